This is an optimization exercise on Yosys and OpenROAD, whose aim is a short achievable clock period and few clock cycles per item, not a production implementation.
Where RTL was checked, it was by simulation tests only, not by an equivalence proof against the original.
Runs are listed by start time; runs that overlapped did not see each other's results, and the first one shown may already differ from the original design.
Some runs may be left out. An edit can pass the tests and still lose a function that they never use.
The RTL of runs 2 to 10, 12, 14, 15, 17, 18, 22 to 24, 26 and 28 was laid out without a check of its function.

[design.v]
module cpu (
   prog_addr, mem_control, equal, mem_addr, mem_data_in, request_rom,
   request_ram,
   clk, rst, opcode, ab_select, op_addr, mem_data_out
   );
input clk, rst;
input [3:0] opcode;
input ab_select;
input [7:0] op_addr;
input [7:0] mem_data_out;
output reg [11:0] prog_addr;
output reg mem_control;
output reg equal;
output reg [11:0] mem_addr;
output reg [7:0] mem_data_in;
output reg request_rom, request_ram;
localparam Env_pos_ROM    = 3'b000;
localparam Espera_ROM     = 3'b001;
localparam Leer_datos     = 3'b010;
localparam Load_o_Store   = 3'b011;
localparam Espera_RAM     = 3'b100;
localparam Registro       = 3'b101;  
localparam Operaciones    = 3'b110;  
localparam fin            = 3'b111;
localparam store = 4'b0100;
localparam load  = 4'b0011;
localparam add   = 4'b1001;
localparam sub   = 4'b1010;
localparam and_  = 4'b0010;
localparam or_   = 4'b0001;
localparam equal_op = 4'b0101;
reg [7:0] a, b, next_a, next_b;
reg [3:0] state, next_state;
reg [3:0] opcode_reg, next_opcode_reg;
reg ab_select_reg, next_ab_select_reg;
reg [7:0] op_addr_reg, next_op_addr_reg;
reg next_mem_control, next_request_rom, next_request_ram;
reg [11:0] next_mem_addr;
reg [7:0] next_mem_data_in;
reg next_equal;
always @(posedge clk) begin
    if (!rst) begin  
        state <= Env_pos_ROM;
        prog_addr <= 12'b0;
        mem_control <= 0;
        mem_addr <= 12'b0;
        mem_data_in <= 8'b0;
        equal <= 0;
        a <= 8'b0;
        b <= 8'b0;
        request_rom <= 0;
        request_ram <= 0;
        opcode_reg <= 4'b0;
        ab_select_reg <= 0;
        op_addr_reg <= 8'b0;
    end else begin  
        state <= next_state;
        a <= next_a;
        b <= next_b;
        mem_control <= next_mem_control;
        mem_addr <= next_mem_addr;
        mem_data_in <= next_mem_data_in;
        request_rom <= next_request_rom;
        request_ram <= next_request_ram;
        opcode_reg <= next_opcode_reg;
        ab_select_reg <= next_ab_select_reg;
        op_addr_reg <= next_op_addr_reg;
        equal <= next_equal;
        if (next_state == Env_pos_ROM) begin
            prog_addr <= prog_addr + 1;
        end
    end
end
always @(*) begin
    next_state = state;
    next_a = a;
    next_b = b;
    next_mem_control = 0;
    next_mem_addr = 12'b0;
    next_mem_data_in = 8'b0;
    next_request_rom = 0;  
    next_request_ram = 0; 
    next_opcode_reg = opcode_reg;
    next_ab_select_reg = ab_select_reg;
    next_op_addr_reg = op_addr_reg;
    next_equal = equal;
    case (state)
        Env_pos_ROM: begin
            next_request_rom = 1;   
            next_state = Espera_ROM;
            next_equal = 0;
        end
        Espera_ROM: begin
            next_state = Leer_datos;
        end
        Leer_datos: begin
            next_opcode_reg = opcode;  
            next_ab_select_reg = ab_select;  
            next_op_addr_reg = op_addr;  
            case (opcode)
                store: begin
                    next_state = Load_o_Store;  
                end
                load: begin
                    next_state = Load_o_Store;  
                end
                default: begin
                    next_state = Operaciones;  
                end
            endcase
        end
        Load_o_Store: begin
            next_request_ram = 1;   
            next_mem_addr = op_addr_reg;  
            case (opcode_reg)
                load: begin 
                    next_mem_control = 1;  
                    next_state = Espera_RAM;
                end
                store: begin
                    next_mem_control = 0;   
                    if (ab_select_reg) begin
                        next_mem_data_in = b;  
                    end else begin
                        next_mem_data_in = a;  
                    end
                    next_state = Espera_RAM;
                end
            endcase
        end
        Espera_RAM: begin
            next_mem_control = mem_control;   
            next_mem_addr = mem_addr;         
            next_mem_data_in = mem_data_in;   
            case (opcode_reg)
                load: begin  
                    next_state = Registro;
                end
                store: begin
                    next_state = Env_pos_ROM;
                end
            endcase
        end
        Registro: begin
            if (ab_select_reg) begin  
                next_b = mem_data_out;  
            end else begin
                next_a = mem_data_out;  
            end
            next_state = Env_pos_ROM;
        end
        Operaciones: begin
            case (opcode_reg)
                add: begin  
                    if (ab_select_reg) begin
                        next_b = a + b;  
                    end else begin
                        next_a = a + b;  
                    end
                    next_state = Env_pos_ROM;
                end
                sub: begin  
                    if (ab_select_reg) begin
                        next_b = a - b;  
                    end else begin
                        next_a = a - b;  
                    end
                    next_state = Env_pos_ROM;
                end
                and_: begin  
                    if (ab_select_reg) begin
                        next_b = a & b;
                    end else begin
                        next_a = a & b;
                    end
                    next_state = Env_pos_ROM;
                end
                or_: begin  
                    if (ab_select_reg) begin
                        next_b = a | b;
                    end else begin
                        next_a = a | b;
                    end
                    next_state = Env_pos_ROM;
                end
                equal_op: begin  
                    next_a = b;
                    next_equal = 1;
                    next_state = fin;
                end
                default: begin
                    next_state = Env_pos_ROM;
                end
            endcase
        end
        fin: begin 
            next_equal = 1;  
        end
        default: begin
            next_state = Env_pos_ROM;
        end
    endcase
end
endmodule
[config.mk]
export PLATFORM = sky130hd
export DESIGN_NAME = cpu
export DESIGN_NICKNAME = cpu
export VERILOG_FILES = /design/flow/design.v
export SDC_FILE = /design/flow/constraint.sdc
export NUM_CORES = 4
export LEC_CHECK = 0
export CAP_MARGIN = 20
export CORE_MARGIN = 2
export CORE_UTILIZATION = 40
export PLACE_DENSITY = 0.6
export SLEW_MARGIN = 20
[constraint.sdc]
create_clock -name core_clock -period 4.0 [get_ports {clk}]
set_input_delay 0.8000 -clock core_clock [delete_from_list [all_inputs] [get_ports {clk}]]
set_output_delay 0.8000 -clock core_clock [all_outputs]
set_load 0.01 [all_outputs]
[run.sh]
#!/bin/bash
# synth_recipe.tcl (not shown) runs the flow's synth.tcl, then flattens the netlist and writes it again
# the make line also repeats each setting of config.mk as NAME=value (left out here)
make -C /OpenROAD-flow-scripts/flow DESIGN_CONFIG=/design/flow/config.mk WORK_HOME=/design/flow/orfs CLKGATE_MAP_FILE= SYNTH_SCRIPT=/design/flow/synth_recipe.tcl finish
==> impl_metrics.prom, run 1 <==
# TYPE chip_impl_metric gauge
chip_impl_info{name="status",value="finished clean"} 1
chip_impl_metric{name="seq_area",unit="sq um"} 1300
chip_impl_metric{name="grt_pass1_vias",unit=""} 3482
chip_impl_metric{name="antenna_cells_inserted",unit=""} 0
chip_impl_metric{name="netlist-cell-type-count",unit=""} 64
chip_impl_metric{name="die_area",unit="sq um"} 10800
chip_impl_metric{name="first_pass_grt_wire_length",unit="mm"} 17.2
chip_impl_info{name="cts.root.buffer_cell",value="sky130_fd_sc_hd__clkbuf_8"} 1
chip_impl_metric{name="detail_route.iter0.violations",unit=""} 163
chip_impl_metric{name="firstDrtPassIters",unit=""} 5
chip_impl_metric{name="layout.nets",unit=""} 575
chip_impl_info{name="cp_cell_sequence",value="and4bb_1 -> o21ai_4 -> nor2_1 -> a32oi_1 -> nor3b_2 -> xor2_1 -> and2_1"} 1
chip_impl_metric{name="critical_path_peak_fanout",unit=""} 17
chip_impl_metric{name="synth-edff-count",unit=""} 0
chip_impl_info{name="dr.max_layer_used",value="met4"} 1
chip_impl_metric{name="share_of_the_clock_period_used_by_the_worst_path_after_layout",unit=""} 0.749
chip_impl_metric{name="met2WireLength",unit="mm"} 4.49
chip_impl_metric{name="worst_slew_margin_rel",unit=""} 0.363
chip_impl_metric{name="globalRouteTotalUtil",unit=""} 0.195
chip_impl_metric{name="gp_congestion",unit=""} 0.904
chip_impl_metric{name="synth_warnings",unit=""} 1
chip_impl_metric{name="maxClockFrequency",unit="GHz"} 0.334
chip_impl_metric{name="synth_sequential_area_ratio",unit=""} 0.326
chip_impl_metric{name="met3_length",unit="um"} 458
chip_impl_metric{name="drt-met1-wl",unit="mm"} 5.00
chip_impl_metric{name="pin_count",unit=""} 59
chip_impl_metric{name="hold_buffers",unit=""} 0
chip_impl_metric{name="maximum_number_of_pins_on_one_net_before_global_route_repair",unit=""} 53
chip_impl_info{name="path_delay_family",value="simple AND/OR/NAND/NOR gates"} 1
chip_impl_metric{name="core_area",unit="sq um"} 9730
chip_impl_info{name="registers.top_by_ff_count",value="prog_addr"} 1
chip_impl_metric{name="dr_total_vias",unit=""} 3561
chip_impl_metric{name="multi_input_area",unit="sq um"} 2470
chip_impl_metric{name="worst_slew_pin_slew",unit="ns"} 0.956
chip_impl_metric{name="netlist_area",unit="sq um"} 3990
chip_impl_metric{name="antenna_found_initial",unit=""} 0
chip_impl_metric{name="count_of_antenna_violating_nets_left_after_detailed_routing",unit=""} 0
chip_impl_metric{name="timing.clock.skew",unit="ns"} 0.0137
chip_impl_metric{name="worst-r2r-setup-slack",unit="ns"} 1.00
chip_impl_metric{name="setup_slack",unit="ns"} 1.00
chip_impl_metric{name="fill_cells",unit=""} 991
chip_impl_metric{name="cts_made_buffers",unit=""} 9
chip_impl_metric{name="dp_slack",unit="ns"} 0.868
chip_impl_metric{name="clock-sinks",unit=""} 65
chip_impl_metric{name="slowest_delay",unit="ns"} 0.77
chip_impl_info{name="predominant_post_synthesis_flop_cell",value="sky130_fd_sc_hd__dfxtp_1"} 1
chip_impl_metric{name="largest_register_ffs",unit=""} 12
chip_impl_metric{name="synth_cells",unit=""} 480
chip_impl_info{name="hp-class",value="flop to flop"} 1
chip_impl_metric{name="latest_clock_arrival_within_the_worst_skew_pair",unit="ns"} 0.35
chip_impl_metric{name="place.port_buffers",unit=""} 54
chip_impl_metric{name="post-cts-setup-buffer-count",unit=""} 0
chip_impl_metric{name="route.detailed.wl_per_inst",unit="um"} 15.3
chip_impl_metric{name="setup_viol_count_final",unit=""} 0
chip_impl_metric{name="std_cell_rows",unit=""} 36
chip_impl_metric{name="die-height",unit="um"} 104
chip_impl_metric{name="clock_tree.buffer_depth",unit=""} 2
chip_impl_metric{name="flop_and_latch_count_out_of_synthesis",unit=""} 65
chip_impl_metric{name="max_cap_violations",unit=""} 0
chip_impl_metric{name="htreeDepth",unit=""} 3
chip_impl_metric{name="route.detailed.vias_per_inst",unit=""} 5.36
chip_impl_metric{name="cell_area_reported_after_detailed_placement",unit="sq um"} 4600
chip_impl_metric{name="worstPathArrival",unit="ns"} 3.25
chip_impl_metric{name="hold_viol_final",unit=""} 0
chip_impl_metric{name="path_buf_inv",unit=""} 0
chip_impl_metric{name="fin_area",unit="sq um"} 4790
chip_impl_metric{name="start_util",unit=""} 0.410
chip_impl_info{name="critical_path.slowest_cell",value="sky130_fd_sc_hd__dfxtp_1"} 1
chip_impl_metric{name="synth.avg_cell_area",unit="sq um"} 8.31
chip_impl_info{name="cp_launch_type",value="flop"} 1
chip_impl_metric{name="area.growth.synth_to_final",unit="%"} 20.1
chip_impl_metric{name="worst_setup_hold_path_clk_slew",unit="ns"} 0.08
chip_impl_metric{name="drive_gt1_frac",unit=""} 0.0640
chip_impl_metric{name="drc_errors",unit=""} 0
chip_impl_info{name="rsz0062_at_grt",value="false"} 1
chip_impl_metric{name="cts.repair.resized",unit=""} 0
chip_impl_metric{name="cp_data_required_time",unit="ns"} 4.25
chip_impl_metric{name="min_period",unit="ns"} 3.00
chip_impl_info{name="clock_tree_from_tritoncts",value="yes"} 1
chip_impl_metric{name="setup_total_negative_slack",unit="ns"} 0
chip_impl_metric{name="final-max-slew-violation-count",unit=""} 0
chip_impl_metric{name="die_x",unit="um"} 104
chip_impl_metric{name="wl",unit="mm"} 10.2
chip_impl_metric{name="globalRouteOverflowTotal",unit=""} 0
chip_impl_info{name="cp-end-kind",value="flop"} 1
chip_impl_metric{name="postSynth.asyncResetShare",unit=""} 0
chip_impl_info{name="critPathKind",value="flop to flop"} 1
chip_impl_metric{name="place.detailed.hpwl",unit="mm"} 7.22
==> cells in the mapped netlist (4+ instances only) <==
library cell	count	area share
sky130_fd_sc_hd__dfxtp_1	65	0.33
sky130_fd_sc_hd__o221ai_1	4	0.0088
sky130_fd_sc_hd__a21oi_1	18	0.023
sky130_fd_sc_hd__xnor2_1	17	0.037
sky130_fd_sc_hd__nand2b_1	7	0.011
sky130_fd_sc_hd__buf_4	6	0.011
sky130_fd_sc_hd__a22o_1	8	0.018
sky130_fd_sc_hd__ha_1	24	0.075
sky130_fd_sc_hd__clkbuf_1	15	0.014
sky130_fd_sc_hd__nor3_1	6	0.0075
sky130_fd_sc_hd__nand3_1	17	0.021
sky130_fd_sc_hd__a31oi_1	6	0.0094
sky130_fd_sc_hd__nor2b_1	7	0.011
sky130_fd_sc_hd__and3_1	4	0.0063
sky130_fd_sc_hd__nand3b_1	5	0.0094
sky130_fd_sc_hd__a221oi_1	4	0.0088
sky130_fd_sc_hd__a21boi_0	14	0.026
sky130_fd_sc_hd__nand4_1	4	0.0063
sky130_fd_sc_hd__a21o_1	5	0.0094
sky130_fd_sc_hd__nand2_1	67	0.063
sky130_fd_sc_hd__and2_1	16	0.025
sky130_fd_sc_hd__o22ai_1	5	0.0078
sky130_fd_sc_hd__nor2_1	29	0.027
sky130_fd_sc_hd__o31ai_1	8	0.015
sky130_fd_sc_hd__mux2i_1	10	0.025
sky130_fd_sc_hd__o21ai_0	32	0.040
sky130_fd_sc_hd__inv_1	22	0.021
==> cell families (layout without fill, tap and decap cells) <==
| kind of cell | Yosys count | after routing | share of synthesized area |
|---|---|---|---|
| XOR/XNOR | 20 | 20 | 0.0439 |
| flip-flops | 65 | 65 | 0.326 |
| AO/OA/AOI/OAI | 128 | 128 | 0.228 |
| multiplexers | 10 | 10 | 0.0251 |
| other | 1 | 5 | 0.000940 |
| buffers and inverters | 50 | 97 | 0.0577 |
| adder cells (fa/ha/maj) | 26 | 26 | 0.0853 |
| AND/OR/NAND/NOR | 180 | 180 | 0.233 |
==> worst register-to-register path: stages (launching register included) <==
cell and delay (ns):
sky130_fd_sc_hd__dfxtp_1 0.77, sky130_fd_sc_hd__and4bb_1 0.43, sky130_fd_sc_hd__o21ai_4 0.24, sky130_fd_sc_hd__nor2_1 0.08
sky130_fd_sc_hd__a32oi_1 0.72, sky130_fd_sc_hd__nor3b_2 0.42, sky130_fd_sc_hd__xor2_1 0.09, sky130_fd_sc_hd__and2_1 0.16
==> placed cells by master (no fill, tap or decap), types with 10 or more instances in the layout <==
cell                              synthesis  routed
sky130_fd_sc_hd__nand3_1                 17      17
sky130_fd_sc_hd__mux2i_1                 10      10
sky130_fd_sc_hd__ha_1                    24      24
sky130_fd_sc_hd__a21oi_1                 18      18
sky130_fd_sc_hd__a21boi_0                14      14
sky130_fd_sc_hd__o21ai_0                 32      32
sky130_fd_sc_hd__xnor2_1                 17      17
sky130_fd_sc_hd__inv_1                   22      22
sky130_fd_sc_hd__nor2_1                  29      29
sky130_fd_sc_hd__nand2_1                 67      67
sky130_fd_sc_hd__and2_1                  16      16
sky130_fd_sc_hd__dfxtp_1                 65      65
sky130_fd_sc_hd__clkdlybuf4s50_1          0      54
==> per-layer routing <==
layer / track usage / up-vias
li1: - / 1774
met1: 0.275 / 1670
met2: 0.297 / 92
met3: 0.0332 / 25
met4: 0.0714 / 0
met5: 0 / -
==> final timing paths <==
check,start,endpoint,cells after the start
setup / recovery,opcode_reg[3],prog_addr[0],7
hold / removal,mem_data_in[6],mem_data_in[6],2
setup reg to reg,opcode_reg[3],prog_addr[0],7
hold reg to reg,mem_data_in[6],mem_data_in[6],2
==> layout make-up <==
cell class / instances / area share
multi-input cells: 369 / 0.516
flip-flops and latches: 65 / 0.272
repair buffers: 58 / 0.119
well taps: 133 / 0.0347
clock buffers: 10 / 0.0266
inverters: 23 / 0.0180
clock inverters: 6 / 0.0138
==> per-stage QoR <==
step / utilization / cells / hold WS (ns)
after global routing: 0.492 / 664 / 0.478
after detailed placement: 0.472 / 648 / 0.441
after global placement: 0.472 / 648 / 0.432
after floorplan: - / 484 / 0.442
final: 0.492 / 664 / 0.453
after CTS: 0.492 / 664 / 0.457
Testbench counts, summed over its fixed seeds: cycles 290,972, instructions 58,115.
Power of run 1 is not shown: the default activity estimate is doubtful for this run.
==> run 2, diff against run 1 <==
==> design.v (replaced) <==
module cpu (
   prog_addr, mem_control, equal, mem_addr, mem_data_in, request_rom,
   request_ram,
   clk, rst, opcode, ab_select, op_addr, mem_data_out
   );
input clk, rst;
input [3:0] opcode;
input ab_select;
input [7:0] op_addr;
input [7:0] mem_data_out;
output reg [11:0] prog_addr;
output reg mem_control;
output reg equal;
output reg [11:0] mem_addr;
output reg [7:0] mem_data_in;
output reg request_rom, request_ram;
localparam store = 4'b0100;
localparam load  = 4'b0011;
localparam add   = 4'b1001;
localparam sub   = 4'b1010;
localparam and_  = 4'b0010;
localparam or_   = 4'b0001;
localparam equal_op = 4'b0101;
reg [7:0] a, b;
reg ir_alu, ir_sel, ir_arith, ir_f1;
reg ld1, ld1_sel, ld2, ld2_sel;
reg st_pend, st_sel;
wire dv     = !equal && !st_pend;
wire is_ld  = (opcode == load);
wire is_st  = (opcode == store);
wire is_alu = (opcode == add) || (opcode == sub) || (opcode == and_) || (opcode == or_);
wire is_eq  = (opcode == equal_op);
wire hazard = dv && is_st && ld1 && (ld1_sel == ab_select);
wire [7:0] a_eff = (ld2 && !ld2_sel) ? mem_data_out : a;
wire [7:0] b_eff = (ld2 &&  ld2_sel) ? mem_data_out : b;
reg [7:0] res;
always @(*) begin
    case ({ir_arith, ir_f1})
        2'b10: res = a_eff + b_eff;
        2'b11: res = a_eff - b_eff;
        2'b01: res = a_eff & b_eff;
        default: res = a_eff | b_eff;
    endcase
end
wire [7:0] a_next = (ir_alu && !ir_sel) ? res : a_eff;
wire [7:0] b_next = (ir_alu &&  ir_sel) ? res : b_eff;
wire st_r = st_pend ? st_sel : ab_select;
always @(posedge clk) begin
    mem_addr    <= st_pend ? mem_addr : {4'b0, op_addr};
    mem_data_in <= st_r ? b_next : a_next;
    mem_control <= !st_pend && is_ld;
    ld1_sel <= ab_select;
    ld2_sel <= ld1_sel;
    ir_sel  <= ab_select;
    ir_arith <= opcode[3];
    ir_f1    <= opcode[1];
    st_sel   <= ab_select;
    if (!rst) begin
        prog_addr   <= 12'b0;
        request_rom <= 1'b1;
        request_ram <= 1'b0;
        equal <= 1'b0;
        a <= 8'b0;
        b <= 8'b0;
        ir_alu <= 1'b0;
        ld1 <= 1'b0;
        ld2 <= 1'b0;
        st_pend <= 1'b0;
    end else begin
        prog_addr   <= hazard ? prog_addr : prog_addr + 12'd1;
        request_rom <= 1'b1;
        request_ram <= (dv && (is_ld || (is_st && !hazard))) || st_pend;
        equal <= equal || (dv && is_eq);
        a <= a_next;
        b <= b_next;
        ir_alu <= dv && is_alu;
        ld1 <= dv && is_ld;
        ld2 <= ld1;
        st_pend <= hazard;
    end
end
endmodule
--- a/config.mk
+++ b/config.mk
@@ -5,8 +5,11 @@
 export SDC_FILE = /design/flow/constraint.sdc
 export NUM_CORES = 4
 export LEC_CHECK = 0
+export ABC_CLOCK_PERIOD_IN_PS = 1500
 export CAP_MARGIN = 20
 export CORE_MARGIN = 2
 export CORE_UTILIZATION = 40
 export PLACE_DENSITY = 0.6
+export SETUP_SLACK_MARGIN = 2.4
 export SLEW_MARGIN = 20
+export TNS_END_PERCENT = 100
==> impl_metrics.prom, run 2 <==
# TYPE chip_impl_metric gauge
chip_impl_info{name="status",value="finished clean"} 1
chip_impl_info{name="critPathLaunch",value="mem_data_out[3]"} 1
chip_impl_metric{name="synth_warnings",unit=""} 1
chip_impl_metric{name="flop_and_latch_count_out_of_synthesis",unit=""} 55
chip_impl_metric{name="seq_area",unit="sq um"} 1220
chip_impl_metric{name="netlist_area",unit="sq um"} 3270
chip_impl_info{name="layout.cells.most_common_list",value="43 x sky130_fd_sc_hd__nor2_1, 43 x sky130_fd_sc_hd__buf_4, 32 x sky130_fd_sc_hd__nand2_1"} 1
chip_impl_info{name="most_common_cell_in_the_synthesized_netlist",value="sky130_fd_sc_hd__dfxtp_1"} 1
chip_impl_metric{name="pin_count",unit=""} 59
chip_impl_metric{name="route.detailed.wl_per_inst",unit="um"} 16.7
chip_impl_info{name="worstReg2RegStart",value="ld2"} 1
chip_impl_metric{name="worstPathArrival",unit="ns"} 3.19
chip_impl_info{name="cp-end-kind",value="flop"} 1
chip_impl_info{name="registers.top_by_ff_count",value="prog_addr"} 1
chip_impl_info{name="synth_top_cells_by_count",value="47 x sky130_fd_sc_hd__dfxtp_1, 46 x sky130_fd_sc_hd__nor2_1, 37 x sky130_fd_sc_hd__nand2_1"} 1
chip_impl_metric{name="multi_input_area",unit="sq um"} 2250
chip_impl_metric{name="worst-r2r-setup-slack",unit="ns"} 1.05
chip_impl_info{name="yosys-top-cells-area",value="sky130_fd_sc_hd__dfxtp_1 29%, sky130_fd_sc_hd__edfxtp_1 7.3%, sky130_fd_sc_hd__nor2_1 5.3%"} 1
chip_impl_metric{name="netlist-cell-type-count",unit=""} 58
chip_impl_metric{name="latest_clock_arrival_within_the_worst_skew_pair",unit="ns"} 0.32
chip_impl_metric{name="max_cap_violations",unit=""} 0
chip_impl_metric{name="synth-edff-count",unit=""} 8
chip_impl_metric{name="maxClockFrequency",unit="GHz"} 0.339
chip_impl_info{name="clock_tree_from_tritoncts",value="yes"} 1
chip_impl_metric{name="share_of_the_clock_period_used_by_the_worst_path_after_layout",unit=""} 0.737
chip_impl_metric{name="std_cell_rows",unit=""} 32
chip_impl_info{name="cpMostUsedCell",value="sky130_fd_sc_hd__xnor2_1"} 1
chip_impl_metric{name="final.hold.worst_slack",unit="ns"} 0.486
chip_impl_info{name="critical_path.slowest_cell",value="sky130_fd_sc_hd__or4_4"} 1
chip_impl_metric{name="synth.avg_cell_area",unit="sq um"} 8.55
chip_impl_metric{name="clock_tree.buffer_depth",unit=""} 2
chip_impl_info{name="predominant_post_synthesis_flop_cell",value="sky130_fd_sc_hd__dfxtp_1"} 1
chip_impl_metric{name="wl",unit="mm"} 9.68
chip_impl_metric{name="post-place-cells",unit=""} 527
chip_impl_metric{name="slowest_delay",unit="ns"} 0.50
chip_impl_metric{name="critical_path_peak_fanout",unit=""} 5
chip_impl_metric{name="dr_total_vias",unit=""} 3234
chip_impl_metric{name="cp_data_required_time",unit="ns"} 4.24
chip_impl_info{name="cts.root.buffer_cell",value="sky130_fd_sc_hd__clkbuf_8"} 1
chip_impl_metric{name="hold_viol_final",unit=""} 0
chip_impl_metric{name="reg2reg_depth",unit=""} 13
chip_impl_metric{name="hold_buffers",unit=""} 0
chip_impl_metric{name="worst_setup_hold_path_clk_slew",unit="ns"} 0.11
chip_impl_metric{name="timing.critical_path.depth",unit=""} 11
chip_impl_metric{name="start_util",unit=""} 0.417
chip_impl_metric{name="detail_route.iter0.violations",unit=""} 207
chip_impl_metric{name="setup_slack",unit="ns"} 1.05
chip_impl_metric{name="worstHoldPathCells",unit=""} 1
chip_impl_metric{name="area.growth.synth_to_final",unit="%"} 42.2
chip_impl_metric{name="layout.nets",unit=""} 509
chip_impl_metric{name="setup_total_negative_slack",unit="ns"} 0
chip_impl_metric{name="globalRouteOverflowTotal",unit=""} 0
chip_impl_metric{name="synth_cells",unit=""} 383
chip_impl_metric{name="maximum_number_of_pins_on_one_net_before_global_route_repair",unit=""} 28
chip_impl_metric{name="synthDominantCellAreaShare",unit=""} 0.287
chip_impl_metric{name="largest_register_ffs",unit=""} 12
chip_impl_metric{name="htreeDepth",unit=""} 2
chip_impl_metric{name="first_pass_grt_wire_length",unit="mm"} 15.1
chip_impl_metric{name="die_x",unit="um"} 94.5
chip_impl_metric{name="grt_pass1_vias",unit=""} 2993
chip_impl_metric{name="antenna_found_initial",unit=""} 0
chip_impl_metric{name="count_of_antenna_violating_nets_left_after_detailed_routing",unit=""} 0
chip_impl_metric{name="timing.clock.skew",unit="ns"} 0.00891
chip_impl_metric{name="worst_slew_margin_rel",unit=""} 0.594
chip_impl_info{name="timing.rr.end",value="a[7]"} 1
chip_impl_info{name="worst_setup_path_endpoint",value="a[7]"} 1
chip_impl_info{name="rsz0062_at_grt",value="true"} 1
chip_impl_info{name="critPathKind",value="input pin to flop"} 1
chip_impl_metric{name="die-height",unit="um"} 94.5
chip_impl_metric{name="route.detailed.vias_per_inst",unit=""} 5.60
chip_impl_metric{name="firstDrtPassIters",unit=""} 6
chip_impl_metric{name="postSynth.asyncResetShare",unit=""} 0
chip_impl_metric{name="die_area",unit="sq um"} 8920
chip_impl_metric{name="globalRouteTotalUtil",unit=""} 0.217
chip_impl_metric{name="fill_cells",unit=""} 719
chip_impl_metric{name="dp_slack",unit="ns"} 0.339
chip_impl_metric{name="path_buf_inv",unit=""} 1
chip_impl_metric{name="min_period",unit="ns"} 2.95
chip_impl_metric{name="place.port_buffers",unit=""} 53
chip_impl_info{name="cp_launch_type",value="input pin"} 1
chip_impl_metric{name="synth_sequential_area_ratio",unit=""} 0.361
chip_impl_metric{name="setup_viol_count_final",unit=""} 0
chip_impl_metric{name="drive_gt1_frac",unit=""} 0.397
chip_impl_info{name="cp_cell_sequence",value="clkdlybuf4s15_1 -> o31ai_4 -> nand3_1 -> nand2_1 -> xnor2_1 -> ha_2 -> or4_4 -> o22ai_4 -> xor2_2 -> xnor2_1 -> a311oi_1"} 1
chip_impl_metric{name="worst_slew_pin_slew",unit="ns"} 0.608
chip_impl_info{name="hp-class",value="flop to flop"} 1
chip_impl_metric{name="layoutNonFillerInstCount",unit=""} 578
chip_impl_metric{name="final-max-slew-violation-count",unit=""} 0
chip_impl_metric{name="place.detailed.hpwl",unit="mm"} 6.33
chip_impl_metric{name="drc_errors",unit=""} 0
chip_impl_info{name="post_synth_top_area_cell",value="sky130_fd_sc_hd__dfxtp_1"} 1
chip_impl_metric{name="cts_made_buffers",unit=""} 5
chip_impl_info{name="path_delay_family",value="simple AND/OR/NAND/NOR gates"} 1
chip_impl_metric{name="clock-sinks",unit=""} 55
chip_impl_metric{name="antenna_cells_inserted",unit=""} 0
chip_impl_metric{name="gp_congestion",unit=""} 0.901
chip_impl_metric{name="core_area",unit="sq um"} 7850
==> run 2: per-layer routing <==
layer  up-vias  global-route usage  wire, um
met4         0              0.0628       175
met5         -                   0         0
met2       146               0.350      4540
li1       1548                   -         -
met3        18              0.0423       738
met1      1522               0.296      4230
==> run 2: worst min path at each step <==
stage	from	endpoint	slack (ns)
finish	ld1	ld2	0.49
global route	ld1	ld2	0.53
CTS	ld1	ld2	0.50
detailed placement	prog_addr[11]	prog_addr[11]	0.49
global placement	prog_addr[11]	prog_addr[11]	0.47
floorplan	ld1_sel	ld2_sel	0.33
==> run 2: worst register-to-register path: cells and delay by family, from the launching register on <==
kind,cells,cell delay [ns]
simple gates,3,0.70
xor+xnor,3,0.47
flops,1,0.39
buf+inv,2,0.29
fa+ha+maj,1,0.22
compound gates,4,0.82
==> run 2: cell type report <==
| type | instances | area share |
|---|---|---|
| inverters | 16 | 0.0167 |
| multi-input cells | 292 | 0.483 |
| clock buffers | 5 | 0.0148 |
| repair buffers | 105 | 0.191 |
| clock inverters | 3 | 0.00591 |
| flip-flops and latches | 55 | 0.261 |
| well taps | 102 | 0.0274 |
==> run 2: per-stage QoR <==
stage	utilization	area [sq um]
after floorplan	-	3440
after global placement	0.514	4030
after detailed placement	0.514	4030
after CTS	0.555	4360
after global routing	0.593	4650
final	0.593	4650
==> run 2: cell families (layout without fill, tap and decap cells) <==
group / Yosys count / in the layout / share of synthesized area
buf+inv: 39 / 129 / 0.0577
xor+xnor: 22 / 22 / 0.0589
fa+ha+maj: 18 / 18 / 0.0661
other cells: 2 / 5 / 0.00229
compound gates: 90 / 90 / 0.183
mux: 26 / 26 / 0.0852
flops: 55 / 55 / 0.361
simple gates: 131 / 131 / 0.186
==> run 2: timing repair <==
item,4_1_cts,5_1_grt
endpoints found under the setup margin,72,60
gates resized for setup,223,42
pin swaps,29,27
buffers inserted,31,12
Power of run 2 is not shown: the default activity estimate is doubtful for this run.
==> run 3, diff against run 2 <==
==> design.v (replaced) <==
module cpu (
   prog_addr, mem_control, equal, mem_addr, mem_data_in, request_rom,
   request_ram,
   clk, rst, opcode, ab_select, op_addr, mem_data_out
   );
input clk, rst;
input [3:0] opcode;
input ab_select;
input [7:0] op_addr;
input [7:0] mem_data_out;
output reg [11:0] prog_addr;
output reg mem_control;
output reg equal;
output reg [11:0] mem_addr;
output reg [7:0] mem_data_in;
output reg request_rom, request_ram;
localparam store = 4'b0100;
localparam load  = 4'b0011;
localparam add   = 4'b1001;
localparam sub   = 4'b1010;
localparam and_  = 4'b0010;
localparam or_   = 4'b0001;
localparam equal_op = 4'b0101;
reg [3:0] a_lo, a_hi, b_lo, b_hi;
reg s1_alu, s1_ld, s1_sel, s1_arith, s1_f1;
reg s2_alu, s2_ld, s2_sel, s2_arith, s2_f1, s2_c;
reg st_pend, st_sel;
wire dv     = !equal && !st_pend;
wire is_ld  = (opcode == load);
wire is_st  = (opcode == store);
wire is_alu = (opcode == add) || (opcode == sub) || (opcode == and_) || (opcode == or_);
wire is_eq  = (opcode == equal_op);
wire hazard = dv && is_st && (s1_ld || s1_alu) && (s1_sel == ab_select);
wire [3:0] a_lo_eff = (s2_ld && !s2_sel) ? mem_data_out[3:0] : a_lo;
wire [3:0] b_lo_eff = (s2_ld &&  s2_sel) ? mem_data_out[3:0] : b_lo;
wire [4:0] sum_lo = {1'b0, a_lo_eff} + {1'b0, b_lo_eff};
wire [4:0] dif_lo = {1'b0, a_lo_eff} + {1'b0, ~b_lo_eff} + 5'd1;
reg  [3:0] r_lo;
always @(*) begin
    case ({s1_arith, s1_f1})
        2'b10: r_lo = sum_lo[3:0];
        2'b11: r_lo = dif_lo[3:0];
        2'b01: r_lo = a_lo_eff & b_lo_eff;
        default: r_lo = a_lo_eff | b_lo_eff;
    endcase
end
wire c_lo = s1_f1 ? dif_lo[4] : sum_lo[4];
wire [3:0] a_lo_next = (s1_alu && !s1_sel) ? r_lo : a_lo_eff;
wire [3:0] b_lo_next = (s1_alu &&  s1_sel) ? r_lo : b_lo_eff;
wire [3:0] sum_hi = a_hi + b_hi + {3'b0, s2_c};
wire [3:0] dif_hi = a_hi + ~b_hi + {3'b0, s2_c};
reg  [3:0] r_hi;
always @(*) begin
    case ({s2_arith, s2_f1})
        2'b10: r_hi = sum_hi;
        2'b11: r_hi = dif_hi;
        2'b01: r_hi = a_hi & b_hi;
        default: r_hi = a_hi | b_hi;
    endcase
    if (s2_ld) r_hi = mem_data_out[7:4];
end
wire s2_w = s2_alu || s2_ld;
wire [3:0] a_hi_next = (s2_w && !s2_sel) ? r_hi : a_hi;
wire [3:0] b_hi_next = (s2_w &&  s2_sel) ? r_hi : b_hi;
wire st_r = st_pend ? st_sel : ab_select;
always @(posedge clk) begin
    mem_addr    <= st_pend ? mem_addr : {4'b0, op_addr};
    mem_data_in <= st_r ? {b_hi_next, b_lo_next} : {a_hi_next, a_lo_next};
    mem_control <= !st_pend && is_ld;
    s1_sel   <= ab_select;
    s1_arith <= opcode[3];
    s1_f1    <= opcode[1];
    s2_sel   <= s1_sel;
    s2_arith <= s1_arith;
    s2_f1    <= s1_f1;
    s2_c     <= c_lo;
    st_sel   <= ab_select;
    if (!rst) begin
        prog_addr   <= 12'b0;
        request_rom <= 1'b1;
        request_ram <= 1'b0;
        equal <= 1'b0;
        a_lo <= 4'b0;
        a_hi <= 4'b0;
        b_lo <= 4'b0;
        b_hi <= 4'b0;
        s1_alu <= 1'b0;
        s1_ld  <= 1'b0;
        s2_alu <= 1'b0;
        s2_ld  <= 1'b0;
        st_pend <= 1'b0;
    end else begin
        prog_addr   <= hazard ? prog_addr : prog_addr + 12'd1;
        request_rom <= 1'b1;
        request_ram <= (dv && (is_ld || (is_st && !hazard))) || st_pend;
        equal <= equal || (dv && is_eq);
        a_lo <= a_lo_next;
        a_hi <= a_hi_next;
        b_lo <= b_lo_next;
        b_hi <= b_hi_next;
        s1_alu <= dv && is_alu;
        s1_ld  <= dv && is_ld;
        s2_alu <= s1_alu;
        s2_ld  <= s1_ld;
        st_pend <= hazard;
    end
end
endmodule
==> impl_metrics.prom, run 3 <==
# TYPE chip_impl_metric gauge
chip_impl_info{name="status",value="finished clean"} 1
chip_impl_metric{name="postSynth.asyncResetShare",unit=""} 0
chip_impl_metric{name="drive_gt1_frac",unit=""} 0.420
chip_impl_metric{name="clock-sinks",unit=""} 59
chip_impl_metric{name="start_util",unit=""} 0.415
chip_impl_metric{name="synth_cells",unit=""} 383
chip_impl_metric{name="die_area",unit="sq um"} 9370
chip_impl_metric{name="std_cell_rows",unit=""} 33
chip_impl_info{name="rsz0062_at_grt",value="true"} 1
chip_impl_metric{name="wl",unit="mm"} 8.68
chip_impl_metric{name="drc_errors",unit=""} 0
chip_impl_metric{name="final-max-slew-violation-count",unit=""} 0
chip_impl_metric{name="clock_tree.buffer_depth",unit=""} 2
chip_impl_info{name="hp-class",value="flop to flop"} 1
chip_impl_metric{name="die-height",unit="um"} 96.8
chip_impl_metric{name="die_x",unit="um"} 96.8
chip_impl_metric{name="synth_warnings",unit=""} 1
chip_impl_metric{name="fill_cells",unit=""} 716
chip_impl_info{name="clock_tree_from_tritoncts",value="yes"} 1
chip_impl_metric{name="detail_route.iter0.violations",unit=""} 91
chip_impl_metric{name="cp_data_required_time",unit="ns"} 4.26
chip_impl_info{name="most_common_cell_in_the_synthesized_netlist",value="sky130_fd_sc_hd__dfxtp_1"} 1
chip_impl_metric{name="area.growth.synth_to_final",unit="%"} 45.6
chip_impl_metric{name="slowest_delay",unit="ns"} 0.54
chip_impl_metric{name="cts_made_buffers",unit=""} 9
chip_impl_info{name="registers.top_by_ff_count",value="prog_addr"} 1
chip_impl_metric{name="globalRouteOverflowTotal",unit=""} 0
chip_impl_metric{name="synth_sequential_area_ratio",unit=""} 0.366
chip_impl_metric{name="count_of_antenna_violating_nets_left_after_detailed_routing",unit=""} 0
chip_impl_metric{name="netlist-cell-type-count",unit=""} 64
chip_impl_info{name="critical_path.slowest_cell",value="sky130_fd_sc_hd__mux4_2"} 1
chip_impl_metric{name="hold_viol_final",unit=""} 0
chip_impl_info{name="cp_launch_type",value="flop"} 1
chip_impl_metric{name="maximum_number_of_pins_on_one_net_before_global_route_repair",unit=""} 29
chip_impl_metric{name="core_area",unit="sq um"} 8300
chip_impl_metric{name="worstPathArrival",unit="ns"} 2.88
chip_impl_metric{name="flop_and_latch_count_out_of_synthesis",unit=""} 59
chip_impl_metric{name="firstDrtPassIters",unit=""} 4
chip_impl_metric{name="route.detailed.vias_per_inst",unit=""} 5.12
chip_impl_info{name="critPathKind",value="flop to flop"} 1
chip_impl_metric{name="place.port_buffers",unit=""} 53
chip_impl_info{name="predominant_post_synthesis_flop_cell",value="sky130_fd_sc_hd__dfxtp_1"} 1
chip_impl_info{name="yosys-top-cells-area",value="sky130_fd_sc_hd__dfxtp_1 30%, sky130_fd_sc_hd__ha_1 8.4%, sky130_fd_sc_hd__edfxtp_1 7.0%"} 1
chip_impl_info{name="reg.largest.list",value="prog_addr x12, mem_addr x8, mem_data_in x8"} 1
chip_impl_metric{name="latest_clock_arrival_within_the_worst_skew_pair",unit="ns"} 0.33
chip_impl_info{name="post_synth_top_area_cell",value="sky130_fd_sc_hd__dfxtp_1"} 1
chip_impl_metric{name="dr_total_vias",unit=""} 3028
chip_impl_info{name="cts.root.buffer_cell",value="sky130_fd_sc_hd__clkbuf_8"} 1
chip_impl_metric{name="netlist_area",unit="sq um"} 3440
chip_impl_metric{name="gp_congestion",unit=""} 0.778
chip_impl_metric{name="place.detailed.hpwl",unit="mm"} 5.73
chip_impl_metric{name="path_buf_inv",unit=""} 2
chip_impl_info{name="layout.cells.most_common_list",value="41 x sky130_fd_sc_hd__buf_4, 39 x sky130_fd_sc_hd__nor2_1, 27 x sky130_fd_sc_hd__buf_6"} 1
chip_impl_metric{name="worst_setup_hold_path_clk_slew",unit="ns"} 0.06
chip_impl_metric{name="synth.avg_cell_area",unit="sq um"} 8.99
chip_impl_metric{name="route.detailed.wl_per_inst",unit="um"} 14.7
chip_impl_metric{name="setup_viol_count_final",unit=""} 0
chip_impl_metric{name="timing.clock.skew",unit="ns"} 0.00782
chip_impl_metric{name="worst_slew_pin_slew",unit="ns"} 0.805
chip_impl_metric{name="largest_register_ffs",unit=""} 12
chip_impl_metric{name="globalRouteTotalUtil",unit=""} 0.188
chip_impl_metric{name="synthDominantCellAreaShare",unit=""} 0.296
chip_impl_metric{name="antenna_cells_inserted",unit=""} 0
chip_impl_metric{name="pin_count",unit=""} 59
chip_impl_metric{name="first_pass_grt_wire_length",unit="mm"} 14.3
chip_impl_metric{name="max_cap_violations",unit=""} 0
chip_impl_metric{name="grt_pass1_vias",unit=""} 2945
chip_impl_info{name="synth_top_cells_by_count",value="51 x sky130_fd_sc_hd__dfxtp_1, 40 x sky130_fd_sc_hd__nor2_1, 32 x sky130_fd_sc_hd__inv_1"} 1
chip_impl_info{name="mostFrequentLayoutCell",value="sky130_fd_sc_hd__buf_4"} 1
chip_impl_metric{name="setup_total_negative_slack",unit="ns"} 0
chip_impl_info{name="cp_cell_sequence",value="nor2b_1 -> buf_4 -> mux2_4 -> ha_4 -> inv_2 -> fa_2 -> mux4_2 -> a22oi_2 -> o22ai_1 -> a21oi_1"} 1
chip_impl_metric{name="antenna_found_initial",unit=""} 0
chip_impl_metric{name="htreeDepth",unit=""} 3
chip_impl_metric{name="maxClockFrequency",unit="GHz"} 0.382
chip_impl_info{name="cp-end-kind",value="flop"} 1
chip_impl_info{name="path_delay_family",value="multiplexers"} 1
chip_impl_metric{name="layout.nets",unit=""} 533
chip_impl_metric{name="share_of_the_clock_period_used_by_the_worst_path_after_layout",unit=""} 0.655
chip_impl_metric{name="min_period",unit="ns"} 2.62
chip_impl_metric{name="synth-edff-count",unit=""} 8
chip_impl_metric{name="worst_slew_margin_rel",unit=""} 0.462
chip_impl_metric{name="critical_path_peak_fanout",unit=""} 4
==> run 3: cell families (layout without fill, tap and decap cells) <==
family          after synthesis  count (layout)  share of synthesized area
simple gates                129             129                      0.199
buf+inv                      54             154                     0.0690
xor+xnor                     11              11                     0.0280
fa+ha+maj                    29              29                      0.118
other cells                   2               5                    0.00218
compound gates               81              81                      0.155
mux                          18              18                     0.0621
flops                        59              59                      0.366
==> run 3: layout make-up <==
class                           instances  area, sq um  share of cell area
Inverter                               34          154              0.0307
Multi-Input combinational cell        273         2300               0.458
Clock inverter                          7         82.6              0.0165
Timing Repair Buffer                  104          907               0.181
Sequential cell                        59         1320               0.263
Clock buffer                            9          124              0.0247
Tap cell                              105          131              0.0262
==> run 3: per-layer routing <==
layer  part of all wire  up-vias  track usage
li1                   -     1511            -
met1               0.45     1455        0.236
met5                  0        -            0
met2               0.50       53        0.321
met3              0.033        9       0.0383
met4              0.015        0       0.0618
==> run 3: metrics by stage <==
stage                     area [sq um]  setup WS, ns   util  hold slack, ns  std cells
after global routing              5010          1.31  0.604           0.494        591
after floorplan                   3630          1.40      -           0.329        386
after detailed placement          4180         0.659  0.504           0.470        525
after CTS                         4760          1.40  0.573           0.486        578
after global placement            4180         0.737  0.504           0.464        525
final                             5010          1.38  0.604           0.485        591
==> run 3: final timing paths <==
check                           slack, ns        endpoint  depth (start not counted)  start
worst min register to register       0.48           s2_ld                          1  s1_ld
worst max-delay path                 1.38  mem_data_in[1]                         10  s2_ld
worst max register to register       1.38  mem_data_in[1]                         10  s2_ld
worst min-delay path                 0.48           s2_ld                          1  s1_ld
==> run 3: repair_timing <==
action,4_1_cts,5_1_grt
gates resized for setup,220,44
pin swaps,25,29
buffers inserted,37,13
setup endpoints to repair,73,63
hold buffers,0,0
Power of run 3 is not shown: the default activity estimate is doubtful for this run.
==> run 4, diff against run 3 <==
==> design.v (replaced) <==
module cpu (
   prog_addr, mem_control, equal, mem_addr, mem_data_in, request_rom,
   request_ram,
   clk, rst, opcode, ab_select, op_addr, mem_data_out
   );
input clk, rst;
input [3:0] opcode;
input ab_select;
input [7:0] op_addr;
input [7:0] mem_data_out;
output reg [11:0] prog_addr;
output reg mem_control;
output reg equal;
output reg [11:0] mem_addr;
output reg [7:0] mem_data_in;
output reg request_rom, request_ram;
localparam store = 4'b0100;
localparam load  = 4'b0011;
localparam add   = 4'b1001;
localparam sub   = 4'b1010;
localparam and_  = 4'b0010;
localparam or_   = 4'b0001;
localparam equal_op = 4'b0101;
localparam L = 3;        
localparam H = 8 - L;    
reg [L-1:0] a_lo, b_lo;
reg [H-1:0] a_hi, b_hi;
reg s1_w, s1_sel;                
reg s1_wa, s1_wb;                
reg s1_arith, s1_sub, s1_and, s1_or;
reg s2_wa, s2_wb;                
reg s2_la, s2_lb;                
reg s2_arith, s2_sub, s2_and, s2_or, s2_c;
reg st_pend, st_sel;
wire dv     = !equal && !st_pend;
wire is_ld  = (opcode == load);
wire is_st  = (opcode == store);
wire is_alu = (opcode == add) || (opcode == sub) || (opcode == and_) || (opcode == or_);
wire is_eq  = (opcode == equal_op);
wire hazard = dv && is_st && s1_w && (s1_sel == ab_select);
wire [L-1:0] a_lo_eff = s2_la ? mem_data_out[L-1:0] : a_lo;
wire [L-1:0] b_lo_eff = s2_lb ? mem_data_out[L-1:0] : b_lo;
wire [L-1:0] y_lo = b_lo_eff ^ {L{s1_sub}};
wire [L:0] sum_lo = {1'b0, a_lo_eff} + {1'b0, y_lo} + {{L{1'b0}}, s1_sub};
wire [L-1:0] r_lo = s1_arith ? sum_lo[L-1:0] :
                    s1_and   ? (a_lo_eff & b_lo_eff) : (a_lo_eff | b_lo_eff);
wire [L-1:0] a_lo_next = s1_wa ? r_lo : a_lo_eff;
wire [L-1:0] b_lo_next = s1_wb ? r_lo : b_lo_eff;
wire [H-1:0] y_hi = b_hi ^ {H{s2_sub}};
wire [H-1:0] sum_hi = a_hi + y_hi + {{(H-1){1'b0}}, s2_c};
wire [H-1:0] r_hi = s2_arith ? sum_hi :
                    s2_and   ? (a_hi & b_hi) : (a_hi | b_hi);
wire [H-1:0] a_hi_next = s2_la ? mem_data_out[7:L] : s2_wa ? r_hi : a_hi;
wire [H-1:0] b_hi_next = s2_lb ? mem_data_out[7:L] : s2_wb ? r_hi : b_hi;
wire st_r = st_pend ? st_sel : ab_select;
always @(posedge clk) begin
    mem_addr    <= st_pend ? mem_addr : {4'b0, op_addr};
    mem_data_in <= st_r ? {b_hi_next, b_lo_eff} : {a_hi_next, a_lo_eff};
    mem_control <= !st_pend && is_ld;
    s1_sel   <= ab_select;
    s1_arith <= opcode[3];
    s1_sub   <= opcode[3] && opcode[1];
    s1_and   <= opcode[1];
    s1_or    <= !opcode[3] && !opcode[1];
    s2_arith <= s1_arith;
    s2_sub   <= s1_sub;
    s2_and   <= s1_and;
    s2_or    <= s1_or;
    s2_c     <= sum_lo[L];
    st_sel   <= ab_select;
    if (!rst) begin
        prog_addr   <= 12'b0;
        request_rom <= 1'b1;
        request_ram <= 1'b0;
        equal <= 1'b0;
        a_lo <= 0;
        a_hi <= 0;
        b_lo <= 0;
        b_hi <= 0;
        s1_w  <= 1'b0;
        s1_wa <= 1'b0;
        s1_wb <= 1'b0;
        s2_wa <= 1'b0;
        s2_wb <= 1'b0;
        s2_la <= 1'b0;
        s2_lb <= 1'b0;
        st_pend <= 1'b0;
    end else begin
        prog_addr   <= hazard ? prog_addr : prog_addr + 12'd1;
        request_rom <= 1'b1;
        request_ram <= (dv && (is_ld || (is_st && !hazard))) || st_pend;
        equal <= equal || (dv && is_eq);
        a_lo <= a_lo_next;
        a_hi <= a_hi_next;
        b_lo <= b_lo_next;
        b_hi <= b_hi_next;
        s1_w  <= dv && (is_alu || is_ld);
        s1_wa <= dv && is_alu && !ab_select;
        s1_wb <= dv && is_alu &&  ab_select;
        s2_wa <= s1_wa;
        s2_wb <= s1_wb;
        s2_la <= s1_w && !s1_wa && !s1_wb && !s1_sel;
        s2_lb <= s1_w && !s1_wa && !s1_wb &&  s1_sel;
        st_pend <= hazard;
    end
end
endmodule
==> impl_metrics.prom, run 4 <==
# TYPE chip_impl_metric gauge
chip_impl_metric{name="area.growth.synth_to_final",unit="%"} 45.4
chip_impl_info{name="rsz0062_at_grt",value="true"} 1
chip_impl_metric{name="cts_made_buffers",unit=""} 9
chip_impl_metric{name="htreeDepth",unit=""} 3
chip_impl_info{name="post_synth_top_area_cell",value="sky130_fd_sc_hd__dfxtp_1"} 1
chip_impl_info{name="hp-class",value="flop to flop"} 1
chip_impl_metric{name="first_pass_grt_wire_length",unit="mm"} 11.9
chip_impl_metric{name="netlist_area",unit="sq um"} 3000
chip_impl_metric{name="latest_clock_arrival_within_the_worst_skew_pair",unit="ns"} 0.34
chip_impl_metric{name="share_of_the_clock_period_used_by_the_worst_path_after_layout",unit=""} 0.532
chip_impl_info{name="cp_launch_type",value="flop"} 1
chip_impl_metric{name="worst_slew_margin_rel",unit=""} 0.481
chip_impl_info{name="registers.top_by_ff_count",value="prog_addr"} 1
chip_impl_metric{name="firstDrtPassIters",unit=""} 4
chip_impl_info{name="synth_top_cells_by_count",value="55 x sky130_fd_sc_hd__dfxtp_1, 40 x sky130_fd_sc_hd__nor2_1, 19 x sky130_fd_sc_hd__a21oi_1"} 1
chip_impl_info{name="status",value="finished clean"} 1
chip_impl_metric{name="core_area",unit="sq um"} 7250
chip_impl_metric{name="cp_data_required_time",unit="ns"} 4.21
chip_impl_metric{name="synth-edff-count",unit=""} 8
chip_impl_metric{name="maxClockFrequency",unit="GHz"} 0.470
chip_impl_metric{name="critical_path_peak_fanout",unit=""} 3
chip_impl_metric{name="wl",unit="mm"} 7.17
chip_impl_metric{name="synth_cells",unit=""} 310
chip_impl_metric{name="drc_errors",unit=""} 0
chip_impl_metric{name="globalRouteOverflowTotal",unit=""} 0
chip_impl_metric{name="place.detailed.hpwl",unit="mm"} 4.43
chip_impl_metric{name="setup_viol_count_final",unit=""} 0
chip_impl_metric{name="max_cap_violations",unit=""} 0
chip_impl_metric{name="flop_and_latch_count_out_of_synthesis",unit=""} 63
chip_impl_metric{name="place.port_buffers",unit=""} 53
chip_impl_info{name="clock_tree_from_tritoncts",value="yes"} 1
chip_impl_metric{name="route.detailed.vias_per_inst",unit=""} 5.04
chip_impl_metric{name="globalRouteTotalUtil",unit=""} 0.180
chip_impl_metric{name="timing.clock.skew",unit="ns"} 0.00867
chip_impl_metric{name="synth.avg_cell_area",unit="sq um"} 9.69
chip_impl_metric{name="fill_cells",unit=""} 629
chip_impl_metric{name="grt_pass1_vias",unit=""} 2513
chip_impl_info{name="cts.root.buffer_cell",value="sky130_fd_sc_hd__clkbuf_8"} 1
chip_impl_info{name="cpMostUsedCell",value="sky130_fd_sc_hd__fa_2"} 1
chip_impl_metric{name="synthDominantCellAreaShare",unit=""} 0.367
chip_impl_info{name="reg.largest.list",value="prog_addr x12, mem_addr x8, mem_data_in x8"} 1
chip_impl_info{name="critPathKind",value="flop to flop"} 1
chip_impl_metric{name="slowest_delay",unit="ns"} 0.37
chip_impl_info{name="critical_path.slowest_cell",value="sky130_fd_sc_hd__fa_2"} 1
chip_impl_metric{name="setup_slack",unit="ns"} 1.87
chip_impl_info{name="yosys-top-cells-area",value="sky130_fd_sc_hd__dfxtp_1 37%, sky130_fd_sc_hd__edfxtp_1 8.0%, sky130_fd_sc_hd__nor2_1 5.0%"} 1
chip_impl_info{name="cp-end-kind",value="flop"} 1
chip_impl_metric{name="worstPathArrival",unit="ns"} 2.34
chip_impl_metric{name="netlist-cell-type-count",unit=""} 56
chip_impl_metric{name="std_cell_rows",unit=""} 31
chip_impl_metric{name="antenna_found_initial",unit=""} 0
chip_impl_metric{name="dp_slack",unit="ns"} 1.26
chip_impl_metric{name="start_util",unit=""} 0.414
chip_impl_metric{name="pin_count",unit=""} 59
chip_impl_metric{name="maximum_number_of_pins_on_one_net_before_global_route_repair",unit=""} 19
chip_impl_metric{name="gp_congestion",unit=""} 0.779
chip_impl_metric{name="postSynth.asyncResetShare",unit=""} 0
chip_impl_metric{name="antenna_cells_inserted",unit=""} 0
chip_impl_metric{name="min_period",unit="ns"} 2.13
chip_impl_metric{name="detail_route.iter0.violations",unit=""} 124
chip_impl_metric{name="die-height",unit="um"} 90.7
chip_impl_metric{name="synth_warnings",unit=""} 1
chip_impl_metric{name="worst_setup_hold_path_clk_slew",unit="ns"} 0.07
chip_impl_metric{name="largest_register_ffs",unit=""} 12
chip_impl_metric{name="die_area",unit="sq um"} 8220
chip_impl_metric{name="route.detailed.wl_per_inst",unit="um"} 14.4
chip_impl_info{name="predominant_post_synthesis_flop_cell",value="sky130_fd_sc_hd__dfxtp_1"} 1
chip_impl_metric{name="drive_gt1_frac",unit=""} 0.413
chip_impl_metric{name="hold_viol_final",unit=""} 0
chip_impl_info{name="most_common_cell_in_the_synthesized_netlist",value="sky130_fd_sc_hd__dfxtp_1"} 1
chip_impl_metric{name="layout.nets",unit=""} 427
chip_impl_metric{name="synth_sequential_area_ratio",unit=""} 0.446
chip_impl_info{name="cp_cell_sequence",value="xor2_1 -> fa_2 -> fa_2 -> a21o_1 -> a21oi_2 -> xnor2_2 -> o211ai_1 -> o221ai_1"} 1
chip_impl_metric{name="count_of_antenna_violating_nets_left_after_detailed_routing",unit=""} 0
chip_impl_metric{name="setup_total_negative_slack",unit="ns"} 0
chip_impl_metric{name="final-max-slew-violation-count",unit=""} 0
chip_impl_metric{name="clock-sinks",unit=""} 63
chip_impl_metric{name="dr_total_vias",unit=""} 2517
chip_impl_info{name="mostFrequentLayoutCell",value="sky130_fd_sc_hd__nor2_1"} 1
chip_impl_metric{name="worst_slew_pin_slew",unit="ns"} 0.756
chip_impl_metric{name="die_x",unit="um"} 90.7
chip_impl_metric{name="clock_tree.buffer_depth",unit=""} 2
chip_impl_info{name="layout.cells.most_common_list",value="40 x sky130_fd_sc_hd__nor2_1, 37 x sky130_fd_sc_hd__buf_4, 36 x sky130_fd_sc_hd__dfxtp_1"} 1
run 4: changes by cell type in the layout (fill, tap and decap cells not counted), sizes merged, moves of 4 or more:
cell	previous run	this run
inv	33	13
xnor2	9	14
nor2b	12	2
ha	23	6
and2	9	4
a21oi	28	19
a311oi	0	7
dfxtp	51	55
o21ai	12	8
buf	86	78
nand2	30	19
xor2	2	11
or3	4	0
run 4: cells by family after synthesis:
logic type / count (synthesis) / share of synthesized area
simple gates: 93 / 0.156
other cells: 2 / 0.00250
compound gates: 63 / 0.143
fa+ha+maj: 11 / 0.0525
xor+xnor: 25 / 0.0754
buf+inv: 35 / 0.0616
flops: 63 / 0.446
mux: 18 / 0.0625
run 4: per-stage QoR:
stage	area [sq um]	hold WS [ns]	cells	utilization
after floorplan	3080	0.374	313	-
after global placement	3600	0.416	445	0.496
after detailed placement	3600	0.420	445	0.496
after CTS	4210	0.425	490	0.580
after global routing	4370	0.445	499	0.602
final	4370	0.430	499	0.602
run 4: per-layer routing:
metal,vias to the layer above,share of wire,global-route usage
met3,6,0.037,0.0476
met2,58,0.50,0.305
met1,1206,0.46,0.224
li1,1247,-,-
met4,0,0.0047,0.0500
met5,-,0,0
run 4: area by class of cell:
type | count | area [sq um] | share of cell area
Clock inverter | 5 | 81.3 | 0.0186
Timing Repair Buffer | 92 | 797 | 0.182
Inverter | 14 | 56.3 | 0.0129
Clock buffer | 11 | 141 | 0.0324
Tap cell | 99 | 124 | 0.0284
Multi-Input combinational cell | 215 | 1780 | 0.408
Sequential cell | 63 | 1390 | 0.317
run 4: path summary, 6_finish.rpt:
kind | startpoint | depth (start not counted) | to | slack [ns]
worst max-delay path | s2_sub | 8 | mem_data_in[7] | 1.87
worst min register to register | s1_and | 0 | s2_and | 0.43
worst max register to register | s2_sub | 8 | mem_data_in[7] | 1.87
worst min-delay path | s1_and | 0 | s2_and | 0.43
run 4: what timing repair did:
item                       CTS  global route
gates resized for setup    232            24
setup buffers               29             9
pin swaps                   19            15
setup endpoints to repair   76            60
hold buffers                 0             0
run 4: worst max-delay path, delay by kind of cell, from the launching register on:
| kind | cells | cell delay (ns) |
|---|---|---|
| xor+xnor | 2 | 0.26 |
| flops | 1 | 0.34 |
| fa+ha+maj | 2 | 0.73 |
| compound gates | 4 | 0.67 |
Power of run 4 is not shown: the default activity estimate is doubtful for this run.
==> run 5, diff against run 4 <==
--- a/design.v
+++ b/design.v
@@ -21,7 +21,7 @@
 localparam and_  = 4'b0010;
 localparam or_   = 4'b0001;
 localparam equal_op = 4'b0101;
-localparam L = 3;        
+localparam L = 4;        
 localparam H = 8 - L;    
 reg [L-1:0] a_lo, b_lo;
 reg [H-1:0] a_hi, b_hi;
==> impl_metrics.prom, run 5 <==
# TYPE chip_impl_metric gauge
chip_impl_metric{name="hold_viol_final",unit=""} 0
chip_impl_info{name="yosys-top-cells-area",value="sky130_fd_sc_hd__dfxtp_1 37%, sky130_fd_sc_hd__edfxtp_1 8.0%, sky130_fd_sc_hd__nor2_1 5.3%"} 1
chip_impl_metric{name="fill_cells",unit=""} 586
chip_impl_metric{name="maximum_number_of_pins_on_one_net_before_global_route_repair",unit=""} 30
chip_impl_metric{name="setup_viol_count_final",unit=""} 0
chip_impl_info{name="predominant_post_synthesis_flop_cell",value="sky130_fd_sc_hd__dfxtp_1"} 1
chip_impl_metric{name="worst_slew_margin_rel",unit=""} 0.612
chip_impl_metric{name="setup_total_negative_slack",unit="ns"} 0
chip_impl_metric{name="multi_input_area",unit="sq um"} 1870
chip_impl_info{name="cp_cell_sequence",value="xnor2_2 -> fa_2 -> inv_2 -> fa_2 -> nand2_1 -> o31a_1 -> a211oi_2 -> a21oi_2 -> mux2i_1"} 1
chip_impl_metric{name="reg2reg_depth",unit=""} 9
chip_impl_metric{name="critical_path_peak_fanout",unit=""} 2
chip_impl_info{name="cp-end-kind",value="flop"} 1
chip_impl_metric{name="synth_sequential_area_ratio",unit=""} 0.449
chip_impl_info{name="capture_endpoint_of_the_worst_hold_path",value="s2_la"} 1
chip_impl_metric{name="postSynth.asyncResetShare",unit=""} 0
chip_impl_metric{name="final-max-slew-violation-count",unit=""} 0
chip_impl_metric{name="largest_register_ffs",unit=""} 12
chip_impl_metric{name="timing.clock.skew",unit="ns"} 0.00604
chip_impl_metric{name="count_of_antenna_violating_nets_left_after_detailed_routing",unit=""} 0
chip_impl_metric{name="flop_and_latch_count_out_of_synthesis",unit=""} 63
chip_impl_metric{name="detail_route.iter0.violations",unit=""} 144
chip_impl_metric{name="latest_clock_arrival_within_the_worst_skew_pair",unit="ns"} 0.33
chip_impl_metric{name="worst_setup_hold_path_clk_slew",unit="ns"} 0.07
chip_impl_metric{name="worst_slew_pin_slew",unit="ns"} 0.570
chip_impl_metric{name="cts_made_buffers",unit=""} 9
chip_impl_info{name="critPathKind",value="flop to flop"} 1
chip_impl_metric{name="route.detailed.vias_per_inst",unit=""} 5.04
chip_impl_info{name="hp-class",value="flop to flop"} 1
chip_impl_metric{name="start_util",unit=""} 0.412
chip_impl_metric{name="post-place-cells",unit=""} 445
chip_impl_metric{name="firstDrtPassIters",unit=""} 6
chip_impl_metric{name="gp_congestion",unit=""} 0.802
chip_impl_info{name="reg.largest.list",value="prog_addr x12, mem_addr x8, mem_data_in x8"} 1
chip_impl_info{name="path_delay_family",value="adder cells"} 1
chip_impl_info{name="status",value="finished clean"} 1
chip_impl_metric{name="worstPathArrival",unit="ns"} 2.29
chip_impl_metric{name="seq_area",unit="sq um"} 1390
chip_impl_info{name="registers.top_by_ff_count",value="prog_addr"} 1
chip_impl_metric{name="slowest_delay",unit="ns"} 0.55
chip_impl_metric{name="drive_gt1_frac",unit=""} 0.460
chip_impl_info{name="rsz0062_at_grt",value="true"} 1
chip_impl_metric{name="place.port_buffers",unit=""} 53
chip_impl_metric{name="synth_warnings",unit=""} 1
chip_impl_metric{name="route.detailed.wl_per_inst",unit="um"} 14.6
chip_impl_metric{name="cp_data_required_time",unit="ns"} 4.26
chip_impl_info{name="worstReg2RegStart",value="b_hi[0]"} 1
chip_impl_metric{name="place.detailed.hpwl",unit="mm"} 4.54
chip_impl_info{name="layout.cells.most_common_list",value="45 x sky130_fd_sc_hd__buf_4, 42 x sky130_fd_sc_hd__nor2_1, 35 x sky130_fd_sc_hd__dfxtp_1"} 1
chip_impl_metric{name="globalRouteTotalUtil",unit=""} 0.188
chip_impl_metric{name="synth_cells",unit=""} 311
chip_impl_metric{name="layoutNonFillerInstCount",unit=""} 510
chip_impl_metric{name="globalRouteOverflowTotal",unit=""} 0
chip_impl_metric{name="maxClockFrequency",unit="GHz"} 0.492
chip_impl_metric{name="antenna_cells_inserted",unit=""} 0
chip_impl_metric{name="share_of_the_clock_period_used_by_the_worst_path_after_layout",unit=""} 0.508
chip_impl_metric{name="dr_total_vias",unit=""} 2570
chip_impl_metric{name="antenna_found_initial",unit=""} 0
chip_impl_metric{name="std_cell_rows",unit=""} 31
chip_impl_metric{name="final.hold.worst_slack",unit="ns"} 0.458
chip_impl_info{name="clock_tree_from_tritoncts",value="yes"} 1
chip_impl_info{name="cts.root.buffer_cell",value="sky130_fd_sc_hd__clkbuf_8"} 1
chip_impl_metric{name="synth-edff-count",unit=""} 8
chip_impl_info{name="cp_launch_type",value="flop"} 1
chip_impl_info{name="timing.rr.end",value="mem_data_in[5]"} 1
chip_impl_info{name="synth_top_cells_by_count",value="55 x sky130_fd_sc_hd__dfxtp_1, 42 x sky130_fd_sc_hd__nor2_1, 24 x sky130_fd_sc_hd__a21oi_1"} 1
chip_impl_metric{name="min_period",unit="ns"} 2.03
chip_impl_metric{name="die_x",unit="um"} 90.4
chip_impl_metric{name="netlist_area",unit="sq um"} 2990
chip_impl_metric{name="wl",unit="mm"} 7.44
chip_impl_metric{name="synthDominantCellAreaShare",unit=""} 0.369
chip_impl_metric{name="netlist-cell-type-count",unit=""} 54
chip_impl_metric{name="path_buf_inv",unit=""} 1
chip_impl_metric{name="pin_count",unit=""} 59
chip_impl_metric{name="area.growth.synth_to_final",unit="%"} 50.5
chip_impl_metric{name="worstHoldPathCells",unit=""} 2
chip_impl_metric{name="drc_errors",unit=""} 0
chip_impl_metric{name="htreeDepth",unit=""} 3
chip_impl_metric{name="core_area",unit="sq um"} 7250
chip_impl_info{name="critical_path.slowest_cell",value="sky130_fd_sc_hd__fa_2"} 1
chip_impl_info{name="most_common_cell_in_the_synthesized_netlist",value="sky130_fd_sc_hd__dfxtp_1"} 1
chip_impl_metric{name="max_cap_violations",unit=""} 0
chip_impl_info{name="hold_path_startpoint",value="s1_w"} 1
chip_impl_metric{name="die_area",unit="sq um"} 8170
chip_impl_metric{name="clock_tree.buffer_depth",unit=""} 2
chip_impl_metric{name="die-height",unit="um"} 90.4
chip_impl_metric{name="clock-sinks",unit=""} 63
chip_impl_metric{name="layout.nets",unit=""} 438
chip_impl_metric{name="worst-r2r-setup-slack",unit="ns"} 1.97
chip_impl_metric{name="grt_pass1_vias",unit=""} 2533
chip_impl_metric{name="first_pass_grt_wire_length",unit="mm"} 12.3
chip_impl_info{name="cpMostUsedCell",value="sky130_fd_sc_hd__fa_2"} 1
chip_impl_info{name="post_synth_top_area_cell",value="sky130_fd_sc_hd__dfxtp_1"} 1
chip_impl_metric{name="synth.avg_cell_area",unit="sq um"} 9.60
chip_impl_info{name="mostFrequentLayoutCell",value="sky130_fd_sc_hd__buf_4"} 1
[run 5: changes by cell type in the layout (fill, tap and decap cells not counted), moves of 4 or more]
cell,change
sky130_fd_sc_hd__a211oi_1,-4
sky130_fd_sc_hd__a21oi_2,+9
sky130_fd_sc_hd__mux2i_4,+4
sky130_fd_sc_hd__o21ai_1,-4
sky130_fd_sc_hd__nand2_1,-8
sky130_fd_sc_hd__buf_4,+8
sky130_fd_sc_hd__a211oi_2,+4
[run 5: worst max-delay path by stage]
stage / from / endpoint / slack (ns) / cells after the start
after floorplan: mem_data_out[2] / a_lo[3] / 1.86 / 7
after global placement: mem_data_out[0] / a_lo[2] / 1.22 / 8
after detailed placement: mem_data_out[0] / a_lo[2] / 1.16 / 8
after CTS: s2_lb / a_lo[3] / 1.97 / 7
after global routing: b_hi[0] / mem_data_in[5] / 1.87 / 9
final: b_hi[0] / mem_data_in[5] / 1.97 / 9
[run 5: final cells by class]
cell class	count	share of cell area
flip-flops and latches	63	0.309
well taps	99	0.0276
multi-input cells	217	0.416
clock inverters	6	0.0136
repair buffers	102	0.193
clock buffers	10	0.0284
inverters	13	0.0120
[run 5: metal layers]
metal / GRT usage / share of wire
met4: 0.0821 / 0.014
met1: 0.247 / 0.47
met2: 0.304 / 0.48
met5: 0 / 0
met3: 0.0317 / 0.033
[run 5: worst reg2reg max path, stage by stage (launching register included)]
cell and delay (ns):
sky130_fd_sc_hd__dfxtp_4 0.35, sky130_fd_sc_hd__xnor2_2 0.16, sky130_fd_sc_hd__fa_2 0.24, sky130_fd_sc_hd__inv_2 0.04, sky130_fd_sc_hd__fa_2 0.55, sky130_fd_sc_hd__nand2_1 0.05
sky130_fd_sc_hd__o31a_1 0.14, sky130_fd_sc_hd__a211oi_2 0.24, sky130_fd_sc_hd__a21oi_2 0.06, sky130_fd_sc_hd__mux2i_1 0.12
[run 5: what timing repair did]
action	CTS	global route
hold buffers	0	0
pin swaps	30	30
setup buffers	43	6
setup endpoints to repair	77	58
resized for setup	239	29
[run 5: cells by family after synthesis]
kind of cell    share of synthesized area
other cells                       0.00252
fa+ha+maj                          0.0520
buf+inv                            0.0507
compound gates                      0.154
flops                               0.449
simple gates                        0.157
xor+xnor                           0.0721
mux                                0.0624
[run 5: metrics by stage]
| stage | setup WS (ns) | cell area (sq um) | utilization |
|---|---|---|---|
| 3_3_place_gp | 1.22 | 3720 | 0.513 |
| 5_1_grt | 1.87 | 4490 | 0.619 |
| 6_report | 1.97 | 4490 | 0.619 |
| 3_5_place_dp | 1.16 | 3720 | 0.513 |
| 2_1_floorplan | 1.86 | 3210 | - |
| 4_1_cts | 1.97 | 4300 | 0.593 |
Power of run 5 is not shown: the default activity estimate is doubtful for this run.
==> run 6, diff against run 5 <==
--- a/design.v
+++ b/design.v
@@ -23,14 +23,44 @@
 localparam equal_op = 4'b0101;
 localparam L = 4;        
 localparam H = 8 - L;    
+function [8:0] slice;    
+    input [7:0] x, y;
+    input cin, arith, sb, an;
+    input integer w;
+    reg [7:0] yy, p, g, t;
+    reg [8:0] c;
+    reg prod;
+    integer i, j, k;
+    begin
+        yy = y ^ {8{sb}};
+        p = x ^ yy;
+        g = x & yy & {8{arith}};
+        t = arith ? p : (an ? (x & y) : (x | y));
+        c = 9'b0;
+        c[0] = cin;
+        for (i = 1; i <= 8; i = i + 1) begin
+            prod = cin;
+            for (j = 0; j < 8; j = j + 1)
+                if (j < i) prod = prod & p[j];
+            c[i] = prod;
+            for (k = 0; k < 8; k = k + 1) begin
+                if (k < i) begin
+                    prod = g[k];
+                    for (j = 0; j < 8; j = j + 1)
+                        if (j > k && j < i) prod = prod & p[j];
+                    c[i] = c[i] | prod;
+                end
+            end
+        end
+        slice = 9'b0;
+        slice[7:0] = t ^ c[7:0];
+        slice[8] = c[w];
+    end
+endfunction
 reg [L-1:0] a_lo, b_lo;
 reg [H-1:0] a_hi, b_hi;
-reg s1_w, s1_sel;                
-reg s1_wa, s1_wb;                
-reg s1_arith, s1_sub, s1_and, s1_or;
-reg s2_wa, s2_wb;                
-reg s2_la, s2_lb;                
-reg s2_arith, s2_sub, s2_and, s2_or, s2_c;
+reg s1_w, s1_sel, s1_wa, s1_wb, s1_arith, s1_sub, s1_and;
+reg s2_wa, s2_wb, s2_la, s2_lb, s2_arith, s2_sub, s2_and, s2_c;
 reg st_pend, st_sel;
 wire dv     = !equal && !st_pend;
 wire is_ld  = (opcode == load);
@@ -40,33 +70,30 @@
 wire hazard = dv && is_st && s1_w && (s1_sel == ab_select);
 wire [L-1:0] a_lo_eff = s2_la ? mem_data_out[L-1:0] : a_lo;
 wire [L-1:0] b_lo_eff = s2_lb ? mem_data_out[L-1:0] : b_lo;
-wire [L-1:0] y_lo = b_lo_eff ^ {L{s1_sub}};
-wire [L:0] sum_lo = {1'b0, a_lo_eff} + {1'b0, y_lo} + {{L{1'b0}}, s1_sub};
-wire [L-1:0] r_lo = s1_arith ? sum_lo[L-1:0] :
-                    s1_and   ? (a_lo_eff & b_lo_eff) : (a_lo_eff | b_lo_eff);
+wire [8:0] lo = slice({{H{1'b0}}, a_lo_eff}, {{H{1'b0}}, b_lo_eff}, s1_sub, s1_arith, s1_sub, s1_and, L);
+wire [L-1:0] r_lo = lo[L-1:0];
 wire [L-1:0] a_lo_next = s1_wa ? r_lo : a_lo_eff;
 wire [L-1:0] b_lo_next = s1_wb ? r_lo : b_lo_eff;
-wire [H-1:0] y_hi = b_hi ^ {H{s2_sub}};
-wire [H-1:0] sum_hi = a_hi + y_hi + {{(H-1){1'b0}}, s2_c};
-wire [H-1:0] r_hi = s2_arith ? sum_hi :
-                    s2_and   ? (a_hi & b_hi) : (a_hi | b_hi);
+wire [8:0] hi = slice({{L{1'b0}}, a_hi}, {{L{1'b0}}, b_hi}, s2_c, s2_arith, s2_sub, s2_and, H);
+wire [H-1:0] r_hi = hi[H-1:0];
 wire [H-1:0] a_hi_next = s2_la ? mem_data_out[7:L] : s2_wa ? r_hi : a_hi;
 wire [H-1:0] b_hi_next = s2_lb ? mem_data_out[7:L] : s2_wb ? r_hi : b_hi;
 wire st_r = st_pend ? st_sel : ab_select;
+wire st_w  = st_r ? s2_wb : s2_wa;
+wire st_l  = st_r ? s2_lb : s2_la;
+wire [H-1:0] st_hi_old = st_l ? mem_data_out[7:L] : (st_r ? b_hi : a_hi);
 always @(posedge clk) begin
     mem_addr    <= st_pend ? mem_addr : {4'b0, op_addr};
-    mem_data_in <= st_r ? {b_hi_next, b_lo_eff} : {a_hi_next, a_lo_eff};
+    mem_data_in <= {st_w ? r_hi : st_hi_old, st_r ? b_lo_eff : a_lo_eff};
     mem_control <= !st_pend && is_ld;
     s1_sel   <= ab_select;
     s1_arith <= opcode[3];
     s1_sub   <= opcode[3] && opcode[1];
     s1_and   <= opcode[1];
-    s1_or    <= !opcode[3] && !opcode[1];
     s2_arith <= s1_arith;
     s2_sub   <= s1_sub;
     s2_and   <= s1_and;
-    s2_or    <= s1_or;
-    s2_c     <= sum_lo[L];
+    s2_c     <= lo[8];
     st_sel   <= ab_select;
     if (!rst) begin
         prog_addr   <= 12'b0;
==> impl_metrics.prom, run 6 <==
# TYPE chip_impl_metric gauge
chip_impl_info{name="status",value="finished clean"} 1
chip_impl_metric{name="netlist_area",unit="sq um"} 3020
chip_impl_metric{name="area.growth.synth_to_final",unit="%"} 50.5
chip_impl_info{name="reg.largest.list",value="prog_addr x12, mem_addr x8, mem_data_in x8"} 1
chip_impl_metric{name="fin_area",unit="sq um"} 4550
chip_impl_info{name="synth_top_cells_by_count",value="55 x sky130_fd_sc_hd__dfxtp_1, 22 x sky130_fd_sc_hd__o21ai_0, 20 x sky130_fd_sc_hd__a21oi_1"} 1
chip_impl_info{name="most_common_cell_in_the_synthesized_netlist",value="sky130_fd_sc_hd__dfxtp_1"} 1
chip_impl_metric{name="fill_cells",unit=""} 624
chip_impl_metric{name="critical_path_peak_fanout",unit=""} 3
chip_impl_metric{name="hold_viol_final",unit=""} 0
chip_impl_metric{name="antenna_found_initial",unit=""} 0
chip_impl_info{name="clock_tree_from_tritoncts",value="yes"} 1
chip_impl_info{name="predominant_post_synthesis_flop_cell",value="sky130_fd_sc_hd__dfxtp_1"} 1
chip_impl_metric{name="min_period",unit="ns"} 1.97
chip_impl_info{name="layout.cells.most_common_list",value="46 x sky130_fd_sc_hd__buf_4, 33 x sky130_fd_sc_hd__dfxtp_1, 22 x sky130_fd_sc_hd__buf_6"} 1
chip_impl_metric{name="setup_total_negative_slack",unit="ns"} 0
chip_impl_metric{name="pin_count",unit=""} 59
chip_impl_metric{name="start_util",unit=""} 0.414
chip_impl_metric{name="maximum_number_of_pins_on_one_net_before_global_route_repair",unit=""} 13
chip_impl_metric{name="core_area",unit="sq um"} 7290
chip_impl_info{name="mostFrequentLayoutCell",value="sky130_fd_sc_hd__buf_4"} 1
chip_impl_metric{name="clock_tree.buffer_depth",unit=""} 2
chip_impl_metric{name="worst_slew_pin_slew",unit="ns"} 0.511
chip_impl_metric{name="gp_congestion",unit=""} 0.836
chip_impl_info{name="critPathKind",value="input pin to flop"} 1
chip_impl_info{name="cp_launch_type",value="input pin"} 1
chip_impl_info{name="registers.top_by_ff_count",value="prog_addr"} 1
chip_impl_metric{name="netlist-cell-type-count",unit=""} 49
chip_impl_info{name="yosys-top-cells-area",value="sky130_fd_sc_hd__dfxtp_1 36%, sky130_fd_sc_hd__edfxtp_1 8.0%, sky130_fd_sc_hd__xor2_1 4.9%"} 1
chip_impl_metric{name="count_of_antenna_violating_nets_left_after_detailed_routing",unit=""} 0
chip_impl_metric{name="place.detailed.hpwl",unit="mm"} 4.62
chip_impl_metric{name="synth.avg_cell_area",unit="sq um"} 9.78
chip_impl_metric{name="die-height",unit="um"} 90.9
chip_impl_metric{name="cts_made_buffers",unit=""} 9
chip_impl_metric{name="synth-edff-count",unit=""} 8
chip_impl_metric{name="route.detailed.vias_per_inst",unit=""} 5.05
chip_impl_info{name="hp-class",value="flop to flop"} 1
chip_impl_metric{name="layout.nets",unit=""} 441
chip_impl_metric{name="grt_pass1_vias",unit=""} 2672
chip_impl_metric{name="synth_sequential_area_ratio",unit=""} 0.444
chip_impl_info{name="rsz0062_at_grt",value="true"} 1
chip_impl_metric{name="synth_warnings",unit=""} 1
chip_impl_metric{name="route.detailed.wl_per_inst",unit="um"} 15.4
chip_impl_metric{name="globalRouteTotalUtil",unit=""} 0.198
chip_impl_metric{name="max_cap_violations",unit=""} 0
chip_impl_metric{name="globalRouteOverflowTotal",unit=""} 0
chip_impl_metric{name="worst_slew_margin_rel",unit=""} 0.659
chip_impl_metric{name="setup_viol_count_final",unit=""} 0
chip_impl_info{name="cts.root.buffer_cell",value="sky130_fd_sc_hd__clkbuf_8"} 1
chip_impl_metric{name="std_cell_rows",unit=""} 31
chip_impl_metric{name="synth_cells",unit=""} 309
chip_impl_metric{name="cell_area_reported_after_detailed_placement",unit="sq um"} 3650
chip_impl_metric{name="final-max-slew-violation-count",unit=""} 0
chip_impl_metric{name="maxClockFrequency",unit="GHz"} 0.508
chip_impl_metric{name="antenna_cells_inserted",unit=""} 0
chip_impl_metric{name="clock-sinks",unit=""} 63
chip_impl_metric{name="die_x",unit="um"} 90.9
chip_impl_metric{name="cp_data_required_time",unit="ns"} 4.20
chip_impl_metric{name="die_area",unit="sq um"} 8270
chip_impl_metric{name="drc_errors",unit=""} 0
chip_impl_metric{name="synthDominantCellAreaShare",unit=""} 0.364
chip_impl_metric{name="drive_gt1_frac",unit=""} 0.422
chip_impl_metric{name="detail_route.iter0.violations",unit=""} 124
chip_impl_metric{name="multi_input_area",unit="sq um"} 1810
chip_impl_metric{name="dr_total_vias",unit=""} 2598
chip_impl_metric{name="seq_area",unit="sq um"} 1390
chip_impl_info{name="post_synth_top_area_cell",value="sky130_fd_sc_hd__dfxtp_1"} 1
chip_impl_metric{name="share_of_the_clock_period_used_by_the_worst_path_after_layout",unit=""} 0.492
chip_impl_metric{name="postSynth.asyncResetShare",unit=""} 0
chip_impl_metric{name="wl",unit="mm"} 7.91
chip_impl_metric{name="final.hold.worst_slack",unit="ns"} 0.460
chip_impl_metric{name="flop_and_latch_count_out_of_synthesis",unit=""} 63
chip_impl_info{name="cp-end-kind",value="flop"} 1
chip_impl_metric{name="worstPathArrival",unit="ns"} 2.17
chip_impl_metric{name="timing.clock.skew",unit="ns"} 0.00728
chip_impl_metric{name="first_pass_grt_wire_length",unit="mm"} 13.0
chip_impl_metric{name="worst_setup_hold_path_clk_slew",unit="ns"} 0.07
chip_impl_metric{name="latest_clock_arrival_within_the_worst_skew_pair",unit="ns"} 0.34
chip_impl_metric{name="firstDrtPassIters",unit=""} 4
chip_impl_metric{name="largest_register_ffs",unit=""} 12
chip_impl_metric{name="htreeDepth",unit=""} 3
chip_impl_metric{name="place.port_buffers",unit=""} 53
run 6: cell count changes in the layout (fill, tap and decap cells not counted), moves of 6 or more:
cell / change
sky130_fd_sc_hd__o21ai_1: +10
sky130_fd_sc_hd__nor3b_1: +6
sky130_fd_sc_hd__o211ai_1: +7
sky130_fd_sc_hd__a211oi_2: -6
sky130_fd_sc_hd__o21ai_0: +7
sky130_fd_sc_hd__a21o_1: -6
sky130_fd_sc_hd__nor2_1: -23
sky130_fd_sc_hd__a21oi_2: -10
run 6: final timing paths:
| check | from | to | slack, ns | cells after the start |
|---|---|---|---|---|
| setup reg to reg | s2_lb | b_lo[3] | 2.07 | 8 |
| hold reg to reg | s1_w | s2_la | 0.46 | 2 |
| setup / recovery | mem_data_out[3] | b_lo[3] | 2.03 | 7 |
| hold / removal | s1_w | s2_la | 0.46 | 2 |
run 6: repair_timing:
action	4_1_cts	5_1_grt
setup endpoints to repair	74	59
pin swaps	26	28
hold buffers	0	0
resized for setup	237	40
setup buffers	39	11
cloned	1	0
run 6: area by class of cell:
| class | count | share of cell area |
|---|---|---|
| multi-input cells | 215 | 0.398 |
| flip-flops and latches | 63 | 0.306 |
| repair buffers | 105 | 0.208 |
| clock buffers | 9 | 0.0272 |
| well taps | 99 | 0.0272 |
| clock inverters | 7 | 0.0193 |
| inverters | 16 | 0.0140 |
run 6: critical path, stage by stage:
cell	delay, ns
sky130_fd_sc_hd__clkdlybuf4s15_1	0.25
sky130_fd_sc_hd__mux2i_4	0.24
sky130_fd_sc_hd__xnor2_2	0.16
sky130_fd_sc_hd__ha_4	0.23
sky130_fd_sc_hd__a22oi_2	0.19
sky130_fd_sc_hd__xor2_1	0.21
sky130_fd_sc_hd__a21oi_1	0.09
run 6: stage by stage:
stage               cells  utilization  worst slack, ns
floorplan             312            -             1.86
global placement      447        0.501             1.22
detailed placement    447        0.501             1.16
CTS                   503        0.594             2.04
global route          514        0.624             1.98
finish                514        0.624             2.03
run 6: logic make-up after synthesis:
family | count (synthesis) | synth area share
AO/OA/AOI/OAI | 79 | 0.166
adder cells (fa/ha/maj) | 12 | 0.0472
buffers and inverters | 34 | 0.0563
XOR/XNOR | 31 | 0.0899
multiplexers | 13 | 0.0509
other | 2 | 0.00249
AND/OR/NAND/NOR | 75 | 0.143
flip-flops | 63 | 0.444
run 6: layer usage:
metal	track usage	part of all wire	vias to the layer above
li1	-	-	1297
met1	0.242	0.44	1234
met2	0.333	0.51	56
met3	0.0442	0.034	11
met4	0.0896	0.017	0
met5	0	0	-
Power of run 6 is not shown: the default activity estimate is doubtful for this run.
==> run 7, diff against run 6 <==
--- a/design.v
+++ b/design.v
@@ -21,7 +21,7 @@
 localparam and_  = 4'b0010;
 localparam or_   = 4'b0001;
 localparam equal_op = 4'b0101;
-localparam L = 4;        
+localparam L = 5;        
 localparam H = 8 - L;    
 function [8:0] slice;    
     input [7:0] x, y;
==> impl_metrics.prom, run 7 <==
# TYPE chip_impl_metric gauge
chip_impl_metric{name="die_x",unit="um"} 91.7
chip_impl_metric{name="route.detailed.wl_per_inst",unit="um"} 15.5
chip_impl_metric{name="globalRouteOverflowTotal",unit=""} 0
chip_impl_metric{name="pin_count",unit=""} 59
chip_impl_info{name="hold_path_startpoint",value="s1_w"} 1
chip_impl_metric{name="clock-sinks",unit=""} 63
chip_impl_metric{name="final-max-slew-violation-count",unit=""} 0
chip_impl_metric{name="die-height",unit="um"} 91.7
chip_impl_metric{name="globalRouteTotalUtil",unit=""} 0.199
chip_impl_info{name="predominant_post_synthesis_flop_cell",value="sky130_fd_sc_hd__dfxtp_1"} 1
chip_impl_metric{name="antenna_found_initial",unit=""} 0
chip_impl_metric{name="timing.clock.skew",unit="ns"} 0.00639
chip_impl_metric{name="slowest_delay",unit="ns"} 0.34
chip_impl_info{name="critPathLaunch",value="mem_data_out[3]"} 1
chip_impl_info{name="reg.largest.list",value="prog_addr x12, mem_addr x8, mem_data_in x8"} 1
chip_impl_info{name="cp_cell_sequence",value="dlygate4sd2_1 -> mux2i_2 -> inv_1 -> ha_1 -> o22a_1 -> a221o_1"} 1
chip_impl_info{name="status",value="finished clean"} 1
chip_impl_metric{name="die_area",unit="sq um"} 8400
chip_impl_metric{name="postSynth.asyncResetShare",unit=""} 0
chip_impl_metric{name="synth-edff-count",unit=""} 8
chip_impl_metric{name="cp_data_required_time",unit="ns"} 4.22
chip_impl_info{name="layout.cells.most_common_list",value="41 x sky130_fd_sc_hd__buf_4, 35 x sky130_fd_sc_hd__dfxtp_1, 24 x sky130_fd_sc_hd__buf_6"} 1
chip_impl_info{name="most_common_cell_in_the_synthesized_netlist",value="sky130_fd_sc_hd__dfxtp_1"} 1
chip_impl_info{name="capture_endpoint_of_the_worst_hold_path",value="s2_la"} 1
chip_impl_info{name="post_synth_top_area_cell",value="sky130_fd_sc_hd__dfxtp_1"} 1
chip_impl_metric{name="dr_total_vias",unit=""} 2789
chip_impl_metric{name="std_cell_rows",unit=""} 31
chip_impl_info{name="critical_path.slowest_cell",value="sky130_fd_sc_hd__a221o_1"} 1
chip_impl_metric{name="synth.avg_cell_area",unit="sq um"} 9.40
chip_impl_metric{name="area.growth.synth_to_final",unit="%"} 52.6
chip_impl_metric{name="worst_slew_pin_slew",unit="ns"} 0.606
chip_impl_metric{name="drive_gt1_frac",unit=""} 0.444
chip_impl_info{name="timing.rr.end",value="a_lo[3]"} 1
chip_impl_metric{name="detail_route.iter0.violations",unit=""} 91
chip_impl_metric{name="maxClockFrequency",unit="GHz"} 0.477
chip_impl_metric{name="setup_total_negative_slack",unit="ns"} 0
chip_impl_metric{name="start_util",unit=""} 0.419
chip_impl_metric{name="worst_setup_hold_path_clk_slew",unit="ns"} 0.07
chip_impl_metric{name="synthDominantCellAreaShare",unit=""} 0.358
chip_impl_metric{name="flop_and_latch_count_out_of_synthesis",unit=""} 63
chip_impl_metric{name="largest_register_ffs",unit=""} 12
chip_impl_metric{name="worst-r2r-setup-slack",unit="ns"} 1.92
chip_impl_info{name="yosys-top-cells-area",value="sky130_fd_sc_hd__dfxtp_1 36%, sky130_fd_sc_hd__edfxtp_1 7.8%, sky130_fd_sc_hd__mux2i_1 6.2%"} 1
chip_impl_metric{name="synth_warnings",unit=""} 1
chip_impl_metric{name="first_pass_grt_wire_length",unit="mm"} 13.2
chip_impl_metric{name="share_of_the_clock_period_used_by_the_worst_path_after_layout",unit=""} 0.524
chip_impl_metric{name="cts_made_buffers",unit=""} 9
chip_impl_info{name="clock_tree_from_tritoncts",value="yes"} 1
chip_impl_metric{name="synth_cells",unit=""} 327
chip_impl_metric{name="synth_sequential_area_ratio",unit=""} 0.436
chip_impl_info{name="critPathKind",value="input pin to flop"} 1
chip_impl_metric{name="count_of_antenna_violating_nets_left_after_detailed_routing",unit=""} 0
chip_impl_metric{name="route.detailed.vias_per_inst",unit=""} 5.22
chip_impl_metric{name="latest_clock_arrival_within_the_worst_skew_pair",unit="ns"} 0.33
chip_impl_info{name="mostFrequentLayoutCell",value="sky130_fd_sc_hd__buf_4"} 1
chip_impl_metric{name="critical_path_peak_fanout",unit=""} 4
chip_impl_info{name="cp-end-kind",value="flop"} 1
chip_impl_metric{name="clock_tree.buffer_depth",unit=""} 2
chip_impl_metric{name="worstHoldPathCells",unit=""} 2
chip_impl_metric{name="fill_cells",unit=""} 557
chip_impl_metric{name="place.port_buffers",unit=""} 53
chip_impl_metric{name="layout.nets",unit=""} 461
chip_impl_metric{name="worst_slew_margin_rel",unit=""} 0.596
chip_impl_metric{name="maximum_number_of_pins_on_one_net_before_global_route_repair",unit=""} 16
chip_impl_metric{name="min_period",unit="ns"} 2.10
chip_impl_metric{name="max_cap_violations",unit=""} 0
chip_impl_metric{name="core_area",unit="sq um"} 7330
chip_impl_info{name="rsz0062_at_grt",value="true"} 1
chip_impl_metric{name="reg2reg_depth",unit=""} 8
chip_impl_metric{name="wl",unit="mm"} 8.28
chip_impl_info{name="cts.root.buffer_cell",value="sky130_fd_sc_hd__clkbuf_8"} 1
chip_impl_metric{name="worstPathArrival",unit="ns"} 2.31
chip_impl_info{name="synth_top_cells_by_count",value="55 x sky130_fd_sc_hd__dfxtp_1, 25 x sky130_fd_sc_hd__nor2_1, 20 x sky130_fd_sc_hd__nand2_1"} 1
chip_impl_metric{name="htreeDepth",unit=""} 3
chip_impl_metric{name="hold_viol_final",unit=""} 0
chip_impl_info{name="cp_launch_type",value="input pin"} 1
chip_impl_info{name="worstReg2RegStart",value="s2_lb"} 1
chip_impl_metric{name="netlist_area",unit="sq um"} 3070
chip_impl_metric{name="setup_viol_count_final",unit=""} 0
chip_impl_metric{name="netlist-cell-type-count",unit=""} 57
chip_impl_info{name="registers.top_by_ff_count",value="prog_addr"} 1
chip_impl_metric{name="drc_errors",unit=""} 0
chip_impl_metric{name="gp_congestion",unit=""} 0.839
chip_impl_metric{name="firstDrtPassIters",unit=""} 4
chip_impl_metric{name="grt_pass1_vias",unit=""} 2696
chip_impl_info{name="hp-class",value="flop to flop"} 1
chip_impl_metric{name="place.detailed.hpwl",unit="mm"} 5.09
chip_impl_metric{name="antenna_cells_inserted",unit=""} 0
## run 7: cell families after synthesis
family	Yosys count	share of synthesized area
adders and majority gates	14	0.0521
AOI/OAI and AO/OA	68	0.149
and+or+nand+nor	102	0.176
xor gates and xnor gates	23	0.0655
buffers and inverters	35	0.0529
other	2	0.00244
DFF	63	0.436
muxes	20	0.0655
## run 7: critical path: cells and delay by family
kind,cells,cell delay (ns)
AOI/OAI and AO/OA,2,0.62
buffers and inverters,2,0.37
adders and majority gates,1,0.32
muxes,1,0.21
## run 7: per-stage QoR
step / cells / utilization / instance area (sq um) / worst slack [ns] / hold slack [ns]
after floorplan: 330 / - / 3210 / 1.70 / 0.330
after global placement: 465 / 0.515 / 3780 / 1.07 / 0.453
after detailed placement: 465 / 0.515 / 3780 / 1.00 / 0.463
after CTS: 522 / 0.599 / 4390 / 1.90 / 0.464
after global routing: 534 / 0.640 / 4690 / 1.83 / 0.500
final: 534 / 0.640 / 4690 / 1.90 / 0.465
## run 7: repair_timing
action                                  in CTS  in global routing
gates cloned                                 2                  0
pin swaps                                   34                 42
gates resized for setup                    244                 46
hold buffers                                 0                  0
buffers inserted                            39                 12
endpoints found under the setup margin      74                 55
## run 7: cell type report
type                    instances  area [sq um]  area share
well taps                      99           124      0.0264
flip-flops and latches         63          1390       0.297
inverters                      15          60.1      0.0128
clock buffers                  11           131      0.0280
repair buffers                108           973       0.208
multi-input cells             232          1950       0.417
clock inverters                 5          48.8      0.0104
repair inverters                1          5.00     0.00107
## run 7: worst max-delay path by stage
stage,endpoint,slack [ns],depth (start not counted)
after floorplan,a_lo[4],1.70,8
final,a_lo[3],1.90,6
after global routing,a_lo[3],1.83,6
after global placement,a_lo[4],1.07,9
after CTS,b_lo[4],1.90,8
after detailed placement,b_lo[4],1.00,9
## run 7: layer usage
metal	track usage	wire [um]	vias to the layer above
met2	0.321	4000	71
met5	0	0	-
li1	-	-	1384
met3	0.0468	398	12
met4	0.0707	128	0
met1	0.260	3750	1322
Power of run 7 is not shown: the default activity estimate is doubtful for this run.
==> run 8, diff against run 7 <==
--- a/design.v
+++ b/design.v
@@ -21,7 +21,7 @@
 localparam and_  = 4'b0010;
 localparam or_   = 4'b0001;
 localparam equal_op = 4'b0101;
-localparam L = 5;        
+localparam L = 3;        
 localparam H = 8 - L;    
 function [8:0] slice;    
     input [7:0] x, y;
==> impl_metrics.prom, run 8 <==
# TYPE chip_impl_metric gauge
chip_impl_metric{name="dp_slack",unit="ns"} 1.03
chip_impl_info{name="mostFrequentLayoutCell",value="sky130_fd_sc_hd__buf_4"} 1
chip_impl_metric{name="place.detailed.hpwl",unit="mm"} 5.03
chip_impl_info{name="registers.top_by_ff_count",value="prog_addr"} 1
chip_impl_metric{name="grtUsageMet3",unit=""} 0.0329
chip_impl_metric{name="hold_buffers",unit=""} 0
chip_impl_metric{name="start_util",unit=""} 0.419
chip_impl_metric{name="detail_route.iter0.violations",unit=""} 90
chip_impl_metric{name="grt_pass1_vias",unit=""} 2563
chip_impl_metric{name="globalRouteOverflowTotal",unit=""} 0
chip_impl_metric{name="groute.layer.met2.usage",unit=""} 0.317
chip_impl_metric{name="final-max-slew-violation-count",unit=""} 0
chip_impl_metric{name="dr_total_vias",unit=""} 2699
chip_impl_info{name="status",value="finished clean"} 1
chip_impl_metric{name="antenna_cells_inserted",unit=""} 0
chip_impl_info{name="synth_top_cells_by_count",value="55 x sky130_fd_sc_hd__dfxtp_1, 26 x sky130_fd_sc_hd__nor2_1, 19 x sky130_fd_sc_hd__mux2i_1"} 1
chip_impl_metric{name="latest_clock_arrival_within_the_worst_skew_pair",unit="ns"} 0.33
chip_impl_metric{name="place.port_buffers",unit=""} 53
chip_impl_metric{name="route.detailed.wl_per_inst",unit="um"} 15.7
chip_impl_metric{name="largest_register_ffs",unit=""} 12
chip_impl_metric{name="setup_total_negative_slack",unit="ns"} 0
chip_impl_metric{name="setup_slack",unit="ns"} 1.86
chip_impl_metric{name="antenna_found_initial",unit=""} 0
chip_impl_metric{name="clock_tree.buffer_depth",unit=""} 2
chip_impl_metric{name="netlist-cell-type-count",unit=""} 50
chip_impl_metric{name="fill_cells",unit=""} 587
chip_impl_info{name="clock_tree_from_tritoncts",value="yes"} 1
chip_impl_metric{name="synthDominantCellAreaShare",unit=""} 0.358
chip_impl_metric{name="std_cell_rows",unit=""} 31
chip_impl_info{name="hp-class",value="flop to flop"} 1
chip_impl_metric{name="die-height",unit="um"} 91.6
chip_impl_metric{name="finalCoreUtilization",unit=""} 0.621
chip_impl_metric{name="critical_path_peak_fanout",unit=""} 6
chip_impl_metric{name="synth_cells",unit=""} 317
chip_impl_metric{name="maximum_number_of_pins_on_one_net_before_global_route_repair",unit=""} 16
chip_impl_metric{name="synth_sequential_area_ratio",unit=""} 0.437
chip_impl_metric{name="first_pass_grt_wire_length",unit="mm"} 12.9
chip_impl_metric{name="postSynth.asyncResetShare",unit=""} 0
chip_impl_info{name="layout.cells.most_common_list",value="35 x sky130_fd_sc_hd__buf_4, 34 x sky130_fd_sc_hd__dfxtp_1, 25 x sky130_fd_sc_hd__buf_6"} 1
chip_impl_metric{name="firstDrtPassIters",unit=""} 4
chip_impl_metric{name="maxClockFrequency",unit="GHz"} 0.468
chip_impl_metric{name="max_cap_violations",unit=""} 0
chip_impl_metric{name="netlist_area",unit="sq um"} 3070
chip_impl_metric{name="worstPathArrival",unit="ns"} 2.34
chip_impl_info{name="globalRoute.busiestLayer",value="met2"} 1
chip_impl_metric{name="timing.clock.skew",unit="ns"} 0.00857
chip_impl_metric{name="drive_gt1_frac",unit=""} 0.411
chip_impl_metric{name="count_of_antenna_violating_nets_left_after_detailed_routing",unit=""} 0
chip_impl_metric{name="share_of_the_clock_period_used_by_the_worst_path_after_layout",unit=""} 0.534
chip_impl_metric{name="synth_warnings",unit=""} 1
chip_impl_metric{name="drc_errors",unit=""} 0
chip_impl_info{name="post_synth_top_area_cell",value="sky130_fd_sc_hd__dfxtp_1"} 1
chip_impl_info{name="yosys-top-cells-area",value="sky130_fd_sc_hd__dfxtp_1 36%, sky130_fd_sc_hd__edfxtp_1 7.8%, sky130_fd_sc_hd__mux2i_1 6.2%"} 1
chip_impl_info{name="most_common_cell_in_the_synthesized_netlist",value="sky130_fd_sc_hd__dfxtp_1"} 1
chip_impl_metric{name="area.growth.synth_to_final",unit="%"} 48.1
chip_impl_metric{name="synth-edff-count",unit=""} 8
chip_impl_metric{name="core_area",unit="sq um"} 7330
chip_impl_metric{name="die_x",unit="um"} 91.6
chip_impl_info{name="cp_launch_type",value="input pin"} 1
chip_impl_metric{name="pin_count",unit=""} 59
chip_impl_info{name="cp-end-kind",value="flop"} 1
chip_impl_metric{name="clock-sinks",unit=""} 63
chip_impl_metric{name="wl",unit="mm"} 8.10
chip_impl_metric{name="grtUsageMet1",unit=""} 0.255
chip_impl_info{name="predominant_post_synthesis_flop_cell",value="sky130_fd_sc_hd__dfxtp_1"} 1
chip_impl_metric{name="globalRouteTotalUtil",unit=""} 0.194
chip_impl_metric{name="route.detailed.vias_per_inst",unit=""} 5.24
chip_impl_metric{name="gp_congestion",unit=""} 0.851
chip_impl_metric{name="setup_viol_count_final",unit=""} 0
chip_impl_info{name="reg.largest.list",value="prog_addr x12, mem_addr x8, mem_data_in x8"} 1
chip_impl_info{name="rsz0062_at_grt",value="true"} 1
chip_impl_info{name="cts.root.buffer_cell",value="sky130_fd_sc_hd__clkbuf_8"} 1
chip_impl_metric{name="synth.avg_cell_area",unit="sq um"} 9.69
chip_impl_metric{name="layout.nets",unit=""} 442
chip_impl_metric{name="die_area",unit="sq um"} 8400
chip_impl_metric{name="hold_viol_final",unit=""} 0
chip_impl_metric{name="flop_and_latch_count_out_of_synthesis",unit=""} 63
chip_impl_info{name="critPathKind",value="input pin to flop"} 1
chip_impl_metric{name="min_period",unit="ns"} 2.14
chip_impl_metric{name="htreeDepth",unit=""} 3
chip_impl_metric{name="worst_setup_hold_path_clk_slew",unit="ns"} 0.07
chip_impl_metric{name="final.hold.worst_slack",unit="ns"} 0.462
chip_impl_metric{name="cp_data_required_time",unit="ns"} 4.20
chip_impl_metric{name="cts_made_buffers",unit=""} 9
## run 8: cell types whose count changed after synthesis, sizes merged, moves of 3 or more
cell	delta
a311o	-3
nand2	-14
a22o	+4
nor3b	+6
clkbuf	+4
a31oi	+4
nand2b	+6
nand4	+4
nand3	-8
inv	-3
o21ai	-5
xnor2	+3
buf	-5
## run 8: layout make-up
class / count / area (sq um) / share of cell area
clock buffers: 12 / 145 / 0.0319
flip-flops and latches: 63 / 1380 / 0.304
clock inverters: 4 / 45.0 / 0.00990
multi-input cells: 226 / 1900 / 0.417
repair buffers: 99 / 907 / 0.199
inverters: 12 / 48.8 / 0.0107
well taps: 99 / 124 / 0.0272
## run 8: repair_timing
action,4_1_cts,5_1_grt
pin swaps,21,31
cloned,2,0
setup endpoints to repair,76,58
resized for setup,232,31
endpoints found under the hold margin,0,0
buffers inserted,37,5
## run 8: stage by stage
step,instance area (sq um),cells
floorplan,3210,320
global placement,3760,455
detailed placement,3760,455
CTS,4370,510
global route,4550,515
finish,4550,515
## run 8: logic make-up after synthesis
family                   Yosys count  share of synthesized area
AND/OR/NAND/NOR                   95                      0.174
AO/OA/AOI/OAI                     63                      0.138
flip-flops                        63                      0.437
buffers and inverters             31                     0.0456
XOR/XNOR                          28                     0.0798
multiplexers                      21                     0.0713
adder cells (fa/ha/maj)           14                     0.0521
other                              2                    0.00244
## run 8: path summary, 6_finish.rpt
kind | to | from | depth (start not counted) | slack [ns]
worst max register to register | b_lo[2] | s2_lb | 8 | 1.95
worst max-delay path | b_lo[2] | mem_data_out[0] | 9 | 1.86
worst min register to register | s2_and | s1_and | 0 | 0.46
worst min-delay path | s2_and | s1_and | 0 | 0.46
## run 8: per-layer routing
metal | part of all wire | up-vias | wire length, um
met5 | 0 | - | 0
met4 | 0.020 | 0 | 165
met3 | 0.033 | 16 | 266
met2 | 0.50 | 54 | 4030
met1 | 0.45 | 1313 | 3630
li1 | - | 1316 | -
## run 8: worst max-delay path: stages
cell and delay, ns:
sky130_fd_sc_hd__buf_8 0.10, sky130_fd_sc_hd__mux2i_4 0.18, sky130_fd_sc_hd__xnor2_2 0.09, sky130_fd_sc_hd__ha_1 0.32, sky130_fd_sc_hd__a22o_1 0.22, sky130_fd_sc_hd__a22o_4 0.25
sky130_fd_sc_hd__and3_4 0.15, sky130_fd_sc_hd__mux2i_1 0.12, sky130_fd_sc_hd__o311ai_1 0.10
Power of run 8 is not shown: the default activity estimate is doubtful for this run.
==> run 9, diff against run 8 <==
--- a/design.v
+++ b/design.v
@@ -21,40 +21,41 @@
 localparam and_  = 4'b0010;
 localparam or_   = 4'b0001;
 localparam equal_op = 4'b0101;
-localparam L = 3;        
+localparam L = 2;        
 localparam H = 8 - L;    
-function [8:0] slice;    
+function [8:0] carries;
     input [7:0] x, y;
-    input cin, arith, sb, an;
-    input integer w;
-    reg [7:0] yy, p, g, t;
-    reg [8:0] c;
+    input sb, cin;
+    reg [7:0] yy, g, t;
     reg prod;
     integer i, j, k;
     begin
         yy = y ^ {8{sb}};
-        p = x ^ yy;
-        g = x & yy & {8{arith}};
-        t = arith ? p : (an ? (x & y) : (x | y));
-        c = 9'b0;
-        c[0] = cin;
+        g = x & yy;
+        t = x | yy;
+        carries = 9'b0;
+        carries[0] = cin;
         for (i = 1; i <= 8; i = i + 1) begin
             prod = cin;
             for (j = 0; j < 8; j = j + 1)
-                if (j < i) prod = prod & p[j];
-            c[i] = prod;
+                if (j < i) prod = prod & t[j];
+            carries[i] = prod;
             for (k = 0; k < 8; k = k + 1) begin
                 if (k < i) begin
                     prod = g[k];
                     for (j = 0; j < 8; j = j + 1)
-                        if (j > k && j < i) prod = prod & p[j];
-                    c[i] = c[i] | prod;
+                        if (j > k && j < i) prod = prod & t[j];
+                    carries[i] = carries[i] | prod;
                 end
             end
         end
-        slice = 9'b0;
-        slice[7:0] = t ^ c[7:0];
-        slice[8] = c[w];
+    end
+endfunction
+function [7:0] half;
+    input [7:0] x, y;
+    input sb, arith, an;
+    begin
+        half = arith ? ((x ^ {8{sb}}) ^ y) : (an ? (x & y) : (x | y));
     end
 endfunction
 reg [L-1:0] a_lo, b_lo;
@@ -70,21 +71,28 @@
 wire hazard = dv && is_st && s1_w && (s1_sel == ab_select);
 wire [L-1:0] a_lo_eff = s2_la ? mem_data_out[L-1:0] : a_lo;
 wire [L-1:0] b_lo_eff = s2_lb ? mem_data_out[L-1:0] : b_lo;
-wire [8:0] lo = slice({{H{1'b0}}, a_lo_eff}, {{H{1'b0}}, b_lo_eff}, s1_sub, s1_arith, s1_sub, s1_and, L);
-wire [L-1:0] r_lo = lo[L-1:0];
+wire [8:0] c_lo = carries({{H{1'b0}}, a_lo_eff}, {{H{1'b0}}, b_lo_eff}, s1_sub, s1_sub);
+wire [7:0] u_lo = half({{H{1'b0}}, a_lo_eff}, {{H{1'b0}}, b_lo_eff}, s1_sub, s1_arith, s1_and);
+wire [L-1:0] r_lo = u_lo[L-1:0] ^ (c_lo[L-1:0] & {L{s1_arith}});
 wire [L-1:0] a_lo_next = s1_wa ? r_lo : a_lo_eff;
 wire [L-1:0] b_lo_next = s1_wb ? r_lo : b_lo_eff;
-wire [8:0] hi = slice({{L{1'b0}}, a_hi}, {{L{1'b0}}, b_hi}, s2_c, s2_arith, s2_sub, s2_and, H);
-wire [H-1:0] r_hi = hi[H-1:0];
-wire [H-1:0] a_hi_next = s2_la ? mem_data_out[7:L] : s2_wa ? r_hi : a_hi;
-wire [H-1:0] b_hi_next = s2_lb ? mem_data_out[7:L] : s2_wb ? r_hi : b_hi;
+wire [8:0] c_hi = carries({{L{1'b0}}, a_hi}, {{L{1'b0}}, b_hi}, s2_sub, s2_c);
+wire [7:0] u_hi8 = half({{L{1'b0}}, a_hi}, {{L{1'b0}}, b_hi}, s2_sub, s2_arith, s2_and);
+wire [H-1:0] u0 = u_hi8[H-1:0];
+wire [H-1:0] u1 = u0 ^ {H{s2_arith}};
+wire [H-1:0] ci = c_hi[H-1:0];
+wire [H-1:0] a_hi0 = s2_la ? mem_data_out[7:L] : s2_wa ? u0 : a_hi;
+wire [H-1:0] a_hi1 = s2_la ? mem_data_out[7:L] : s2_wa ? u1 : a_hi;
+wire [H-1:0] b_hi0 = s2_lb ? mem_data_out[7:L] : s2_wb ? u0 : b_hi;
+wire [H-1:0] b_hi1 = s2_lb ? mem_data_out[7:L] : s2_wb ? u1 : b_hi;
+wire [H-1:0] a_hi_next = (ci & a_hi1) | (~ci & a_hi0);
+wire [H-1:0] b_hi_next = (ci & b_hi1) | (~ci & b_hi0);
 wire st_r = st_pend ? st_sel : ab_select;
-wire st_w  = st_r ? s2_wb : s2_wa;
-wire st_l  = st_r ? s2_lb : s2_la;
-wire [H-1:0] st_hi_old = st_l ? mem_data_out[7:L] : (st_r ? b_hi : a_hi);
+wire [H-1:0] st_hi0 = st_r ? b_hi0 : a_hi0;
+wire [H-1:0] st_hi1 = st_r ? b_hi1 : a_hi1;
 always @(posedge clk) begin
     mem_addr    <= st_pend ? mem_addr : {4'b0, op_addr};
-    mem_data_in <= {st_w ? r_hi : st_hi_old, st_r ? b_lo_eff : a_lo_eff};
+    mem_data_in <= {(ci & st_hi1) | (~ci & st_hi0), st_r ? b_lo_eff : a_lo_eff};
     mem_control <= !st_pend && is_ld;
     s1_sel   <= ab_select;
     s1_arith <= opcode[3];
@@ -93,7 +101,7 @@
     s2_arith <= s1_arith;
     s2_sub   <= s1_sub;
     s2_and   <= s1_and;
-    s2_c     <= lo[8];
+    s2_c     <= c_lo[L];
     st_sel   <= ab_select;
     if (!rst) begin
         prog_addr   <= 12'b0;
==> impl_metrics.prom, run 9 <==
# TYPE chip_impl_metric gauge
chip_impl_info{name="status",value="finished clean"} 1
chip_impl_metric{name="share_of_the_clock_period_used_by_the_worst_path_after_layout",unit=""} 0.491
chip_impl_metric{name="synth_sequential_area_ratio",unit=""} 0.389
chip_impl_metric{name="grt_pass1_vias",unit=""} 3141
chip_impl_info{name="yosys-top-cells-area",value="sky130_fd_sc_hd__dfxtp_1 32%, sky130_fd_sc_hd__edfxtp_1 7.0%, sky130_fd_sc_hd__a21oi_1 5.1%"} 1
chip_impl_metric{name="antenna_found_initial",unit=""} 0
chip_impl_metric{name="std_cell_rows",unit=""} 33
chip_impl_info{name="capture_endpoint_of_the_worst_hold_path",value="s2_sub"} 1
chip_impl_metric{name="worst-r2r-setup-slack",unit="ns"} 2.08
chip_impl_metric{name="critical_path_peak_fanout",unit=""} 4
chip_impl_metric{name="reg2reg_depth",unit=""} 7
chip_impl_info{name="clock_tree_from_tritoncts",value="yes"} 1
chip_impl_metric{name="place.port_buffers",unit=""} 53
chip_impl_metric{name="wl",unit="mm"} 9.06
chip_impl_metric{name="worstPathArrival",unit="ns"} 2.20
chip_impl_metric{name="cp_data_required_time",unit="ns"} 4.23
chip_impl_metric{name="place.detailed.hpwl",unit="mm"} 5.25
chip_impl_info{name="hp-class",value="flop to flop"} 1
chip_impl_metric{name="post-place-cells",unit=""} 534
chip_impl_metric{name="final-max-slew-violation-count",unit=""} 0
chip_impl_metric{name="timing.clock.skew",unit="ns"} 0.0134
chip_impl_metric{name="synthDominantCellAreaShare",unit=""} 0.320
chip_impl_info{name="synth_top_cells_by_count",value="55 x sky130_fd_sc_hd__dfxtp_1, 44 x sky130_fd_sc_hd__nor2_1, 35 x sky130_fd_sc_hd__a21oi_1"} 1
chip_impl_metric{name="globalRouteTotalUtil",unit=""} 0.191
chip_impl_metric{name="clock_tree.buffer_depth",unit=""} 2
chip_impl_metric{name="start_util",unit=""} 0.415
chip_impl_info{name="predominant_post_synthesis_flop_cell",value="sky130_fd_sc_hd__dfxtp_1"} 1
chip_impl_metric{name="pin_count",unit=""} 59
chip_impl_info{name="cp_launch_type",value="input pin"} 1
chip_impl_info{name="reg.largest.list",value="prog_addr x12, mem_addr x8, mem_data_in x8"} 1
chip_impl_metric{name="worst_setup_hold_path_clk_slew",unit="ns"} 0.07
chip_impl_metric{name="worstHoldPathCells",unit=""} 0
chip_impl_info{name="critPathKind",value="input pin to flop"} 1
chip_impl_metric{name="area.growth.synth_to_final",unit="%"} 42.6
chip_impl_info{name="timing.rr.end",value="mem_data_in[5]"} 1
chip_impl_metric{name="die_x",unit="um"} 96.8
chip_impl_metric{name="groute.layer.met2.usage",unit=""} 0.318
chip_impl_metric{name="latest_clock_arrival_within_the_worst_skew_pair",unit="ns"} 0.35
chip_impl_metric{name="min_period",unit="ns"} 1.96
chip_impl_metric{name="core_area",unit="sq um"} 8300
chip_impl_metric{name="synth_warnings",unit=""} 1
chip_impl_metric{name="detail_route.iter0.violations",unit=""} 108
chip_impl_info{name="layout.cells.most_common_list",value="41 x sky130_fd_sc_hd__nor2_1, 36 x sky130_fd_sc_hd__buf_4, 31 x sky130_fd_sc_hd__a21oi_1"} 1
chip_impl_metric{name="cts_made_buffers",unit=""} 9
chip_impl_metric{name="netlist_area",unit="sq um"} 3440
chip_impl_metric{name="die-height",unit="um"} 96.8
chip_impl_metric{name="dr_total_vias",unit=""} 3228
chip_impl_metric{name="setup_viol_count_final",unit=""} 0
chip_impl_metric{name="drive_gt1_frac",unit=""} 0.398
chip_impl_info{name="registers.top_by_ff_count",value="prog_addr"} 1
chip_impl_metric{name="firstDrtPassIters",unit=""} 4
chip_impl_metric{name="route.detailed.vias_per_inst",unit=""} 5.43
chip_impl_info{name="mostFrequentLayoutCell",value="sky130_fd_sc_hd__nor2_1"} 1
chip_impl_metric{name="hold_viol_final",unit=""} 0
chip_impl_info{name="hold_path_startpoint",value="s1_sub"} 1
chip_impl_metric{name="htreeDepth",unit=""} 3
chip_impl_metric{name="drc_errors",unit=""} 0
chip_impl_metric{name="postSynth.asyncResetShare",unit=""} 0
chip_impl_metric{name="grtUsageMet1",unit=""} 0.238
chip_impl_metric{name="antenna_cells_inserted",unit=""} 0
chip_impl_metric{name="grtUsageMet3",unit=""} 0.0448
chip_impl_metric{name="first_pass_grt_wire_length",unit="mm"} 14.8
chip_impl_metric{name="flop_and_latch_count_out_of_synthesis",unit=""} 63
chip_impl_metric{name="count_of_antenna_violating_nets_left_after_detailed_routing",unit=""} 0
chip_impl_metric{name="maxClockFrequency",unit="GHz"} 0.509
chip_impl_metric{name="route.detailed.wl_per_inst",unit="um"} 15.2
chip_impl_metric{name="netlist-cell-type-count",unit=""} 61
chip_impl_metric{name="largest_register_ffs",unit=""} 12
chip_impl_metric{name="maximum_number_of_pins_on_one_net_before_global_route_repair",unit=""} 28
chip_impl_info{name="cts.root.buffer_cell",value="sky130_fd_sc_hd__clkbuf_8"} 1
chip_impl_metric{name="synth.avg_cell_area",unit="sq um"} 8.48
chip_impl_info{name="cp-end-kind",value="flop"} 1
chip_impl_metric{name="gp_congestion",unit=""} 0.786
chip_impl_metric{name="synth-edff-count",unit=""} 8
chip_impl_info{name="globalRoute.busiestLayer",value="met2"} 1
chip_impl_metric{name="setup_total_negative_slack",unit="ns"} 0
chip_impl_info{name="post_synth_top_area_cell",value="sky130_fd_sc_hd__dfxtp_1"} 1
chip_impl_metric{name="fill_cells",unit=""} 714
chip_impl_metric{name="clock-sinks",unit=""} 63
chip_impl_metric{name="synth_cells",unit=""} 406
chip_impl_metric{name="die_area",unit="sq um"} 9370
chip_impl_info{name="rsz0062_at_grt",value="true"} 1
chip_impl_metric{name="layout.nets",unit=""} 509
chip_impl_metric{name="layoutNonFillerInstCount",unit=""} 595
chip_impl_metric{name="globalRouteOverflowTotal",unit=""} 0
chip_impl_info{name="worstReg2RegStart",value="b_hi[1]"} 1
chip_impl_info{name="most_common_cell_in_the_synthesized_netlist",value="sky130_fd_sc_hd__dfxtp_1"} 1
chip_impl_metric{name="max_cap_violations",unit=""} 0
## run 9: cell types whose count changed after synthesis, moves of 9 or more
cell,before,now
sky130_fd_sc_hd__a21oi_1,14,35
sky130_fd_sc_hd__clkbuf_1,10,19
sky130_fd_sc_hd__nand2_1,7,26
sky130_fd_sc_hd__nor2_1,26,44
sky130_fd_sc_hd__o21ai_0,13,29
## run 9: final cells by class
| type | count | area (sq um) | area share |
|---|---|---|---|
| well taps | 105 | 131 | 0.0268 |
| flip-flops and latches | 63 | 1420 | 0.289 |
| clock buffers | 10 | 128 | 0.0260 |
| inverters | 10 | 42.5 | 0.00866 |
| clock inverters | 6 | 62.6 | 0.0127 |
| multi-input cells | 303 | 2260 | 0.460 |
| repair buffers | 98 | 870 | 0.177 |
## run 9: worst max path at each step
stage                    from             to  slack, ns  depth (start not counted)
floorplan           ab_select  prog_addr[10]       1.81                          8
global placement    ab_select  prog_addr[10]       1.06                          8
detailed placement  ab_select  prog_addr[10]       1.01                          8
CTS                 ab_select  prog_addr[10]       2.07                          8
global route        ab_select  prog_addr[10]       1.96                          8
finish              ab_select  prog_addr[10]       2.04                          8
## run 9: layer usage
metal  vias to the layer above  wire [um]  part of all wire
li1                       1611          -                 -
met1                      1526       4070              0.45
met2                        75       4430              0.49
met3                        16        409             0.045
met4                         0        154             0.017
met5                         -          0                 0
## run 9: timing repair
action,CTS,global route
endpoints found under the setup margin,76,64
pin swaps,30,42
hold buffers,0,0
setup buffers,33,11
resized for setup,224,54
gates cloned,1,0
## run 9: stage by stage
step / util / area, sq um / setup slack (ns) / hold slack (ns)
global placement: 0.487 / 4040 / 1.06 / 0.397
detailed placement: 0.487 / 4040 / 1.01 / 0.406
finish: 0.592 / 4910 / 2.04 / 0.411
floorplan: - / 3570 / 1.81 / 0.352
global route: 0.592 / 4910 / 1.96 / 0.421
CTS: 0.554 / 4590 / 2.07 / 0.407
## run 9: cell families (layout without fill, tap and decap cells)
logic type      after synthesis  count (layout)  synth area share
xor+xnor                     20              20            0.0509
compound gates              110             110             0.203
fa+ha+maj                     6               6            0.0189
mux                          25              25            0.0781
buf+inv                      44             124            0.0599
other cells                   2               5           0.00218
flops                        63              63             0.389
simple gates                136             137             0.198
## run 9: critical path, cell delays in order
cell	delay, ns
sky130_fd_sc_hd__buf_8	0.10
sky130_fd_sc_hd__xnor2_2	0.13
sky130_fd_sc_hd__nand3_2	0.10
sky130_fd_sc_hd__or4_4	0.58
sky130_fd_sc_hd__and3_4	0.20
sky130_fd_sc_hd__nand4_1	0.10
sky130_fd_sc_hd__xor2_1	0.14
sky130_fd_sc_hd__nor2_1	0.05
Power of run 9 is not shown: the default activity estimate is doubtful for this run.
==> run 10, diff against run 9 <==
--- a/design.v
+++ b/design.v
@@ -21,7 +21,7 @@
 localparam and_  = 4'b0010;
 localparam or_   = 4'b0001;
 localparam equal_op = 4'b0101;
-localparam L = 2;        
+localparam L = 3;        
 localparam H = 8 - L;    
 function [8:0] carries;
     input [7:0] x, y;
==> impl_metrics.prom, run 10 <==
# TYPE chip_impl_metric gauge
chip_impl_info{name="reg.largest.list",value="prog_addr x12, mem_addr x8, mem_data_in x8"} 1
chip_impl_metric{name="area.growth.synth_to_final",unit="%"} 43.1
chip_impl_info{name="hp-class",value="flop to flop"} 1
chip_impl_metric{name="die-height",unit="um"} 97.8
chip_impl_info{name="cts.root.buffer_cell",value="sky130_fd_sc_hd__clkbuf_8"} 1
chip_impl_metric{name="htreeDepth",unit=""} 3
chip_impl_metric{name="start_util",unit=""} 0.408
chip_impl_metric{name="layout.nets",unit=""} 532
chip_impl_metric{name="die_area",unit="sq um"} 9570
chip_impl_metric{name="largest_register_ffs",unit=""} 12
chip_impl_metric{name="synth_warnings",unit=""} 1
chip_impl_metric{name="dr_total_vias",unit=""} 3419
chip_impl_metric{name="hold_buffers",unit=""} 0
chip_impl_metric{name="setup_viol_count_final",unit=""} 0
chip_impl_metric{name="fill_cells",unit=""} 763
chip_impl_metric{name="netlist-cell-type-count",unit=""} 65
chip_impl_metric{name="cp_data_required_time",unit="ns"} 4.23
chip_impl_metric{name="count_of_antenna_violating_nets_left_after_detailed_routing",unit=""} 0
chip_impl_metric{name="drc_errors",unit=""} 0
chip_impl_metric{name="worstPathArrival",unit="ns"} 2.17
chip_impl_metric{name="setup_slack",unit="ns"} 2.07
chip_impl_metric{name="synth_cells",unit=""} 422
chip_impl_metric{name="clock_tree.buffer_depth",unit=""} 2
chip_impl_metric{name="wl",unit="mm"} 9.76
chip_impl_metric{name="pin_count",unit=""} 59
chip_impl_metric{name="latest_clock_arrival_within_the_worst_skew_pair",unit="ns"} 0.34
chip_impl_metric{name="critical_path_peak_fanout",unit=""} 14
chip_impl_info{name="cp-end-kind",value="flop"} 1
chip_impl_metric{name="globalRouteTotalUtil",unit=""} 0.205
chip_impl_info{name="cp_cell_sequence",value="inv_1 -> a211oi_4 -> nor4_4 -> a311oi_1 -> a21oi_1 -> mux2_4"} 1
chip_impl_info{name="registers.top_by_ff_count",value="prog_addr"} 1
chip_impl_metric{name="grt_pass1_vias",unit=""} 3337
chip_impl_metric{name="dp_slack",unit="ns"} 1.08
chip_impl_info{name="status",value="finished clean"} 1
chip_impl_info{name="clock_tree_from_tritoncts",value="yes"} 1
chip_impl_metric{name="netlist_area",unit="sq um"} 3520
chip_impl_metric{name="seq_area",unit="sq um"} 1410
chip_impl_metric{name="fin_area",unit="sq um"} 5040
chip_impl_metric{name="route.detailed.wl_per_inst",unit="um"} 15.7
chip_impl_metric{name="hold_viol_final",unit=""} 0
chip_impl_metric{name="synth-edff-count",unit=""} 8
chip_impl_metric{name="path_buf_inv",unit=""} 1
chip_impl_metric{name="synth_sequential_area_ratio",unit=""} 0.381
chip_impl_metric{name="firstDrtPassIters",unit=""} 5
chip_impl_metric{name="core_area",unit="sq um"} 8640
chip_impl_metric{name="timing.clock.skew",unit="ns"} 0.0106
chip_impl_metric{name="route.detailed.vias_per_inst",unit=""} 5.51
chip_impl_info{name="cp_launch_type",value="flop"} 1
chip_impl_metric{name="cell_area_reported_after_detailed_placement",unit="sq um"} 4190
chip_impl_metric{name="min_period",unit="ns"} 1.93
chip_impl_metric{name="detail_route.iter0.violations",unit=""} 124
chip_impl_metric{name="clock-sinks",unit=""} 63
chip_impl_info{name="rsz0062_at_grt",value="true"} 1
chip_impl_metric{name="share_of_the_clock_period_used_by_the_worst_path_after_layout",unit=""} 0.484
chip_impl_metric{name="maxClockFrequency",unit="GHz"} 0.517
chip_impl_metric{name="antenna_found_initial",unit=""} 0
chip_impl_metric{name="flop_and_latch_count_out_of_synthesis",unit=""} 63
chip_impl_metric{name="maximum_number_of_pins_on_one_net_before_global_route_repair",unit=""} 16
chip_impl_metric{name="cts_made_buffers",unit=""} 9
chip_impl_info{name="post_synth_top_area_cell",value="sky130_fd_sc_hd__dfxtp_1"} 1
chip_impl_info{name="critPathKind",value="flop to flop"} 1
chip_impl_metric{name="synthDominantCellAreaShare",unit=""} 0.313
chip_impl_metric{name="multi_input_area",unit="sq um"} 2310
chip_impl_metric{name="gp_congestion",unit=""} 0.797
chip_impl_metric{name="final-max-slew-violation-count",unit=""} 0
chip_impl_info{name="most_common_cell_in_the_synthesized_netlist",value="sky130_fd_sc_hd__dfxtp_1"} 1
chip_impl_metric{name="antenna_cells_inserted",unit=""} 0
chip_impl_info{name="synth_top_cells_by_count",value="55 x sky130_fd_sc_hd__dfxtp_1, 44 x sky130_fd_sc_hd__nor2_1, 39 x sky130_fd_sc_hd__a21oi_1"} 1
chip_impl_metric{name="setup_total_negative_slack",unit="ns"} 0
chip_impl_info{name="predominant_post_synthesis_flop_cell",value="sky130_fd_sc_hd__dfxtp_1"} 1
chip_impl_info{name="critical_path.slowest_cell",value="sky130_fd_sc_hd__dfxtp_2"} 1
chip_impl_metric{name="slowest_delay",unit="ns"} 0.54
chip_impl_metric{name="place.detailed.hpwl",unit="mm"} 6.19
chip_impl_metric{name="place.port_buffers",unit=""} 53
chip_impl_metric{name="max_cap_violations",unit=""} 0
chip_impl_info{name="layout.cells.most_common_list",value="41 x sky130_fd_sc_hd__nor2_1, 41 x sky130_fd_sc_hd__buf_4, 30 x sky130_fd_sc_hd__a21oi_1"} 1
chip_impl_info{name="path_delay_family",value="compound AO/OA/AOI/OAI gates"} 1
chip_impl_info{name="yosys-top-cells-area",value="sky130_fd_sc_hd__dfxtp_1 31%, sky130_fd_sc_hd__edfxtp_1 6.8%, sky130_fd_sc_hd__a21oi_1 5.5%"} 1
chip_impl_metric{name="worst_setup_hold_path_clk_slew",unit="ns"} 0.08
chip_impl_metric{name="postSynth.asyncResetShare",unit=""} 0
chip_impl_metric{name="drive_gt1_frac",unit=""} 0.405
chip_impl_metric{name="die_x",unit="um"} 97.8
chip_impl_metric{name="finalCoreUtilization",unit=""} 0.583
chip_impl_metric{name="globalRouteOverflowTotal",unit=""} 0
chip_impl_metric{name="synth.avg_cell_area",unit="sq um"} 8.34
chip_impl_metric{name="first_pass_grt_wire_length",unit="mm"} 16.2
chip_impl_metric{name="std_cell_rows",unit=""} 34
-- run 10: cell count changes after synthesis, moves of 6 or more --
cell,delta
sky130_fd_sc_hd__inv_1,+7
sky130_fd_sc_hd__clkbuf_1,-6
sky130_fd_sc_hd__and3_1,+6
sky130_fd_sc_hd__nand2_1,+6
sky130_fd_sc_hd__o21a_1,-8
-- run 10: stage by stage --
step,std cells,hold slack [ns]
after global placement,558,0.444
after detailed placement,558,0.432
after floorplan,425,0.329
after CTS,612,0.430
after global routing,621,0.446
final,621,0.426
-- run 10: routing by layer --
metal | GRT usage | vias up | wire length [um] | share of wire
li1 | - | 1686 | - | -
met1 | 0.278 | 1630 | 4380 | 0.45
met2 | 0.334 | 95 | 4870 | 0.50
met3 | 0.0336 | 8 | 408 | 0.042
met4 | 0.0673 | 0 | 99 | 0.010
met5 | 0 | - | 0 | 0
-- run 10: final cells by class --
type / count / area share
multi-input combinational: 318 / 0.459
sequential: 63 / 0.279
timing repair buffer: 99 / 0.172
tap: 108 / 0.0268
clock inverter: 7 / 0.0248
clock buffer: 9 / 0.0246
inverter: 16 / 0.0127
timing repair inverter: 1 / 0.000994
-- run 10: kinds of logic (layout without fill, tap and decap cells) --
| family | after synthesis | after routing | synth area share |
|---|---|---|---|
| AO/OA/AOI/OAI | 124 | 124 | 0.225 |
| XOR/XNOR | 21 | 21 | 0.0522 |
| adder cells (fa/ha/maj) | 7 | 7 | 0.0210 |
| buffers and inverters | 44 | 132 | 0.0590 |
| flip-flops | 63 | 63 | 0.381 |
| multiplexers | 18 | 18 | 0.0569 |
| other | 2 | 5 | 0.00213 |
| AND/OR/NAND/NOR | 143 | 143 | 0.203 |
-- run 10: what timing repair did --
action	CTS	global route
gates resized for setup	241	37
hold endpoints to repair	0	0
endpoints found under the setup margin	76	66
pin swaps	35	24
buffers inserted	37	9
gates cloned	1	0
-- run 10: path summary, 6_finish.rpt --
path | depth (start not counted) | slack, ns | from | to
max | 6 | 2.07 | s2_arith | mem_data_in[4]
min | 0 | 0.43 | s1_and | s2_and
max reg2reg | 6 | 2.07 | s2_arith | mem_data_in[4]
min reg2reg | 0 | 0.43 | s1_and | s2_and
Power of run 10 is not shown: the default activity estimate is doubtful for this run.
==> run 11, diff against run 10 <==
--- a/design.v
+++ b/design.v
@@ -21,41 +21,40 @@
 localparam and_  = 4'b0010;
 localparam or_   = 4'b0001;
 localparam equal_op = 4'b0101;
-localparam L = 3;        
+localparam L = 2;        
 localparam H = 8 - L;    
-function [8:0] carries;
+function [8:0] slice;    
     input [7:0] x, y;
-    input sb, cin;
-    reg [7:0] yy, g, t;
+    input cin, arith, sb, an;
+    input integer w;
+    reg [7:0] yy, p, g, t;
+    reg [8:0] c;
     reg prod;
     integer i, j, k;
     begin
         yy = y ^ {8{sb}};
-        g = x & yy;
-        t = x | yy;
-        carries = 9'b0;
-        carries[0] = cin;
+        p = x ^ yy;
+        g = x & yy & {8{arith}};
+        t = arith ? p : (an ? (x & y) : (x | y));
+        c = 9'b0;
+        c[0] = cin;
         for (i = 1; i <= 8; i = i + 1) begin
             prod = cin;
             for (j = 0; j < 8; j = j + 1)
-                if (j < i) prod = prod & t[j];
-            carries[i] = prod;
+                if (j < i) prod = prod & p[j];
+            c[i] = prod;
             for (k = 0; k < 8; k = k + 1) begin
                 if (k < i) begin
                     prod = g[k];
                     for (j = 0; j < 8; j = j + 1)
-                        if (j > k && j < i) prod = prod & t[j];
-                    carries[i] = carries[i] | prod;
+                        if (j > k && j < i) prod = prod & p[j];
+                    c[i] = c[i] | prod;
                 end
             end
         end
-    end
-endfunction
-function [7:0] half;
-    input [7:0] x, y;
-    input sb, arith, an;
-    begin
-        half = arith ? ((x ^ {8{sb}}) ^ y) : (an ? (x & y) : (x | y));
+        slice = 9'b0;
+        slice[7:0] = t ^ c[7:0];
+        slice[8] = c[w];
     end
 endfunction
 reg [L-1:0] a_lo, b_lo;
@@ -71,28 +70,21 @@
 wire hazard = dv && is_st && s1_w && (s1_sel == ab_select);
 wire [L-1:0] a_lo_eff = s2_la ? mem_data_out[L-1:0] : a_lo;
 wire [L-1:0] b_lo_eff = s2_lb ? mem_data_out[L-1:0] : b_lo;
-wire [8:0] c_lo = carries({{H{1'b0}}, a_lo_eff}, {{H{1'b0}}, b_lo_eff}, s1_sub, s1_sub);
-wire [7:0] u_lo = half({{H{1'b0}}, a_lo_eff}, {{H{1'b0}}, b_lo_eff}, s1_sub, s1_arith, s1_and);
-wire [L-1:0] r_lo = u_lo[L-1:0] ^ (c_lo[L-1:0] & {L{s1_arith}});
+wire [8:0] lo = slice({{H{1'b0}}, a_lo_eff}, {{H{1'b0}}, b_lo_eff}, s1_sub, s1_arith, s1_sub, s1_and, L);
+wire [L-1:0] r_lo = lo[L-1:0];
 wire [L-1:0] a_lo_next = s1_wa ? r_lo : a_lo_eff;
 wire [L-1:0] b_lo_next = s1_wb ? r_lo : b_lo_eff;
-wire [8:0] c_hi = carries({{L{1'b0}}, a_hi}, {{L{1'b0}}, b_hi}, s2_sub, s2_c);
-wire [7:0] u_hi8 = half({{L{1'b0}}, a_hi}, {{L{1'b0}}, b_hi}, s2_sub, s2_arith, s2_and);
-wire [H-1:0] u0 = u_hi8[H-1:0];
-wire [H-1:0] u1 = u0 ^ {H{s2_arith}};
-wire [H-1:0] ci = c_hi[H-1:0];
-wire [H-1:0] a_hi0 = s2_la ? mem_data_out[7:L] : s2_wa ? u0 : a_hi;
-wire [H-1:0] a_hi1 = s2_la ? mem_data_out[7:L] : s2_wa ? u1 : a_hi;
-wire [H-1:0] b_hi0 = s2_lb ? mem_data_out[7:L] : s2_wb ? u0 : b_hi;
-wire [H-1:0] b_hi1 = s2_lb ? mem_data_out[7:L] : s2_wb ? u1 : b_hi;
-wire [H-1:0] a_hi_next = (ci & a_hi1) | (~ci & a_hi0);
-wire [H-1:0] b_hi_next = (ci & b_hi1) | (~ci & b_hi0);
+wire [8:0] hi = slice({{L{1'b0}}, a_hi}, {{L{1'b0}}, b_hi}, s2_c, s2_arith, s2_sub, s2_and, H);
+wire [H-1:0] r_hi = hi[H-1:0];
+wire [H-1:0] a_hi_next = s2_la ? mem_data_out[7:L] : s2_wa ? r_hi : a_hi;
+wire [H-1:0] b_hi_next = s2_lb ? mem_data_out[7:L] : s2_wb ? r_hi : b_hi;
 wire st_r = st_pend ? st_sel : ab_select;
-wire [H-1:0] st_hi0 = st_r ? b_hi0 : a_hi0;
-wire [H-1:0] st_hi1 = st_r ? b_hi1 : a_hi1;
+wire st_w  = st_r ? s2_wb : s2_wa;
+wire st_l  = st_r ? s2_lb : s2_la;
+wire [H-1:0] st_hi_old = st_l ? mem_data_out[7:L] : (st_r ? b_hi : a_hi);
 always @(posedge clk) begin
     mem_addr    <= st_pend ? mem_addr : {4'b0, op_addr};
-    mem_data_in <= {(ci & st_hi1) | (~ci & st_hi0), st_r ? b_lo_eff : a_lo_eff};
+    mem_data_in <= {st_w ? r_hi : st_hi_old, st_r ? b_lo_eff : a_lo_eff};
     mem_control <= !st_pend && is_ld;
     s1_sel   <= ab_select;
     s1_arith <= opcode[3];
@@ -101,7 +93,7 @@
     s2_arith <= s1_arith;
     s2_sub   <= s1_sub;
     s2_and   <= s1_and;
-    s2_c     <= c_lo[L];
+    s2_c     <= lo[8];
     st_sel   <= ab_select;
     if (!rst) begin
         prog_addr   <= 12'b0;
==> impl_metrics.prom, run 11 <==
# TYPE chip_impl_metric gauge
chip_impl_metric{name="pin_count",unit=""} 59
chip_impl_info{name="clock_tree_from_tritoncts",value="yes"} 1
chip_impl_info{name="yosys-top-cells-area",value="sky130_fd_sc_hd__dfxtp_1 36%, sky130_fd_sc_hd__edfxtp_1 7.8%, sky130_fd_sc_hd__xnor2_1 4.3%"} 1
chip_impl_metric{name="first_pass_grt_wire_length",unit="mm"} 12.6
chip_impl_metric{name="synth.avg_cell_area",unit="sq um"} 9.52
chip_impl_metric{name="std_cell_rows",unit=""} 31
chip_impl_metric{name="flop_and_latch_count_out_of_synthesis",unit=""} 63
chip_impl_metric{name="synth_sequential_area_ratio",unit=""} 0.438
chip_impl_info{name="registers.top_by_ff_count",value="prog_addr"} 1
chip_impl_metric{name="synth-edff-count",unit=""} 8
chip_impl_metric{name="route.detailed.wl_per_inst",unit="um"} 14.8
chip_impl_metric{name="worst-r2r-setup-slack",unit="ns"} 2.15
chip_impl_metric{name="die_area",unit="sq um"} 8380
chip_impl_metric{name="synthDominantCellAreaShare",unit=""} 0.359
chip_impl_metric{name="worst_setup_hold_path_clk_slew",unit="ns"} 0.07
chip_impl_metric{name="antenna_cells_inserted",unit=""} 0
chip_impl_metric{name="die-height",unit="um"} 91.5
chip_impl_metric{name="maxClockFrequency",unit="GHz"} 0.542
chip_impl_metric{name="gp_congestion",unit=""} 0.796
chip_impl_metric{name="globalRouteTotalUtil",unit=""} 0.191
chip_impl_info{name="post_synth_top_area_cell",value="sky130_fd_sc_hd__dfxtp_1"} 1
chip_impl_metric{name="start_util",unit=""} 0.418
chip_impl_metric{name="final-max-slew-violation-count",unit=""} 0
chip_impl_metric{name="multi_input_area",unit="sq um"} 1890
chip_impl_metric{name="maximum_number_of_pins_on_one_net_before_global_route_repair",unit=""} 20
chip_impl_metric{name="timing.clock.skew",unit="ns"} 0.00526
chip_impl_info{name="status",value="finished clean"} 1
chip_impl_metric{name="synth_warnings",unit=""} 1
chip_impl_metric{name="slowest_delay",unit="ns"} 0.38
chip_impl_metric{name="latest_clock_arrival_within_the_worst_skew_pair",unit="ns"} 0.33
chip_impl_info{name="critPathKind",value="flop to flop"} 1
chip_impl_metric{name="min_period",unit="ns"} 1.85
chip_impl_metric{name="netlist_area",unit="sq um"} 3060
chip_impl_metric{name="clock_tree.buffer_depth",unit=""} 2
chip_impl_info{name="synth_top_cells_by_count",value="55 x sky130_fd_sc_hd__dfxtp_1, 25 x sky130_fd_sc_hd__o21ai_0, 21 x sky130_fd_sc_hd__a21oi_1"} 1
chip_impl_info{name="critical_path.slowest_cell",value="sky130_fd_sc_hd__dfxtp_4"} 1
chip_impl_metric{name="fill_cells",unit=""} 634
chip_impl_info{name="reg.largest.list",value="prog_addr x12, mem_addr x8, mem_data_in x8"} 1
chip_impl_info{name="hold_path_startpoint",value="s1_and"} 1
chip_impl_metric{name="cp_data_required_time",unit="ns"} 4.21
chip_impl_info{name="cp-end-kind",value="flop"} 1
chip_impl_metric{name="share_of_the_clock_period_used_by_the_worst_path_after_layout",unit=""} 0.461
chip_impl_metric{name="place.port_buffers",unit=""} 53
chip_impl_metric{name="core_area",unit="sq um"} 7330
chip_impl_metric{name="hold_viol_final",unit=""} 0
chip_impl_metric{name="globalRouteOverflowTotal",unit=""} 0
chip_impl_info{name="cp_launch_type",value="flop"} 1
chip_impl_info{name="worstReg2RegStart",value="s2_sub"} 1
chip_impl_info{name="hp-class",value="flop to flop"} 1
chip_impl_metric{name="count_of_antenna_violating_nets_left_after_detailed_routing",unit=""} 0
chip_impl_metric{name="critical_path_peak_fanout",unit=""} 6
chip_impl_metric{name="netlist-cell-type-count",unit=""} 52
chip_impl_info{name="rsz0062_at_grt",value="true"} 1
chip_impl_metric{name="worstPathArrival",unit="ns"} 2.06
chip_impl_metric{name="grt_pass1_vias",unit=""} 2561
chip_impl_metric{name="max_cap_violations",unit=""} 0
chip_impl_info{name="predominant_post_synthesis_flop_cell",value="sky130_fd_sc_hd__dfxtp_1"} 1
chip_impl_info{name="layout.cells.most_common_list",value="37 x sky130_fd_sc_hd__buf_4, 36 x sky130_fd_sc_hd__dfxtp_1, 19 x sky130_fd_sc_hd__buf_6"} 1
chip_impl_metric{name="antenna_found_initial",unit=""} 0
chip_impl_metric{name="drive_gt1_frac",unit=""} 0.392
chip_impl_info{name="cp_cell_sequence",value="xor2_1 -> ha_1 -> a22o_4 -> o2bb2ai_4 -> a21oi_2 -> xnor2_2 -> mux2i_1"} 1
chip_impl_metric{name="setup_viol_count_final",unit=""} 0
chip_impl_metric{name="cts_made_buffers",unit=""} 9
chip_impl_metric{name="clock-sinks",unit=""} 63
chip_impl_info{name="cts.root.buffer_cell",value="sky130_fd_sc_hd__clkbuf_8"} 1
chip_impl_metric{name="hold_buffers",unit=""} 0
chip_impl_metric{name="htreeDepth",unit=""} 3
chip_impl_metric{name="dr_total_vias",unit=""} 2673
chip_impl_metric{name="layout.nets",unit=""} 439
chip_impl_metric{name="firstDrtPassIters",unit=""} 5
chip_impl_metric{name="synth_cells",unit=""} 322
chip_impl_metric{name="largest_register_ffs",unit=""} 12
chip_impl_metric{name="drc_errors",unit=""} 0
chip_impl_info{name="critPathLaunch",value="s2_sub"} 1
chip_impl_metric{name="die_x",unit="um"} 91.5
chip_impl_metric{name="area.growth.synth_to_final",unit="%"} 45.4
chip_impl_metric{name="postSynth.asyncResetShare",unit=""} 0
chip_impl_metric{name="wl",unit="mm"} 7.55
chip_impl_info{name="mostFrequentLayoutCell",value="sky130_fd_sc_hd__buf_4"} 1
chip_impl_metric{name="seq_area",unit="sq um"} 1380
chip_impl_info{name="most_common_cell_in_the_synthesized_netlist",value="sky130_fd_sc_hd__dfxtp_1"} 1
chip_impl_metric{name="detail_route.iter0.violations",unit=""} 41
chip_impl_metric{name="setup_total_negative_slack",unit="ns"} 0
chip_impl_metric{name="route.detailed.vias_per_inst",unit=""} 5.22
chip_impl_metric{name="place.detailed.hpwl",unit="mm"} 5.20
run 11: cell count changes in the layout (fill, tap and decap cells not counted), sizes merged, moves of 6 or more:
| cell | previous run | this run |
|---|---|---|
| nor3b | 1 | 12 |
| a21oi | 39 | 21 |
| nor2 | 46 | 19 |
| buf | 85 | 78 |
| and3 | 10 | 1 |
| nand2 | 32 | 10 |
| o21ai | 33 | 27 |
| a22oi | 6 | 0 |
| ha | 1 | 8 |
| inv | 18 | 8 |
run 11: what timing repair did:
item | CTS | global route
gates cloned | 0 | 0
setup buffers | 30 | 8
endpoints found under the setup margin | 78 | 57
pin swaps | 16 | 19
resized for setup | 231 | 30
run 11: path summary, 6_finish.rpt:
kind / end / depth (start not counted)
worst max-delay path: mem_data_in[6] / 7
worst min-delay path: s2_and / 0
worst max register to register: mem_data_in[6] / 7
worst min register to register: s2_and / 0
run 11: kinds of logic after synthesis:
logic type / synth area share
buf+inv: 0.0449
compound gates: 0.169
fa+ha+maj: 0.0523
mux: 0.0547
xor+xnor: 0.0715
flops: 0.438
other cells: 0.00245
simple gates: 0.167
run 11: per-stage QoR:
stage / instances / hold WS [ns] / area, sq um / util / setup WS, ns
2_1_floorplan: 325 / 0.329 / 3240 / - / 2.07
3_3_place_gp: 458 / 0.377 / 3780 / 0.515 / 1.23
3_5_place_dp: 458 / 0.376 / 3780 / 0.515 / 1.22
4_1_cts: 504 / 0.382 / 4270 / 0.583 / 2.15
5_1_grt: 512 / 0.389 / 4460 / 0.608 / 2.07
6_report: 512 / 0.385 / 4460 / 0.608 / 2.15
run 11: layout make-up:
type	instances	area share
clock buffer	14	0.0435
timing repair buffer	92	0.180
clock inverter	2	0.00225
inverter	10	0.0115
sequential	63	0.310
tap	99	0.0278
multi-input combinational	232	0.425
run 11: critical path: cells and delay by family, from the launching register on:
family                   cells  cell delay, ns
AO/OA/AOI/OAI                3            0.56
flip-flops                   1            0.38
XOR/XNOR                     2            0.34
adder cells (fa/ha/maj)      1            0.32
multiplexers                 1            0.11
run 11: metal layers:
| metal | routed length, um | vias to the layer above | global-route usage | share of wire |
|---|---|---|---|---|
| met3 | 284 | 8 | 0.0440 | 0.038 |
| li1 | - | 1339 | - | - |
| met2 | 3750 | 49 | 0.312 | 0.50 |
| met1 | 3440 | 1277 | 0.241 | 0.46 |
| met4 | 77 | 0 | 0.0795 | 0.010 |
| met5 | 0 | - | 0 | 0 |
Testbench counts for the RTL of run 11, summed over its fixed seeds: cycles 66,392, instructions 58,115.
Power of run 11 is not shown: the default activity estimate is doubtful for this run.
==> run 12, diff against run 11 <==
--- a/design.v
+++ b/design.v
@@ -62,12 +62,20 @@
 reg s1_w, s1_sel, s1_wa, s1_wb, s1_arith, s1_sub, s1_and;
 reg s2_wa, s2_wb, s2_la, s2_lb, s2_arith, s2_sub, s2_and, s2_c;
 reg st_pend, st_sel;
+reg use_sk, sk_ld, sk_st, sk_alu, sk_eq, sk_sel, sk_arith, sk_sub, sk_and;
+reg [7:0] sk_addr;
+wire in_ld  = (opcode == load);
+wire in_st  = (opcode == store);
+wire in_alu = (opcode == add) || (opcode == sub) || (opcode == and_) || (opcode == or_);
+wire in_eq  = (opcode == equal_op);
 wire dv     = !equal && !st_pend;
-wire is_ld  = (opcode == load);
-wire is_st  = (opcode == store);
-wire is_alu = (opcode == add) || (opcode == sub) || (opcode == and_) || (opcode == or_);
-wire is_eq  = (opcode == equal_op);
-wire hazard = dv && is_st && s1_w && (s1_sel == ab_select);
+wire is_ld  = use_sk ? sk_ld  : in_ld;
+wire is_st  = use_sk ? sk_st  : in_st;
+wire is_alu = use_sk ? sk_alu : in_alu;
+wire is_eq  = use_sk ? sk_eq  : in_eq;
+wire sel    = use_sk ? sk_sel : ab_select;
+wire [7:0] addr = use_sk ? sk_addr : op_addr;
+wire hazard = dv && !use_sk && in_st && s1_w && (s1_sel == ab_select);
 wire [L-1:0] a_lo_eff = s2_la ? mem_data_out[L-1:0] : a_lo;
 wire [L-1:0] b_lo_eff = s2_lb ? mem_data_out[L-1:0] : b_lo;
 wire [8:0] lo = slice({{H{1'b0}}, a_lo_eff}, {{H{1'b0}}, b_lo_eff}, s1_sub, s1_arith, s1_sub, s1_and, L);
@@ -78,18 +86,27 @@
 wire [H-1:0] r_hi = hi[H-1:0];
 wire [H-1:0] a_hi_next = s2_la ? mem_data_out[7:L] : s2_wa ? r_hi : a_hi;
 wire [H-1:0] b_hi_next = s2_lb ? mem_data_out[7:L] : s2_wb ? r_hi : b_hi;
-wire st_r = st_pend ? st_sel : ab_select;
+wire st_r = st_pend ? st_sel : sel;
 wire st_w  = st_r ? s2_wb : s2_wa;
 wire st_l  = st_r ? s2_lb : s2_la;
 wire [H-1:0] st_hi_old = st_l ? mem_data_out[7:L] : (st_r ? b_hi : a_hi);
 always @(posedge clk) begin
-    mem_addr    <= st_pend ? mem_addr : {4'b0, op_addr};
+    mem_addr    <= st_pend ? mem_addr : {4'b0, addr};
     mem_data_in <= {st_w ? r_hi : st_hi_old, st_r ? b_lo_eff : a_lo_eff};
     mem_control <= !st_pend && is_ld;
-    s1_sel   <= ab_select;
-    s1_arith <= opcode[3];
-    s1_sub   <= opcode[3] && opcode[1];
-    s1_and   <= opcode[1];
+    s1_sel   <= sel;
+    s1_arith <= use_sk ? sk_arith : opcode[3];
+    s1_sub   <= use_sk ? sk_sub : (opcode[3] && opcode[1]);
+    s1_and   <= use_sk ? sk_and : opcode[1];
+    sk_ld    <= in_ld;
+    sk_st    <= in_st;
+    sk_alu   <= in_alu;
+    sk_eq    <= in_eq;
+    sk_sel   <= ab_select;
+    sk_arith <= opcode[3];
+    sk_sub   <= opcode[3] && opcode[1];
+    sk_and   <= opcode[1];
+    sk_addr  <= op_addr;
     s2_arith <= s1_arith;
     s2_sub   <= s1_sub;
     s2_and   <= s1_and;
@@ -112,8 +129,9 @@
         s2_la <= 1'b0;
         s2_lb <= 1'b0;
         st_pend <= 1'b0;
+        use_sk  <= 1'b0;
     end else begin
-        prog_addr   <= hazard ? prog_addr : prog_addr + 12'd1;
+        prog_addr   <= st_pend ? prog_addr : prog_addr + 12'd1;
         request_rom <= 1'b1;
         request_ram <= (dv && (is_ld || (is_st && !hazard))) || st_pend;
         equal <= equal || (dv && is_eq);
@@ -122,13 +140,14 @@
         b_lo <= b_lo_next;
         b_hi <= b_hi_next;
         s1_w  <= dv && (is_alu || is_ld);
-        s1_wa <= dv && is_alu && !ab_select;
-        s1_wb <= dv && is_alu &&  ab_select;
+        s1_wa <= dv && is_alu && !sel;
+        s1_wb <= dv && is_alu &&  sel;
         s2_wa <= s1_wa;
         s2_wb <= s1_wb;
         s2_la <= s1_w && !s1_wa && !s1_wb && !s1_sel;
         s2_lb <= s1_w && !s1_wa && !s1_wb &&  s1_sel;
         st_pend <= hazard;
+        use_sk  <= st_pend;
     end
 end
 endmodule
==> impl_metrics.prom, run 12 <==
# TYPE chip_impl_metric gauge
chip_impl_metric{name="post_synth_and_or_nand_nor_area_fraction",unit=""} 0.147
chip_impl_info{name="cp_launch_type",value="flop"} 1
chip_impl_metric{name="die_area",unit="sq um"} 9720
chip_impl_metric{name="critical_path_peak_fanout",unit=""} 7
chip_impl_metric{name="synth_sequential_area_ratio",unit=""} 0.470
chip_impl_info{name="main_combinational_cell_family_by_area_after_synthesis",value="simple AND/OR/NAND/NOR gates"} 1
chip_impl_metric{name="synthDominantCellAreaShare",unit=""} 0.403
chip_impl_metric{name="flop_and_latch_count_out_of_synthesis",unit=""} 80
chip_impl_metric{name="globalRouteTotalUtil",unit=""} 0.183
chip_impl_info{name="synth_top_cells_by_count",value="72 x sky130_fd_sc_hd__dfxtp_1, 25 x sky130_fd_sc_hd__nor2_1, 22 x sky130_fd_sc_hd__a21oi_1"} 1
chip_impl_metric{name="post-place-cells",unit=""} 503
chip_impl_metric{name="netlist_area",unit="sq um"} 3580
chip_impl_info{name="status",value="finished clean"} 1
chip_impl_metric{name="first_pass_grt_wire_length",unit="mm"} 14.1
chip_impl_metric{name="gp_congestion",unit=""} 0.818
chip_impl_metric{name="htreeDepth",unit=""} 3
chip_impl_metric{name="layout.nets",unit=""} 477
chip_impl_metric{name="drc_errors",unit=""} 0
chip_impl_metric{name="pin_count",unit=""} 59
chip_impl_metric{name="setup_total_negative_slack",unit="ns"} 0
chip_impl_metric{name="setup_slack",unit="ns"} 2.17
chip_impl_metric{name="share_of_the_clock_period_used_by_the_worst_path_after_layout",unit=""} 0.458
chip_impl_info{name="yosys-top-cells-area",value="sky130_fd_sc_hd__dfxtp_1 40%, sky130_fd_sc_hd__edfxtp_1 6.7%, sky130_fd_sc_hd__mux2_2 4.1%"} 1
chip_impl_metric{name="drive_gt1_frac",unit=""} 0.392
chip_impl_metric{name="post_synth_fa_ha_maj_area_fraction",unit=""} 0.0448
chip_impl_metric{name="globalRouteOverflowTotal",unit=""} 0
chip_impl_metric{name="max_cap_violations",unit=""} 0
chip_impl_metric{name="yosys-mux-area-fraction",unit=""} 0.0881
chip_impl_metric{name="maxClockFrequency",unit="GHz"} 0.546
chip_impl_metric{name="firstDrtPassIters",unit=""} 4
chip_impl_metric{name="antenna_found_initial",unit=""} 0
chip_impl_info{name="hp-class",value="flop to flop"} 1
chip_impl_metric{name="hold_buffers",unit=""} 0
chip_impl_metric{name="multi_input_area",unit="sq um"} 2080
chip_impl_metric{name="min_period",unit="ns"} 1.83
chip_impl_metric{name="place.port_buffers",unit=""} 53
chip_impl_metric{name="fill_cells",unit=""} 761
chip_impl_metric{name="std_cell_rows",unit=""} 34
chip_impl_info{name="rsz0062_at_grt",value="true"} 1
chip_impl_metric{name="dp_slack",unit="ns"} 1.33
chip_impl_metric{name="worst_setup_hold_path_clk_slew",unit="ns"} 0.10
chip_impl_metric{name="final-max-slew-violation-count",unit=""} 0
chip_impl_info{name="post_synth_top_area_cell",value="sky130_fd_sc_hd__dfxtp_1"} 1
chip_impl_metric{name="dr_total_vias",unit=""} 2943
chip_impl_info{name="registers.top_by_ff_count",value="prog_addr"} 1
chip_impl_metric{name="route.detailed.wl_per_inst",unit="um"} 15.6
chip_impl_metric{name="clock-sinks",unit=""} 80
chip_impl_metric{name="latest_clock_arrival_within_the_worst_skew_pair",unit="ns"} 0.36
chip_impl_metric{name="clock_tree.buffer_depth",unit=""} 2
chip_impl_metric{name="hold_viol_final",unit=""} 0
chip_impl_metric{name="netlist-cell-type-count",unit=""} 56
chip_impl_metric{name="cp_data_required_time",unit="ns"} 4.24
chip_impl_metric{name="worstPathArrival",unit="ns"} 2.07
chip_impl_metric{name="synth.avg_cell_area",unit="sq um"} 10.0
chip_impl_metric{name="die-height",unit="um"} 98.6
chip_impl_metric{name="seq_area",unit="sq um"} 1730
chip_impl_info{name="most_common_cell_in_the_synthesized_netlist",value="sky130_fd_sc_hd__dfxtp_1"} 1
chip_impl_metric{name="synth-edff-count",unit=""} 8
chip_impl_metric{name="share_of_the_synthesized_area_in_compound_gates_ao_oa_aoi_oai",unit=""} 0.138
chip_impl_metric{name="finalCoreUtilization",unit=""} 0.581
chip_impl_info{name="critPathKind",value="flop to flop"} 1
chip_impl_metric{name="start_util",unit=""} 0.412
chip_impl_metric{name="synth_cells",unit=""} 356
chip_impl_info{name="predominant_post_synthesis_flop_cell",value="sky130_fd_sc_hd__dfxtp_1"} 1
chip_impl_info{name="cts.root.buffer_cell",value="sky130_fd_sc_hd__clkbuf_8"} 1
chip_impl_metric{name="place.detailed.hpwl",unit="mm"} 5.58
chip_impl_metric{name="antenna_cells_inserted",unit=""} 0
chip_impl_info{name="mostFrequentLayoutCell",value="sky130_fd_sc_hd__dfxtp_1"} 1
chip_impl_metric{name="area.growth.synth_to_final",unit="%"} 41.1
chip_impl_metric{name="maximum_number_of_pins_on_one_net_before_global_route_repair",unit=""} 20
chip_impl_info{name="layout.cells.most_common_list",value="49 x sky130_fd_sc_hd__dfxtp_1, 38 x sky130_fd_sc_hd__buf_4, 25 x sky130_fd_sc_hd__nor2_1"} 1
chip_impl_metric{name="setup_viol_count_final",unit=""} 0
chip_impl_metric{name="die_x",unit="um"} 98.6
chip_impl_metric{name="count_of_antenna_violating_nets_left_after_detailed_routing",unit=""} 0
chip_impl_metric{name="largest_register_ffs",unit=""} 12
chip_impl_metric{name="cts_made_buffers",unit=""} 9
chip_impl_metric{name="postSynth.asyncResetShare",unit=""} 0
chip_impl_metric{name="route.detailed.vias_per_inst",unit=""} 5.26
chip_impl_metric{name="wl",unit="mm"} 8.74
chip_impl_metric{name="grt_pass1_vias",unit=""} 2923
chip_impl_metric{name="synth-xor-area-share",unit=""} 0.0710
chip_impl_info{name="cp-end-kind",value="flop"} 1
chip_impl_metric{name="core_area",unit="sq um"} 8680
chip_impl_metric{name="synth_warnings",unit=""} 1
chip_impl_metric{name="timing.clock.skew",unit="ns"} 0.0158
chip_impl_metric{name="detail_route.iter0.violations",unit=""} 124
chip_impl_metric{name="layoutNonFillerInstCount",unit=""} 559
chip_impl_info{name="clock_tree_from_tritoncts",value="yes"} 1
## run 12: cell types whose count changed in the layout (fill, tap and decap cells not counted), moves of 5 or more
cell and change:
sky130_fd_sc_hd__a21oi_2 -6, sky130_fd_sc_hd__dfxtp_1 +13, sky130_fd_sc_hd__nand2_1 +7, sky130_fd_sc_hd__buf_2 -5
sky130_fd_sc_hd__mux2_2 +13, sky130_fd_sc_hd__nor2_1 +8, sky130_fd_sc_hd__o21ai_0 -5
## run 12: cell type report
cell class | count | share of cell area
multi-input combinational | 250 | 0.413
inverter | 10 | 0.00868
sequential | 80 | 0.342
tap | 108 | 0.0268
timing repair buffer | 95 | 0.170
clock buffer | 9 | 0.0245
clock inverter | 7 | 0.0144
## run 12: repair_timing
item | CTS | global route
gates cloned | 1 | 0
setup endpoints to repair | 80 | 61
buffers inserted | 34 | 5
gates resized for setup | 230 | 28
pin swaps | 26 | 22
## run 12: final timing paths
check	end	cells after the start	startpoint	slack (ns)
setup reg to reg	mem_data_in[7]	7	s2_sub	2.17
hold / removal	s2_and	0	s1_and	0.39
hold reg to reg	s2_and	0	s1_and	0.39
setup / recovery	mem_data_in[7]	7	s2_sub	2.17
## run 12: layer usage
metal	track usage	part of all wire	vias to the layer above
li1	-	-	1448
met1	0.221	0.43	1408
met2	0.322	0.51	71
met3	0.0312	0.041	16
met4	0.0780	0.023	0
met5	0	0	-
## run 12: critical path, stage by stage, from the launching register on
cell and delay [ns]:
sky130_fd_sc_hd__dfxtp_4 0.41, sky130_fd_sc_hd__xor2_1 0.15, sky130_fd_sc_hd__ha_1 0.32, sky130_fd_sc_hd__a22o_4 0.27, sky130_fd_sc_hd__o2bb2ai_4 0.15, sky130_fd_sc_hd__a21oi_4 0.16
sky130_fd_sc_hd__xnor2_2 0.16, sky130_fd_sc_hd__mux2i_1 0.10
## run 12: kinds of logic (layout without fill, tap and decap cells)
family,count (synthesis),count (layout)
and+or+nand+nor,96,96
muxes,29,29
AOI/OAI and AO/OA,77,77
adders and majority gates,14,14
xor gates and xnor gates,29,29
other,2,5
DFF,80,80
buffers and inverters,29,121
## run 12: stage by stage
| step | hold slack (ns) | area, sq um |
|---|---|---|
| final | 0.391 | 5050 |
| after global routing | 0.411 | 5050 |
| after CTS | 0.397 | 4890 |
| after detailed placement | 0.379 | 4220 |
| after global placement | 0.379 | 4220 |
| after floorplan | 0.329 | 3650 |
Power of run 12 is not shown: the default activity estimate is doubtful for this run.
==> run 13, diff against run 12 <==
==> design.v: back to that of run 11 <==
--- a/config.mk
+++ b/config.mk
@@ -10,6 +10,6 @@
 export CORE_MARGIN = 2
 export CORE_UTILIZATION = 40
 export PLACE_DENSITY = 0.6
-export SETUP_SLACK_MARGIN = 2.4
+export SETUP_SLACK_MARGIN = 2.2
 export SLEW_MARGIN = 20
 export TNS_END_PERCENT = 100
==> impl_metrics.prom, run 13 <==
# TYPE chip_impl_metric gauge
chip_impl_info{name="critPathKind",value="flop to flop"} 1
chip_impl_metric{name="post_synth_and_or_nand_nor_area_fraction",unit=""} 0.167
chip_impl_metric{name="synth.avg_cell_area",unit="sq um"} 9.52
chip_impl_metric{name="antenna_cells_inserted",unit=""} 0
chip_impl_metric{name="setup_total_negative_slack",unit="ns"} 0
chip_impl_metric{name="synth-edff-count",unit=""} 8
chip_impl_metric{name="core_area",unit="sq um"} 7330
chip_impl_metric{name="clock-sinks",unit=""} 63
chip_impl_metric{name="worst-r2r-setup-slack",unit="ns"} 2.15
chip_impl_metric{name="die_area",unit="sq um"} 8380
chip_impl_info{name="critical_path.slowest_cell",value="sky130_fd_sc_hd__dfxtp_4"} 1
chip_impl_metric{name="place.detailed.hpwl",unit="mm"} 5.02
chip_impl_info{name="predominant_post_synthesis_flop_cell",value="sky130_fd_sc_hd__dfxtp_1"} 1
chip_impl_metric{name="dr_total_vias",unit=""} 2660
chip_impl_info{name="synth_top_cells_by_count",value="55 x sky130_fd_sc_hd__dfxtp_1, 25 x sky130_fd_sc_hd__o21ai_0, 21 x sky130_fd_sc_hd__a21oi_1"} 1
chip_impl_info{name="reg.largest.list",value="prog_addr x12, mem_addr x8, mem_data_in x8"} 1
chip_impl_metric{name="min_period",unit="ns"} 1.85
chip_impl_metric{name="max_cap_violations",unit=""} 0
chip_impl_metric{name="postSynth.asyncResetShare",unit=""} 0
chip_impl_metric{name="maximum_number_of_pins_on_one_net_before_global_route_repair",unit=""} 20
chip_impl_metric{name="route.detailed.wl_per_inst",unit="um"} 14.8
chip_impl_metric{name="latest_clock_arrival_within_the_worst_skew_pair",unit="ns"} 0.34
chip_impl_info{name="path_delay_family",value="compound AO/OA/AOI/OAI gates"} 1
chip_impl_metric{name="count_of_antenna_violating_nets_left_after_detailed_routing",unit=""} 0
chip_impl_metric{name="area.growth.synth_to_final",unit="%"} 39.3
chip_impl_metric{name="reg2reg_depth",unit=""} 7
chip_impl_info{name="main_combinational_cell_family_by_area_after_synthesis",value="compound AO/OA/AOI/OAI gates"} 1
chip_impl_metric{name="worst_slew_pin_slew",unit="ns"} 0.576
chip_impl_metric{name="netlist-cell-type-count",unit=""} 52
chip_impl_metric{name="firstDrtPassIters",unit=""} 5
chip_impl_info{name="layout.cells.most_common_list",value="39 x sky130_fd_sc_hd__dfxtp_1, 23 x sky130_fd_sc_hd__buf_4, 17 x sky130_fd_sc_hd__nor2_1"} 1
chip_impl_metric{name="drc_errors",unit=""} 0
chip_impl_metric{name="die_x",unit="um"} 91.5
chip_impl_info{name="mostFrequentLayoutCell",value="sky130_fd_sc_hd__dfxtp_1"} 1
chip_impl_metric{name="antenna_found_initial",unit=""} 0
chip_impl_metric{name="detail_route.iter0.violations",unit=""} 119
chip_impl_metric{name="cts_made_buffers",unit=""} 9
chip_impl_metric{name="htreeDepth",unit=""} 3
chip_impl_metric{name="seq_area",unit="sq um"} 1370
chip_impl_metric{name="worstPathArrival",unit="ns"} 2.07
chip_impl_metric{name="worstHoldPathCells",unit=""} 0
chip_impl_metric{name="grt_pass1_vias",unit=""} 2506
chip_impl_metric{name="fill_cells",unit=""} 640
chip_impl_metric{name="maxClockFrequency",unit="GHz"} 0.540
chip_impl_info{name="hold_path_startpoint",value="s1_and"} 1
chip_impl_metric{name="critical_path_peak_fanout",unit=""} 5
chip_impl_info{name="registers.top_by_ff_count",value="prog_addr"} 1
chip_impl_metric{name="path_buf_inv",unit=""} 0
chip_impl_info{name="cp-end-kind",value="flop"} 1
chip_impl_metric{name="globalRouteOverflowTotal",unit=""} 0
chip_impl_metric{name="flop_and_latch_count_out_of_synthesis",unit=""} 63
chip_impl_metric{name="die-height",unit="um"} 91.5
chip_impl_info{name="timing.rr.end",value="b_hi[5]"} 1
chip_impl_info{name="yosys-top-cells-area",value="sky130_fd_sc_hd__dfxtp_1 36%, sky130_fd_sc_hd__edfxtp_1 7.8%, sky130_fd_sc_hd__xnor2_1 4.3%"} 1
chip_impl_metric{name="place.port_buffers",unit=""} 53
chip_impl_metric{name="start_util",unit=""} 0.418
chip_impl_metric{name="largest_register_ffs",unit=""} 12
chip_impl_metric{name="share_of_the_clock_period_used_by_the_worst_path_after_layout",unit=""} 0.463
chip_impl_metric{name="clock_tree.buffer_depth",unit=""} 2
chip_impl_metric{name="netlist_area",unit="sq um"} 3060
chip_impl_metric{name="layout.nets",unit=""} 427
chip_impl_metric{name="pin_count",unit=""} 59
chip_impl_metric{name="synth_sequential_area_ratio",unit=""} 0.438
chip_impl_metric{name="worst_setup_hold_path_clk_slew",unit="ns"} 0.07
chip_impl_metric{name="timing.clock.skew",unit="ns"} 0.00943
chip_impl_metric{name="post_synth_fa_ha_maj_area_fraction",unit=""} 0.0523
chip_impl_info{name="cp_cell_sequence",value="xor2_1 -> ha_1 -> a22o_4 -> o2bb2ai_4 -> a21oi_2 -> xnor2_2 -> o21ai_1"} 1
chip_impl_metric{name="multi_input_area",unit="sq um"} 1830
chip_impl_metric{name="drive_gt1_frac",unit=""} 0.281
chip_impl_metric{name="synth_cells",unit=""} 322
chip_impl_metric{name="setup_viol_count_final",unit=""} 0
chip_impl_info{name="post_synth_top_area_cell",value="sky130_fd_sc_hd__dfxtp_1"} 1
chip_impl_info{name="worstReg2RegStart",value="s2_sub"} 1
chip_impl_info{name="cts.root.buffer_cell",value="sky130_fd_sc_hd__clkbuf_8"} 1
chip_impl_metric{name="synth-xor-area-share",unit=""} 0.0715
chip_impl_metric{name="globalRouteTotalUtil",unit=""} 0.184
chip_impl_metric{name="slowest_delay",unit="ns"} 0.37
chip_impl_metric{name="synthDominantCellAreaShare",unit=""} 0.359
chip_impl_metric{name="hold_viol_final",unit=""} 0
chip_impl_metric{name="yosys-mux-area-fraction",unit=""} 0.0547
chip_impl_info{name="status",value="finished clean"} 1
chip_impl_metric{name="share_of_the_synthesized_area_in_compound_gates_ao_oa_aoi_oai",unit=""} 0.169
chip_impl_metric{name="wl",unit="mm"} 7.39
chip_impl_info{name="capture_endpoint_of_the_worst_hold_path",value="s2_and"} 1
chip_impl_metric{name="synth_warnings",unit=""} 1
chip_impl_info{name="rsz0062_at_grt",value="true"} 1
chip_impl_metric{name="std_cell_rows",unit=""} 31
chip_impl_info{name="cp_launch_type",value="flop"} 1
chip_impl_info{name="hp-class",value="flop to flop"} 1
chip_impl_info{name="clock_tree_from_tritoncts",value="yes"} 1
chip_impl_metric{name="worst_slew_margin_rel",unit=""} 0.615
chip_impl_info{name="most_common_cell_in_the_synthesized_netlist",value="sky130_fd_sc_hd__dfxtp_1"} 1
chip_impl_metric{name="first_pass_grt_wire_length",unit="mm"} 12.1
chip_impl_metric{name="gp_congestion",unit=""} 0.811
chip_impl_metric{name="cp_data_required_time",unit="ns"} 4.22
chip_impl_metric{name="route.detailed.vias_per_inst",unit=""} 5.34
chip_impl_metric{name="final-max-slew-violation-count",unit=""} 0
run 13: kinds of logic after synthesis:
| group | after synthesis |
|---|---|
| flops | 63 |
| compound gates | 84 |
| simple gates | 89 |
| fa+ha+maj | 14 |
| mux | 15 |
| xor+xnor | 25 |
| buf+inv | 30 |
| other cells | 2 |
run 13: repair_timing:
action,CTS,global route
hold buffers,0,0
cloned,1,0
buffers inserted,13,12
endpoints found under the setup margin,71,45
resized for setup,120,50
pin swaps,32,27
run 13: worst max path at each step:
stage / from / endpoint / slack [ns] / cells past startpoint
after CTS: s2_sub / mem_data_in[5] / 2.13 / 7
after detailed placement: ab_select / mem_data_in[3] / 1.30 / 6
after global routing: s2_sub / b_hi[5] / 2.09 / 7
after floorplan: mem_data_out[0] / a_lo[1] / 2.07 / 6
final: s2_sub / b_hi[5] / 2.15 / 7
after global placement: ab_select / mem_data_in[3] / 1.32 / 6
run 13: cell type report:
type	instances	share of cell area
inverters	10	0.0117
repair buffers	80	0.168
clock buffers	13	0.0396
multi-input cells	232	0.429
flip-flops and latches	63	0.321
well taps	99	0.0290
clock inverters	1	0.00117
run 13: metrics by stage:
step | instance area (sq um) | worst slack (ns) | hold slack, ns | util | std cells
final | 4270 | 2.15 | 0.395 | 0.582 | 498
after global routing | 4270 | 2.09 | 0.403 | 0.582 | 498
after detailed placement | 3710 | 1.30 | 0.388 | 0.506 | 458
after global placement | 3710 | 1.32 | 0.395 | 0.506 | 458
after floorplan | 3150 | 2.07 | 0.329 | - | 325
after CTS | 4080 | 2.13 | 0.391 | 0.556 | 486
run 13: worst reg2reg max path: cells and delay by family (launching register included):
family / cells / cell delay, ns
adder cells (fa/ha/maj): 1 / 0.32
AO/OA/AOI/OAI: 4 / 0.70
XOR/XNOR: 2 / 0.33
flip-flops: 1 / 0.37
run 13: per-layer routing:
metal / share of wire / vias to the layer above / global-route usage
met4: 0.027 / 0 / 0.0922
li1: - / 1318 / -
met3: 0.054 / 17 / 0.0440
met1: 0.47 / 1230 / 0.246
met2: 0.45 / 95 / 0.278
met5: 0 / - / 0
Testbench counts for the RTL of run 13, summed over its fixed seeds: cycles 66,392, instructions 58,115.
Power of run 13 is not shown: the default activity estimate is doubtful for this run.
==> run 14, diff against run 13 <==
==> design.v (replaced) <==
module cpu (
   prog_addr, mem_control, equal, mem_addr, mem_data_in, request_rom,
   request_ram,
   clk, rst, opcode, ab_select, op_addr, mem_data_out
   );
input clk, rst;
input [3:0] opcode;
input ab_select;
input [7:0] op_addr;
input [7:0] mem_data_out;
output reg [11:0] prog_addr;
output reg mem_control;
output reg equal;
output reg [11:0] mem_addr;
output reg [7:0] mem_data_in;
output reg request_rom, request_ram;
localparam store = 4'b0100;
localparam load  = 4'b0011;
localparam add   = 4'b1001;
localparam sub   = 4'b1010;
localparam and_  = 4'b0010;
localparam or_   = 4'b0001;
localparam equal_op = 4'b0101;
localparam L = 2;        
localparam H = 8 - L;    
function [8:0] slice;    
    input [7:0] x, y;
    input cin, arith, sb, an;
    input integer w;
    reg [7:0] yy, p, g, t;
    reg [8:0] c;
    reg prod;
    integer i, j, k;
    begin
        yy = y ^ {8{sb}};
        p = x ^ yy;
        g = x & yy & {8{arith}};
        t = arith ? p : (an ? (x & y) : (x | y));
        c = 9'b0;
        c[0] = cin;
        for (i = 1; i <= 8; i = i + 1) begin
            prod = cin;
            for (j = 0; j < 8; j = j + 1)
                if (j < i) prod = prod & p[j];
            c[i] = prod;
            for (k = 0; k < 8; k = k + 1) begin
                if (k < i) begin
                    prod = g[k];
                    for (j = 0; j < 8; j = j + 1)
                        if (j > k && j < i) prod = prod & p[j];
                    c[i] = c[i] | prod;
                end
            end
        end
        slice = 9'b0;
        slice[7:0] = t ^ c[7:0];
        slice[8] = c[w];
    end
endfunction
reg [L-1:0] a_lo, b_lo;
reg [H-1:0] a_hi, b_hi;
reg s1_wa, s1_wb, s1_la, s1_lb, s1_arith, s1_sub, s1_and, s1_fwd;
reg s2_wa, s2_wb, s2_arith, s2_sub, s2_and, s2_c;
reg s2_la_bus, s2_lb_bus;    
reg s2_la_fwd, s2_lb_fwd;    
reg [7:0] fwd_data;
reg sb_v, sb_new, sb_sel;
reg [7:0] sb_addr, sb_data;
wire dv     = !equal;
wire is_ld  = dv && (opcode == load);
wire is_st  = dv && (opcode == store);
wire is_alu = dv && ((opcode == add) || (opcode == sub) || (opcode == and_) || (opcode == or_));
wire is_eq  = dv && (opcode == equal_op);
wire [L-1:0] a_lo_old = s2_la_fwd ? fwd_data[L-1:0] : a_lo;
wire [L-1:0] b_lo_old = s2_lb_fwd ? fwd_data[L-1:0] : b_lo;
wire [L-1:0] a_lo_eff = s2_la_bus ? mem_data_out[L-1:0] : a_lo_old;
wire [L-1:0] b_lo_eff = s2_lb_bus ? mem_data_out[L-1:0] : b_lo_old;
wire [8:0] lo = slice({{H{1'b0}}, a_lo_eff}, {{H{1'b0}}, b_lo_eff}, s1_sub, s1_arith, s1_sub, s1_and, L);
wire [L-1:0] r_lo = lo[L-1:0];
wire [L-1:0] a_lo_next = s1_wa ? r_lo : a_lo_eff;
wire [L-1:0] b_lo_next = s1_wb ? r_lo : b_lo_eff;
wire [8:0] hi = slice({{L{1'b0}}, a_hi}, {{L{1'b0}}, b_hi}, s2_c, s2_arith, s2_sub, s2_and, H);
wire [H-1:0] r_hi = hi[H-1:0];
wire [H-1:0] a_hi_old = s2_la_fwd ? fwd_data[7:L] : s2_wa ? r_hi : a_hi;
wire [H-1:0] b_hi_old = s2_lb_fwd ? fwd_data[7:L] : s2_wb ? r_hi : b_hi;
wire [H-1:0] a_hi_next = s2_la_bus ? mem_data_out[7:L] : a_hi_old;
wire [H-1:0] b_hi_next = s2_lb_bus ? mem_data_out[7:L] : b_hi_old;
wire [7:0] st_live = sb_sel ? {b_hi_next, b_lo_eff} : {a_hi_next, a_lo_eff};
wire [7:0] sb_cur  = sb_new ? st_live : sb_data;
wire sb_issue = sb_v && !is_ld;
always @(posedge clk) begin
    mem_addr    <= {4'b0, is_ld ? op_addr : sb_addr};
    mem_control <= is_ld;
    mem_data_in <= sb_cur;
    if (sb_new) sb_data <= st_live;
    if (is_st) begin
        sb_addr <= op_addr;
        sb_sel  <= ab_select;
    end
    s1_arith <= opcode[3];
    s1_sub   <= opcode[3] && opcode[1];
    s1_and   <= opcode[1];
    s2_arith <= s1_arith;
    s2_sub   <= s1_sub;
    s2_and   <= s1_and;
    s2_c     <= lo[8];
    fwd_data <= sb_data;
    if (!rst) begin
        prog_addr   <= 12'b0;
        request_rom <= 1'b1;
        request_ram <= 1'b0;
        equal <= 1'b0;
        a_lo <= 0;
        a_hi <= 0;
        b_lo <= 0;
        b_hi <= 0;
        s1_wa <= 1'b0;
        s1_wb <= 1'b0;
        s1_la <= 1'b0;
        s1_lb <= 1'b0;
        s1_fwd <= 1'b0;
        s2_wa <= 1'b0;
        s2_wb <= 1'b0;
        s2_la_bus <= 1'b0;
        s2_lb_bus <= 1'b0;
        s2_la_fwd <= 1'b0;
        s2_lb_fwd <= 1'b0;
        sb_v   <= 1'b0;
        sb_new <= 1'b0;
    end else begin
        prog_addr   <= prog_addr + 12'd1;
        request_rom <= 1'b1;
        request_ram <= is_ld || sb_v;
        equal <= equal || is_eq;
        a_lo <= a_lo_next;
        a_hi <= a_hi_next;
        b_lo <= b_lo_next;
        b_hi <= b_hi_next;
        s1_wa <= is_alu && !ab_select;
        s1_wb <= is_alu &&  ab_select;
        s1_la <= is_ld && !ab_select;
        s1_lb <= is_ld &&  ab_select;
        s1_fwd <= is_ld && sb_v && (op_addr == sb_addr);
        s2_wa <= s1_wa;
        s2_wb <= s1_wb;
        s2_la_bus <= s1_la && !s1_fwd;
        s2_lb_bus <= s1_lb && !s1_fwd;
        s2_la_fwd <= s1_la &&  s1_fwd;
        s2_lb_fwd <= s1_lb &&  s1_fwd;
        sb_v   <= is_st || (sb_v && is_ld);
        sb_new <= is_st;
    end
end
endmodule
--- a/config.mk
+++ b/config.mk
@@ -10,6 +10,6 @@
 export CORE_MARGIN = 2
 export CORE_UTILIZATION = 40
 export PLACE_DENSITY = 0.6
-export SETUP_SLACK_MARGIN = 2.2
+export SETUP_SLACK_MARGIN = 2.4
 export SLEW_MARGIN = 20
 export TNS_END_PERCENT = 100
==> impl_metrics.prom, run 14 <==
# TYPE chip_impl_metric gauge
chip_impl_metric{name="core_area",unit="sq um"} 9330
chip_impl_metric{name="die_x",unit="um"} 102
chip_impl_info{name="layout.cells.most_common_list",value="47 x sky130_fd_sc_hd__nand2_1, 42 x sky130_fd_sc_hd__dfxtp_1, 35 x sky130_fd_sc_hd__nor2_1"} 1
chip_impl_metric{name="htreeDepth",unit=""} 3
chip_impl_metric{name="post-place-cells",unit=""} 570
chip_impl_metric{name="firstDrtPassIters",unit=""} 4
chip_impl_info{name="critPathLaunch",value="s2_sub"} 1
chip_impl_metric{name="maxClockFrequency",unit="GHz"} 0.450
chip_impl_metric{name="count_of_antenna_violating_nets_left_after_detailed_routing",unit=""} 0
chip_impl_metric{name="layoutNonFillerInstCount",unit=""} 628
chip_impl_metric{name="critical_path_peak_fanout",unit=""} 5
chip_impl_metric{name="cts_made_buffers",unit=""} 9
chip_impl_metric{name="fin_area",unit="sq um"} 5290
chip_impl_info{name="hold_path_startpoint",value="mem_data_in[0]"} 1
chip_impl_info{name="post_synth_top_area_cell",value="sky130_fd_sc_hd__dfxtp_1"} 1
chip_impl_metric{name="grt_pass1_vias",unit=""} 3306
chip_impl_metric{name="netlist_area",unit="sq um"} 3870
chip_impl_metric{name="globalRouteTotalUtil",unit=""} 0.203
chip_impl_metric{name="first_pass_grt_wire_length",unit="mm"} 16.1
chip_impl_metric{name="dr_total_vias",unit=""} 3206
chip_impl_info{name="yosys-top-cells-area",value="sky130_fd_sc_hd__dfxtp_1 35%, sky130_fd_sc_hd__edfxtp_1 13%, sky130_fd_sc_hd__nand2_1 4.8%"} 1
chip_impl_metric{name="antenna_cells_inserted",unit=""} 0
chip_impl_metric{name="start_util",unit=""} 0.415
chip_impl_metric{name="maximum_number_of_pins_on_one_net_before_global_route_repair",unit=""} 17
chip_impl_metric{name="clock-sinks",unit=""} 84
chip_impl_metric{name="synth_warnings",unit=""} 1
chip_impl_info{name="status",value="finished clean"} 1
chip_impl_info{name="cp_launch_type",value="flop"} 1
chip_impl_metric{name="detail_route.iter0.violations",unit=""} 118
chip_impl_metric{name="path_buf_inv",unit=""} 0
chip_impl_metric{name="worst_slew_margin_rel",unit=""} 0.572
chip_impl_info{name="cp-end-kind",value="flop"} 1
chip_impl_metric{name="wl",unit="mm"} 10.1
chip_impl_metric{name="place.port_buffers",unit=""} 53
chip_impl_metric{name="route.detailed.wl_per_inst",unit="um"} 16.1
chip_impl_metric{name="drc_errors",unit=""} 0
chip_impl_info{name="mostFrequentLayoutCell",value="sky130_fd_sc_hd__nand2_1"} 1
chip_impl_info{name="cp_cell_sequence",value="xor2_1 -> ha_1 -> a21oi_2 -> o22ai_2 -> a22oi_2 -> xor2_2 -> o22ai_1 -> mux2_4"} 1
chip_impl_info{name="registers.top_by_ff_count",value="prog_addr"} 1
chip_impl_metric{name="worstPathArrival",unit="ns"} 2.34
chip_impl_metric{name="netlist-cell-type-count",unit=""} 54
chip_impl_info{name="most_common_cell_in_the_synthesized_netlist",value="sky130_fd_sc_hd__dfxtp_1"} 1
chip_impl_metric{name="worst_setup_hold_path_clk_slew",unit="ns"} 0.09
chip_impl_metric{name="place.detailed.hpwl",unit="mm"} 6.17
chip_impl_info{name="path_delay_family",value="compound AO/OA/AOI/OAI gates"} 1
chip_impl_metric{name="slowest_delay",unit="ns"} 0.38
chip_impl_metric{name="synth_cells",unit=""} 405
chip_impl_info{name="critical_path.slowest_cell",value="sky130_fd_sc_hd__dfxtp_4"} 1
chip_impl_info{name="worstReg2RegStart",value="s2_sub"} 1
chip_impl_info{name="cts.root.buffer_cell",value="sky130_fd_sc_hd__clkbuf_8"} 1
chip_impl_metric{name="cell_area_reported_after_detailed_placement",unit="sq um"} 4540
chip_impl_info{name="synth_top_cells_by_count",value="67 x sky130_fd_sc_hd__dfxtp_1, 49 x sky130_fd_sc_hd__nand2_1, 39 x sky130_fd_sc_hd__nor2_1"} 1
chip_impl_info{name="critPathKind",value="flop to flop"} 1
chip_impl_metric{name="cp_data_required_time",unit="ns"} 4.11
chip_impl_info{name="predominant_post_synthesis_flop_cell",value="sky130_fd_sc_hd__dfxtp_1"} 1
chip_impl_metric{name="setup_total_negative_slack",unit="ns"} 0
chip_impl_metric{name="postSynth.asyncResetShare",unit=""} 0
chip_impl_metric{name="synthDominantCellAreaShare",unit=""} 0.346
chip_impl_metric{name="share_of_the_clock_period_used_by_the_worst_path_after_layout",unit=""} 0.556
chip_impl_metric{name="gp_congestion",unit=""} 0.864
chip_impl_metric{name="antenna_found_initial",unit=""} 0
chip_impl_metric{name="final-max-slew-violation-count",unit=""} 0
chip_impl_metric{name="worst_slew_pin_slew",unit="ns"} 0.642
chip_impl_metric{name="latest_clock_arrival_within_the_worst_skew_pair",unit="ns"} 0.35
chip_impl_metric{name="min_period",unit="ns"} 2.22
chip_impl_metric{name="largest_register_ffs",unit=""} 12
chip_impl_metric{name="setup_viol_count_final",unit=""} 0
chip_impl_metric{name="synth_sequential_area_ratio",unit=""} 0.478
chip_impl_metric{name="die-height",unit="um"} 102
chip_impl_metric{name="drive_gt1_frac",unit=""} 0.345
chip_impl_metric{name="std_cell_rows",unit=""} 35
chip_impl_metric{name="synth.avg_cell_area",unit="sq um"} 9.56
chip_impl_metric{name="finalCoreUtilization",unit=""} 0.568
chip_impl_info{name="clock_tree_from_tritoncts",value="yes"} 1
chip_impl_metric{name="clock_tree.buffer_depth",unit=""} 2
chip_impl_metric{name="hold_buffers",unit=""} 0
chip_impl_metric{name="flop_and_latch_count_out_of_synthesis",unit=""} 84
chip_impl_metric{name="hold_viol_final",unit=""} 0
chip_impl_info{name="hp-class",value="flop to flop"} 1
chip_impl_metric{name="route.detailed.vias_per_inst",unit=""} 5.11
chip_impl_metric{name="worst-r2r-setup-slack",unit="ns"} 1.78
chip_impl_metric{name="die_area",unit="sq um"} 10500
chip_impl_metric{name="timing.clock.skew",unit="ns"} 0.00850
chip_impl_metric{name="area.growth.synth_to_final",unit="%"} 36.7
chip_impl_metric{name="globalRouteOverflowTotal",unit=""} 0
chip_impl_metric{name="synth-edff-count",unit=""} 17
chip_impl_metric{name="layout.nets",unit=""} 525
chip_impl_metric{name="max_cap_violations",unit=""} 0
chip_impl_info{name="rsz0062_at_grt",value="true"} 1
chip_impl_metric{name="pin_count",unit=""} 59
==> run 14: per-layer routing <==
layer	vias to the layer above	GRT usage	routed length (um)
li1	1582	-	-
met1	1512	0.242	4260
met2	93	0.346	4960
met3	19	0.0588	611
met4	0	0.0769	272
met5	-	0	0
==> run 14: cell type report <==
type,count,area [sq um]
fillers,842,4030
repair buffers,95,865
flip-flops and latches,84,1900
repair inverters,1,7.51
clock buffers,12,156
well taps,129,161
clock inverters,4,55.1
inverters,12,56.3
multi-input cells,291,2090
==> run 14: kinds of logic (layout without fill, tap and decap cells) <==
family / count (synthesis) / in the layout / share of synthesized area
mux: 19 / 19 / 0.0640
buf+inv: 33 / 124 / 0.0430
compound gates: 74 / 74 / 0.121
fa+ha+maj: 12 / 12 / 0.0365
simple gates: 147 / 147 / 0.178
flops: 84 / 84 / 0.478
xor+xnor: 34 / 34 / 0.0769
other cells: 2 / 5 / 0.00194
==> run 14: final timing paths <==
path | to | cells past startpoint
hold / removal | fwd_data[0] | 0
setup / recovery | mem_data_in[7] | 8
setup reg to reg | mem_data_in[7] | 8
hold reg to reg | fwd_data[0] | 0
==> run 14: repair_timing <==
action,in CTS,in global routing
gates resized for setup,206,27
setup endpoints to repair,92,81
setup buffers,32,8
pin swaps,24,19
cloned,2,0
==> run 14: metrics by stage <==
| stage | hold WS [ns] | setup slack [ns] |
|---|---|---|
| finish | 0.369 | 1.78 |
| global route | 0.383 | 1.72 |
| CTS | 0.373 | 1.73 |
| detailed placement | 0.358 | 1.35 |
| global placement | 0.349 | 1.40 |
| floorplan | 0.374 | 1.83 |
Power of run 14 is not shown: the default activity estimate is doubtful for this run.
==> run 15, diff against run 14 <==
--- a/design.v
+++ b/design.v
@@ -81,18 +81,26 @@
 wire [L-1:0] b_lo_next = s1_wb ? r_lo : b_lo_eff;
 wire [8:0] hi = slice({{L{1'b0}}, a_hi}, {{L{1'b0}}, b_hi}, s2_c, s2_arith, s2_sub, s2_and, H);
 wire [H-1:0] r_hi = hi[H-1:0];
-wire [H-1:0] a_hi_old = s2_la_fwd ? fwd_data[7:L] : s2_wa ? r_hi : a_hi;
-wire [H-1:0] b_hi_old = s2_lb_fwd ? fwd_data[7:L] : s2_wb ? r_hi : b_hi;
-wire [H-1:0] a_hi_next = s2_la_bus ? mem_data_out[7:L] : a_hi_old;
-wire [H-1:0] b_hi_next = s2_lb_bus ? mem_data_out[7:L] : b_hi_old;
-wire [7:0] st_live = sb_sel ? {b_hi_next, b_lo_eff} : {a_hi_next, a_lo_eff};
-wire [7:0] sb_cur  = sb_new ? st_live : sb_data;
+wire [H-1:0] bus_hi = mem_data_out[7:L];
+wire a_keep = !s2_wa && !s2_la_bus;
+wire b_keep = !s2_wb && !s2_lb_bus;
+wire [H-1:0] a_hi_k = s2_la_fwd ? fwd_data[7:L] : a_hi;
+wire [H-1:0] b_hi_k = s2_lb_fwd ? fwd_data[7:L] : b_hi;
+wire [H-1:0] a_hi_next = ({H{s2_wa}} & r_hi) | ({H{s2_la_bus}} & bus_hi) | ({H{a_keep}} & a_hi_k);
+wire [H-1:0] b_hi_next = ({H{s2_wb}} & r_hi) | ({H{s2_lb_bus}} & bus_hi) | ({H{b_keep}} & b_hi_k);
+wire st_r   = sb_new && (sb_sel ? s2_wb : s2_wa);
+wire st_bus = sb_new && (sb_sel ? s2_lb_bus : s2_la_bus);
+wire st_k   = !st_r && !st_bus;
+wire [H-1:0] st_hi_k = !sb_new ? sb_data[7:L] : sb_sel ? b_hi_k : a_hi_k;
+wire [H-1:0] sb_cur_hi = ({H{st_r}} & r_hi) | ({H{st_bus}} & bus_hi) | ({H{st_k}} & st_hi_k);
+wire [L-1:0] sb_cur_lo = !sb_new ? sb_data[L-1:0] : sb_sel ? b_lo_eff : a_lo_eff;
+wire [7:0] sb_cur = {sb_cur_hi, sb_cur_lo};
 wire sb_issue = sb_v && !is_ld;
 always @(posedge clk) begin
     mem_addr    <= {4'b0, is_ld ? op_addr : sb_addr};
     mem_control <= is_ld;
     mem_data_in <= sb_cur;
-    if (sb_new) sb_data <= st_live;
+    sb_data     <= sb_cur;
     if (is_st) begin
         sb_addr <= op_addr;
         sb_sel  <= ab_select;
==> impl_metrics.prom, run 15 <==
# TYPE chip_impl_metric gauge
chip_impl_metric{name="critical_path_peak_fanout",unit=""} 4
chip_impl_metric{name="drive_gt1_frac",unit=""} 0.373
chip_impl_metric{name="globalRouteTotalUtil",unit=""} 0.182
chip_impl_metric{name="synthDominantCellAreaShare",unit=""} 0.371
chip_impl_metric{name="post-place-cells",unit=""} 565
chip_impl_metric{name="latest_clock_arrival_within_the_worst_skew_pair",unit="ns"} 0.35
chip_impl_info{name="hp-class",value="flop to flop"} 1
chip_impl_info{name="status",value="finished clean"} 1
chip_impl_metric{name="max_cap_violations",unit=""} 0
chip_impl_metric{name="worst_slew_margin_rel",unit=""} 0.639
chip_impl_metric{name="share_of_the_clock_period_used_by_the_worst_path_after_layout",unit=""} 0.516
chip_impl_metric{name="synth_cells",unit=""} 398
chip_impl_metric{name="std_cell_rows",unit=""} 36
chip_impl_metric{name="globalRouteOverflowTotal",unit=""} 0
chip_impl_metric{name="grt_pass1_vias",unit=""} 3045
chip_impl_metric{name="synth-edff-count",unit=""} 11
chip_impl_metric{name="postSynth.asyncResetShare",unit=""} 0
chip_impl_info{name="clock_tree_from_tritoncts",value="yes"} 1
chip_impl_metric{name="setup_total_negative_slack",unit="ns"} 0
chip_impl_metric{name="firstDrtPassIters",unit=""} 4
chip_impl_metric{name="die-height",unit="um"} 103
chip_impl_metric{name="netlist-cell-type-count",unit=""} 53
chip_impl_info{name="registers.top_by_ff_count",value="prog_addr"} 1
chip_impl_info{name="critPathKind",value="input pin to flop"} 1
chip_impl_metric{name="netlist_area",unit="sq um"} 3940
chip_impl_metric{name="die_area",unit="sq um"} 10600
chip_impl_info{name="synth_top_cells_by_count",value="73 x sky130_fd_sc_hd__dfxtp_1, 45 x sky130_fd_sc_hd__nand2_1, 24 x sky130_fd_sc_hd__nor2_1"} 1
chip_impl_metric{name="antenna_found_initial",unit=""} 0
chip_impl_metric{name="dr_total_vias",unit=""} 3135
chip_impl_metric{name="finalCoreUtilization",unit=""} 0.556
chip_impl_info{name="mostFrequentLayoutCell",value="sky130_fd_sc_hd__nand2_1"} 1
chip_impl_info{name="cts.root.buffer_cell",value="sky130_fd_sc_hd__clkbuf_8"} 1
chip_impl_info{name="cp_launch_type",value="input pin"} 1
chip_impl_metric{name="flop_and_latch_count_out_of_synthesis",unit=""} 84
chip_impl_metric{name="pin_count",unit=""} 59
chip_impl_metric{name="drc_errors",unit=""} 0
chip_impl_metric{name="min_period",unit="ns"} 2.07
chip_impl_info{name="most_common_cell_in_the_synthesized_netlist",value="sky130_fd_sc_hd__dfxtp_1"} 1
chip_impl_metric{name="fin_area",unit="sq um"} 5360
chip_impl_metric{name="clock_tree.buffer_depth",unit=""} 2
chip_impl_metric{name="synth_warnings",unit=""} 1
chip_impl_metric{name="layoutNonFillerInstCount",unit=""} 621
chip_impl_metric{name="worst_setup_hold_path_clk_slew",unit="ns"} 0.09
chip_impl_metric{name="htreeDepth",unit=""} 3
chip_impl_metric{name="wl",unit="mm"} 9.32
chip_impl_metric{name="area.growth.synth_to_final",unit="%"} 36.1
chip_impl_metric{name="first_pass_grt_wire_length",unit="mm"} 14.8
chip_impl_metric{name="antenna_cells_inserted",unit=""} 0
chip_impl_metric{name="place.port_buffers",unit=""} 53
chip_impl_metric{name="worst_slew_pin_slew",unit="ns"} 0.542
chip_impl_metric{name="maximum_number_of_pins_on_one_net_before_global_route_repair",unit=""} 30
chip_impl_metric{name="layout.nets",unit=""} 514
chip_impl_metric{name="worstPathArrival",unit="ns"} 2.35
chip_impl_metric{name="count_of_antenna_violating_nets_left_after_detailed_routing",unit=""} 0
chip_impl_metric{name="gp_congestion",unit=""} 0.821
chip_impl_metric{name="clock-sinks",unit=""} 84
chip_impl_metric{name="die_x",unit="um"} 103
chip_impl_metric{name="route.detailed.vias_per_inst",unit=""} 5.05
chip_impl_metric{name="start_util",unit=""} 0.408
chip_impl_info{name="rsz0062_at_grt",value="true"} 1
chip_impl_metric{name="largest_register_ffs",unit=""} 12
chip_impl_metric{name="synth_sequential_area_ratio",unit=""} 0.455
chip_impl_metric{name="final-max-slew-violation-count",unit=""} 0
chip_impl_metric{name="hold_viol_final",unit=""} 0
chip_impl_metric{name="place.detailed.hpwl",unit="mm"} 5.89
chip_impl_metric{name="setup_viol_count_final",unit=""} 0
chip_impl_info{name="cp-end-kind",value="flop"} 1
chip_impl_metric{name="timing.clock.skew",unit="ns"} 0.0152
chip_impl_metric{name="core_area",unit="sq um"} 9640
chip_impl_metric{name="maxClockFrequency",unit="GHz"} 0.484
chip_impl_info{name="post_synth_top_area_cell",value="sky130_fd_sc_hd__dfxtp_1"} 1
chip_impl_metric{name="cts_made_buffers",unit=""} 9
chip_impl_metric{name="synth.avg_cell_area",unit="sq um"} 9.89
chip_impl_info{name="yosys-top-cells-area",value="sky130_fd_sc_hd__dfxtp_1 37%, sky130_fd_sc_hd__edfxtp_1 8.4%, sky130_fd_sc_hd__mux2i_1 5.6%"} 1
chip_impl_info{name="predominant_post_synthesis_flop_cell",value="sky130_fd_sc_hd__dfxtp_1"} 1
chip_impl_metric{name="route.detailed.wl_per_inst",unit="um"} 15.0
chip_impl_info{name="layout.cells.most_common_list",value="43 x sky130_fd_sc_hd__nand2_1, 42 x sky130_fd_sc_hd__dfxtp_1, 35 x sky130_fd_sc_hd__buf_4"} 1
chip_impl_metric{name="detail_route.iter0.violations",unit=""} 118
chip_impl_metric{name="fill_cells",unit=""} 916
chip_impl_metric{name="cell_area_reported_after_detailed_placement",unit="sq um"} 4570
chip_impl_metric{name="cp_data_required_time",unit="ns"} 4.28
## run 15: worst max-delay path, cell delays in order
cell and delay, ns:
sky130_fd_sc_hd__clkdlybuf4s15_2 0.22, sky130_fd_sc_hd__mux2i_4 0.18, sky130_fd_sc_hd__xnor2_2 0.14, sky130_fd_sc_hd__ha_1 0.27
sky130_fd_sc_hd__a22oi_2 0.23, sky130_fd_sc_hd__buf_4 0.17, sky130_fd_sc_hd__and3_1 0.15, sky130_fd_sc_hd__mux2i_1 0.07
sky130_fd_sc_hd__a21boi_1 0.13
## run 15: layout make-up
type / instances / area, sq um / area share
Clock inverter: 6 / 47.5 / 0.00888
Inverter: 11 / 46.3 / 0.00864
Timing Repair Buffer: 94 / 868 / 0.162
Sequential cell: 84 / 1850 / 0.345
Multi-Input combinational cell: 283 / 2250 / 0.420
Tap cell: 133 / 166 / 0.0311
Clock buffer: 10 / 128 / 0.0238
## run 15: logic make-up (layout without fill, tap and decap cells)
logic type                 count (synthesis)  in the layout  synth area share
AOI/OAI and AO/OA                         70             70             0.125
xor gates and xnor gates                  34             34            0.0776
adders and majority gates                 12             12            0.0359
buffers and inverters                     34            121            0.0474
DFF                                       84             84             0.455
muxes                                     34             34            0.0973
other                                      2              5           0.00191
and+or+nand+nor                          128            128             0.159
## run 15: final timing paths
kind                         from           to  slack [ns]  cells after the start
setup / recovery  mem_data_out[0]      a_lo[1]        1.93                      9
hold / removal     mem_data_in[2]  fwd_data[2]        0.38                      0
setup reg to reg        s2_lb_fwd      a_lo[1]        1.94                      9
hold reg to reg    mem_data_in[2]  fwd_data[2]        0.38                      0
## run 15: repair_timing
item,4_1_cts,5_1_grt
hold buffers,0,0
setup endpoints to repair,101,63
gates resized for setup,217,36
setup buffers,32,7
pin swaps,15,22
cloned,1,0
## run 15: per-layer routing
| metal | track usage | share of wire | wire length [um] | vias up |
|---|---|---|---|---|
| li1 | - | - | - | 1550 |
| met1 | 0.227 | 0.43 | 4020 | 1497 |
| met2 | 0.315 | 0.50 | 4690 | 77 |
| met3 | 0.0477 | 0.051 | 473 | 11 |
| met4 | 0.0415 | 0.014 | 129 | 0 |
| met5 | 0 | 0 | 0 | - |
## run 15: metrics by stage
| step | hold WS (ns) | setup WS (ns) |
|---|---|---|
| after floorplan | 0.372 | 1.87 |
| after global placement | 0.355 | 1.25 |
| after detailed placement | 0.358 | 1.16 |
| after CTS | 0.380 | 1.91 |
| after global routing | 0.389 | 1.84 |
| final | 0.378 | 1.93 |
Power of run 15 is not shown: the default activity estimate is doubtful for this run.
==> run 16, diff against run 15 <==
--- a/design.v
+++ b/design.v
@@ -27,33 +27,33 @@
     input [7:0] x, y;
     input cin, arith, sb, an;
     input integer w;
-    reg [7:0] yy, p, g, t;
+    reg [7:0] yy, g, t, u;
     reg [8:0] c;
     reg prod;
     integer i, j, k;
     begin
         yy = y ^ {8{sb}};
-        p = x ^ yy;
-        g = x & yy & {8{arith}};
-        t = arith ? p : (an ? (x & y) : (x | y));
+        g = x & yy;
+        t = x | yy;
         c = 9'b0;
         c[0] = cin;
         for (i = 1; i <= 8; i = i + 1) begin
             prod = cin;
             for (j = 0; j < 8; j = j + 1)
-                if (j < i) prod = prod & p[j];
+                if (j < i) prod = prod & t[j];
             c[i] = prod;
             for (k = 0; k < 8; k = k + 1) begin
                 if (k < i) begin
                     prod = g[k];
                     for (j = 0; j < 8; j = j + 1)
-                        if (j > k && j < i) prod = prod & p[j];
+                        if (j > k && j < i) prod = prod & t[j];
                     c[i] = c[i] | prod;
                 end
             end
         end
+        u = arith ? ((x ^ {8{sb}}) ^ y) : (an ? (x & y) : (x | y));
         slice = 9'b0;
-        slice[7:0] = t ^ c[7:0];
+        slice[7:0] = u ^ (c[7:0] & {8{arith}});
         slice[8] = c[w];
     end
 endfunction
==> impl_metrics.prom, run 16 <==
# TYPE chip_impl_metric gauge
chip_impl_metric{name="synth-edff-count",unit=""} 11
chip_impl_metric{name="cp_data_required_time",unit="ns"} 4.29
chip_impl_metric{name="cts_made_buffers",unit=""} 9
chip_impl_info{name="hp-class",value="flop to flop"} 1
chip_impl_metric{name="start_util",unit=""} 0.409
chip_impl_metric{name="die_x",unit="um"} 106
chip_impl_metric{name="maximum_number_of_pins_on_one_net_before_global_route_repair",unit=""} 17
chip_impl_metric{name="grt_pass1_vias",unit=""} 3684
chip_impl_info{name="synth_top_cells_by_count",value="73 x sky130_fd_sc_hd__dfxtp_1, 65 x sky130_fd_sc_hd__nand2_1, 43 x sky130_fd_sc_hd__nor2_1"} 1
chip_impl_metric{name="max_cap_violations",unit=""} 0
chip_impl_metric{name="flop_and_latch_count_out_of_synthesis",unit=""} 84
chip_impl_metric{name="netlist_area",unit="sq um"} 4200
chip_impl_metric{name="grtUsageMet1",unit=""} 0.260
chip_impl_metric{name="worst-r2r-setup-slack",unit="ns"} 2.15
chip_impl_metric{name="synth.avg_cell_area",unit="sq um"} 8.86
chip_impl_metric{name="grtUsageMet3",unit=""} 0.0472
chip_impl_metric{name="core_area",unit="sq um"} 10300
chip_impl_metric{name="clock-sinks",unit=""} 84
chip_impl_info{name="registers.top_by_ff_count",value="prog_addr"} 1
chip_impl_info{name="clock_tree_from_tritoncts",value="yes"} 1
chip_impl_metric{name="setup_viol_count_final",unit=""} 0
chip_impl_metric{name="synth_sequential_area_ratio",unit=""} 0.427
chip_impl_metric{name="netlist-cell-type-count",unit=""} 62
chip_impl_metric{name="firstDrtPassIters",unit=""} 5
chip_impl_info{name="timing.rr.end",value="a_hi[4]"} 1
chip_impl_metric{name="latest_clock_arrival_within_the_worst_skew_pair",unit="ns"} 0.36
chip_impl_info{name="cp_launch_type",value="flop"} 1
chip_impl_metric{name="layout.nets",unit=""} 600
chip_impl_metric{name="die-height",unit="um"} 106
chip_impl_metric{name="route.detailed.wl_per_inst",unit="um"} 16.2
chip_impl_metric{name="clock_tree.buffer_depth",unit=""} 2
chip_impl_metric{name="postSynth.asyncResetShare",unit=""} 0
chip_impl_metric{name="drive_gt1_frac",unit=""} 0.403
chip_impl_metric{name="fin_area",unit="sq um"} 5950
chip_impl_metric{name="first_pass_grt_wire_length",unit="mm"} 18.2
chip_impl_metric{name="antenna_found_initial",unit=""} 0
chip_impl_metric{name="reg2reg_depth",unit=""} 6
chip_impl_metric{name="place.port_buffers",unit=""} 53
chip_impl_metric{name="die_area",unit="sq um"} 11300
chip_impl_metric{name="place.detailed.hpwl",unit="mm"} 7.06
chip_impl_info{name="cts.root.buffer_cell",value="sky130_fd_sc_hd__clkbuf_8"} 1
chip_impl_metric{name="gp_congestion",unit=""} 0.795
chip_impl_metric{name="share_of_the_clock_period_used_by_the_worst_path_after_layout",unit=""} 0.462
chip_impl_metric{name="hold_viol_final",unit=""} 0
chip_impl_metric{name="timing.clock.skew",unit="ns"} 0.0134
chip_impl_info{name="critPathKind",value="flop to flop"} 1
chip_impl_metric{name="worst_setup_hold_path_clk_slew",unit="ns"} 0.09
chip_impl_info{name="predominant_post_synthesis_flop_cell",value="sky130_fd_sc_hd__dfxtp_1"} 1
chip_impl_metric{name="globalRouteTotalUtil",unit=""} 0.205
chip_impl_info{name="globalRoute.busiestLayer",value="met2"} 1
chip_impl_info{name="worstReg2RegStart",value="s2_sub"} 1
chip_impl_metric{name="pin_count",unit=""} 59
chip_impl_metric{name="dr_total_vias",unit=""} 3845
chip_impl_info{name="cp-end-kind",value="flop"} 1
chip_impl_metric{name="fill_cells",unit=""} 887
chip_impl_metric{name="route.detailed.vias_per_inst",unit=""} 5.36
chip_impl_metric{name="cell_area_reported_after_detailed_placement",unit="sq um"} 4880
chip_impl_metric{name="count_of_antenna_violating_nets_left_after_detailed_routing",unit=""} 0
chip_impl_metric{name="globalRouteOverflowTotal",unit=""} 0
chip_impl_metric{name="maxClockFrequency",unit="GHz"} 0.542
chip_impl_metric{name="drc_errors",unit=""} 0
chip_impl_metric{name="synth_cells",unit=""} 474
chip_impl_metric{name="synthDominantCellAreaShare",unit=""} 0.348
chip_impl_info{name="layout.cells.most_common_list",value="62 x sky130_fd_sc_hd__nand2_1, 59 x sky130_fd_sc_hd__buf_4, 39 x sky130_fd_sc_hd__nor2_1"} 1
chip_impl_metric{name="detail_route.iter0.violations",unit=""} 222
chip_impl_info{name="yosys-top-cells-area",value="sky130_fd_sc_hd__dfxtp_1 35%, sky130_fd_sc_hd__edfxtp_1 7.9%, sky130_fd_sc_hd__mux2i_1 6.2%"} 1
chip_impl_metric{name="htreeDepth",unit=""} 3
chip_impl_info{name="most_common_cell_in_the_synthesized_netlist",value="sky130_fd_sc_hd__dfxtp_1"} 1
chip_impl_info{name="status",value="finished clean"} 1
chip_impl_metric{name="area.growth.synth_to_final",unit="%"} 41.7
chip_impl_metric{name="wl",unit="mm"} 11.6
chip_impl_info{name="post_synth_top_area_cell",value="sky130_fd_sc_hd__dfxtp_1"} 1
chip_impl_metric{name="worstPathArrival",unit="ns"} 2.14
chip_impl_metric{name="antenna_cells_inserted",unit=""} 0
chip_impl_metric{name="largest_register_ffs",unit=""} 12
chip_impl_metric{name="critical_path_peak_fanout",unit=""} 7
chip_impl_metric{name="groute.layer.met2.usage",unit=""} 0.334
chip_impl_info{name="mostFrequentLayoutCell",value="sky130_fd_sc_hd__nand2_1"} 1
chip_impl_metric{name="std_cell_rows",unit=""} 37
chip_impl_metric{name="setup_total_negative_slack",unit="ns"} 0
chip_impl_info{name="worst_setup_path_endpoint",value="a_hi[4]"} 1
chip_impl_metric{name="min_period",unit="ns"} 1.85
chip_impl_metric{name="synth_warnings",unit=""} 1
chip_impl_info{name="critPathLaunch",value="s2_sub"} 1
chip_impl_info{name="rsz0062_at_grt",value="true"} 1
chip_impl_metric{name="final-max-slew-violation-count",unit=""} 0
==> run 16: routing by layer <==
layer  share of wire  up-vias
met5               0        -
met4           0.027        0
met3           0.060       32
met2            0.48      140
met1            0.43     1810
li1                -     1863
==> run 16: what timing repair did <==
| action | in CTS | in global routing |
|---|---|---|
| pin swaps | 12 | 19 |
| buffers inserted | 43 | 17 |
| hold buffers | 0 | 0 |
| resized for setup | 239 | 58 |
| gates cloned | 4 | 0 |
| setup endpoints to repair | 93 | 64 |
==> run 16: layout make-up <==
type | count | area [sq um] | area share
clock buffer | 10 | 138 | 0.0231
clock inverter | 6 | 37.5 | 0.00631
tap | 136 | 170 | 0.0286
timing repair buffer | 118 | 1070 | 0.180
timing repair inverter | 1 | 7.51 | 0.00126
multi-input combinational | 346 | 2580 | 0.434
sequential | 84 | 1870 | 0.315
inverter | 16 | 70.1 | 0.0118
==> run 16: metrics by stage <==
step / instances / util / worst slack (ns) / hold WS (ns)
final: 717 / 0.579 / 2.15 / 0.364
after global routing: 717 / 0.579 / 2.10 / 0.386
after CTS: 700 / 0.546 / 2.16 / 0.363
after detailed placement: 637 / 0.475 / 1.46 / 0.355
after global placement: 637 / 0.475 / 1.49 / 0.351
after floorplan: 477 / - / 2.18 / 0.359
==> run 16: logic make-up (layout without fill, tap and decap cells) <==
kind of cell	after synthesis	after routing	synth area share
buffers and inverters	48	151	0.0644
xor gates and xnor gates	29	29	0.0605
and+or+nand+nor	170	170	0.184
muxes	33	34	0.0808
AOI/OAI and AO/OA	104	104	0.172
other	2	5	0.00179
DFF	84	84	0.427
adders and majority gates	4	4	0.0104
==> run 16: how the worst min path moves through the flow <==
stage                         startpoint          end  depth (start not counted)
after floorplan                 s1_arith     s2_arith                          0
after global placement    mem_data_in[1]  fwd_data[1]                          0
after detailed placement  mem_data_in[1]  fwd_data[1]                          0
after CTS                 mem_data_in[1]  fwd_data[1]                          0
after global routing      mem_data_in[1]  fwd_data[1]                          0
final                     mem_data_in[1]  fwd_data[1]                          0
==> run 16: worst max-delay path, stage by stage (launching register included) <==
cell	delay (ns)
sky130_fd_sc_hd__dfxtp_4	0.38
sky130_fd_sc_hd__xnor2_1	0.13
sky130_fd_sc_hd__maj3_2	0.33
sky130_fd_sc_hd__a21o_4	0.20
sky130_fd_sc_hd__o311a_4	0.34
sky130_fd_sc_hd__or3_1	0.33
sky130_fd_sc_hd__nand3_1	0.07
Testbench counts for the RTL of run 16, summed over its fixed seeds: cycles 61,315, instructions 58,115.
Power of run 16 is not shown: the default activity estimate is doubtful for this run.
==> run 17, diff against run 16 <==
--- a/design.v
+++ b/design.v
@@ -21,7 +21,7 @@
 localparam and_  = 4'b0010;
 localparam or_   = 4'b0001;
 localparam equal_op = 4'b0101;
-localparam L = 2;        
+localparam L = 3;        
 localparam H = 8 - L;    
 function [8:0] slice;    
     input [7:0] x, y;
==> impl_metrics.prom, run 17 <==
# TYPE chip_impl_metric gauge
chip_impl_info{name="status",value="finished clean"} 1
chip_impl_info{name="rsz0062_at_grt",value="true"} 1
chip_impl_metric{name="die_x",unit="um"} 104
chip_impl_metric{name="cp_data_required_time",unit="ns"} 4.24
chip_impl_metric{name="wl",unit="mm"} 10.1
chip_impl_info{name="yosys-top-cells-area",value="sky130_fd_sc_hd__dfxtp_1 36%, sky130_fd_sc_hd__edfxtp_1 9.1%, sky130_fd_sc_hd__mux2_2 4.5%"} 1
chip_impl_info{name="critPathKind",value="flop to flop"} 1
chip_impl_info{name="cp-end-kind",value="flop"} 1
chip_impl_metric{name="globalRouteTotalUtil",unit=""} 0.193
chip_impl_metric{name="min_period",unit="ns"} 1.86
chip_impl_info{name="synth_top_cells_by_count",value="72 x sky130_fd_sc_hd__dfxtp_1, 47 x sky130_fd_sc_hd__nor2_1, 32 x sky130_fd_sc_hd__nand2_1"} 1
chip_impl_metric{name="die-height",unit="um"} 104
chip_impl_info{name="layout.cells.most_common_list",value="45 x sky130_fd_sc_hd__nor2_1, 45 x sky130_fd_sc_hd__buf_4, 33 x sky130_fd_sc_hd__dfxtp_1"} 1
chip_impl_metric{name="critical_path_peak_fanout",unit=""} 6
chip_impl_info{name="path_delay_family",value="compound AO/OA/AOI/OAI gates"} 1
chip_impl_metric{name="worstPathArrival",unit="ns"} 2.11
chip_impl_metric{name="hold_buffers",unit=""} 0
chip_impl_metric{name="start_util",unit=""} 0.409
chip_impl_metric{name="clock_tree.buffer_depth",unit=""} 2
chip_impl_info{name="cp_cell_sequence",value="xnor2_2 -> maj3_2 -> a211oi_2 -> or2_4 -> a31oi_4 -> a221oi_2 -> nor2_1"} 1
chip_impl_metric{name="gp_congestion",unit=""} 0.794
chip_impl_metric{name="first_pass_grt_wire_length",unit="mm"} 16.7
chip_impl_metric{name="flop_and_latch_count_out_of_synthesis",unit=""} 84
chip_impl_metric{name="hold_viol_final",unit=""} 0
chip_impl_metric{name="synth_cells",unit=""} 427
chip_impl_info{name="post_synth_top_area_cell",value="sky130_fd_sc_hd__dfxtp_1"} 1
chip_impl_info{name="cp_launch_type",value="flop"} 1
chip_impl_metric{name="std_cell_rows",unit=""} 36
chip_impl_metric{name="synth_sequential_area_ratio",unit=""} 0.454
chip_impl_metric{name="postSynth.asyncResetShare",unit=""} 0
chip_impl_metric{name="globalRouteOverflowTotal",unit=""} 0
chip_impl_metric{name="count_of_antenna_violating_nets_left_after_detailed_routing",unit=""} 0
chip_impl_metric{name="cts_made_buffers",unit=""} 9
chip_impl_info{name="most_common_cell_in_the_synthesized_netlist",value="sky130_fd_sc_hd__dfxtp_1"} 1
chip_impl_metric{name="synthDominantCellAreaShare",unit=""} 0.364
chip_impl_metric{name="route.detailed.vias_per_inst",unit=""} 5.26
chip_impl_metric{name="seq_area",unit="sq um"} 1880
chip_impl_metric{name="pin_count",unit=""} 59
chip_impl_metric{name="worst_slew_pin_slew",unit="ns"} 0.556
chip_impl_info{name="registers.top_by_ff_count",value="prog_addr"} 1
chip_impl_metric{name="grt_pass1_vias",unit=""} 3324
chip_impl_metric{name="drc_errors",unit=""} 0
chip_impl_metric{name="netlist_area",unit="sq um"} 3970
chip_impl_metric{name="fill_cells",unit=""} 854
chip_impl_metric{name="maximum_number_of_pins_on_one_net_before_global_route_repair",unit=""} 29
chip_impl_metric{name="netlist-cell-type-count",unit=""} 57
chip_impl_metric{name="core_area",unit="sq um"} 9680
chip_impl_metric{name="antenna_found_initial",unit=""} 0
chip_impl_metric{name="latest_clock_arrival_within_the_worst_skew_pair",unit="ns"} 0.35
chip_impl_info{name="critical_path.slowest_cell",value="sky130_fd_sc_hd__dfxtp_4"} 1
chip_impl_metric{name="detail_route.iter0.violations",unit=""} 149
chip_impl_metric{name="worst_slew_margin_rel",unit=""} 0.629
chip_impl_metric{name="area.growth.synth_to_final",unit="%"} 41.5
chip_impl_metric{name="synth.avg_cell_area",unit="sq um"} 9.29
chip_impl_metric{name="place.detailed.hpwl",unit="mm"} 6.17
chip_impl_metric{name="place.port_buffers",unit=""} 53
chip_impl_metric{name="route.detailed.wl_per_inst",unit="um"} 15.4
chip_impl_info{name="cts.root.buffer_cell",value="sky130_fd_sc_hd__clkbuf_8"} 1
chip_impl_metric{name="drive_gt1_frac",unit=""} 0.422
chip_impl_info{name="clock_tree_from_tritoncts",value="yes"} 1
chip_impl_metric{name="maxClockFrequency",unit="GHz"} 0.536
chip_impl_metric{name="slowest_delay",unit="ns"} 0.40
chip_impl_metric{name="layout.nets",unit=""} 540
chip_impl_metric{name="synth-edff-count",unit=""} 12
chip_impl_info{name="hp-class",value="flop to flop"} 1
chip_impl_metric{name="path_buf_inv",unit=""} 0
chip_impl_metric{name="setup_total_negative_slack",unit="ns"} 0
chip_impl_info{name="predominant_post_synthesis_flop_cell",value="sky130_fd_sc_hd__dfxtp_1"} 1
chip_impl_metric{name="timing.clock.skew",unit="ns"} 0.00661
chip_impl_metric{name="largest_register_ffs",unit=""} 12
chip_impl_metric{name="share_of_the_clock_period_used_by_the_worst_path_after_layout",unit=""} 0.466
chip_impl_metric{name="multi_input_area",unit="sq um"} 2350
chip_impl_metric{name="clock-sinks",unit=""} 84
chip_impl_metric{name="setup_viol_count_final",unit=""} 0
chip_impl_metric{name="final-max-slew-violation-count",unit=""} 0
chip_impl_metric{name="dr_total_vias",unit=""} 3439
chip_impl_metric{name="die_area",unit="sq um"} 10700
chip_impl_metric{name="worst_setup_hold_path_clk_slew",unit="ns"} 0.09
chip_impl_metric{name="antenna_cells_inserted",unit=""} 0
chip_impl_metric{name="firstDrtPassIters",unit=""} 4
chip_impl_metric{name="synth_warnings",unit=""} 1
chip_impl_metric{name="max_cap_violations",unit=""} 0
chip_impl_metric{name="htreeDepth",unit=""} 3
-- run 17: final timing paths --
path / start / to / slack [ns] / cells past startpoint
min: mem_data_in[0] / fwd_data[0] / 0.37 / 0
max reg2reg: s2_sub / a_hi[3] / 2.14 / 7
max: s2_sub / a_hi[3] / 2.14 / 7
min reg2reg: mem_data_in[0] / fwd_data[0] / 0.37 / 0
-- run 17: worst reg2reg max path: cells and delay by family, from the launching register on --
kind,cells,cell delay (ns)
fa+ha+maj,1,0.36
flops,1,0.40
compound gates,3,0.61
simple gates,2,0.22
xor+xnor,1,0.15
-- run 17: kinds of logic (layout without fill, tap and decap cells) --
logic type	Yosys count	after routing	share of synthesized area
other cells	2	5	0.00189
simple gates	133	134	0.157
fa+ha+maj	6	6	0.0161
xor+xnor	31	31	0.0685
mux	31	31	0.0833
flops	84	84	0.454
compound gates	101	101	0.171
buf+inv	39	129	0.0473
-- run 17: cell type report --
cell class	instances	area share
clock buffer	9	0.0221
multi-input combinational	308	0.420
clock inverter	7	0.0192
inverter	11	0.00825
timing repair buffer	102	0.166
tap	133	0.0297
sequential	84	0.335
-- run 17: metrics by stage --
stage / std cells / hold WS [ns] / util / cell area, sq um / worst slack, ns
floorplan: 430 / 0.329 / - / 4130 / 2.08
global placement: 588 / 0.354 / 0.482 / 4660 / 1.44
detailed placement: 588 / 0.356 / 0.482 / 4660 / 1.38
CTS: 647 / 0.374 / 0.561 / 5440 / 2.15
global route: 654 / 0.386 / 0.579 / 5610 / 2.08
finish: 654 / 0.372 / 0.579 / 5610 / 2.14
-- run 17: per-layer routing --
| metal | GRT usage | up-vias | share of wire |
|---|---|---|---|
| met3 | 0.0321 | 21 | 0.046 |
| met2 | 0.327 | 104 | 0.50 |
| li1 | - | 1693 | - |
| met1 | 0.247 | 1621 | 0.43 |
| met4 | 0.0753 | 0 | 0.023 |
| met5 | 0 | - | 0 |
-- run 17: what timing repair did --
action,CTS,global route
pin swaps,18,12
gates cloned,2,0
setup endpoints to repair,94,57
setup buffers,41,7
resized for setup,245,41
Power of run 17 is not shown: the default activity estimate is doubtful for this run.
==> run 18, diff against run 17 <==
==> design.v (replaced) <==
module cpu (
   prog_addr, mem_control, equal, mem_addr, mem_data_in, request_rom,
   request_ram,
   clk, rst, opcode, ab_select, op_addr, mem_data_out
   );
input clk, rst;
input [3:0] opcode;
input ab_select;
input [7:0] op_addr;
input [7:0] mem_data_out;
output reg [11:0] prog_addr;
output reg mem_control;
output reg equal;
output reg [11:0] mem_addr;
output reg [7:0] mem_data_in;
output reg request_rom, request_ram;
localparam store = 4'b0100;
localparam load  = 4'b0011;
localparam add   = 4'b1001;
localparam sub   = 4'b1010;
localparam and_  = 4'b0010;
localparam or_   = 4'b0001;
localparam equal_op = 4'b0101;
localparam L1 = 2;       
localparam L2 = 5;       
localparam W2 = L2 - L1;
localparam W3 = 8 - L2;
function [8:0] slice;    
    input [7:0] x, y;
    input cin, arith, sb, an;
    input integer w;
    reg [7:0] yy, g, t, u;
    reg [8:0] c;
    reg prod;
    integer i, j, k;
    begin
        yy = y ^ {8{sb}};
        g = x & yy;
        t = x | yy;
        c = 9'b0;
        c[0] = cin;
        for (i = 1; i <= 8; i = i + 1) begin
            prod = cin;
            for (j = 0; j < 8; j = j + 1)
                if (j < i) prod = prod & t[j];
            c[i] = prod;
            for (k = 0; k < 8; k = k + 1) begin
                if (k < i) begin
                    prod = g[k];
                    for (j = 0; j < 8; j = j + 1)
                        if (j > k && j < i) prod = prod & t[j];
                    c[i] = c[i] | prod;
                end
            end
        end
        u = arith ? ((x ^ {8{sb}}) ^ y) : (an ? (x & y) : (x | y));
        slice = 9'b0;
        slice[7:0] = u ^ (c[7:0] & {8{arith}});
        slice[8] = c[w];
    end
endfunction
reg [L1-1:0] a1, b1;
reg [L2-1:L1] a2, b2;
reg [7:L2] a3, b3;
reg s1_wa, s1_wb, s1_la, s1_lb, s1_arith, s1_sub, s1_and, s1_f0, s1_f1;
reg s2_wa, s2_wb, s2_arith, s2_sub, s2_and, s2_c;
reg s2_la_bus, s2_lb_bus, s2_la_fwd, s2_lb_fwd;
reg s3_wa, s3_wb, s3_la, s3_lb, s3_arith, s3_sub, s3_and, s3_c;
reg [7:L2] ld3;
reg [7:0] fwd_data;
reg e0_v, e1_v, e0_sel, e1_sel;
reg [1:0] e0_age, e1_age;
reg [7:0] e0_addr, e1_addr;
reg [L2-1:0] e0_d12, e1_d12;
reg [7:L2] e0_d3, e1_d3;
reg halt;
wire dv     = !halt;
wire is_ld  = dv && (opcode == load);
wire is_st  = dv && (opcode == store);
wire is_alu = dv && ((opcode == add) || (opcode == sub) || (opcode == and_) || (opcode == or_));
wire is_eq  = dv && (opcode == equal_op);
wire [L1-1:0] bus1 = mem_data_out[L1-1:0];
wire [L1-1:0] a1_k = s2_la_fwd ? fwd_data[L1-1:0] : a1;
wire [L1-1:0] b1_k = s2_lb_fwd ? fwd_data[L1-1:0] : b1;
wire [L1-1:0] a1_eff = s2_la_bus ? bus1 : a1_k;
wire [L1-1:0] b1_eff = s2_lb_bus ? bus1 : b1_k;
wire [8:0] q1 = slice({{(8-L1){1'b0}}, a1_eff}, {{(8-L1){1'b0}}, b1_eff}, s1_sub, s1_arith, s1_sub, s1_and, L1);
wire [L1-1:0] r1 = q1[L1-1:0];
wire [L1-1:0] a1_next = s1_wa ? r1 : a1_eff;
wire [L1-1:0] b1_next = s1_wb ? r1 : b1_eff;
wire [W2-1:0] bus2 = mem_data_out[L2-1:L1];
wire [8:0] q2 = slice({{(8-W2){1'b0}}, a2}, {{(8-W2){1'b0}}, b2}, s2_c, s2_arith, s2_sub, s2_and, W2);
wire [W2-1:0] r2 = q2[W2-1:0];
wire a2_keep = !s2_wa && !s2_la_bus;
wire b2_keep = !s2_wb && !s2_lb_bus;
wire [W2-1:0] a2_k = s2_la_fwd ? fwd_data[L2-1:L1] : a2;
wire [W2-1:0] b2_k = s2_lb_fwd ? fwd_data[L2-1:L1] : b2;
wire [W2-1:0] a2_next = ({W2{s2_wa}} & r2) | ({W2{s2_la_bus}} & bus2) | ({W2{a2_keep}} & a2_k);
wire [W2-1:0] b2_next = ({W2{s2_wb}} & r2) | ({W2{s2_lb_bus}} & bus2) | ({W2{b2_keep}} & b2_k);
wire [8:0] q3 = slice({{(8-W3){1'b0}}, a3}, {{(8-W3){1'b0}}, b3}, s3_c, s3_arith, s3_sub, s3_and, W3);
wire [W3-1:0] r3 = q3[W3-1:0];
wire [W3-1:0] a3_k = s3_la ? ld3 : a3;
wire [W3-1:0] b3_k = s3_lb ? ld3 : b3;
wire [W3-1:0] a3_next = ({W3{s3_wa}} & r3) | ({W3{!s3_wa}} & a3_k);
wire [W3-1:0] b3_next = ({W3{s3_wb}} & r3) | ({W3{!s3_wb}} & b3_k);
wire [L2-1:0] live12_0 = e0_sel ? {b2_next, b1_eff} : {a2_next, a1_eff};
wire [L2-1:0] live12_1 = e1_sel ? {b2_next, b1_eff} : {a2_next, a1_eff};
wire [W3-1:0] live3_0  = e0_sel ? b3_next : a3_next;
wire [W3-1:0] live3_1  = e1_sel ? b3_next : a3_next;
wire [L2-1:0] e0_d12_n = (e0_age == 2'd0) ? live12_0 : e0_d12;
wire [L2-1:0] e1_d12_n = (e1_age == 2'd0) ? live12_1 : e1_d12;
wire [W3-1:0] e0_d3_n  = (e0_age == 2'd1) ? live3_0 : e0_d3;
wire [W3-1:0] e1_d3_n  = (e1_age == 2'd1) ? live3_1 : e1_d3;
wire [1:0] e0_age_n = (e0_age == 2'd0) ? 2'd1 : 2'd2;
wire [1:0] e1_age_n = (e1_age == 2'd0) ? 2'd1 : 2'd2;
wire issue = e0_v && (e0_age != 2'd0) && !is_ld;
wire p0_v = issue ? e1_v : e0_v;
wire p1_v = issue ? 1'b0 : e1_v;
wire push0 = is_st && !p0_v;
wire push1 = is_st &&  p0_v;
wire m1 = e1_v && (e1_addr == op_addr);
wire m0 = e0_v && (e0_addr == op_addr);
always @(posedge clk) begin
    mem_addr    <= {4'b0, is_ld ? op_addr : e0_addr};
    mem_control <= is_ld;
    mem_data_in <= {e0_d3_n, e0_d12};
    s1_arith <= opcode[3];
    s1_sub   <= opcode[3] && opcode[1];
    s1_and   <= opcode[1];
    s2_arith <= s1_arith;
    s2_sub   <= s1_sub;
    s2_and   <= s1_and;
    s2_c     <= q1[8];
    s3_arith <= s2_arith;
    s3_sub   <= s2_sub;
    s3_and   <= s2_and;
    s3_c     <= q2[8];
    ld3      <= (s2_la_fwd || s2_lb_fwd) ? fwd_data[7:L2] : mem_data_out[7:L2];
    fwd_data <= s1_f1 ? {e1_d3_n, e1_d12} : {e0_d3_n, e0_d12};
    if (issue) begin
        e0_sel  <= e1_sel;
        e0_addr <= e1_addr;
        e0_d12  <= e1_d12_n;
        e0_d3   <= e1_d3_n;
        e0_age  <= e1_age_n;
    end else begin
        e0_d12  <= e0_d12_n;
        e0_d3   <= e0_d3_n;
        e0_age  <= e0_age_n;
    end
    e1_d12 <= e1_d12_n;
    e1_d3  <= e1_d3_n;
    e1_age <= e1_age_n;
    if (push0) begin
        e0_sel  <= ab_select;
        e0_addr <= op_addr;
        e0_age  <= 2'd0;
    end
    if (push1) begin
        e1_sel  <= ab_select;
        e1_addr <= op_addr;
        e1_age  <= 2'd0;
    end
    if (!rst) begin
        prog_addr   <= 12'b0;
        request_rom <= 1'b1;
        request_ram <= 1'b0;
        equal <= 1'b0;
        halt  <= 1'b0;
        a1 <= 0; a2 <= 0; a3 <= 0;
        b1 <= 0; b2 <= 0; b3 <= 0;
        s1_wa <= 1'b0; s1_wb <= 1'b0; s1_la <= 1'b0; s1_lb <= 1'b0;
        s1_f0 <= 1'b0; s1_f1 <= 1'b0;
        s2_wa <= 1'b0; s2_wb <= 1'b0;
        s2_la_bus <= 1'b0; s2_lb_bus <= 1'b0; s2_la_fwd <= 1'b0; s2_lb_fwd <= 1'b0;
        s3_wa <= 1'b0; s3_wb <= 1'b0; s3_la <= 1'b0; s3_lb <= 1'b0;
        e0_v <= 1'b0;
        e1_v <= 1'b0;
    end else begin
        prog_addr   <= prog_addr + 12'd1;
        request_rom <= 1'b1;
        request_ram <= is_ld || issue;
        halt  <= halt || is_eq;
        equal <= (halt || is_eq) && !p0_v;
        a1 <= a1_next; a2 <= a2_next; a3 <= a3_next;
        b1 <= b1_next; b2 <= b2_next; b3 <= b3_next;
        s1_wa <= is_alu && !ab_select;
        s1_wb <= is_alu &&  ab_select;
        s1_la <= is_ld && !ab_select;
        s1_lb <= is_ld &&  ab_select;
        s1_f1 <= is_ld && m1;
        s1_f0 <= is_ld && m0 && !m1;
        s2_wa <= s1_wa;
        s2_wb <= s1_wb;
        s2_la_bus <= s1_la && !(s1_f0 || s1_f1);
        s2_lb_bus <= s1_lb && !(s1_f0 || s1_f1);
        s2_la_fwd <= s1_la &&  (s1_f0 || s1_f1);
        s2_lb_fwd <= s1_lb &&  (s1_f0 || s1_f1);
        s3_wa <= s2_wa;
        s3_wb <= s2_wb;
        s3_la <= s2_la_bus || s2_la_fwd;
        s3_lb <= s2_lb_bus || s2_lb_fwd;
        e0_v <= p0_v || push0;
        e1_v <= p1_v || push1;
    end
end
endmodule
==> impl_metrics.prom, run 18 <==
# TYPE chip_impl_metric gauge
chip_impl_metric{name="route.detailed.wl_per_inst",unit="um"} 16.2
chip_impl_info{name="registers.top_by_ff_count",value="prog_addr"} 1
chip_impl_metric{name="cts_made_buffers",unit=""} 17
chip_impl_info{name="most_common_cell_in_the_synthesized_netlist",value="sky130_fd_sc_hd__dfxtp_1"} 1
chip_impl_info{name="synth_top_cells_by_count",value="103 x sky130_fd_sc_hd__dfxtp_1, 54 x sky130_fd_sc_hd__nand2_1, 51 x sky130_fd_sc_hd__nor2_1"} 1
chip_impl_metric{name="hold_buffers",unit=""} 0
chip_impl_metric{name="place.detailed.hpwl",unit="mm"} 8.93
chip_impl_metric{name="largest_register_ffs",unit=""} 12
chip_impl_metric{name="gp_congestion",unit=""} 0.850
chip_impl_metric{name="final-max-slew-violation-count",unit=""} 0
chip_impl_info{name="path_delay_family",value="compound AO/OA/AOI/OAI gates"} 1
chip_impl_metric{name="die-height",unit="um"} 124
chip_impl_info{name="critical_path.slowest_cell",value="sky130_fd_sc_hd__clkdlybuf4s50_1"} 1
chip_impl_metric{name="min_period",unit="ns"} 2.16
chip_impl_metric{name="critical_path_peak_fanout",unit=""} 3
chip_impl_info{name="mostFrequentLayoutCell",value="sky130_fd_sc_hd__dfxtp_1"} 1
chip_impl_metric{name="hold_viol_final",unit=""} 0
chip_impl_metric{name="worst_setup_hold_path_clk_slew",unit="ns"} 0.06
chip_impl_metric{name="pin_count",unit=""} 59
chip_impl_metric{name="latest_clock_arrival_within_the_worst_skew_pair",unit="ns"} 0.41
chip_impl_metric{name="netlist_area",unit="sq um"} 5730
chip_impl_metric{name="globalRouteOverflowTotal",unit=""} 0
chip_impl_metric{name="layout.nets",unit=""} 725
chip_impl_info{name="yosys-top-cells-area",value="sky130_fd_sc_hd__dfxtp_1 36%, sky130_fd_sc_hd__edfxtp_1 12%, sky130_fd_sc_hd__mux2i_1 4.5%"} 1
chip_impl_metric{name="synth.avg_cell_area",unit="sq um"} 9.70
chip_impl_metric{name="fill_cells",unit=""} 1197
chip_impl_metric{name="path_buf_inv",unit=""} 1
chip_impl_metric{name="postSynth.asyncResetShare",unit=""} 0
chip_impl_metric{name="slowest_delay",unit="ns"} 0.48
chip_impl_metric{name="cp_data_required_time",unit="ns"} 4.16
chip_impl_metric{name="synth-edff-count",unit=""} 23
chip_impl_metric{name="share_of_the_synthesized_area_in_compound_gates_ao_oa_aoi_oai",unit=""} 0.146
chip_impl_metric{name="drc_errors",unit=""} 0
chip_impl_info{name="cp_cell_sequence",value="clkdlybuf4s50_1 -> a22o_1 -> a41o_1 -> a31oi_4 -> mux2i_1 -> mux2_4"} 1
chip_impl_metric{name="die_x",unit="um"} 124
chip_impl_info{name="predominant_post_synthesis_flop_cell",value="sky130_fd_sc_hd__dfxtp_1"} 1
chip_impl_metric{name="share_of_the_clock_period_used_by_the_worst_path_after_layout",unit=""} 0.541
chip_impl_info{name="layout.cells.most_common_list",value="64 x sky130_fd_sc_hd__dfxtp_1, 55 x sky130_fd_sc_hd__buf_4, 49 x sky130_fd_sc_hd__nand2_1"} 1
chip_impl_metric{name="die_area",unit="sq um"} 15300
chip_impl_metric{name="dr_total_vias",unit=""} 4729
chip_impl_metric{name="core_area",unit="sq um"} 13900
chip_impl_metric{name="wl",unit="mm"} 14.5
chip_impl_metric{name="first_pass_grt_wire_length",unit="mm"} 23.1
chip_impl_metric{name="netlist-cell-type-count",unit=""} 65
chip_impl_metric{name="maxClockFrequency",unit="GHz"} 0.462
chip_impl_metric{name="worst_slew_pin_slew",unit="ns"} 0.682
chip_impl_metric{name="drive_gt1_frac",unit=""} 0.403
chip_impl_metric{name="detail_route.iter0.violations",unit=""} 304
chip_impl_metric{name="setup_viol_count_final",unit=""} 0
chip_impl_metric{name="post_synth_fa_ha_maj_area_fraction",unit=""} 0.00742
chip_impl_metric{name="htreeDepth",unit=""} 4
chip_impl_info{name="cts.root.buffer_cell",value="sky130_fd_sc_hd__clkbuf_16"} 1
chip_impl_metric{name="max_cap_violations",unit=""} 0
chip_impl_metric{name="clock-sinks",unit=""} 126
chip_impl_metric{name="antenna_cells_inserted",unit=""} 0
chip_impl_metric{name="yosys-mux-area-fraction",unit=""} 0.0899
chip_impl_metric{name="firstDrtPassIters",unit=""} 4
chip_impl_metric{name="route.detailed.vias_per_inst",unit=""} 5.29
chip_impl_metric{name="antenna_found_initial",unit=""} 0
chip_impl_info{name="main_combinational_cell_family_by_area_after_synthesis",value="simple AND/OR/NAND/NOR gates"} 1
chip_impl_metric{name="timing.clock.skew",unit="ns"} 0.0110
chip_impl_metric{name="synth_cells",unit=""} 591
chip_impl_metric{name="worst_slew_margin_rel",unit=""} 0.543
chip_impl_info{name="status",value="finished clean"} 1
chip_impl_metric{name="maximum_number_of_pins_on_one_net_before_global_route_repair",unit=""} 44
chip_impl_metric{name="synthDominantCellAreaShare",unit=""} 0.360
chip_impl_info{name="critPathKind",value="input pin to flop"} 1
chip_impl_metric{name="place.port_buffers",unit=""} 53
chip_impl_metric{name="area.growth.synth_to_final",unit="%"} 40.5
chip_impl_metric{name="post_synth_and_or_nand_nor_area_fraction",unit=""} 0.177
chip_impl_metric{name="grt_pass1_vias",unit=""} 4541
chip_impl_metric{name="globalRouteTotalUtil",unit=""} 0.198
chip_impl_metric{name="worstPathArrival",unit="ns"} 2.32
chip_impl_info{name="rsz0062_at_grt",value="true"} 1
chip_impl_metric{name="start_util",unit=""} 0.411
chip_impl_metric{name="synth_warnings",unit=""} 1
chip_impl_info{name="clock_tree_from_tritoncts",value="yes"} 1
chip_impl_metric{name="flop_and_latch_count_out_of_synthesis",unit=""} 126
chip_impl_metric{name="count_of_antenna_violating_nets_left_after_detailed_routing",unit=""} 0
chip_impl_info{name="post_synth_top_area_cell",value="sky130_fd_sc_hd__dfxtp_1"} 1
chip_impl_info{name="hp-class",value="flop to flop"} 1
chip_impl_metric{name="synth_sequential_area_ratio",unit=""} 0.480
chip_impl_info{name="cp_launch_type",value="input pin"} 1
chip_impl_info{name="cp-end-kind",value="flop"} 1
chip_impl_metric{name="std_cell_rows",unit=""} 43
chip_impl_metric{name="clock_tree.buffer_depth",unit=""} 2
chip_impl_metric{name="synth-xor-area-share",unit=""} 0.0581
chip_impl_metric{name="setup_total_negative_slack",unit="ns"} 0
## run 18: changes by cell type in the layout (fill, tap and decap cells not counted), sizes merged, moves of 10 or more
| cell | previous run | this run |
|---|---|---|
| xnor2 | 13 | 23 |
| nor2b | 0 | 17 |
| and2 | 5 | 20 |
| o21a | 2 | 13 |
| nand2 | 32 | 54 |
| buf | 83 | 106 |
| mux2i | 15 | 26 |
| dfxtp | 72 | 103 |
| edfxtp | 12 | 23 |
## run 18: final timing paths
| kind | start | endpoint | slack [ns] | cells after the start |
|---|---|---|---|---|
| setup / recovery | mem_data_out[3] | e0_d12[3] | 1.84 | 6 |
| hold / removal | s2_and | s3_and | 0.39 | 0 |
| setup reg to reg | a2[2] | e0_d12[3] | 1.85 | 7 |
| hold reg to reg | s2_and | s3_and | 0.39 | 0 |
## run 18: layout make-up
class	instances	area [sq um]	share of cell area
Inverter	13	56.3	0.00699
Sequential cell	126	2840	0.352
Timing Repair Buffer	119	1050	0.130
Clock inverter	15	138	0.0171
Multi-Input combinational cell	424	3330	0.413
Clock buffer	17	425	0.0528
Tap cell	180	225	0.0280
## run 18: what timing repair did
item                       4_1_cts  5_1_grt
cloned                           3        1
setup endpoints to repair      122      111
resized for setup              289       62
buffers inserted                50       12
pin swaps                       31       37
## run 18: cell families (layout without fill, tap and decap cells)
| logic type | after synthesis | count (layout) |
|---|---|---|
| simple gates | 205 | 206 |
| flops | 126 | 126 |
| compound gates | 121 | 123 |
| mux | 48 | 48 |
| buf+inv | 47 | 164 |
| xor+xnor | 38 | 38 |
| fa+ha+maj | 4 | 4 |
| other cells | 2 | 5 |
## run 18: routing by layer
metal / track usage / vias up / wire length [um]
met5: 0 / - / 0
met4: 0.0817 / 0 / 276
met3: 0.0380 / 21 / 587
met2: 0.328 / 101 / 7160
met1: 0.253 / 2307 / 6470
li1: - / 2300 / -
## run 18: metrics by stage
stage	instance area (sq um)	util	cells	hold WS (ns)	setup WS [ns]
6_report	8060	0.578	894	0.392	1.84
5_1_grt	8060	0.578	894	0.397	1.76
4_1_cts	7790	0.559	881	0.395	1.83
3_3_place_gp	6510	0.467	796	0.380	1.06
2_1_floorplan	5980	-	594	0.326	1.73
3_5_place_dp	6510	0.467	796	0.384	0.985
Power of run 18 is not shown: the default activity estimate is doubtful for this run.
==> run 19, diff against run 18 <==
--- a/design.v
+++ b/design.v
@@ -68,11 +68,15 @@
 reg s3_wa, s3_wb, s3_la, s3_lb, s3_arith, s3_sub, s3_and, s3_c;
 reg [7:L2] ld3;
 reg [7:0] fwd_data;
-reg e0_v, e1_v, e0_sel, e1_sel;
+reg rd, wr;
+reg e0_v, e1_v;
 reg [1:0] e0_age, e1_age;
 reg [7:0] e0_addr, e1_addr;
 reg [L2-1:0] e0_d12, e1_d12;
 reg [7:L2] e0_d3, e1_d3;
+reg st1_sel, st2_sel;            
+reg [L2-1:0] stg12;
+reg [7:L2] stg3;
 reg halt;
 wire dv     = !halt;
 wire is_ld  = dv && (opcode == load);
@@ -103,27 +107,36 @@
 wire [W3-1:0] b3_k = s3_lb ? ld3 : b3;
 wire [W3-1:0] a3_next = ({W3{s3_wa}} & r3) | ({W3{!s3_wa}} & a3_k);
 wire [W3-1:0] b3_next = ({W3{s3_wb}} & r3) | ({W3{!s3_wb}} & b3_k);
-wire [L2-1:0] live12_0 = e0_sel ? {b2_next, b1_eff} : {a2_next, a1_eff};
-wire [L2-1:0] live12_1 = e1_sel ? {b2_next, b1_eff} : {a2_next, a1_eff};
-wire [W3-1:0] live3_0  = e0_sel ? b3_next : a3_next;
-wire [W3-1:0] live3_1  = e1_sel ? b3_next : a3_next;
-wire [L2-1:0] e0_d12_n = (e0_age == 2'd0) ? live12_0 : e0_d12;
-wire [L2-1:0] e1_d12_n = (e1_age == 2'd0) ? live12_1 : e1_d12;
-wire [W3-1:0] e0_d3_n  = (e0_age == 2'd1) ? live3_0 : e0_d3;
-wire [W3-1:0] e1_d3_n  = (e1_age == 2'd1) ? live3_1 : e1_d3;
-wire [1:0] e0_age_n = (e0_age == 2'd0) ? 2'd1 : 2'd2;
-wire [1:0] e1_age_n = (e1_age == 2'd0) ? 2'd1 : 2'd2;
-wire issue = e0_v && (e0_age != 2'd0) && !is_ld;
-wire p0_v = issue ? e1_v : e0_v;
-wire p1_v = issue ? 1'b0 : e1_v;
-wire push0 = is_st && !p0_v;
-wire push1 = is_st &&  p0_v;
+wire [L2-1:0] live12 = st1_sel ? {b2_next, b1_eff} : {a2_next, a1_eff};
+wire [W3-1:0] live3  = st2_sel ? b3_next : a3_next;
+function [7:0] ent_val;
+    input [1:0] age;
+    input [L2-1:0] d12;
+    input [7:L2] d3;
+    input [L2-1:0] s12;
+    input [7:L2] s3, l3;
+    begin
+        ent_val[L2-1:0] = (age == 2'd1) ? s12 : d12;
+        ent_val[7:L2]   = (age == 2'd1) ? l3 : (age == 2'd2) ? s3 : d3;
+    end
+endfunction
+wire [7:0] v0 = ent_val(e0_age, e0_d12, e0_d3, stg12, stg3, live3);
+wire [7:0] v1 = ent_val(e1_age, e1_d12, e1_d3, stg12, stg3, live3);
+wire rd_v = rd ? e1_v : e0_v;
+wire [1:0] rd_age = rd ? e1_age : e0_age;
+wire issue = rd_v && (rd_age != 2'd0) && !is_ld;
+wire pop0 = issue && !rd;
+wire pop1 = issue &&  rd;
+wire push0 = is_st && !wr;
+wire push1 = is_st &&  wr;
+wire left = (e0_v && !pop0) || (e1_v && !pop1);
 wire m1 = e1_v && (e1_addr == op_addr);
 wire m0 = e0_v && (e0_addr == op_addr);
+wire fsel = (m0 && m1) ? !rd : m1;
 always @(posedge clk) begin
-    mem_addr    <= {4'b0, is_ld ? op_addr : e0_addr};
+    mem_addr    <= {4'b0, is_ld ? op_addr : (rd ? e1_addr : e0_addr)};
     mem_control <= is_ld;
-    mem_data_in <= {e0_d3_n, e0_d12};
+    mem_data_in <= rd ? v1 : v0;
     s1_arith <= opcode[3];
     s1_sub   <= opcode[3] && opcode[1];
     s1_and   <= opcode[1];
@@ -136,28 +149,22 @@
     s3_and   <= s2_and;
     s3_c     <= q2[8];
     ld3      <= (s2_la_fwd || s2_lb_fwd) ? fwd_data[7:L2] : mem_data_out[7:L2];
-    fwd_data <= s1_f1 ? {e1_d3_n, e1_d12} : {e0_d3_n, e0_d12};
-    if (issue) begin
-        e0_sel  <= e1_sel;
-        e0_addr <= e1_addr;
-        e0_d12  <= e1_d12_n;
-        e0_d3   <= e1_d3_n;
-        e0_age  <= e1_age_n;
-    end else begin
-        e0_d12  <= e0_d12_n;
-        e0_d3   <= e0_d3_n;
-        e0_age  <= e0_age_n;
-    end
-    e1_d12 <= e1_d12_n;
-    e1_d3  <= e1_d3_n;
-    e1_age <= e1_age_n;
+    fwd_data <= s1_f1 ? v1 : v0;
+    st1_sel  <= ab_select;
+    st2_sel  <= st1_sel;
+    stg12    <= live12;
+    stg3     <= live3;
+    if (e0_age == 2'd1) e0_d12 <= stg12;
+    if (e1_age == 2'd1) e1_d12 <= stg12;
+    if (e0_age == 2'd2) e0_d3 <= stg3;
+    if (e1_age == 2'd2) e1_d3 <= stg3;
+    if (e0_age != 2'd3) e0_age <= e0_age + 2'd1;
+    if (e1_age != 2'd3) e1_age <= e1_age + 2'd1;
     if (push0) begin
-        e0_sel  <= ab_select;
         e0_addr <= op_addr;
         e0_age  <= 2'd0;
     end
     if (push1) begin
-        e1_sel  <= ab_select;
         e1_addr <= op_addr;
         e1_age  <= 2'd0;
     end
@@ -176,20 +183,22 @@
         s3_wa <= 1'b0; s3_wb <= 1'b0; s3_la <= 1'b0; s3_lb <= 1'b0;
         e0_v <= 1'b0;
         e1_v <= 1'b0;
+        rd <= 1'b0;
+        wr <= 1'b0;
     end else begin
         prog_addr   <= prog_addr + 12'd1;
         request_rom <= 1'b1;
         request_ram <= is_ld || issue;
         halt  <= halt || is_eq;
-        equal <= (halt || is_eq) && !p0_v;
+        equal <= (halt || is_eq) && !left;
         a1 <= a1_next; a2 <= a2_next; a3 <= a3_next;
         b1 <= b1_next; b2 <= b2_next; b3 <= b3_next;
         s1_wa <= is_alu && !ab_select;
         s1_wb <= is_alu &&  ab_select;
         s1_la <= is_ld && !ab_select;
         s1_lb <= is_ld &&  ab_select;
-        s1_f1 <= is_ld && m1;
-        s1_f0 <= is_ld && m0 && !m1;
+        s1_f1 <= is_ld && (m0 || m1) &&  fsel;
+        s1_f0 <= is_ld && (m0 || m1) && !fsel;
         s2_wa <= s1_wa;
         s2_wb <= s1_wb;
         s2_la_bus <= s1_la && !(s1_f0 || s1_f1);
@@ -200,8 +209,10 @@
         s3_wb <= s2_wb;
         s3_la <= s2_la_bus || s2_la_fwd;
         s3_lb <= s2_lb_bus || s2_lb_fwd;
-        e0_v <= p0_v || push0;
-        e1_v <= p1_v || push1;
+        e0_v <= (e0_v && !pop0) || push0;
+        e1_v <= (e1_v && !pop1) || push1;
+        if (issue) rd <= !rd;
+        if (is_st) wr <= !wr;
     end
 end
 endmodule
==> flow/run.sh (new file) <==
#!/bin/bash
# The standard layout, with the port buffers inserted as buf_4 cells instead
# of the buffer that buffer_ports picks by default (a delay cell here).
set -euo pipefail
bash standard.sh BUFFER_PORTS_ARGS="-buffer_cell sky130_fd_sc_hd__buf_4" finish > standard_flow.log 2>&1
==> standard.sh (new file) <==
#!/bin/bash
# synth_recipe.tcl (not shown) runs the flow's synth.tcl, then flattens the netlist and writes it again
# the make line also repeats each setting of config.mk as NAME=value (left out here)
make -C /OpenROAD-flow-scripts/flow DESIGN_CONFIG=/design/flow/config.mk WORK_HOME=/design/flow/orfs CLKGATE_MAP_FILE= SYNTH_SCRIPT=/design/flow/synth_recipe.tcl "${@:-finish}"
removed: run.sh
==> impl_metrics.prom, run 19 <==
# TYPE chip_impl_metric gauge
chip_impl_info{name="status",value="finished clean"} 1
chip_impl_metric{name="grt_pass1_vias",unit=""} 4677
chip_impl_metric{name="layout.nets",unit=""} 746
chip_impl_metric{name="dr_total_vias",unit=""} 4677
chip_impl_metric{name="groute.layer.met2.usage",unit=""} 0.311
chip_impl_metric{name="antenna_found_initial",unit=""} 0
chip_impl_info{name="yosys-top-cells-area",value="sky130_fd_sc_hd__dfxtp_1 41%, sky130_fd_sc_hd__edfxtp_1 8.2%, sky130_fd_sc_hd__nor2_1 4.9%"} 1
chip_impl_metric{name="area.growth.synth_to_final",unit="%"} 37.5
chip_impl_metric{name="flop_and_latch_count_out_of_synthesis",unit=""} 136
chip_impl_metric{name="layoutNonFillerInstCount",unit=""} 912
chip_impl_metric{name="die_area",unit="sq um"} 15700
chip_impl_metric{name="grtUsageMet1",unit=""} 0.212
chip_impl_metric{name="die-height",unit="um"} 125
chip_impl_info{name="rsz0062_at_grt",value="true"} 1
chip_impl_info{name="hp-class",value="flop to flop"} 1
chip_impl_metric{name="synth_sequential_area_ratio",unit=""} 0.490
chip_impl_metric{name="count_of_antenna_violating_nets_left_after_detailed_routing",unit=""} 0
chip_impl_info{name="most_common_cell_in_the_synthesized_netlist",value="sky130_fd_sc_hd__dfxtp_1"} 1
chip_impl_metric{name="wl",unit="mm"} 14.3
chip_impl_metric{name="cp_data_required_time",unit="ns"} 4.30
chip_impl_metric{name="max_cap_violations",unit=""} 0
chip_impl_metric{name="gp_congestion",unit=""} 0.802
chip_impl_metric{name="post-place-cells",unit=""} 822
chip_impl_metric{name="pin_count",unit=""} 59
chip_impl_metric{name="final.hold.worst_slack",unit="ns"} 0.417
chip_impl_metric{name="route.detailed.vias_per_inst",unit=""} 5.13
chip_impl_metric{name="hold_buffers",unit=""} 0
chip_impl_metric{name="worst-r2r-setup-slack",unit="ns"} 2.21
chip_impl_metric{name="drive_gt1_frac",unit=""} 0.398
chip_impl_metric{name="std_cell_rows",unit=""} 44
chip_impl_metric{name="latest_clock_arrival_within_the_worst_skew_pair",unit="ns"} 0.41
chip_impl_metric{name="largest_register_ffs",unit=""} 12
chip_impl_info{name="synth_top_cells_by_count",value="120 x sky130_fd_sc_hd__dfxtp_1, 76 x sky130_fd_sc_hd__nor2_1, 41 x sky130_fd_sc_hd__a21oi_1"} 1
chip_impl_info{name="clock_tree_from_tritoncts",value="yes"} 1
chip_impl_metric{name="maxClockFrequency",unit="GHz"} 0.560
chip_impl_metric{name="netlist-cell-type-count",unit=""} 59
chip_impl_metric{name="maximum_number_of_pins_on_one_net_before_global_route_repair",unit=""} 23
chip_impl_metric{name="place.detailed.hpwl",unit="mm"} 8.97
chip_impl_metric{name="globalRouteOverflowTotal",unit=""} 0
chip_impl_metric{name="firstDrtPassIters",unit=""} 4
chip_impl_metric{name="synthDominantCellAreaShare",unit=""} 0.409
chip_impl_info{name="critPathKind",value="flop to flop"} 1
chip_impl_metric{name="antenna_cells_inserted",unit=""} 0
chip_impl_metric{name="place.port_buffers",unit=""} 53
chip_impl_metric{name="first_pass_grt_wire_length",unit="mm"} 22.4
chip_impl_metric{name="worst_slew_margin_rel",unit=""} 0.522
chip_impl_metric{name="globalRouteTotalUtil",unit=""} 0.177
chip_impl_metric{name="grtUsageMet3",unit=""} 0.0334
chip_impl_metric{name="core_area",unit="sq um"} 14400
chip_impl_metric{name="critical_path_peak_fanout",unit=""} 5
chip_impl_metric{name="setup_viol_count_final",unit=""} 0
chip_impl_info{name="cp_launch_type",value="flop"} 1
chip_impl_metric{name="htreeDepth",unit=""} 4
chip_impl_metric{name="netlist_area",unit="sq um"} 5880
chip_impl_metric{name="detail_route.iter0.violations",unit=""} 205
chip_impl_metric{name="cts_made_buffers",unit=""} 17
chip_impl_info{name="cts.root.buffer_cell",value="sky130_fd_sc_hd__clkbuf_16"} 1
chip_impl_metric{name="start_util",unit=""} 0.408
chip_impl_metric{name="setup_total_negative_slack",unit="ns"} 0
chip_impl_metric{name="clock-sinks",unit=""} 136
chip_impl_metric{name="worst_slew_pin_slew",unit="ns"} 0.716
chip_impl_metric{name="final-max-slew-violation-count",unit=""} 0
chip_impl_metric{name="share_of_the_clock_period_used_by_the_worst_path_after_layout",unit=""} 0.446
chip_impl_metric{name="synth_cells",unit=""} 617
chip_impl_metric{name="timing.clock.skew",unit="ns"} 0.00504
chip_impl_metric{name="hold_viol_final",unit=""} 0
chip_impl_metric{name="synth-edff-count",unit=""} 16
chip_impl_info{name="layout.cells.most_common_list",value="71 x sky130_fd_sc_hd__buf_4, 69 x sky130_fd_sc_hd__nor2_1, 66 x sky130_fd_sc_hd__dfxtp_1"} 1
chip_impl_metric{name="die_x",unit="um"} 125
chip_impl_info{name="globalRoute.busiestLayer",value="met2"} 1
chip_impl_info{name="mostFrequentLayoutCell",value="sky130_fd_sc_hd__buf_4"} 1
chip_impl_metric{name="postSynth.asyncResetShare",unit=""} 0
chip_impl_metric{name="worstPathArrival",unit="ns"} 2.08
chip_impl_metric{name="drc_errors",unit=""} 0
chip_impl_metric{name="worst_setup_hold_path_clk_slew",unit="ns"} 0.05
chip_impl_info{name="cp-end-kind",value="flop"} 1
chip_impl_info{name="post_synth_top_area_cell",value="sky130_fd_sc_hd__dfxtp_1"} 1
chip_impl_metric{name="synth_warnings",unit=""} 1
chip_impl_metric{name="route.detailed.wl_per_inst",unit="um"} 15.6
chip_impl_metric{name="fill_cells",unit=""} 1259
chip_impl_metric{name="clock_tree.buffer_depth",unit=""} 2
chip_impl_info{name="predominant_post_synthesis_flop_cell",value="sky130_fd_sc_hd__dfxtp_1"} 1
chip_impl_metric{name="synth.avg_cell_area",unit="sq um"} 9.53
chip_impl_metric{name="min_period",unit="ns"} 1.79
chip_impl_info{name="registers.top_by_ff_count",value="prog_addr"} 1
## run 19: cell count changes in the layout (fill, tap and decap cells not counted), moves of 9 or more
cell and delta:
sky130_fd_sc_hd__a21oi_1 +11, sky130_fd_sc_hd__buf_2 -15, sky130_fd_sc_hd__buf_4 +16, sky130_fd_sc_hd__buf_6 +9, sky130_fd_sc_hd__dfxtp_2 +11, sky130_fd_sc_hd__inv_1 +16, sky130_fd_sc_hd__mux2_2 +10, sky130_fd_sc_hd__mux2_4 -12
sky130_fd_sc_hd__nand2_1 -17, sky130_fd_sc_hd__nor2_1 +25, sky130_fd_sc_hd__xor2_1 +11
## run 19: repair_timing
| action | CTS | global route |
|---|---|---|
| cloned | 1 | 0 |
| gates resized for setup | 126 | 62 |
| buffers inserted | 34 | 24 |
| endpoints found under the setup margin | 76 | 71 |
| pin swaps | 32 | 22 |
## run 19: routing by layer
metal | vias up | wire (um)
li1 | 2331 | -
met1 | 2243 | 6250
met2 | 83 | 7350
met3 | 20 | 385
met4 | 0 | 261
met5 | - | 0
## run 19: cell type report
| class | count | area [sq um] | share of cell area |
|---|---|---|---|
| multi-input combinational | 417 | 3160 | 0.391 |
| sequential | 136 | 3000 | 0.371 |
| tap | 184 | 230 | 0.0285 |
| clock buffer | 28 | 497 | 0.0615 |
| timing repair buffer | 112 | 997 | 0.123 |
| inverter | 31 | 128 | 0.0158 |
| timing repair inverter | 1 | 7.51 | 0.000929 |
| clock inverter | 3 | 65.1 | 0.00805 |
## run 19: final timing paths
kind              startpoint        to  depth (start not counted)
hold / removal        s1_and    s2_and                          0
setup / recovery       b2[2]  stg12[4]                          6
setup reg to reg       b2[2]  stg12[4]                          6
hold reg to reg       s1_and    s2_and                          0
## run 19: stage by stage
stage	area (sq um)	util	setup slack, ns
final	8080	0.560	2.21
after global routing	8080	0.560	2.16
after CTS	7670	0.532	2.22
after detailed placement	6480	0.449	1.75
after global placement	6480	0.449	1.86
after floorplan	6080	-	2.18
## run 19: cell families after synthesis
group | share of synthesized area
AOI/OAI and AO/OA | 0.141
muxes | 0.0860
buffers and inverters | 0.0500
DFF | 0.490
adders and majority gates | 0.0217
xor gates and xnor gates | 0.0626
other | 0.00128
and+or+nand+nor | 0.147
## run 19: worst max-delay path, cell delays in order, from the launching register on
cell and delay, ns:
sky130_fd_sc_hd__dfxtp_4 0.38, sky130_fd_sc_hd__mux2i_4 0.24, sky130_fd_sc_hd__o32ai_4 0.13, sky130_fd_sc_hd__or4_4 0.44, sky130_fd_sc_hd__o311ai_4 0.13, sky130_fd_sc_hd__o21ai_2 0.09, sky130_fd_sc_hd__mux2_2 0.26
Testbench counts for the RTL of run 19, summed over its fixed seeds: cycles 61,751, instructions 58,115.
Power of run 19 is not shown: the default activity estimate is doubtful for this run.
==> run 20, diff against run 19 <==
--- a/config.mk
+++ b/config.mk
@@ -5,7 +5,7 @@
 export SDC_FILE = /design/flow/constraint.sdc
 export NUM_CORES = 4
 export LEC_CHECK = 0
-export ABC_CLOCK_PERIOD_IN_PS = 1500
+export ABC_CLOCK_PERIOD_IN_PS = 1000
 export CAP_MARGIN = 20
 export CORE_MARGIN = 2
 export CORE_UTILIZATION = 40
==> impl_metrics.prom, run 20 <==
# TYPE chip_impl_metric gauge
chip_impl_info{name="status",value="finished clean"} 1
chip_impl_metric{name="first_pass_grt_wire_length",unit="mm"} 22.4
chip_impl_metric{name="antenna_found_initial",unit=""} 0
chip_impl_info{name="post_synth_top_area_cell",value="sky130_fd_sc_hd__dfxtp_1"} 1
chip_impl_metric{name="layout.nets",unit=""} 746
chip_impl_metric{name="path_buf_inv",unit=""} 0
chip_impl_metric{name="cts_made_buffers",unit=""} 17
chip_impl_info{name="cp_launch_type",value="flop"} 1
chip_impl_info{name="hp-class",value="flop to flop"} 1
chip_impl_metric{name="area.growth.synth_to_final",unit="%"} 37.5
chip_impl_metric{name="flop_and_latch_count_out_of_synthesis",unit=""} 136
chip_impl_info{name="synth_top_cells_by_count",value="120 x sky130_fd_sc_hd__dfxtp_1, 76 x sky130_fd_sc_hd__nor2_1, 41 x sky130_fd_sc_hd__a21oi_1"} 1
chip_impl_metric{name="clock_tree.buffer_depth",unit=""} 2
chip_impl_metric{name="detail_route.iter0.violations",unit=""} 205
chip_impl_metric{name="route.detailed.wl_per_inst",unit="um"} 15.6
chip_impl_metric{name="firstDrtPassIters",unit=""} 4
chip_impl_info{name="most_common_cell_in_the_synthesized_netlist",value="sky130_fd_sc_hd__dfxtp_1"} 1
chip_impl_metric{name="setup_viol_count_final",unit=""} 0
chip_impl_metric{name="share_of_the_clock_period_used_by_the_worst_path_after_layout",unit=""} 0.446
chip_impl_info{name="cp_cell_sequence",value="mux2i_4 -> o32ai_4 -> or4_4 -> o311ai_4 -> o21ai_2 -> mux2_2"} 1
chip_impl_metric{name="route.detailed.vias_per_inst",unit=""} 5.13
chip_impl_metric{name="min_period",unit="ns"} 1.79
chip_impl_metric{name="worstPathArrival",unit="ns"} 2.08
chip_impl_info{name="cp-end-kind",value="flop"} 1
chip_impl_metric{name="synth_sequential_area_ratio",unit=""} 0.490
chip_impl_metric{name="place.port_buffers",unit=""} 53
chip_impl_metric{name="start_util",unit=""} 0.408
chip_impl_metric{name="die_x",unit="um"} 125
chip_impl_metric{name="netlist-cell-type-count",unit=""} 59
chip_impl_metric{name="wl",unit="mm"} 14.3
chip_impl_metric{name="place.detailed.hpwl",unit="mm"} 8.97
chip_impl_metric{name="seq_area",unit="sq um"} 3000
chip_impl_metric{name="worst_slew_pin_slew",unit="ns"} 0.716
chip_impl_metric{name="core_area",unit="sq um"} 14400
chip_impl_metric{name="latest_clock_arrival_within_the_worst_skew_pair",unit="ns"} 0.41
chip_impl_metric{name="fill_cells",unit=""} 1259
chip_impl_metric{name="hold_viol_final",unit=""} 0
chip_impl_metric{name="synth.avg_cell_area",unit="sq um"} 9.53
chip_impl_info{name="mostFrequentLayoutCell",value="sky130_fd_sc_hd__buf_4"} 1
chip_impl_metric{name="antenna_cells_inserted",unit=""} 0
chip_impl_metric{name="drc_errors",unit=""} 0
chip_impl_metric{name="die-height",unit="um"} 125
chip_impl_metric{name="worst_setup_hold_path_clk_slew",unit="ns"} 0.05
chip_impl_metric{name="globalRouteTotalUtil",unit=""} 0.177
chip_impl_info{name="layout.cells.most_common_list",value="71 x sky130_fd_sc_hd__buf_4, 69 x sky130_fd_sc_hd__nor2_1, 66 x sky130_fd_sc_hd__dfxtp_1"} 1
chip_impl_metric{name="drive_gt1_frac",unit=""} 0.398
chip_impl_metric{name="htreeDepth",unit=""} 4
chip_impl_metric{name="count_of_antenna_violating_nets_left_after_detailed_routing",unit=""} 0
chip_impl_metric{name="synthDominantCellAreaShare",unit=""} 0.409
chip_impl_metric{name="slowest_delay",unit="ns"} 0.44
chip_impl_info{name="critical_path.slowest_cell",value="sky130_fd_sc_hd__or4_4"} 1
chip_impl_metric{name="clock-sinks",unit=""} 136
chip_impl_metric{name="largest_register_ffs",unit=""} 12
chip_impl_metric{name="dr_total_vias",unit=""} 4677
chip_impl_metric{name="netlist_area",unit="sq um"} 5880
chip_impl_metric{name="setup_total_negative_slack",unit="ns"} 0
chip_impl_metric{name="final.hold.worst_slack",unit="ns"} 0.417
chip_impl_metric{name="globalRouteOverflowTotal",unit=""} 0
chip_impl_info{name="yosys-top-cells-area",value="sky130_fd_sc_hd__dfxtp_1 41%, sky130_fd_sc_hd__edfxtp_1 8.2%, sky130_fd_sc_hd__nor2_1 4.9%"} 1
chip_impl_metric{name="final-max-slew-violation-count",unit=""} 0
chip_impl_metric{name="worst_slew_margin_rel",unit=""} 0.522
chip_impl_metric{name="hold_buffers",unit=""} 0
chip_impl_info{name="cts.root.buffer_cell",value="sky130_fd_sc_hd__clkbuf_16"} 1
chip_impl_metric{name="maximum_number_of_pins_on_one_net_before_global_route_repair",unit=""} 23
chip_impl_metric{name="gp_congestion",unit=""} 0.802
chip_impl_metric{name="cp_data_required_time",unit="ns"} 4.30
chip_impl_info{name="predominant_post_synthesis_flop_cell",value="sky130_fd_sc_hd__dfxtp_1"} 1
chip_impl_info{name="clock_tree_from_tritoncts",value="yes"} 1
chip_impl_metric{name="pin_count",unit=""} 59
chip_impl_metric{name="synth_cells",unit=""} 617
chip_impl_metric{name="synth_warnings",unit=""} 1
chip_impl_metric{name="timing.clock.skew",unit="ns"} 0.00504
chip_impl_metric{name="die_area",unit="sq um"} 15700
chip_impl_metric{name="multi_input_area",unit="sq um"} 3160
chip_impl_metric{name="grt_pass1_vias",unit=""} 4677
chip_impl_metric{name="maxClockFrequency",unit="GHz"} 0.560
chip_impl_info{name="rsz0062_at_grt",value="true"} 1
chip_impl_metric{name="postSynth.asyncResetShare",unit=""} 0
chip_impl_info{name="path_delay_family",value="multiplexers"} 1
chip_impl_metric{name="synth-edff-count",unit=""} 16
chip_impl_info{name="registers.top_by_ff_count",value="prog_addr"} 1
chip_impl_metric{name="std_cell_rows",unit=""} 44
chip_impl_metric{name="critical_path_peak_fanout",unit=""} 5
chip_impl_info{name="critPathKind",value="flop to flop"} 1
chip_impl_metric{name="max_cap_violations",unit=""} 0
## run 20: layer usage
layer | vias to the layer above | part of all wire | global-route usage
met5 | - | 0 | 0
met4 | 0 | 0.018 | 0.0725
met1 | 2243 | 0.44 | 0.212
li1 | 2331 | - | -
met3 | 20 | 0.027 | 0.0334
met2 | 83 | 0.52 | 0.311
## run 20: through the flow
step                      utilization  cells  worst slack, ns  area (sq um)
after floorplan                     -    620             2.18          6080
after global placement          0.449    822             1.86          6480
after detailed placement        0.449    822             1.75          6480
after CTS                       0.532    888             2.22          7670
after global routing            0.560    912             2.16          8080
final                           0.560    912             2.21          8080
## run 20: kinds of logic (layout without fill, tap and decap cells)
| group | count (synthesis) | after routing | synth area share |
|---|---|---|---|
| fa+ha+maj | 11 | 11 | 0.0217 |
| flops | 136 | 136 | 0.490 |
| buf+inv | 67 | 175 | 0.0500 |
| mux | 48 | 48 | 0.0860 |
| compound gates | 125 | 125 | 0.141 |
| simple gates | 186 | 186 | 0.147 |
| other cells | 2 | 5 | 0.00128 |
| xor+xnor | 42 | 42 | 0.0626 |
## run 20: path summary, 6_finish.rpt
check / end / start / cells past startpoint / slack [ns]
hold reg to reg: s2_and / s1_and / 0 / 0.42
setup / recovery: stg12[4] / b2[2] / 6 / 2.21
hold / removal: s2_and / s1_and / 0 / 0.42
setup reg to reg: stg12[4] / b2[2] / 6 / 2.21
## run 20: timing repair
action | in CTS | in global routing
setup endpoints to repair | 76 | 71
setup buffers | 34 | 24
cloned | 1 | 0
pin swaps | 32 | 22
gates resized for setup | 126 | 62
## run 20: worst register-to-register path, cell delays in order, from the launching register on
cell	delay, ns
sky130_fd_sc_hd__dfxtp_4	0.38
sky130_fd_sc_hd__mux2i_4	0.24
sky130_fd_sc_hd__o32ai_4	0.13
sky130_fd_sc_hd__or4_4	0.44
sky130_fd_sc_hd__o311ai_4	0.13
sky130_fd_sc_hd__o21ai_2	0.10
sky130_fd_sc_hd__mux2_2	0.26
## run 20: cell type report
class,instances,share of cell area
well taps,184,0.0285
flip-flops and latches,136,0.371
repair inverters,1,0.000929
repair buffers,112,0.123
clock buffers,28,0.0615
multi-input cells,417,0.391
inverters,31,0.0158
clock inverters,3,0.00805
Power of run 20 is not shown: the default activity estimate is doubtful for this run.
==> run 21, diff against run 20 <==
==> config.mk (replaced) <==
export PLATFORM = sky130hd
export DESIGN_NAME = cpu
export DESIGN_NICKNAME = cpu
export VERILOG_FILES = /design/flow/design.v
export SDC_FILE = /design/flow/constraint.sdc
export NUM_CORES = 4
export LEC_CHECK = 0
export ABC_CLOCK_PERIOD_IN_PS = 1500
export CAP_MARGIN = 20
export CORE_MARGIN = 2
export CORE_UTILIZATION = 55
export PLACE_DENSITY = 0.75
export SETUP_SLACK_MARGIN = 2.4
export SLEW_MARGIN = 20
export TNS_END_PERCENT = 100
==> impl_metrics.prom, run 21 <==
# TYPE chip_impl_metric gauge
chip_impl_metric{name="globalRouteTotalUtil",unit=""} 0.242
chip_impl_metric{name="synth_cells",unit=""} 617
chip_impl_metric{name="wl",unit="mm"} 13.4
chip_impl_metric{name="setup_viol_count_final",unit=""} 0
chip_impl_info{name="yosys-top-cells-area",value="sky130_fd_sc_hd__dfxtp_1 41%, sky130_fd_sc_hd__edfxtp_1 8.2%, sky130_fd_sc_hd__nor2_1 4.9%"} 1
chip_impl_metric{name="netlist_area",unit="sq um"} 5880
chip_impl_metric{name="layout.nets",unit=""} 732
chip_impl_info{name="cp_launch_type",value="flop"} 1
chip_impl_metric{name="layoutNonFillerInstCount",unit=""} 851
chip_impl_info{name="clock_tree_from_tritoncts",value="yes"} 1
chip_impl_metric{name="synth-edff-count",unit=""} 16
chip_impl_metric{name="antenna_cells_inserted",unit=""} 0
chip_impl_info{name="synth_top_cells_by_count",value="120 x sky130_fd_sc_hd__dfxtp_1, 76 x sky130_fd_sc_hd__nor2_1, 41 x sky130_fd_sc_hd__a21oi_1"} 1
chip_impl_metric{name="netlist-cell-type-count",unit=""} 59
chip_impl_metric{name="reg2reg_depth",unit=""} 6
chip_impl_metric{name="synth_sequential_area_ratio",unit=""} 0.490
chip_impl_info{name="most_common_cell_in_the_synthesized_netlist",value="sky130_fd_sc_hd__dfxtp_1"} 1
chip_impl_metric{name="route.detailed.wl_per_inst",unit="um"} 15.8
chip_impl_metric{name="clock_tree.buffer_depth",unit=""} 2
chip_impl_metric{name="worst-r2r-setup-slack",unit="ns"} 2.22
chip_impl_metric{name="final-max-slew-violation-count",unit=""} 0
chip_impl_metric{name="htreeDepth",unit=""} 4
chip_impl_metric{name="max_cap_violations",unit=""} 0
chip_impl_metric{name="hold_viol_final",unit=""} 0
chip_impl_metric{name="globalRouteOverflowTotal",unit=""} 0
chip_impl_metric{name="setup_slack",unit="ns"} 2.22
chip_impl_info{name="layout.cells.most_common_list",value="70 x sky130_fd_sc_hd__nor2_1, 69 x sky130_fd_sc_hd__dfxtp_1, 62 x sky130_fd_sc_hd__buf_4"} 1
chip_impl_metric{name="synthDominantCellAreaShare",unit=""} 0.409
chip_impl_metric{name="setup_total_negative_slack",unit="ns"} 0
chip_impl_metric{name="dp_slack",unit="ns"} 1.84
chip_impl_metric{name="largest_register_ffs",unit=""} 12
chip_impl_info{name="mostFrequentLayoutCell",value="sky130_fd_sc_hd__nor2_1"} 1
chip_impl_metric{name="synth_warnings",unit=""} 1
chip_impl_info{name="rsz0062_at_grt",value="true"} 1
chip_impl_metric{name="count_of_antenna_violating_nets_left_after_detailed_routing",unit=""} 0
chip_impl_info{name="post_synth_top_area_cell",value="sky130_fd_sc_hd__dfxtp_1"} 1
chip_impl_metric{name="clock-sinks",unit=""} 136
chip_impl_metric{name="hold_buffers",unit=""} 0
chip_impl_info{name="worstReg2RegStart",value="b2[2]"} 1
chip_impl_metric{name="maximum_number_of_pins_on_one_net_before_global_route_repair",unit=""} 32
chip_impl_metric{name="min_period",unit="ns"} 1.78
chip_impl_metric{name="path_buf_inv",unit=""} 1
chip_impl_metric{name="firstDrtPassIters",unit=""} 4
chip_impl_metric{name="cts_made_buffers",unit=""} 17
chip_impl_info{name="cp-end-kind",value="output pin"} 1
chip_impl_metric{name="dr_total_vias",unit=""} 4688
chip_impl_metric{name="worst_slew_margin_rel",unit=""} 0.526
chip_impl_metric{name="area.growth.synth_to_final",unit="%"} 33.3
chip_impl_metric{name="critical_path_peak_fanout",unit=""} 2
chip_impl_metric{name="timing.critical_path.depth",unit=""} 1
chip_impl_info{name="hold_path_startpoint",value="s1_and"} 1
chip_impl_metric{name="place.detailed.hpwl",unit="mm"} 8.32
chip_impl_metric{name="share_of_the_clock_period_used_by_the_worst_path_after_layout",unit=""} 0.445
chip_impl_metric{name="antenna_found_initial",unit=""} 0
chip_impl_metric{name="slowest_delay",unit="ns"} 0.35
chip_impl_info{name="predominant_post_synthesis_flop_cell",value="sky130_fd_sc_hd__dfxtp_1"} 1
chip_impl_metric{name="drive_gt1_frac",unit=""} 0.383
chip_impl_info{name="critical_path.slowest_cell",value="sky130_fd_sc_hd__dfxtp_4"} 1
chip_impl_metric{name="std_cell_rows",unit=""} 37
chip_impl_info{name="cp_cell_sequence",value="buf_6"} 1
chip_impl_metric{name="final.hold.worst_slack",unit="ns"} 0.412
chip_impl_metric{name="post-place-cells",unit=""} 774
chip_impl_metric{name="timing.clock.skew",unit="ns"} 0.00855
chip_impl_metric{name="cp_data_required_time",unit="ns"} 3.20
chip_impl_metric{name="worst_setup_hold_path_clk_slew",unit="ns"} 0.06
chip_impl_metric{name="core_area",unit="sq um"} 10400
chip_impl_metric{name="die_x",unit="um"} 107
chip_impl_metric{name="latest_clock_arrival_within_the_worst_skew_pair",unit="ns"} 0.52
chip_impl_metric{name="pin_count",unit=""} 59
chip_impl_metric{name="worst_slew_pin_slew",unit="ns"} 0.711
chip_impl_metric{name="flop_and_latch_count_out_of_synthesis",unit=""} 136
chip_impl_metric{name="detail_route.iter0.violations",unit=""} 252
chip_impl_info{name="capture_endpoint_of_the_worst_hold_path",value="s2_and"} 1
chip_impl_metric{name="gp_congestion",unit=""} 0.813
chip_impl_metric{name="postSynth.asyncResetShare",unit=""} 0
chip_impl_info{name="registers.top_by_ff_count",value="prog_addr"} 1
chip_impl_info{name="critPathKind",value="flop to output pin"} 1
chip_impl_metric{name="die-height",unit="um"} 107
chip_impl_info{name="hp-class",value="flop to flop"} 1
chip_impl_info{name="timing.rr.end",value="stg12[4]"} 1
chip_impl_metric{name="first_pass_grt_wire_length",unit="mm"} 22.0
chip_impl_metric{name="die_area",unit="sq um"} 11500
chip_impl_metric{name="synth.avg_cell_area",unit="sq um"} 9.53
chip_impl_info{name="path_delay_family",value="flip-flops"} 1
chip_impl_metric{name="drc_errors",unit=""} 0
chip_impl_metric{name="route.detailed.vias_per_inst",unit=""} 5.51
chip_impl_metric{name="grt_pass1_vias",unit=""} 4781
chip_impl_metric{name="worstPathArrival",unit="ns"} 0.98
chip_impl_info{name="status",value="finished clean"} 1
chip_impl_metric{name="worstHoldPathCells",unit=""} 0
chip_impl_metric{name="start_util",unit=""} 0.567
chip_impl_metric{name="place.port_buffers",unit=""} 53
chip_impl_metric{name="maxClockFrequency",unit="GHz"} 0.561
chip_impl_info{name="cts.root.buffer_cell",value="sky130_fd_sc_hd__clkbuf_8"} 1
## run 21: changes by cell type in the layout (fill, tap and decap cells not counted), sizes merged
cell | previous run | this run
buf | 112 | 98
clkbuf | 28 | 20
clkinv | 1 | 9
inv | 30 | 31
## run 21: final cells by class
cell class              instances  area (sq um)
repair buffers                 98           871
well taps                     136           170
inverters                      31           121
repair inverters                1          5.00
fillers                       699          2530
clock buffers                  20           425
flip-flops and latches        136          2990
multi-input cells             417          3130
clock inverters                12           125
## run 21: how the worst max path moves through the flow
stage	startpoint	to	slack [ns]
CTS	b2[2]	stg12[4]	2.18
detailed placement	rst	equal	1.84
finish	prog_addr[4]	prog_addr[4]	2.22
global placement	rst	equal	1.90
floorplan	mem_data_out[0]	a1[1]	2.18
global route	b2[2]	stg12[4]	2.16
## run 21: cell families after synthesis
group	share of synthesized area
AND/OR/NAND/NOR	0.147
buffers and inverters	0.0500
XOR/XNOR	0.0626
other	0.00128
AO/OA/AOI/OAI	0.141
adder cells (fa/ha/maj)	0.0217
multiplexers	0.0860
flip-flops	0.490
## run 21: stage by stage
stage	area (sq um)	util
after floorplan	6080	-
after global placement	6420	0.619
after detailed placement	6420	0.619
after CTS	7550	0.728
after global routing	7840	0.756
final	7840	0.756
## run 21: what timing repair did
action / 4_1_cts / 5_1_grt
setup buffers: 33 / 11
gates resized for setup: 123 / 47
gates cloned: 0 / 1
setup endpoints to repair: 68 / 61
pin swaps: 27 / 28
## run 21: per-layer routing
metal,global-route usage,share of wire
met1,0.283,0.43
met2,0.425,0.52
met3,0.0533,0.030
met4,0.105,0.022
met5,0,0
Power of run 21 is not shown: the default activity estimate is doubtful for this run.
==> run 22, diff against run 21 <==
--- a/design.v
+++ b/design.v
@@ -21,7 +21,7 @@
 localparam and_  = 4'b0010;
 localparam or_   = 4'b0001;
 localparam equal_op = 4'b0101;
-localparam L1 = 2;       
+localparam L1 = 1;       
 localparam L2 = 5;       
 localparam W2 = L2 - L1;
 localparam W3 = 8 - L2;
@@ -59,9 +59,55 @@
         slice[8] = c[w];
     end
 endfunction
+function [24:0] stage;
+    input [3:0] a, b, g, t, p, ld;
+    input cin, arith, an, wa, wb, la, lb, sn;
+    input integer w;
+    reg [4:0] c;
+    reg [3:0] u, r0, r1, a0, a1, b0, b1, y0, y1;
+    reg [3:0] ro, ao, bo, go, to, po;
+    reg prod;
+    integer i, j, k;
+    begin
+        c = 5'b0;
+        c[0] = cin;
+        for (i = 1; i <= 4; i = i + 1) begin
+            prod = cin;
+            for (j = 0; j < 4; j = j + 1)
+                if (j < i) prod = prod & t[j];
+            c[i] = prod;
+            for (k = 0; k < 4; k = k + 1) begin
+                if (k < i) begin
+                    prod = g[k];
+                    for (j = 0; j < 4; j = j + 1)
+                        if (j > k && j < i) prod = prod & t[j];
+                    c[i] = c[i] | prod;
+                end
+            end
+        end
+        u  = arith ? p : (an ? g : t);
+        r0 = u;
+        r1 = u ^ {4{arith}};
+        a0 = wa ? r0 : la ? ld : a;
+        a1 = wa ? r1 : la ? ld : a;
+        b0 = wb ? r0 : lb ? ld : b;
+        b1 = wb ? r1 : lb ? ld : b;
+        y0 = b0 ^ {4{sn}};
+        y1 = b1 ^ {4{sn}};
+        for (i = 0; i < 4; i = i + 1) begin
+            ro[i] = c[i] ? r1[i] : r0[i];
+            ao[i] = c[i] ? a1[i] : a0[i];
+            bo[i] = c[i] ? b1[i] : b0[i];
+            go[i] = c[i] ? (a1[i] & y1[i]) : (a0[i] & y0[i]);
+            to[i] = c[i] ? (a1[i] | y1[i]) : (a0[i] | y0[i]);
+            po[i] = c[i] ? (a1[i] ^ y1[i]) : (a0[i] ^ y0[i]);
+        end
+        stage = {c[w], ro, ao, bo, go, to, po};
+    end
+endfunction
 reg [L1-1:0] a1, b1;
-reg [L2-1:L1] a2, b2;
-reg [7:L2] a3, b3;
+reg [L2-1:L1] a2, b2, g2, t2, p2;
+reg [7:L2] a3, b3, g3, t3, p3;
 reg s1_wa, s1_wb, s1_la, s1_lb, s1_arith, s1_sub, s1_and, s1_f0, s1_f1;
 reg s2_wa, s2_wb, s2_arith, s2_sub, s2_and, s2_c;
 reg s2_la_bus, s2_lb_bus, s2_la_fwd, s2_lb_fwd;
@@ -74,9 +120,7 @@
 reg [7:0] e0_addr, e1_addr;
 reg [L2-1:0] e0_d12, e1_d12;
 reg [7:L2] e0_d3, e1_d3;
-reg st1_sel, st2_sel;            
-reg [L2-1:0] stg12;
-reg [7:L2] stg3;
+reg st1_sel, st2_sel, st3_sel;   
 reg halt;
 wire dv     = !halt;
 wire is_ld  = dv && (opcode == load);
@@ -93,35 +137,35 @@
 wire [L1-1:0] a1_next = s1_wa ? r1 : a1_eff;
 wire [L1-1:0] b1_next = s1_wb ? r1 : b1_eff;
 wire [W2-1:0] bus2 = mem_data_out[L2-1:L1];
-wire [8:0] q2 = slice({{(8-W2){1'b0}}, a2}, {{(8-W2){1'b0}}, b2}, s2_c, s2_arith, s2_sub, s2_and, W2);
-wire [W2-1:0] r2 = q2[W2-1:0];
-wire a2_keep = !s2_wa && !s2_la_bus;
-wire b2_keep = !s2_wb && !s2_lb_bus;
-wire [W2-1:0] a2_k = s2_la_fwd ? fwd_data[L2-1:L1] : a2;
-wire [W2-1:0] b2_k = s2_lb_fwd ? fwd_data[L2-1:L1] : b2;
-wire [W2-1:0] a2_next = ({W2{s2_wa}} & r2) | ({W2{s2_la_bus}} & bus2) | ({W2{a2_keep}} & a2_k);
-wire [W2-1:0] b2_next = ({W2{s2_wb}} & r2) | ({W2{s2_lb_bus}} & bus2) | ({W2{b2_keep}} & b2_k);
-wire [8:0] q3 = slice({{(8-W3){1'b0}}, a3}, {{(8-W3){1'b0}}, b3}, s3_c, s3_arith, s3_sub, s3_and, W3);
-wire [W3-1:0] r3 = q3[W3-1:0];
+wire [W2-1:0] ld2 = (s2_la_bus || s2_lb_bus) ? bus2 : fwd_data[L2-1:L1];
+wire [24:0] q2 = stage(a2, b2, g2, t2, p2, ld2, s2_c, s2_arith, s2_and, s2_wa, s2_wb,
+                       s2_la_bus || s2_la_fwd, s2_lb_bus || s2_lb_fwd, s1_sub, W2);
+wire [W2-1:0] a2_next = q2[16+W2-1:16];
+wire [W2-1:0] b2_next = q2[12+W2-1:12];
+wire [24:0] q3 = stage(a3, b3, g3, t3, p3, ld3, s3_c, s3_arith, s3_and, s3_wa, s3_wb,
+                       s3_la, s3_lb, s2_sub, W3);
+wire [W3-1:0] r3 = q3[20+W3-1:20];
 wire [W3-1:0] a3_k = s3_la ? ld3 : a3;
 wire [W3-1:0] b3_k = s3_lb ? ld3 : b3;
-wire [W3-1:0] a3_next = ({W3{s3_wa}} & r3) | ({W3{!s3_wa}} & a3_k);
-wire [W3-1:0] b3_next = ({W3{s3_wb}} & r3) | ({W3{!s3_wb}} & b3_k);
-wire [L2-1:0] live12 = st1_sel ? {b2_next, b1_eff} : {a2_next, a1_eff};
-wire [W3-1:0] live3  = st2_sel ? b3_next : a3_next;
-function [7:0] ent_val;
-    input [1:0] age;
-    input [L2-1:0] d12;
-    input [7:L2] d3;
-    input [L2-1:0] s12;
-    input [7:L2] s3, l3;
-    begin
-        ent_val[L2-1:0] = (age == 2'd1) ? s12 : d12;
-        ent_val[7:L2]   = (age == 2'd1) ? l3 : (age == 2'd2) ? s3 : d3;
-    end
-endfunction
-wire [7:0] v0 = ent_val(e0_age, e0_d12, e0_d3, stg12, stg3, live3);
-wire [7:0] v1 = ent_val(e1_age, e1_d12, e1_d3, stg12, stg3, live3);
+wire [W3-1:0] a3_next = q3[16+W3-1:16];
+wire [W3-1:0] b3_next = q3[12+W3-1:12];
+wire [L2-1:0] reg12 = st2_sel ? {b2, b1} : {a2, a1};
+wire [W3-1:0] reg3  = st3_sel ? b3 : a3;
+wire live3_r = st2_sel ? s3_wb : s3_wa;          
+wire [W3-1:0] live3_k = st2_sel ? b3_k : a3_k;
+wire [W3-1:0] live3 = live3_r ? r3 : live3_k;
+wire [L2-1:0] v0_12 = (e0_age == 2'd1) ? reg12 : e0_d12;
+wire [L2-1:0] v1_12 = (e1_age == 2'd1) ? reg12 : e1_d12;
+wire [W3-1:0] v0_3k = (e0_age == 2'd1) ? live3_k : (e0_age == 2'd2) ? reg3 : e0_d3;
+wire [W3-1:0] v1_3k = (e1_age == 2'd1) ? live3_k : (e1_age == 2'd2) ? reg3 : e1_d3;
+wire v0_r = (e0_age == 2'd1) && live3_r;
+wire v1_r = (e1_age == 2'd1) && live3_r;
+wire md_r = rd ? v1_r : v0_r;
+wire [W3-1:0] md_3k = rd ? v1_3k : v0_3k;
+wire [L2-1:0] md_12 = rd ? v1_12 : v0_12;
+wire fw_r = s1_f1 ? v1_r : v0_r;
+wire [W3-1:0] fw_3k = s1_f1 ? v1_3k : v0_3k;
+wire [L2-1:0] fw_12 = s1_f1 ? v1_12 : v0_12;
 wire rd_v = rd ? e1_v : e0_v;
 wire [1:0] rd_age = rd ? e1_age : e0_age;
 wire issue = rd_v && (rd_age != 2'd0) && !is_ld;
@@ -136,7 +180,7 @@
 always @(posedge clk) begin
     mem_addr    <= {4'b0, is_ld ? op_addr : (rd ? e1_addr : e0_addr)};
     mem_control <= is_ld;
-    mem_data_in <= rd ? v1 : v0;
+    mem_data_in <= {md_r ? r3 : md_3k, md_12};
     s1_arith <= opcode[3];
     s1_sub   <= opcode[3] && opcode[1];
     s1_and   <= opcode[1];
@@ -147,17 +191,22 @@
     s3_arith <= s2_arith;
     s3_sub   <= s2_sub;
     s3_and   <= s2_and;
-    s3_c     <= q2[8];
+    s3_c     <= q2[24];
+    g2 <= q2[8+W2-1:8];
+    t2 <= q2[4+W2-1:4];
+    p2 <= q2[W2-1:0];
+    g3 <= q3[8+W3-1:8];
+    t3 <= q3[4+W3-1:4];
+    p3 <= q3[W3-1:0];
     ld3      <= (s2_la_fwd || s2_lb_fwd) ? fwd_data[7:L2] : mem_data_out[7:L2];
-    fwd_data <= s1_f1 ? v1 : v0;
+    fwd_data <= {fw_r ? r3 : fw_3k, fw_12};
     st1_sel  <= ab_select;
     st2_sel  <= st1_sel;
-    stg12    <= live12;
-    stg3     <= live3;
-    if (e0_age == 2'd1) e0_d12 <= stg12;
-    if (e1_age == 2'd1) e1_d12 <= stg12;
-    if (e0_age == 2'd2) e0_d3 <= stg3;
-    if (e1_age == 2'd2) e1_d3 <= stg3;
+    st3_sel  <= st2_sel;
+    if (e0_age == 2'd1) e0_d12 <= reg12;
+    if (e1_age == 2'd1) e1_d12 <= reg12;
+    if (e0_age == 2'd2) e0_d3 <= reg3;
+    if (e1_age == 2'd2) e1_d3 <= reg3;
     if (e0_age != 2'd3) e0_age <= e0_age + 2'd1;
     if (e1_age != 2'd3) e1_age <= e1_age + 2'd1;
     if (push0) begin
--- a/config.mk
+++ b/config.mk
@@ -8,8 +8,8 @@
 export ABC_CLOCK_PERIOD_IN_PS = 1500
 export CAP_MARGIN = 20
 export CORE_MARGIN = 2
-export CORE_UTILIZATION = 55
-export PLACE_DENSITY = 0.75
+export CORE_UTILIZATION = 40
+export PLACE_DENSITY = 0.6
 export SETUP_SLACK_MARGIN = 2.4
 export SLEW_MARGIN = 20
 export TNS_END_PERCENT = 100
==> impl_metrics.prom, run 22 <==
# TYPE chip_impl_metric gauge
chip_impl_info{name="status",value="finished clean"} 1
chip_impl_metric{name="count_of_antenna_violating_nets_left_after_detailed_routing",unit=""} 0
chip_impl_metric{name="globalRouteTotalUtil",unit=""} 0.184
chip_impl_metric{name="maximum_number_of_pins_on_one_net_before_global_route_repair",unit=""} 27
chip_impl_metric{name="worst-r2r-setup-slack",unit="ns"} 1.82
chip_impl_info{name="clock_tree_from_tritoncts",value="yes"} 1
chip_impl_metric{name="netlist-cell-type-count",unit=""} 58
chip_impl_info{name="hold_path_startpoint",value="st1_sel"} 1
chip_impl_metric{name="detail_route.iter0.violations",unit=""} 335
chip_impl_info{name="mostFrequentLayoutCell",value="sky130_fd_sc_hd__dfxtp_1"} 1
chip_impl_metric{name="wl",unit="mm"} 16.7
chip_impl_metric{name="die-height",unit="um"} 137
chip_impl_metric{name="drive_gt1_frac",unit=""} 0.342
chip_impl_metric{name="post_synth_fa_ha_maj_area_fraction",unit=""} 0.0623
chip_impl_info{name="critPathLaunch",value="s2_lb_bus"} 1
chip_impl_metric{name="pin_count",unit=""} 59
chip_impl_metric{name="largest_register_ffs",unit=""} 12
chip_impl_metric{name="setup_total_negative_slack",unit="ns"} 0
chip_impl_metric{name="start_util",unit=""} 0.408
chip_impl_metric{name="share_of_the_synthesized_area_in_compound_gates_ao_oa_aoi_oai",unit=""} 0.142
chip_impl_info{name="worstReg2RegStart",value="s2_lb_bus"} 1
chip_impl_info{name="main_combinational_cell_family_by_area_after_synthesis",value="compound AO/OA/AOI/OAI gates"} 1
chip_impl_info{name="most_common_cell_in_the_synthesized_netlist",value="sky130_fd_sc_hd__dfxtp_1"} 1
chip_impl_metric{name="synth_warnings",unit=""} 1
chip_impl_metric{name="timing.clock.skew",unit="ns"} 0.00703
chip_impl_metric{name="synth.avg_cell_area",unit="sq um"} 9.72
chip_impl_info{name="yosys-top-cells-area",value="sky130_fd_sc_hd__dfxtp_1 38%, sky130_fd_sc_hd__mux2i_1 7.8%, sky130_fd_sc_hd__edfxtp_1 6.8%"} 1
chip_impl_metric{name="min_period",unit="ns"} 2.18
chip_impl_metric{name="critical_path_peak_fanout",unit=""} 5
chip_impl_metric{name="postSynth.asyncResetShare",unit=""} 0
chip_impl_metric{name="globalRouteOverflowTotal",unit=""} 0
chip_impl_info{name="cp-end-kind",value="flop"} 1
chip_impl_info{name="worst_setup_path_endpoint",value="p2[3]"} 1
chip_impl_metric{name="yosys-mux-area-fraction",unit=""} 0.110
chip_impl_metric{name="grt_pass1_vias",unit=""} 5553
chip_impl_metric{name="cts_made_buffers",unit=""} 17
chip_impl_metric{name="clock_tree.buffer_depth",unit=""} 2
chip_impl_info{name="cp_launch_type",value="flop"} 1
chip_impl_metric{name="worst_slew_pin_slew",unit="ns"} 0.718
chip_impl_metric{name="synth-edff-count",unit=""} 16
chip_impl_metric{name="flop_and_latch_count_out_of_synthesis",unit=""} 149
chip_impl_info{name="timing.rr.end",value="p2[3]"} 1
chip_impl_metric{name="route.detailed.vias_per_inst",unit=""} 5.14
chip_impl_metric{name="worst_slew_margin_rel",unit=""} 0.520
chip_impl_info{name="synth_top_cells_by_count",value="133 x sky130_fd_sc_hd__dfxtp_1, 62 x sky130_fd_sc_hd__nand2_1, 56 x sky130_fd_sc_hd__nor2_1"} 1
chip_impl_metric{name="std_cell_rows",unit=""} 48
chip_impl_metric{name="reg2reg_depth",unit=""} 7
chip_impl_info{name="cts.root.buffer_cell",value="sky130_fd_sc_hd__clkbuf_16"} 1
chip_impl_metric{name="finalCoreUtilization",unit=""} 0.531
chip_impl_metric{name="area.growth.synth_to_final",unit="%"} 30.1
chip_impl_metric{name="die_area",unit="sq um"} 18700
chip_impl_metric{name="setup_viol_count_final",unit=""} 0
chip_impl_metric{name="synth_cells",unit=""} 723
chip_impl_info{name="critPathKind",value="flop to flop"} 1
chip_impl_metric{name="die_x",unit="um"} 137
chip_impl_metric{name="firstDrtPassIters",unit=""} 4
chip_impl_metric{name="maxClockFrequency",unit="GHz"} 0.460
chip_impl_metric{name="place.port_buffers",unit=""} 53
chip_impl_metric{name="gp_congestion",unit=""} 0.864
chip_impl_metric{name="place.detailed.hpwl",unit="mm"} 11.1
chip_impl_metric{name="dr_total_vias",unit=""} 5408
chip_impl_metric{name="core_area",unit="sq um"} 17200
chip_impl_metric{name="synthDominantCellAreaShare",unit=""} 0.379
chip_impl_metric{name="netlist_area",unit="sq um"} 7030
chip_impl_info{name="post_synth_top_area_cell",value="sky130_fd_sc_hd__dfxtp_1"} 1
chip_impl_metric{name="layout.nets",unit=""} 872
chip_impl_metric{name="cp_data_required_time",unit="ns"} 4.31
chip_impl_metric{name="latest_clock_arrival_within_the_worst_skew_pair",unit="ns"} 0.43
chip_impl_info{name="registers.top_by_ff_count",value="prog_addr"} 1
chip_impl_metric{name="share_of_the_clock_period_used_by_the_worst_path_after_layout",unit=""} 0.544
chip_impl_metric{name="hold_buffers",unit=""} 0
chip_impl_metric{name="synth-xor-area-share",unit=""} 0.0723
chip_impl_metric{name="htreeDepth",unit=""} 4
chip_impl_metric{name="synth_sequential_area_ratio",unit=""} 0.447
chip_impl_metric{name="max_cap_violations",unit=""} 0
chip_impl_metric{name="post_synth_and_or_nand_nor_area_fraction",unit=""} 0.117
chip_impl_metric{name="clock-sinks",unit=""} 149
chip_impl_metric{name="antenna_cells_inserted",unit=""} 0
chip_impl_metric{name="worstPathArrival",unit="ns"} 2.49
chip_impl_info{name="rsz0062_at_grt",value="true"} 1
chip_impl_metric{name="antenna_found_initial",unit=""} 0
chip_impl_info{name="hp-class",value="flop to flop"} 1
chip_impl_metric{name="worst_setup_hold_path_clk_slew",unit="ns"} 0.06
chip_impl_metric{name="hold_viol_final",unit=""} 0
chip_impl_metric{name="route.detailed.wl_per_inst",unit="um"} 15.9
chip_impl_metric{name="first_pass_grt_wire_length",unit="mm"} 26.8
chip_impl_info{name="predominant_post_synthesis_flop_cell",value="sky130_fd_sc_hd__dfxtp_1"} 1
chip_impl_metric{name="drc_errors",unit=""} 0
chip_impl_metric{name="final-max-slew-violation-count",unit=""} 0
chip_impl_info{name="layout.cells.most_common_list",value="84 x sky130_fd_sc_hd__dfxtp_1, 70 x sky130_fd_sc_hd__buf_4, 61 x sky130_fd_sc_hd__nand2_1"} 1
## run 22: layout make-up
cell class | instances | area (sq um)
timing repair buffer | 105 | 937
timing repair inverter | 1 | 5.00
clock inverter | 14 | 126
clock buffer | 18 | 429
tap | 225 | 282
inverter | 40 | 168
multi-input combinational | 500 | 3970
fill | 1529 | 8090
sequential | 149 | 3230
## run 22: per-layer routing
layer	share of wire	GRT usage	wire length, um	vias to the layer above
met5	0	0	0	-
met4	0.018	0.0613	297	0
met3	0.043	0.0548	714	21
met2	0.50	0.324	8430	108
met1	0.44	0.214	7290	2605
li1	-	-	-	2674
## run 22: worst min-delay path by stage
stage	endpoint	slack, ns	cells past startpoint
3_5_place_dp	st2_sel	0.31	0
3_3_place_gp	st2_sel	0.31	0
4_1_cts	st2_sel	0.33	0
6_report	st2_sel	0.32	0
2_1_floorplan	st2_sel	0.31	0
5_1_grt	st2_sel	0.34	0
## run 22: logic make-up (layout without fill, tap and decap cells)
kind of cell / Yosys count / count (layout)
DFF: 149 / 149
AOI/OAI and AO/OA: 147 / 147
and+or+nand+nor: 180 / 180
xor gates and xnor gates: 58 / 58
buffers and inverters: 77 / 178
adders and majority gates: 35 / 35
other: 2 / 5
muxes: 75 / 75
## run 22: worst max-delay path, stage by stage (launching register included)
cell and delay, ns:
sky130_fd_sc_hd__dfxtp_4 0.36, sky130_fd_sc_hd__buf_6 0.13, sky130_fd_sc_hd__or2_4 0.28, sky130_fd_sc_hd__a311oi_4 0.38
sky130_fd_sc_hd__a21o_1 0.16, sky130_fd_sc_hd__xor2_1 0.19, sky130_fd_sc_hd__ha_2 0.30, sky130_fd_sc_hd__mux2_4 0.27
## run 22: repair_timing
action                     CTS  global route
buffers inserted            32            18
resized for setup          106            50
pin swaps                   10            17
gates cloned                 0             1
setup endpoints to repair   85            92
## run 22: per-stage QoR
step / std cells / instance area [sq um] / setup slack [ns] / hold slack (ns)
finish: 1052 / 9150 / 1.82 / 0.325
global placement: 969 / 7660 / 1.66 / 0.312
global route: 1052 / 9150 / 1.79 / 0.339
detailed placement: 969 / 7660 / 1.60 / 0.314
CTS: 1033 / 8790 / 1.87 / 0.326
floorplan: 726 / 7180 / 1.84 / 0.310
Power of run 22 is not shown: the default activity estimate is doubtful for this run.
==> run 23, diff against run 22 <==
--- a/design.v
+++ b/design.v
@@ -21,8 +21,8 @@
 localparam and_  = 4'b0010;
 localparam or_   = 4'b0001;
 localparam equal_op = 4'b0101;
-localparam L1 = 1;       
-localparam L2 = 5;       
+localparam L1 = 3;       
+localparam L2 = 6;       
 localparam W2 = L2 - L1;
 localparam W3 = 8 - L2;
 function [8:0] slice;    
@@ -59,55 +59,9 @@
         slice[8] = c[w];
     end
 endfunction
-function [24:0] stage;
-    input [3:0] a, b, g, t, p, ld;
-    input cin, arith, an, wa, wb, la, lb, sn;
-    input integer w;
-    reg [4:0] c;
-    reg [3:0] u, r0, r1, a0, a1, b0, b1, y0, y1;
-    reg [3:0] ro, ao, bo, go, to, po;
-    reg prod;
-    integer i, j, k;
-    begin
-        c = 5'b0;
-        c[0] = cin;
-        for (i = 1; i <= 4; i = i + 1) begin
-            prod = cin;
-            for (j = 0; j < 4; j = j + 1)
-                if (j < i) prod = prod & t[j];
-            c[i] = prod;
-            for (k = 0; k < 4; k = k + 1) begin
-                if (k < i) begin
-                    prod = g[k];
-                    for (j = 0; j < 4; j = j + 1)
-                        if (j > k && j < i) prod = prod & t[j];
-                    c[i] = c[i] | prod;
-                end
-            end
-        end
-        u  = arith ? p : (an ? g : t);
-        r0 = u;
-        r1 = u ^ {4{arith}};
-        a0 = wa ? r0 : la ? ld : a;
-        a1 = wa ? r1 : la ? ld : a;
-        b0 = wb ? r0 : lb ? ld : b;
-        b1 = wb ? r1 : lb ? ld : b;
-        y0 = b0 ^ {4{sn}};
-        y1 = b1 ^ {4{sn}};
-        for (i = 0; i < 4; i = i + 1) begin
-            ro[i] = c[i] ? r1[i] : r0[i];
-            ao[i] = c[i] ? a1[i] : a0[i];
-            bo[i] = c[i] ? b1[i] : b0[i];
-            go[i] = c[i] ? (a1[i] & y1[i]) : (a0[i] & y0[i]);
-            to[i] = c[i] ? (a1[i] | y1[i]) : (a0[i] | y0[i]);
-            po[i] = c[i] ? (a1[i] ^ y1[i]) : (a0[i] ^ y0[i]);
-        end
-        stage = {c[w], ro, ao, bo, go, to, po};
-    end
-endfunction
 reg [L1-1:0] a1, b1;
-reg [L2-1:L1] a2, b2, g2, t2, p2;
-reg [7:L2] a3, b3, g3, t3, p3;
+reg [L2-1:L1] a2, b2;
+reg [7:L2] a3, b3;
 reg s1_wa, s1_wb, s1_la, s1_lb, s1_arith, s1_sub, s1_and, s1_f0, s1_f1;
 reg s2_wa, s2_wb, s2_arith, s2_sub, s2_and, s2_c;
 reg s2_la_bus, s2_lb_bus, s2_la_fwd, s2_lb_fwd;
@@ -137,18 +91,20 @@
 wire [L1-1:0] a1_next = s1_wa ? r1 : a1_eff;
 wire [L1-1:0] b1_next = s1_wb ? r1 : b1_eff;
 wire [W2-1:0] bus2 = mem_data_out[L2-1:L1];
-wire [W2-1:0] ld2 = (s2_la_bus || s2_lb_bus) ? bus2 : fwd_data[L2-1:L1];
-wire [24:0] q2 = stage(a2, b2, g2, t2, p2, ld2, s2_c, s2_arith, s2_and, s2_wa, s2_wb,
-                       s2_la_bus || s2_la_fwd, s2_lb_bus || s2_lb_fwd, s1_sub, W2);
-wire [W2-1:0] a2_next = q2[16+W2-1:16];
-wire [W2-1:0] b2_next = q2[12+W2-1:12];
-wire [24:0] q3 = stage(a3, b3, g3, t3, p3, ld3, s3_c, s3_arith, s3_and, s3_wa, s3_wb,
-                       s3_la, s3_lb, s2_sub, W3);
-wire [W3-1:0] r3 = q3[20+W3-1:20];
+wire [8:0] q2 = slice({{(8-W2){1'b0}}, a2}, {{(8-W2){1'b0}}, b2}, s2_c, s2_arith, s2_sub, s2_and, W2);
+wire [W2-1:0] r2 = q2[W2-1:0];
+wire a2_keep = !s2_wa && !s2_la_bus;
+wire b2_keep = !s2_wb && !s2_lb_bus;
+wire [W2-1:0] a2_k = s2_la_fwd ? fwd_data[L2-1:L1] : a2;
+wire [W2-1:0] b2_k = s2_lb_fwd ? fwd_data[L2-1:L1] : b2;
+wire [W2-1:0] a2_next = ({W2{s2_wa}} & r2) | ({W2{s2_la_bus}} & bus2) | ({W2{a2_keep}} & a2_k);
+wire [W2-1:0] b2_next = ({W2{s2_wb}} & r2) | ({W2{s2_lb_bus}} & bus2) | ({W2{b2_keep}} & b2_k);
+wire [8:0] q3 = slice({{(8-W3){1'b0}}, a3}, {{(8-W3){1'b0}}, b3}, s3_c, s3_arith, s3_sub, s3_and, W3);
+wire [W3-1:0] r3 = q3[W3-1:0];
 wire [W3-1:0] a3_k = s3_la ? ld3 : a3;
 wire [W3-1:0] b3_k = s3_lb ? ld3 : b3;
-wire [W3-1:0] a3_next = q3[16+W3-1:16];
-wire [W3-1:0] b3_next = q3[12+W3-1:12];
+wire [W3-1:0] a3_next = ({W3{s3_wa}} & r3) | ({W3{!s3_wa}} & a3_k);
+wire [W3-1:0] b3_next = ({W3{s3_wb}} & r3) | ({W3{!s3_wb}} & b3_k);
 wire [L2-1:0] reg12 = st2_sel ? {b2, b1} : {a2, a1};
 wire [W3-1:0] reg3  = st3_sel ? b3 : a3;
 wire live3_r = st2_sel ? s3_wb : s3_wa;          
@@ -191,13 +147,7 @@
     s3_arith <= s2_arith;
     s3_sub   <= s2_sub;
     s3_and   <= s2_and;
-    s3_c     <= q2[24];
-    g2 <= q2[8+W2-1:8];
-    t2 <= q2[4+W2-1:4];
-    p2 <= q2[W2-1:0];
-    g3 <= q3[8+W3-1:8];
-    t3 <= q3[4+W3-1:4];
-    p3 <= q3[W3-1:0];
+    s3_c     <= q2[8];
     ld3      <= (s2_la_fwd || s2_lb_fwd) ? fwd_data[7:L2] : mem_data_out[7:L2];
     fwd_data <= {fw_r ? r3 : fw_3k, fw_12};
     st1_sel  <= ab_select;
==> impl_metrics.prom, run 23 <==
# TYPE chip_impl_metric gauge
chip_impl_info{name="cts.root.buffer_cell",value="sky130_fd_sc_hd__clkbuf_16"} 1
chip_impl_info{name="status",value="finished clean"} 1
chip_impl_metric{name="htreeDepth",unit=""} 4
chip_impl_metric{name="critical_path_peak_fanout",unit=""} 4
chip_impl_metric{name="latest_clock_arrival_within_the_worst_skew_pair",unit="ns"} 0.42
chip_impl_metric{name="core_area",unit="sq um"} 13800
chip_impl_metric{name="worst_slew_pin_slew",unit="ns"} 0.653
chip_impl_metric{name="route.detailed.wl_per_inst",unit="um"} 15.1
chip_impl_metric{name="netlist_area",unit="sq um"} 5630
chip_impl_metric{name="worst_slew_margin_rel",unit=""} 0.564
chip_impl_info{name="registers.top_by_ff_count",value="prog_addr"} 1
chip_impl_metric{name="place.detailed.hpwl",unit="mm"} 8.65
chip_impl_info{name="synth_top_cells_by_count",value="112 x sky130_fd_sc_hd__dfxtp_1, 69 x sky130_fd_sc_hd__nor2_1, 53 x sky130_fd_sc_hd__nand2_1"} 1
chip_impl_metric{name="hold_viol_final",unit=""} 0
chip_impl_info{name="critPathKind",value="flop to flop"} 1
chip_impl_info{name="cp_launch_type",value="flop"} 1
chip_impl_metric{name="maximum_number_of_pins_on_one_net_before_global_route_repair",unit=""} 25
chip_impl_metric{name="synth-edff-count",unit=""} 16
chip_impl_metric{name="max_cap_violations",unit=""} 0
chip_impl_info{name="most_common_cell_in_the_synthesized_netlist",value="sky130_fd_sc_hd__dfxtp_1"} 1
chip_impl_metric{name="globalRouteTotalUtil",unit=""} 0.185
chip_impl_metric{name="die_area",unit="sq um"} 15000
chip_impl_metric{name="cell_area_reported_after_detailed_placement",unit="sq um"} 6190
chip_impl_metric{name="setup_viol_count_final",unit=""} 0
chip_impl_metric{name="pin_count",unit=""} 59
chip_impl_metric{name="cp_data_required_time",unit="ns"} 4.29
chip_impl_info{name="mostFrequentLayoutCell",value="sky130_fd_sc_hd__nor2_1"} 1
chip_impl_metric{name="detail_route.iter0.violations",unit=""} 274
chip_impl_metric{name="layout.nets",unit=""} 710
chip_impl_metric{name="drc_errors",unit=""} 0
chip_impl_metric{name="worst_setup_hold_path_clk_slew",unit="ns"} 0.06
chip_impl_metric{name="clock_tree.buffer_depth",unit=""} 2
chip_impl_metric{name="slowest_delay",unit="ns"} 0.38
chip_impl_info{name="predominant_post_synthesis_flop_cell",value="sky130_fd_sc_hd__dfxtp_1"} 1
chip_impl_info{name="post_synth_top_area_cell",value="sky130_fd_sc_hd__dfxtp_1"} 1
chip_impl_info{name="cp_cell_sequence",value="mux2i_2 -> o21ai_4 -> mux2i_4 -> nor2_2 -> a221oi_2 -> xor2_1 -> a21oi_1"} 1
chip_impl_metric{name="met3_length",unit="um"} 736
chip_impl_metric{name="path_buf_inv",unit=""} 0
chip_impl_metric{name="clock-sinks",unit=""} 128
chip_impl_metric{name="timing.clock.skew",unit="ns"} 0.0109
chip_impl_info{name="critical_path.slowest_cell",value="sky130_fd_sc_hd__dfxtp_4"} 1
chip_impl_metric{name="synth_warnings",unit=""} 1
chip_impl_metric{name="synthDominantCellAreaShare",unit=""} 0.399
chip_impl_info{name="hp-class",value="flop to flop"} 1
chip_impl_metric{name="gp_congestion",unit=""} 0.748
chip_impl_metric{name="share_of_the_clock_period_used_by_the_worst_path_after_layout",unit=""} 0.471
chip_impl_metric{name="dr_total_vias",unit=""} 4494
chip_impl_info{name="layout.cells.most_common_list",value="61 x sky130_fd_sc_hd__nor2_1, 60 x sky130_fd_sc_hd__dfxtp_1, 54 x sky130_fd_sc_hd__buf_4"} 1
chip_impl_metric{name="setup_total_negative_slack",unit="ns"} 0
chip_impl_metric{name="finalCoreUtilization",unit=""} 0.548
chip_impl_info{name="dr.max_layer_used",value="met4"} 1
chip_impl_metric{name="grt_pass1_vias",unit=""} 4421
chip_impl_metric{name="hold_buffers",unit=""} 0
chip_impl_metric{name="area.growth.synth_to_final",unit="%"} 34.7
chip_impl_metric{name="final-max-slew-violation-count",unit=""} 0
chip_impl_metric{name="met2WireLength",unit="mm"} 6.50
chip_impl_metric{name="globalRouteOverflowTotal",unit=""} 0
chip_impl_metric{name="count_of_antenna_violating_nets_left_after_detailed_routing",unit=""} 0
chip_impl_info{name="cp-end-kind",value="flop"} 1
chip_impl_metric{name="synth.avg_cell_area",unit="sq um"} 9.22
chip_impl_metric{name="synth_cells",unit=""} 610
chip_impl_metric{name="postSynth.asyncResetShare",unit=""} 0
chip_impl_metric{name="antenna_found_initial",unit=""} 0
chip_impl_info{name="path_delay_family",value="compound AO/OA/AOI/OAI gates"} 1
chip_impl_metric{name="antenna_cells_inserted",unit=""} 0
chip_impl_metric{name="largest_register_ffs",unit=""} 12
chip_impl_metric{name="cts_made_buffers",unit=""} 17
chip_impl_info{name="yosys-top-cells-area",value="sky130_fd_sc_hd__dfxtp_1 40%, sky130_fd_sc_hd__edfxtp_1 8.5%, sky130_fd_sc_hd__mux2i_1 6.2%"} 1
chip_impl_metric{name="wl",unit="mm"} 13.2
chip_impl_metric{name="flop_and_latch_count_out_of_synthesis",unit=""} 128
chip_impl_metric{name="netlist-cell-type-count",unit=""} 50
chip_impl_metric{name="first_pass_grt_wire_length",unit="mm"} 21.1
chip_impl_info{name="clock_tree_from_tritoncts",value="yes"} 1
chip_impl_metric{name="die_x",unit="um"} 123
chip_impl_info{name="rsz0062_at_grt",value="true"} 1
chip_impl_metric{name="die-height",unit="um"} 123
chip_impl_metric{name="route.detailed.vias_per_inst",unit=""} 5.15
chip_impl_metric{name="drt-met1-wl",unit="mm"} 5.74
chip_impl_metric{name="fin_area",unit="sq um"} 7570
chip_impl_metric{name="synth_sequential_area_ratio",unit=""} 0.484
chip_impl_metric{name="drive_gt1_frac",unit=""} 0.361
chip_impl_metric{name="firstDrtPassIters",unit=""} 4
chip_impl_metric{name="std_cell_rows",unit=""} 43
chip_impl_metric{name="start_util",unit=""} 0.407
chip_impl_metric{name="worstPathArrival",unit="ns"} 2.17
chip_impl_metric{name="place.port_buffers",unit=""} 53
chip_impl_metric{name="min_period",unit="ns"} 1.88
chip_impl_metric{name="maxClockFrequency",unit="GHz"} 0.531
==> run 23: cell count changes after synthesis, moves of 16 or more <==
cell | before | now
sky130_fd_sc_hd__mux2i_1 | 55 | 35
sky130_fd_sc_hd__inv_1 | 38 | 20
sky130_fd_sc_hd__ha_1 | 35 | 7
sky130_fd_sc_hd__xnor2_1 | 29 | 13
sky130_fd_sc_hd__dfxtp_1 | 133 | 112
==> run 23: stage by stage <==
stage,instances,hold slack (ns),setup slack [ns]
2_1_floorplan,613,0.310,2.04
3_5_place_dp,808,0.335,1.69
3_3_place_gp,808,0.311,1.79
5_1_grt,872,0.359,2.05
4_1_cts,861,0.342,2.14
6_report,872,0.341,2.12
==> run 23: cell type report <==
type / count / area [sq um]
sequential: 128 / 2830
multi-input combinational: 426 / 3050
clock buffer: 22 / 485
tap: 180 / 225
inverter: 20 / 80.1
timing repair inverter: 1 / 7.51
clock inverter: 9 / 131
timing repair buffer: 86 / 766
fill: 1195 / 6250
==> run 23: per-layer routing <==
layer,GRT usage,vias up
li1,-,2230
met1,0.216,2129
met2,0.309,115
met3,0.0558,20
met4,0.0862,0
met5,0,-
==> run 23: repair_timing <==
item,4_1_cts,5_1_grt
gates resized for setup,115,56
endpoints found under the setup margin,58,61
cloned,1,0
pin swaps,11,16
buffers inserted,21,11
==> run 23: final timing paths <==
kind	slack [ns]	to	cells after the start	startpoint
worst max-delay path	2.12	a1[2]	7	s2_lb_fwd
worst min-delay path	0.34	st2_sel	0	st1_sel
worst max register to register	2.12	a1[2]	7	s2_lb_fwd
worst min register to register	0.34	st2_sel	0	st1_sel
==> run 23: logic make-up after synthesis <==
| group | after synthesis | share of synthesized area |
|---|---|---|
| and+or+nand+nor | 197 | 0.158 |
| DFF | 128 | 0.484 |
| AOI/OAI and AO/OA | 120 | 0.128 |
| buffers and inverters | 59 | 0.0456 |
| muxes | 49 | 0.0907 |
| xor gates and xnor gates | 40 | 0.0623 |
| adders and majority gates | 15 | 0.0298 |
| other | 2 | 0.00134 |
Power of run 23 is not shown: the default activity estimate is doubtful for this run.
==> run 24, diff against run 23 <==
--- a/design.v
+++ b/design.v
@@ -22,7 +22,7 @@
 localparam or_   = 4'b0001;
 localparam equal_op = 4'b0101;
 localparam L1 = 3;       
-localparam L2 = 6;       
+localparam L2 = 5;       
 localparam W2 = L2 - L1;
 localparam W3 = 8 - L2;
 function [8:0] slice;    
==> impl_metrics.prom, run 24 <==
# TYPE chip_impl_metric gauge
chip_impl_info{name="status",value="finished clean"} 1
chip_impl_metric{name="setup_slack",unit="ns"} 2.17
chip_impl_info{name="cp-end-kind",value="flop"} 1
chip_impl_metric{name="met3_length",unit="um"} 764
chip_impl_metric{name="postSynth.asyncResetShare",unit=""} 0
chip_impl_metric{name="antenna_found_initial",unit=""} 0
chip_impl_metric{name="synthDominantCellAreaShare",unit=""} 0.389
chip_impl_metric{name="worstPathArrival",unit="ns"} 2.16
chip_impl_metric{name="drive_gt1_frac",unit=""} 0.369
chip_impl_metric{name="start_util",unit=""} 0.404
chip_impl_metric{name="die_area",unit="sq um"} 15500
chip_impl_metric{name="synth-edff-count",unit=""} 16
chip_impl_metric{name="netlist-cell-type-count",unit=""} 53
chip_impl_metric{name="die_x",unit="um"} 125
chip_impl_info{name="layout.cells.most_common_list",value="74 x sky130_fd_sc_hd__buf_4, 61 x sky130_fd_sc_hd__dfxtp_1, 52 x sky130_fd_sc_hd__nor2_1"} 1
chip_impl_info{name="dr.max_layer_used",value="met4"} 1
chip_impl_info{name="rsz0062_at_grt",value="true"} 1
chip_impl_metric{name="clock-sinks",unit=""} 129
chip_impl_metric{name="worst-r2r-setup-slack",unit="ns"} 2.17
chip_impl_info{name="timing.rr.end",value="a1[1]"} 1
chip_impl_metric{name="cp_data_required_time",unit="ns"} 4.33
chip_impl_metric{name="count_of_antenna_violating_nets_left_after_detailed_routing",unit=""} 0
chip_impl_metric{name="share_of_the_clock_period_used_by_the_worst_path_after_layout",unit=""} 0.458
chip_impl_metric{name="dr_total_vias",unit=""} 4913
chip_impl_info{name="critPathKind",value="flop to flop"} 1
chip_impl_info{name="cts.root.buffer_cell",value="sky130_fd_sc_hd__clkbuf_16"} 1
chip_impl_metric{name="firstDrtPassIters",unit=""} 5
chip_impl_metric{name="gp_congestion",unit=""} 0.784
chip_impl_metric{name="place.port_buffers",unit=""} 53
chip_impl_info{name="registers.top_by_ff_count",value="prog_addr"} 1
chip_impl_info{name="most_common_cell_in_the_synthesized_netlist",value="sky130_fd_sc_hd__dfxtp_1"} 1
chip_impl_metric{name="cts_made_buffers",unit=""} 17
chip_impl_metric{name="met2WireLength",unit="mm"} 7.23
chip_impl_info{name="post_synth_top_area_cell",value="sky130_fd_sc_hd__dfxtp_1"} 1
chip_impl_metric{name="critical_path_peak_fanout",unit=""} 4
chip_impl_metric{name="die-height",unit="um"} 125
chip_impl_metric{name="grt_pass1_vias",unit=""} 4858
chip_impl_metric{name="maxClockFrequency",unit="GHz"} 0.546
chip_impl_info{name="yosys-top-cells-area",value="sky130_fd_sc_hd__dfxtp_1 39%, sky130_fd_sc_hd__edfxtp_1 8.3%, sky130_fd_sc_hd__mux2i_1 6.5%"} 1
chip_impl_metric{name="htreeDepth",unit=""} 4
chip_impl_metric{name="synth_warnings",unit=""} 1
chip_impl_metric{name="worst_setup_hold_path_clk_slew",unit="ns"} 0.05
chip_impl_metric{name="core_area",unit="sq um"} 14400
chip_impl_metric{name="setup_total_negative_slack",unit="ns"} 0
chip_impl_metric{name="max_cap_violations",unit=""} 0
chip_impl_metric{name="synth_cells",unit=""} 637
chip_impl_metric{name="std_cell_rows",unit=""} 44
chip_impl_info{name="predominant_post_synthesis_flop_cell",value="sky130_fd_sc_hd__dfxtp_1"} 1
chip_impl_metric{name="route.detailed.vias_per_inst",unit=""} 5.32
chip_impl_metric{name="final-max-slew-violation-count",unit=""} 0
chip_impl_metric{name="setup_viol_count_final",unit=""} 0
chip_impl_metric{name="dp_slack",unit="ns"} 1.81
chip_impl_metric{name="min_period",unit="ns"} 1.83
chip_impl_metric{name="largest_register_ffs",unit=""} 12
chip_impl_metric{name="place.detailed.hpwl",unit="mm"} 9.30
chip_impl_info{name="capture_endpoint_of_the_worst_hold_path",value="st2_sel"} 1
chip_impl_metric{name="maximum_number_of_pins_on_one_net_before_global_route_repair",unit=""} 31
chip_impl_metric{name="worstHoldPathCells",unit=""} 0
chip_impl_info{name="worstReg2RegStart",value="s2_la_fwd"} 1
chip_impl_metric{name="route.detailed.wl_per_inst",unit="um"} 15.8
chip_impl_metric{name="netlist_area",unit="sq um"} 5810
chip_impl_metric{name="synth_sequential_area_ratio",unit=""} 0.472
chip_impl_info{name="clock_tree_from_tritoncts",value="yes"} 1
chip_impl_metric{name="reg2reg_depth",unit=""} 6
chip_impl_info{name="hold_path_startpoint",value="st1_sel"} 1
chip_impl_metric{name="synth.avg_cell_area",unit="sq um"} 9.12
chip_impl_info{name="synth_top_cells_by_count",value="113 x sky130_fd_sc_hd__dfxtp_1, 61 x sky130_fd_sc_hd__nor2_1, 53 x sky130_fd_sc_hd__o21ai_0"} 1
chip_impl_metric{name="hold_viol_final",unit=""} 0
chip_impl_info{name="mostFrequentLayoutCell",value="sky130_fd_sc_hd__buf_4"} 1
chip_impl_metric{name="latest_clock_arrival_within_the_worst_skew_pair",unit="ns"} 0.42
chip_impl_metric{name="globalRouteOverflowTotal",unit=""} 0
chip_impl_metric{name="drt-met1-wl",unit="mm"} 6.34
chip_impl_metric{name="globalRouteTotalUtil",unit=""} 0.187
chip_impl_metric{name="antenna_cells_inserted",unit=""} 0
chip_impl_metric{name="drc_errors",unit=""} 0
chip_impl_metric{name="flop_and_latch_count_out_of_synthesis",unit=""} 129
chip_impl_metric{name="layout.nets",unit=""} 757
chip_impl_info{name="hp-class",value="flop to flop"} 1
chip_impl_metric{name="detail_route.iter0.violations",unit=""} 312
chip_impl_metric{name="clock_tree.buffer_depth",unit=""} 2
chip_impl_metric{name="first_pass_grt_wire_length",unit="mm"} 23.4
chip_impl_metric{name="timing.clock.skew",unit="ns"} 0.0112
chip_impl_metric{name="final.hold.worst_slack",unit="ns"} 0.332
chip_impl_metric{name="cell_area_reported_after_detailed_placement",unit="sq um"} 6350
chip_impl_metric{name="wl",unit="mm"} 14.6
chip_impl_metric{name="pin_count",unit=""} 59
chip_impl_metric{name="area.growth.synth_to_final",unit="%"} 35.4
chip_impl_metric{name="fin_area",unit="sq um"} 7870
chip_impl_info{name="cp_launch_type",value="flop"} 1
==> run 24: worst max-delay path, stage by stage (launching register included) <==
cell                       delay [ns]
sky130_fd_sc_hd__dfxtp_4         0.40
sky130_fd_sc_hd__mux2i_4         0.26
sky130_fd_sc_hd__o211ai_1        0.21
sky130_fd_sc_hd__a21oi_4         0.30
sky130_fd_sc_hd__xnor2_2         0.09
sky130_fd_sc_hd__a32o_2          0.24
sky130_fd_sc_hd__a221oi_2        0.24
==> run 24: layout make-up <==
| type | instances | area (sq um) |
|---|---|---|
| repair buffers | 106 | 925 |
| fillers | 1265 | 6500 |
| flip-flops and latches | 129 | 2860 |
| multi-input cells | 450 | 3220 |
| repair inverters | 1 | 7.51 |
| inverters | 22 | 91.3 |
| well taps | 184 | 230 |
| clock buffers | 21 | 450 |
| clock inverters | 11 | 91.3 |
==> run 24: stage by stage <==
step | instances | util
after global routing | 924 | 0.548
after CTS | 907 | 0.522
final | 924 | 0.548
after global placement | 838 | 0.442
after floorplan | 640 | -
after detailed placement | 838 | 0.442
==> run 24: cell families after synthesis <==
group,synth area share
xor gates and xnor gates,0.0558
and+or+nand+nor,0.152
buffers and inverters,0.0474
adders and majority gates,0.0220
AOI/OAI and AO/OA,0.163
muxes,0.0868
DFF,0.472
other,0.00129
==> run 24: how the worst max path moves through the flow <==
stage	startpoint	endpoint	slack (ns)	depth (start not counted)
floorplan	mem_data_out[0]	a1[1]	2.10	6
global placement	rst	equal	1.86	4
detailed placement	rst	equal	1.81	4
CTS	s2_la_fwd	a1[1]	2.22	6
global route	s2_la_fwd	a1[1]	2.11	6
finish	s2_la_fwd	a1[1]	2.17	6
==> run 24: timing repair <==
| item | CTS | global route |
|---|---|---|
| buffers inserted | 37 | 15 |
| setup endpoints to repair | 65 | 69 |
| hold buffers | 0 | 0 |
| gates cloned | 0 | 2 |
| pin swaps | 18 | 17 |
| hold endpoints to repair | 0 | 0 |
| resized for setup | 115 | 68 |
==> run 24: layer usage <==
metal / vias up / global-route usage
met4: 0 / 0.0694
met1: 2348 / 0.225
met5: - / 0
met2: 139 / 0.318
met3: 24 / 0.0524
li1: 2402 / -
Power of run 24 is not shown: the default activity estimate is doubtful for this run.
==> run 25, diff against run 24 <==
--- a/design.v
+++ b/design.v
@@ -21,7 +21,7 @@
 localparam and_  = 4'b0010;
 localparam or_   = 4'b0001;
 localparam equal_op = 4'b0101;
-localparam L1 = 3;       
+localparam L1 = 2;       
 localparam L2 = 5;       
 localparam W2 = L2 - L1;
 localparam W3 = 8 - L2;
==> impl_metrics.prom, run 25 <==
# TYPE chip_impl_metric gauge
chip_impl_metric{name="worst_setup_hold_path_clk_slew",unit="ns"} 0.05
chip_impl_info{name="predominant_post_synthesis_flop_cell",value="sky130_fd_sc_hd__dfxtp_1"} 1
chip_impl_metric{name="place.detailed.hpwl",unit="mm"} 9.01
chip_impl_metric{name="clock_tree.buffer_depth",unit=""} 2
chip_impl_metric{name="setup_viol_count_final",unit=""} 0
chip_impl_metric{name="netlist-cell-type-count",unit=""} 68
chip_impl_info{name="post_synth_top_area_cell",value="sky130_fd_sc_hd__dfxtp_1"} 1
chip_impl_metric{name="route.detailed.wl_per_inst",unit="um"} 15.1
chip_impl_metric{name="critical_path_peak_fanout",unit=""} 4
chip_impl_metric{name="start_util",unit=""} 0.409
chip_impl_metric{name="largest_register_ffs",unit=""} 12
chip_impl_metric{name="dr_total_vias",unit=""} 4816
chip_impl_metric{name="firstDrtPassIters",unit=""} 4
chip_impl_metric{name="core_area",unit="sq um"} 14500
chip_impl_metric{name="globalRouteOverflowTotal",unit=""} 0
chip_impl_info{name="cts.root.buffer_cell",value="sky130_fd_sc_hd__clkbuf_16"} 1
chip_impl_metric{name="slowest_delay",unit="ns"} 0.37
chip_impl_info{name="hp-class",value="flop to flop"} 1
chip_impl_metric{name="synth.avg_cell_area",unit="sq um"} 9.31
chip_impl_metric{name="finalCoreUtilization",unit=""} 0.554
chip_impl_metric{name="synth-edff-count",unit=""} 16
chip_impl_metric{name="final-max-slew-violation-count",unit=""} 0
chip_impl_info{name="yosys-top-cells-area",value="sky130_fd_sc_hd__dfxtp_1 38%, sky130_fd_sc_hd__edfxtp_1 8.1%, sky130_fd_sc_hd__mux2i_1 6.4%"} 1
chip_impl_metric{name="drive_gt1_frac",unit=""} 0.370
chip_impl_metric{name="grt_pass1_vias",unit=""} 4693
chip_impl_metric{name="cts_made_buffers",unit=""} 17
chip_impl_metric{name="fin_area",unit="sq um"} 8060
chip_impl_metric{name="drc_errors",unit=""} 0
chip_impl_metric{name="htreeDepth",unit=""} 4
chip_impl_metric{name="setup_total_negative_slack",unit="ns"} 0
chip_impl_info{name="mostFrequentLayoutCell",value="sky130_fd_sc_hd__nor2_1"} 1
chip_impl_metric{name="multi_input_area",unit="sq um"} 3290
chip_impl_info{name="critPathKind",value="flop to flop"} 1
chip_impl_metric{name="hold_viol_final",unit=""} 0
chip_impl_info{name="most_common_cell_in_the_synthesized_netlist",value="sky130_fd_sc_hd__dfxtp_1"} 1
chip_impl_info{name="path_delay_family",value="compound AO/OA/AOI/OAI gates"} 1
chip_impl_metric{name="die-height",unit="um"} 126
chip_impl_metric{name="gp_congestion",unit=""} 0.825
chip_impl_metric{name="synthDominantCellAreaShare",unit=""} 0.380
chip_impl_metric{name="detail_route.iter0.violations",unit=""} 254
chip_impl_metric{name="path_buf_inv",unit=""} 0
chip_impl_metric{name="wl",unit="mm"} 13.9
chip_impl_metric{name="fill_cells",unit=""} 1302
chip_impl_metric{name="first_pass_grt_wire_length",unit="mm"} 22.6
chip_impl_metric{name="place.port_buffers",unit=""} 53
chip_impl_info{name="status",value="finished clean"} 1
chip_impl_metric{name="hold_buffers",unit=""} 0
chip_impl_metric{name="cp_data_required_time",unit="ns"} 4.32
chip_impl_metric{name="layout.nets",unit=""} 756
chip_impl_metric{name="maxClockFrequency",unit="GHz"} 0.565
chip_impl_info{name="synth_top_cells_by_count",value="113 x sky130_fd_sc_hd__dfxtp_1, 70 x sky130_fd_sc_hd__nor2_1, 51 x sky130_fd_sc_hd__nand2_1"} 1
chip_impl_metric{name="count_of_antenna_violating_nets_left_after_detailed_routing",unit=""} 0
chip_impl_metric{name="min_period",unit="ns"} 1.77
chip_impl_metric{name="max_cap_violations",unit=""} 0
chip_impl_info{name="cp-end-kind",value="flop"} 1
chip_impl_metric{name="antenna_found_initial",unit=""} 0
chip_impl_metric{name="die_x",unit="um"} 126
chip_impl_metric{name="clock-sinks",unit=""} 129
chip_impl_metric{name="share_of_the_clock_period_used_by_the_worst_path_after_layout",unit=""} 0.443
chip_impl_metric{name="antenna_cells_inserted",unit=""} 0
chip_impl_info{name="cp_cell_sequence",value="xor2_2 -> a2111oi_4 -> or3b_4 -> a21oi_2 -> a311o_1 -> o22ai_1"} 1
chip_impl_info{name="critical_path.slowest_cell",value="sky130_fd_sc_hd__a311o_1"} 1
chip_impl_metric{name="die_area",unit="sq um"} 15900
chip_impl_info{name="clock_tree_from_tritoncts",value="yes"} 1
chip_impl_metric{name="synth_warnings",unit=""} 1
chip_impl_metric{name="std_cell_rows",unit=""} 44
chip_impl_metric{name="netlist_area",unit="sq um"} 5950
chip_impl_metric{name="synth_cells",unit=""} 639
chip_impl_metric{name="seq_area",unit="sq um"} 2870
chip_impl_info{name="registers.top_by_ff_count",value="prog_addr"} 1
chip_impl_info{name="rsz0062_at_grt",value="true"} 1
chip_impl_metric{name="postSynth.asyncResetShare",unit=""} 0
chip_impl_metric{name="timing.clock.skew",unit="ns"} 0.0129
chip_impl_metric{name="latest_clock_arrival_within_the_worst_skew_pair",unit="ns"} 0.42
chip_impl_metric{name="worstPathArrival",unit="ns"} 2.10
chip_impl_metric{name="synth_sequential_area_ratio",unit=""} 0.461
chip_impl_info{name="layout.cells.most_common_list",value="63 x sky130_fd_sc_hd__nor2_1, 62 x sky130_fd_sc_hd__buf_4, 57 x sky130_fd_sc_hd__dfxtp_1"} 1
chip_impl_metric{name="flop_and_latch_count_out_of_synthesis",unit=""} 129
chip_impl_metric{name="area.growth.synth_to_final",unit="%"} 35.4
chip_impl_metric{name="worst-r2r-setup-slack",unit="ns"} 2.23
chip_impl_metric{name="pin_count",unit=""} 59
chip_impl_info{name="cp_launch_type",value="flop"} 1
chip_impl_metric{name="globalRouteTotalUtil",unit=""} 0.176
chip_impl_metric{name="route.detailed.vias_per_inst",unit=""} 5.23
chip_impl_metric{name="maximum_number_of_pins_on_one_net_before_global_route_repair",unit=""} 22
chip_impl_metric{name="cell_area_reported_after_detailed_placement",unit="sq um"} 6480
==> run 25: cell families (layout without fill, tap and decap cells) <==
kind of cell,count (synthesis),in the layout,synth area share
DFF,129,129,0.461
muxes,53,53,0.0959
AOI/OAI and AO/OA,136,136,0.150
adders and majority gates,13,13,0.0250
buffers and inverters,68,162,0.0534
xor gates and xnor gates,41,41,0.0604
and+or+nand+nor,197,197,0.153
other,2,5,0.00126
==> run 25: timing repair <==
item	4_1_cts	5_1_grt
endpoints found under the hold margin	0	0
cloned	1	1
buffers inserted	30	21
pin swaps	19	29
resized for setup	120	60
endpoints found under the setup margin	68	76
==> run 25: area by class of cell <==
type,instances,share of cell area
clock buffer,23,0.0621
clock inverter,6,0.00683
inverter,26,0.0129
multi-input combinational,445,0.409
sequential,129,0.356
tap,184,0.0286
timing repair buffer,106,0.124
timing repair inverter,1,0.000932
==> run 25: stage by stage <==
stage,hold slack [ns],cells,setup WS [ns]
after floorplan,0.310,642,2.22
after global placement,0.313,838,1.77
after detailed placement,0.315,838,1.74
after CTS,0.325,898,2.20
after global routing,0.346,920,2.17
final,0.334,920,2.23
==> run 25: layer usage <==
layer  track usage  routed length [um]  vias to the layer above
li1              -                   -                     2374
met1         0.219                6100                     2278
met2         0.293                6780                      126
met3        0.0429                 660                       38
met4        0.0737                 350                        0
met5             0                   0                        -
==> run 25: worst paths after layout <==
path / startpoint / to / cells after the start
worst min register to register: st1_sel / st2_sel / 0
worst max register to register: b2[2] / b2[4] / 6
worst min-delay path: st1_sel / st2_sel / 0
worst max-delay path: b2[2] / b2[4] / 6
Testbench counts for the RTL of run 25, summed over its fixed seeds: cycles 61,751, instructions 58,115.
Power of run 25 is not shown: the default activity estimate is doubtful for this run.
==> run 26, diff against run 25 <==
--- a/design.v
+++ b/design.v
@@ -59,9 +59,35 @@
         slice[8] = c[w];
     end
 endfunction
+function [4:0] carries;
+    input [3:0] g, t;
+    input cin;
+    reg prod;
+    integer i, j, k;
+    begin
+        carries = 5'b0;
+        carries[0] = cin;
+        for (i = 1; i <= 4; i = i + 1) begin
+            prod = cin;
+            for (j = 0; j < 4; j = j + 1)
+                if (j < i) prod = prod & t[j];
+            carries[i] = prod;
+            for (k = 0; k < 4; k = k + 1) begin
+                if (k < i) begin
+                    prod = g[k];
+                    for (j = 0; j < 4; j = j + 1)
+                        if (j > k && j < i) prod = prod & t[j];
+                    carries[i] = carries[i] | prod;
+                end
+            end
+        end
+    end
+endfunction
 reg [L1-1:0] a1, b1;
 reg [L2-1:L1] a2, b2;
 reg [7:L2] a3, b3;
+reg [L2-1:L1] y2;
+reg [7:L2] y3;
 reg s1_wa, s1_wb, s1_la, s1_lb, s1_arith, s1_sub, s1_and, s1_f0, s1_f1;
 reg s2_wa, s2_wb, s2_arith, s2_sub, s2_and, s2_c;
 reg s2_la_bus, s2_lb_bus, s2_la_fwd, s2_lb_fwd;
@@ -76,6 +102,7 @@
 reg [7:L2] e0_d3, e1_d3;
 reg st1_sel, st2_sel, st3_sel;   
 reg halt;
+reg [11:0] pc_next;
 wire dv     = !halt;
 wire is_ld  = dv && (opcode == load);
 wire is_st  = dv && (opcode == store);
@@ -91,20 +118,33 @@
 wire [L1-1:0] a1_next = s1_wa ? r1 : a1_eff;
 wire [L1-1:0] b1_next = s1_wb ? r1 : b1_eff;
 wire [W2-1:0] bus2 = mem_data_out[L2-1:L1];
-wire [8:0] q2 = slice({{(8-W2){1'b0}}, a2}, {{(8-W2){1'b0}}, b2}, s2_c, s2_arith, s2_sub, s2_and, W2);
-wire [W2-1:0] r2 = q2[W2-1:0];
+wire [W2-1:0] g2 = a2 & y2;
+wire [W2-1:0] t2 = a2 | y2;
+wire [4:0] c2 = carries(g2, t2, s2_c);
+wire [W2-1:0] u2 = s2_arith ? ((a2 ^ {W2{s2_sub}}) ^ b2) : (s2_and ? g2 : t2);
+wire [W2-1:0] e2 = c2[W2-1:0] & {W2{s2_arith}};
+wire [W2-1:0] r2 = u2 ^ e2;
+wire [W2-1:0] r2y = (u2 ^ {W2{s1_sub}}) ^ e2;    
 wire a2_keep = !s2_wa && !s2_la_bus;
 wire b2_keep = !s2_wb && !s2_lb_bus;
 wire [W2-1:0] a2_k = s2_la_fwd ? fwd_data[L2-1:L1] : a2;
 wire [W2-1:0] b2_k = s2_lb_fwd ? fwd_data[L2-1:L1] : b2;
 wire [W2-1:0] a2_next = ({W2{s2_wa}} & r2) | ({W2{s2_la_bus}} & bus2) | ({W2{a2_keep}} & a2_k);
 wire [W2-1:0] b2_next = ({W2{s2_wb}} & r2) | ({W2{s2_lb_bus}} & bus2) | ({W2{b2_keep}} & b2_k);
-wire [8:0] q3 = slice({{(8-W3){1'b0}}, a3}, {{(8-W3){1'b0}}, b3}, s3_c, s3_arith, s3_sub, s3_and, W3);
-wire [W3-1:0] r3 = q3[W3-1:0];
+wire [W2-1:0] y2_next = ({W2{s2_wb}} & r2y) | ({W2{s2_lb_bus}} & (bus2 ^ {W2{s1_sub}}))
+                      | ({W2{b2_keep}} & (b2_k ^ {W2{s1_sub}}));
+wire [W3-1:0] g3 = a3 & y3;
+wire [W3-1:0] t3 = a3 | y3;
+wire [4:0] c3 = carries(g3, t3, s3_c);
+wire [W3-1:0] u3 = s3_arith ? ((a3 ^ {W3{s3_sub}}) ^ b3) : (s3_and ? g3 : t3);
+wire [W3-1:0] e3 = c3[W3-1:0] & {W3{s3_arith}};
+wire [W3-1:0] r3 = u3 ^ e3;
+wire [W3-1:0] r3y = (u3 ^ {W3{s2_sub}}) ^ e3;
 wire [W3-1:0] a3_k = s3_la ? ld3 : a3;
 wire [W3-1:0] b3_k = s3_lb ? ld3 : b3;
 wire [W3-1:0] a3_next = ({W3{s3_wa}} & r3) | ({W3{!s3_wa}} & a3_k);
 wire [W3-1:0] b3_next = ({W3{s3_wb}} & r3) | ({W3{!s3_wb}} & b3_k);
+wire [W3-1:0] y3_next = ({W3{s3_wb}} & r3y) | ({W3{!s3_wb}} & (b3_k ^ {W3{s2_sub}}));
 wire [L2-1:0] reg12 = st2_sel ? {b2, b1} : {a2, a1};
 wire [W3-1:0] reg3  = st3_sel ? b3 : a3;
 wire live3_r = st2_sel ? s3_wb : s3_wa;          
@@ -147,7 +187,9 @@
     s3_arith <= s2_arith;
     s3_sub   <= s2_sub;
     s3_and   <= s2_and;
-    s3_c     <= q2[8];
+    s3_c     <= c2[W2];
+    y2       <= y2_next;
+    y3       <= y3_next;
     ld3      <= (s2_la_fwd || s2_lb_fwd) ? fwd_data[7:L2] : mem_data_out[7:L2];
     fwd_data <= {fw_r ? r3 : fw_3k, fw_12};
     st1_sel  <= ab_select;
@@ -169,6 +211,7 @@
     end
     if (!rst) begin
         prog_addr   <= 12'b0;
+        pc_next     <= 12'd1;
         request_rom <= 1'b1;
         request_ram <= 1'b0;
         equal <= 1'b0;
@@ -185,7 +228,8 @@
         rd <= 1'b0;
         wr <= 1'b0;
     end else begin
-        prog_addr   <= prog_addr + 12'd1;
+        prog_addr   <= pc_next;
+        pc_next     <= pc_next + 12'd1;
         request_rom <= 1'b1;
         request_ram <= is_ld || issue;
         halt  <= halt || is_eq;
==> impl_metrics.prom, run 26 <==
# TYPE chip_impl_metric gauge
chip_impl_metric{name="clock_tree.buffer_depth",unit=""} 2
chip_impl_metric{name="cp_data_required_time",unit="ns"} 4.31
chip_impl_metric{name="worst_setup_hold_path_clk_slew",unit="ns"} 0.06
chip_impl_metric{name="drc_errors",unit=""} 0
chip_impl_metric{name="cell_area_reported_after_detailed_placement",unit="sq um"} 6760
chip_impl_info{name="path_delay_family",value="XOR/XNOR gates"} 1
chip_impl_metric{name="detail_route.iter0.violations",unit=""} 207
chip_impl_metric{name="drive_gt1_frac",unit=""} 0.344
chip_impl_info{name="post_synth_top_area_cell",value="sky130_fd_sc_hd__dfxtp_1"} 1
chip_impl_metric{name="antenna_cells_inserted",unit=""} 0
chip_impl_metric{name="layoutNonFillerInstCount",unit=""} 879
chip_impl_metric{name="timing.clock.skew",unit="ns"} 0.00555
chip_impl_metric{name="min_period",unit="ns"} 1.69
chip_impl_info{name="cts.root.buffer_cell",value="sky130_fd_sc_hd__clkbuf_16"} 1
chip_impl_info{name="status",value="finished clean"} 1
chip_impl_metric{name="die-height",unit="um"} 128
chip_impl_metric{name="fin_area",unit="sq um"} 7990
chip_impl_info{name="clock_tree_from_tritoncts",value="yes"} 1
chip_impl_metric{name="area.growth.synth_to_final",unit="%"} 30.3
chip_impl_metric{name="maximum_number_of_pins_on_one_net_before_global_route_repair",unit=""} 35
chip_impl_info{name="most_common_cell_in_the_synthesized_netlist",value="sky130_fd_sc_hd__dfxtp_1"} 1
chip_impl_info{name="mostFrequentLayoutCell",value="sky130_fd_sc_hd__dfxtp_1"} 1
chip_impl_info{name="worstReg2RegStart",value="b2[3]"} 1
chip_impl_metric{name="synth-edff-count",unit=""} 16
chip_impl_metric{name="path_buf_inv",unit=""} 0
chip_impl_metric{name="globalRouteOverflowTotal",unit=""} 0
chip_impl_info{name="cpMostUsedCell",value="sky130_fd_sc_hd__xnor2_1"} 1
chip_impl_info{name="predominant_post_synthesis_flop_cell",value="sky130_fd_sc_hd__dfxtp_1"} 1
chip_impl_info{name="rsz0062_at_grt",value="true"} 1
chip_impl_metric{name="synth_cells",unit=""} 611
chip_impl_info{name="cp_cell_sequence",value="xnor3_1 -> xnor2_1 -> mux2_4 -> xnor2_1 -> a221o_1"} 1
chip_impl_metric{name="route.detailed.vias_per_inst",unit=""} 5.15
chip_impl_info{name="cp-end-kind",value="flop"} 1
chip_impl_info{name="critPathKind",value="flop to flop"} 1
chip_impl_metric{name="cts_made_buffers",unit=""} 17
chip_impl_metric{name="maxClockFrequency",unit="GHz"} 0.592
chip_impl_metric{name="flop_and_latch_count_out_of_synthesis",unit=""} 147
chip_impl_metric{name="postSynth.asyncResetShare",unit=""} 0
chip_impl_metric{name="htreeDepth",unit=""} 4
chip_impl_metric{name="synth_warnings",unit=""} 1
chip_impl_metric{name="netlist-cell-type-count",unit=""} 50
chip_impl_info{name="reg.largest.list",value="pc_next x12, prog_addr x12"} 1
chip_impl_metric{name="fill_cells",unit=""} 1322
chip_impl_metric{name="post-place-cells",unit=""} 827
chip_impl_metric{name="critical_path_peak_fanout",unit=""} 3
chip_impl_metric{name="latest_clock_arrival_within_the_worst_skew_pair",unit="ns"} 0.41
chip_impl_metric{name="netlist_area",unit="sq um"} 6130
chip_impl_info{name="layout.cells.most_common_list",value="75 x sky130_fd_sc_hd__dfxtp_1, 64 x sky130_fd_sc_hd__nor2_1, 47 x sky130_fd_sc_hd__dfxtp_2"} 1
chip_impl_metric{name="worst_slew_pin_slew",unit="ns"} 0.522
chip_impl_metric{name="firstDrtPassIters",unit=""} 5
chip_impl_info{name="hold_path_startpoint",value="st1_sel"} 1
chip_impl_metric{name="layout.nets",unit=""} 709
chip_impl_metric{name="reg2reg_depth",unit=""} 5
chip_impl_metric{name="share_of_the_clock_period_used_by_the_worst_path_after_layout",unit=""} 0.422
chip_impl_metric{name="synthDominantCellAreaShare",unit=""} 0.428
chip_impl_metric{name="antenna_found_initial",unit=""} 1
chip_impl_metric{name="std_cell_rows",unit=""} 45
chip_impl_metric{name="final.hold.worst_slack",unit="ns"} 0.338
chip_impl_metric{name="worst_slew_margin_rel",unit=""} 0.651
chip_impl_info{name="cp_launch_type",value="flop"} 1
chip_impl_metric{name="wl",unit="mm"} 13.8
chip_impl_metric{name="place.port_buffers",unit=""} 53
chip_impl_metric{name="grt_pass1_vias",unit=""} 4538
chip_impl_metric{name="globalRouteTotalUtil",unit=""} 0.176
chip_impl_metric{name="setup_viol_count_final",unit=""} 0
chip_impl_metric{name="place.detailed.hpwl",unit="mm"} 9.18
chip_impl_metric{name="worstHoldPathCells",unit=""} 0
chip_impl_metric{name="final-max-slew-violation-count",unit=""} 0
chip_impl_metric{name="start_util",unit=""} 0.406
chip_impl_metric{name="hold_viol_final",unit=""} 0
chip_impl_info{name="yosys-top-cells-area",value="sky130_fd_sc_hd__dfxtp_1 43%, sky130_fd_sc_hd__edfxtp_1 7.8%, sky130_fd_sc_hd__mux2i_1 6.7%"} 1
chip_impl_metric{name="worstPathArrival",unit="ns"} 2.00
chip_impl_metric{name="route.detailed.wl_per_inst",unit="um"} 15.7
chip_impl_metric{name="slowest_delay",unit="ns"} 0.40
chip_impl_metric{name="die_area",unit="sq um"} 16300
chip_impl_metric{name="count_of_antenna_violating_nets_left_after_detailed_routing",unit=""} 0
chip_impl_metric{name="pin_count",unit=""} 59
chip_impl_info{name="timing.rr.end",value="y2[3]"} 1
chip_impl_info{name="hp-class",value="flop to flop"} 1
chip_impl_info{name="synth_top_cells_by_count",value="131 x sky130_fd_sc_hd__dfxtp_1, 70 x sky130_fd_sc_hd__nor2_1, 41 x sky130_fd_sc_hd__mux2i_1"} 1
chip_impl_metric{name="first_pass_grt_wire_length",unit="mm"} 22.5
chip_impl_metric{name="clock-sinks",unit=""} 147
chip_impl_metric{name="synth.avg_cell_area",unit="sq um"} 10.0
chip_impl_metric{name="synth_sequential_area_ratio",unit=""} 0.506
chip_impl_metric{name="max_cap_violations",unit=""} 0
chip_impl_metric{name="dr_total_vias",unit=""} 4529
chip_impl_metric{name="core_area",unit="sq um"} 15100
chip_impl_metric{name="die_x",unit="um"} 128
chip_impl_metric{name="worst-r2r-setup-slack",unit="ns"} 2.31
chip_impl_info{name="critical_path.slowest_cell",value="sky130_fd_sc_hd__xnor3_1"} 1
chip_impl_metric{name="gp_congestion",unit=""} 0.796
chip_impl_metric{name="setup_total_negative_slack",unit="ns"} 0
chip_impl_info{name="capture_endpoint_of_the_worst_hold_path",value="st2_sel"} 1
## run 26: how the worst max path moves through the flow
stage	start	to	slack, ns	depth (start not counted)
after floorplan	mem_data_out[1]	b1[1]	2.33	5
after global placement	opcode[2]	equal	2.01	7
after detailed placement	opcode[2]	equal	1.96	7
after CTS	b2[3]	y2[3]	2.32	5
after global routing	b2[3]	y2[3]	2.28	5
final	b2[3]	y2[3]	2.31	5
## run 26: layout make-up
cell class                 count  area, sq um  share of cell area
clock buffer                  23          519              0.0650
clock inverter                 8          120              0.0150
inverter                      20         81.3              0.0102
multi-input combinational    418         3140               0.393
sequential                   147         3200               0.400
tap                          188          235              0.0294
timing repair buffer          74          692              0.0866
timing repair inverter         1         7.51            0.000940
## run 26: timing repair
action                                  4_1_cts  5_1_grt
hold buffers                                  0        0
setup buffers                                14        6
endpoints found under the hold margin         0        0
gates resized for setup                      87       57
gates cloned                                  1        0
pin swaps                                    12       13
endpoints found under the setup margin       73       73
## run 26: metal layers
| metal | global-route usage | share of wire |
|---|---|---|
| met4 | 0.0808 | 0.023 |
| met3 | 0.0367 | 0.040 |
| met5 | 0 | 0.00051 |
| met2 | 0.289 | 0.48 |
| met1 | 0.224 | 0.46 |
## run 26: kinds of logic after synthesis
family	count (synthesis)	synth area share
buffers and inverters	49	0.0355
and+or+nand+nor	180	0.139
xor gates and xnor gates	48	0.0777
AOI/OAI and AO/OA	110	0.111
adders and majority gates	16	0.0298
other	2	0.00122
DFF	147	0.506
muxes	59	0.100
## run 26: per-stage QoR
stage | utilization | setup slack [ns]
2_1_floorplan | - | 2.33
3_3_place_gp | 0.448 | 2.01
3_5_place_dp | 0.448 | 1.96
4_1_cts | 0.513 | 2.32
5_1_grt | 0.530 | 2.28
6_report | 0.530 | 2.31
Power of run 26 is not shown: the default activity estimate is doubtful for this run.
==> run 27, diff against run 26 <==
--- a/design.v
+++ b/design.v
@@ -59,35 +59,9 @@
         slice[8] = c[w];
     end
 endfunction
-function [4:0] carries;
-    input [3:0] g, t;
-    input cin;
-    reg prod;
-    integer i, j, k;
-    begin
-        carries = 5'b0;
-        carries[0] = cin;
-        for (i = 1; i <= 4; i = i + 1) begin
-            prod = cin;
-            for (j = 0; j < 4; j = j + 1)
-                if (j < i) prod = prod & t[j];
-            carries[i] = prod;
-            for (k = 0; k < 4; k = k + 1) begin
-                if (k < i) begin
-                    prod = g[k];
-                    for (j = 0; j < 4; j = j + 1)
-                        if (j > k && j < i) prod = prod & t[j];
-                    carries[i] = carries[i] | prod;
-                end
-            end
-        end
-    end
-endfunction
 reg [L1-1:0] a1, b1;
 reg [L2-1:L1] a2, b2;
 reg [7:L2] a3, b3;
-reg [L2-1:L1] y2;
-reg [7:L2] y3;
 reg s1_wa, s1_wb, s1_la, s1_lb, s1_arith, s1_sub, s1_and, s1_f0, s1_f1;
 reg s2_wa, s2_wb, s2_arith, s2_sub, s2_and, s2_c;
 reg s2_la_bus, s2_lb_bus, s2_la_fwd, s2_lb_fwd;
@@ -118,33 +92,20 @@
 wire [L1-1:0] a1_next = s1_wa ? r1 : a1_eff;
 wire [L1-1:0] b1_next = s1_wb ? r1 : b1_eff;
 wire [W2-1:0] bus2 = mem_data_out[L2-1:L1];
-wire [W2-1:0] g2 = a2 & y2;
-wire [W2-1:0] t2 = a2 | y2;
-wire [4:0] c2 = carries(g2, t2, s2_c);
-wire [W2-1:0] u2 = s2_arith ? ((a2 ^ {W2{s2_sub}}) ^ b2) : (s2_and ? g2 : t2);
-wire [W2-1:0] e2 = c2[W2-1:0] & {W2{s2_arith}};
-wire [W2-1:0] r2 = u2 ^ e2;
-wire [W2-1:0] r2y = (u2 ^ {W2{s1_sub}}) ^ e2;    
+wire [8:0] q2 = slice({{(8-W2){1'b0}}, a2}, {{(8-W2){1'b0}}, b2}, s2_c, s2_arith, s2_sub, s2_and, W2);
+wire [W2-1:0] r2 = q2[W2-1:0];
 wire a2_keep = !s2_wa && !s2_la_bus;
 wire b2_keep = !s2_wb && !s2_lb_bus;
 wire [W2-1:0] a2_k = s2_la_fwd ? fwd_data[L2-1:L1] : a2;
 wire [W2-1:0] b2_k = s2_lb_fwd ? fwd_data[L2-1:L1] : b2;
 wire [W2-1:0] a2_next = ({W2{s2_wa}} & r2) | ({W2{s2_la_bus}} & bus2) | ({W2{a2_keep}} & a2_k);
 wire [W2-1:0] b2_next = ({W2{s2_wb}} & r2) | ({W2{s2_lb_bus}} & bus2) | ({W2{b2_keep}} & b2_k);
-wire [W2-1:0] y2_next = ({W2{s2_wb}} & r2y) | ({W2{s2_lb_bus}} & (bus2 ^ {W2{s1_sub}}))
-                      | ({W2{b2_keep}} & (b2_k ^ {W2{s1_sub}}));
-wire [W3-1:0] g3 = a3 & y3;
-wire [W3-1:0] t3 = a3 | y3;
-wire [4:0] c3 = carries(g3, t3, s3_c);
-wire [W3-1:0] u3 = s3_arith ? ((a3 ^ {W3{s3_sub}}) ^ b3) : (s3_and ? g3 : t3);
-wire [W3-1:0] e3 = c3[W3-1:0] & {W3{s3_arith}};
-wire [W3-1:0] r3 = u3 ^ e3;
-wire [W3-1:0] r3y = (u3 ^ {W3{s2_sub}}) ^ e3;
+wire [8:0] q3 = slice({{(8-W3){1'b0}}, a3}, {{(8-W3){1'b0}}, b3}, s3_c, s3_arith, s3_sub, s3_and, W3);
+wire [W3-1:0] r3 = q3[W3-1:0];
 wire [W3-1:0] a3_k = s3_la ? ld3 : a3;
 wire [W3-1:0] b3_k = s3_lb ? ld3 : b3;
 wire [W3-1:0] a3_next = ({W3{s3_wa}} & r3) | ({W3{!s3_wa}} & a3_k);
 wire [W3-1:0] b3_next = ({W3{s3_wb}} & r3) | ({W3{!s3_wb}} & b3_k);
-wire [W3-1:0] y3_next = ({W3{s3_wb}} & r3y) | ({W3{!s3_wb}} & (b3_k ^ {W3{s2_sub}}));
 wire [L2-1:0] reg12 = st2_sel ? {b2, b1} : {a2, a1};
 wire [W3-1:0] reg3  = st3_sel ? b3 : a3;
 wire live3_r = st2_sel ? s3_wb : s3_wa;          
@@ -187,9 +148,7 @@
     s3_arith <= s2_arith;
     s3_sub   <= s2_sub;
     s3_and   <= s2_and;
-    s3_c     <= c2[W2];
-    y2       <= y2_next;
-    y3       <= y3_next;
+    s3_c     <= q2[8];
     ld3      <= (s2_la_fwd || s2_lb_fwd) ? fwd_data[7:L2] : mem_data_out[7:L2];
     fwd_data <= {fw_r ? r3 : fw_3k, fw_12};
     st1_sel  <= ab_select;
==> impl_metrics.prom, run 27 <==
# TYPE chip_impl_metric gauge
chip_impl_metric{name="antenna_cells_inserted",unit=""} 0
chip_impl_metric{name="postSynth.asyncResetShare",unit=""} 0
chip_impl_metric{name="synth.avg_cell_area",unit="sq um"} 9.32
chip_impl_info{name="cts.root.buffer_cell",value="sky130_fd_sc_hd__clkbuf_16"} 1
chip_impl_metric{name="route.detailed.wl_per_inst",unit="um"} 15.4
chip_impl_metric{name="wl",unit="mm"} 14.4
chip_impl_info{name="predominant_post_synthesis_flop_cell",value="sky130_fd_sc_hd__dfxtp_1"} 1
chip_impl_metric{name="place.port_buffers",unit=""} 53
chip_impl_info{name="critPathLaunch",value="b2[3]"} 1
chip_impl_metric{name="seq_area",unit="sq um"} 3100
chip_impl_metric{name="globalRouteTotalUtil",unit=""} 0.174
chip_impl_metric{name="setup_viol_count_final",unit=""} 0
chip_impl_metric{name="std_cell_rows",unit=""} 45
chip_impl_info{name="worst_setup_path_endpoint",value="a2[4]"} 1
chip_impl_metric{name="count_of_antenna_violating_nets_left_after_detailed_routing",unit=""} 0
chip_impl_metric{name="die_area",unit="sq um"} 16500
chip_impl_info{name="synth_top_cells_by_count",value="125 x sky130_fd_sc_hd__dfxtp_1, 59 x sky130_fd_sc_hd__nor2_1, 56 x sky130_fd_sc_hd__nand2_1"} 1
chip_impl_metric{name="globalRouteOverflowTotal",unit=""} 0
chip_impl_metric{name="timing.clock.skew",unit="ns"} 0.00459
chip_impl_info{name="yosys-top-cells-area",value="sky130_fd_sc_hd__dfxtp_1 41%, sky130_fd_sc_hd__edfxtp_1 7.8%, sky130_fd_sc_hd__mux2i_1 6.5%"} 1
chip_impl_metric{name="flop_and_latch_count_out_of_synthesis",unit=""} 141
chip_impl_metric{name="critical_path_peak_fanout",unit=""} 6
chip_impl_metric{name="die_x",unit="um"} 128
chip_impl_metric{name="layout.nets",unit=""} 761
chip_impl_metric{name="synth_warnings",unit=""} 1
chip_impl_metric{name="grtUsageMet1",unit=""} 0.216
chip_impl_metric{name="dr_total_vias",unit=""} 4864
chip_impl_metric{name="grtUsageMet3",unit=""} 0.0384
chip_impl_metric{name="setup_total_negative_slack",unit="ns"} 0
chip_impl_info{name="cp_launch_type",value="flop"} 1
chip_impl_info{name="layout.cells.most_common_list",value="69 x sky130_fd_sc_hd__dfxtp_1, 53 x sky130_fd_sc_hd__nand2_1, 52 x sky130_fd_sc_hd__buf_4"} 1
chip_impl_metric{name="drc_errors",unit=""} 0
chip_impl_metric{name="die-height",unit="um"} 128
chip_impl_metric{name="antenna_found_initial",unit=""} 0
chip_impl_metric{name="detail_route.iter0.violations",unit=""} 255
chip_impl_info{name="critPathKind",value="flop to flop"} 1
chip_impl_metric{name="synth_cells",unit=""} 663
chip_impl_info{name="most_common_cell_in_the_synthesized_netlist",value="sky130_fd_sc_hd__dfxtp_1"} 1
chip_impl_metric{name="start_util",unit=""} 0.408
chip_impl_metric{name="fill_cells",unit=""} 1284
chip_impl_metric{name="worst-r2r-setup-slack",unit="ns"} 2.31
chip_impl_metric{name="final-max-slew-violation-count",unit=""} 0
chip_impl_info{name="cp-end-kind",value="flop"} 1
chip_impl_metric{name="synthDominantCellAreaShare",unit=""} 0.405
chip_impl_metric{name="area.growth.synth_to_final",unit="%"} 31.9
chip_impl_metric{name="latest_clock_arrival_within_the_worst_skew_pair",unit="ns"} 0.42
chip_impl_info{name="timing.rr.end",value="a2[4]"} 1
chip_impl_metric{name="worst_setup_hold_path_clk_slew",unit="ns"} 0.06
chip_impl_metric{name="first_pass_grt_wire_length",unit="mm"} 22.6
chip_impl_metric{name="min_period",unit="ns"} 1.69
chip_impl_metric{name="share_of_the_clock_period_used_by_the_worst_path_after_layout",unit=""} 0.421
chip_impl_metric{name="max_cap_violations",unit=""} 0
chip_impl_metric{name="netlist-cell-type-count",unit=""} 61
chip_impl_metric{name="groute.layer.met2.usage",unit=""} 0.286
chip_impl_metric{name="grt_pass1_vias",unit=""} 4771
chip_impl_info{name="status",value="finished clean"} 1
chip_impl_metric{name="htreeDepth",unit=""} 4
chip_impl_metric{name="netlist_area",unit="sq um"} 6180
chip_impl_metric{name="synth-edff-count",unit=""} 16
chip_impl_metric{name="route.detailed.vias_per_inst",unit=""} 5.22
chip_impl_metric{name="maximum_number_of_pins_on_one_net_before_global_route_repair",unit=""} 35
chip_impl_info{name="rsz0062_at_grt",value="true"} 1
chip_impl_metric{name="firstDrtPassIters",unit=""} 5
chip_impl_metric{name="clock_tree.buffer_depth",unit=""} 2
chip_impl_info{name="worstReg2RegStart",value="b2[3]"} 1
chip_impl_metric{name="pin_count",unit=""} 59
chip_impl_info{name="post_synth_top_area_cell",value="sky130_fd_sc_hd__dfxtp_1"} 1
chip_impl_metric{name="worst_slew_pin_slew",unit="ns"} 0.693
chip_impl_metric{name="gp_congestion",unit=""} 0.799
chip_impl_metric{name="drive_gt1_frac",unit=""} 0.343
chip_impl_metric{name="cts_made_buffers",unit=""} 17
chip_impl_info{name="reg.largest.list",value="pc_next x12, prog_addr x12"} 1
chip_impl_metric{name="core_area",unit="sq um"} 15100
chip_impl_metric{name="place.detailed.hpwl",unit="mm"} 9.15
chip_impl_metric{name="maxClockFrequency",unit="GHz"} 0.593
chip_impl_metric{name="clock-sinks",unit=""} 141
chip_impl_info{name="mostFrequentLayoutCell",value="sky130_fd_sc_hd__dfxtp_1"} 1
chip_impl_metric{name="cp_data_required_time",unit="ns"} 4.34
chip_impl_metric{name="hold_buffers",unit=""} 0
chip_impl_metric{name="hold_viol_final",unit=""} 0
chip_impl_metric{name="synth_sequential_area_ratio",unit=""} 0.483
chip_impl_metric{name="reg2reg_depth",unit=""} 6
chip_impl_metric{name="worst_slew_margin_rel",unit=""} 0.537
chip_impl_metric{name="multi_input_area",unit="sq um"} 3330
chip_impl_info{name="hp-class",value="flop to flop"} 1
chip_impl_metric{name="worstPathArrival",unit="ns"} 2.02
chip_impl_info{name="globalRoute.busiestLayer",value="met2"} 1
chip_impl_info{name="clock_tree_from_tritoncts",value="yes"} 1
==> run 27: changes by cell type in the layout (fill, tap and decap cells not counted), sizes merged, moves of 11 or more <==
cell,delta
nand2,+23
o21ai,+17
nor2,-11
a21oi,+21
buf,+14
nor3,+11
==> run 27: worst min path at each step <==
stage | start | endpoint | depth (start not counted)
6_report | st1_sel | st2_sel | 0
5_1_grt | st1_sel | st2_sel | 0
4_1_cts | st1_sel | st2_sel | 0
3_5_place_dp | st1_sel | st2_sel | 0
3_3_place_gp | st1_sel | st2_sel | 0
2_1_floorplan | st1_sel | st2_sel | 0
==> run 27: area by class of cell <==
class	instances	share of cell area
Clock inverter	14	0.0186
Multi-Input combinational cell	457	0.409
Tap cell	188	0.0289
Sequential cell	141	0.380
Inverter	26	0.0120
Timing Repair Buffer	88	0.0987
Clock buffer	18	0.0527
==> run 27: logic make-up (layout without fill, tap and decap cells) <==
group           after synthesis  in the layout  synth area share
compound gates              146            147             0.147
xor+xnor                     38             38            0.0539
fa+ha+maj                    12             12            0.0223
buf+inv                      70            146            0.0490
flops                       141            141             0.483
mux                          54             54            0.0925
other cells                   2              5           0.00122
simple gates                200            201             0.152
==> run 27: timing repair <==
item,in CTS,in global routing
buffers inserted,23,10
pin swaps,13,17
endpoints found under the setup margin,81,62
resized for setup,113,61
gates cloned,1,1
==> run 27: layer usage <==
metal | vias up | part of all wire
met5 | - | 0
met4 | 0 | 0.025
met3 | 29 | 0.032
met2 | 86 | 0.49
met1 | 2325 | 0.45
li1 | 2424 | -
==> run 27: worst max-delay path, stage by stage, from the launching register on <==
cell and delay (ns):
sky130_fd_sc_hd__dfxtp_4 0.37, sky130_fd_sc_hd__xor2_2 0.19, sky130_fd_sc_hd__a2111oi_4 0.35, sky130_fd_sc_hd__or3b_4 0.19, sky130_fd_sc_hd__a21oi_1 0.05, sky130_fd_sc_hd__a311o_1 0.30
sky130_fd_sc_hd__o22ai_1 0.14
==> run 27: per-stage QoR <==
step | instance area [sq um] | instances | hold slack [ns] | worst slack [ns] | util
6_report | 8150 | 932 | 0.329 | 2.31 | 0.538
5_1_grt | 8150 | 932 | 0.337 | 2.25 | 0.538
4_1_cts | 7850 | 921 | 0.331 | 2.31 | 0.518
3_5_place_dp | 6730 | 865 | 0.319 | 1.57 | 0.444
3_3_place_gp | 6730 | 865 | 0.312 | 1.61 | 0.444
2_1_floorplan | 6300 | 666 | 0.310 | 2.21 | -
Testbench counts for the RTL of run 27, summed over its fixed seeds: cycles 61,751, instructions 58,115.
Power of run 27 is not shown: the default activity estimate is doubtful for this run.
==> run 28, diff against run 27 <==
--- a/design.v
+++ b/design.v
@@ -59,9 +59,35 @@
         slice[8] = c[w];
     end
 endfunction
+function [4:0] carries;
+    input [3:0] g, t;
+    input cin;
+    reg prod;
+    integer i, j, k;
+    begin
+        carries = 5'b0;
+        carries[0] = cin;
+        for (i = 1; i <= 4; i = i + 1) begin
+            prod = cin;
+            for (j = 0; j < 4; j = j + 1)
+                if (j < i) prod = prod & t[j];
+            carries[i] = prod;
+            for (k = 0; k < 4; k = k + 1) begin
+                if (k < i) begin
+                    prod = g[k];
+                    for (j = 0; j < 4; j = j + 1)
+                        if (j > k && j < i) prod = prod & t[j];
+                    carries[i] = carries[i] | prod;
+                end
+            end
+        end
+    end
+endfunction
 reg [L1-1:0] a1, b1;
 reg [L2-1:L1] a2, b2;
 reg [7:L2] a3, b3;
+reg [L2-1:L1] y2, x2;
+reg [7:L2] y3, x3;
 reg s1_wa, s1_wb, s1_la, s1_lb, s1_arith, s1_sub, s1_and, s1_f0, s1_f1;
 reg s2_wa, s2_wb, s2_arith, s2_sub, s2_and, s2_c;
 reg s2_la_bus, s2_lb_bus, s2_la_fwd, s2_lb_fwd;
@@ -92,20 +118,36 @@
 wire [L1-1:0] a1_next = s1_wa ? r1 : a1_eff;
 wire [L1-1:0] b1_next = s1_wb ? r1 : b1_eff;
 wire [W2-1:0] bus2 = mem_data_out[L2-1:L1];
-wire [8:0] q2 = slice({{(8-W2){1'b0}}, a2}, {{(8-W2){1'b0}}, b2}, s2_c, s2_arith, s2_sub, s2_and, W2);
-wire [W2-1:0] r2 = q2[W2-1:0];
+wire [W2-1:0] g2 = a2 & y2;
+wire [W2-1:0] t2 = a2 | y2;
+wire [4:0] c2 = carries(g2, t2, s2_c);
+wire [W2-1:0] u2 = s2_arith ? (x2 ^ b2) : (s2_and ? g2 : t2);
+wire [W2-1:0] e2 = c2[W2-1:0] & {W2{s2_arith}};
+wire [W2-1:0] r2 = u2 ^ e2;
+wire [W2-1:0] r2y = (u2 ^ {W2{s1_sub}}) ^ e2;    
 wire a2_keep = !s2_wa && !s2_la_bus;
 wire b2_keep = !s2_wb && !s2_lb_bus;
 wire [W2-1:0] a2_k = s2_la_fwd ? fwd_data[L2-1:L1] : a2;
 wire [W2-1:0] b2_k = s2_lb_fwd ? fwd_data[L2-1:L1] : b2;
 wire [W2-1:0] a2_next = ({W2{s2_wa}} & r2) | ({W2{s2_la_bus}} & bus2) | ({W2{a2_keep}} & a2_k);
 wire [W2-1:0] b2_next = ({W2{s2_wb}} & r2) | ({W2{s2_lb_bus}} & bus2) | ({W2{b2_keep}} & b2_k);
-wire [8:0] q3 = slice({{(8-W3){1'b0}}, a3}, {{(8-W3){1'b0}}, b3}, s3_c, s3_arith, s3_sub, s3_and, W3);
-wire [W3-1:0] r3 = q3[W3-1:0];
+wire [W2-1:0] x2_next = ({W2{s2_wa}} & r2y) | ({W2{s2_la_bus}} & (bus2 ^ {W2{s1_sub}}))
+                      | ({W2{a2_keep}} & (a2_k ^ {W2{s1_sub}}));
+wire [W2-1:0] y2_next = ({W2{s2_wb}} & r2y) | ({W2{s2_lb_bus}} & (bus2 ^ {W2{s1_sub}}))
+                      | ({W2{b2_keep}} & (b2_k ^ {W2{s1_sub}}));
+wire [W3-1:0] g3 = a3 & y3;
+wire [W3-1:0] t3 = a3 | y3;
+wire [4:0] c3 = carries(g3, t3, s3_c);
+wire [W3-1:0] u3 = s3_arith ? (x3 ^ b3) : (s3_and ? g3 : t3);
+wire [W3-1:0] e3 = c3[W3-1:0] & {W3{s3_arith}};
+wire [W3-1:0] r3 = u3 ^ e3;
+wire [W3-1:0] r3y = (u3 ^ {W3{s2_sub}}) ^ e3;
 wire [W3-1:0] a3_k = s3_la ? ld3 : a3;
 wire [W3-1:0] b3_k = s3_lb ? ld3 : b3;
 wire [W3-1:0] a3_next = ({W3{s3_wa}} & r3) | ({W3{!s3_wa}} & a3_k);
 wire [W3-1:0] b3_next = ({W3{s3_wb}} & r3) | ({W3{!s3_wb}} & b3_k);
+wire [W3-1:0] x3_next = ({W3{s3_wa}} & r3y) | ({W3{!s3_wa}} & (a3_k ^ {W3{s2_sub}}));
+wire [W3-1:0] y3_next = ({W3{s3_wb}} & r3y) | ({W3{!s3_wb}} & (b3_k ^ {W3{s2_sub}}));
 wire [L2-1:0] reg12 = st2_sel ? {b2, b1} : {a2, a1};
 wire [W3-1:0] reg3  = st3_sel ? b3 : a3;
 wire live3_r = st2_sel ? s3_wb : s3_wa;          
@@ -148,7 +190,11 @@
     s3_arith <= s2_arith;
     s3_sub   <= s2_sub;
     s3_and   <= s2_and;
-    s3_c     <= q2[8];
+    s3_c     <= c2[W2];
+    y2       <= y2_next;
+    y3       <= y3_next;
+    x2       <= x2_next;
+    x3       <= x3_next;
     ld3      <= (s2_la_fwd || s2_lb_fwd) ? fwd_data[7:L2] : mem_data_out[7:L2];
     fwd_data <= {fw_r ? r3 : fw_3k, fw_12};
     st1_sel  <= ab_select;
==> impl_metrics.prom, run 28 <==
# TYPE chip_impl_metric gauge
chip_impl_metric{name="synth_sequential_area_ratio",unit=""} 0.509
chip_impl_metric{name="worstPathArrival",unit="ns"} 2.03
chip_impl_metric{name="count_of_antenna_violating_nets_left_after_detailed_routing",unit=""} 0
chip_impl_metric{name="hold_viol_final",unit=""} 0
chip_impl_metric{name="dp_slack",unit="ns"} 1.71
chip_impl_metric{name="final-max-slew-violation-count",unit=""} 0
chip_impl_metric{name="gp_congestion",unit=""} 0.883
chip_impl_metric{name="dr_total_vias",unit=""} 4828
chip_impl_metric{name="clock_tree.buffer_depth",unit=""} 2
chip_impl_info{name="cts.root.buffer_cell",value="sky130_fd_sc_hd__clkbuf_16"} 1
chip_impl_metric{name="hold_buffers",unit=""} 0
chip_impl_info{name="critPathKind",value="flop to flop"} 1
chip_impl_metric{name="die-height",unit="um"} 129
chip_impl_metric{name="place.detailed.hpwl",unit="mm"} 9.54
chip_impl_metric{name="post-place-cells",unit=""} 869
chip_impl_metric{name="maximum_number_of_pins_on_one_net_before_global_route_repair",unit=""} 32
chip_impl_metric{name="route.detailed.wl_per_inst",unit="um"} 15.7
chip_impl_info{name="mostFrequentLayoutCell",value="sky130_fd_sc_hd__dfxtp_1"} 1
chip_impl_metric{name="grt_pass1_vias",unit=""} 4671
chip_impl_metric{name="met2WireLength",unit="mm"} 6.91
chip_impl_metric{name="cts_made_buffers",unit=""} 17
chip_impl_info{name="dr.max_layer_used",value="met4"} 1
chip_impl_metric{name="synth_cells",unit=""} 633
chip_impl_metric{name="firstDrtPassIters",unit=""} 5
chip_impl_metric{name="timing.clock.skew",unit="ns"} 0.0173
chip_impl_metric{name="layout.nets",unit=""} 744
chip_impl_info{name="cp-end-kind",value="flop"} 1
chip_impl_metric{name="layoutNonFillerInstCount",unit=""} 938
chip_impl_metric{name="fill_cells",unit=""} 1361
chip_impl_metric{name="setup_total_negative_slack",unit="ns"} 0
chip_impl_metric{name="netlist_area",unit="sq um"} 6290
chip_impl_info{name="rsz0062_at_grt",value="true"} 1
chip_impl_metric{name="globalRouteOverflowTotal",unit=""} 0
chip_impl_info{name="yosys-top-cells-area",value="sky130_fd_sc_hd__dfxtp_1 43%, sky130_fd_sc_hd__edfxtp_1 7.6%, sky130_fd_sc_hd__mux2i_1 6.5%"} 1
chip_impl_metric{name="flop_and_latch_count_out_of_synthesis",unit=""} 152
chip_impl_metric{name="cp_data_required_time",unit="ns"} 4.31
chip_impl_metric{name="critical_path_peak_fanout",unit=""} 4
chip_impl_metric{name="detail_route.iter0.violations",unit=""} 303
chip_impl_metric{name="worst_setup_hold_path_clk_slew",unit="ns"} 0.06
chip_impl_metric{name="worstHoldPathCells",unit=""} 0
chip_impl_metric{name="wl",unit="mm"} 14.7
chip_impl_metric{name="synth_warnings",unit=""} 1
chip_impl_metric{name="maxClockFrequency",unit="GHz"} 0.580
chip_impl_metric{name="antenna_cells_inserted",unit=""} 0
chip_impl_info{name="layout.cells.most_common_list",value="85 x sky130_fd_sc_hd__dfxtp_1, 63 x sky130_fd_sc_hd__nor2_1, 54 x sky130_fd_sc_hd__buf_4"} 1
chip_impl_metric{name="die_x",unit="um"} 129
chip_impl_metric{name="synth.avg_cell_area",unit="sq um"} 9.94
chip_impl_info{name="predominant_post_synthesis_flop_cell",value="sky130_fd_sc_hd__dfxtp_1"} 1
chip_impl_metric{name="htreeDepth",unit=""} 4
chip_impl_metric{name="netlist-cell-type-count",unit=""} 57
chip_impl_info{name="post_synth_top_area_cell",value="sky130_fd_sc_hd__dfxtp_1"} 1
chip_impl_metric{name="drc_errors",unit=""} 0
chip_impl_info{name="cp_launch_type",value="flop"} 1
chip_impl_metric{name="postSynth.asyncResetShare",unit=""} 0
chip_impl_metric{name="area.growth.synth_to_final",unit="%"} 30.8
chip_impl_metric{name="synthDominantCellAreaShare",unit=""} 0.433
chip_impl_metric{name="std_cell_rows",unit=""} 45
chip_impl_metric{name="max_cap_violations",unit=""} 0
chip_impl_metric{name="synth-edff-count",unit=""} 16
chip_impl_metric{name="met3_length",unit="um"} 683
chip_impl_info{name="synth_top_cells_by_count",value="136 x sky130_fd_sc_hd__dfxtp_1, 64 x sky130_fd_sc_hd__nor2_1, 41 x sky130_fd_sc_hd__mux2i_1"} 1
chip_impl_metric{name="clock-sinks",unit=""} 152
chip_impl_metric{name="die_area",unit="sq um"} 16700
chip_impl_metric{name="reg2reg_depth",unit=""} 5
chip_impl_info{name="hp-class",value="flop to flop"} 1
chip_impl_metric{name="place.port_buffers",unit=""} 53
chip_impl_info{name="clock_tree_from_tritoncts",value="yes"} 1
chip_impl_metric{name="drt-met1-wl",unit="mm"} 6.81
chip_impl_metric{name="pin_count",unit=""} 59
chip_impl_metric{name="drive_gt1_frac",unit=""} 0.336
chip_impl_info{name="reg.largest.list",value="pc_next x12, prog_addr x12"} 1
chip_impl_metric{name="route.detailed.vias_per_inst",unit=""} 5.15
chip_impl_metric{name="setup_slack",unit="ns"} 2.28
chip_impl_info{name="status",value="finished clean"} 1
chip_impl_metric{name="latest_clock_arrival_within_the_worst_skew_pair",unit="ns"} 0.42
chip_impl_metric{name="core_area",unit="sq um"} 15300
chip_impl_metric{name="setup_viol_count_final",unit=""} 0
chip_impl_metric{name="first_pass_grt_wire_length",unit="mm"} 23.5
chip_impl_metric{name="antenna_found_initial",unit=""} 0
chip_impl_info{name="most_common_cell_in_the_synthesized_netlist",value="sky130_fd_sc_hd__dfxtp_1"} 1
chip_impl_metric{name="min_period",unit="ns"} 1.72
chip_impl_metric{name="start_util",unit=""} 0.411
chip_impl_metric{name="share_of_the_clock_period_used_by_the_worst_path_after_layout",unit=""} 0.431
chip_impl_metric{name="globalRouteTotalUtil",unit=""} 0.181
run 28: changes by cell type in the layout (fill, tap and decap cells not counted), moves of 8 or more:
cell | before | now
sky130_fd_sc_hd__dfxtp_4 | 19 | 10
sky130_fd_sc_hd__nand2_1 | 53 | 40
sky130_fd_sc_hd__nor2_1 | 47 | 63
sky130_fd_sc_hd__mux2_2 | 5 | 15
sky130_fd_sc_hd__nor2_2 | 8 | 0
sky130_fd_sc_hd__a21oi_1 | 47 | 34
sky130_fd_sc_hd__dfxtp_1 | 69 | 85
run 28: layer usage:
metal  vias to the layer above  global-route usage
met4                         0              0.0734
met1                      2335               0.237
li1                       2342                   -
met5                         -                   0
met2                       131               0.286
met3                        20              0.0483
run 28: stage by stage:
stage | cell area (sq um) | hold slack (ns) | util
floorplan | 6400 | 0.310 | -
global placement | 6910 | 0.313 | 0.451
detailed placement | 6910 | 0.312 | 0.451
CTS | 7950 | 0.324 | 0.519
global route | 8230 | 0.334 | 0.538
finish | 8230 | 0.324 | 0.538
run 28: what timing repair did:
item	4_1_cts	5_1_grt
cloned	2	1
setup buffers	17	17
pin swaps	7	14
endpoints found under the setup margin	110	85
hold endpoints to repair	0	0
gates resized for setup	100	42
run 28: final timing paths:
kind,endpoint,slack [ns],from
max,x2[4],2.28,a2[2]
min,st2_sel,0.32,st1_sel
max reg2reg,x2[4],2.28,a2[2]
min reg2reg,st2_sel,0.32,st1_sel
run 28: critical path, cell delays in order, from the launching register on:
cell and delay (ns):
sky130_fd_sc_hd__dfxtp_2 0.34, sky130_fd_sc_hd__maj3_2 0.37, sky130_fd_sc_hd__o2111a_1 0.29, sky130_fd_sc_hd__nor3_4 0.16
sky130_fd_sc_hd__xnor2_1 0.12, sky130_fd_sc_hd__a221o_2 0.33
run 28: layout make-up:
type / count / area [sq um] / share of cell area
inverter: 23 / 96.3 / 0.0117
timing repair inverter: 3 / 20.0 / 0.00243
clock inverter: 14 / 150 / 0.0182
multi-input combinational: 429 / 3180 / 0.387
tap: 211 / 264 / 0.0321
clock buffer: 18 / 429 / 0.0521
sequential: 152 / 3290 / 0.400
timing repair buffer: 88 / 797 / 0.0968
run 28: logic make-up (layout without fill, tap and decap cells):
group	after synthesis	count (layout)	synth area share
buf+inv	55	146	0.0384
compound gates	123	123	0.122
fa+ha+maj	13	13	0.0237
flops	152	152	0.509
simple gates	179	179	0.137
xor+xnor	48	48	0.0668
mux	61	61	0.102
other cells	2	5	0.00119
Power of run 28 is not shown: the default activity estimate is doubtful for this run.

static timing again, ports no longer ideal:
The results above use ideal ports. As a check the final layouts listed here were re-extracted and re-timed, cells and wires unchanged.
Step 1, drivers: a clkbuf_16 drives clk and a buf_2 each remaining input, both assumed.
Step 2, shift: input delay + t, output delay - t, t = (earliest + latest rising clock arrival at the registers) / 2. This alone moves slack from input paths to output paths.
Slacks: ideal / step 1 / step 2; pairs: ideal / step 1.
run | t (ns) | setup WS [ns] | worst setup path at the end | slew at the worst register clock pin (ns)
run 1 | 0.371 | 1.003 / 1.003 / 0.827 | input to register | 0.08 / 0.08
run 2 | 0.348 | 1.050 / 1.054 / 0.710 | input to register | 0.11 / 0.11
run 3 | 0.360 | 1.380 / 1.380 / 1.041 | input to register | 0.07 / 0.07
run 4 | 0.362 | 1.872 / 1.872 / 1.714 | input to register | 0.07 / 0.07
run 5 | 0.357 | 1.970 / 1.970 / 1.683 | input to register | 0.07 / 0.07
run 6 | 0.364 | 2.032 / 2.033 / 1.669 | input to register | 0.08 / 0.08
run 7 | 0.360 | 1.905 / 1.917 / 1.556 | input to register | 0.07 / 0.07
run 8 | 0.362 | 1.863 / 1.850 / 1.488 | input to register | 0.07 / 0.07
run 9 | 0.372 | 2.037 / 2.025 / 1.653 | input to register | 0.08 / 0.08
run 10 | 0.365 | 2.065 / 2.065 / 1.808 | input to register | 0.08 / 0.08
run 11 | 0.358 | 2.155 / 2.155 / 1.884 | input to register | 0.07 / 0.07
run 12 | 0.379 | 2.170 / 2.170 / 1.882 | input to register | 0.10 / 0.10
run 13 | 0.367 | 2.149 / 2.149 / 1.865 | input to register | 0.07 / 0.07
run 14 | 0.381 | 1.776 / 1.776 / 1.735 | input to register | 0.09 / 0.09
run 15 | 0.382 | 1.935 / 1.938 / 1.566 | input to register | 0.10 / 0.10
run 16 | 0.383 | 2.154 / 2.154 / 2.072 | input to register | 0.09 / 0.09
run 17 | 0.383 | 2.135 / 2.135 / 1.894 | input to register | 0.09 / 0.09
run 18 | 0.447 | 1.835 / 1.846 / 1.399 | input to register | 0.06 / 0.06
run 19 | 0.446 | 2.215 / 2.215 / 1.868 | input to register | 0.05 / 0.05
run 20 | 0.446 | 2.215 / 2.215 / 1.868 | input to register | 0.05 / 0.05
run 21 | 0.548 | 2.219 / 2.184 / 1.939 | input to register | 0.06 / 0.06
run 22 | 0.466 | 1.824 / 1.824 / 1.603 | input to register | 0.06 / 0.06
run 23 | 0.458 | 2.117 / 2.117 / 1.760 | input to register | 0.06 / 0.06
run 24 | 0.453 | 2.169 / 2.169 / 1.813 | input to register | 0.06 / 0.06
run 25 | 0.451 | 2.229 / 2.229 / 1.991 | input to register | 0.06 / 0.06
run 26 | 0.453 | 2.311 / 2.307 / 2.066 | input to register | 0.06 / 0.06
run 27 | 0.452 | 2.314 / 2.303 / 1.987 | input to register | 0.06 / 0.06
run 28 | 0.453 | 2.277 / 2.277 / 2.022 | input to register | 0.07 / 0.07
After both steps setup and hold are still met in every run listed. The setup slack of run 18, which loses most, moves by +0.011 ns with the drivers and by -0.436 ns with both steps.
